Source: an optimization exercise on an open RTL-to-GDS flow (aim: small area). Production flows keep margins and buffers that such runs may drop. Only simulation tests tie the RTL to the original design; equivalence was not proved. Runs are listed by start time; runs that overlapped did not see each other's results, and the first one shown may already differ from the original design. Not every run is shown, and edits may drop behaviour that the tests do not exercise. Power figures rest on the tool's default switching activity, not on a simulated workload.

==> flow/run.sh <==
#!/bin/bash
# synth_recipe.tcl (not shown) runs the flow's synth.tcl, then flattens the netlist and writes it again
# the make line also repeats each setting of config.mk as NAME=value (left out here)
make -C /OpenROAD-flow-scripts/flow DESIGN_CONFIG=/design/flow/config.mk WORK_HOME=/design/flow/orfs CLKGATE_MAP_FILE= SYNTH_SCRIPT=/design/flow/synth_recipe.tcl finish
==> flow/config.mk <==
export PLATFORM = sky130hd
export DESIGN_NAME = MAC
export DESIGN_NICKNAME = MAC
export VERILOG_FILES = /design/flow/design.v
export SDC_FILE = /design/flow/constraint.sdc
export NUM_CORES = 4
export LEC_CHECK = 0
export CAP_MARGIN = 20
export CORE_MARGIN = 2
export CORE_UTILIZATION = 40
export PLACE_DENSITY = 0.6
export SLEW_MARGIN = 20
==> flow/constraint.sdc <==
create_clock -name core_clock -period 8.5 [get_ports {clk}]
set_input_delay 1.7000 -clock core_clock [delete_from_list [all_inputs] [get_ports {clk}]]
set_output_delay 1.7000 -clock core_clock [all_outputs]
set_load 0.01 [all_outputs]
==> flow/design.v <==
`timescale 1ns / 1ps
module mult_add(
input CLK,
input CE,
input SCLR,
input [15 : 0] A,
input [15 : 0] B,
input [27 : 0] C,
output reg [32 : 0] P
    );
reg [15 : 0] a_r;
reg [15 : 0] b_r;
always @ (posedge CLK)
begin
    if (SCLR) begin
        a_r <= 0;
        b_r <= 0;
    end
    else if (CE) begin
        a_r <= A;
        b_r <= B;
    end
end
always @ (posedge CLK)
begin
    if (SCLR)
        P <= 0;
    else if (CE)
        P <= $signed(a_r) * $signed(b_r) + $signed(C);
end
endmodule
`timescale 1ns / 1ps
module MAC(
input clk,
input rst,
input [16 - 1 : 0] mac_en, 
input [16 * 16 - 1 : 0] img,
input [16 / 8 * 16 - 1 : 0] ker,
input [16 * 28 - 1 : 0] partial_output, 
output [16 * 33 - 1 : 0] result, 
output reg result_vld,
output partial_output_prepare
    );
integer j;
genvar i;
reg [1 : 0] mac_en_d [0:16-1];
always @ (posedge clk)
begin
    if (rst)
    for (j=0;j<16;j=j+1)
        mac_en_d[j] <= 0;
    else
    for (j=0;j<16;j=j+1)
        mac_en_d[j] <= {mac_en_d[j][0],mac_en[j]};
end 
assign partial_output_prepare = mac_en_d[0][1];
always @ (posedge clk)
begin
    result_vld <= mac_en_d[0][1];
end
generate for (i = 0; i < 16; i=i+1) begin :mult_add
    mult_add u_mult_add (
      .CLK(clk),     
      .CE(mac_en[i]||mac_en_d[i][1]),       
      .SCLR(rst),   
      .A(img[i * 16 +: 16]),         
      .B(ker[(i/8) *16 +: 16]),         
      .C({partial_output[i*28 +: 28]}),         
      .P(result[i*33 +: 33])         
    );
end
endgenerate 
endmodule
==> results of run 1 <==
==> metrics by stage <==
stage	cell area (um2)	hold WS, ns	std cells	setup WS (ns)
after global routing	233700	0.4147	31160	0.7469
after CTS	233600	0.3967	31140	1.095
final	233900	0.4000	31261	1.102
after floorplan	209100	0.4009	23452	1.629
after detailed placement	228200	0.4160	30865	0.5953
after global placement	228200	0.4158	30865	0.5989
==> worst max-delay path: cells and delay by family, from the launching register on <==
kind | cells | cell delay (ns)
buf+inv | 5 | 0.27
fa+ha+maj | 7 | 3.34
flops | 1 | 0.85
simple gates | 4 | 0.72
xor+xnor | 1 | 0.14
compound gates | 7 | 2.00
==> cells in the mapped netlist (8+ instances only) <==
library cell	n	area share (%)
inv_1	5602	10
fa_1	4720	45
nand2_1	3832	6.9
and2_1	1939	5.8
ha_1	1536	9.2
a21oi_1	1267	3.0
dfxtp_1	1073	10
clkbuf_1	909	1.6
nor2_1	507	0.91
xnor2_1	384	1.6
a21o_1	224	0.80
o21ai_0	146	0.35
xor2_1	111	0.46
nand3_1	103	0.25
nor2b_1	99	0.30
nand2b_1	93	0.28
nor3_1	88	0.21
a211oi_1	77	0.28
o21ai_1	66	0.16
a31oi_1	61	0.18
buf_1	60	0.11
and3_1	51	0.15
o21bai_1	48	0.17
o21a_1	46	0.17
or3_1	46	0.14
nand4_1	36	0.11
or2_2	29	0.087
o211ai_1	27	0.097
o31ai_1	27	0.097
buf_4	14	0.050
o31a_1	13	0.054
a22o_1	12	0.050
a31o_2	11	0.046
nor4b_1	11	0.046
a211o_1	10	0.042
a221o_1	9	0.043
a311oi_1	9	0.038
and4_1	9	0.038
or4_1	9	0.032
nand3b_1	8	0.029
==> sequential cells by signal, indices dropped and copies added (netlist names) <==
register / flops
mac_en_d: 32
mult_add.u_mult_add.P: 528
mult_add.u_mult_add.a_r: 256
mult_add.u_mult_add.b_r: 256
result_vld: 1
==> cell families after synthesis <==
group / share of synthesized area, %
AOI/OAI and AO/OA: 6.018
xor gates and xnor gates: 2.073
adders and majority gates: 54.37
buffers and inverters: 11.88
DFF: 10.27
muxes: 0.03410
and+or+nand+nor: 15.35
==> worst max path at each step <==
stage                                                      start                                          to  slack (ns)
finish                mult_add[1].u_mult_add.b_r[8]$_SDFFE_PP0P_   mult_add[1].u_mult_add.P[32]$_SDFFE_PP0P_        1.10
global route        mult_add[10].u_mult_add.a_r[10]$_SDFFE_PP0P_  mult_add[10].u_mult_add.P[31]$_SDFFE_PP0P_        0.75
CTS                  mult_add[1].u_mult_add.a_r[14]$_SDFFE_PP0P_   mult_add[1].u_mult_add.P[32]$_SDFFE_PP0P_        1.09
detailed placement                            partial_output[43]   mult_add[1].u_mult_add.P[32]$_SDFFE_PP0P_        0.60
global placement                              partial_output[43]   mult_add[1].u_mult_add.P[32]$_SDFFE_PP0P_        0.60
floorplan                                    partial_output[155]   mult_add[5].u_mult_add.P[32]$_SDFFE_PP0P_        1.63
==> metal layers <==
layer	global-route usage, %	vias up	share of wire [%]	routed length, um
li1	-	70211	-	-
met1	32.79	80103	40	267500
met2	42.25	4687	47	315600
met3	6.036	996	8.2	55050
met4	11.23	80	4.9	33160
met5	0	-	0.077	515
==> final cells by class <==
class	instances	area share, %
antenna	121	0.1294
clock buffer	198	1.844
clock inverter	77	0.4584
inverter	5603	8.993
multi-input combinational	15786	69.66
sequential	1073	9.183
tap	6942	3.713
timing repair buffer	1461	6.018
==> power by group through the flow <==
| stage | sequential (mW) | clock [mW] | combinational, mW |
|---|---|---|---|
| 6_report | 7.39 | 7.20 | 23.7 |
| 5_1_grt | 7.48 | 7.56 | 26.7 |
| 4_1_cts | 7.38 | 7.42 | 23.9 |
| 3_5_place_dp | 7.47 | 0 | 23.7 |
| 3_3_place_gp | 7.45 | 0 | 23.5 |
| 2_1_floorplan | 6.84 | 0 | 15.9 |
==> summary.json, run 1 <==
{
  "final_common_cell": {"value": "inv_1"},
  "worst-r2r-setup-slack": {"value": 1.10, "unit": "ns"},
  "top_level_ports": {"value": 1284},
  "cts_buffers": {"value": 157},
  "grt_setup_unrepaired": {"value": "no"},
  "reg2reg_depth": {"value": 24},
  "relSlewSlack": {"value": 26.84, "unit": "%"},
  "detailedPlacementHpwl": {"value": 545200, "unit": "um"},
  "ctsLongestPathBuffers": {"value": 4},
  "post_synth_instance_area": {"value": 209100, "unit": "um2"},
  "port_buffers": {"value": 1283},
  "setup.worst_path.start_class": {"value": "flop"},
  "final_layout_size_suffix_gt1_share": {"value": 2.294, "unit": "%"},
  "syn_to_final_growth": {"value": 11.85, "unit": "%"},
  "max_freq": {"value": 0.1352, "unit": "GHz"},
  "filler_cells": {"value": 50919},
  "numClockSinks": {"value": 1073},
  "finalHoldViolCount": {"value": 0},
  "largest_net_degree_at_the_start_of_global_routing": {"value": 144},
  "final_min_period_over_clock_period": {"value": 87.04, "unit": "%"},
  "clk_latency": {"value": 0.93, "unit": "ns"},
  "internal_dissipation": {"value": 20.18, "unit": "mW"},
  "power.share.clock": {"value": 18.8, "unit": "%"},
  "synth-edff-count": {"value": 0},
  "p_sw": {"value": 18.11, "unit": "mW"},
  "grt-ovfl-total": {"value": 0},
  "die_width": {"value": 727.1, "unit": "um"},
  "hold-path-cell-count": {"value": 1},
  "hp-class": {"value": "flop to flop"},
  "register_area": {"value": 21480, "unit": "um2"},
  "routed_via_density": {"value": 4.993},
  "cts_tree": {"value": "done"},
  "vias_in_the_first_global_route": {"value": 167089},
  "post_layout_utilization_of_the_core": {"value": 44.90, "unit": "%"},
  "multi_input_gate_area_in_the_final_layout": {"value": 162900, "unit": "um2"},
  "vias": {"value": 156077},
  "timing.rr.start": {"value": "mult_add[1].u_mult_add.b_r[8]$_SDFFE_PP0P_"},
  "worst-endpoint-required": {"value": 9.30, "unit": "ns"},
  "crit_path_end_kind": {"value": "flop"},
  "worst_setup_hold_path_clk_slew": {"value": 0.06, "unit": "ns"},
  "layout.cells.most_common_list": {"value": "inv_1, fa_1, nand2_1, and2_1, ha_1"},
  "max_stage_delay": {"value": 0.85, "unit": "ns"},
  "post_synth_inst_count": {"value": 23452},
  "dominant_synthesized_flop_cell": {"value": "dfxtp_1"},
  "post-layout-total-power": {"value": 38.30, "unit": "mW"},
  "netlist-cell-type-count": {"value": 97},
  "tightestPinTransition": {"value": 1.096, "unit": "ns"},
  "grt.total_usage": {"value": 25.85, "unit": "%"},
  "initial_utilization": {"value": 40.15, "unit": "%"},
  "chipHeight": {"value": 727.1, "unit": "um"},
  "critical_path.max_fanout": {"value": 17},
  "ctsRootBufferMaster": {"value": "clkbuf_16"},
  "drc": {"value": 0},
  "setup_violations": {"value": 0},
  "max-vdd-ir-drop": {"value": 0.1630, "unit": "mV"},
  "detail_route.iter0.violations": {"value": 9321},
  "min_from": {"value": "mac_en_d[15][0]$_SDFF_PP0_"},
  "post_cts_hold_buffer_count": {"value": 0},
  "worst-setup-path-type": {"value": "flop to flop"},
  "final.setup_skew": {"value": 0.06484, "unit": "ns"},
  "timing.setup.tns": {"value": 0, "unit": "ns"},
  "async_reset_ff_share": {"value": 0, "unit": "%"},
  "timing.hold.worst_endpoint": {"value": "mac_en_d[15][1]$_SDFF_PP0_"},
  "crit_path_cell_trace": {"value": "nand2_1 > fa_1 > inv_1 > fa_1 > inv_1 > fa_1 > inv_1 > fa_1 > fa_1 > inv_1 > fa_1 > inv_1 > ha_1 > and3_1 > o211ai_1 > and2_0 > a22o_1 > a311oi_1 > o2111ai_1 > a21oi_1 > a211oi_1 > xnor2_1 > nand2_1 > a21oi_1"},
  "worst-endpoint-arrival": {"value": 8.19, "unit": "ns"},
  "antenna_found_initial": {"value": 107},
  "power.share.sequential": {"value": 19.3, "unit": "%"},
  "antenna_left": {"value": 0},
  "critical_path.slowest_cell": {"value": "dfxtp_1"},
  "design.die.area": {"value": 528600, "unit": "um2"},
  "routed_wl": {"value": 671800, "unit": "um"},
  "leakage": {"value": 118.2, "unit": "nW"},
  "synthesis.area_per_instance": {"value": 8.917, "unit": "um2"},
  "worst_path_most_repeated_cell": {"value": "fa_1"},
  "outcome": {"value": "no timing/DRC/antenna violations"},
  "cts.htree.levels": {"value": 4},
  "combPwrFrac": {"value": 61.9, "unit": "%"},
  "slew_viol_final": {"value": 0},
  "max_cap_viol_count": {"value": 0},
  "cts.repair.resized": {"value": 0},
  "yosys_register_bits": {"value": 1073},
  "core": {"value": 520900, "unit": "um2"},
  "worst_r2r_endpoint": {"value": "mult_add[1].u_mult_add.P[32]$_SDFFE_PP0P_"},
  "grt_first_pass_wirelength": {"value": 1037000, "unit": "um"},
  "fp-row-count": {"value": 265},
  "sw_frac_of_total": {"value": 47.30, "unit": "%"},
  "routabilityCongestion": {"value": 0.9211},
  "seq_area_frac_synth": {"value": 10.27, "unit": "%"},
  "nets": {"value": 31092},
  "cts.repair_timing.setup_buffer_count": {"value": 0},
  "power_per_cell_area": {"value": 163.7, "unit": "nW/um2"},
  "avgRoutedWirePerCell": {"value": 21.49, "unit": "um"},
  "drt_pass1_iterations": {"value": 5},
  "final_min_period": {"value": 7.398, "unit": "ns"},
  "yosysWarnings": {"value": 3}
}
==> run 2, diff against run 1 <==
--- a/flow/design.v
+++ b/flow/design.v
@@ -13,13 +13,626 @@
 always @ (posedge CLK)
 begin
-    if (SCLR) begin
+    if (SCLR)
         a_r <= 0;
-        b_r <= 0;
-    end
-    else if (CE) begin
+    else if (CE)
         a_r <= A;
+    if (CE)
         b_r <= B;
-    end
 end
+wire one0 = b_r[0] ^ 1'b0;
+wire two0 = (b_r[1] & ~b_r[0] & ~1'b0) | (~b_r[1] & b_r[0] & 1'b0);
+wire none0 = ~one0;
+wire ntwo0 = ~two0;
+wire ng0 = b_r[1] & ~(b_r[0] & 1'b0);
+wire nx0_0; xn u_x0_0 (.a(a_r[0]), .b(ng0), .y(nx0_0));
+wire nx0_1; xn u_x0_1 (.a(a_r[1]), .b(ng0), .y(nx0_1));
+wire nx0_2; xn u_x0_2 (.a(a_r[2]), .b(ng0), .y(nx0_2));
+wire nx0_3; xn u_x0_3 (.a(a_r[3]), .b(ng0), .y(nx0_3));
+wire nx0_4; xn u_x0_4 (.a(a_r[4]), .b(ng0), .y(nx0_4));
+wire nx0_5; xn u_x0_5 (.a(a_r[5]), .b(ng0), .y(nx0_5));
+wire nx0_6; xn u_x0_6 (.a(a_r[6]), .b(ng0), .y(nx0_6));
+wire nx0_7; xn u_x0_7 (.a(a_r[7]), .b(ng0), .y(nx0_7));
+wire nx0_8; xn u_x0_8 (.a(a_r[8]), .b(ng0), .y(nx0_8));
+wire nx0_9; xn u_x0_9 (.a(a_r[9]), .b(ng0), .y(nx0_9));
+wire nx0_10; xn u_x0_10 (.a(a_r[10]), .b(ng0), .y(nx0_10));
+wire nx0_11; xn u_x0_11 (.a(a_r[11]), .b(ng0), .y(nx0_11));
+wire nx0_12; xn u_x0_12 (.a(a_r[12]), .b(ng0), .y(nx0_12));
+wire nx0_13; xn u_x0_13 (.a(a_r[13]), .b(ng0), .y(nx0_13));
+wire nx0_14; xn u_x0_14 (.a(a_r[14]), .b(ng0), .y(nx0_14));
+wire nx0_15; xn u_x0_15 (.a(a_r[15]), .b(ng0), .y(nx0_15));
+wire pp0_0 = (one0 & ~nx0_0) | (two0 & ng0);
+wire pp0_1; bpp u_pp0_1 (.na(none0), .nb(ntwo0), .xa(nx0_1), .xb(nx0_0), .pp(pp0_1));
+wire pp0_2; bpp u_pp0_2 (.na(none0), .nb(ntwo0), .xa(nx0_2), .xb(nx0_1), .pp(pp0_2));
+wire pp0_3; bpp u_pp0_3 (.na(none0), .nb(ntwo0), .xa(nx0_3), .xb(nx0_2), .pp(pp0_3));
+wire pp0_4; bpp u_pp0_4 (.na(none0), .nb(ntwo0), .xa(nx0_4), .xb(nx0_3), .pp(pp0_4));
+wire pp0_5; bpp u_pp0_5 (.na(none0), .nb(ntwo0), .xa(nx0_5), .xb(nx0_4), .pp(pp0_5));
+wire pp0_6; bpp u_pp0_6 (.na(none0), .nb(ntwo0), .xa(nx0_6), .xb(nx0_5), .pp(pp0_6));
+wire pp0_7; bpp u_pp0_7 (.na(none0), .nb(ntwo0), .xa(nx0_7), .xb(nx0_6), .pp(pp0_7));
+wire pp0_8; bpp u_pp0_8 (.na(none0), .nb(ntwo0), .xa(nx0_8), .xb(nx0_7), .pp(pp0_8));
+wire pp0_9; bpp u_pp0_9 (.na(none0), .nb(ntwo0), .xa(nx0_9), .xb(nx0_8), .pp(pp0_9));
+wire pp0_10; bpp u_pp0_10 (.na(none0), .nb(ntwo0), .xa(nx0_10), .xb(nx0_9), .pp(pp0_10));
+wire pp0_11; bpp u_pp0_11 (.na(none0), .nb(ntwo0), .xa(nx0_11), .xb(nx0_10), .pp(pp0_11));
+wire pp0_12; bpp u_pp0_12 (.na(none0), .nb(ntwo0), .xa(nx0_12), .xb(nx0_11), .pp(pp0_12));
+wire pp0_13; bpp u_pp0_13 (.na(none0), .nb(ntwo0), .xa(nx0_13), .xb(nx0_12), .pp(pp0_13));
+wire pp0_14; bpp u_pp0_14 (.na(none0), .nb(ntwo0), .xa(nx0_14), .xb(nx0_13), .pp(pp0_14));
+wire pp0_15; bpp u_pp0_15 (.na(none0), .nb(ntwo0), .xa(nx0_15), .xb(nx0_14), .pp(pp0_15));
+wire pp0_16 = ~((one0 | two0) & ~nx0_15);
+wire one1 = b_r[2] ^ b_r[1];
+wire two1 = (b_r[3] & ~b_r[2] & ~b_r[1]) | (~b_r[3] & b_r[2] & b_r[1]);
+wire none1 = ~one1;
+wire ntwo1 = ~two1;
+wire ng1 = b_r[3] & ~(b_r[2] & b_r[1]);
+wire nx1_0; xn u_x1_0 (.a(a_r[0]), .b(ng1), .y(nx1_0));
+wire nx1_1; xn u_x1_1 (.a(a_r[1]), .b(ng1), .y(nx1_1));
+wire nx1_2; xn u_x1_2 (.a(a_r[2]), .b(ng1), .y(nx1_2));
+wire nx1_3; xn u_x1_3 (.a(a_r[3]), .b(ng1), .y(nx1_3));
+wire nx1_4; xn u_x1_4 (.a(a_r[4]), .b(ng1), .y(nx1_4));
+wire nx1_5; xn u_x1_5 (.a(a_r[5]), .b(ng1), .y(nx1_5));
+wire nx1_6; xn u_x1_6 (.a(a_r[6]), .b(ng1), .y(nx1_6));
+wire nx1_7; xn u_x1_7 (.a(a_r[7]), .b(ng1), .y(nx1_7));
+wire nx1_8; xn u_x1_8 (.a(a_r[8]), .b(ng1), .y(nx1_8));
+wire nx1_9; xn u_x1_9 (.a(a_r[9]), .b(ng1), .y(nx1_9));
+wire nx1_10; xn u_x1_10 (.a(a_r[10]), .b(ng1), .y(nx1_10));
+wire nx1_11; xn u_x1_11 (.a(a_r[11]), .b(ng1), .y(nx1_11));
+wire nx1_12; xn u_x1_12 (.a(a_r[12]), .b(ng1), .y(nx1_12));
+wire nx1_13; xn u_x1_13 (.a(a_r[13]), .b(ng1), .y(nx1_13));
+wire nx1_14; xn u_x1_14 (.a(a_r[14]), .b(ng1), .y(nx1_14));
+wire nx1_15; xn u_x1_15 (.a(a_r[15]), .b(ng1), .y(nx1_15));
+wire pp1_0 = (one1 & ~nx1_0) | (two1 & ng1);
+wire pp1_1; bpp u_pp1_1 (.na(none1), .nb(ntwo1), .xa(nx1_1), .xb(nx1_0), .pp(pp1_1));
+wire pp1_2; bpp u_pp1_2 (.na(none1), .nb(ntwo1), .xa(nx1_2), .xb(nx1_1), .pp(pp1_2));
+wire pp1_3; bpp u_pp1_3 (.na(none1), .nb(ntwo1), .xa(nx1_3), .xb(nx1_2), .pp(pp1_3));
+wire pp1_4; bpp u_pp1_4 (.na(none1), .nb(ntwo1), .xa(nx1_4), .xb(nx1_3), .pp(pp1_4));
+wire pp1_5; bpp u_pp1_5 (.na(none1), .nb(ntwo1), .xa(nx1_5), .xb(nx1_4), .pp(pp1_5));
+wire pp1_6; bpp u_pp1_6 (.na(none1), .nb(ntwo1), .xa(nx1_6), .xb(nx1_5), .pp(pp1_6));
+wire pp1_7; bpp u_pp1_7 (.na(none1), .nb(ntwo1), .xa(nx1_7), .xb(nx1_6), .pp(pp1_7));
+wire pp1_8; bpp u_pp1_8 (.na(none1), .nb(ntwo1), .xa(nx1_8), .xb(nx1_7), .pp(pp1_8));
+wire pp1_9; bpp u_pp1_9 (.na(none1), .nb(ntwo1), .xa(nx1_9), .xb(nx1_8), .pp(pp1_9));
+wire pp1_10; bpp u_pp1_10 (.na(none1), .nb(ntwo1), .xa(nx1_10), .xb(nx1_9), .pp(pp1_10));
+wire pp1_11; bpp u_pp1_11 (.na(none1), .nb(ntwo1), .xa(nx1_11), .xb(nx1_10), .pp(pp1_11));
+wire pp1_12; bpp u_pp1_12 (.na(none1), .nb(ntwo1), .xa(nx1_12), .xb(nx1_11), .pp(pp1_12));
+wire pp1_13; bpp u_pp1_13 (.na(none1), .nb(ntwo1), .xa(nx1_13), .xb(nx1_12), .pp(pp1_13));
+wire pp1_14; bpp u_pp1_14 (.na(none1), .nb(ntwo1), .xa(nx1_14), .xb(nx1_13), .pp(pp1_14));
+wire pp1_15; bpp u_pp1_15 (.na(none1), .nb(ntwo1), .xa(nx1_15), .xb(nx1_14), .pp(pp1_15));
+wire pp1_16 = ~((one1 | two1) & ~nx1_15);
+wire one2 = b_r[4] ^ b_r[3];
+wire two2 = (b_r[5] & ~b_r[4] & ~b_r[3]) | (~b_r[5] & b_r[4] & b_r[3]);
+wire none2 = ~one2;
+wire ntwo2 = ~two2;
+wire ng2 = b_r[5] & ~(b_r[4] & b_r[3]);
+wire nx2_0; xn u_x2_0 (.a(a_r[0]), .b(ng2), .y(nx2_0));
+wire nx2_1; xn u_x2_1 (.a(a_r[1]), .b(ng2), .y(nx2_1));
+wire nx2_2; xn u_x2_2 (.a(a_r[2]), .b(ng2), .y(nx2_2));
+wire nx2_3; xn u_x2_3 (.a(a_r[3]), .b(ng2), .y(nx2_3));
+wire nx2_4; xn u_x2_4 (.a(a_r[4]), .b(ng2), .y(nx2_4));
+wire nx2_5; xn u_x2_5 (.a(a_r[5]), .b(ng2), .y(nx2_5));
+wire nx2_6; xn u_x2_6 (.a(a_r[6]), .b(ng2), .y(nx2_6));
+wire nx2_7; xn u_x2_7 (.a(a_r[7]), .b(ng2), .y(nx2_7));
+wire nx2_8; xn u_x2_8 (.a(a_r[8]), .b(ng2), .y(nx2_8));
+wire nx2_9; xn u_x2_9 (.a(a_r[9]), .b(ng2), .y(nx2_9));
+wire nx2_10; xn u_x2_10 (.a(a_r[10]), .b(ng2), .y(nx2_10));
+wire nx2_11; xn u_x2_11 (.a(a_r[11]), .b(ng2), .y(nx2_11));
+wire nx2_12; xn u_x2_12 (.a(a_r[12]), .b(ng2), .y(nx2_12));
+wire nx2_13; xn u_x2_13 (.a(a_r[13]), .b(ng2), .y(nx2_13));
+wire nx2_14; xn u_x2_14 (.a(a_r[14]), .b(ng2), .y(nx2_14));
+wire nx2_15; xn u_x2_15 (.a(a_r[15]), .b(ng2), .y(nx2_15));
+wire pp2_0 = (one2 & ~nx2_0) | (two2 & ng2);
+wire pp2_1; bpp u_pp2_1 (.na(none2), .nb(ntwo2), .xa(nx2_1), .xb(nx2_0), .pp(pp2_1));
+wire pp2_2; bpp u_pp2_2 (.na(none2), .nb(ntwo2), .xa(nx2_2), .xb(nx2_1), .pp(pp2_2));
+wire pp2_3; bpp u_pp2_3 (.na(none2), .nb(ntwo2), .xa(nx2_3), .xb(nx2_2), .pp(pp2_3));
+wire pp2_4; bpp u_pp2_4 (.na(none2), .nb(ntwo2), .xa(nx2_4), .xb(nx2_3), .pp(pp2_4));
+wire pp2_5; bpp u_pp2_5 (.na(none2), .nb(ntwo2), .xa(nx2_5), .xb(nx2_4), .pp(pp2_5));
+wire pp2_6; bpp u_pp2_6 (.na(none2), .nb(ntwo2), .xa(nx2_6), .xb(nx2_5), .pp(pp2_6));
+wire pp2_7; bpp u_pp2_7 (.na(none2), .nb(ntwo2), .xa(nx2_7), .xb(nx2_6), .pp(pp2_7));
+wire pp2_8; bpp u_pp2_8 (.na(none2), .nb(ntwo2), .xa(nx2_8), .xb(nx2_7), .pp(pp2_8));
+wire pp2_9; bpp u_pp2_9 (.na(none2), .nb(ntwo2), .xa(nx2_9), .xb(nx2_8), .pp(pp2_9));
+wire pp2_10; bpp u_pp2_10 (.na(none2), .nb(ntwo2), .xa(nx2_10), .xb(nx2_9), .pp(pp2_10));
+wire pp2_11; bpp u_pp2_11 (.na(none2), .nb(ntwo2), .xa(nx2_11), .xb(nx2_10), .pp(pp2_11));
+wire pp2_12; bpp u_pp2_12 (.na(none2), .nb(ntwo2), .xa(nx2_12), .xb(nx2_11), .pp(pp2_12));
+wire pp2_13; bpp u_pp2_13 (.na(none2), .nb(ntwo2), .xa(nx2_13), .xb(nx2_12), .pp(pp2_13));
+wire pp2_14; bpp u_pp2_14 (.na(none2), .nb(ntwo2), .xa(nx2_14), .xb(nx2_13), .pp(pp2_14));
+wire pp2_15; bpp u_pp2_15 (.na(none2), .nb(ntwo2), .xa(nx2_15), .xb(nx2_14), .pp(pp2_15));
+wire pp2_16 = ~((one2 | two2) & ~nx2_15);
+wire one3 = b_r[6] ^ b_r[5];
+wire two3 = (b_r[7] & ~b_r[6] & ~b_r[5]) | (~b_r[7] & b_r[6] & b_r[5]);
+wire none3 = ~one3;
+wire ntwo3 = ~two3;
+wire ng3 = b_r[7] & ~(b_r[6] & b_r[5]);
+wire nx3_0; xn u_x3_0 (.a(a_r[0]), .b(ng3), .y(nx3_0));
+wire nx3_1; xn u_x3_1 (.a(a_r[1]), .b(ng3), .y(nx3_1));
+wire nx3_2; xn u_x3_2 (.a(a_r[2]), .b(ng3), .y(nx3_2));
+wire nx3_3; xn u_x3_3 (.a(a_r[3]), .b(ng3), .y(nx3_3));
+wire nx3_4; xn u_x3_4 (.a(a_r[4]), .b(ng3), .y(nx3_4));
+wire nx3_5; xn u_x3_5 (.a(a_r[5]), .b(ng3), .y(nx3_5));
+wire nx3_6; xn u_x3_6 (.a(a_r[6]), .b(ng3), .y(nx3_6));
+wire nx3_7; xn u_x3_7 (.a(a_r[7]), .b(ng3), .y(nx3_7));
+wire nx3_8; xn u_x3_8 (.a(a_r[8]), .b(ng3), .y(nx3_8));
+wire nx3_9; xn u_x3_9 (.a(a_r[9]), .b(ng3), .y(nx3_9));
+wire nx3_10; xn u_x3_10 (.a(a_r[10]), .b(ng3), .y(nx3_10));
+wire nx3_11; xn u_x3_11 (.a(a_r[11]), .b(ng3), .y(nx3_11));
+wire nx3_12; xn u_x3_12 (.a(a_r[12]), .b(ng3), .y(nx3_12));
+wire nx3_13; xn u_x3_13 (.a(a_r[13]), .b(ng3), .y(nx3_13));
+wire nx3_14; xn u_x3_14 (.a(a_r[14]), .b(ng3), .y(nx3_14));
+wire nx3_15; xn u_x3_15 (.a(a_r[15]), .b(ng3), .y(nx3_15));
+wire pp3_0 = (one3 & ~nx3_0) | (two3 & ng3);
+wire pp3_1; bpp u_pp3_1 (.na(none3), .nb(ntwo3), .xa(nx3_1), .xb(nx3_0), .pp(pp3_1));
+wire pp3_2; bpp u_pp3_2 (.na(none3), .nb(ntwo3), .xa(nx3_2), .xb(nx3_1), .pp(pp3_2));
+wire pp3_3; bpp u_pp3_3 (.na(none3), .nb(ntwo3), .xa(nx3_3), .xb(nx3_2), .pp(pp3_3));
+wire pp3_4; bpp u_pp3_4 (.na(none3), .nb(ntwo3), .xa(nx3_4), .xb(nx3_3), .pp(pp3_4));
+wire pp3_5; bpp u_pp3_5 (.na(none3), .nb(ntwo3), .xa(nx3_5), .xb(nx3_4), .pp(pp3_5));
+wire pp3_6; bpp u_pp3_6 (.na(none3), .nb(ntwo3), .xa(nx3_6), .xb(nx3_5), .pp(pp3_6));
+wire pp3_7; bpp u_pp3_7 (.na(none3), .nb(ntwo3), .xa(nx3_7), .xb(nx3_6), .pp(pp3_7));
+wire pp3_8; bpp u_pp3_8 (.na(none3), .nb(ntwo3), .xa(nx3_8), .xb(nx3_7), .pp(pp3_8));
+wire pp3_9; bpp u_pp3_9 (.na(none3), .nb(ntwo3), .xa(nx3_9), .xb(nx3_8), .pp(pp3_9));
+wire pp3_10; bpp u_pp3_10 (.na(none3), .nb(ntwo3), .xa(nx3_10), .xb(nx3_9), .pp(pp3_10));
+wire pp3_11; bpp u_pp3_11 (.na(none3), .nb(ntwo3), .xa(nx3_11), .xb(nx3_10), .pp(pp3_11));
+wire pp3_12; bpp u_pp3_12 (.na(none3), .nb(ntwo3), .xa(nx3_12), .xb(nx3_11), .pp(pp3_12));
+wire pp3_13; bpp u_pp3_13 (.na(none3), .nb(ntwo3), .xa(nx3_13), .xb(nx3_12), .pp(pp3_13));
+wire pp3_14; bpp u_pp3_14 (.na(none3), .nb(ntwo3), .xa(nx3_14), .xb(nx3_13), .pp(pp3_14));
+wire pp3_15; bpp u_pp3_15 (.na(none3), .nb(ntwo3), .xa(nx3_15), .xb(nx3_14), .pp(pp3_15));
+wire pp3_16 = ~((one3 | two3) & ~nx3_15);
+wire one4 = b_r[8] ^ b_r[7];
+wire two4 = (b_r[9] & ~b_r[8] & ~b_r[7]) | (~b_r[9] & b_r[8] & b_r[7]);
+wire none4 = ~one4;
+wire ntwo4 = ~two4;
+wire ng4 = b_r[9] & ~(b_r[8] & b_r[7]);
+wire nx4_0; xn u_x4_0 (.a(a_r[0]), .b(ng4), .y(nx4_0));
+wire nx4_1; xn u_x4_1 (.a(a_r[1]), .b(ng4), .y(nx4_1));
+wire nx4_2; xn u_x4_2 (.a(a_r[2]), .b(ng4), .y(nx4_2));
+wire nx4_3; xn u_x4_3 (.a(a_r[3]), .b(ng4), .y(nx4_3));
+wire nx4_4; xn u_x4_4 (.a(a_r[4]), .b(ng4), .y(nx4_4));
+wire nx4_5; xn u_x4_5 (.a(a_r[5]), .b(ng4), .y(nx4_5));
+wire nx4_6; xn u_x4_6 (.a(a_r[6]), .b(ng4), .y(nx4_6));
+wire nx4_7; xn u_x4_7 (.a(a_r[7]), .b(ng4), .y(nx4_7));
+wire nx4_8; xn u_x4_8 (.a(a_r[8]), .b(ng4), .y(nx4_8));
+wire nx4_9; xn u_x4_9 (.a(a_r[9]), .b(ng4), .y(nx4_9));
+wire nx4_10; xn u_x4_10 (.a(a_r[10]), .b(ng4), .y(nx4_10));
+wire nx4_11; xn u_x4_11 (.a(a_r[11]), .b(ng4), .y(nx4_11));
+wire nx4_12; xn u_x4_12 (.a(a_r[12]), .b(ng4), .y(nx4_12));
+wire nx4_13; xn u_x4_13 (.a(a_r[13]), .b(ng4), .y(nx4_13));
+wire nx4_14; xn u_x4_14 (.a(a_r[14]), .b(ng4), .y(nx4_14));
+wire nx4_15; xn u_x4_15 (.a(a_r[15]), .b(ng4), .y(nx4_15));
+wire pp4_0 = (one4 & ~nx4_0) | (two4 & ng4);
+wire pp4_1; bpp u_pp4_1 (.na(none4), .nb(ntwo4), .xa(nx4_1), .xb(nx4_0), .pp(pp4_1));
+wire pp4_2; bpp u_pp4_2 (.na(none4), .nb(ntwo4), .xa(nx4_2), .xb(nx4_1), .pp(pp4_2));
+wire pp4_3; bpp u_pp4_3 (.na(none4), .nb(ntwo4), .xa(nx4_3), .xb(nx4_2), .pp(pp4_3));
+wire pp4_4; bpp u_pp4_4 (.na(none4), .nb(ntwo4), .xa(nx4_4), .xb(nx4_3), .pp(pp4_4));
+wire pp4_5; bpp u_pp4_5 (.na(none4), .nb(ntwo4), .xa(nx4_5), .xb(nx4_4), .pp(pp4_5));
+wire pp4_6; bpp u_pp4_6 (.na(none4), .nb(ntwo4), .xa(nx4_6), .xb(nx4_5), .pp(pp4_6));
+wire pp4_7; bpp u_pp4_7 (.na(none4), .nb(ntwo4), .xa(nx4_7), .xb(nx4_6), .pp(pp4_7));
+wire pp4_8; bpp u_pp4_8 (.na(none4), .nb(ntwo4), .xa(nx4_8), .xb(nx4_7), .pp(pp4_8));
+wire pp4_9; bpp u_pp4_9 (.na(none4), .nb(ntwo4), .xa(nx4_9), .xb(nx4_8), .pp(pp4_9));
+wire pp4_10; bpp u_pp4_10 (.na(none4), .nb(ntwo4), .xa(nx4_10), .xb(nx4_9), .pp(pp4_10));
+wire pp4_11; bpp u_pp4_11 (.na(none4), .nb(ntwo4), .xa(nx4_11), .xb(nx4_10), .pp(pp4_11));
+wire pp4_12; bpp u_pp4_12 (.na(none4), .nb(ntwo4), .xa(nx4_12), .xb(nx4_11), .pp(pp4_12));
+wire pp4_13; bpp u_pp4_13 (.na(none4), .nb(ntwo4), .xa(nx4_13), .xb(nx4_12), .pp(pp4_13));
+wire pp4_14; bpp u_pp4_14 (.na(none4), .nb(ntwo4), .xa(nx4_14), .xb(nx4_13), .pp(pp4_14));
+wire pp4_15; bpp u_pp4_15 (.na(none4), .nb(ntwo4), .xa(nx4_15), .xb(nx4_14), .pp(pp4_15));
+wire pp4_16 = ~((one4 | two4) & ~nx4_15);
+wire one5 = b_r[10] ^ b_r[9];
+wire two5 = (b_r[11] & ~b_r[10] & ~b_r[9]) | (~b_r[11] & b_r[10] & b_r[9]);
+wire none5 = ~one5;
+wire ntwo5 = ~two5;
+wire ng5 = b_r[11] & ~(b_r[10] & b_r[9]);
+wire nx5_0; xn u_x5_0 (.a(a_r[0]), .b(ng5), .y(nx5_0));
+wire nx5_1; xn u_x5_1 (.a(a_r[1]), .b(ng5), .y(nx5_1));
+wire nx5_2; xn u_x5_2 (.a(a_r[2]), .b(ng5), .y(nx5_2));
+wire nx5_3; xn u_x5_3 (.a(a_r[3]), .b(ng5), .y(nx5_3));
+wire nx5_4; xn u_x5_4 (.a(a_r[4]), .b(ng5), .y(nx5_4));
+wire nx5_5; xn u_x5_5 (.a(a_r[5]), .b(ng5), .y(nx5_5));
+wire nx5_6; xn u_x5_6 (.a(a_r[6]), .b(ng5), .y(nx5_6));
+wire nx5_7; xn u_x5_7 (.a(a_r[7]), .b(ng5), .y(nx5_7));
+wire nx5_8; xn u_x5_8 (.a(a_r[8]), .b(ng5), .y(nx5_8));
+wire nx5_9; xn u_x5_9 (.a(a_r[9]), .b(ng5), .y(nx5_9));
+wire nx5_10; xn u_x5_10 (.a(a_r[10]), .b(ng5), .y(nx5_10));
+wire nx5_11; xn u_x5_11 (.a(a_r[11]), .b(ng5), .y(nx5_11));
+wire nx5_12; xn u_x5_12 (.a(a_r[12]), .b(ng5), .y(nx5_12));
+wire nx5_13; xn u_x5_13 (.a(a_r[13]), .b(ng5), .y(nx5_13));
+wire nx5_14; xn u_x5_14 (.a(a_r[14]), .b(ng5), .y(nx5_14));
+wire nx5_15; xn u_x5_15 (.a(a_r[15]), .b(ng5), .y(nx5_15));
+wire pp5_0 = (one5 & ~nx5_0) | (two5 & ng5);
+wire pp5_1; bpp u_pp5_1 (.na(none5), .nb(ntwo5), .xa(nx5_1), .xb(nx5_0), .pp(pp5_1));
+wire pp5_2; bpp u_pp5_2 (.na(none5), .nb(ntwo5), .xa(nx5_2), .xb(nx5_1), .pp(pp5_2));
+wire pp5_3; bpp u_pp5_3 (.na(none5), .nb(ntwo5), .xa(nx5_3), .xb(nx5_2), .pp(pp5_3));
+wire pp5_4; bpp u_pp5_4 (.na(none5), .nb(ntwo5), .xa(nx5_4), .xb(nx5_3), .pp(pp5_4));
+wire pp5_5; bpp u_pp5_5 (.na(none5), .nb(ntwo5), .xa(nx5_5), .xb(nx5_4), .pp(pp5_5));
+wire pp5_6; bpp u_pp5_6 (.na(none5), .nb(ntwo5), .xa(nx5_6), .xb(nx5_5), .pp(pp5_6));
+wire pp5_7; bpp u_pp5_7 (.na(none5), .nb(ntwo5), .xa(nx5_7), .xb(nx5_6), .pp(pp5_7));
+wire pp5_8; bpp u_pp5_8 (.na(none5), .nb(ntwo5), .xa(nx5_8), .xb(nx5_7), .pp(pp5_8));
+wire pp5_9; bpp u_pp5_9 (.na(none5), .nb(ntwo5), .xa(nx5_9), .xb(nx5_8), .pp(pp5_9));
+wire pp5_10; bpp u_pp5_10 (.na(none5), .nb(ntwo5), .xa(nx5_10), .xb(nx5_9), .pp(pp5_10));
+wire pp5_11; bpp u_pp5_11 (.na(none5), .nb(ntwo5), .xa(nx5_11), .xb(nx5_10), .pp(pp5_11));
+wire pp5_12; bpp u_pp5_12 (.na(none5), .nb(ntwo5), .xa(nx5_12), .xb(nx5_11), .pp(pp5_12));
+wire pp5_13; bpp u_pp5_13 (.na(none5), .nb(ntwo5), .xa(nx5_13), .xb(nx5_12), .pp(pp5_13));
+wire pp5_14; bpp u_pp5_14 (.na(none5), .nb(ntwo5), .xa(nx5_14), .xb(nx5_13), .pp(pp5_14));
+wire pp5_15; bpp u_pp5_15 (.na(none5), .nb(ntwo5), .xa(nx5_15), .xb(nx5_14), .pp(pp5_15));
+wire pp5_16 = ~((one5 | two5) & ~nx5_15);
+wire one6 = b_r[12] ^ b_r[11];
+wire two6 = (b_r[13] & ~b_r[12] & ~b_r[11]) | (~b_r[13] & b_r[12] & b_r[11]);
+wire none6 = ~one6;
+wire ntwo6 = ~two6;
+wire ng6 = b_r[13] & ~(b_r[12] & b_r[11]);
+wire nx6_0; xn u_x6_0 (.a(a_r[0]), .b(ng6), .y(nx6_0));
+wire nx6_1; xn u_x6_1 (.a(a_r[1]), .b(ng6), .y(nx6_1));
+wire nx6_2; xn u_x6_2 (.a(a_r[2]), .b(ng6), .y(nx6_2));
+wire nx6_3; xn u_x6_3 (.a(a_r[3]), .b(ng6), .y(nx6_3));
+wire nx6_4; xn u_x6_4 (.a(a_r[4]), .b(ng6), .y(nx6_4));
+wire nx6_5; xn u_x6_5 (.a(a_r[5]), .b(ng6), .y(nx6_5));
+wire nx6_6; xn u_x6_6 (.a(a_r[6]), .b(ng6), .y(nx6_6));
+wire nx6_7; xn u_x6_7 (.a(a_r[7]), .b(ng6), .y(nx6_7));
+wire nx6_8; xn u_x6_8 (.a(a_r[8]), .b(ng6), .y(nx6_8));
+wire nx6_9; xn u_x6_9 (.a(a_r[9]), .b(ng6), .y(nx6_9));
+wire nx6_10; xn u_x6_10 (.a(a_r[10]), .b(ng6), .y(nx6_10));
+wire nx6_11; xn u_x6_11 (.a(a_r[11]), .b(ng6), .y(nx6_11));
+wire nx6_12; xn u_x6_12 (.a(a_r[12]), .b(ng6), .y(nx6_12));
+wire nx6_13; xn u_x6_13 (.a(a_r[13]), .b(ng6), .y(nx6_13));
+wire nx6_14; xn u_x6_14 (.a(a_r[14]), .b(ng6), .y(nx6_14));
+wire nx6_15; xn u_x6_15 (.a(a_r[15]), .b(ng6), .y(nx6_15));
+wire pp6_0 = (one6 & ~nx6_0) | (two6 & ng6);
+wire pp6_1; bpp u_pp6_1 (.na(none6), .nb(ntwo6), .xa(nx6_1), .xb(nx6_0), .pp(pp6_1));
+wire pp6_2; bpp u_pp6_2 (.na(none6), .nb(ntwo6), .xa(nx6_2), .xb(nx6_1), .pp(pp6_2));
+wire pp6_3; bpp u_pp6_3 (.na(none6), .nb(ntwo6), .xa(nx6_3), .xb(nx6_2), .pp(pp6_3));
+wire pp6_4; bpp u_pp6_4 (.na(none6), .nb(ntwo6), .xa(nx6_4), .xb(nx6_3), .pp(pp6_4));
+wire pp6_5; bpp u_pp6_5 (.na(none6), .nb(ntwo6), .xa(nx6_5), .xb(nx6_4), .pp(pp6_5));
+wire pp6_6; bpp u_pp6_6 (.na(none6), .nb(ntwo6), .xa(nx6_6), .xb(nx6_5), .pp(pp6_6));
+wire pp6_7; bpp u_pp6_7 (.na(none6), .nb(ntwo6), .xa(nx6_7), .xb(nx6_6), .pp(pp6_7));
+wire pp6_8; bpp u_pp6_8 (.na(none6), .nb(ntwo6), .xa(nx6_8), .xb(nx6_7), .pp(pp6_8));
+wire pp6_9; bpp u_pp6_9 (.na(none6), .nb(ntwo6), .xa(nx6_9), .xb(nx6_8), .pp(pp6_9));
+wire pp6_10; bpp u_pp6_10 (.na(none6), .nb(ntwo6), .xa(nx6_10), .xb(nx6_9), .pp(pp6_10));
+wire pp6_11; bpp u_pp6_11 (.na(none6), .nb(ntwo6), .xa(nx6_11), .xb(nx6_10), .pp(pp6_11));
+wire pp6_12; bpp u_pp6_12 (.na(none6), .nb(ntwo6), .xa(nx6_12), .xb(nx6_11), .pp(pp6_12));
+wire pp6_13; bpp u_pp6_13 (.na(none6), .nb(ntwo6), .xa(nx6_13), .xb(nx6_12), .pp(pp6_13));
+wire pp6_14; bpp u_pp6_14 (.na(none6), .nb(ntwo6), .xa(nx6_14), .xb(nx6_13), .pp(pp6_14));
+wire pp6_15; bpp u_pp6_15 (.na(none6), .nb(ntwo6), .xa(nx6_15), .xb(nx6_14), .pp(pp6_15));
+wire pp6_16 = ~((one6 | two6) & ~nx6_15);
+wire one7 = b_r[14] ^ b_r[13];
+wire two7 = (b_r[15] & ~b_r[14] & ~b_r[13]) | (~b_r[15] & b_r[14] & b_r[13]);
+wire none7 = ~one7;
+wire ntwo7 = ~two7;
+wire ng7 = b_r[15] & ~(b_r[14] & b_r[13]);
+wire nx7_0; xn u_x7_0 (.a(a_r[0]), .b(ng7), .y(nx7_0));
+wire nx7_1; xn u_x7_1 (.a(a_r[1]), .b(ng7), .y(nx7_1));
+wire nx7_2; xn u_x7_2 (.a(a_r[2]), .b(ng7), .y(nx7_2));
+wire nx7_3; xn u_x7_3 (.a(a_r[3]), .b(ng7), .y(nx7_3));
+wire nx7_4; xn u_x7_4 (.a(a_r[4]), .b(ng7), .y(nx7_4));
+wire nx7_5; xn u_x7_5 (.a(a_r[5]), .b(ng7), .y(nx7_5));
+wire nx7_6; xn u_x7_6 (.a(a_r[6]), .b(ng7), .y(nx7_6));
+wire nx7_7; xn u_x7_7 (.a(a_r[7]), .b(ng7), .y(nx7_7));
+wire nx7_8; xn u_x7_8 (.a(a_r[8]), .b(ng7), .y(nx7_8));
+wire nx7_9; xn u_x7_9 (.a(a_r[9]), .b(ng7), .y(nx7_9));
+wire nx7_10; xn u_x7_10 (.a(a_r[10]), .b(ng7), .y(nx7_10));
+wire nx7_11; xn u_x7_11 (.a(a_r[11]), .b(ng7), .y(nx7_11));
+wire nx7_12; xn u_x7_12 (.a(a_r[12]), .b(ng7), .y(nx7_12));
+wire nx7_13; xn u_x7_13 (.a(a_r[13]), .b(ng7), .y(nx7_13));
+wire nx7_14; xn u_x7_14 (.a(a_r[14]), .b(ng7), .y(nx7_14));
+wire nx7_15; xn u_x7_15 (.a(a_r[15]), .b(ng7), .y(nx7_15));
+wire pp7_0 = (one7 & ~nx7_0) | (two7 & ng7);
+wire pp7_1; bpp u_pp7_1 (.na(none7), .nb(ntwo7), .xa(nx7_1), .xb(nx7_0), .pp(pp7_1));
+wire pp7_2; bpp u_pp7_2 (.na(none7), .nb(ntwo7), .xa(nx7_2), .xb(nx7_1), .pp(pp7_2));
+wire pp7_3; bpp u_pp7_3 (.na(none7), .nb(ntwo7), .xa(nx7_3), .xb(nx7_2), .pp(pp7_3));
+wire pp7_4; bpp u_pp7_4 (.na(none7), .nb(ntwo7), .xa(nx7_4), .xb(nx7_3), .pp(pp7_4));
+wire pp7_5; bpp u_pp7_5 (.na(none7), .nb(ntwo7), .xa(nx7_5), .xb(nx7_4), .pp(pp7_5));
+wire pp7_6; bpp u_pp7_6 (.na(none7), .nb(ntwo7), .xa(nx7_6), .xb(nx7_5), .pp(pp7_6));
+wire pp7_7; bpp u_pp7_7 (.na(none7), .nb(ntwo7), .xa(nx7_7), .xb(nx7_6), .pp(pp7_7));
+wire pp7_8; bpp u_pp7_8 (.na(none7), .nb(ntwo7), .xa(nx7_8), .xb(nx7_7), .pp(pp7_8));
+wire pp7_9; bpp u_pp7_9 (.na(none7), .nb(ntwo7), .xa(nx7_9), .xb(nx7_8), .pp(pp7_9));
+wire pp7_10; bpp u_pp7_10 (.na(none7), .nb(ntwo7), .xa(nx7_10), .xb(nx7_9), .pp(pp7_10));
+wire pp7_11; bpp u_pp7_11 (.na(none7), .nb(ntwo7), .xa(nx7_11), .xb(nx7_10), .pp(pp7_11));
+wire pp7_12; bpp u_pp7_12 (.na(none7), .nb(ntwo7), .xa(nx7_12), .xb(nx7_11), .pp(pp7_12));
+wire pp7_13; bpp u_pp7_13 (.na(none7), .nb(ntwo7), .xa(nx7_13), .xb(nx7_12), .pp(pp7_13));
+wire pp7_14; bpp u_pp7_14 (.na(none7), .nb(ntwo7), .xa(nx7_14), .xb(nx7_13), .pp(pp7_14));
+wire pp7_15; bpp u_pp7_15 (.na(none7), .nb(ntwo7), .xa(nx7_15), .xb(nx7_14), .pp(pp7_15));
+wire pp7_16 = ~((one7 | two7) & ~nx7_15);
+wire c27n = ~C[27];
+wire s1, c2; fa u_s1 (.a(C[0]), .b(ng0), .ci(pp0_0), .s(s1), .co(c2));
+wire s3, c4; fa u_s3 (.a(C[1]), .b(pp0_1), .ci(c2), .s(s3), .co(c4));
+wire s5, c6; fa u_s5 (.a(C[2]), .b(ng1), .ci(pp0_2), .s(s5), .co(c6));
+wire s7, c8; fa u_s7 (.a(pp1_0), .b(s5), .ci(c4), .s(s7), .co(c8));
+wire s9, c10; fa u_s9 (.a(C[3]), .b(pp0_3), .ci(pp1_1), .s(s9), .co(c10));
+wire s11, c12; fa u_s11 (.a(c6), .b(s9), .ci(c8), .s(s11), .co(c12));
+wire s13, c14; fa u_s13 (.a(C[4]), .b(ng2), .ci(pp0_4), .s(s13), .co(c14));
+wire s15, c16; fa u_s15 (.a(pp1_2), .b(pp2_0), .ci(c10), .s(s15), .co(c16));
+wire s17, c18; fa u_s17 (.a(s13), .b(s15), .ci(c12), .s(s17), .co(c18));
+wire s19, c20; fa u_s19 (.a(C[5]), .b(pp0_5), .ci(pp1_3), .s(s19), .co(c20));
+wire s21, c22; fa u_s21 (.a(pp2_1), .b(c14), .ci(s19), .s(s21), .co(c22));
+wire s23, c24; fa u_s23 (.a(c16), .b(s21), .ci(c18), .s(s23), .co(c24));
+wire s25, c26; fa u_s25 (.a(C[6]), .b(ng3), .ci(pp0_6), .s(s25), .co(c26));
+wire s27, c28; fa u_s27 (.a(pp1_4), .b(pp2_2), .ci(pp3_0), .s(s27), .co(c28));
+wire s29, c30; fa u_s29 (.a(c20), .b(s25), .ci(s27), .s(s29), .co(c30));
+wire s31, c32; ha u_s31 (.a(c22), .b(s29), .s(s31), .co(c32));
+wire s33, c34; fa u_s33 (.a(C[7]), .b(pp0_7), .ci(pp1_5), .s(s33), .co(c34));
+wire s35, c36; fa u_s35 (.a(pp2_3), .b(pp3_1), .ci(c26), .s(s35), .co(c36));
+wire s37, c38; fa u_s37 (.a(c28), .b(s33), .ci(c30), .s(s37), .co(c38));
+wire s39, c40; ha u_s39 (.a(s35), .b(c32), .s(s39), .co(c40));
+wire s41, c42; fa u_s41 (.a(C[8]), .b(ng4), .ci(pp0_8), .s(s41), .co(c42));
+wire s43, c44; fa u_s43 (.a(pp1_6), .b(pp2_4), .ci(pp3_2), .s(s43), .co(c44));
+wire s45, c46; fa u_s45 (.a(pp4_0), .b(c34), .ci(s41), .s(s45), .co(c46));
+wire s47, c48; fa u_s47 (.a(s43), .b(c36), .ci(s45), .s(s47), .co(c48));
+wire s49, c50; ha u_s49 (.a(c38), .b(c40), .s(s49), .co(c50));
+wire s51, c52; fa u_s51 (.a(C[9]), .b(pp0_9), .ci(pp1_7), .s(s51), .co(c52));
+wire s53, c54; fa u_s53 (.a(pp2_5), .b(pp3_3), .ci(pp4_1), .s(s53), .co(c54));
+wire s55, c56; fa u_s55 (.a(c42), .b(c44), .ci(s51), .s(s55), .co(c56));
+wire s57, c58; fa u_s57 (.a(s53), .b(c46), .ci(s55), .s(s57), .co(c58));
+wire s59, c60; ha u_s59 (.a(c48), .b(s57), .s(s59), .co(c60));
+wire s61, c62; fa u_s61 (.a(C[10]), .b(ng5), .ci(pp0_10), .s(s61), .co(c62));
+wire s63, c64; fa u_s63 (.a(pp1_8), .b(pp2_6), .ci(pp3_4), .s(s63), .co(c64));
+wire s65, c66; fa u_s65 (.a(pp4_2), .b(pp5_0), .ci(c52), .s(s65), .co(c66));
+wire s67, c68; fa u_s67 (.a(c54), .b(s61), .ci(s63), .s(s67), .co(c68));
+wire s69, c70; fa u_s69 (.a(c56), .b(s65), .ci(s67), .s(s69), .co(c70));
+wire s71, c72; ha u_s71 (.a(c58), .b(s69), .s(s71), .co(c72));
+wire s73, c74; fa u_s73 (.a(C[11]), .b(pp0_11), .ci(pp1_9), .s(s73), .co(c74));
+wire s75, c76; fa u_s75 (.a(pp2_7), .b(pp3_5), .ci(pp4_3), .s(s75), .co(c76));
+wire s77, c78; fa u_s77 (.a(pp5_1), .b(c62), .ci(c64), .s(s77), .co(c78));
+wire s79, c80; fa u_s79 (.a(s73), .b(s75), .ci(c66), .s(s79), .co(c80));
+wire s81, c82; fa u_s81 (.a(c68), .b(s77), .ci(s79), .s(s81), .co(c82));
+wire s83, c84; ha u_s83 (.a(c70), .b(c72), .s(s83), .co(c84));
+wire s85, c86; fa u_s85 (.a(C[12]), .b(ng6), .ci(pp0_12), .s(s85), .co(c86));
+wire s87, c88; fa u_s87 (.a(pp1_10), .b(pp2_8), .ci(pp3_6), .s(s87), .co(c88));
+wire s89, c90; fa u_s89 (.a(pp4_4), .b(pp5_2), .ci(pp6_0), .s(s89), .co(c90));
+wire s91, c92; fa u_s91 (.a(c74), .b(c76), .ci(s85), .s(s91), .co(c92));
+wire s93, c94; fa u_s93 (.a(s87), .b(s89), .ci(c78), .s(s93), .co(c94));
+wire s95, c96; fa u_s95 (.a(s91), .b(c80), .ci(s93), .s(s95), .co(c96));
+wire s97, c98; ha u_s97 (.a(c82), .b(s95), .s(s97), .co(c98));
+wire s99, c100; fa u_s99 (.a(C[13]), .b(pp0_13), .ci(pp1_11), .s(s99), .co(c100));
+wire s101, c102; fa u_s101 (.a(pp2_9), .b(pp3_7), .ci(pp4_5), .s(s101), .co(c102));
+wire s103, c104; fa u_s103 (.a(pp5_3), .b(pp6_1), .ci(c86), .s(s103), .co(c104));
+wire s105, c106; fa u_s105 (.a(c88), .b(c90), .ci(s101), .s(s105), .co(c106));
+wire s107, c108; fa u_s107 (.a(s99), .b(c92), .ci(s103), .s(s107), .co(c108));
+wire s109, c110; fa u_s109 (.a(s105), .b(c94), .ci(s107), .s(s109), .co(c110));
+wire s111, c112; ha u_s111 (.a(c96), .b(s109), .s(s111), .co(c112));
+wire s113, c114; fa u_s113 (.a(C[14]), .b(ng7), .ci(pp0_14), .s(s113), .co(c114));
+wire s115, c116; fa u_s115 (.a(pp1_12), .b(pp2_10), .ci(pp3_8), .s(s115), .co(c116));
+wire s117, c118; fa u_s117 (.a(pp4_6), .b(pp5_4), .ci(pp6_2), .s(s117), .co(c118));
+wire s119, c120; fa u_s119 (.a(pp7_0), .b(c100), .ci(c102), .s(s119), .co(c120));
+wire s121, c122; fa u_s121 (.a(s113), .b(s115), .ci(s117), .s(s121), .co(c122));
+wire s123, c124; fa u_s123 (.a(c104), .b(c106), .ci(s119), .s(s123), .co(c124));
+wire s125, c126; fa u_s125 (.a(s121), .b(c108), .ci(s123), .s(s125), .co(c126));
+wire s127, c128; ha u_s127 (.a(c110), .b(s125), .s(s127), .co(c128));
+wire s129, c130; fa u_s129 (.a(C[15]), .b(pp0_15), .ci(pp1_13), .s(s129), .co(c130));
+wire s131, c132; fa u_s131 (.a(pp2_11), .b(pp3_9), .ci(pp4_7), .s(s131), .co(c132));
+wire s133, c134; fa u_s133 (.a(pp5_5), .b(pp6_3), .ci(pp7_1), .s(s133), .co(c134));
+wire s135, c136; fa u_s135 (.a(c114), .b(c116), .ci(c118), .s(s135), .co(c136));
+wire s137, c138; fa u_s137 (.a(s129), .b(s131), .ci(s133), .s(s137), .co(c138));
+wire s139, c140; fa u_s139 (.a(c120), .b(c122), .ci(s135), .s(s139), .co(c140));
+wire s141, c142; fa u_s141 (.a(s137), .b(c124), .ci(s139), .s(s141), .co(c142));
+wire s143, c144; ha u_s143 (.a(c126), .b(s141), .s(s143), .co(c144));
+wire s145, c146; fa u_s145 (.a(1'b1), .b(C[16]), .ci(pp0_16), .s(s145), .co(c146));
+wire s147, c148; fa u_s147 (.a(pp1_14), .b(pp2_12), .ci(pp3_10), .s(s147), .co(c148));
+wire s149, c150; fa u_s149 (.a(pp4_8), .b(pp5_6), .ci(pp6_4), .s(s149), .co(c150));
+wire s151, c152; fa u_s151 (.a(pp7_2), .b(c130), .ci(c132), .s(s151), .co(c152));
+wire s153, c154; fa u_s153 (.a(c134), .b(s145), .ci(s147), .s(s153), .co(c154));
+wire s155, c156; fa u_s155 (.a(s149), .b(c136), .ci(c138), .s(s155), .co(c156));
+wire s157, c158; fa u_s157 (.a(s151), .b(s153), .ci(c140), .s(s157), .co(c158));
+wire s159, c160; fa u_s159 (.a(s155), .b(c142), .ci(s157), .s(s159), .co(c160));
+wire s161, c162; fa u_s161 (.a(1'b1), .b(C[17]), .ci(pp1_15), .s(s161), .co(c162));
+wire s163, c164; fa u_s163 (.a(pp2_13), .b(pp3_11), .ci(pp4_9), .s(s163), .co(c164));
+wire s165, c166; fa u_s165 (.a(pp5_7), .b(pp6_5), .ci(pp7_3), .s(s165), .co(c166));
+wire s167, c168; fa u_s167 (.a(c146), .b(c148), .ci(c150), .s(s167), .co(c168));
+wire s169, c170; fa u_s169 (.a(s161), .b(s163), .ci(s165), .s(s169), .co(c170));
+wire s171, c172; fa u_s171 (.a(c152), .b(c154), .ci(s167), .s(s171), .co(c172));
+wire s173, c174; fa u_s173 (.a(s169), .b(c156), .ci(s171), .s(s173), .co(c174));
+wire s175, c176; ha u_s175 (.a(c158), .b(s173), .s(s175), .co(c176));
+wire s177, c178; fa u_s177 (.a(C[18]), .b(pp1_16), .ci(pp2_14), .s(s177), .co(c178));
+wire s179, c180; fa u_s179 (.a(pp3_12), .b(pp4_10), .ci(pp5_8), .s(s179), .co(c180));
+wire s181, c182; fa u_s181 (.a(pp6_6), .b(pp7_4), .ci(c162), .s(s181), .co(c182));
+wire s183, c184; fa u_s183 (.a(c164), .b(c166), .ci(s177), .s(s183), .co(c184));
+wire s185, c186; fa u_s185 (.a(s179), .b(c168), .ci(c170), .s(s185), .co(c186));
+wire s187, c188; fa u_s187 (.a(s181), .b(s183), .ci(c172), .s(s187), .co(c188));
+wire s189, c190; fa u_s189 (.a(s185), .b(c174), .ci(s187), .s(s189), .co(c190));
+wire s191, c192; fa u_s191 (.a(1'b1), .b(C[19]), .ci(pp2_15), .s(s191), .co(c192));
+wire s193, c194; fa u_s193 (.a(pp3_13), .b(pp4_11), .ci(pp5_9), .s(s193), .co(c194));
+wire s195, c196; fa u_s195 (.a(pp6_7), .b(pp7_5), .ci(c178), .s(s195), .co(c196));
+wire s197, c198; fa u_s197 (.a(c180), .b(s191), .ci(s193), .s(s197), .co(c198));
+wire s199, c200; fa u_s199 (.a(c182), .b(c184), .ci(s195), .s(s199), .co(c200));
+wire s201, c202; fa u_s201 (.a(s197), .b(c186), .ci(s199), .s(s201), .co(c202));
+wire s203, c204; ha u_s203 (.a(c188), .b(s201), .s(s203), .co(c204));
+wire s205, c206; fa u_s205 (.a(C[20]), .b(pp2_16), .ci(pp3_14), .s(s205), .co(c206));
+wire s207, c208; fa u_s207 (.a(pp4_12), .b(pp5_10), .ci(pp6_8), .s(s207), .co(c208));
+wire s209, c210; fa u_s209 (.a(pp7_6), .b(c192), .ci(c194), .s(s209), .co(c210));
+wire s211, c212; fa u_s211 (.a(s205), .b(s207), .ci(c196), .s(s211), .co(c212));
+wire s213, c214; fa u_s213 (.a(c198), .b(s209), .ci(c200), .s(s213), .co(c214));
+wire s215, c216; fa u_s215 (.a(s211), .b(c202), .ci(s213), .s(s215), .co(c216));
+wire s217, c218; fa u_s217 (.a(1'b1), .b(C[21]), .ci(pp3_15), .s(s217), .co(c218));
+wire s219, c220; fa u_s219 (.a(pp4_13), .b(pp5_11), .ci(pp6_9), .s(s219), .co(c220));
+wire s221, c222; fa u_s221 (.a(pp7_7), .b(c206), .ci(c208), .s(s221), .co(c222));
+wire s223, c224; fa u_s223 (.a(s217), .b(s219), .ci(c210), .s(s223), .co(c224));
+wire s225, c226; fa u_s225 (.a(s221), .b(c212), .ci(s223), .s(s225), .co(c226));
+wire s227, c228; ha u_s227 (.a(c214), .b(s225), .s(s227), .co(c228));
+wire s229, c230; fa u_s229 (.a(C[22]), .b(pp3_16), .ci(pp4_14), .s(s229), .co(c230));
+wire s231, c232; fa u_s231 (.a(pp5_12), .b(pp6_10), .ci(pp7_8), .s(s231), .co(c232));
+wire s233, c234; fa u_s233 (.a(c218), .b(c220), .ci(s229), .s(s233), .co(c234));
+wire s235, c236; fa u_s235 (.a(s231), .b(c222), .ci(s233), .s(s235), .co(c236));
+wire s237, c238; fa u_s237 (.a(c224), .b(s235), .ci(c226), .s(s237), .co(c238));
+wire s239, c240; fa u_s239 (.a(1'b1), .b(C[23]), .ci(pp4_15), .s(s239), .co(c240));
+wire s241, c242; fa u_s241 (.a(pp5_13), .b(pp6_11), .ci(pp7_9), .s(s241), .co(c242));
+wire s243, c244; fa u_s243 (.a(c230), .b(c232), .ci(s239), .s(s243), .co(c244));
+wire s245, c246; fa u_s245 (.a(s241), .b(c234), .ci(s243), .s(s245), .co(c246));
+wire s247, c248; ha u_s247 (.a(c236), .b(s245), .s(s247), .co(c248));
+wire s249, c250; fa u_s249 (.a(C[24]), .b(pp4_16), .ci(pp5_14), .s(s249), .co(c250));
+wire s251, c252; fa u_s251 (.a(pp6_12), .b(pp7_10), .ci(c240), .s(s251), .co(c252));
+wire s253, c254; fa u_s253 (.a(c242), .b(s249), .ci(c244), .s(s253), .co(c254));
+wire s255, c256; fa u_s255 (.a(s251), .b(c246), .ci(s253), .s(s255), .co(c256));
+wire s257, c258; fa u_s257 (.a(1'b1), .b(C[25]), .ci(pp5_15), .s(s257), .co(c258));
+wire s259, c260; fa u_s259 (.a(pp6_13), .b(pp7_11), .ci(c250), .s(s259), .co(c260));
+wire s261, c262; fa u_s261 (.a(s257), .b(c252), .ci(s259), .s(s261), .co(c262));
+wire s263, c264; ha u_s263 (.a(c254), .b(s261), .s(s263), .co(c264));
+wire s265, c266; fa u_s265 (.a(C[26]), .b(pp5_16), .ci(pp6_14), .s(s265), .co(c266));
+wire s267, c268; fa u_s267 (.a(pp7_12), .b(c258), .ci(s265), .s(s267), .co(c268));
+wire s269, c270; fa u_s269 (.a(c260), .b(s267), .ci(c262), .s(s269), .co(c270));
+wire s271, c272; fa u_s271 (.a(c27n), .b(pp6_15), .ci(pp7_13), .s(s271), .co(c272));
+wire s273, c274; fa u_s273 (.a(c266), .b(s271), .ci(c268), .s(s273), .co(c274));
+wire s275, c276; fa u_s275 (.a(pp6_16), .b(pp7_14), .ci(c272), .s(s275), .co(c276));
+wire s277, c278; ha u_s277 (.a(1'b1), .b(pp7_15), .s(s277), .co(c278));
+wire g6 = s31 & c24;
+wire p6 = s31 ^ c24;
+wire g7 = s37 & s39;
+wire p7 = s37 ^ s39;
+wire g8 = s47 & s49;
+wire p8 = s47 ^ s49;
+wire g9 = c50 & s59;
+wire p9 = c50 ^ s59;
+wire g10 = c60 & s71;
+wire p10 = c60 ^ s71;
+wire g11 = s81 & s83;
+wire p11 = s81 ^ s83;
+wire g12 = c84 & s97;
+wire p12 = c84 ^ s97;
+wire g13 = c98 & s111;
+wire p13 = c98 ^ s111;
+wire g14 = c112 & s127;
+wire p14 = c112 ^ s127;
+wire g15 = c128 & s143;
+wire p15 = c128 ^ s143;
+wire g16 = c144 & s159;
+wire p16 = c144 ^ s159;
+wire g17 = s175 & c160;
+wire p17 = s175 ^ c160;
+wire g18 = c176 & s189;
+wire p18 = c176 ^ s189;
+wire g19 = s203 & c190;
+wire p19 = s203 ^ c190;
+wire g20 = c204 & s215;
+wire p20 = c204 ^ s215;
+wire g21 = s227 & c216;
+wire p21 = s227 ^ c216;
+wire g22 = c228 & s237;
+wire p22 = c228 ^ s237;
+wire g23 = s247 & c238;
+wire p23 = s247 ^ c238;
+wire g24 = c248 & s255;
+wire p24 = c248 ^ s255;
+wire g25 = s263 & c256;
+wire p25 = s263 ^ c256;
+wire g26 = c264 & s269;
+wire p26 = c264 ^ s269;
+wire g27 = s273 & c270;
+wire p27 = s273 ^ c270;
+wire g28 = s275 & c274;
+wire p28 = s275 ^ c274;
+wire g29 = s277 & c276;
+wire p29 = s277 ^ c276;
+wire g30 = pp7_16 & c278;
+wire p30 = pp7_16 ^ c278;
+wire g31 = 1'b0 & 1'b1;
+wire p31 = 1'b0 ^ 1'b1;
+wire g32 = 1'b0 & 1'b1;
+wire p32 = 1'b0 ^ 1'b1;
+wire G279 = g7 | (p7 & g6);
+wire P280 = p7 & p6;
+wire G281 = g9 | (p9 & g8);
+wire P282 = p9 & p8;
+wire G283 = g11 | (p11 & g10);
+wire P284 = p11 & p10;
+wire G285 = g13 | (p13 & g12);
+wire P286 = p13 & p12;
+wire G287 = g15 | (p15 & g14);
+wire P288 = p15 & p14;
+wire G289 = g17 | (p17 & g16);
+wire P290 = p17 & p16;
+wire G291 = g19 | (p19 & g18);
+wire P292 = p19 & p18;
+wire G293 = g21 | (p21 & g20);
+wire P294 = p21 & p20;
+wire G295 = g23 | (p23 & g22);
+wire P296 = p23 & p22;
+wire G297 = g25 | (p25 & g24);
+wire P298 = p25 & p24;
+wire G299 = g27 | (p27 & g26);
+wire P300 = p27 & p26;
+wire G301 = g29 | (p29 & g28);
+wire P302 = p29 & p28;
+wire G303 = g31 | (p31 & g30);
+wire P304 = p31 & p30;
+wire G305 = G281 | (P282 & G279);
+wire P306 = P282 & P280;
+wire G307 = G285 | (P286 & G283);
+wire P308 = P286 & P284;
+wire G309 = G289 | (P290 & G287);
+wire P310 = P290 & P288;
+wire G311 = G293 | (P294 & G291);
+wire P312 = P294 & P292;
+wire G313 = G297 | (P298 & G295);
+wire P314 = P298 & P296;
+wire G315 = G301 | (P302 & G299);
+wire P316 = P302 & P300;
+wire G317 = G307 | (P308 & G305);
+wire P318 = P308 & P306;
+wire G319 = G311 | (P312 & G309);
+wire P320 = P312 & P310;
+wire G321 = G315 | (P316 & G313);
+wire P322 = P316 & P314;
+wire G323 = G319 | (P320 & G317);
+wire P324 = P320 & P318;
+wire G325 = G321 | (P322 & G323);
+wire P326 = P322 & P324;
+wire G327 = G309 | (P310 & G317);
+wire P328 = P310 & P318;
+wire G329 = G313 | (P314 & G323);
+wire P330 = P314 & P324;
+wire G331 = G283 | (P284 & G305);
+wire P332 = P284 & P306;
+wire G333 = G287 | (P288 & G317);
+wire P334 = P288 & P318;
+wire G335 = G291 | (P292 & G327);
+wire P336 = P292 & P328;
+wire G337 = G295 | (P296 & G323);
+wire P338 = P296 & P324;
+wire G339 = G299 | (P300 & G329);
+wire P340 = P300 & P330;
+wire G341 = G303 | (P304 & G325);
+wire P342 = P304 & P326;
+wire G343 = g8 | (p8 & G279);
+wire P344 = p8 & P280;
+wire G345 = g10 | (p10 & G305);
+wire P346 = p10 & P306;
+wire G347 = g12 | (p12 & G331);
+wire P348 = p12 & P332;
+wire G349 = g14 | (p14 & G317);
+wire P350 = p14 & P318;
+wire G351 = g16 | (p16 & G333);
+wire P352 = p16 & P334;
+wire G353 = g18 | (p18 & G327);
+wire P354 = p18 & P328;
+wire G355 = g20 | (p20 & G335);
+wire P356 = p20 & P336;
+wire G357 = g22 | (p22 & G323);
+wire P358 = p22 & P324;
+wire G359 = g24 | (p24 & G337);
+wire P360 = p24 & P338;
+wire G361 = g26 | (p26 & G329);
+wire P362 = p26 & P330;
+wire G363 = g28 | (p28 & G339);
+wire P364 = p28 & P340;
+wire G365 = g30 | (p30 & G325);
+wire P366 = p30 & P326;
+wire G367 = g32 | (p32 & G341);
+wire P368 = p32 & P342;
+wire o369 = p7 ^ g6;
+wire o370 = p8 ^ G279;
+wire o371 = p9 ^ G343;
+wire o372 = p10 ^ G305;
+wire o373 = p11 ^ G345;
+wire o374 = p12 ^ G331;
+wire o375 = p13 ^ G347;
+wire o376 = p14 ^ G317;
+wire o377 = p15 ^ G349;
+wire o378 = p16 ^ G333;
+wire o379 = p17 ^ G351;
+wire o380 = p18 ^ G327;
+wire o381 = p19 ^ G353;
+wire o382 = p20 ^ G335;
+wire o383 = p21 ^ G355;
+wire o384 = p22 ^ G323;
+wire o385 = p23 ^ G357;
+wire o386 = p24 ^ G337;
+wire o387 = p25 ^ G359;
+wire o388 = p26 ^ G329;
+wire o389 = p27 ^ G361;
+wire o390 = p28 ^ G339;
+wire o391 = p29 ^ G363;
+wire o392 = p30 ^ G325;
+wire o393 = p31 ^ G365;
+wire o394 = p32 ^ G341;
+wire [32:0] sum = {o394, o393, o392, o391, o390, o389, o388, o387, o386, o385, o384, o383, o382, o381, o380, o379, o378, o377, o376, o375, o374, o373, o372, o371, o370, o369, p6, s23, s17, s11, s7, s3, s1};
 always @ (posedge CLK)
 begin
@@ -27,7 +640,21 @@
         P <= 0;
     else if (CE)
-        P <= $signed(a_r) * $signed(b_r) + $signed(C);
+        P <= sum;
 end
 endmodule
+module bpp(input na, input nb, input xa, input xb, output pp);
+assign pp = ~((na | xa) & (nb | xb));
+endmodule
+module fa(input a, input b, input ci, output s, output co);
+assign s = a ^ b ^ ci;
+assign co = (a & b) | (a & ci) | (b & ci);
+endmodule
+module ha(input a, input b, output s, output co);
+assign s = a ^ b;
+assign co = a & b;
+endmodule
+module xn(input a, input b, output y);
+assign y = ~(a ^ b);
+endmodule
 `timescale 1ns / 1ps
 module MAC(
--- a/flow/config.mk
+++ b/flow/config.mk
@@ -6,4 +6,5 @@
 export NUM_CORES = 4
 export LEC_CHECK = 0
+export ABC_CLOCK_PERIOD_IN_PS = 8500
 export CAP_MARGIN = 20
 export CORE_MARGIN = 2
@@ -11,2 +12,4 @@
 export PLACE_DENSITY = 0.6
 export SLEW_MARGIN = 20
+export SYNTH_HIERARCHICAL = 1
+export SYNTH_MINIMUM_KEEP_SIZE = 0
==> run 2 against run 1 <==
Against the previous run: synthesized area shrank 37%; still clean; critical endpoint is now mult_add[10].u_mult_add.P[29]$_SDFFE_PP0P_; synthesized cell count down 49%; largest power group unchanged; die area down 37%; worst setup slack improved by 0.59 ns; sequential cell count shrank 16; clock skew is 0.012 ns lower.
==> summary.json, run 2 <==
{
  "filler_cells": {"value": 30315, "change": "was 50919"},
  "ctsRootBufferMaster": {"value": "clkbuf_16", "change": "unchanged"},
  "chipHeight": {"value": 576.3, "unit": "um", "change": "was 727.1 um"},
  "drc": {"value": 0, "change": "unchanged"},
  "avgRoutedWirePerCell": {"value": 25.39, "unit": "um", "change": "was 21.49 um"},
  "nets": {"value": 17200, "change": "was 31092"},
  "netlist-cell-type-count": {"value": 42, "change": "was 97"},
  "synth.top_cell.area_share": {"value": 33.26, "unit": "%", "change": "was 45.18%"},
  "hold-worst-slack": {"value": 0.3820, "unit": "ns", "change": "was 0.4000 ns"},
  "top_level_ports": {"value": 1284, "change": "unchanged"},
  "max_flop_register": {"value": "mult_add.u_mult_add.P", "change": "unchanged"},
  "worst-r2r-setup-slack": {"value": 1.69, "unit": "ns", "change": "was 1.10 ns"},
  "cts.repair_timing.setup_buffer_count": {"value": 0, "change": "unchanged"},
  "synth-edff-count": {"value": 256, "change": "was 0"},
  "design.die.area": {"value": 332100, "unit": "um2", "change": "was 528600 um2"},
  "worst_r2r_endpoint": {"value": "mult_add[10].u_mult_add.P[29]$_SDFFE_PP0P_", "change": "was mult_add[1].u_mult_add.P[32]$_SDFFE_PP0P_"},
  "final_min_period_over_clock_period": {"value": 80.11, "unit": "%", "change": "was 87.04%"},
  "setup_violations": {"value": 0, "change": "unchanged"},
  "outcome": {"value": "no timing/DRC/antenna violations", "change": "unchanged"},
  "synthesis.area_per_instance": {"value": 10.90, "unit": "um2", "change": "was 8.917 um2"},
  "post-synth-top-count-cell": {"value": "xnor2_1", "change": "was inv_1"},
  "syn_to_final_growth": {"value": 19.15, "unit": "%", "change": "was 11.85%"},
  "hp-class": {"value": "flop to flop", "change": "unchanged"},
  "layoutNonFillerInstCount": {"value": 18116, "change": "was 31261"},
  "port_buffers": {"value": 1283, "change": "unchanged"},
  "largest_registers": {"value": "mult_add.u_mult_add.P (512), mult_add.u_mult_add.a_r (256), mult_add.u_mult_add.b_r (256)", "change": "was mult_add.u_mult_add.P (528), mult_add.u_mult_add.a_r (256), mult_add.u_mult_add.b_r (256)"},
  "cts_buffers": {"value": 144, "change": "was 157"},
  "initial_utilization": {"value": 40.11, "unit": "%", "change": "was 40.15%"},
  "cts_tree": {"value": "done", "change": "unchanged"},
  "detailedPlacementHpwl": {"value": 375600, "unit": "um", "change": "was 545200 um"},
  "relSlewSlack": {"value": 22.02, "unit": "%", "change": "was 26.84%"},
  "post_synth_inst_count": {"value": 12020, "change": "was 23452"},
  "dp_worst_setup_slack": {"value": 0.9480, "unit": "ns", "change": "was 0.5953 ns"},
  "post_cts_hold_buffer_count": {"value": 0, "change": "unchanged"},
  "final_layout_size_suffix_gt1_share": {"value": 5.430, "unit": "%", "change": "was 2.294%"},
  "crit_path_end_kind": {"value": "flop", "change": "unchanged"},
  "worst_slack": {"value": 1.691, "unit": "ns", "change": "was 1.102 ns"},
  "largest_reg_flops": {"value": 512, "change": "was 528"},
  "worst-setup-path-type": {"value": "flop to flop", "change": "unchanged"},
  "routed_wl": {"value": 460000, "unit": "um", "change": "was 671800 um"},
  "setup.worst_path.start_class": {"value": "flop", "change": "unchanged"},
  "async_reset_ff_share": {"value": 0, "unit": "%", "change": "unchanged"},
  "routed_via_density": {"value": 5.754, "change": "was 4.993"},
  "leakage": {"value": 58.93, "unit": "nW", "change": "was 118.2 nW"},
  "yosysWarnings": {"value": 9, "change": "was 3"},
  "drt_pass1_iterations": {"value": 8, "change": "was 5"},
  "timing.setup.tns": {"value": 0, "unit": "ns", "change": "unchanged"},
  "numClockSinks": {"value": 1057, "change": "was 1073"},
  "grt-ovfl-total": {"value": 0, "change": "unchanged"},
  "clk_latency": {"value": 0.87, "unit": "ns", "change": "was 0.93 ns"},
  "timing.rr.start": {"value": "mult_add[10].u_mult_add.b_r[1]$_DFFE_PP_", "change": "was mult_add[1].u_mult_add.b_r[8]$_SDFFE_PP0P_"},
  "critical_path.max_fanout": {"value": 22, "change": "was 17"},
  "die_width": {"value": 576.3, "unit": "um", "change": "was 727.1 um"},
  "final_common_cell": {"value": "xnor2_1", "change": "was inv_1"},
  "vias": {"value": 104235, "change": "was 156077"},
  "grt_first_pass_wirelength": {"value": 684300, "unit": "um", "change": "was 1037000 um"},
  "cts.repair.resized": {"value": 0, "change": "unchanged"},
  "slew_viol_final": {"value": 0, "change": "unchanged"},
  "seq_area_frac_synth": {"value": 18.11, "unit": "%", "change": "was 10.27%"},
  "ys_top_cells_by_count": {"value": "xnor2_1, fa_1, o22ai_1", "change": "was inv_1, fa_1, nand2_1"},
  "power_per_cell_area": {"value": 510.4, "unit": "nW/um2", "change": "was 163.7 nW/um2"},
  "routabilityCongestion": {"value": 0.9811, "change": "was 0.9211"},
  "dpl.cell_count": {"value": 17731, "change": "was 30865"},
  "final.setup_skew": {"value": 0.05309, "unit": "ns", "change": "was 0.06484 ns"},
  "timing.hold.worst_endpoint": {"value": "result_vld$_DFF_P_", "change": "was mac_en_d[15][1]$_SDFF_PP0_"},
  "min_from": {"value": "mac_en_d[0][1]$_SDFF_PP0_", "change": "was mac_en_d[15][0]$_SDFF_PP0_"},
  "worst-endpoint-arrival": {"value": 7.54, "unit": "ns", "change": "was 8.19 ns"},
  "vias_in_the_first_global_route": {"value": 104901, "change": "was 167089"},
  "cts.htree.levels": {"value": 4, "change": "unchanged"},
  "max_freq": {"value": 0.1469, "unit": "GHz", "change": "was 0.1352 GHz"},
  "max-vdd-ir-drop": {"value": 0.4843, "unit": "mV", "change": "was 0.1630 mV"},
  "layout.cells.most_common_list": {"value": "xnor2_1, fa_1, o22ai_1, clkdlybuf4s50_1, nor2_1", "change": "was inv_1, fa_1, nand2_1, and2_1, ha_1"},
  "post_synth_instance_area": {"value": 131000, "unit": "um2", "change": "was 209100 um2"},
  "dominant_synthesized_flop_cell": {"value": "dfxtp_1", "change": "unchanged"},
  "finalHoldViolCount": {"value": 0, "change": "unchanged"},
  "post-layout-total-power": {"value": 79.67, "unit": "mW", "change": "was 38.30 mW"},
  "yosys_register_bits": {"value": 1057, "change": "was 1073"},
  "grt.total_usage": {"value": 27.33, "unit": "%", "change": "was 25.85%"},
  "largest_net_degree_at_the_start_of_global_routing": {"value": 163, "change": "was 144"},
  "worst_setup_hold_path_clk_slew": {"value": 0.06, "unit": "ns", "change": "about the same"},
  "final_min_period": {"value": 6.809, "unit": "ns", "change": "was 7.398 ns"},
  "hold-path-cell-count": {"value": 0, "change": "was 1"},
  "ctsLongestPathBuffers": {"value": 4, "change": "unchanged"},
  "tightestPinTransition": {"value": 1.168, "unit": "ns", "change": "was 1.096 ns"},
  "detail_route.iter0.violations": {"value": 9847, "change": "was 9321"},
  "core": {"value": 326600, "unit": "um2", "change": "was 520900 um2"},
  "antenna_left": {"value": 0, "change": "unchanged"},
  "fp-row-count": {"value": 210, "change": "was 265"},
  "worst-endpoint-required": {"value": 9.23, "unit": "ns", "change": "was 9.30 ns"},
  "max_cap_viol_count": {"value": 0, "change": "unchanged"},
  "netlist.top_cell.by_area": {"value": "fa_1", "change": "unchanged"},
  "top_cells_by_area_in_the_synthesized_netlist": {"value": "fa_1, xnor2_1, dfxtp_1, o22ai_1, ha_1", "change": "was fa_1, dfxtp_1, inv_1, ha_1, nand2_1"},
  "antenna_found_initial": {"value": 147, "change": "was 107"},
  "grt_setup_unrepaired": {"value": "no", "change": "unchanged"},
  "reg2reg_depth": {"value": 19, "change": "was 24"}
}
run 2: per-layer routing:
metal	wire length, um	track usage (%)	part of all wire [%]	vias up
met5	173	0	0.038	-
met4	24300	14.59	5.3	30
met3	42550	6.475	9.3	811
met2	202600	41.18	44	4839
met1	190300	36.35	41	52030
li1	-	-	-	46525
run 2: cell families (layout without fill, tap and decap cells):
| group | after synthesis | in the layout | share of synthesized area (%) |
|---|---|---|---|
| AO/OA/AOI/OAI | 2912 | 2912 | 14.76 |
| AND/OR/NAND/NOR | 1600 | 1600 | 5.334 |
| XOR/XNOR | 2224 | 2224 | 14.87 |
| multiplexers | 576 | 576 | 4.402 |
| other | 16 | 236 | 0.04585 |
| buffers and inverters | 723 | 2253 | 2.187 |
| adder cells (fa/ha/maj) | 2912 | 2912 | 40.29 |
| flip-flops | 1057 | 1057 | 18.11 |
run 2: cell type report:
type	instances	area, um2	share of cell area [%]
Multi-Input combinational cell	10336	105300	67.48
Inverter	512	1922	1.231
Tap cell	4346	5438	3.484
Timing Repair Buffer	1483	14430	9.248
Antenna cell	124	310.3	0.1988
Clock inverter	74	888.4	0.5692
Sequential cell	1057	23720	15.20
Clock buffer	184	4041	2.589
run 2: critical path, cell delays in order, from the launching register on:
cell and delay (ns):
edfxtp_1 0.36, buf_4 0.25, ha_1 0.25, nor2_2 0.84, xnor2_1 0.23, o22ai_1 0.30, fa_1 0.46, fa_1 0.43
fa_1 0.53, fa_1 0.46, ha_1 0.30, ha_1 0.33, a21oi_1 0.30, o21ai_0 0.25, nand3_1 0.15, o2111ai_2 0.19
a31o_1 0.28, fa_1 0.37, xnor2_1 0.14, a211oi_1 0.25
run 2: Yosys stat by module (local to each module, per instance):
module	cells	area (um2)
ha	1	12.51
mult_add	359	3591
fa	1	20.02
bpp	1	6.256
MAC	84	983.4
xn	1	8.758
run 2: metrics by stage:
| step | area, um2 | utilization [%] |
|---|---|---|
| 5_1_grt | 156000 | 47.75 |
| 2_1_floorplan | 131300 | - |
| 6_report | 156100 | 47.79 |
| 3_3_place_gp | 150500 | 46.09 |
| 4_1_cts | 155500 | 47.61 |
| 3_5_place_dp | 150600 | 46.10 |
run 2: report_power, final:
| part | leakage, nW | total, mW | switching [mW] | internal (mW) |
|---|---|---|---|---|
| registers | 9.17 | 7.68 | 1.22 | 6.47 |
| clock network | 2.43 | 6.49 | 2.69 | 3.80 |
| logic | 47.3 | 65.5 | 35.7 | 29.8 |
run 2: worst max-delay path by stage:
stage | cells past startpoint | slack [ns] | from | endpoint
floorplan | 17 | 1.87 | mult_add[0].u_mult_add.b_r[1]$_DFFE_PP_ | mult_add[0].u_mult_add.P[23]$_SDFFE_PP0P_
global placement | 17 | 1.02 | partial_output[224] | mult_add[8].u_mult_add.P[29]$_SDFFE_PP0P_
detailed placement | 17 | 0.95 | partial_output[224] | mult_add[8].u_mult_add.P[29]$_SDFFE_PP0P_
CTS | 19 | 1.75 | mult_add[10].u_mult_add.b_r[1]$_DFFE_PP_ | mult_add[10].u_mult_add.P[29]$_SDFFE_PP0P_
global route | 17 | 1.36 | mult_add[8].u_mult_add.b_r[1]$_DFFE_PP_ | mult_add[8].u_mult_add.P[23]$_SDFFE_PP0P_
finish | 19 | 1.69 | mult_add[10].u_mult_add.b_r[1]$_DFFE_PP_ | mult_add[10].u_mult_add.P[29]$_SDFFE_PP0P_
==> run 3, diff against run 2 <==
--- a/flow/design.v
+++ b/flow/design.v
@@ -11,13 +11,8 @@
 reg [15 : 0] a_r;
 reg [15 : 0] b_r;
-always @ (posedge CLK)
-begin
-    if (SCLR)
-        a_r <= 0;
-    else if (CE)
-        a_r <= A;
-    if (CE)
-        b_r <= B;
-end
+wire e1 = CE & ~SCLR;
+wire e0 = ~(CE | SCLR);
+wire [15 : 0] a_d, b_d;
+wire [32 : 0] p_d;
 wire one0 = b_r[0] ^ 1'b0;
 wire two0 = (b_r[1] & ~b_r[0] & ~1'b0) | (~b_r[1] & b_r[0] & 1'b0);
@@ -397,5 +392,5 @@
 wire s141, c142; fa u_s141 (.a(s137), .b(c124), .ci(s139), .s(s141), .co(c142));
 wire s143, c144; ha u_s143 (.a(c126), .b(s141), .s(s143), .co(c144));
-wire s145, c146; fa u_s145 (.a(1'b1), .b(C[16]), .ci(pp0_16), .s(s145), .co(c146));
+wire s145, c146; fa1 u_s145 (.a(C[16]), .b(pp0_16), .s(s145), .co(c146));
 wire s147, c148; fa u_s147 (.a(pp1_14), .b(pp2_12), .ci(pp3_10), .s(s147), .co(c148));
 wire s149, c150; fa u_s149 (.a(pp4_8), .b(pp5_6), .ci(pp6_4), .s(s149), .co(c150));
@@ -405,5 +400,5 @@
 wire s157, c158; fa u_s157 (.a(s151), .b(s153), .ci(c140), .s(s157), .co(c158));
 wire s159, c160; fa u_s159 (.a(s155), .b(c142), .ci(s157), .s(s159), .co(c160));
-wire s161, c162; fa u_s161 (.a(1'b1), .b(C[17]), .ci(pp1_15), .s(s161), .co(c162));
+wire s161, c162; fa1 u_s161 (.a(C[17]), .b(pp1_15), .s(s161), .co(c162));
 wire s163, c164; fa u_s163 (.a(pp2_13), .b(pp3_11), .ci(pp4_9), .s(s163), .co(c164));
 wire s165, c166; fa u_s165 (.a(pp5_7), .b(pp6_5), .ci(pp7_3), .s(s165), .co(c166));
@@ -420,5 +415,5 @@
 wire s187, c188; fa u_s187 (.a(s181), .b(s183), .ci(c172), .s(s187), .co(c188));
 wire s189, c190; fa u_s189 (.a(s185), .b(c174), .ci(s187), .s(s189), .co(c190));
-wire s191, c192; fa u_s191 (.a(1'b1), .b(C[19]), .ci(pp2_15), .s(s191), .co(c192));
+wire s191, c192; fa1 u_s191 (.a(C[19]), .b(pp2_15), .s(s191), .co(c192));
 wire s193, c194; fa u_s193 (.a(pp3_13), .b(pp4_11), .ci(pp5_9), .s(s193), .co(c194));
 wire s195, c196; fa u_s195 (.a(pp6_7), .b(pp7_5), .ci(c178), .s(s195), .co(c196));
@@ -433,5 +428,5 @@
 wire s213, c214; fa u_s213 (.a(c198), .b(s209), .ci(c200), .s(s213), .co(c214));
 wire s215, c216; fa u_s215 (.a(s211), .b(c202), .ci(s213), .s(s215), .co(c216));
-wire s217, c218; fa u_s217 (.a(1'b1), .b(C[21]), .ci(pp3_15), .s(s217), .co(c218));
+wire s217, c218; fa1 u_s217 (.a(C[21]), .b(pp3_15), .s(s217), .co(c218));
 wire s219, c220; fa u_s219 (.a(pp4_13), .b(pp5_11), .ci(pp6_9), .s(s219), .co(c220));
 wire s221, c222; fa u_s221 (.a(pp7_7), .b(c206), .ci(c208), .s(s221), .co(c222));
@@ -444,5 +439,5 @@
 wire s235, c236; fa u_s235 (.a(s231), .b(c222), .ci(s233), .s(s235), .co(c236));
 wire s237, c238; fa u_s237 (.a(c224), .b(s235), .ci(c226), .s(s237), .co(c238));
-wire s239, c240; fa u_s239 (.a(1'b1), .b(C[23]), .ci(pp4_15), .s(s239), .co(c240));
+wire s239, c240; fa1 u_s239 (.a(C[23]), .b(pp4_15), .s(s239), .co(c240));
 wire s241, c242; fa u_s241 (.a(pp5_13), .b(pp6_11), .ci(pp7_9), .s(s241), .co(c242));
 wire s243, c244; fa u_s243 (.a(c230), .b(c232), .ci(s239), .s(s243), .co(c244));
@@ -453,5 +448,5 @@
 wire s253, c254; fa u_s253 (.a(c242), .b(s249), .ci(c244), .s(s253), .co(c254));
 wire s255, c256; fa u_s255 (.a(s251), .b(c246), .ci(s253), .s(s255), .co(c256));
-wire s257, c258; fa u_s257 (.a(1'b1), .b(C[25]), .ci(pp5_15), .s(s257), .co(c258));
+wire s257, c258; fa1 u_s257 (.a(C[25]), .b(pp5_15), .s(s257), .co(c258));
 wire s259, c260; fa u_s259 (.a(pp6_13), .b(pp7_11), .ci(c250), .s(s259), .co(c260));
 wire s261, c262; fa u_s261 (.a(s257), .b(c252), .ci(s259), .s(s261), .co(c262));
@@ -463,5 +458,6 @@
 wire s273, c274; fa u_s273 (.a(c266), .b(s271), .ci(c268), .s(s273), .co(c274));
 wire s275, c276; fa u_s275 (.a(pp6_16), .b(pp7_14), .ci(c272), .s(s275), .co(c276));
-wire s277, c278; ha u_s277 (.a(1'b1), .b(pp7_15), .s(s277), .co(c278));
+wire s277 = ~pp7_15;
+wire c278 = pp7_15;
 wire g6 = s31 & c24;
 wire p6 = s31 ^ c24;
@@ -512,6 +508,6 @@
 wire g29 = s277 & c276;
 wire p29 = s277 ^ c276;
-wire g30 = pp7_16 & c278;
-wire p30 = pp7_16 ^ c278;
+wire g30 = c278 & pp7_16;
+wire p30 = c278 ^ pp7_16;
 wire g31 = 1'b0 & 1'b1;
 wire p31 = 1'b0 ^ 1'b1;
@@ -635,12 +631,23 @@
 wire o394 = p32 ^ G341;
 wire [32:0] sum = {o394, o393, o392, o391, o390, o389, o388, o387, o386, o385, o384, o383, o382, o381, o380, o379, o378, o377, o376, o375, o374, o373, o372, o371, o370, o369, p6, s23, s17, s11, s7, s3, s1};
+genvar i;
+generate for (i = 0; i < 16; i = i + 1) begin : ab_in
+    rmux u_a (.e1(e1), .d(A[i]), .e0(e0), .q(a_r[i]), .y(a_d[i]));
+    rmux u_b (.e1(e1), .d(B[i]), .e0(e0), .q(b_r[i]), .y(b_d[i]));
+end
+for (i = 0; i < 33; i = i + 1) begin : p_in
+    rmux u_p (.e1(e1), .d(sum[i]), .e0(e0), .q(P[i]), .y(p_d[i]));
+end
+endgenerate
 always @ (posedge CLK)
 begin
-    if (SCLR)
-        P <= 0;
-    else if (CE)
-        P <= sum;
+    a_r <= a_d;
+    b_r <= b_d;
+    P <= p_d;
 end
 endmodule
+module rmux(input e1, input d, input e0, input q, output y);
+assign y = (e1 & d) | (e0 & q);
+endmodule
 module bpp(input na, input nb, input xa, input xb, output pp);
 assign pp = ~((na | xa) & (nb | xb));
@@ -650,4 +657,11 @@
 assign co = (a & b) | (a & ci) | (b & ci);
 endmodule
+module fa1(input a, input b, output s, output co);
+xn u_s (.a(a), .b(b), .y(s));
+or2 u_c (.a(a), .b(b), .y(co));
+endmodule
+module or2(input a, input b, output y);
+assign y = a | b;
+endmodule
 module ha(input a, input b, output s, output co);
 assign s = a ^ b;
==> run 3 against run 2 <==
Against the previous run: clock power up 1%; critical path depth unchanged; routed wire length up 1.1%; fmax up 0.90%; sequential cell count up 16; non-clock buffer count down 19; cell area down 2.8%.
==> summary.json, run 3 <==
{
  "outcome": {"value": "no timing/DRC/antenna violations", "change": "unchanged"},
  "power.share.sequential": {"value": 14.9, "unit": "%", "change": "was 9.6%"},
  "post-synth-top-count-cell": {"value": "xnor2_1", "change": "unchanged"},
  "top_cells_by_area_in_the_synthesized_netlist": {"value": "fa_1, dfxtp_1, xnor2_1, o22ai_1, a22o_1", "change": "was fa_1, xnor2_1, dfxtp_1, o22ai_1, ha_1"},
  "max_freq": {"value": 0.1482, "unit": "GHz", "change": "was 0.1469 GHz"},
  "yosys_register_bits": {"value": 1073, "change": "was 1057"},
  "core": {"value": 315000, "unit": "um2", "change": "was 326600 um2"},
  "min_from": {"value": "mac_en_d[0][1]$_SDFF_PP0_", "change": "unchanged"},
  "chipHeight": {"value": 566.6, "unit": "um", "change": "was 576.3 um"},
  "reg2reg_depth": {"value": 19, "change": "unchanged"},
  "synthAdderAreaFrac": {"value": 40.00, "unit": "%", "change": "was 40.29%"},
  "setup_violations": {"value": 0, "change": "unchanged"},
  "cts.repair.resized": {"value": 0, "change": "unchanged"},
  "antenna_found_initial": {"value": 125, "change": "was 147"},
  "cts.repair_timing.setup_buffer_count": {"value": 0, "change": "unchanged"},
  "post_synth_inst_count": {"value": 11508, "change": "was 12020"},
  "start_point_of_the_critical_path": {"value": "mult_add[3].u_mult_add.b_r[1]$_DFF_P_", "change": "was mult_add[10].u_mult_add.b_r[1]$_DFFE_PP_"},
  "tightestPinTransition": {"value": 1.157, "unit": "ns", "change": "was 1.168 ns"},
  "avgRoutedWirePerCell": {"value": 26.64, "unit": "um", "change": "was 25.39 um"},
  "largest_net_degree_at_the_start_of_global_routing": {"value": 66, "change": "was 163"},
  "worst-setup-path-type": {"value": "flop to flop", "change": "unchanged"},
  "routed_wl": {"value": 464800, "unit": "um", "change": "was 460000 um"},
  "p_sw": {"value": 22.59, "unit": "mW", "change": "was 39.63 mW"},
  "synth-compound-area-share": {"value": 21.33, "unit": "%", "change": "was 14.76%"},
  "cts.htree.levels": {"value": 4, "change": "unchanged"},
  "synthXorXnorAreaFrac": {"value": 16.05, "unit": "%", "change": "was 14.87%"},
  "post_cts_hold_buffer_count": {"value": 0, "change": "unchanged"},
  "worst_path_most_repeated_cell": {"value": "fa_1", "change": "unchanged"},
  "fp-row-count": {"value": 206, "change": "was 210"},
  "timing.setup.tns": {"value": 0, "unit": "ns", "change": "unchanged"},
  "slew_viol_final": {"value": 0, "change": "unchanged"},
  "routabilityCongestion": {"value": 0.9647, "change": "was 0.9811"},
  "grt_setup_unrepaired": {"value": "no", "change": "unchanged"},
  "critical_path_depth": {"value": 19, "change": "unchanged"},
  "port_buffers": {"value": 1283, "change": "unchanged"},
  "combPwrFrac": {"value": 71.6, "unit": "%", "change": "was 82.2%"},
  "critPathTopFamily": {"value": "adder cells", "change": "unchanged"},
  "hold-path-cell-count": {"value": 0, "change": "unchanged"},
  "synth.top_cell.area_share": {"value": 32.88, "unit": "%", "change": "was 33.26%"},
  "hp-class": {"value": "flop to flop", "change": "unchanged"},
  "power_per_cell_area": {"value": 319.3, "unit": "nW/um2", "change": "was 510.4 nW/um2"},
  "top_level_ports": {"value": 1284, "change": "unchanged"},
  "synth_top_family_by_area": {"value": "adder cells", "change": "unchanged"},
  "drc": {"value": 0, "change": "unchanged"},
  "grt_first_pass_wirelength": {"value": 694200, "unit": "um", "change": "was 684300 um"},
  "routed_via_density": {"value": 5.908, "change": "was 5.754"},
  "synth_simple_gate_area_share": {"value": 3.794, "unit": "%", "change": "was 5.334%"},
  "critical_path.max_fanout": {"value": 14, "change": "was 22"},
  "sw_frac_of_total": {"value": 46.62, "unit": "%", "change": "was 49.74%"},
  "critical_path.slowest_cell": {"value": "nor2_2", "change": "unchanged"},
  "worst-endpoint-arrival": {"value": 7.46, "unit": "ns", "change": "was 7.54 ns"},
  "post_synth_instance_area": {"value": 126600, "unit": "um2", "change": "was 131000 um2"},
  "worst-endpoint-required": {"value": 9.22, "unit": "ns", "change": "was 9.23 ns"},
  "cts_tree": {"value": "done", "change": "unchanged"},
  "seq_area_frac_synth": {"value": 16.96, "unit": "%", "change": "was 18.11%"},
  "antenna_left": {"value": 0, "change": "unchanged"},
  "internal_dissipation": {"value": 25.87, "unit": "mW", "change": "was 40.04 mW"},
  "syn_to_final_growth": {"value": 19.85, "unit": "%", "change": "was 19.15%"},
  "filler_cells": {"value": 29090, "change": "was 30315"},
  "yosys-mux-area-fraction": {"value": 0, "unit": "%", "change": "was 4.402%"},
  "grt-ovfl-total": {"value": 0, "change": "unchanged"},
  "final_layout_size_suffix_gt1_share": {"value": 5.707, "unit": "%", "change": "was 5.430%"},
  "critPathBufInv": {"value": 1, "change": "unchanged"},
  "netlist-cell-type-count": {"value": 40, "change": "was 42"},
  "netlist.top_cell.by_area": {"value": "fa_1", "change": "unchanged"},
  "async_reset_ff_share": {"value": 0, "unit": "%", "change": "unchanged"},
  "vias": {"value": 103085, "change": "was 104235"},
  "final_common_cell": {"value": "xnor2_1", "change": "unchanged"},
  "post_layout_utilization_of_the_core": {"value": 48.18, "unit": "%", "change": "was 47.79%"},
  "die_width": {"value": 566.6, "unit": "um", "change": "was 576.3 um"},
  "ctsRootBufferMaster": {"value": "clkbuf_16", "change": "unchanged"},
  "dominant_synthesized_flop_cell": {"value": "dfxtp_1", "change": "unchanged"},
  "drt_pass1_iterations": {"value": 6, "change": "was 8"},
  "hold-worst-slack": {"value": 0.3751, "unit": "ns", "change": "was 0.3820 ns"},
  "numClockSinks": {"value": 1073, "change": "was 1057"},
  "final_min_period_over_clock_period": {"value": 79.40, "unit": "%", "change": "was 80.11%"},
  "crit_path_cell_trace": {"value": "buf_4 > ha_1 > nor2_2 > xnor2_1 > o22ai_1 > fa_1 > fa_1 > fa_1 > fa_1 > ha_1 > ha_1 > a21oi_1 > o21ai_0 > nand4_1 > o2111ai_2 > a31o_1 > fa_1 > xor2_1 > a22o_1", "change": "was buf_4 > ha_1 > nor2_2 > xnor2_1 > o22ai_1 > fa_1 > fa_1 > fa_1 > fa_1 > ha_1 > ha_1 > a21oi_1 > o21ai_0 > nand3_1 > o2111ai_2 > a31o_1 > fa_1 > xnor2_1 > a211oi_1"},
  "final.setup_skew": {"value": 0.04244, "unit": "ns", "change": "was 0.05309 ns"},
  "relSlewSlack": {"value": 22.76, "unit": "%", "change": "was 22.02%"},
  "crit_path_end_kind": {"value": "flop", "change": "unchanged"},
  "max_flop_register": {"value": "mult_add.u_mult_add.P", "change": "unchanged"},
  "clk_latency": {"value": 0.85, "unit": "ns", "change": "was 0.87 ns"},
  "ys_top_cells_by_count": {"value": "xnor2_1, fa_1, o22ai_1", "change": "unchanged"},
  "largest_reg_flops": {"value": 528, "change": "was 512"},
  "final_min_period": {"value": 6.749, "unit": "ns", "change": "was 6.809 ns"},
  "yosysWarnings": {"value": 9, "change": "unchanged"},
  "design.die.area": {"value": 321100, "unit": "um2", "change": "was 332100 um2"},
  "layout.cells.most_common_list": {"value": "xnor2_1, fa_1, o22ai_1, clkdlybuf4s50_1, dfxtp_1", "change": "was xnor2_1, fa_1, o22ai_1, clkdlybuf4s50_1, nor2_1"},
  "initial_utilization": {"value": 40.20, "unit": "%", "change": "was 40.11%"},
  "worst_setup_hold_path_clk_slew": {"value": 0.06, "unit": "ns", "change": "about the same"},
  "max-vdd-ir-drop": {"value": 0.2053, "unit": "mV", "change": "was 0.4843 mV"},
  "grt.total_usage": {"value": 28.49, "unit": "%", "change": "was 27.33%"},
  "max_cap_viol_count": {"value": 0, "change": "unchanged"},
  "timing.rr.start": {"value": "mult_add[3].u_mult_add.b_r[1]$_DFF_P_", "change": "was mult_add[10].u_mult_add.b_r[1]$_DFFE_PP_"},
  "synthesis.area_per_instance": {"value": 11.00, "unit": "um2", "change": "was 10.90 um2"},
  "synth-edff-count": {"value": 0, "change": "was 256"},
  "detailedPlacementHpwl": {"value": 380400, "unit": "um", "change": "was 375600 um"},
  "ctsLongestPathBuffers": {"value": 4, "change": "unchanged"},
  "setup.worst_path.start_class": {"value": "flop", "change": "unchanged"},
  "vias_in_the_first_global_route": {"value": 104643, "change": "was 104901"},
  "finalHoldViolCount": {"value": 0, "change": "unchanged"},
  "detail_route.iter0.violations": {"value": 8734, "change": "was 9847"},
  "largest_registers": {"value": "mult_add.u_mult_add.P (528), mult_add.u_mult_add.a_r (256), mult_add.u_mult_add.b_r (256)", "change": "was mult_add.u_mult_add.P (512), mult_add.u_mult_add.a_r (256), mult_add.u_mult_add.b_r (256)"},
  "max_stage_delay": {"value": 0.63, "unit": "ns", "change": "was 0.84 ns"},
  "nets": {"value": 16670, "change": "was 17200"},
  "cts_buffers": {"value": 145, "change": "was 144"},
  "leakage": {"value": 57.11, "unit": "nW", "change": "was 58.93 nW"},
  "power.share.clock": {"value": 13.5, "unit": "%", "change": "was 8.2%"}
}
run 3: changes by cell type after synthesis, sizes merged, moves of 32 or more:
| cell | before | now |
|---|---|---|
| a211oi | 208 | 16 |
| a22o | 0 | 1040 |
| buf | 131 | 3 |
| clkbuf | 80 | 0 |
| dfxtp | 801 | 1073 |
| edfxtp | 256 | 0 |
| fa | 2176 | 2080 |
| inv | 512 | 624 |
| mux2i | 576 | 0 |
| nand3 | 64 | 32 |
| nor2 | 960 | 208 |
| or2 | 64 | 144 |
| xor2 | 0 | 80 |
run 3: power by group through the flow:
stage	sequential [mW]	clock, mW	combinational (mW)
finish	7.23	6.56	34.7
global route	7.33	6.93	39.1
CTS	7.23	6.75	34.8
detailed placement	7.31	0	34.6
global placement	7.33	0	34.3
floorplan	7.28	0	24.5
run 3: worst register-to-register path, cell delays in order, from the launching register on:
cell	delay [ns]
dfxtp_1	0.47
buf_4	0.30
ha_1	0.23
nor2_2	0.63
xnor2_1	0.19
o22ai_1	0.31
fa_1	0.48
fa_1	0.43
fa_1	0.55
fa_1	0.45
ha_1	0.31
ha_1	0.33
a21oi_1	0.25
o21ai_0	0.22
nand4_1	0.17
o2111ai_2	0.25
a31o_1	0.31
fa_1	0.38
xor2_1	0.17
a22o_1	0.20
run 3: modules after synthesis (local to each module, per instance), excerpt:
| module | flops+latches | copies in the design |
|---|---|---|
| bpp | 0 | 1920 |
| fa | 0 | 1872 |
| mult_add | 65 | 16 |
| or2 | 0 | 96 |
| ha | 0 | 240 |
| xn | 0 | 2144 |
| MAC | 33 | 1 |
| rmux | 0 | 1040 |
run 3: area by class of cell:
type / instances / area (um2) / share of cell area, %
inverters: 624 / 2342 / 1.543
well taps: 4160 / 5205 / 3.430
flip-flops and latches: 1073 / 21480 / 14.15
multi-input cells: 9808 / 103500 / 68.20
clock buffers: 196 / 4155 / 2.738
clock inverters: 65 / 835.8 / 0.5508
diodes: 58 / 145.1 / 0.09564
repair buffers: 1464 / 14090 / 9.285
run 3: kinds of logic (layout without fill, tap and decap cells):
| kind of cell | after synthesis | in the layout |
|---|---|---|
| DFF | 1073 | 1073 |
| AOI/OAI and AO/OA | 3760 | 3760 |
| xor gates and xnor gates | 2320 | 2320 |
| and+or+nand+nor | 928 | 928 |
| other | 0 | 58 |
| buffers and inverters | 627 | 2349 |
| adders and majority gates | 2800 | 2800 |
run 3: final timing paths:
kind	end	slack [ns]
setup / recovery	mult_add[3].u_mult_add.P[29]$_DFF_P_	1.75
setup reg to reg	mult_add[3].u_mult_add.P[29]$_DFF_P_	1.75
hold / removal	result_vld$_DFF_P_	0.38
hold reg to reg	result_vld$_DFF_P_	0.38
run 3: stage by stage:
stage	total power, mW	area (um2)	std cells	setup slack, ns
finish	48.46	151800	17448	1.751
global route	53.40	151700	17422	1.569
CTS	48.80	151300	17381	1.821
detailed placement	41.87	146300	17120	0.9139
global placement	41.59	146300	17118	0.9031
floorplan	31.75	126600	11508	1.953
run 3: metal layers:
metal | global-route usage (%) | part of all wire, % | up-vias
li1 | - | - | 46178
met1 | 37.26 | 41 | 51963
met3 | 7.112 | 8.9 | 741
met4 | 11.44 | 4.5 | 92
met5 | 0 | 0.13 | -
met2 | 45.02 | 45 | 4111
==> run 4, diff against run 3 <==
--- a/flow/design.v
+++ b/flow/design.v
@@ -335,14 +335,14 @@
 wire s27, c28; fa u_s27 (.a(pp1_4), .b(pp2_2), .ci(pp3_0), .s(s27), .co(c28));
 wire s29, c30; fa u_s29 (.a(c20), .b(s25), .ci(s27), .s(s29), .co(c30));
-wire s31, c32; ha u_s31 (.a(c22), .b(s29), .s(s31), .co(c32));
+wire s31, c32; fa u_s31 (.a(c22), .b(s29), .ci(c24), .s(s31), .co(c32));
 wire s33, c34; fa u_s33 (.a(C[7]), .b(pp0_7), .ci(pp1_5), .s(s33), .co(c34));
 wire s35, c36; fa u_s35 (.a(pp2_3), .b(pp3_1), .ci(c26), .s(s35), .co(c36));
 wire s37, c38; fa u_s37 (.a(c28), .b(s33), .ci(c30), .s(s37), .co(c38));
-wire s39, c40; ha u_s39 (.a(s35), .b(c32), .s(s39), .co(c40));
+wire s39, c40; fa u_s39 (.a(s35), .b(s37), .ci(c32), .s(s39), .co(c40));
 wire s41, c42; fa u_s41 (.a(C[8]), .b(ng4), .ci(pp0_8), .s(s41), .co(c42));
 wire s43, c44; fa u_s43 (.a(pp1_6), .b(pp2_4), .ci(pp3_2), .s(s43), .co(c44));
 wire s45, c46; fa u_s45 (.a(pp4_0), .b(c34), .ci(s41), .s(s45), .co(c46));
 wire s47, c48; fa u_s47 (.a(s43), .b(c36), .ci(s45), .s(s47), .co(c48));
-wire s49, c50; ha u_s49 (.a(c38), .b(c40), .s(s49), .co(c50));
+wire s49, c50; ha u_s49 (.a(c38), .b(s47), .s(s49), .co(c50));
 wire s51, c52; fa u_s51 (.a(C[9]), .b(pp0_9), .ci(pp1_7), .s(s51), .co(c52));
 wire s53, c54; fa u_s53 (.a(pp2_5), .b(pp3_3), .ci(pp4_1), .s(s53), .co(c54));
@@ -460,10 +460,6 @@
 wire s277 = ~pp7_15;
 wire c278 = pp7_15;
-wire g6 = s31 & c24;
-wire p6 = s31 ^ c24;
-wire g7 = s37 & s39;
-wire p7 = s37 ^ s39;
-wire g8 = s47 & s49;
-wire p8 = s47 ^ s49;
+wire g8 = s49 & c40;
+wire p8 = s49 ^ c40;
 wire g9 = c50 & s59;
 wire p9 = c50 ^ s59;
@@ -514,121 +510,113 @@
 wire g32 = 1'b0 & 1'b1;
 wire p32 = 1'b0 ^ 1'b1;
-wire G279 = g7 | (p7 & g6);
-wire P280 = p7 & p6;
-wire G281 = g9 | (p9 & g8);
-wire P282 = p9 & p8;
-wire G283 = g11 | (p11 & g10);
-wire P284 = p11 & p10;
-wire G285 = g13 | (p13 & g12);
-wire P286 = p13 & p12;
-wire G287 = g15 | (p15 & g14);
-wire P288 = p15 & p14;
-wire G289 = g17 | (p17 & g16);
-wire P290 = p17 & p16;
-wire G291 = g19 | (p19 & g18);
-wire P292 = p19 & p18;
-wire G293 = g21 | (p21 & g20);
-wire P294 = p21 & p20;
-wire G295 = g23 | (p23 & g22);
-wire P296 = p23 & p22;
-wire G297 = g25 | (p25 & g24);
-wire P298 = p25 & p24;
-wire G299 = g27 | (p27 & g26);
-wire P300 = p27 & p26;
-wire G301 = g29 | (p29 & g28);
-wire P302 = p29 & p28;
-wire G303 = g31 | (p31 & g30);
-wire P304 = p31 & p30;
-wire G305 = G281 | (P282 & G279);
-wire P306 = P282 & P280;
-wire G307 = G285 | (P286 & G283);
-wire P308 = P286 & P284;
-wire G309 = G289 | (P290 & G287);
-wire P310 = P290 & P288;
-wire G311 = G293 | (P294 & G291);
-wire P312 = P294 & P292;
-wire G313 = G297 | (P298 & G295);
-wire P314 = P298 & P296;
-wire G315 = G301 | (P302 & G299);
-wire P316 = P302 & P300;
-wire G317 = G307 | (P308 & G305);
-wire P318 = P308 & P306;
-wire G319 = G311 | (P312 & G309);
-wire P320 = P312 & P310;
-wire G321 = G315 | (P316 & G313);
-wire P322 = P316 & P314;
-wire G323 = G319 | (P320 & G317);
-wire P324 = P320 & P318;
-wire G325 = G321 | (P322 & G323);
-wire P326 = P322 & P324;
-wire G327 = G309 | (P310 & G317);
-wire P328 = P310 & P318;
-wire G329 = G313 | (P314 & G323);
-wire P330 = P314 & P324;
-wire G331 = G283 | (P284 & G305);
-wire P332 = P284 & P306;
-wire G333 = G287 | (P288 & G317);
-wire P334 = P288 & P318;
-wire G335 = G291 | (P292 & G327);
-wire P336 = P292 & P328;
-wire G337 = G295 | (P296 & G323);
-wire P338 = P296 & P324;
-wire G339 = G299 | (P300 & G329);
-wire P340 = P300 & P330;
-wire G341 = G303 | (P304 & G325);
-wire P342 = P304 & P326;
-wire G343 = g8 | (p8 & G279);
-wire P344 = p8 & P280;
-wire G345 = g10 | (p10 & G305);
-wire P346 = p10 & P306;
-wire G347 = g12 | (p12 & G331);
-wire P348 = p12 & P332;
-wire G349 = g14 | (p14 & G317);
-wire P350 = p14 & P318;
-wire G351 = g16 | (p16 & G333);
-wire P352 = p16 & P334;
-wire G353 = g18 | (p18 & G327);
-wire P354 = p18 & P328;
-wire G355 = g20 | (p20 & G335);
-wire P356 = p20 & P336;
-wire G357 = g22 | (p22 & G323);
-wire P358 = p22 & P324;
-wire G359 = g24 | (p24 & G337);
-wire P360 = p24 & P338;
-wire G361 = g26 | (p26 & G329);
-wire P362 = p26 & P330;
-wire G363 = g28 | (p28 & G339);
-wire P364 = p28 & P340;
-wire G365 = g30 | (p30 & G325);
-wire P366 = p30 & P326;
-wire G367 = g32 | (p32 & G341);
-wire P368 = p32 & P342;
-wire o369 = p7 ^ g6;
-wire o370 = p8 ^ G279;
-wire o371 = p9 ^ G343;
-wire o372 = p10 ^ G305;
-wire o373 = p11 ^ G345;
-wire o374 = p12 ^ G331;
-wire o375 = p13 ^ G347;
-wire o376 = p14 ^ G317;
-wire o377 = p15 ^ G349;
-wire o378 = p16 ^ G333;
-wire o379 = p17 ^ G351;
-wire o380 = p18 ^ G327;
-wire o381 = p19 ^ G353;
-wire o382 = p20 ^ G335;
-wire o383 = p21 ^ G355;
-wire o384 = p22 ^ G323;
-wire o385 = p23 ^ G357;
-wire o386 = p24 ^ G337;
-wire o387 = p25 ^ G359;
-wire o388 = p26 ^ G329;
-wire o389 = p27 ^ G361;
-wire o390 = p28 ^ G339;
-wire o391 = p29 ^ G363;
-wire o392 = p30 ^ G325;
-wire o393 = p31 ^ G365;
-wire o394 = p32 ^ G341;
-wire [32:0] sum = {o394, o393, o392, o391, o390, o389, o388, o387, o386, o385, o384, o383, o382, o381, o380, o379, o378, o377, o376, o375, o374, o373, o372, o371, o370, o369, p6, s23, s17, s11, s7, s3, s1};
+wire G279 = g9 | (p9 & g8);
+wire P280 = p9 & p8;
+wire G281 = g11 | (p11 & g10);
+wire P282 = p11 & p10;
+wire G283 = g13 | (p13 & g12);
+wire P284 = p13 & p12;
+wire G285 = g15 | (p15 & g14);
+wire P286 = p15 & p14;
+wire G287 = g17 | (p17 & g16);
+wire P288 = p17 & p16;
+wire G289 = g19 | (p19 & g18);
+wire P290 = p19 & p18;
+wire G291 = g21 | (p21 & g20);
+wire P292 = p21 & p20;
+wire G293 = g23 | (p23 & g22);
+wire P294 = p23 & p22;
+wire G295 = g25 | (p25 & g24);
+wire P296 = p25 & p24;
+wire G297 = g27 | (p27 & g26);
+wire P298 = p27 & p26;
+wire G299 = g29 | (p29 & g28);
+wire P300 = p29 & p28;
+wire G301 = g31 | (p31 & g30);
+wire P302 = p31 & p30;
+wire G303 = G281 | (P282 & G279);
+wire P304 = P282 & P280;
+wire G305 = G285 | (P286 & G283);
+wire P306 = P286 & P284;
+wire G307 = G289 | (P290 & G287);
+wire P308 = P290 & P288;
+wire G309 = G293 | (P294 & G291);
+wire P310 = P294 & P292;
+wire G311 = G297 | (P298 & G295);
+wire P312 = P298 & P296;
+wire G313 = G301 | (P302 & G299);
+wire P314 = P302 & P300;
+wire G315 = G305 | (P306 & G303);
+wire P316 = P306 & P304;
+wire G317 = G309 | (P310 & G307);
+wire P318 = P310 & P308;
+wire G319 = G313 | (P314 & G311);
+wire P320 = P314 & P312;
+wire G321 = G317 | (P318 & G315);
+wire P322 = P318 & P316;
+wire G323 = G319 | (P320 & G321);
+wire P324 = P320 & P322;
+wire G325 = G307 | (P308 & G315);
+wire P326 = P308 & P316;
+wire G327 = G311 | (P312 & G321);
+wire P328 = P312 & P322;
+wire G329 = G283 | (P284 & G303);
+wire P330 = P284 & P304;
+wire G331 = G287 | (P288 & G315);
+wire P332 = P288 & P316;
+wire G333 = G291 | (P292 & G325);
+wire P334 = P292 & P326;
+wire G335 = G295 | (P296 & G321);
+wire P336 = P296 & P322;
+wire G337 = G299 | (P300 & G327);
+wire P338 = P300 & P328;
+wire G339 = g10 | (p10 & G279);
+wire P340 = p10 & P280;
+wire G341 = g12 | (p12 & G303);
+wire P342 = p12 & P304;
+wire G343 = g14 | (p14 & G329);
+wire P344 = p14 & P330;
+wire G345 = g16 | (p16 & G315);
+wire P346 = p16 & P316;
+wire G347 = g18 | (p18 & G331);
+wire P348 = p18 & P332;
+wire G349 = g20 | (p20 & G325);
+wire P350 = p20 & P326;
+wire G351 = g22 | (p22 & G333);
+wire P352 = p22 & P334;
+wire G353 = g24 | (p24 & G321);
+wire P354 = p24 & P322;
+wire G355 = g26 | (p26 & G335);
+wire P356 = p26 & P336;
+wire G357 = g28 | (p28 & G327);
+wire P358 = p28 & P328;
+wire G359 = g30 | (p30 & G337);
+wire P360 = p30 & P338;
+wire G361 = g32 | (p32 & G323);
+wire P362 = p32 & P324;
+wire o363 = p9 ^ g8;
+wire o364 = p10 ^ G279;
+wire o365 = p11 ^ G339;
+wire o366 = p12 ^ G303;
+wire o367 = p13 ^ G341;
+wire o368 = p14 ^ G329;
+wire o369 = p15 ^ G343;
+wire o370 = p16 ^ G315;
+wire o371 = p17 ^ G345;
+wire o372 = p18 ^ G331;
+wire o373 = p19 ^ G347;
+wire o374 = p20 ^ G325;
+wire o375 = p21 ^ G349;
+wire o376 = p22 ^ G333;
+wire o377 = p23 ^ G351;
+wire o378 = p24 ^ G321;
+wire o379 = p25 ^ G353;
+wire o380 = p26 ^ G335;
+wire o381 = p27 ^ G355;
+wire o382 = p28 ^ G327;
+wire o383 = p29 ^ G357;
+wire o384 = p30 ^ G337;
+wire o385 = p31 ^ G359;
+wire o386 = p32 ^ G323;
+wire [32:0] sum = {o386, o385, o384, o383, o382, o381, o380, o379, o378, o377, o376, o375, o374, o373, o372, o371, o370, o369, o368, o367, o366, o365, o364, o363, p8, s39, s31, s23, s17, s11, s7, s3, s1};
 genvar i;
 generate for (i = 0; i < 16; i = i + 1) begin : ab_in
==> flow/flow/run.sh (new file) <==
#!/bin/bash
# The standard layout (standard.sh: standard synthesis, floorplan,
# placement, CTS, routing), with the ports buffered by the smallest buffer
# instead of the one buffer_ports picks on its own.
set -euo pipefail
export BUFFER_PORTS_ARGS="-buffer_cell sky130_fd_sc_hd__buf_1"
bash standard.sh synth > synth.log 2>&1
bash standard.sh finish > finish.log 2>&1
==> flow/standard.sh (new file) <==
#!/bin/bash
# synth_recipe.tcl (not shown) runs the flow's synth.tcl, then flattens the netlist and writes it again
# the make line also repeats each setting of config.mk as NAME=value (left out here)
make -C /OpenROAD-flow-scripts/flow DESIGN_CONFIG=/design/flow/config.mk WORK_HOME=/design/flow/orfs CLKGATE_MAP_FILE= SYNTH_SCRIPT=/design/flow/synth_recipe.tcl "${@:-finish}"
--- a/flow/config.mk
+++ b/flow/config.mk
@@ -10,4 +10,5 @@
 export CORE_MARGIN = 2
 export CORE_UTILIZATION = 40
+export CTS_BUF_LIST = sky130_fd_sc_hd__clkbuf_8
 export PLACE_DENSITY = 0.6
 export SLEW_MARGIN = 20
removed: flow/run.sh
==> run 4 against run 3 <==
Against the previous run: critical path depth increased by 1; hold slack better by 0.060 ns; core utilization is 2.4 points lower; routed wire length decreased by 4.1%; non-clock buffer count up 40; still clean on timing, DRC and antenna; highest routed layer unchanged; final cell count decreased by 0.58%.
==> summary.json, run 4 <==
{
  "dp_worst_setup_slack": {"value": 0.5541, "unit": "ns", "change": "was 0.9139 ns"},
  "sw_frac_of_total": {"value": 47.03, "unit": "%", "change": "was 46.62%"},
  "final_layout_size_suffix_gt1_share": {"value": 6.550, "unit": "%", "change": "was 5.707%"},
  "final_min_period": {"value": 7.475, "unit": "ns", "change": "was 6.749 ns"},
  "final_min_period_over_clock_period": {"value": 87.94, "unit": "%", "change": "was 79.40%"},
  "die_width": {"value": 563.1, "unit": "um", "change": "was 566.6 um"},
  "post_synth_instance_area": {"value": 125000, "unit": "um2", "change": "was 126600 um2"},
  "internal_dissipation": {"value": 23.90, "unit": "mW", "change": "was 25.87 mW"},
  "vias": {"value": 102291, "change": "was 103085"},
  "max_freq": {"value": 0.1338, "unit": "GHz", "change": "was 0.1482 GHz"},
  "largest_registers": {"value": "mult_add.u_mult_add.P (528), mult_add.u_mult_add.a_r (256), mult_add.u_mult_add.b_r (256)", "change": "unchanged"},
  "worst_path_most_repeated_cell": {"value": "fa_1", "change": "unchanged"},
  "detailedPlacementHpwl": {"value": 363500, "unit": "um", "change": "was 380400 um"},
  "core": {"value": 311400, "unit": "um2", "change": "was 315000 um2"},
  "cts_tree": {"value": "done", "change": "unchanged"},
  "detail_route.iter0.violations": {"value": 9011, "change": "was 8734"},
  "seq_area_frac_synth": {"value": 17.18, "unit": "%", "change": "was 16.96%"},
  "largest_reg_flops": {"value": 528, "change": "unchanged"},
  "cts_buffers": {"value": 214, "change": "was 145"},
  "hold-worst-slack": {"value": 0.4346, "unit": "ns", "change": "was 0.3751 ns"},
  "top_level_ports": {"value": 1284, "change": "unchanged"},
  "worst_slack": {"value": 1.025, "unit": "ns", "change": "was 1.751 ns"},
  "routed_via_density": {"value": 5.897, "change": "was 5.908"},
  "critical_path.slowest_cell": {"value": "nor2_2", "change": "unchanged"},
  "post_cts_hold_buffer_count": {"value": 0, "change": "unchanged"},
  "cts.repair_timing.setup_buffer_count": {"value": 0, "change": "unchanged"},
  "dominant_synthesized_flop_cell": {"value": "dfxtp_1", "change": "unchanged"},
  "worst-endpoint-arrival": {"value": 8.48, "unit": "ns", "change": "was 7.46 ns"},
  "cts.repair.resized": {"value": 0, "change": "unchanged"},
  "final_common_cell": {"value": "xnor2_1", "change": "unchanged"},
  "chipHeight": {"value": 563.1, "unit": "um", "change": "was 566.6 um"},
  "leakage": {"value": 53.57, "unit": "nW", "change": "was 57.11 nW"},
  "top_cells_by_area_in_the_synthesized_netlist": {"value": "fa_1, dfxtp_1, xnor2_1, o22ai_1, a22o_1", "change": "unchanged"},
  "power_per_cell_area": {"value": 316.5, "unit": "nW/um2", "change": "was 319.3 nW/um2"},
  "filler_cells": {"value": 29854, "change": "was 29090"},
  "layoutNonFillerInstCount": {"value": 17346, "change": "was 17448"},
  "nets": {"value": 16475, "change": "was 16670"},
  "grt_setup_unrepaired": {"value": "no", "change": "unchanged"},
  "slew_viol_final": {"value": 0, "change": "unchanged"},
  "critical_path.max_fanout": {"value": 17, "change": "was 14"},
  "yosysWarnings": {"value": 9, "change": "unchanged"},
  "cts.htree.levels": {"value": 4, "change": "unchanged"},
  "drt_pass1_iterations": {"value": 6, "change": "unchanged"},
  "dpl.cell_count": {"value": 16867, "change": "was 17120"},
  "ctsRootBufferMaster": {"value": "clkbuf_8", "change": "was clkbuf_16"},
  "netlist.top_cell.by_area": {"value": "fa_1", "change": "unchanged"},
  "timing.setup.tns": {"value": 0, "unit": "ns", "change": "unchanged"},
  "initial_utilization": {"value": 40.16, "unit": "%", "change": "was 40.20%"},
  "layout.cells.most_common_list": {"value": "xnor2_1, fa_1, o22ai_1, buf_1, dfxtp_1", "change": "was xnor2_1, fa_1, o22ai_1, clkdlybuf4s50_1, dfxtp_1"},
  "port_buffers": {"value": 1283, "change": "unchanged"},
  "reg2reg_depth": {"value": 20, "change": "was 19"},
  "max_cap_viol_count": {"value": 0, "change": "unchanged"},
  "netlist-cell-type-count": {"value": 37, "change": "was 40"},
  "synth.top_cell.area_share": {"value": 33.56, "unit": "%", "change": "was 32.88%"},
  "outcome": {"value": "no timing/DRC/antenna violations", "change": "unchanged"},
  "hp-class": {"value": "flop to flop", "change": "unchanged"},
  "grt-ovfl-total": {"value": 0, "change": "unchanged"},
  "post-synth-top-count-cell": {"value": "xnor2_1", "change": "unchanged"},
  "crit_path_end_kind": {"value": "flop", "change": "unchanged"},
  "worst-endpoint-required": {"value": 9.50, "unit": "ns", "change": "was 9.22 ns"},
  "vias_in_the_first_global_route": {"value": 102982, "change": "was 104643"},
  "antenna_found_initial": {"value": 136, "change": "was 125"},
  "grt.total_usage": {"value": 27.64, "unit": "%", "change": "was 28.49%"},
  "antenna_left": {"value": 0, "change": "unchanged"},
  "routabilityCongestion": {"value": 0.9756, "change": "was 0.9647"},
  "routed_wl": {"value": 445900, "unit": "um", "change": "was 464800 um"},
  "p_sw": {"value": 21.23, "unit": "mW", "change": "was 22.59 mW"},
  "worst-setup-path-type": {"value": "flop to flop", "change": "unchanged"},
  "crit_path_cell_trace": {"value": "ha_1 > nor2_2 > fa_1 > fa_1 > fa_1 > fa_1 > fa_1 > fa_1 > fa_1 > ha_1 > fa_1 > a211oi_1 > o21ai_2 > o2111ai_1 > o21a_2 > o21ai_2 > a31oi_1 > fa_1 > inv_1 > a22o_1", "change": "was buf_4 > ha_1 > nor2_2 > xnor2_1 > o22ai_1 > fa_1 > fa_1 > fa_1 > fa_1 > ha_1 > ha_1 > a21oi_1 > o21ai_0 > nand4_1 > o2111ai_2 > a31o_1 > fa_1 > xor2_1 > a22o_1"},
  "power.share.sequential": {"value": 16.0, "unit": "%", "change": "was 14.9%"},
  "numClockSinks": {"value": 1073, "change": "unchanged"},
  "yosys_register_bits": {"value": 1073, "change": "unchanged"},
  "relSlewSlack": {"value": 22.56, "unit": "%", "change": "was 22.76%"},
  "design.die.area": {"value": 317100, "unit": "um2", "change": "was 321100 um2"},
  "largest_net_degree_at_the_start_of_global_routing": {"value": 66, "change": "unchanged"},
  "ctsLongestPathBuffers": {"value": 4, "change": "unchanged"},
  "grt_first_pass_wirelength": {"value": 667600, "unit": "um", "change": "was 694200 um"},
  "hold-path-cell-count": {"value": 1, "change": "was 0"},
  "post_synth_inst_count": {"value": 11236, "change": "was 11508"},
  "max_stage_delay": {"value": 0.79, "unit": "ns", "change": "was 0.63 ns"},
  "fp-row-count": {"value": 205, "change": "was 206"},
  "finalHoldViolCount": {"value": 0, "change": "unchanged"},
  "setup_violations": {"value": 0, "change": "unchanged"},
  "max_flop_register": {"value": "mult_add.u_mult_add.P", "change": "unchanged"},
  "syn_to_final_growth": {"value": 14.03, "unit": "%", "change": "was 19.85%"},
  "setup.worst_path.start_class": {"value": "flop", "change": "unchanged"},
  "drc": {"value": 0, "change": "unchanged"},
  "power.share.clock": {"value": 13.9, "unit": "%", "change": "was 13.5%"},
  "avgRoutedWirePerCell": {"value": 25.71, "unit": "um", "change": "was 26.64 um"},
  "final.setup_skew": {"value": 0.1026, "unit": "ns", "change": "was 0.04244 ns"},
  "max-vdd-ir-drop": {"value": 0.2363, "unit": "mV", "change": "was 0.2053 mV"},
  "combPwrFrac": {"value": 70.1, "unit": "%", "change": "was 71.6%"},
  "ys_top_cells_by_count": {"value": "xnor2_1, fa_1, o22ai_1", "change": "unchanged"},
  "synthesis.area_per_instance": {"value": 11.13, "unit": "um2", "change": "was 11.00 um2"},
  "clk_latency": {"value": 1.09, "unit": "ns", "change": "was 0.85 ns"},
  "synth-edff-count": {"value": 0, "change": "unchanged"},
  "tightestPinTransition": {"value": 1.160, "unit": "ns", "change": "was 1.157 ns"},
  "async_reset_ff_share": {"value": 0, "unit": "%", "change": "unchanged"},
  "worst_setup_hold_path_clk_slew": {"value": 0.08, "unit": "ns", "change": "was 0.06 ns"}
}
==> run 4: changes by cell type after synthesis, sizes merged, moves of 48 or more <==
cell	delta
ha	-48
nor2	-64
nand2	-48
nor3	-48
a21oi	-80
==> run 4: metal layers <==
metal | GRT usage, % | vias to the layer above | part of all wire (%)
li1 | - | 45378 | -
met1 | 36.94 | 51579 | 42
met2 | 41.38 | 4333 | 43
met3 | 7.466 | 925 | 9.5
met4 | 13.27 | 76 | 5.4
met5 | 0 | - | 0.10
==> run 4: area by class of cell <==
class | instances | area (um2) | share of cell area (%)
Multi-Input combinational cell | 9504 | 101800 | 71.42
Inverter | 656 | 2462 | 1.727
Clock buffer | 262 | 3606 | 2.529
Antenna cell | 77 | 192.7 | 0.1351
Tap cell | 4140 | 5180 | 3.633
Sequential cell | 1073 | 21480 | 15.07
Clock inverter | 130 | 1289 | 0.9038
Timing Repair Buffer | 1504 | 6534 | 4.582
==> run 4: metrics by stage <==
stage	cell area, um2	total power [mW]	utilization (%)
floorplan	125000	30.60	-
global placement	137100	38.39	44.03
detailed placement	137100	38.80	44.04
CTS	142000	45.41	45.61
global route	142500	49.91	45.76
finish	142600	45.13	45.79
==> run 4: path summary, 6_finish.rpt <==
kind	end	startpoint	slack, ns
setup reg to reg	mult_add[9].u_mult_add.P[30]$_DFF_P_	mult_add[9].u_mult_add.b_r[1]$_DFF_P_	1.02
setup / recovery	mult_add[9].u_mult_add.P[30]$_DFF_P_	mult_add[9].u_mult_add.b_r[1]$_DFF_P_	1.02
hold / removal	mac_en_d[9][1]$_SDFF_PP0_	mac_en_d[9][0]$_SDFF_PP0_	0.43
hold reg to reg	mac_en_d[9][1]$_SDFF_PP0_	mac_en_d[9][0]$_SDFF_PP0_	0.43
==> run 4: power by group through the flow <==
| stage | sequential [mW] | combinational (mW) | clock, mW |
|---|---|---|---|
| final | 7.21 | 31.6 | 6.27 |
| after global placement | 7.30 | 31.1 | 0 |
| after CTS | 7.20 | 31.8 | 6.43 |
| after floorplan | 7.28 | 23.3 | 0 |
| after global routing | 7.31 | 36.0 | 6.64 |
| after detailed placement | 7.29 | 31.5 | 0 |
==> run 4: logic make-up after synthesis <==
logic type / share of synthesized area, %
buf+inv: 1.987
simple gates: 2.930
xor+xnor: 16.14
flops: 17.18
fa+ha+maj: 40.28
compound gates: 21.49
==> run 4: Yosys stat by module, one instance, submodules excluded, excerpt <==
module	area, um2	flip-flops and latches	copies in the design
rmux	8.758	0	1040
mult_add	2678	65	16
ha	12.51	0	208
or2	6.256	0	96
MAC	983.4	33	1
fa	20.02	0	1904
bpp	6.256	0	1920
xn	8.758	0	2144
==> run 4: worst max-delay path: cells and delay by family, from the launching register on <==
family                   cells  cell delay (ns)
adder cells (fa/ha/maj)     11             4.50
AND/OR/NAND/NOR              1             0.79
flip-flops                   1             0.55
AO/OA/AOI/OAI                7             1.49
buffers and inverters        1             0.06
==> run 5, diff against run 4 <==
--- a/flow/design.v
+++ b/flow/design.v
@@ -344,10 +344,10 @@
 wire s45, c46; fa u_s45 (.a(pp4_0), .b(c34), .ci(s41), .s(s45), .co(c46));
 wire s47, c48; fa u_s47 (.a(s43), .b(c36), .ci(s45), .s(s47), .co(c48));
-wire s49, c50; ha u_s49 (.a(c38), .b(s47), .s(s49), .co(c50));
+wire s49, c50; fa u_s49 (.a(c38), .b(s47), .ci(c40), .s(s49), .co(c50));
 wire s51, c52; fa u_s51 (.a(C[9]), .b(pp0_9), .ci(pp1_7), .s(s51), .co(c52));
 wire s53, c54; fa u_s53 (.a(pp2_5), .b(pp3_3), .ci(pp4_1), .s(s53), .co(c54));
 wire s55, c56; fa u_s55 (.a(c42), .b(c44), .ci(s51), .s(s55), .co(c56));
 wire s57, c58; fa u_s57 (.a(s53), .b(c46), .ci(s55), .s(s57), .co(c58));
-wire s59, c60; ha u_s59 (.a(c48), .b(s57), .s(s59), .co(c60));
+wire s59, c60; fa u_s59 (.a(c48), .b(s57), .ci(c50), .s(s59), .co(c60));
 wire s61, c62; fa u_s61 (.a(C[10]), .b(ng5), .ci(pp0_10), .s(s61), .co(c62));
 wire s63, c64; fa u_s63 (.a(pp1_8), .b(pp2_6), .ci(pp3_4), .s(s63), .co(c64));
@@ -460,10 +460,6 @@
 wire s277 = ~pp7_15;
 wire c278 = pp7_15;
-wire g8 = s49 & c40;
-wire p8 = s49 ^ c40;
-wire g9 = c50 & s59;
-wire p9 = c50 ^ s59;
-wire g10 = c60 & s71;
-wire p10 = c60 ^ s71;
+wire g10 = s71 & c60;
+wire p10 = s71 ^ c60;
 wire g11 = s81 & s83;
 wire p11 = s81 ^ s83;
@@ -510,113 +506,101 @@
 wire g32 = 1'b0 & 1'b1;
 wire p32 = 1'b0 ^ 1'b1;
-wire G279 = g9 | (p9 & g8);
-wire P280 = p9 & p8;
-wire G281 = g11 | (p11 & g10);
-wire P282 = p11 & p10;
-wire G283 = g13 | (p13 & g12);
-wire P284 = p13 & p12;
-wire G285 = g15 | (p15 & g14);
-wire P286 = p15 & p14;
-wire G287 = g17 | (p17 & g16);
-wire P288 = p17 & p16;
-wire G289 = g19 | (p19 & g18);
-wire P290 = p19 & p18;
-wire G291 = g21 | (p21 & g20);
-wire P292 = p21 & p20;
-wire G293 = g23 | (p23 & g22);
-wire P294 = p23 & p22;
-wire G295 = g25 | (p25 & g24);
-wire P296 = p25 & p24;
-wire G297 = g27 | (p27 & g26);
-wire P298 = p27 & p26;
-wire G299 = g29 | (p29 & g28);
-wire P300 = p29 & p28;
-wire G301 = g31 | (p31 & g30);
-wire P302 = p31 & p30;
-wire G303 = G281 | (P282 & G279);
-wire P304 = P282 & P280;
-wire G305 = G285 | (P286 & G283);
-wire P306 = P286 & P284;
-wire G307 = G289 | (P290 & G287);
-wire P308 = P290 & P288;
-wire G309 = G293 | (P294 & G291);
-wire P310 = P294 & P292;
-wire G311 = G297 | (P298 & G295);
-wire P312 = P298 & P296;
-wire G313 = G301 | (P302 & G299);
-wire P314 = P302 & P300;
-wire G315 = G305 | (P306 & G303);
-wire P316 = P306 & P304;
-wire G317 = G309 | (P310 & G307);
-wire P318 = P310 & P308;
-wire G319 = G313 | (P314 & G311);
-wire P320 = P314 & P312;
-wire G321 = G317 | (P318 & G315);
-wire P322 = P318 & P316;
-wire G323 = G319 | (P320 & G321);
-wire P324 = P320 & P322;
-wire G325 = G307 | (P308 & G315);
-wire P326 = P308 & P316;
-wire G327 = G311 | (P312 & G321);
-wire P328 = P312 & P322;
-wire G329 = G283 | (P284 & G303);
-wire P330 = P284 & P304;
-wire G331 = G287 | (P288 & G315);
-wire P332 = P288 & P316;
-wire G333 = G291 | (P292 & G325);
-wire P334 = P292 & P326;
-wire G335 = G295 | (P296 & G321);
-wire P336 = P296 & P322;
-wire G337 = G299 | (P300 & G327);
-wire P338 = P300 & P328;
-wire G339 = g10 | (p10 & G279);
-wire P340 = p10 & P280;
-wire G341 = g12 | (p12 & G303);
-wire P342 = p12 & P304;
-wire G343 = g14 | (p14 & G329);
-wire P344 = p14 & P330;
-wire G345 = g16 | (p16 & G315);
-wire P346 = p16 & P316;
-wire G347 = g18 | (p18 & G331);
-wire P348 = p18 & P332;
-wire G349 = g20 | (p20 & G325);
-wire P350 = p20 & P326;
-wire G351 = g22 | (p22 & G333);
-wire P352 = p22 & P334;
-wire G353 = g24 | (p24 & G321);
-wire P354 = p24 & P322;
-wire G355 = g26 | (p26 & G335);
-wire P356 = p26 & P336;
-wire G357 = g28 | (p28 & G327);
-wire P358 = p28 & P328;
-wire G359 = g30 | (p30 & G337);
-wire P360 = p30 & P338;
-wire G361 = g32 | (p32 & G323);
-wire P362 = p32 & P324;
-wire o363 = p9 ^ g8;
-wire o364 = p10 ^ G279;
-wire o365 = p11 ^ G339;
-wire o366 = p12 ^ G303;
-wire o367 = p13 ^ G341;
-wire o368 = p14 ^ G329;
-wire o369 = p15 ^ G343;
-wire o370 = p16 ^ G315;
-wire o371 = p17 ^ G345;
-wire o372 = p18 ^ G331;
-wire o373 = p19 ^ G347;
-wire o374 = p20 ^ G325;
-wire o375 = p21 ^ G349;
-wire o376 = p22 ^ G333;
-wire o377 = p23 ^ G351;
-wire o378 = p24 ^ G321;
-wire o379 = p25 ^ G353;
-wire o380 = p26 ^ G335;
-wire o381 = p27 ^ G355;
-wire o382 = p28 ^ G327;
-wire o383 = p29 ^ G357;
-wire o384 = p30 ^ G337;
-wire o385 = p31 ^ G359;
-wire o386 = p32 ^ G323;
-wire [32:0] sum = {o386, o385, o384, o383, o382, o381, o380, o379, o378, o377, o376, o375, o374, o373, o372, o371, o370, o369, o368, o367, o366, o365, o364, o363, p8, s39, s31, s23, s17, s11, s7, s3, s1};
+wire G279 = g11 | (p11 & g10);
+wire P280 = p11 & p10;
+wire G281 = g13 | (p13 & g12);
+wire P282 = p13 & p12;
+wire G283 = g15 | (p15 & g14);
+wire P284 = p15 & p14;
+wire G285 = g17 | (p17 & g16);
+wire P286 = p17 & p16;
+wire G287 = g19 | (p19 & g18);
+wire P288 = p19 & p18;
+wire G289 = g21 | (p21 & g20);
+wire P290 = p21 & p20;
+wire G291 = g23 | (p23 & g22);
+wire P292 = p23 & p22;
+wire G293 = g25 | (p25 & g24);
+wire P294 = p25 & p24;
+wire G295 = g27 | (p27 & g26);
+wire P296 = p27 & p26;
+wire G297 = g29 | (p29 & g28);
+wire P298 = p29 & p28;
+wire G299 = g31 | (p31 & g30);
+wire P300 = p31 & p30;
+wire G301 = G281 | (P282 & G279);
+wire P302 = P282 & P280;
+wire G303 = G285 | (P286 & G283);
+wire P304 = P286 & P284;
+wire G305 = G289 | (P290 & G287);
+wire P306 = P290 & P288;
+wire G307 = G293 | (P294 & G291);
+wire P308 = P294 & P292;
+wire G309 = G297 | (P298 & G295);
+wire P310 = P298 & P296;
+wire G311 = G303 | (P304 & G301);
+wire P312 = P304 & P302;
+wire G313 = G307 | (P308 & G305);
+wire P314 = P308 & P306;
+wire G315 = G313 | (P314 & G311);
+wire P316 = P314 & P312;
+wire G317 = G305 | (P306 & G311);
+wire P318 = P306 & P312;
+wire G319 = G309 | (P310 & G315);
+wire P320 = P310 & P316;
+wire G321 = G283 | (P284 & G301);
+wire P322 = P284 & P302;
+wire G323 = G287 | (P288 & G311);
+wire P324 = P288 & P312;
+wire G325 = G291 | (P292 & G317);
+wire P326 = P292 & P318;
+wire G327 = G295 | (P296 & G315);
+wire P328 = P296 & P316;
+wire G329 = G299 | (P300 & G319);
+wire P330 = P300 & P320;
+wire G331 = g12 | (p12 & G279);
+wire P332 = p12 & P280;
+wire G333 = g14 | (p14 & G301);
+wire P334 = p14 & P302;
+wire G335 = g16 | (p16 & G321);
+wire P336 = p16 & P322;
+wire G337 = g18 | (p18 & G311);
+wire P338 = p18 & P312;
+wire G339 = g20 | (p20 & G323);
+wire P340 = p20 & P324;
+wire G341 = g22 | (p22 & G317);
+wire P342 = p22 & P318;
+wire G343 = g24 | (p24 & G325);
+wire P344 = p24 & P326;
+wire G345 = g26 | (p26 & G315);
+wire P346 = p26 & P316;
+wire G347 = g28 | (p28 & G327);
+wire P348 = p28 & P328;
+wire G349 = g30 | (p30 & G319);
+wire P350 = p30 & P320;
+wire G351 = g32 | (p32 & G329);
+wire P352 = p32 & P330;
+wire o353 = p11 ^ g10;
+wire o354 = p12 ^ G279;
+wire o355 = p13 ^ G331;
+wire o356 = p14 ^ G301;
+wire o357 = p15 ^ G333;
+wire o358 = p16 ^ G321;
+wire o359 = p17 ^ G335;
+wire o360 = p18 ^ G311;
+wire o361 = p19 ^ G337;
+wire o362 = p20 ^ G323;
+wire o363 = p21 ^ G339;
+wire o364 = p22 ^ G317;
+wire o365 = p23 ^ G341;
+wire o366 = p24 ^ G325;
+wire o367 = p25 ^ G343;
+wire o368 = p26 ^ G315;
+wire o369 = p27 ^ G345;
+wire o370 = p28 ^ G327;
+wire o371 = p29 ^ G347;
+wire o372 = p30 ^ G319;
+wire o373 = p31 ^ G349;
+wire o374 = p32 ^ G329;
+wire [32:0] sum = {o374, o373, o372, o371, o370, o369, o368, o367, o366, o365, o364, o363, o362, o361, o360, o359, o358, o357, o356, o355, o354, o353, p10, s59, s49, s39, s31, s23, s17, s11, s7, s3, s1};
 genvar i;
 generate for (i = 0; i < 16; i = i + 1) begin : ab_in
==> run 5 against run 4 <==
Against the previous run: synthesized cell count decreased by 0.85%; via count shrank 0.26%; hold slack got worse by 0.034 ns; still clean; worst setup slack got worse by 0.25 ns; clock power down 5.4%; cell area is 0.32% lower; final cell count decreased by 0.47%; sequential cell count is the same.
==> summary.json, run 5 <==
{
  "max_stage_delay": {"value": 0.61, "unit": "ns", "change": "was 0.79 ns"},
  "drc": {"value": 0, "change": "unchanged"},
  "final.setup_skew": {"value": 0.08068, "unit": "ns", "change": "was 0.1026 ns"},
  "cts.repair_timing.setup_buffer_count": {"value": 0, "change": "unchanged"},
  "syn_to_final_growth": {"value": 14.30, "unit": "%", "change": "was 14.03%"},
  "fp-row-count": {"value": 204, "change": "was 205"},
  "worst_setup_hold_path_clk_slew": {"value": 0.06, "unit": "ns", "change": "was 0.08 ns"},
  "setup.worst_path.start_class": {"value": "flop", "change": "unchanged"},
  "timing.setup.tns": {"value": 0, "unit": "ns", "change": "unchanged"},
  "post_synth_inst_count": {"value": 11140, "change": "was 11236"},
  "yosysWarnings": {"value": 9, "change": "unchanged"},
  "hp-class": {"value": "flop to flop", "change": "unchanged"},
  "grt_setup_unrepaired": {"value": "no", "change": "unchanged"},
  "yosys_register_bits": {"value": 1073, "change": "unchanged"},
  "largest_reg_flops": {"value": 528, "change": "unchanged"},
  "routed_via_density": {"value": 5.909, "change": "was 5.897"},
  "top_cells_by_area_in_the_synthesized_netlist": {"value": "fa_1, dfxtp_1, xnor2_1, o22ai_1, a22o_1", "change": "unchanged"},
  "cts.repair.resized": {"value": 0, "change": "unchanged"},
  "final_common_cell": {"value": "xnor2_1", "change": "unchanged"},
  "vias_in_the_first_global_route": {"value": 102815, "change": "was 102982"},
  "antenna_found_initial": {"value": 72, "change": "was 136"},
  "antenna_left": {"value": 0, "change": "unchanged"},
  "critical_path.slowest_cell": {"value": "dfxtp_1", "change": "was nor2_2"},
  "synthXorXnorAreaFrac": {"value": 16.12, "unit": "%", "change": "was 16.14%"},
  "design.die.area": {"value": 315300, "unit": "um2", "change": "was 317100 um2"},
  "drt_pass1_iterations": {"value": 8, "change": "was 6"},
  "slew_viol_final": {"value": 0, "change": "unchanged"},
  "synth-compound-area-share": {"value": 21.69, "unit": "%", "change": "was 21.49%"},
  "critPathTopFamily": {"value": "adder cells", "change": "unchanged"},
  "worst_path_most_repeated_cell": {"value": "fa_1", "change": "unchanged"},
  "synth_simple_gate_area_share": {"value": 3.107, "unit": "%", "change": "was 2.930%"},
  "final_min_period_over_clock_period": {"value": 90.88, "unit": "%", "change": "was 87.94%"},
  "initial_utilization": {"value": 40.23, "unit": "%", "change": "was 40.16%"},
  "grt-ovfl-total": {"value": 0, "change": "unchanged"},
  "core": {"value": 309100, "unit": "um2", "change": "was 311400 um2"},
  "netlist-cell-type-count": {"value": 36, "change": "was 37"},
  "crit_path_cell_trace": {"value": "buf_4 > nand2_1 > buf_4 > o22ai_1 > fa_1 > fa_1 > fa_1 > fa_1 > fa_1 > fa_1 > fa_1 > fa_1 > fa_1 > ha_1 > fa_1 > a211o_1 > a211oi_2 > or4_4 > a31oi_1 > fa_1 > xor2_1 > a22o_1", "change": "was ha_1 > nor2_2 > fa_1 > fa_1 > fa_1 > fa_1 > fa_1 > fa_1 > fa_1 > ha_1 > fa_1 > a211oi_1 > o21ai_2 > o2111ai_1 > o21a_2 > o21ai_2 > a31oi_1 > fa_1 > inv_1 > a22o_1"},
  "post_synth_instance_area": {"value": 124300, "unit": "um2", "change": "was 125000 um2"},
  "largest_net_degree_at_the_start_of_global_routing": {"value": 66, "change": "unchanged"},
  "top_level_ports": {"value": 1284, "change": "unchanged"},
  "largest_registers": {"value": "mult_add.u_mult_add.P (528), mult_add.u_mult_add.a_r (256), mult_add.u_mult_add.b_r (256)", "change": "unchanged"},
  "synth.top_cell.area_share": {"value": 34.00, "unit": "%", "change": "was 33.56%"},
  "critPathBufInv": {"value": 2, "change": "was 1"},
  "setup_violations": {"value": 0, "change": "unchanged"},
  "min_from": {"value": "mac_en_d[0][1]$_SDFF_PP0_", "change": "was mac_en_d[9][0]$_SDFF_PP0_"},
  "max_freq": {"value": 0.1295, "unit": "GHz", "change": "was 0.1338 GHz"},
  "critical_path.max_fanout": {"value": 15, "change": "was 17"},
  "avgRoutedWirePerCell": {"value": 25.73, "unit": "um", "change": "was 25.71 um"},
  "cts_tree": {"value": "done", "change": "unchanged"},
  "worst-endpoint-required": {"value": 9.38, "unit": "ns", "change": "was 9.50 ns"},
  "nets": {"value": 16397, "change": "was 16475"},
  "grt.total_usage": {"value": 27.63, "unit": "%", "change": "was 27.64%"},
  "yosys-mux-area-fraction": {"value": 0, "unit": "%", "change": "unchanged"},
  "synthesis.area_per_instance": {"value": 11.16, "unit": "um2", "change": "was 11.13 um2"},
  "outcome": {"value": "no timing/DRC/antenna violations", "change": "unchanged"},
  "ctsRootBufferMaster": {"value": "clkbuf_8", "change": "unchanged"},
  "netlist.top_cell.by_area": {"value": "fa_1", "change": "unchanged"},
  "worst-endpoint-arrival": {"value": 8.61, "unit": "ns", "change": "was 8.48 ns"},
  "routed_wl": {"value": 444100, "unit": "um", "change": "was 445900 um"},
  "layout.cells.most_common_list": {"value": "xnor2_1, fa_1, o22ai_1, buf_1, dfxtp_1", "change": "unchanged"},
  "timing.rr.start": {"value": "mult_add[0].u_mult_add.b_r[1]$_DFF_P_", "change": "was mult_add[9].u_mult_add.b_r[1]$_DFF_P_"},
  "tightestPinTransition": {"value": 1.145, "unit": "ns", "change": "was 1.160 ns"},
  "max_flop_register": {"value": "mult_add.u_mult_add.P", "change": "unchanged"},
  "crit_path_end_kind": {"value": "flop", "change": "unchanged"},
  "power_per_cell_area": {"value": 323.2, "unit": "nW/um2", "change": "was 316.5 nW/um2"},
  "numClockSinks": {"value": 1073, "change": "unchanged"},
  "cts.htree.levels": {"value": 4, "change": "unchanged"},
  "routabilityCongestion": {"value": 0.9706, "change": "was 0.9756"},
  "synth_top_family_by_area": {"value": "adder cells", "change": "unchanged"},
  "final_layout_size_suffix_gt1_share": {"value": 7.240, "unit": "%", "change": "was 6.550%"},
  "die_width": {"value": 561.5, "unit": "um", "change": "was 563.1 um"},
  "vias": {"value": 102026, "change": "was 102291"},
  "relSlewSlack": {"value": 23.57, "unit": "%", "change": "was 22.56%"},
  "hold-worst-slack": {"value": 0.4006, "unit": "ns", "change": "was 0.4346 ns"},
  "seq_area_frac_synth": {"value": 17.28, "unit": "%", "change": "was 17.18%"},
  "ctsLongestPathBuffers": {"value": 4, "change": "unchanged"},
  "grt_first_pass_wirelength": {"value": 666100, "unit": "um", "change": "was 667600 um"},
  "max-vdd-ir-drop": {"value": 0.2760, "unit": "mV", "change": "was 0.2363 mV"},
  "synthAdderAreaFrac": {"value": 39.96, "unit": "%", "change": "was 40.28%"},
  "ys_top_cells_by_count": {"value": "xnor2_1, fa_1, o22ai_1", "change": "unchanged"},
  "post_layout_utilization_of_the_core": {"value": 45.98, "unit": "%", "change": "was 45.79%"},
  "dominant_synthesized_flop_cell": {"value": "dfxtp_1", "change": "unchanged"},
  "detail_route.iter0.violations": {"value": 9017, "change": "was 9011"},
  "clk_latency": {"value": 1.05, "unit": "ns", "change": "was 1.09 ns"},
  "post_cts_hold_buffer_count": {"value": 0, "change": "unchanged"},
  "port_buffers": {"value": 1283, "change": "unchanged"},
  "cts_buffers": {"value": 206, "change": "was 214"},
  "post-synth-top-count-cell": {"value": "xnor2_1", "change": "unchanged"},
  "finalHoldViolCount": {"value": 0, "change": "unchanged"},
  "worst-setup-path-type": {"value": "flop to flop", "change": "unchanged"},
  "final_min_period": {"value": 7.725, "unit": "ns", "change": "was 7.475 ns"},
  "max_cap_viol_count": {"value": 0, "change": "unchanged"},
  "detailedPlacementHpwl": {"value": 364300, "unit": "um", "change": "was 363500 um"},
  "synth-edff-count": {"value": 0, "change": "unchanged"},
  "start_point_of_the_critical_path": {"value": "mult_add[0].u_mult_add.b_r[1]$_DFF_P_", "change": "was mult_add[9].u_mult_add.b_r[1]$_DFF_P_"},
  "leakage": {"value": 53.37, "unit": "nW", "change": "was 53.57 nW"},
  "async_reset_ff_share": {"value": 0, "unit": "%", "change": "unchanged"},
  "chipHeight": {"value": 561.5, "unit": "um", "change": "was 563.1 um"}
}
[run 5: cell types whose count changed in the layout (fill, tap and decap cells not counted), sizes merged, moves of 32 or more]
| cell | delta |
|---|---|
| inv | -51 |
| diode | -39 |
| o21ai | -80 |
| buf | +90 |
| ha | -80 |
| a221oi | -32 |
| nand2 | +32 |
| o21a | +32 |
| nor2 | +64 |
[run 5: cell families (layout without fill, tap and decap cells)]
kind of cell / after synthesis / count (layout)
AOI/OAI and AO/OA: 3728 / 3728
adders and majority gates: 2704 / 2704
xor gates and xnor gates: 2288 / 2288
DFF: 1073 / 1073
and+or+nand+nor: 736 / 736
buffers and inverters: 611 / 2578
other: 0 / 38
[run 5: worst paths after layout]
path                                          end  slack (ns)  depth (start not counted)
max          mult_add[0].u_mult_add.P[29]$_DFF_P_        0.78                         22
min                            result_vld$_DFF_P_        0.40                          0
max reg2reg  mult_add[0].u_mult_add.P[29]$_DFF_P_        0.78                         22
min reg2reg                    result_vld$_DFF_P_        0.40                          0
[run 5: per-module statistics from Yosys, one instance, submodules excluded, a selection]
module | cells | flip-flops and latches | times used
rmux | 1 | 0 | 1040
xn | 1 | 0 | 2144
MAC | 84 | 33 | 1
bpp | 1 | 0 | 1920
fa | 1 | 0 | 1936
or2 | 1 | 0 | 96
ha | 1 | 0 | 176
mult_add | 234 | 65 | 16
[run 5: per-stage QoR]
stage                     setup slack [ns]  total power [mW]  std cells  area, um2
after global routing                0.4545             50.58      17245     142100
after floorplan                     0.6304             31.22      11140     124300
after global placement              0.1071             39.44      16843     137100
after CTS                           0.8215             46.12      17223     141800
final                               0.7751             45.94      17265     142100
after detailed placement           0.07143             39.86      16847     137200
[run 5: metal layers]
metal	track usage (%)	share of wire, %	up-vias
met5	0.1807	0.072	-
met4	10.98	4.6	40
met3	6.231	9.3	821
met2	42.80	44	4616
met1	37.38	42	51453
li1	-	-	45096
[run 5: final cells by class]
cell class | count | area (um2)
Fill cell | 29470 | 167000
Inverter | 608 | 2282
Timing Repair Buffer | 1594 | 7191
Sequential cell | 1073 | 21480
Clock buffer | 261 | 3592
Antenna cell | 38 | 95.09
Multi-Input combinational cell | 9456 | 101300
Tap cell | 4120 | 5155
Clock inverter | 115 | 1051
[run 5: where the power goes]
part	leakage, nW	total [mW]	internal [mW]	switching [mW]
logic	41.9	32.8	15.0	17.8
clock network	2.55	5.93	3.30	2.63
registers	8.87	7.25	6.12	1.12
total	53.4	45.9	24.4	21.5
==> run 6, diff against run 5 <==
--- a/flow/design.v
+++ b/flow/design.v
@@ -355,5 +355,5 @@
 wire s67, c68; fa u_s67 (.a(c54), .b(s61), .ci(s63), .s(s67), .co(c68));
 wire s69, c70; fa u_s69 (.a(c56), .b(s65), .ci(s67), .s(s69), .co(c70));
-wire s71, c72; ha u_s71 (.a(c58), .b(s69), .s(s71), .co(c72));
+wire s71, c72; fa u_s71 (.a(c58), .b(s69), .ci(c60), .s(s71), .co(c72));
 wire s73, c74; fa u_s73 (.a(C[11]), .b(pp0_11), .ci(pp1_9), .s(s73), .co(c74));
 wire s75, c76; fa u_s75 (.a(pp2_7), .b(pp3_5), .ci(pp4_3), .s(s75), .co(c76));
@@ -361,5 +361,5 @@
 wire s79, c80; fa u_s79 (.a(s73), .b(s75), .ci(c66), .s(s79), .co(c80));
 wire s81, c82; fa u_s81 (.a(c68), .b(s77), .ci(s79), .s(s81), .co(c82));
-wire s83, c84; ha u_s83 (.a(c70), .b(c72), .s(s83), .co(c84));
+wire s83, c84; fa u_s83 (.a(c70), .b(s81), .ci(c72), .s(s83), .co(c84));
 wire s85, c86; fa u_s85 (.a(C[12]), .b(ng6), .ci(pp0_12), .s(s85), .co(c86));
 wire s87, c88; fa u_s87 (.a(pp1_10), .b(pp2_8), .ci(pp3_6), .s(s87), .co(c88));
@@ -460,10 +460,6 @@
 wire s277 = ~pp7_15;
 wire c278 = pp7_15;
-wire g10 = s71 & c60;
-wire p10 = s71 ^ c60;
-wire g11 = s81 & s83;
-wire p11 = s81 ^ s83;
-wire g12 = c84 & s97;
-wire p12 = c84 ^ s97;
+wire g12 = s97 & c84;
+wire p12 = s97 ^ c84;
 wire g13 = c98 & s111;
 wire p13 = c98 ^ s111;
@@ -506,101 +502,93 @@
 wire g32 = 1'b0 & 1'b1;
 wire p32 = 1'b0 ^ 1'b1;
-wire G279 = g11 | (p11 & g10);
-wire P280 = p11 & p10;
-wire G281 = g13 | (p13 & g12);
-wire P282 = p13 & p12;
-wire G283 = g15 | (p15 & g14);
-wire P284 = p15 & p14;
-wire G285 = g17 | (p17 & g16);
-wire P286 = p17 & p16;
-wire G287 = g19 | (p19 & g18);
-wire P288 = p19 & p18;
-wire G289 = g21 | (p21 & g20);
-wire P290 = p21 & p20;
-wire G291 = g23 | (p23 & g22);
-wire P292 = p23 & p22;
-wire G293 = g25 | (p25 & g24);
-wire P294 = p25 & p24;
-wire G295 = g27 | (p27 & g26);
-wire P296 = p27 & p26;
-wire G297 = g29 | (p29 & g28);
-wire P298 = p29 & p28;
-wire G299 = g31 | (p31 & g30);
-wire P300 = p31 & p30;
-wire G301 = G281 | (P282 & G279);
-wire P302 = P282 & P280;
-wire G303 = G285 | (P286 & G283);
-wire P304 = P286 & P284;
-wire G305 = G289 | (P290 & G287);
-wire P306 = P290 & P288;
-wire G307 = G293 | (P294 & G291);
-wire P308 = P294 & P292;
-wire G309 = G297 | (P298 & G295);
-wire P310 = P298 & P296;
-wire G311 = G303 | (P304 & G301);
-wire P312 = P304 & P302;
-wire G313 = G307 | (P308 & G305);
-wire P314 = P308 & P306;
-wire G315 = G313 | (P314 & G311);
-wire P316 = P314 & P312;
-wire G317 = G305 | (P306 & G311);
-wire P318 = P306 & P312;
-wire G319 = G309 | (P310 & G315);
-wire P320 = P310 & P316;
-wire G321 = G283 | (P284 & G301);
-wire P322 = P284 & P302;
-wire G323 = G287 | (P288 & G311);
-wire P324 = P288 & P312;
-wire G325 = G291 | (P292 & G317);
-wire P326 = P292 & P318;
-wire G327 = G295 | (P296 & G315);
-wire P328 = P296 & P316;
-wire G329 = G299 | (P300 & G319);
-wire P330 = P300 & P320;
-wire G331 = g12 | (p12 & G279);
-wire P332 = p12 & P280;
-wire G333 = g14 | (p14 & G301);
-wire P334 = p14 & P302;
-wire G335 = g16 | (p16 & G321);
-wire P336 = p16 & P322;
-wire G337 = g18 | (p18 & G311);
-wire P338 = p18 & P312;
-wire G339 = g20 | (p20 & G323);
-wire P340 = p20 & P324;
-wire G341 = g22 | (p22 & G317);
-wire P342 = p22 & P318;
-wire G343 = g24 | (p24 & G325);
-wire P344 = p24 & P326;
-wire G345 = g26 | (p26 & G315);
-wire P346 = p26 & P316;
-wire G347 = g28 | (p28 & G327);
-wire P348 = p28 & P328;
-wire G349 = g30 | (p30 & G319);
-wire P350 = p30 & P320;
-wire G351 = g32 | (p32 & G329);
-wire P352 = p32 & P330;
-wire o353 = p11 ^ g10;
-wire o354 = p12 ^ G279;
-wire o355 = p13 ^ G331;
-wire o356 = p14 ^ G301;
-wire o357 = p15 ^ G333;
-wire o358 = p16 ^ G321;
-wire o359 = p17 ^ G335;
-wire o360 = p18 ^ G311;
-wire o361 = p19 ^ G337;
-wire o362 = p20 ^ G323;
-wire o363 = p21 ^ G339;
-wire o364 = p22 ^ G317;
-wire o365 = p23 ^ G341;
-wire o366 = p24 ^ G325;
-wire o367 = p25 ^ G343;
-wire o368 = p26 ^ G315;
-wire o369 = p27 ^ G345;
-wire o370 = p28 ^ G327;
-wire o371 = p29 ^ G347;
-wire o372 = p30 ^ G319;
-wire o373 = p31 ^ G349;
-wire o374 = p32 ^ G329;
-wire [32:0] sum = {o374, o373, o372, o371, o370, o369, o368, o367, o366, o365, o364, o363, o362, o361, o360, o359, o358, o357, o356, o355, o354, o353, p10, s59, s49, s39, s31, s23, s17, s11, s7, s3, s1};
+wire G279 = g13 | (p13 & g12);
+wire P280 = p13 & p12;
+wire G281 = g15 | (p15 & g14);
+wire P282 = p15 & p14;
+wire G283 = g17 | (p17 & g16);
+wire P284 = p17 & p16;
+wire G285 = g19 | (p19 & g18);
+wire P286 = p19 & p18;
+wire G287 = g21 | (p21 & g20);
+wire P288 = p21 & p20;
+wire G289 = g23 | (p23 & g22);
+wire P290 = p23 & p22;
+wire G291 = g25 | (p25 & g24);
+wire P292 = p25 & p24;
+wire G293 = g27 | (p27 & g26);
+wire P294 = p27 & p26;
+wire G295 = g29 | (p29 & g28);
+wire P296 = p29 & p28;
+wire G297 = g31 | (p31 & g30);
+wire P298 = p31 & p30;
+wire G299 = G281 | (P282 & G279);
+wire P300 = P282 & P280;
+wire G301 = G285 | (P286 & G283);
+wire P302 = P286 & P284;
+wire G303 = G289 | (P290 & G287);
+wire P304 = P290 & P288;
+wire G305 = G293 | (P294 & G291);
+wire P306 = P294 & P292;
+wire G307 = G297 | (P298 & G295);
+wire P308 = P298 & P296;
+wire G309 = G301 | (P302 & G299);
+wire P310 = P302 & P300;
+wire G311 = G305 | (P306 & G303);
+wire P312 = P306 & P304;
+wire G313 = G311 | (P312 & G309);
+wire P314 = P312 & P310;
+wire G315 = G303 | (P304 & G309);
+wire P316 = P304 & P310;
+wire G317 = G307 | (P308 & G313);
+wire P318 = P308 & P314;
+wire G319 = G283 | (P284 & G299);
+wire P320 = P284 & P300;
+wire G321 = G287 | (P288 & G309);
+wire P322 = P288 & P310;
+wire G323 = G291 | (P292 & G315);
+wire P324 = P292 & P316;
+wire G325 = G295 | (P296 & G313);
+wire P326 = P296 & P314;
+wire G327 = g14 | (p14 & G279);
+wire P328 = p14 & P280;
+wire G329 = g16 | (p16 & G299);
+wire P330 = p16 & P300;
+wire G331 = g18 | (p18 & G319);
+wire P332 = p18 & P320;
+wire G333 = g20 | (p20 & G309);
+wire P334 = p20 & P310;
+wire G335 = g22 | (p22 & G321);
+wire P336 = p22 & P322;
+wire G337 = g24 | (p24 & G315);
+wire P338 = p24 & P316;
+wire G339 = g26 | (p26 & G323);
+wire P340 = p26 & P324;
+wire G341 = g28 | (p28 & G313);
+wire P342 = p28 & P314;
+wire G343 = g30 | (p30 & G325);
+wire P344 = p30 & P326;
+wire G345 = g32 | (p32 & G317);
+wire P346 = p32 & P318;
+wire o347 = p13 ^ g12;
+wire o348 = p14 ^ G279;
+wire o349 = p15 ^ G327;
+wire o350 = p16 ^ G299;
+wire o351 = p17 ^ G329;
+wire o352 = p18 ^ G319;
+wire o353 = p19 ^ G331;
+wire o354 = p20 ^ G309;
+wire o355 = p21 ^ G333;
+wire o356 = p22 ^ G321;
+wire o357 = p23 ^ G335;
+wire o358 = p24 ^ G315;
+wire o359 = p25 ^ G337;
+wire o360 = p26 ^ G323;
+wire o361 = p27 ^ G339;
+wire o362 = p28 ^ G313;
+wire o363 = p29 ^ G341;
+wire o364 = p30 ^ G325;
+wire o365 = p31 ^ G343;
+wire o366 = p32 ^ G317;
+wire [32:0] sum = {o366, o365, o364, o363, o362, o361, o360, o359, o358, o357, o356, o355, o354, o353, o352, o351, o350, o349, o348, o347, p12, s83, s71, s59, s49, s39, s31, s23, s17, s11, s7, s3, s1};
 genvar i;
 generate for (i = 0; i < 16; i = i + 1) begin : ab_in
--- a/flow/config.mk
+++ b/flow/config.mk
@@ -9,7 +9,8 @@
 export CAP_MARGIN = 20
 export CORE_MARGIN = 2
-export CORE_UTILIZATION = 40
-export CTS_BUF_LIST = sky130_fd_sc_hd__clkbuf_8
-export PLACE_DENSITY = 0.6
+export CORE_UTILIZATION = 55
+export CTS_CLUSTER_DIAMETER = 100
+export CTS_CLUSTER_SIZE = 30
+export PLACE_DENSITY = 0.7
 export SLEW_MARGIN = 20
 export SYNTH_HIERARCHICAL = 1
==> run 6 against run 5 <==
Against the previous run: non-clock buffer count grew 199; worst setup slack lost 0.63 ns; sequential power shrank 0.7%; total power shrank 4.1%; sequential cell count is the same; sequential share of layout area grew 0.28 points; die area shrank 28%; register-to-register slack lost 0.46 ns; global-route usage grew 13 points; routed wire length grew 5.3%; clock-buffer cell count shrank 185; largest power group unchanged; clock power shrank 27%.
==> summary.json, run 6 <==
{
  "relSlewSlack": {"value": 24.09, "unit": "%", "change": "was 23.57%"},
  "hold-worst-slack": {"value": 0.4366, "unit": "ns", "change": "was 0.4006 ns"},
  "crit_path_end_kind": {"value": "flop", "change": "unchanged"},
  "cts_buffers": {"value": 71, "change": "was 206"},
  "yosys_register_bits": {"value": 1073, "change": "unchanged"},
  "fp-row-count": {"value": 173, "change": "was 204"},
  "synth.top_cell.area_share": {"value": 34.57, "unit": "%", "change": "was 34.00%"},
  "top_cells_by_area_in_the_synthesized_netlist": {"value": "fa_1, dfxtp_1, xnor2_1, o22ai_1, a22o_1", "change": "unchanged"},
  "vias_in_the_first_global_route": {"value": 106075, "change": "was 102815"},
  "routed_via_density": {"value": 6.559, "change": "was 5.909"},
  "ctsRootBufferMaster": {"value": "clkbuf_16", "change": "was clkbuf_8"},
  "leakage": {"value": 52.24, "unit": "nW", "change": "was 53.37 nW"},
  "netlist.top_cell.by_area": {"value": "fa_1", "change": "unchanged"},
  "cts.htree.levels": {"value": 3, "change": "was 4"},
  "post_layout_utilization_of_the_core": {"value": 62.70, "unit": "%", "change": "was 45.98%"},
  "worst-endpoint-arrival": {"value": 9.01, "unit": "ns", "change": "was 8.61 ns"},
  "detailedPlacementHpwl": {"value": 386100, "unit": "um", "change": "was 364300 um"},
  "worst-endpoint-required": {"value": 9.15, "unit": "ns", "change": "was 9.38 ns"},
  "layout.cells.most_common_list": {"value": "xnor2_1, fa_1, o22ai_1, buf_1, dfxtp_1", "change": "unchanged"},
  "async_reset_ff_share": {"value": 0, "unit": "%", "change": "unchanged"},
  "die_width": {"value": 477.3, "unit": "um", "change": "was 561.5 um"},
  "initial_utilization": {"value": 55.38, "unit": "%", "change": "was 40.23%"},
  "hp-class": {"value": "flop to flop", "change": "unchanged"},
  "nets": {"value": 16269, "change": "was 16397"},
  "routed_wl": {"value": 467600, "unit": "um", "change": "was 444100 um"},
  "final_layout_size_suffix_gt1_share": {"value": 7.233, "unit": "%", "change": "was 7.240%"},
  "register_area": {"value": 21480, "unit": "um2", "change": "about the same"},
  "setup.worst_path.start_class": {"value": "input port", "change": "was flop"},
  "yosysWarnings": {"value": 9, "change": "unchanged"},
  "setup.worst_path.end": {"value": "mult_add[9].u_mult_add.P[29]$_DFF_P_", "change": "was mult_add[0].u_mult_add.P[29]$_DFF_P_"},
  "multi_input_gate_area_in_the_final_layout": {"value": 100500, "unit": "um2", "change": "was 101300 um2"},
  "reg2reg_depth": {"value": 23, "change": "was 22"},
  "core": {"value": 222500, "unit": "um2", "change": "was 309100 um2"},
  "start_point_of_the_critical_path": {"value": "partial_output[252]", "change": "was mult_add[0].u_mult_add.b_r[1]$_DFF_P_"},
  "max_freq": {"value": 0.1197, "unit": "GHz", "change": "was 0.1295 GHz"},
  "filler_cells": {"value": 18669, "change": "was 29470"},
  "timing.rr.start": {"value": "mult_add[0].u_mult_add.b_r[1]$_DFF_P_", "change": "unchanged"},
  "synth-edff-count": {"value": 0, "change": "unchanged"},
  "critical_path.max_fanout": {"value": 2, "change": "was 15"},
  "numClockSinks": {"value": 1073, "change": "unchanged"},
  "setup_violations": {"value": 0, "change": "unchanged"},
  "ys_top_cells_by_count": {"value": "xnor2_1, fa_1, o22ai_1", "change": "unchanged"},
  "grt-ovfl-total": {"value": 0, "change": "unchanged"},
  "final_common_cell": {"value": "xnor2_1", "change": "unchanged"},
  "post_synth_inst_count": {"value": 10980, "change": "was 11140"},
  "worst-setup-path-type": {"value": "input port to flop", "change": "was flop to flop"},
  "grt_first_pass_wirelength": {"value": 691400, "unit": "um", "change": "was 666100 um"},
  "max-vdd-ir-drop": {"value": 0.2768, "unit": "mV", "change": "was 0.2760 mV"},
  "largest_net_degree_at_the_start_of_global_routing": {"value": 66, "change": "unchanged"},
  "chipHeight": {"value": 477.3, "unit": "um", "change": "was 561.5 um"},
  "vias": {"value": 104898, "change": "was 102026"},
  "outcome": {"value": "no timing/DRC/antenna violations", "change": "unchanged"},
  "max_flop_register": {"value": "mult_add.u_mult_add.P", "change": "unchanged"},
  "largest_registers": {"value": "mult_add.u_mult_add.P (528), mult_add.u_mult_add.a_r (256), mult_add.u_mult_add.b_r (256)", "change": "unchanged"},
  "finalHoldViolCount": {"value": 0, "change": "unchanged"},
  "post_synth_instance_area": {"value": 123200, "unit": "um2", "change": "was 124300 um2"},
  "ctsLongestPathBuffers": {"value": 3, "change": "was 4"},
  "max_cap_viol_count": {"value": 0, "change": "unchanged"},
  "worst-r2r-setup-slack": {"value": 0.32, "unit": "ns", "change": "was 0.78 ns"},
  "avgRoutedWirePerCell": {"value": 29.23, "unit": "um", "change": "was 25.73 um"},
  "port_buffers": {"value": 1283, "change": "unchanged"},
  "detail_route.iter0.violations": {"value": 9984, "change": "was 9017"},
  "antenna_found_initial": {"value": 160, "change": "was 72"},
  "netlist-cell-type-count": {"value": 32, "change": "was 36"},
  "antenna_left": {"value": 0, "change": "unchanged"},
  "worst_r2r_endpoint": {"value": "mult_add[0].u_mult_add.P[29]$_DFF_P_", "change": "unchanged"},
  "seq_area_frac_synth": {"value": 17.43, "unit": "%", "change": "was 17.28%"},
  "routabilityCongestion": {"value": 1.039, "change": "was 0.9706"},
  "dp_worst_setup_slack": {"value": -0.7420, "unit": "ns", "change": "was 0.07143 ns"},
  "final.setup_skew": {"value": 0.05390, "unit": "ns", "change": "was 0.08068 ns"},
  "worst_slack": {"value": 0.1476, "unit": "ns", "change": "was 0.7751 ns"},
  "syn_to_final_growth": {"value": 13.23, "unit": "%", "change": "was 14.30%"},
  "design.die.area": {"value": 227800, "unit": "um2", "change": "was 315300 um2"},
  "power_per_cell_area": {"value": 315.7, "unit": "nW/um2", "change": "was 323.2 nW/um2"},
  "cts_tree": {"value": "done", "change": "unchanged"},
  "worst_setup_hold_path_clk_slew": {"value": 0.11, "unit": "ns", "change": "was 0.06 ns"},
  "grt.total_usage": {"value": 40.40, "unit": "%", "change": "was 27.63%"},
  "final_min_period": {"value": 8.352, "unit": "ns", "change": "was 7.725 ns"},
  "clk_latency": {"value": 0.78, "unit": "ns", "change": "was 1.05 ns"},
  "drt_pass1_iterations": {"value": 5, "change": "was 8"},
  "post-synth-top-count-cell": {"value": "xnor2_1", "change": "unchanged"},
  "tightestPinTransition": {"value": 1.137, "unit": "ns", "change": "was 1.145 ns"},
  "final_min_period_over_clock_period": {"value": 98.26, "unit": "%", "change": "was 90.88%"},
  "drc": {"value": 0, "change": "unchanged"},
  "synthesis.area_per_instance": {"value": 11.22, "unit": "um2", "change": "was 11.16 um2"},
  "largest_reg_flops": {"value": 528, "change": "unchanged"},
  "top_level_ports": {"value": 1284, "change": "unchanged"},
  "post_cts_hold_buffer_count": {"value": 0, "change": "unchanged"},
  "slew_viol_final": {"value": 0, "change": "unchanged"},
  "dominant_synthesized_flop_cell": {"value": "dfxtp_1", "change": "unchanged"}
}
-- run 6: changes by cell type after synthesis, moves of 32 or more --
cell / delta
o21a_1: -32
and2_1: +32
nor2_1: -48
inv_1: -64
ha_1: -48
o211ai_1: +32
a21oi_1: +32
nand2_1: -32
a31oi_1: -32
-- run 6: modules after synthesis (local to each module, per instance), a selection --
module	cell area, um2	cells inside
mult_add	2534	224
rmux	8.758	1
ha	12.51	1
bpp	6.256	1
MAC	983.4	84
or2	6.256	1
xn	8.758	1
fa	20.02	1
-- run 6: worst min-delay path by stage --
stage,start,endpoint,slack [ns],depth (start not counted)
floorplan,mac_en_d[0][1]$_SDFF_PP0_,result_vld$_DFF_P_,0.39,0
global placement,mac_en_d[0][0]$_SDFF_PP0_,mac_en_d[0][1]$_SDFF_PP0_,0.42,1
detailed placement,mac_en_d[8][0]$_SDFF_PP0_,mac_en_d[8][1]$_SDFF_PP0_,0.42,1
CTS,mac_en_d[4][0]$_SDFF_PP0_,mac_en_d[4][1]$_SDFF_PP0_,0.43,1
global route,mac_en_d[14][0]$_SDFF_PP0_,mac_en_d[14][1]$_SDFF_PP0_,0.44,1
finish,mac_en_d[4][0]$_SDFF_PP0_,mac_en_d[4][1]$_SDFF_PP0_,0.44,1
-- run 6: cell type report --
type | count | area share (%)
Clock buffer | 76 | 1.308
Tap cell | 2975 | 2.668
Timing Repair Buffer | 1793 | 6.212
Antenna cell | 119 | 0.2134
Multi-Input combinational cell | 9360 | 72.05
Inverter | 544 | 1.464
Clock inverter | 54 | 0.6834
Sequential cell | 1073 | 15.40
-- run 6: cell families after synthesis --
group	count (synthesis)	share of synthesized area, %
compound gates	3712	21.64
simple gates	704	3.006
fa+ha+maj	2672	40.10
flops	1073	17.43
xor+xnor	2272	16.15
buf+inv	547	1.675
-- run 6: metrics by stage --
stage                     setup TNS [ns]  area (um2)  total power, mW  std cells
after floorplan                        0      123500            29.72      10980
after global placement            -40.04      136200            38.26      15739
after detailed placement          -55.77      136300            39.30      15741
after CTS                              0      139000            43.83      15871
after global routing            -0.06168      139400            48.08      15954
final                                  0      139500            44.04      15994
-- run 6: layer usage --
layer  vias up  global-route usage, %  wire [um]
met5         -                      0        447
met4        68                  26.35      35890
met3      1139                  10.74      50160
met2      5835                  60.66     204000
met1     53119                  51.55     177000
li1      44737                      -          -
-- run 6: timing repair --
| action | 4_1_cts | 5_1_grt |
|---|---|---|
| gates resized for setup | 0 | 18 |
| setup buffers | 0 | 2 |
| endpoints found under the setup margin | 0 | 27 |
-- run 6: power breakdown --
group	switching, mW	leakage (nW)	internal [mW]
Clock	2.43	1.34	1.90
Sequential	1.10	8.87	6.11
Combinational	17.8	42.0	14.7
-- run 6: critical path, stage by stage --
cell	delay, ns
buf_1	0.19
fa_1	0.48
fa_2	0.35
fa_1	0.39
fa_1	0.40
fa_1	0.40
fa_1	0.40
fa_1	0.39
fa_1	0.40
fa_1	0.39
fa_1	0.40
fa_2	0.35
fa_1	0.38
ha_1	0.22
fa_2	0.38
a211oi_4	0.31
o211ai_1	0.18
and4b_2	0.28
or2_1	0.25
fa_1	0.38
xor2_1	0.18
a22o_1	0.21
==> run 7, diff against run 6 <==
==> flow/design.v: back to that of run 5 <==
==> run 7 against run 6 <==
Against the previous run: clock skew is 0.012 ns higher; synthesized cell count up 1.5%; clock-buffer cell count increased by 2; fmax grew 6.3%; final cell count shrank 0.34%; via count fell by 1.5%; worst setup slack improved by 0.49 ns; clock power increased by 0.9%; critical path depth shrank 1; largest power group unchanged.
==> summary.json, run 7 <==
{
  "outcome": {"value": "no timing/DRC/antenna violations", "change": "unchanged"},
  "cts_tree": {"value": "done", "change": "unchanged"},
  "grt_setup_unrepaired": {"value": "no"},
  "worst-setup-path-type": {"value": "flop to flop", "change": "was input port to flop"},
  "die_width": {"value": 479.5, "unit": "um", "change": "was 477.3 um"},
  "post-layout-total-power": {"value": 44.96, "unit": "mW", "change": "was 44.04 mW"},
  "design.die.area": {"value": 229900, "unit": "um2", "change": "was 227800 um2"},
  "layout.cells.most_common_list": {"value": "xnor2_1, fa_1, o22ai_1, buf_1, dfxtp_1", "change": "unchanged"},
  "setup.worst_path.start_class": {"value": "flop", "change": "was input port"},
  "initial_utilization": {"value": 55.34, "unit": "%", "change": "was 55.38%"},
  "max_freq": {"value": 0.1273, "unit": "GHz", "change": "was 0.1197 GHz"},
  "synthesis.area_per_instance": {"value": 11.16, "unit": "um2", "change": "was 11.22 um2"},
  "sw_frac_of_total": {"value": 48.55, "unit": "%", "change": "was 48.35%"},
  "drc": {"value": 0, "change": "unchanged"},
  "numClockSinks": {"value": 1073, "change": "unchanged"},
  "power.share.sequential": {"value": 16.0, "unit": "%", "change": "was 16.4%"},
  "worst_setup_hold_path_clk_slew": {"value": 0.11, "unit": "ns", "change": "about the same"},
  "relSlewSlack": {"value": 24.92, "unit": "%", "change": "was 24.09%"},
  "slew_viol_final": {"value": 0, "change": "unchanged"},
  "ctsRootBufferMaster": {"value": "clkbuf_16", "change": "unchanged"},
  "port_buffers": {"value": 1283, "change": "unchanged"},
  "largest_reg_flops": {"value": 528, "change": "unchanged"},
  "crit_path_end_kind": {"value": "flop", "change": "unchanged"},
  "clk_latency": {"value": 0.79, "unit": "ns", "change": "was 0.78 ns"},
  "antenna_found_initial": {"value": 140, "change": "was 160"},
  "timing.hold.worst_endpoint": {"value": "result_vld$_DFF_P_", "change": "was mac_en_d[4][1]$_SDFF_PP0_"},
  "netlist-cell-type-count": {"value": 36, "change": "was 32"},
  "max_stage_delay": {"value": 0.79, "unit": "ns", "change": "was 0.48 ns"},
  "cts_buffers": {"value": 72, "change": "was 71"},
  "top_cells_by_area_in_the_synthesized_netlist": {"value": "fa_1, dfxtp_1, xnor2_1, o22ai_1, a22o_1", "change": "unchanged"},
  "placed_area": {"value": 135700, "unit": "um2", "change": "was 136300 um2"},
  "critical_path.slowest_cell": {"value": "nor2_2", "change": "was fa_1"},
  "fp-row-count": {"value": 174, "change": "was 173"},
  "detail_route.iter0.violations": {"value": 9533, "change": "was 9984"},
  "filler_cells": {"value": 18951, "change": "was 18669"},
  "final_common_cell": {"value": "xnor2_1", "change": "unchanged"},
  "worst-endpoint-arrival": {"value": 8.54, "unit": "ns", "change": "was 9.01 ns"},
  "routabilityCongestion": {"value": 1.015, "change": "was 1.039"},
  "tightestPinTransition": {"value": 1.125, "unit": "ns", "change": "was 1.137 ns"},
  "power.share.clock": {"value": 9.7, "unit": "%", "change": "was 9.8%"},
  "detailedPlacementHpwl": {"value": 368100, "unit": "um", "change": "was 386100 um"},
  "nets": {"value": 16257, "change": "was 16269"},
  "grt.total_usage": {"value": 38.74, "unit": "%", "change": "was 40.40%"},
  "grt_first_pass_wirelength": {"value": 674200, "unit": "um", "change": "was 691400 um"},
  "dp_worst_setup_slack": {"value": -0.08986, "unit": "ns", "change": "was -0.7420 ns"},
  "post_synth_inst_count": {"value": 11140, "change": "was 10980"},
  "synth.top_cell.area_share": {"value": 34.00, "unit": "%", "change": "was 34.57%"},
  "routed_wl": {"value": 451100, "unit": "um", "change": "was 467600 um"},
  "worst-r2r-setup-slack": {"value": 0.64, "unit": "ns", "change": "was 0.32 ns"},
  "max-vdd-ir-drop": {"value": 0.3246, "unit": "mV", "change": "was 0.2768 mV"},
  "vias_in_the_first_global_route": {"value": 105929, "change": "was 106075"},
  "drt_pass1_iterations": {"value": 6, "change": "was 5"},
  "leakage": {"value": 52.19, "unit": "nW", "change": "was 52.24 nW"},
  "design_area": {"value": 139100, "unit": "um2", "change": "was 139500 um2"},
  "syn_to_final_growth": {"value": 11.87, "unit": "%", "change": "was 13.23%"},
  "post_synth_instance_area": {"value": 124300, "unit": "um2", "change": "was 123200 um2"},
  "synth-edff-count": {"value": 0, "change": "unchanged"},
  "seq_area_frac_synth": {"value": 17.28, "unit": "%", "change": "was 17.43%"},
  "post-synth-top-count-cell": {"value": "xnor2_1", "change": "unchanged"},
  "power_per_cell_area": {"value": 323.2, "unit": "nW/um2", "change": "was 315.7 nW/um2"},
  "hold-path-cell-count": {"value": 0, "change": "was 1"},
  "worst_slack": {"value": 0.6424, "unit": "ns", "change": "was 0.1476 ns"},
  "internal_dissipation": {"value": 23.13, "unit": "mW", "change": "was 22.75 mW"},
  "grt-ovfl-total": {"value": 0, "change": "unchanged"},
  "combPwrFrac": {"value": 74.3, "unit": "%", "change": "was 73.8%"},
  "setup_violations": {"value": 0, "change": "unchanged"},
  "core": {"value": 224700, "unit": "um2", "change": "was 222500 um2"},
  "min_from": {"value": "mac_en_d[0][1]$_SDFF_PP0_", "change": "was mac_en_d[4][0]$_SDFF_PP0_"},
  "cts.repair.resized": {"value": 0, "change": "unchanged"},
  "multi_input_gate_area_in_the_final_layout": {"value": 101300, "unit": "um2", "change": "was 100500 um2"},
  "async_reset_ff_share": {"value": 0, "unit": "%", "change": "unchanged"},
  "ctsLongestPathBuffers": {"value": 3, "change": "unchanged"},
  "max_flop_register": {"value": "mult_add.u_mult_add.P", "change": "unchanged"},
  "p_sw": {"value": 21.83, "unit": "mW", "change": "was 21.29 mW"},
  "critical_path.max_fanout": {"value": 17, "change": "was 2"},
  "final.setup_skew": {"value": 0.06578, "unit": "ns", "change": "was 0.05390 ns"},
  "yosysWarnings": {"value": 9, "change": "unchanged"},
  "post_cts_hold_buffer_count": {"value": 0, "change": "unchanged"},
  "crit_path_cell_trace": {"value": "ha_1 > nor2_2 > fa_1 > fa_1 > fa_1 > fa_1 > fa_1 > fa_1 > fa_1 > fa_1 > fa_1 > ha_1 > fa_1 > a211o_1 > a211oi_2 > buf_4 > or4_4 > a31oi_1 > fa_1 > xor2_1 > a22o_1", "change": "was buf_1 > fa_1 > fa_2 > fa_1 > fa_1 > fa_1 > fa_1 > fa_1 > fa_1 > fa_1 > fa_1 > fa_2 > fa_1 > ha_1 > fa_2 > a211oi_4 > o211ai_1 > and4b_2 > or2_1 > fa_1 > xor2_1 > a22o_1"},
  "finalHoldViolCount": {"value": 0, "change": "unchanged"},
  "layoutNonFillerInstCount": {"value": 15939, "change": "was 15994"},
  "max_cap_viol_count": {"value": 0, "change": "unchanged"},
  "dominant_synthesized_flop_cell": {"value": "dfxtp_1", "change": "unchanged"},
  "hp-class": {"value": "flop to flop", "change": "unchanged"},
  "worst_r2r_endpoint": {"value": "mult_add[9].u_mult_add.P[29]$_DFF_P_", "change": "was mult_add[0].u_mult_add.P[29]$_DFF_P_"},
  "timing.rr.start": {"value": "mult_add[9].u_mult_add.b_r[1]$_DFF_P_", "change": "was mult_add[0].u_mult_add.b_r[1]$_DFF_P_"},
  "top_level_ports": {"value": 1284, "change": "unchanged"},
  "reg2reg_depth": {"value": 21, "change": "was 23"},
  "register_area": {"value": 21480, "unit": "um2", "change": "about the same"},
  "worst_path_most_repeated_cell": {"value": "fa_1", "change": "unchanged"},
  "avgRoutedWirePerCell": {"value": 28.30, "unit": "um", "change": "was 29.23 um"},
  "yosys_register_bits": {"value": 1073, "change": "unchanged"},
  "chipHeight": {"value": 479.5, "unit": "um", "change": "was 477.3 um"},
  "largest_net_degree_at_the_start_of_global_routing": {"value": 66, "change": "unchanged"},
  "vias": {"value": 103318, "change": "was 104898"},
  "largest_registers": {"value": "mult_add.u_mult_add.P (528), mult_add.u_mult_add.a_r (256), mult_add.u_mult_add.b_r (256)", "change": "unchanged"},
  "hold-worst-slack": {"value": 0.3737, "unit": "ns", "change": "was 0.4366 ns"},
  "routed_via_density": {"value": 6.482, "change": "was 6.559"},
  "final_min_period": {"value": 7.858, "unit": "ns", "change": "was 8.352 ns"},
  "ys_top_cells_by_count": {"value": "xnor2_1, fa_1, o22ai_1", "change": "unchanged"},
  "cts.htree.levels": {"value": 3, "change": "unchanged"},
  "final_min_period_over_clock_period": {"value": 92.44, "unit": "%", "change": "was 98.26%"},
  "final_layout_size_suffix_gt1_share": {"value": 5.841, "unit": "%", "change": "was 7.233%"},
  "cts.repair_timing.setup_buffer_count": {"value": 0, "change": "unchanged"},
  "worst-endpoint-required": {"value": 9.18, "unit": "ns", "change": "was 9.15 ns"},
  "antenna_left": {"value": 0, "change": "unchanged"},
  "netlist.top_cell.by_area": {"value": "fa_1", "change": "unchanged"},
  "dpl.cell_count": {"value": 15713, "change": "was 15741"}
}
## run 7: layout make-up
cell class	count	share of cell area (%)
antenna	89	0.1601
clock buffer	78	1.395
clock inverter	55	0.7007
inverter	608	1.641
multi-input combinational	9456	72.82
sequential	1073	15.44
tap	2992	2.691
timing repair buffer	1588	5.145
## run 7: worst max path at each step
stage	start	to
2_1_floorplan	mult_add[0].u_mult_add.b_r[1]$_DFF_P_	mult_add[0].u_mult_add.P[29]$_DFF_P_
3_3_place_gp	partial_output[252]	mult_add[9].u_mult_add.P[29]$_DFF_P_
3_5_place_dp	partial_output[392]	mult_add[14].u_mult_add.P[29]$_DFF_P_
4_1_cts	mult_add[8].u_mult_add.b_r[1]$_DFF_P_	mult_add[8].u_mult_add.P[29]$_DFF_P_
5_1_grt	mult_add[9].u_mult_add.b_r[1]$_DFF_P_	mult_add[9].u_mult_add.P[27]$_DFF_P_
6_report	mult_add[9].u_mult_add.b_r[1]$_DFF_P_	mult_add[9].u_mult_add.P[29]$_DFF_P_
## run 7: kinds of logic after synthesis
logic type               after synthesis  synth area share [%]
buffers and inverters                611                 1.854
AND/OR/NAND/NOR                      736                 3.107
XOR/XNOR                            2288                 16.12
flip-flops                          1073                 17.28
AO/OA/AOI/OAI                       3728                 21.69
adder cells (fa/ha/maj)             2704                 39.96
## run 7: critical path, delay by kind of cell, from the launching register on
family / cells / cell delay [ns]
DFF: 1 / 0.46
and+or+nand+nor: 2 / 0.93
adders and majority gates: 13 / 5.17
buffers and inverters: 1 / 0.18
xor gates and xnor gates: 1 / 0.17
AOI/OAI and AO/OA: 4 / 0.89
## run 7: per-module statistics from Yosys, one instance, submodules excluded, excerpt
module	flops+latches	copies in the design
mult_add	65	16
or2	0	96
xn	0	2144
bpp	0	1920
ha	0	176
rmux	0	1040
fa	0	1936
MAC	33	1
## run 7: stage by stage
stage | TNS, ns | util (%)
global route | 0 | 61.88
finish | 0 | 61.91
floorplan | 0 | -
global placement | 0 | 60.37
detailed placement | -0.1825 | 60.41
CTS | 0 | 61.70
## run 7: metal layers
layer | track usage, % | wire length [um] | up-vias
li1 | - | - | 44765
met1 | 49.60 | 174200 | 52282
met2 | 58.76 | 199200 | 5122
met3 | 9.874 | 44740 | 1087
met4 | 24.36 | 32580 | 62
met5 | 0 | 413 | -
## run 7: power groups by stage
| stage | Combinational, mW | Sequential (mW) | Clock, mW |
|---|---|---|---|
| 2_1_floorplan | 23.9 | 7.31 | 0 |
| 3_3_place_gp | 32.0 | 7.26 | 0 |
| 3_5_place_dp | 33.0 | 7.27 | 0 |
| 4_1_cts | 33.3 | 7.17 | 4.45 |
| 5_1_grt | 37.3 | 7.28 | 4.63 |
| 6_report | 33.4 | 7.20 | 4.36 |
==> run 8, diff against run 7 <==
--- a/flow/design.v
+++ b/flow/design.v
@@ -460,50 +460,29 @@
 wire s277 = ~pp7_15;
 wire c278 = pp7_15;
-wire g10 = s71 & c60;
-wire p10 = s71 ^ c60;
-wire g11 = s81 & s83;
-wire p11 = s81 ^ s83;
-wire g12 = c84 & s97;
-wire p12 = c84 ^ s97;
-wire g13 = c98 & s111;
-wire p13 = c98 ^ s111;
-wire g14 = c112 & s127;
-wire p14 = c112 ^ s127;
-wire g15 = c128 & s143;
-wire p15 = c128 ^ s143;
-wire g16 = c144 & s159;
-wire p16 = c144 ^ s159;
-wire g17 = s175 & c160;
-wire p17 = s175 ^ c160;
-wire g18 = c176 & s189;
-wire p18 = c176 ^ s189;
-wire g19 = s203 & c190;
-wire p19 = s203 ^ c190;
-wire g20 = c204 & s215;
-wire p20 = c204 ^ s215;
-wire g21 = s227 & c216;
-wire p21 = s227 ^ c216;
-wire g22 = c228 & s237;
-wire p22 = c228 ^ s237;
-wire g23 = s247 & c238;
-wire p23 = s247 ^ c238;
-wire g24 = c248 & s255;
-wire p24 = c248 ^ s255;
-wire g25 = s263 & c256;
-wire p25 = s263 ^ c256;
-wire g26 = c264 & s269;
-wire p26 = c264 ^ s269;
-wire g27 = s273 & c270;
-wire p27 = s273 ^ c270;
-wire g28 = s275 & c274;
-wire p28 = s275 ^ c274;
-wire g29 = s277 & c276;
-wire p29 = s277 ^ c276;
-wire g30 = c278 & pp7_16;
-wire p30 = c278 ^ pp7_16;
-wire g31 = 1'b0 & 1'b1;
-wire p31 = 1'b0 ^ 1'b1;
-wire g32 = 1'b0 & 1'b1;
-wire p32 = 1'b0 ^ 1'b1;
+wire g10, p10; ha u_gp10 (.a(s71), .b(c60), .s(p10), .co(g10));
+wire g11, p11; ha u_gp11 (.a(s81), .b(s83), .s(p11), .co(g11));
+wire g12, p12; ha u_gp12 (.a(c84), .b(s97), .s(p12), .co(g12));
+wire g13, p13; ha u_gp13 (.a(c98), .b(s111), .s(p13), .co(g13));
+wire g14, p14; ha u_gp14 (.a(c112), .b(s127), .s(p14), .co(g14));
+wire g15, p15; ha u_gp15 (.a(c128), .b(s143), .s(p15), .co(g15));
+wire g16, p16; ha u_gp16 (.a(c144), .b(s159), .s(p16), .co(g16));
+wire g17, p17; ha u_gp17 (.a(s175), .b(c160), .s(p17), .co(g17));
+wire g18, p18; ha u_gp18 (.a(c176), .b(s189), .s(p18), .co(g18));
+wire g19, p19; ha u_gp19 (.a(s203), .b(c190), .s(p19), .co(g19));
+wire g20, p20; ha u_gp20 (.a(c204), .b(s215), .s(p20), .co(g20));
+wire g21, p21; ha u_gp21 (.a(s227), .b(c216), .s(p21), .co(g21));
+wire g22, p22; ha u_gp22 (.a(c228), .b(s237), .s(p22), .co(g22));
+wire g23, p23; ha u_gp23 (.a(s247), .b(c238), .s(p23), .co(g23));
+wire g24, p24; ha u_gp24 (.a(c248), .b(s255), .s(p24), .co(g24));
+wire g25, p25; ha u_gp25 (.a(s263), .b(c256), .s(p25), .co(g25));
+wire g26, p26; ha u_gp26 (.a(c264), .b(s269), .s(p26), .co(g26));
+wire g27, p27; ha u_gp27 (.a(s273), .b(c270), .s(p27), .co(g27));
+wire g28, p28; ha u_gp28 (.a(s275), .b(c274), .s(p28), .co(g28));
+wire g29, p29; ha u_gp29 (.a(s277), .b(c276), .s(p29), .co(g29));
+wire g30, p30; ha u_gp30 (.a(c278), .b(pp7_16), .s(p30), .co(g30));
+wire g31 = 1'b0;
+wire p31 = 1'b1;
+wire g32 = 1'b0;
+wire p32 = 1'b1;
 wire G279 = g11 | (p11 & g10);
 wire P280 = p11 & p10;
@@ -580,24 +559,24 @@
 wire G351 = g32 | (p32 & G329);
 wire P352 = p32 & P330;
-wire o353 = p11 ^ g10;
-wire o354 = p12 ^ G279;
-wire o355 = p13 ^ G331;
-wire o356 = p14 ^ G301;
-wire o357 = p15 ^ G333;
-wire o358 = p16 ^ G321;
-wire o359 = p17 ^ G335;
-wire o360 = p18 ^ G311;
-wire o361 = p19 ^ G337;
-wire o362 = p20 ^ G323;
-wire o363 = p21 ^ G339;
-wire o364 = p22 ^ G317;
-wire o365 = p23 ^ G341;
-wire o366 = p24 ^ G325;
-wire o367 = p25 ^ G343;
-wire o368 = p26 ^ G315;
-wire o369 = p27 ^ G345;
-wire o370 = p28 ^ G327;
-wire o371 = p29 ^ G347;
-wire o372 = p30 ^ G319;
+wire o353; xo u_o353 (.a(p11), .b(g10), .y(o353));
+wire o354; xo u_o354 (.a(p12), .b(G279), .y(o354));
+wire o355; xo u_o355 (.a(p13), .b(G331), .y(o355));
+wire o356; xo u_o356 (.a(p14), .b(G301), .y(o356));
+wire o357; xo u_o357 (.a(p15), .b(G333), .y(o357));
+wire o358; xo u_o358 (.a(p16), .b(G321), .y(o358));
+wire o359; xo u_o359 (.a(p17), .b(G335), .y(o359));
+wire o360; xo u_o360 (.a(p18), .b(G311), .y(o360));
+wire o361; xo u_o361 (.a(p19), .b(G337), .y(o361));
+wire o362; xo u_o362 (.a(p20), .b(G323), .y(o362));
+wire o363; xo u_o363 (.a(p21), .b(G339), .y(o363));
+wire o364; xo u_o364 (.a(p22), .b(G317), .y(o364));
+wire o365; xo u_o365 (.a(p23), .b(G341), .y(o365));
+wire o366; xo u_o366 (.a(p24), .b(G325), .y(o366));
+wire o367; xo u_o367 (.a(p25), .b(G343), .y(o367));
+wire o368; xo u_o368 (.a(p26), .b(G315), .y(o368));
+wire o369; xo u_o369 (.a(p27), .b(G345), .y(o369));
+wire o370; xo u_o370 (.a(p28), .b(G327), .y(o370));
+wire o371; xo u_o371 (.a(p29), .b(G347), .y(o371));
+wire o372; xo u_o372 (.a(p30), .b(G319), .y(o372));
 wire o373 = p31 ^ G349;
 wire o374 = p32 ^ G329;
@@ -640,4 +619,7 @@
 assign co = a & b;
 endmodule
+module xo(input a, input b, output y);
+assign y = a ^ b;
+endmodule
 module xn(input a, input b, output y);
 assign y = ~(a ^ b);
==> flow/flow/run.sh (replaced) <==
#!/bin/bash
set -euo pipefail
export BUFFER_PORTS_ARGS="-buffer_cell sky130_fd_sc_hd__buf_1"
export RECOVER_POWER=100
bash standard.sh synth > synth.log 2>&1
bash standard.sh finish > finish.log 2>&1
==> run 8 against run 7 <==
Against the previous run: the layout now fails its checks (capacitance limit, slew limit); combinational power down 2%; fmax increased by 0.29%; total power decreased by 1.9%; sequential share of layout area up 0.21 points; sequential power up 2%.
==> summary.json, run 8 <==
{
  "worst-endpoint-required": {"value": 9.14, "unit": "ns", "change": "was 9.18 ns"},
  "synth-edff-count": {"value": 0, "change": "unchanged"},
  "seq_area_frac_synth": {"value": 17.40, "unit": "%", "change": "was 17.28%"},
  "filler_cells": {"value": 18846, "change": "was 18951"},
  "ys_top_cells_by_count": {"value": "xnor2_1, fa_1, o22ai_1", "change": "unchanged"},
  "fp-row-count": {"value": 173, "change": "was 174"},
  "routed_wl": {"value": 461100, "unit": "um", "change": "was 451100 um"},
  "setup_violations": {"value": 0, "change": "unchanged"},
  "max_cap_viol_count": {"value": 11, "change": "was 0"},
  "placed_area": {"value": 134300, "unit": "um2", "change": "was 135700 um2"},
  "dp_worst_setup_slack": {"value": 0.5273, "unit": "ns", "change": "was -0.08986 ns"},
  "ctsLongestPathBuffers": {"value": 3, "change": "unchanged"},
  "cts_buffers": {"value": 69, "change": "was 72"},
  "worst-endpoint-arrival": {"value": 8.48, "unit": "ns", "change": "was 8.54 ns"},
  "setup.worst_path.start_class": {"value": "flop", "change": "unchanged"},
  "worst-r2r-setup-slack": {"value": 0.67, "unit": "ns", "change": "was 0.64 ns"},
  "post_synth_inst_count": {"value": 11204, "change": "was 11140"},
  "ctsRootBufferMaster": {"value": "clkbuf_16", "change": "unchanged"},
  "final_min_period": {"value": 7.835, "unit": "ns", "change": "was 7.858 ns"},
  "finalHoldViolCount": {"value": 0, "change": "unchanged"},
  "multi_input_gate_area_in_the_final_layout": {"value": 101200, "unit": "um2", "change": "was 101300 um2"},
  "relSlewSlack": {"value": -155.0, "unit": "%", "change": "was 24.92%"},
  "antenna_found_initial": {"value": 143, "change": "was 140"},
  "final_layout_size_suffix_gt1_share": {"value": 4.795, "unit": "%", "change": "was 5.841%"},
  "leakage": {"value": 52.48, "unit": "nW", "change": "was 52.19 nW"},
  "core": {"value": 222700, "unit": "um2", "change": "was 224700 um2"},
  "detail_route.iter0.violations": {"value": 10326, "change": "was 9533"},
  "max_freq": {"value": 0.1276, "unit": "GHz", "change": "was 0.1273 GHz"},
  "post_layout_utilization_of_the_core": {"value": 61.62, "unit": "%", "change": "was 61.91%"},
  "layout.cells.most_common_list": {"value": "xnor2_1, fa_1, o22ai_1, buf_1, dfxtp_1", "change": "unchanged"},
  "cts.htree.levels": {"value": 3, "change": "unchanged"},
  "setup.worst_path.end": {"value": "mult_add[1].u_mult_add.P[21]$_DFF_P_", "change": "was mult_add[9].u_mult_add.P[29]$_DFF_P_"},
  "final_common_cell": {"value": "xnor2_1", "change": "unchanged"},
  "dominant_synthesized_flop_cell": {"value": "dfxtp_1", "change": "unchanged"},
  "design.die.area": {"value": 228200, "unit": "um2", "change": "was 229900 um2"},
  "outcome": {"value": "failed layout checks", "change": "was no timing/DRC/antenna violations"},
  "design_area": {"value": 137200, "unit": "um2", "change": "was 139100 um2"},
  "initial_utilization": {"value": 55.42, "unit": "%", "change": "was 55.34%"},
  "drt_pass1_iterations": {"value": 6, "change": "unchanged"},
  "grt_first_pass_wirelength": {"value": 683900, "unit": "um", "change": "was 674200 um"},
  "numClockSinks": {"value": 1073, "change": "unchanged"},
  "syn_to_final_growth": {"value": 11.19, "unit": "%", "change": "was 11.87%"},
  "largest_registers": {"value": "mult_add.u_mult_add.P (528), mult_add.u_mult_add.a_r (256), mult_add.u_mult_add.b_r (256)", "change": "unchanged"},
  "timing.setup.tns": {"value": 0, "unit": "ns", "change": "unchanged"},
  "routed_via_density": {"value": 6.585, "change": "was 6.482"},
  "failed_checks": {"value": "capacitance limit, slew limit"},
  "drt-met1-wl": {"value": 173900, "unit": "um", "change": "was 174200 um"},
  "reg2reg_depth": {"value": 21, "change": "unchanged"},
  "antenna_left": {"value": 0, "change": "unchanged"},
  "final_min_period_over_clock_period": {"value": 92.17, "unit": "%", "change": "was 92.44%"},
  "nets": {"value": 16111, "change": "was 16257"},
  "power_per_cell_area": {"value": 321.5, "unit": "nW/um2", "change": "was 323.2 nW/um2"},
  "worst_setup_hold_path_clk_slew": {"value": 0.10, "unit": "ns", "change": "was 0.11 ns"},
  "slew_viol_final": {"value": 564, "change": "was 0"},
  "drc": {"value": 0, "change": "unchanged"},
  "crit_path_end_kind": {"value": "flop", "change": "unchanged"},
  "routabilityCongestion": {"value": 1.008, "change": "was 1.015"},
  "grt.total_usage": {"value": 39.62, "unit": "%", "change": "was 38.74%"},
  "die_width": {"value": 477.8, "unit": "um", "change": "was 479.5 um"},
  "avgRoutedWirePerCell": {"value": 28.99, "unit": "um", "change": "was 28.30 um"},
  "netlist-cell-type-count": {"value": 37, "change": "was 36"},
  "cts.repair.resized": {"value": 0, "change": "unchanged"},
  "clk_latency": {"value": 0.79, "unit": "ns", "change": "about the same"},
  "largest_reg_flops": {"value": 528, "change": "unchanged"},
  "final.setup_skew": {"value": 0.04731, "unit": "ns", "change": "was 0.06578 ns"},
  "met2WireLength": {"value": 203200, "unit": "um", "change": "was 199200 um"},
  "cts.repair_timing.setup_buffer_count": {"value": 0, "change": "unchanged"},
  "yosysWarnings": {"value": 9, "change": "unchanged"},
  "grt_setup_unrepaired": {"value": "no", "change": "unchanged"},
  "wire_length_on_met3": {"value": 48140, "unit": "um", "change": "was 44740 um"},
  "yosys_register_bits": {"value": 1073, "change": "unchanged"},
  "vias_in_the_first_global_route": {"value": 106204, "change": "was 105929"},
  "start_point_of_the_critical_path": {"value": "mult_add[1].u_mult_add.b_r[1]$_DFF_P_", "change": "was mult_add[9].u_mult_add.b_r[1]$_DFF_P_"},
  "worst_r2r_endpoint": {"value": "mult_add[1].u_mult_add.P[21]$_DFF_P_", "change": "was mult_add[9].u_mult_add.P[29]$_DFF_P_"},
  "netlist.top_cell.by_area": {"value": "fa_1", "change": "unchanged"},
  "top_level_ports": {"value": 1284, "change": "unchanged"},
  "max-vdd-ir-drop": {"value": 0.4051, "unit": "mV", "change": "was 0.3246 mV"},
  "worst_slack": {"value": 0.6654, "unit": "ns", "change": "was 0.6424 ns"},
  "critical_path.max_fanout": {"value": 23, "change": "was 17"},
  "synth.top_cell.area_share": {"value": 31.40, "unit": "%", "change": "was 34.00%"},
  "largest_net_degree_at_the_start_of_global_routing": {"value": 66, "change": "unchanged"},
  "cts_tree": {"value": "done", "change": "unchanged"},
  "chipHeight": {"value": 477.8, "unit": "um", "change": "was 479.5 um"},
  "hp-class": {"value": "flop to flop", "change": "unchanged"},
  "tightestPinTransition": {"value": 3.825, "unit": "ns", "change": "was 1.125 ns"},
  "post_cts_hold_buffer_count": {"value": 0, "change": "unchanged"},
  "top_cells_by_area_in_the_synthesized_netlist": {"value": "fa_1, dfxtp_1, xnor2_1, o22ai_1, a22o_1", "change": "unchanged"},
  "synthesis.area_per_instance": {"value": 11.02, "unit": "um2", "change": "was 11.16 um2"},
  "post-synth-top-count-cell": {"value": "xnor2_1", "change": "unchanged"},
  "async_reset_ff_share": {"value": 0, "unit": "%", "change": "unchanged"},
  "max_flop_register": {"value": "mult_add.u_mult_add.P", "change": "unchanged"},
  "worst-setup-path-type": {"value": "flop to flop", "change": "unchanged"},
  "grt-ovfl-total": {"value": 0, "change": "unchanged"},
  "register_area": {"value": 21480, "unit": "um2", "change": "about the same"},
  "post-layout-total-power": {"value": 44.13, "unit": "mW", "change": "was 44.96 mW"},
  "port_buffers": {"value": 1283, "change": "unchanged"},
  "timing.rr.start": {"value": "mult_add[1].u_mult_add.b_r[1]$_DFF_P_", "change": "was mult_add[9].u_mult_add.b_r[1]$_DFF_P_"},
  "post_synth_instance_area": {"value": 123400, "unit": "um2", "change": "was 124300 um2"},
  "top_layer_used": {"value": "met5", "change": "unchanged"},
  "vias": {"value": 104726, "change": "was 103318"},
  "detailedPlacementHpwl": {"value": 373600, "unit": "um", "change": "was 368100 um"}
}
[run 8: worst min-delay path by stage]
stage / startpoint / to / slack, ns / cells after the start
6_report: mac_en_d[1][0]$_SDFF_PP0_ / mac_en_d[1][1]$_SDFF_PP0_ / 0.42 / 1
5_1_grt: mac_en_d[1][0]$_SDFF_PP0_ / mac_en_d[1][1]$_SDFF_PP0_ / 0.45 / 1
4_1_cts: mac_en_d[1][0]$_SDFF_PP0_ / mac_en_d[1][1]$_SDFF_PP0_ / 0.43 / 1
3_5_place_dp: mac_en_d[8][0]$_SDFF_PP0_ / mac_en_d[8][1]$_SDFF_PP0_ / 0.43 / 1
3_3_place_gp: mac_en_d[0][0]$_SDFF_PP0_ / mac_en_d[0][1]$_SDFF_PP0_ / 0.42 / 1
2_1_floorplan: mac_en_d[0][1]$_SDFF_PP0_ / result_vld$_DFF_P_ / 0.39 / 0
[run 8: power by group]
group	leakage, nW	switching, mW	internal (mW)
Clock	1.25	2.31	1.83
Sequential	8.87	1.22	6.09
Combinational	42.4	18.2	14.4
[run 8: logic make-up (layout without fill, tap and decap cells)]
logic type,Yosys count,after routing,share of synthesized area [%]
xor+xnor,2464,2464,17.48
buf+inv,371,2014,1.137
fa+ha+maj,2560,2560,37.72
other cells,0,82,0
flops,1073,1073,17.40
compound gates,3856,3856,22.57
simple gates,880,880,3.681
[run 8: layout make-up]
type | count | share of cell area (%)
Clock inverter | 47 | 0.5971
Multi-Input combinational cell | 9760 | 73.74
Clock buffer | 74 | 1.317
Timing Repair Buffer | 1525 | 4.822
Sequential cell | 1073 | 15.65
Tap cell | 2975 | 2.712
Antenna cell | 82 | 0.1495
Inverter | 368 | 1.006
[run 8: per-layer routing]
layer	vias up	global-route usage, %
met3	1136	11.10
met1	52983	49.64
met5	-	0
met4	86	24.75
met2	5313	60.51
li1	45208	-
[run 8: stage by stage]
stage          hold slack (ns)  cells
2_1_floorplan           0.3891  11204
3_3_place_gp            0.4181  15694
3_5_place_dp            0.4278  15696
4_1_cts                 0.4286  15817
5_1_grt                 0.4497  15871
6_report                0.4162  15904
[run 8: per-module statistics from Yosys (local to each module, per instance), excerpt]
module  cells  cell area (um2)
xn          1            8.758
MAC        84            983.4
rmux        1            8.758
ha          1            12.51
bpp         1            6.256
or2         1            6.256
xo          1            8.758
[run 8: critical path, stage by stage, from the launching register on]
cell,delay (ns)
dfxtp_1,0.31
buf_4,0.23
ha_1,0.24
nor2_1,1.30
fa_1,0.67
fa_1,0.42
fa_1,0.39
fa_1,0.40
fa_1,0.39
fa_1,0.40
fa_1,0.40
fa_1,0.39
fa_1,0.38
ha_1,0.22
a21o_1,0.22
a22oi_2,0.27
o21a_2,0.24
inv_1,0.08
a21o_1,0.21
a31o_1,0.23
xor2_1,0.15
a22o_1,0.21
==> run 9, diff against run 8 <==
==> flow/flow/run.sh (replaced) <==
#!/bin/bash
# The standard layout (standard.sh: standard synthesis, floorplan,
# placement, CTS, routing), with the ports buffered by the smallest buffer
# instead of the one buffer_ports picks on its own.
set -euo pipefail
export BUFFER_PORTS_ARGS="-buffer_cell sky130_fd_sc_hd__buf_1"
bash standard.sh synth > synth.log 2>&1
bash standard.sh finish > finish.log 2>&1
--- a/flow/config.mk
+++ b/flow/config.mk
@@ -10,6 +10,6 @@
 export CORE_MARGIN = 2
 export CORE_UTILIZATION = 55
-export CTS_CLUSTER_DIAMETER = 100
-export CTS_CLUSTER_SIZE = 30
+export CTS_CLUSTER_DIAMETER = 70
+export CTS_CLUSTER_SIZE = 25
 export PLACE_DENSITY = 0.7
 export SLEW_MARGIN = 20
==> run 9 against run 8 <==
Against the previous run: now clean on timing, DRC and antenna; critical path depth is 1 lower; sequential cell count is the same; fmax is 1.4% higher; largest cell class unchanged; hold slack improved by 0.023 ns.
==> summary.json, run 9 <==
{
  "post-synth-top-count-cell": {"value": "xnor2_1", "change": "unchanged"},
  "combPwrFrac": {"value": 72.4, "unit": "%", "change": "was 74.0%"},
  "drt_pass1_iterations": {"value": 6, "change": "unchanged"},
  "cts_tree": {"value": "done", "change": "unchanged"},
  "post_synth_inst_count": {"value": 11204, "change": "unchanged"},
  "clk_latency": {"value": 0.80, "unit": "ns", "change": "was 0.79 ns"},
  "post_synth_instance_area": {"value": 123400, "unit": "um2", "change": "unchanged"},
  "hold-path-cell-count": {"value": 1, "change": "unchanged"},
  "met2WireLength": {"value": 203300, "unit": "um", "change": "was 203200 um"},
  "relSlewSlack": {"value": 23.91, "unit": "%", "change": "was -155.0%"},
  "detail_route.iter0.violations": {"value": 10188, "change": "was 10326"},
  "ys_top_cells_by_count": {"value": "xnor2_1, fa_1, o22ai_1", "change": "unchanged"},
  "final_common_cell": {"value": "xnor2_1", "change": "unchanged"},
  "sw_frac_of_total": {"value": 49.10, "unit": "%", "change": "was 49.36%"},
  "yosysWarnings": {"value": 9, "change": "unchanged"},
  "placed_area": {"value": 134300, "unit": "um2", "change": "unchanged"},
  "power.share.clock": {"value": 11.5, "unit": "%", "change": "was 9.4%"},
  "leakage": {"value": 53.07, "unit": "nW", "change": "was 52.48 nW"},
  "slew_viol_final": {"value": 0, "change": "was 564"},
  "die_width": {"value": 477.8, "unit": "um", "change": "unchanged"},
  "core": {"value": 222700, "unit": "um2", "change": "unchanged"},
  "grt.total_usage": {"value": 39.62, "unit": "%", "change": "about the same"},
  "final.setup_skew": {"value": 0.03715, "unit": "ns", "change": "was 0.04731 ns"},
  "antenna_found_initial": {"value": 142, "change": "was 143"},
  "routed_via_density": {"value": 6.567, "change": "was 6.585"},
  "worst-setup-path-type": {"value": "flop to flop", "change": "unchanged"},
  "grt_setup_unrepaired": {"value": "no", "change": "unchanged"},
  "internal_dissipation": {"value": 23.04, "unit": "mW", "change": "was 22.35 mW"},
  "largest_registers": {"value": "mult_add.u_mult_add.P (528), mult_add.u_mult_add.a_r (256), mult_add.u_mult_add.b_r (256)", "change": "unchanged"},
  "routabilityCongestion": {"value": 1.008, "change": "unchanged"},
  "wire_length_on_met3": {"value": 48670, "unit": "um", "change": "was 48140 um"},
  "min_from": {"value": "mac_en_d[1][0]$_SDFF_PP0_", "change": "unchanged"},
  "drc": {"value": 0, "change": "unchanged"},
  "outcome": {"value": "no timing/DRC/antenna violations", "change": "was failed layout checks"},
  "syn_to_final_growth": {"value": 12.24, "unit": "%", "change": "was 11.19%"},
  "top_cells_by_area_in_the_synthesized_netlist": {"value": "fa_1, dfxtp_1, xnor2_1, o22ai_1, a22o_1", "change": "unchanged"},
  "timing.hold.worst_endpoint": {"value": "mac_en_d[1][1]$_SDFF_PP0_", "change": "unchanged"},
  "final_min_period": {"value": 7.725, "unit": "ns", "change": "was 7.835 ns"},
  "antenna_left": {"value": 0, "change": "unchanged"},
  "dp_worst_setup_slack": {"value": 0.5273, "unit": "ns", "change": "unchanged"},
  "post_layout_utilization_of_the_core": {"value": 62.21, "unit": "%", "change": "was 61.62%"},
  "cts.htree.levels": {"value": 3, "change": "unchanged"},
  "post_cts_hold_buffer_count": {"value": 0, "change": "unchanged"},
  "critical_path.max_fanout": {"value": 23, "change": "unchanged"},
  "worst_slack": {"value": 0.7748, "unit": "ns", "change": "was 0.6654 ns"},
  "seq_area_frac_synth": {"value": 17.40, "unit": "%", "change": "unchanged"},
  "hp-class": {"value": "flop to flop", "change": "unchanged"},
  "initial_utilization": {"value": 55.42, "unit": "%", "change": "unchanged"},
  "final_layout_size_suffix_gt1_share": {"value": 5.462, "unit": "%", "change": "was 4.795%"},
  "top_layer_used": {"value": "met5", "change": "unchanged"},
  "design.die.area": {"value": 228200, "unit": "um2", "change": "unchanged"},
  "routed_wl": {"value": 461100, "unit": "um", "change": "about the same"},
  "power.share.sequential": {"value": 16.2, "unit": "%", "change": "was 16.6%"},
  "grt_first_pass_wirelength": {"value": 684400, "unit": "um", "change": "was 683900 um"},
  "layout.cells.most_common_list": {"value": "xnor2_1, fa_1, o22ai_1, buf_1, dfxtp_1", "change": "unchanged"},
  "design_area": {"value": 138600, "unit": "um2", "change": "was 137200 um2"},
  "netlist-cell-type-count": {"value": 37, "change": "unchanged"},
  "netlist.top_cell.by_area": {"value": "fa_1", "change": "unchanged"},
  "timing.rr.start": {"value": "mult_add[2].u_mult_add.b_r[1]$_DFF_P_", "change": "was mult_add[1].u_mult_add.b_r[1]$_DFF_P_"},
  "ctsRootBufferMaster": {"value": "clkbuf_16", "change": "unchanged"},
  "worst-r2r-setup-slack": {"value": 0.77, "unit": "ns", "change": "was 0.67 ns"},
  "power_per_cell_area": {"value": 326.8, "unit": "nW/um2", "change": "was 321.5 nW/um2"},
  "drt-met1-wl": {"value": 173400, "unit": "um", "change": "was 173900 um"},
  "hold-worst-slack": {"value": 0.4396, "unit": "ns", "change": "was 0.4162 ns"},
  "ctsLongestPathBuffers": {"value": 3, "change": "unchanged"},
  "nets": {"value": 16139, "change": "was 16111"},
  "detailedPlacementHpwl": {"value": 373600, "unit": "um", "change": "unchanged"},
  "cts_buffers": {"value": 96, "change": "was 69"},
  "largest_reg_flops": {"value": 528, "change": "unchanged"},
  "start_point_of_the_critical_path": {"value": "mult_add[2].u_mult_add.b_r[1]$_DFF_P_", "change": "was mult_add[1].u_mult_add.b_r[1]$_DFF_P_"},
  "tightestPinTransition": {"value": 1.140, "unit": "ns", "change": "was 3.825 ns"},
  "cts.repair_timing.setup_buffer_count": {"value": 0, "change": "unchanged"},
  "grt-ovfl-total": {"value": 0, "change": "unchanged"},
  "register_area": {"value": 21480, "unit": "um2", "change": "about the same"},
  "fp-row-count": {"value": 173, "change": "unchanged"},
  "max-vdd-ir-drop": {"value": 0.4023, "unit": "mV", "change": "was 0.4051 mV"},
  "worst_r2r_endpoint": {"value": "mult_add[2].u_mult_add.P[21]$_DFF_P_", "change": "was mult_add[1].u_mult_add.P[21]$_DFF_P_"},
  "port_buffers": {"value": 1283, "change": "unchanged"},
  "filler_cells": {"value": 18684, "change": "was 18846"},
  "max_stage_delay": {"value": 1.05, "unit": "ns", "change": "was 1.30 ns"},
  "worst_setup_hold_path_clk_slew": {"value": 0.10, "unit": "ns", "change": "about the same"},
  "dominant_synthesized_flop_cell": {"value": "dfxtp_1", "change": "unchanged"},
  "finalHoldViolCount": {"value": 0, "change": "unchanged"},
  "p_sw": {"value": 22.23, "unit": "mW", "change": "was 21.78 mW"},
  "max_cap_viol_count": {"value": 0, "change": "was 11"},
  "vias_in_the_first_global_route": {"value": 106650, "change": "was 106204"},
  "multi_input_gate_area_in_the_final_layout": {"value": 101300, "unit": "um2", "change": "was 101200 um2"},
  "numClockSinks": {"value": 1073, "change": "unchanged"},
  "final_min_period_over_clock_period": {"value": 90.88, "unit": "%", "change": "was 92.17%"},
  "timing.setup.tns": {"value": 0, "unit": "ns", "change": "unchanged"},
  "synth-edff-count": {"value": 0, "change": "unchanged"},
  "yosys_register_bits": {"value": 1073, "change": "unchanged"},
  "avgRoutedWirePerCell": {"value": 28.89, "unit": "um", "change": "was 28.99 um"},
  "vias": {"value": 104806, "change": "was 104726"},
  "max_freq": {"value": 0.1294, "unit": "GHz", "change": "was 0.1276 GHz"},
  "worst-endpoint-arrival": {"value": 8.42, "unit": "ns", "change": "was 8.48 ns"},
  "largest_net_degree_at_the_start_of_global_routing": {"value": 66, "change": "unchanged"},
  "top_level_ports": {"value": 1284, "change": "unchanged"},
  "async_reset_ff_share": {"value": 0, "unit": "%", "change": "unchanged"},
  "max_flop_register": {"value": "mult_add.u_mult_add.P", "change": "unchanged"},
  "synthesis.area_per_instance": {"value": 11.02, "unit": "um2", "change": "unchanged"},
  "crit_path_end_kind": {"value": "flop", "change": "unchanged"},
  "crit_path_cell_trace": {"value": "nand2_1 > o22ai_1 > fa_1 > fa_1 > fa_1 > fa_1 > fa_1 > fa_1 > fa_1 > fa_1 > fa_1 > ha_1 > a21o_1 > a22oi_2 > o21a_2 > inv_2 > a21o_1 > a31o_1 > xor2_1 > a22o_1", "change": "was buf_4 > ha_1 > nor2_1 > fa_1 > fa_1 > fa_1 > fa_1 > fa_1 > fa_1 > fa_1 > fa_1 > fa_1 > ha_1 > a21o_1 > a22oi_2 > o21a_2 > inv_1 > a21o_1 > a31o_1 > xor2_1 > a22o_1"},
  "setup_violations": {"value": 0, "change": "unchanged"},
  "critical_path.slowest_cell": {"value": "dfxtp_1", "change": "was nor2_1"},
  "setup.worst_path.start_class": {"value": "flop", "change": "unchanged"},
  "cts.repair.resized": {"value": 0, "change": "unchanged"},
  "reg2reg_depth": {"value": 20, "change": "was 21"},
  "synth.top_cell.area_share": {"value": 31.40, "unit": "%", "change": "unchanged"},
  "worst-endpoint-required": {"value": 9.19, "unit": "ns", "change": "was 9.14 ns"},
  "worst_path_most_repeated_cell": {"value": "fa_1", "change": "unchanged"},
  "chipHeight": {"value": 477.8, "unit": "um", "change": "unchanged"}
}
-- run 9: cell families (layout without fill, tap and decap cells) --
group	count (synthesis)	count (layout)	synth area share [%]
AND/OR/NAND/NOR	880	880	3.681
other	0	77	0
flip-flops	1073	1073	17.40
AO/OA/AOI/OAI	3856	3856	22.57
adder cells (fa/ha/maj)	2560	2560	37.72
XOR/XNOR	2464	2464	17.48
buffers and inverters	371	2074	1.137
-- run 9: how the worst max path moves through the flow --
stage / end / slack, ns / cells past startpoint
3_3_place_gp: mult_add[2].u_mult_add.P[21]$_DFF_P_ / 0.60 / 20
3_5_place_dp: mult_add[2].u_mult_add.P[21]$_DFF_P_ / 0.53 / 20
2_1_floorplan: mult_add[0].u_mult_add.P[21]$_DFF_P_ / 1.18 / 20
5_1_grt: mult_add[2].u_mult_add.P[21]$_DFF_P_ / 0.45 / 20
4_1_cts: mult_add[2].u_mult_add.P[21]$_DFF_P_ / 0.86 / 20
6_report: mult_add[2].u_mult_add.P[21]$_DFF_P_ / 0.77 / 20
-- run 9: per-module statistics from Yosys, one instance, submodules excluded, excerpt --
module,flops+latches,copies in the design,cell area [um2],cells inside
rmux,0,1040,8.758,1
or2,0,96,6.256,1
xn,0,2144,8.758,1
ha,0,512,12.51,1
mult_add,65,16,2125,197
xo,0,320,8.758,1
MAC,33,1,983.4,84
-- run 9: worst max-delay path, delay by kind of cell, from the launching register on --
family / cells / cell delay [ns]
buf+inv: 1 / 0.05
simple gates: 1 / 0.54
compound gates: 7 / 1.81
xor+xnor: 1 / 0.16
fa+ha+maj: 10 / 3.98
flops: 1 / 1.05
-- run 9: area by class of cell --
| class | count | area share, % |
|---|---|---|
| inverter | 368 | 0.9970 |
| multi-input combinational | 9760 | 73.11 |
| timing repair buffer | 1526 | 4.832 |
| clock buffer | 103 | 1.782 |
| sequential | 1073 | 15.50 |
| tap | 2975 | 2.687 |
| clock inverter | 77 | 0.9455 |
| antenna | 77 | 0.1391 |
-- run 9: routing by layer --
layer  track usage (%)  up-vias
li1                  -    45298
met1             49.28    52845
met2             60.37     5406
met3             11.28     1177
met4             25.63       80
met5                 0        -
-- run 9: per-stage QoR --
| step | instances | power, mW |
|---|---|---|
| after floorplan | 11204 | 30.94 |
| after global placement | 15694 | 38.70 |
| after detailed placement | 15696 | 39.54 |
| after CTS | 15876 | 45.03 |
| after global routing | 15929 | 49.03 |
| final | 15959 | 45.28 |
-- run 9: power by group through the flow --
stage	clock (mW)	sequential (mW)	combinational (mW)
floorplan	0	7.28	23.7
global placement	0	7.37	31.3
detailed placement	0	7.39	32.1
CTS	5.26	7.29	32.5
global route	5.45	7.39	36.2
finish	5.18	7.33	32.8
==> run 10, diff against run 9 <==
--- a/flow/config.mk
+++ b/flow/config.mk
@@ -9,8 +9,8 @@
 export CAP_MARGIN = 20
 export CORE_MARGIN = 2
-export CORE_UTILIZATION = 55
+export CORE_UTILIZATION = 65
 export CTS_CLUSTER_DIAMETER = 70
 export CTS_CLUSTER_SIZE = 25
-export PLACE_DENSITY = 0.7
+export PLACE_DENSITY = 0.8
 export SLEW_MARGIN = 20
 export SYNTH_HIERARCHICAL = 1
==> run 10 against run 9 <==
Against the previous run: fmax up 1.1%; routed wire length down 2.5%; core utilization up 11 points; largest cell class unchanged; highest routed layer unchanged.
==> summary.json, run 10 <==
{
  "outcome": {"value": "no timing/DRC/antenna violations", "change": "unchanged"},
  "finalHoldViolCount": {"value": 0, "change": "unchanged"},
  "power.share.clock": {"value": 11.2, "unit": "%", "change": "was 11.5%"},
  "post-synth-top-count-cell": {"value": "xnor2_1", "change": "unchanged"},
  "grt.total_usage": {"value": 45.75, "unit": "%", "change": "was 39.62%"},
  "max-vdd-ir-drop": {"value": 0.5383, "unit": "mV", "change": "was 0.4023 mV"},
  "routed_via_density": {"value": 6.935, "change": "was 6.567"},
  "min_from": {"value": "mac_en_d[3][0]$_SDFF_PP0_", "change": "was mac_en_d[1][0]$_SDFF_PP0_"},
  "hold-worst-slack": {"value": 0.4445, "unit": "ns", "change": "was 0.4396 ns"},
  "leakage": {"value": 52.81, "unit": "nW", "change": "was 53.07 nW"},
  "post-layout-total-power": {"value": 45.31, "unit": "mW", "change": "was 45.28 mW"},
  "chipHeight": {"value": 439.8, "unit": "um", "change": "was 477.8 um"},
  "design.die.area": {"value": 193400, "unit": "um2", "change": "was 228200 um2"},
  "tightestPinTransition": {"value": 1.245, "unit": "ns", "change": "was 1.140 ns"},
  "vias_in_the_first_global_route": {"value": 108629, "change": "was 106650"},
  "post_synth_instance_area": {"value": 123400, "unit": "um2", "change": "unchanged"},
  "dpl.cell_count": {"value": 15179, "change": "was 15696"},
  "timing.hold.worst_endpoint": {"value": "mac_en_d[3][1]$_SDFF_PP0_", "change": "was mac_en_d[1][1]$_SDFF_PP0_"},
  "worst-setup-path-type": {"value": "flop to flop", "change": "unchanged"},
  "post_layout_utilization_of_the_core": {"value": 73.15, "unit": "%", "change": "was 62.21%"},
  "largest_net_degree_at_the_start_of_global_routing": {"value": 66, "change": "unchanged"},
  "cts.repair.resized": {"value": 0, "change": "unchanged"},
  "final_min_period_over_clock_period": {"value": 89.89, "unit": "%", "change": "was 90.88%"},
  "seq_area_frac_synth": {"value": 17.40, "unit": "%", "change": "unchanged"},
  "ys_top_cells_by_count": {"value": "xnor2_1, fa_1, o22ai_1", "change": "unchanged"},
  "nets": {"value": 16098, "change": "was 16139"},
  "max_cap_viol_count": {"value": 0, "change": "unchanged"},
  "grt_setup_unrepaired": {"value": "no", "change": "unchanged"},
  "final_layout_size_suffix_gt1_share": {"value": 5.061, "unit": "%", "change": "was 5.462%"},
  "layoutNonFillerInstCount": {"value": 15507, "change": "was 15959"},
  "worst-endpoint-arrival": {"value": 8.34, "unit": "ns", "change": "was 8.42 ns"},
  "relSlewSlack": {"value": 16.99, "unit": "%", "change": "was 23.91%"},
  "final_min_period": {"value": 7.641, "unit": "ns", "change": "was 7.725 ns"},
  "p_sw": {"value": 22.40, "unit": "mW", "change": "was 22.23 mW"},
  "initial_utilization": {"value": 65.59, "unit": "%", "change": "was 55.42%"},
  "layout.cells.most_common_list": {"value": "xnor2_1, fa_1, o22ai_1, buf_1, dfxtp_1", "change": "unchanged"},
  "post_synth_inst_count": {"value": 11204, "change": "unchanged"},
  "synthesis.area_per_instance": {"value": 11.02, "unit": "um2", "change": "unchanged"},
  "yosys_register_bits": {"value": 1073, "change": "unchanged"},
  "hold-path-cell-count": {"value": 1, "change": "unchanged"},
  "core": {"value": 188200, "unit": "um2", "change": "was 222700 um2"},
  "design_area": {"value": 137700, "unit": "um2", "change": "was 138600 um2"},
  "detailedPlacementHpwl": {"value": 358600, "unit": "um", "change": "was 373600 um"},
  "cts_tree": {"value": "done", "change": "unchanged"},
  "fp-row-count": {"value": 159, "change": "was 173"},
  "placed_area": {"value": 133400, "unit": "um2", "change": "was 134300 um2"},
  "crit_path_end_kind": {"value": "flop", "change": "unchanged"},
  "detail_route.iter0.violations": {"value": 11683, "change": "was 10188"},
  "internal_dissipation": {"value": 22.91, "unit": "mW", "change": "was 23.04 mW"},
  "ctsLongestPathBuffers": {"value": 3, "change": "unchanged"},
  "ctsRootBufferMaster": {"value": "clkbuf_16", "change": "unchanged"},
  "syn_to_final_growth": {"value": 11.53, "unit": "%", "change": "was 12.24%"},
  "routabilityCongestion": {"value": 1.049, "change": "was 1.008"},
  "power.share.sequential": {"value": 16.0, "unit": "%", "change": "was 16.2%"},
  "grt_first_pass_wirelength": {"value": 671700, "unit": "um", "change": "was 684400 um"},
  "grt-ovfl-total": {"value": 0, "change": "unchanged"},
  "sw_frac_of_total": {"value": 49.43, "unit": "%", "change": "was 49.10%"},
  "timing.rr.start": {"value": "mult_add[2].u_mult_add.b_r[1]$_DFF_P_", "change": "unchanged"},
  "combPwrFrac": {"value": 72.8, "unit": "%", "change": "was 72.4%"},
  "yosysWarnings": {"value": 9, "change": "unchanged"},
  "worst_slack": {"value": 0.8592, "unit": "ns", "change": "was 0.7748 ns"},
  "routed_wl": {"value": 449400, "unit": "um", "change": "was 461100 um"},
  "port_buffers": {"value": 1283, "change": "unchanged"},
  "clk_latency": {"value": 0.81, "unit": "ns", "change": "was 0.80 ns"},
  "reg2reg_depth": {"value": 20, "change": "unchanged"},
  "worst-endpoint-required": {"value": 9.20, "unit": "ns", "change": "was 9.19 ns"},
  "top_cells_by_area_in_the_synthesized_netlist": {"value": "fa_1, dfxtp_1, xnor2_1, o22ai_1, a22o_1", "change": "unchanged"},
  "async_reset_ff_share": {"value": 0, "unit": "%", "change": "unchanged"},
  "numClockSinks": {"value": 1073, "change": "unchanged"},
  "netlist-cell-type-count": {"value": 37, "change": "unchanged"},
  "worst_r2r_endpoint": {"value": "mult_add[2].u_mult_add.P[21]$_DFF_P_", "change": "unchanged"},
  "netlist.top_cell.by_area": {"value": "fa_1", "change": "unchanged"},
  "dp_worst_setup_slack": {"value": 0.5512, "unit": "ns", "change": "was 0.5273 ns"},
  "power_per_cell_area": {"value": 329.1, "unit": "nW/um2", "change": "was 326.8 nW/um2"},
  "worst-r2r-setup-slack": {"value": 0.86, "unit": "ns", "change": "was 0.77 ns"},
  "antenna_left": {"value": 0, "change": "unchanged"},
  "largest_reg_flops": {"value": 528, "change": "unchanged"},
  "dominant_synthesized_flop_cell": {"value": "dfxtp_1", "change": "unchanged"},
  "final_common_cell": {"value": "xnor2_1", "change": "unchanged"},
  "antenna_found_initial": {"value": 170, "change": "was 142"},
  "timing.setup.tns": {"value": 0, "unit": "ns", "change": "unchanged"},
  "cts.repair_timing.setup_buffer_count": {"value": 0, "change": "unchanged"},
  "die_width": {"value": 439.8, "unit": "um", "change": "was 477.8 um"},
  "cts.htree.levels": {"value": 3, "change": "unchanged"},
  "drt_pass1_iterations": {"value": 8, "change": "was 6"},
  "synth-edff-count": {"value": 0, "change": "unchanged"},
  "largest_registers": {"value": "mult_add.u_mult_add.P (528), mult_add.u_mult_add.a_r (256), mult_add.u_mult_add.b_r (256)", "change": "unchanged"},
  "final.setup_skew": {"value": 0.04067, "unit": "ns", "change": "was 0.03715 ns"},
  "hp-class": {"value": "flop to flop", "change": "unchanged"},
  "post_cts_hold_buffer_count": {"value": 0, "change": "unchanged"},
  "top_level_ports": {"value": 1284, "change": "unchanged"},
  "setup.worst_path.start_class": {"value": "flop", "change": "unchanged"},
  "synth.top_cell.area_share": {"value": 31.40, "unit": "%", "change": "unchanged"},
  "worst_setup_hold_path_clk_slew": {"value": 0.10, "unit": "ns", "change": "about the same"},
  "max_freq": {"value": 0.1309, "unit": "GHz", "change": "was 0.1294 GHz"},
  "cts_buffers": {"value": 93, "change": "was 96"},
  "avgRoutedWirePerCell": {"value": 28.98, "unit": "um", "change": "was 28.89 um"},
  "critical_path.max_fanout": {"value": 23, "change": "unchanged"},
  "slew_viol_final": {"value": 0, "change": "unchanged"},
  "max_flop_register": {"value": "mult_add.u_mult_add.P", "change": "unchanged"},
  "vias": {"value": 107548, "change": "was 104806"},
  "setup_violations": {"value": 0, "change": "unchanged"},
  "drc": {"value": 0, "change": "unchanged"}
}
run 10: logic make-up after synthesis:
| kind of cell | count (synthesis) | synth area share (%) |
|---|---|---|
| AOI/OAI and AO/OA | 3856 | 22.57 |
| adders and majority gates | 2560 | 37.72 |
| xor gates and xnor gates | 2464 | 17.48 |
| DFF | 1073 | 17.40 |
| and+or+nand+nor | 880 | 3.681 |
| buffers and inverters | 371 | 1.137 |
run 10: how the worst max path moves through the flow:
stage,startpoint,to,slack (ns),cells after the start
after CTS,mult_add[4].u_mult_add.b_r[1]$_DFF_P_,mult_add[4].u_mult_add.P[21]$_DFF_P_,0.84,20
final,mult_add[2].u_mult_add.b_r[1]$_DFF_P_,mult_add[2].u_mult_add.P[21]$_DFF_P_,0.86,20
after global placement,partial_output[364],mult_add[13].u_mult_add.P[21]$_DFF_P_,0.67,20
after detailed placement,partial_output[392],mult_add[14].u_mult_add.P[21]$_DFF_P_,0.55,20
after global routing,mult_add[2].u_mult_add.b_r[1]$_DFF_P_,mult_add[2].u_mult_add.P[21]$_DFF_P_,0.54,20
after floorplan,mult_add[0].u_mult_add.b_r[1]$_DFF_P_,mult_add[0].u_mult_add.P[21]$_DFF_P_,1.18,20
run 10: layout make-up:
type                    count  area (um2)
clock buffers              98        2410
flip-flops and latches   1073       21480
well taps                2495        3122
clock inverters            76        1202
repair buffers           1488        6396
multi-input cells        9760      101300
fillers                 13734       50530
diodes                    149       372.9
inverters                 368        1381
run 10: power by group through the flow:
stage	clock (mW)	sequential [mW]	combinational, mW
5_1_grt	5.31	7.32	36.1
4_1_cts	5.13	7.19	32.3
6_report	5.10	7.25	33.0
3_3_place_gp	0	7.26	30.6
3_5_place_dp	0	7.29	32.0
2_1_floorplan	0	7.28	23.7
run 10: routing by layer:
metal | wire length (um) | vias up | track usage (%)
met5 | 694 | - | 0.9181
met4 | 46720 | 70 | 38.15
met3 | 50550 | 1800 | 13.85
met2 | 194700 | 6801 | 67.83
met1 | 156700 | 53592 | 54.73
li1 | - | 45285 | -
run 10: worst max-delay path: stages, from the launching register on:
cell	delay (ns)
dfxtp_1	0.67
ha_1	0.41
nor2_2	0.80
fa_1	0.59
fa_1	0.44
fa_1	0.40
fa_1	0.40
fa_1	0.40
fa_1	0.39
fa_1	0.39
fa_1	0.39
fa_1	0.38
ha_1	0.22
a21o_1	0.20
a22oi_2	0.31
o21a_2	0.24
inv_2	0.05
a21o_1	0.21
a31o_1	0.24
xor2_1	0.16
a22o_1	0.20
run 10: per-module statistics from Yosys, one instance, submodules excluded, a selection:
| module | times used | cells | area [um2] |
|---|---|---|---|
| xn | 2144 | 1 | 8.758 |
| or2 | 96 | 1 | 6.256 |
| rmux | 1040 | 1 | 8.758 |
| mult_add | 16 | 197 | 2125 |
| MAC | 1 | 84 | 983.4 |
| bpp | 1920 | 1 | 6.256 |
| fa | 1936 | 1 | 20.02 |
| xo | 320 | 1 | 8.758 |
| ha | 512 | 1 | 12.51 |
==> run 11, diff against run 10 <==
--- a/flow/design.v
+++ b/flow/design.v
@@ -355,5 +355,5 @@
 wire s67, c68; fa u_s67 (.a(c54), .b(s61), .ci(s63), .s(s67), .co(c68));
 wire s69, c70; fa u_s69 (.a(c56), .b(s65), .ci(s67), .s(s69), .co(c70));
-wire s71, c72; ha u_s71 (.a(c58), .b(s69), .s(s71), .co(c72));
+wire s71, c72; fa u_s71 (.a(c58), .b(s69), .ci(c60), .s(s71), .co(c72));
 wire s73, c74; fa u_s73 (.a(C[11]), .b(pp0_11), .ci(pp1_9), .s(s73), .co(c74));
 wire s75, c76; fa u_s75 (.a(pp2_7), .b(pp3_5), .ci(pp4_3), .s(s75), .co(c76));
@@ -361,5 +361,5 @@
 wire s79, c80; fa u_s79 (.a(s73), .b(s75), .ci(c66), .s(s79), .co(c80));
 wire s81, c82; fa u_s81 (.a(c68), .b(s77), .ci(s79), .s(s81), .co(c82));
-wire s83, c84; ha u_s83 (.a(c70), .b(c72), .s(s83), .co(c84));
+wire s83, c84; ha u_s83 (.a(c70), .b(s81), .s(s83), .co(c84));
 wire s85, c86; fa u_s85 (.a(C[12]), .b(ng6), .ci(pp0_12), .s(s85), .co(c86));
 wire s87, c88; fa u_s87 (.a(pp1_10), .b(pp2_8), .ci(pp3_6), .s(s87), .co(c88));
@@ -460,6 +460,5 @@
 wire s277 = ~pp7_15;
 wire c278 = pp7_15;
-wire g10, p10; ha u_gp10 (.a(s71), .b(c60), .s(p10), .co(g10));
-wire g11, p11; ha u_gp11 (.a(s81), .b(s83), .s(p11), .co(g11));
+wire g11, p11; ha u_gp11 (.a(s83), .b(c72), .s(p11), .co(g11));
 wire g12, p12; ha u_gp12 (.a(c84), .b(s97), .s(p12), .co(g12));
 wire g13, p13; ha u_gp13 (.a(c98), .b(s111), .s(p13), .co(g13));
@@ -485,26 +484,26 @@
 wire g32 = 1'b0;
 wire p32 = 1'b1;
-wire G279 = g11 | (p11 & g10);
-wire P280 = p11 & p10;
-wire G281 = g13 | (p13 & g12);
-wire P282 = p13 & p12;
-wire G283 = g15 | (p15 & g14);
-wire P284 = p15 & p14;
-wire G285 = g17 | (p17 & g16);
-wire P286 = p17 & p16;
-wire G287 = g19 | (p19 & g18);
-wire P288 = p19 & p18;
-wire G289 = g21 | (p21 & g20);
-wire P290 = p21 & p20;
-wire G291 = g23 | (p23 & g22);
-wire P292 = p23 & p22;
-wire G293 = g25 | (p25 & g24);
-wire P294 = p25 & p24;
-wire G295 = g27 | (p27 & g26);
-wire P296 = p27 & p26;
-wire G297 = g29 | (p29 & g28);
-wire P298 = p29 & p28;
-wire G299 = g31 | (p31 & g30);
-wire P300 = p31 & p30;
+wire G279 = g12 | (p12 & g11);
+wire P280 = p12 & p11;
+wire G281 = g14 | (p14 & g13);
+wire P282 = p14 & p13;
+wire G283 = g16 | (p16 & g15);
+wire P284 = p16 & p15;
+wire G285 = g18 | (p18 & g17);
+wire P286 = p18 & p17;
+wire G287 = g20 | (p20 & g19);
+wire P288 = p20 & p19;
+wire G289 = g22 | (p22 & g21);
+wire P290 = p22 & p21;
+wire G291 = g24 | (p24 & g23);
+wire P292 = p24 & p23;
+wire G293 = g26 | (p26 & g25);
+wire P294 = p26 & p25;
+wire G295 = g28 | (p28 & g27);
+wire P296 = p28 & p27;
+wire G297 = g30 | (p30 & g29);
+wire P298 = p30 & p29;
+wire G299 = g32 | (p32 & g31);
+wire P300 = p32 & p31;
 wire G301 = G281 | (P282 & G279);
 wire P302 = P282 & P280;
@@ -537,49 +536,46 @@
 wire G329 = G299 | (P300 & G319);
 wire P330 = P300 & P320;
-wire G331 = g12 | (p12 & G279);
-wire P332 = p12 & P280;
-wire G333 = g14 | (p14 & G301);
-wire P334 = p14 & P302;
-wire G335 = g16 | (p16 & G321);
-wire P336 = p16 & P322;
-wire G337 = g18 | (p18 & G311);
-wire P338 = p18 & P312;
-wire G339 = g20 | (p20 & G323);
-wire P340 = p20 & P324;
-wire G341 = g22 | (p22 & G317);
-wire P342 = p22 & P318;
-wire G343 = g24 | (p24 & G325);
-wire P344 = p24 & P326;
-wire G345 = g26 | (p26 & G315);
-wire P346 = p26 & P316;
-wire G347 = g28 | (p28 & G327);
-wire P348 = p28 & P328;
-wire G349 = g30 | (p30 & G319);
-wire P350 = p30 & P320;
-wire G351 = g32 | (p32 & G329);
-wire P352 = p32 & P330;
-wire o353; xo u_o353 (.a(p11), .b(g10), .y(o353));
-wire o354; xo u_o354 (.a(p12), .b(G279), .y(o354));
-wire o355; xo u_o355 (.a(p13), .b(G331), .y(o355));
-wire o356; xo u_o356 (.a(p14), .b(G301), .y(o356));
-wire o357; xo u_o357 (.a(p15), .b(G333), .y(o357));
-wire o358; xo u_o358 (.a(p16), .b(G321), .y(o358));
-wire o359; xo u_o359 (.a(p17), .b(G335), .y(o359));
-wire o360; xo u_o360 (.a(p18), .b(G311), .y(o360));
-wire o361; xo u_o361 (.a(p19), .b(G337), .y(o361));
-wire o362; xo u_o362 (.a(p20), .b(G323), .y(o362));
-wire o363; xo u_o363 (.a(p21), .b(G339), .y(o363));
-wire o364; xo u_o364 (.a(p22), .b(G317), .y(o364));
-wire o365; xo u_o365 (.a(p23), .b(G341), .y(o365));
-wire o366; xo u_o366 (.a(p24), .b(G325), .y(o366));
-wire o367; xo u_o367 (.a(p25), .b(G343), .y(o367));
-wire o368; xo u_o368 (.a(p26), .b(G315), .y(o368));
-wire o369; xo u_o369 (.a(p27), .b(G345), .y(o369));
-wire o370; xo u_o370 (.a(p28), .b(G327), .y(o370));
-wire o371; xo u_o371 (.a(p29), .b(G347), .y(o371));
-wire o372; xo u_o372 (.a(p30), .b(G319), .y(o372));
-wire o373 = p31 ^ G349;
-wire o374 = p32 ^ G329;
-wire [32:0] sum = {o374, o373, o372, o371, o370, o369, o368, o367, o366, o365, o364, o363, o362, o361, o360, o359, o358, o357, o356, o355, o354, o353, p10, s59, s49, s39, s31, s23, s17, s11, s7, s3, s1};
+wire G331 = g13 | (p13 & G279);
+wire P332 = p13 & P280;
+wire G333 = g15 | (p15 & G301);
+wire P334 = p15 & P302;
+wire G335 = g17 | (p17 & G321);
+wire P336 = p17 & P322;
+wire G337 = g19 | (p19 & G311);
+wire P338 = p19 & P312;
+wire G339 = g21 | (p21 & G323);
+wire P340 = p21 & P324;
+wire G341 = g23 | (p23 & G317);
+wire P342 = p23 & P318;
+wire G343 = g25 | (p25 & G325);
+wire P344 = p25 & P326;
+wire G345 = g27 | (p27 & G315);
+wire P346 = p27 & P316;
+wire G347 = g29 | (p29 & G327);
+wire P348 = p29 & P328;
+wire G349 = g31 | (p31 & G319);
+wire P350 = p31 & P320;
+wire o351; xo u_o351 (.a(p12), .b(g11), .y(o351));
+wire o352; xo u_o352 (.a(p13), .b(G279), .y(o352));
+wire o353; xo u_o353 (.a(p14), .b(G331), .y(o353));
+wire o354; xo u_o354 (.a(p15), .b(G301), .y(o354));
+wire o355; xo u_o355 (.a(p16), .b(G333), .y(o355));
+wire o356; xo u_o356 (.a(p17), .b(G321), .y(o356));
+wire o357; xo u_o357 (.a(p18), .b(G335), .y(o357));
+wire o358; xo u_o358 (.a(p19), .b(G311), .y(o358));
+wire o359; xo u_o359 (.a(p20), .b(G337), .y(o359));
+wire o360; xo u_o360 (.a(p21), .b(G323), .y(o360));
+wire o361; xo u_o361 (.a(p22), .b(G339), .y(o361));
+wire o362; xo u_o362 (.a(p23), .b(G317), .y(o362));
+wire o363; xo u_o363 (.a(p24), .b(G341), .y(o363));
+wire o364; xo u_o364 (.a(p25), .b(G325), .y(o364));
+wire o365; xo u_o365 (.a(p26), .b(G343), .y(o365));
+wire o366; xo u_o366 (.a(p27), .b(G315), .y(o366));
+wire o367; xo u_o367 (.a(p28), .b(G345), .y(o367));
+wire o368; xo u_o368 (.a(p29), .b(G327), .y(o368));
+wire o369; xo u_o369 (.a(p30), .b(G347), .y(o369));
+wire o370 = p31 ^ G319;
+wire o371 = p32 ^ G349;
+wire [32:0] sum = {o371, o370, o369, o368, o367, o366, o365, o364, o363, o362, o361, o360, o359, o358, o357, o356, o355, o354, o353, o352, o351, p11, s71, s59, s49, s39, s31, s23, s17, s11, s7, s3, s1};
 genvar i;
 generate for (i = 0; i < 16; i = i + 1) begin : ab_in
--- a/flow/config.mk
+++ b/flow/config.mk
@@ -9,8 +9,8 @@
 export CAP_MARGIN = 20
 export CORE_MARGIN = 2
-export CORE_UTILIZATION = 65
+export CORE_UTILIZATION = 55
 export CTS_CLUSTER_DIAMETER = 70
 export CTS_CLUSTER_SIZE = 25
-export PLACE_DENSITY = 0.8
+export PLACE_DENSITY = 0.7
 export SLEW_MARGIN = 20
 export SYNTH_HIERARCHICAL = 1
==> run 11 against run 10 <==
Against the previous run: clock-buffer cell count is 10 higher; synthesized cell count shrank 0.71%; critical path type unchanged; largest power group unchanged; first-iteration DRC count shrank 14%; cell area up 0.48%; global-route usage is 6.2 points lower; synthesized area is 0.50% lower; still clean on timing, DRC and antenna; clock skew up 0.0033 ns; sequential cell count stayed put; routed wire length increased by 1.3%.
==> summary.json, run 11 <==
{
  "top_cells_by_area_in_the_synthesized_netlist": {"value": "fa_1, dfxtp_1, xnor2_1, o22ai_1, a22o_1", "change": "unchanged"},
  "hold-path-cell-count": {"value": 1, "change": "unchanged"},
  "antenna_left": {"value": 0, "change": "unchanged"},
  "fp-row-count": {"value": 173, "change": "was 159"},
  "grt_first_pass_wirelength": {"value": 682900, "unit": "um", "change": "was 671700 um"},
  "worst_r2r_endpoint": {"value": "mult_add[10].u_mult_add.P[26]$_DFF_P_", "change": "was mult_add[2].u_mult_add.P[21]$_DFF_P_"},
  "final_layout_size_suffix_gt1_share": {"value": 5.289, "unit": "%", "change": "was 5.061%"},
  "detail_route.iter0.violations": {"value": 10000, "change": "was 11683"},
  "initial_utilization": {"value": 55.30, "unit": "%", "change": "was 65.59%"},
  "post_cts_hold_buffer_count": {"value": 0, "change": "unchanged"},
  "largest_net_degree_at_the_start_of_global_routing": {"value": 66, "change": "unchanged"},
  "worst-setup-path-type": {"value": "flop to flop", "change": "unchanged"},
  "critPathBufInv": {"value": 0, "change": "was 1"},
  "leakage": {"value": 52.84, "unit": "nW", "change": "was 52.81 nW"},
  "post_synth_instance_area": {"value": 122800, "unit": "um2", "change": "was 123400 um2"},
  "antenna_found_initial": {"value": 150, "change": "was 170"},
  "async_reset_ff_share": {"value": 0, "unit": "%", "change": "unchanged"},
  "max-vdd-ir-drop": {"value": 0.3633, "unit": "mV", "change": "was 0.5383 mV"},
  "chipHeight": {"value": 476.6, "unit": "um", "change": "was 439.8 um"},
  "ctsRootBufferMaster": {"value": "clkbuf_16", "change": "unchanged"},
  "internal_dissipation": {"value": 23.17, "unit": "mW", "change": "was 22.91 mW"},
  "routed_via_density": {"value": 6.556, "change": "was 6.935"},
  "dominant_synthesized_flop_cell": {"value": "dfxtp_1", "change": "unchanged"},
  "hp-class": {"value": "flop to flop", "change": "unchanged"},
  "vias": {"value": 104542, "change": "was 107548"},
  "max_freq": {"value": 0.1279, "unit": "GHz", "change": "was 0.1309 GHz"},
  "avgRoutedWirePerCell": {"value": 28.56, "unit": "um", "change": "was 28.98 um"},
  "grt-ovfl-total": {"value": 0, "change": "unchanged"},
  "yosysWarnings": {"value": 9, "change": "unchanged"},
  "max_cap_viol_count": {"value": 0, "change": "unchanged"},
  "die_width": {"value": 476.6, "unit": "um", "change": "was 439.8 um"},
  "power.share.clock": {"value": 11.7, "unit": "%", "change": "was 11.2%"},
  "cts_tree": {"value": "done", "change": "unchanged"},
  "critical_path.max_fanout": {"value": 17, "change": "was 23"},
  "yosys_register_bits": {"value": 1073, "change": "unchanged"},
  "numClockSinks": {"value": 1073, "change": "unchanged"},
  "crit_path_cell_trace": {"value": "ha_1 > nor2_2 > fa_1 > fa_1 > fa_1 > fa_1 > fa_1 > fa_1 > fa_1 > fa_1 > fa_1 > fa_1 > ha_1 > a21o_1 > a22o_1 > a41o_4 > a21oi_1 > o21ai_1 > xor2_1 > a22o_1", "change": "was ha_1 > nor2_2 > fa_1 > fa_1 > fa_1 > fa_1 > fa_1 > fa_1 > fa_1 > fa_1 > fa_1 > ha_1 > a21o_1 > a22oi_2 > o21a_2 > inv_2 > a21o_1 > a31o_1 > xor2_1 > a22o_1"},
  "post-synth-top-count-cell": {"value": "xnor2_1", "change": "unchanged"},
  "largest_reg_flops": {"value": 528, "change": "unchanged"},
  "netlist.top_cell.by_area": {"value": "fa_1", "change": "unchanged"},
  "worst_setup_hold_path_clk_slew": {"value": 0.08, "unit": "ns", "change": "was 0.10 ns"},
  "netlist-cell-type-count": {"value": 30, "change": "was 37"},
  "finalHoldViolCount": {"value": 0, "change": "unchanged"},
  "routed_wl": {"value": 455400, "unit": "um", "change": "was 449400 um"},
  "cts.repair_timing.setup_buffer_count": {"value": 0, "change": "unchanged"},
  "sw_frac_of_total": {"value": 48.93, "unit": "%", "change": "was 49.43%"},
  "syn_to_final_growth": {"value": 12.63, "unit": "%", "change": "was 11.53%"},
  "combPwrFrac": {"value": 72.5, "unit": "%", "change": "was 72.8%"},
  "relSlewSlack": {"value": 23.05, "unit": "%", "change": "was 16.99%"},
  "cts.htree.levels": {"value": 3, "change": "unchanged"},
  "slew_viol_final": {"value": 0, "change": "unchanged"},
  "crit_path_end_kind": {"value": "flop", "change": "unchanged"},
  "ys_top_cells_by_count": {"value": "xnor2_1, fa_1, o22ai_1", "change": "unchanged"},
  "final_common_cell": {"value": "xnor2_1", "change": "unchanged"},
  "power_per_cell_area": {"value": 327.9, "unit": "nW/um2", "change": "was 329.1 nW/um2"},
  "tightestPinTransition": {"value": 1.153, "unit": "ns", "change": "was 1.245 ns"},
  "timing.setup.tns": {"value": 0, "unit": "ns", "change": "unchanged"},
  "vias_in_the_first_global_route": {"value": 106859, "change": "was 108629"},
  "grt.total_usage": {"value": 39.51, "unit": "%", "change": "was 45.75%"},
  "synthesis.area_per_instance": {"value": 11.04, "unit": "um2", "change": "was 11.02 um2"},
  "top_level_ports": {"value": 1284, "change": "unchanged"},
  "register_area": {"value": 21480, "unit": "um2", "change": "about the same"},
  "setup.worst_path.start_class": {"value": "flop", "change": "unchanged"},
  "post_synth_inst_count": {"value": 11124, "change": "was 11204"},
  "ctsLongestPathBuffers": {"value": 3, "change": "unchanged"},
  "critical_path.slowest_cell": {"value": "nor2_2", "change": "unchanged"},
  "nets": {"value": 16088, "change": "was 16098"},
  "routabilityCongestion": {"value": 0.9981, "change": "was 1.049"},
  "max_flop_register": {"value": "mult_add.u_mult_add.P", "change": "unchanged"},
  "timing.rr.start": {"value": "mult_add[10].u_mult_add.b_r[1]$_DFF_P_", "change": "was mult_add[2].u_mult_add.b_r[1]$_DFF_P_"},
  "clk_latency": {"value": 0.80, "unit": "ns", "change": "was 0.81 ns"},
  "worst-r2r-setup-slack": {"value": 0.68, "unit": "ns", "change": "was 0.86 ns"},
  "synth-edff-count": {"value": 0, "change": "unchanged"},
  "filler_cells": {"value": 18692, "change": "was 13734"},
  "outcome": {"value": "no timing/DRC/antenna violations", "change": "unchanged"},
  "final_min_period_over_clock_period": {"value": 91.99, "unit": "%", "change": "was 89.89%"},
  "core": {"value": 222100, "unit": "um2", "change": "was 188200 um2"},
  "drt_pass1_iterations": {"value": 9, "change": "was 8"},
  "final.setup_skew": {"value": 0.04395, "unit": "ns", "change": "was 0.04067 ns"},
  "worst_path_most_repeated_cell": {"value": "fa_1", "change": "unchanged"},
  "worst-endpoint-arrival": {"value": 8.47, "unit": "ns", "change": "was 8.34 ns"},
  "power.share.sequential": {"value": 15.8, "unit": "%", "change": "was 16.0%"},
  "min_from": {"value": "mac_en_d[12][0]$_SDFF_PP0_", "change": "was mac_en_d[3][0]$_SDFF_PP0_"},
  "largest_registers": {"value": "mult_add.u_mult_add.P (528), mult_add.u_mult_add.a_r (256), mult_add.u_mult_add.b_r (256)", "change": "unchanged"},
  "timing.hold.worst_endpoint": {"value": "mac_en_d[12][1]$_SDFF_PP0_", "change": "was mac_en_d[3][1]$_SDFF_PP0_"},
  "max_stage_delay": {"value": 0.82, "unit": "ns", "change": "was 0.80 ns"},
  "cts.repair.resized": {"value": 0, "change": "unchanged"},
  "multi_input_gate_area_in_the_final_layout": {"value": 100700, "unit": "um2", "change": "was 101300 um2"},
  "post-layout-total-power": {"value": 45.36, "unit": "mW", "change": "was 45.31 mW"},
  "layout.cells.most_common_list": {"value": "xnor2_1, fa_1, o22ai_1, buf_1, dfxtp_1", "change": "unchanged"},
  "port_buffers": {"value": 1283, "change": "unchanged"},
  "critPathTopFamily": {"value": "adder cells", "change": "unchanged"},
  "seq_area_frac_synth": {"value": 17.49, "unit": "%", "change": "was 17.40%"},
  "design.die.area": {"value": 227100, "unit": "um2", "change": "was 193400 um2"},
  "final_min_period": {"value": 7.819, "unit": "ns", "change": "was 7.641 ns"},
  "detailedPlacementHpwl": {"value": 367900, "unit": "um", "change": "was 358600 um"},
  "reg2reg_depth": {"value": 20, "change": "unchanged"},
  "synth.top_cell.area_share": {"value": 31.82, "unit": "%", "change": "was 31.40%"},
  "drc": {"value": 0, "change": "unchanged"},
  "worst-endpoint-required": {"value": 9.16, "unit": "ns", "change": "was 9.20 ns"},
  "p_sw": {"value": 22.20, "unit": "mW", "change": "was 22.40 mW"},
  "cts_buffers": {"value": 98, "change": "was 93"},
  "setup_violations": {"value": 0, "change": "unchanged"},
  "grt_setup_unrepaired": {"value": "no", "change": "unchanged"}
}
run 11: cell type report:
type / count / area share (%)
diodes: 95 / 0.1719
clock buffers: 108 / 1.899
clock inverters: 77 / 0.9099
inverters: 336 / 0.9117
multi-input cells: 9712 / 72.82
flip-flops and latches: 1073 / 15.53
well taps: 2975 / 2.691
repair buffers: 1569 / 5.067
run 11: per-stage QoR:
step           hold slack, ns  utilization [%]  instances  setup WS, ns  instance area (um2)
3_3_place_gp           0.4183            60.31      15655        0.1579               133900
3_5_place_dp           0.4220            60.35      15661       0.07550               134000
4_1_cts                0.4420            62.10      15846        0.6572               137900
5_1_grt                0.4642            62.26      15917        0.3800               138300
6_report               0.4474            62.29      15945        0.6807               138300
2_1_floorplan          0.3891                -      11124        0.6980               122800
run 11: power groups by stage:
stage	Combinational, mW	Clock [mW]	Sequential, mW
final	32.9	5.30	7.16
after global routing	36.4	5.56	7.24
after CTS	32.7	5.38	7.13
after detailed placement	32.3	0	7.23
after global placement	31.4	0	7.22
after floorplan	23.6	0	7.27
run 11: worst register-to-register path, stage by stage, from the launching register on:
cell	delay, ns
dfxtp_1	0.46
ha_1	0.28
nor2_2	0.82
fa_1	0.60
fa_1	0.42
fa_1	0.39
fa_1	0.42
fa_1	0.39
fa_1	0.38
fa_1	0.40
fa_1	0.39
fa_1	0.39
fa_1	0.42
ha_1	0.22
a21o_1	0.20
a22o_1	0.24
a41o_4	0.33
a21oi_1	0.39
o21ai_1	0.17
xor2_1	0.19
a22o_1	0.23
run 11: per-layer routing:
| metal | track usage (%) | wire length (um) | vias to the layer above |
|---|---|---|---|
| met4 | 25.76 | 35360 | 74 |
| met3 | 10.72 | 46330 | 1179 |
| met5 | 0 | 431 | - |
| met2 | 60.57 | 203100 | 5387 |
| li1 | - | - | 45171 |
| met1 | 49.19 | 170100 | 52731 |
run 11: kinds of logic after synthesis:
family,after synthesis,synth area share [%]
compound gates,3856,22.67
xor+xnor,2448,17.46
fa+ha+maj,2544,37.85
buf+inv,339,1.045
flops,1073,17.49
simple gates,864,3.488
run 11: worst max path at each step:
stage / from / end / slack (ns) / cells past startpoint
after floorplan: mult_add[0].u_mult_add.b_r[1]$_DFF_P_ / mult_add[0].u_mult_add.P[22]$_DFF_P_ / 0.70 / 20
after global placement: partial_output[308] / mult_add[11].u_mult_add.P[27]$_DFF_P_ / 0.16 / 20
after detailed placement: partial_output[280] / mult_add[10].u_mult_add.P[26]$_DFF_P_ / 0.08 / 20
after CTS: mult_add[10].u_mult_add.b_r[1]$_DFF_P_ / mult_add[10].u_mult_add.P[26]$_DFF_P_ / 0.66 / 21
after global routing: mult_add[10].u_mult_add.b_r[1]$_DFF_P_ / mult_add[10].u_mult_add.P[26]$_DFF_P_ / 0.38 / 20
final: mult_add[10].u_mult_add.b_r[1]$_DFF_P_ / mult_add[10].u_mult_add.P[26]$_DFF_P_ / 0.68 / 20
run 11: per-module statistics from Yosys (local to each module, per instance), excerpt:
module / cells / flip-flops and latches
MAC: 84 / 33
fa: 1 / 0
rmux: 1 / 0
or2: 1 / 0
bpp: 1 / 0
mult_add: 194 / 65
==> run 12, diff against run 11 <==
--- a/flow/design.v
+++ b/flow/design.v
@@ -15,9 +15,8 @@
 wire [15 : 0] a_d, b_d;
 wire [32 : 0] p_d;
-wire one0 = b_r[0] ^ 1'b0;
-wire two0 = (b_r[1] & ~b_r[0] & ~1'b0) | (~b_r[1] & b_r[0] & 1'b0);
-wire none0 = ~one0;
-wire ntwo0 = ~two0;
+wire none0 = ~b_r[0];
+wire ntwo0 = ~((b_r[1] & ~b_r[0] & ~1'b0) | (~b_r[1] & b_r[0] & 1'b0));
 wire ng0 = b_r[1] & ~(b_r[0] & 1'b0);
+wire pg0 = ~ng0;
 wire nx0_0; xn u_x0_0 (.a(a_r[0]), .b(ng0), .y(nx0_0));
 wire nx0_1; xn u_x0_1 (.a(a_r[1]), .b(ng0), .y(nx0_1));
@@ -36,5 +35,5 @@
 wire nx0_14; xn u_x0_14 (.a(a_r[14]), .b(ng0), .y(nx0_14));
 wire nx0_15; xn u_x0_15 (.a(a_r[15]), .b(ng0), .y(nx0_15));
-wire pp0_0 = (one0 & ~nx0_0) | (two0 & ng0);
+wire pp0_0; bpp u_pp0_0 (.na(none0), .nb(ntwo0), .xa(nx0_0), .xb(pg0), .pp(pp0_0));
 wire pp0_1; bpp u_pp0_1 (.na(none0), .nb(ntwo0), .xa(nx0_1), .xb(nx0_0), .pp(pp0_1));
 wire pp0_2; bpp u_pp0_2 (.na(none0), .nb(ntwo0), .xa(nx0_2), .xb(nx0_1), .pp(pp0_2));
@@ -52,10 +51,9 @@
 wire pp0_14; bpp u_pp0_14 (.na(none0), .nb(ntwo0), .xa(nx0_14), .xb(nx0_13), .pp(pp0_14));
 wire pp0_15; bpp u_pp0_15 (.na(none0), .nb(ntwo0), .xa(nx0_15), .xb(nx0_14), .pp(pp0_15));
-wire pp0_16 = ~((one0 | two0) & ~nx0_15);
-wire one1 = b_r[2] ^ b_r[1];
-wire two1 = (b_r[3] & ~b_r[2] & ~b_r[1]) | (~b_r[3] & b_r[2] & b_r[1]);
-wire none1 = ~one1;
-wire ntwo1 = ~two1;
+wire pp0_16 = (none0 & ntwo0) | nx0_15;
+wire none1; xn u_none1 (.a(b_r[2]), .b(b_r[1]), .y(none1));
+wire ntwo1 = ~((b_r[3] & ~b_r[2] & ~b_r[1]) | (~b_r[3] & b_r[2] & b_r[1]));
 wire ng1 = b_r[3] & ~(b_r[2] & b_r[1]);
+wire pg1 = ~ng1;
 wire nx1_0; xn u_x1_0 (.a(a_r[0]), .b(ng1), .y(nx1_0));
 wire nx1_1; xn u_x1_1 (.a(a_r[1]), .b(ng1), .y(nx1_1));
@@ -74,5 +72,5 @@
 wire nx1_14; xn u_x1_14 (.a(a_r[14]), .b(ng1), .y(nx1_14));
 wire nx1_15; xn u_x1_15 (.a(a_r[15]), .b(ng1), .y(nx1_15));
-wire pp1_0 = (one1 & ~nx1_0) | (two1 & ng1);
+wire pp1_0; bpp u_pp1_0 (.na(none1), .nb(ntwo1), .xa(nx1_0), .xb(pg1), .pp(pp1_0));
 wire pp1_1; bpp u_pp1_1 (.na(none1), .nb(ntwo1), .xa(nx1_1), .xb(nx1_0), .pp(pp1_1));
 wire pp1_2; bpp u_pp1_2 (.na(none1), .nb(ntwo1), .xa(nx1_2), .xb(nx1_1), .pp(pp1_2));
@@ -90,10 +88,9 @@
 wire pp1_14; bpp u_pp1_14 (.na(none1), .nb(ntwo1), .xa(nx1_14), .xb(nx1_13), .pp(pp1_14));
 wire pp1_15; bpp u_pp1_15 (.na(none1), .nb(ntwo1), .xa(nx1_15), .xb(nx1_14), .pp(pp1_15));
-wire pp1_16 = ~((one1 | two1) & ~nx1_15);
-wire one2 = b_r[4] ^ b_r[3];
-wire two2 = (b_r[5] & ~b_r[4] & ~b_r[3]) | (~b_r[5] & b_r[4] & b_r[3]);
-wire none2 = ~one2;
-wire ntwo2 = ~two2;
+wire pp1_16 = (none1 & ntwo1) | nx1_15;
+wire none2; xn u_none2 (.a(b_r[4]), .b(b_r[3]), .y(none2));
+wire ntwo2 = ~((b_r[5] & ~b_r[4] & ~b_r[3]) | (~b_r[5] & b_r[4] & b_r[3]));
 wire ng2 = b_r[5] & ~(b_r[4] & b_r[3]);
+wire pg2 = ~ng2;
 wire nx2_0; xn u_x2_0 (.a(a_r[0]), .b(ng2), .y(nx2_0));
 wire nx2_1; xn u_x2_1 (.a(a_r[1]), .b(ng2), .y(nx2_1));
@@ -112,5 +109,5 @@
 wire nx2_14; xn u_x2_14 (.a(a_r[14]), .b(ng2), .y(nx2_14));
 wire nx2_15; xn u_x2_15 (.a(a_r[15]), .b(ng2), .y(nx2_15));
-wire pp2_0 = (one2 & ~nx2_0) | (two2 & ng2);
+wire pp2_0; bpp u_pp2_0 (.na(none2), .nb(ntwo2), .xa(nx2_0), .xb(pg2), .pp(pp2_0));
 wire pp2_1; bpp u_pp2_1 (.na(none2), .nb(ntwo2), .xa(nx2_1), .xb(nx2_0), .pp(pp2_1));
 wire pp2_2; bpp u_pp2_2 (.na(none2), .nb(ntwo2), .xa(nx2_2), .xb(nx2_1), .pp(pp2_2));
@@ -128,10 +125,9 @@
 wire pp2_14; bpp u_pp2_14 (.na(none2), .nb(ntwo2), .xa(nx2_14), .xb(nx2_13), .pp(pp2_14));
 wire pp2_15; bpp u_pp2_15 (.na(none2), .nb(ntwo2), .xa(nx2_15), .xb(nx2_14), .pp(pp2_15));
-wire pp2_16 = ~((one2 | two2) & ~nx2_15);
-wire one3 = b_r[6] ^ b_r[5];
-wire two3 = (b_r[7] & ~b_r[6] & ~b_r[5]) | (~b_r[7] & b_r[6] & b_r[5]);
-wire none3 = ~one3;
-wire ntwo3 = ~two3;
+wire pp2_16 = (none2 & ntwo2) | nx2_15;
+wire none3; xn u_none3 (.a(b_r[6]), .b(b_r[5]), .y(none3));
+wire ntwo3 = ~((b_r[7] & ~b_r[6] & ~b_r[5]) | (~b_r[7] & b_r[6] & b_r[5]));
 wire ng3 = b_r[7] & ~(b_r[6] & b_r[5]);
+wire pg3 = ~ng3;
 wire nx3_0; xn u_x3_0 (.a(a_r[0]), .b(ng3), .y(nx3_0));
 wire nx3_1; xn u_x3_1 (.a(a_r[1]), .b(ng3), .y(nx3_1));
@@ -150,5 +146,5 @@
 wire nx3_14; xn u_x3_14 (.a(a_r[14]), .b(ng3), .y(nx3_14));
 wire nx3_15; xn u_x3_15 (.a(a_r[15]), .b(ng3), .y(nx3_15));
-wire pp3_0 = (one3 & ~nx3_0) | (two3 & ng3);
+wire pp3_0; bpp u_pp3_0 (.na(none3), .nb(ntwo3), .xa(nx3_0), .xb(pg3), .pp(pp3_0));
 wire pp3_1; bpp u_pp3_1 (.na(none3), .nb(ntwo3), .xa(nx3_1), .xb(nx3_0), .pp(pp3_1));
 wire pp3_2; bpp u_pp3_2 (.na(none3), .nb(ntwo3), .xa(nx3_2), .xb(nx3_1), .pp(pp3_2));
@@ -166,10 +162,9 @@
 wire pp3_14; bpp u_pp3_14 (.na(none3), .nb(ntwo3), .xa(nx3_14), .xb(nx3_13), .pp(pp3_14));
 wire pp3_15; bpp u_pp3_15 (.na(none3), .nb(ntwo3), .xa(nx3_15), .xb(nx3_14), .pp(pp3_15));
-wire pp3_16 = ~((one3 | two3) & ~nx3_15);
-wire one4 = b_r[8] ^ b_r[7];
-wire two4 = (b_r[9] & ~b_r[8] & ~b_r[7]) | (~b_r[9] & b_r[8] & b_r[7]);
-wire none4 = ~one4;
-wire ntwo4 = ~two4;
+wire pp3_16 = (none3 & ntwo3) | nx3_15;
+wire none4; xn u_none4 (.a(b_r[8]), .b(b_r[7]), .y(none4));
+wire ntwo4 = ~((b_r[9] & ~b_r[8] & ~b_r[7]) | (~b_r[9] & b_r[8] & b_r[7]));
 wire ng4 = b_r[9] & ~(b_r[8] & b_r[7]);
+wire pg4 = ~ng4;
 wire nx4_0; xn u_x4_0 (.a(a_r[0]), .b(ng4), .y(nx4_0));
 wire nx4_1; xn u_x4_1 (.a(a_r[1]), .b(ng4), .y(nx4_1));
@@ -188,5 +183,5 @@
 wire nx4_14; xn u_x4_14 (.a(a_r[14]), .b(ng4), .y(nx4_14));
 wire nx4_15; xn u_x4_15 (.a(a_r[15]), .b(ng4), .y(nx4_15));
-wire pp4_0 = (one4 & ~nx4_0) | (two4 & ng4);
+wire pp4_0; bpp u_pp4_0 (.na(none4), .nb(ntwo4), .xa(nx4_0), .xb(pg4), .pp(pp4_0));
 wire pp4_1; bpp u_pp4_1 (.na(none4), .nb(ntwo4), .xa(nx4_1), .xb(nx4_0), .pp(pp4_1));
 wire pp4_2; bpp u_pp4_2 (.na(none4), .nb(ntwo4), .xa(nx4_2), .xb(nx4_1), .pp(pp4_2));
@@ -204,10 +199,9 @@
 wire pp4_14; bpp u_pp4_14 (.na(none4), .nb(ntwo4), .xa(nx4_14), .xb(nx4_13), .pp(pp4_14));
 wire pp4_15; bpp u_pp4_15 (.na(none4), .nb(ntwo4), .xa(nx4_15), .xb(nx4_14), .pp(pp4_15));
-wire pp4_16 = ~((one4 | two4) & ~nx4_15);
-wire one5 = b_r[10] ^ b_r[9];
-wire two5 = (b_r[11] & ~b_r[10] & ~b_r[9]) | (~b_r[11] & b_r[10] & b_r[9]);
-wire none5 = ~one5;
-wire ntwo5 = ~two5;
+wire pp4_16 = (none4 & ntwo4) | nx4_15;
+wire none5; xn u_none5 (.a(b_r[10]), .b(b_r[9]), .y(none5));
+wire ntwo5 = ~((b_r[11] & ~b_r[10] & ~b_r[9]) | (~b_r[11] & b_r[10] & b_r[9]));
 wire ng5 = b_r[11] & ~(b_r[10] & b_r[9]);
+wire pg5 = ~ng5;
 wire nx5_0; xn u_x5_0 (.a(a_r[0]), .b(ng5), .y(nx5_0));
 wire nx5_1; xn u_x5_1 (.a(a_r[1]), .b(ng5), .y(nx5_1));
@@ -226,5 +220,5 @@
 wire nx5_14; xn u_x5_14 (.a(a_r[14]), .b(ng5), .y(nx5_14));
 wire nx5_15; xn u_x5_15 (.a(a_r[15]), .b(ng5), .y(nx5_15));
-wire pp5_0 = (one5 & ~nx5_0) | (two5 & ng5);
+wire pp5_0; bpp u_pp5_0 (.na(none5), .nb(ntwo5), .xa(nx5_0), .xb(pg5), .pp(pp5_0));
 wire pp5_1; bpp u_pp5_1 (.na(none5), .nb(ntwo5), .xa(nx5_1), .xb(nx5_0), .pp(pp5_1));
 wire pp5_2; bpp u_pp5_2 (.na(none5), .nb(ntwo5), .xa(nx5_2), .xb(nx5_1), .pp(pp5_2));
@@ -242,10 +236,9 @@
 wire pp5_14; bpp u_pp5_14 (.na(none5), .nb(ntwo5), .xa(nx5_14), .xb(nx5_13), .pp(pp5_14));
 wire pp5_15; bpp u_pp5_15 (.na(none5), .nb(ntwo5), .xa(nx5_15), .xb(nx5_14), .pp(pp5_15));
-wire pp5_16 = ~((one5 | two5) & ~nx5_15);
-wire one6 = b_r[12] ^ b_r[11];
-wire two6 = (b_r[13] & ~b_r[12] & ~b_r[11]) | (~b_r[13] & b_r[12] & b_r[11]);
-wire none6 = ~one6;
-wire ntwo6 = ~two6;
+wire pp5_16 = (none5 & ntwo5) | nx5_15;
+wire none6; xn u_none6 (.a(b_r[12]), .b(b_r[11]), .y(none6));
+wire ntwo6 = ~((b_r[13] & ~b_r[12] & ~b_r[11]) | (~b_r[13] & b_r[12] & b_r[11]));
 wire ng6 = b_r[13] & ~(b_r[12] & b_r[11]);
+wire pg6 = ~ng6;
 wire nx6_0; xn u_x6_0 (.a(a_r[0]), .b(ng6), .y(nx6_0));
 wire nx6_1; xn u_x6_1 (.a(a_r[1]), .b(ng6), .y(nx6_1));
@@ -264,5 +257,5 @@
 wire nx6_14; xn u_x6_14 (.a(a_r[14]), .b(ng6), .y(nx6_14));
 wire nx6_15; xn u_x6_15 (.a(a_r[15]), .b(ng6), .y(nx6_15));
-wire pp6_0 = (one6 & ~nx6_0) | (two6 & ng6);
+wire pp6_0; bpp u_pp6_0 (.na(none6), .nb(ntwo6), .xa(nx6_0), .xb(pg6), .pp(pp6_0));
 wire pp6_1; bpp u_pp6_1 (.na(none6), .nb(ntwo6), .xa(nx6_1), .xb(nx6_0), .pp(pp6_1));
 wire pp6_2; bpp u_pp6_2 (.na(none6), .nb(ntwo6), .xa(nx6_2), .xb(nx6_1), .pp(pp6_2));
@@ -280,10 +273,9 @@
 wire pp6_14; bpp u_pp6_14 (.na(none6), .nb(ntwo6), .xa(nx6_14), .xb(nx6_13), .pp(pp6_14));
 wire pp6_15; bpp u_pp6_15 (.na(none6), .nb(ntwo6), .xa(nx6_15), .xb(nx6_14), .pp(pp6_15));
-wire pp6_16 = ~((one6 | two6) & ~nx6_15);
-wire one7 = b_r[14] ^ b_r[13];
-wire two7 = (b_r[15] & ~b_r[14] & ~b_r[13]) | (~b_r[15] & b_r[14] & b_r[13]);
-wire none7 = ~one7;
-wire ntwo7 = ~two7;
+wire pp6_16 = (none6 & ntwo6) | nx6_15;
+wire none7; xn u_none7 (.a(b_r[14]), .b(b_r[13]), .y(none7));
+wire ntwo7 = ~((b_r[15] & ~b_r[14] & ~b_r[13]) | (~b_r[15] & b_r[14] & b_r[13]));
 wire ng7 = b_r[15] & ~(b_r[14] & b_r[13]);
+wire pg7 = ~ng7;
 wire nx7_0; xn u_x7_0 (.a(a_r[0]), .b(ng7), .y(nx7_0));
 wire nx7_1; xn u_x7_1 (.a(a_r[1]), .b(ng7), .y(nx7_1));
@@ -302,5 +294,5 @@
 wire nx7_14; xn u_x7_14 (.a(a_r[14]), .b(ng7), .y(nx7_14));
 wire nx7_15; xn u_x7_15 (.a(a_r[15]), .b(ng7), .y(nx7_15));
-wire pp7_0 = (one7 & ~nx7_0) | (two7 & ng7);
+wire pp7_0; bpp u_pp7_0 (.na(none7), .nb(ntwo7), .xa(nx7_0), .xb(pg7), .pp(pp7_0));
 wire pp7_1; bpp u_pp7_1 (.na(none7), .nb(ntwo7), .xa(nx7_1), .xb(nx7_0), .pp(pp7_1));
 wire pp7_2; bpp u_pp7_2 (.na(none7), .nb(ntwo7), .xa(nx7_2), .xb(nx7_1), .pp(pp7_2));
@@ -318,5 +310,5 @@
 wire pp7_14; bpp u_pp7_14 (.na(none7), .nb(ntwo7), .xa(nx7_14), .xb(nx7_13), .pp(pp7_14));
 wire pp7_15; bpp u_pp7_15 (.na(none7), .nb(ntwo7), .xa(nx7_15), .xb(nx7_14), .pp(pp7_15));
-wire pp7_16 = ~((one7 | two7) & ~nx7_15);
+wire pp7_16 = (none7 & ntwo7) | nx7_15;
 wire c27n = ~C[27];
 wire s1, c2; fa u_s1 (.a(C[0]), .b(ng0), .ci(pp0_0), .s(s1), .co(c2));
@@ -355,5 +347,5 @@
 wire s67, c68; fa u_s67 (.a(c54), .b(s61), .ci(s63), .s(s67), .co(c68));
 wire s69, c70; fa u_s69 (.a(c56), .b(s65), .ci(s67), .s(s69), .co(c70));
-wire s71, c72; fa u_s71 (.a(c58), .b(s69), .ci(c60), .s(s71), .co(c72));
+wire s71, c72; ha u_s71 (.a(c58), .b(s69), .s(s71), .co(c72));
 wire s73, c74; fa u_s73 (.a(C[11]), .b(pp0_11), .ci(pp1_9), .s(s73), .co(c74));
 wire s75, c76; fa u_s75 (.a(pp2_7), .b(pp3_5), .ci(pp4_3), .s(s75), .co(c76));
@@ -361,5 +353,5 @@
 wire s79, c80; fa u_s79 (.a(s73), .b(s75), .ci(c66), .s(s79), .co(c80));
 wire s81, c82; fa u_s81 (.a(c68), .b(s77), .ci(s79), .s(s81), .co(c82));
-wire s83, c84; ha u_s83 (.a(c70), .b(s81), .s(s83), .co(c84));
+wire s83, c84; ha u_s83 (.a(c70), .b(c72), .s(s83), .co(c84));
 wire s85, c86; fa u_s85 (.a(C[12]), .b(ng6), .ci(pp0_12), .s(s85), .co(c86));
 wire s87, c88; fa u_s87 (.a(pp1_10), .b(pp2_8), .ci(pp3_6), .s(s87), .co(c88));
@@ -460,5 +452,6 @@
 wire s277 = ~pp7_15;
 wire c278 = pp7_15;
-wire g11, p11; ha u_gp11 (.a(s83), .b(c72), .s(p11), .co(g11));
+wire g10, p10; ha u_gp10 (.a(s71), .b(c60), .s(p10), .co(g10));
+wire g11, p11; ha u_gp11 (.a(s81), .b(s83), .s(p11), .co(g11));
 wire g12, p12; ha u_gp12 (.a(c84), .b(s97), .s(p12), .co(g12));
 wire g13, p13; ha u_gp13 (.a(c98), .b(s111), .s(p13), .co(g13));
@@ -484,26 +477,26 @@
 wire g32 = 1'b0;
 wire p32 = 1'b1;
-wire G279 = g12 | (p12 & g11);
-wire P280 = p12 & p11;
-wire G281 = g14 | (p14 & g13);
-wire P282 = p14 & p13;
-wire G283 = g16 | (p16 & g15);
-wire P284 = p16 & p15;
-wire G285 = g18 | (p18 & g17);
-wire P286 = p18 & p17;
-wire G287 = g20 | (p20 & g19);
-wire P288 = p20 & p19;
-wire G289 = g22 | (p22 & g21);
-wire P290 = p22 & p21;
-wire G291 = g24 | (p24 & g23);
-wire P292 = p24 & p23;
-wire G293 = g26 | (p26 & g25);
-wire P294 = p26 & p25;
-wire G295 = g28 | (p28 & g27);
-wire P296 = p28 & p27;
-wire G297 = g30 | (p30 & g29);
-wire P298 = p30 & p29;
-wire G299 = g32 | (p32 & g31);
-wire P300 = p32 & p31;
+wire G279 = g11 | (p11 & g10);
+wire P280 = p11 & p10;
+wire G281 = g13 | (p13 & g12);
+wire P282 = p13 & p12;
+wire G283 = g15 | (p15 & g14);
+wire P284 = p15 & p14;
+wire G285 = g17 | (p17 & g16);
+wire P286 = p17 & p16;
+wire G287 = g19 | (p19 & g18);
+wire P288 = p19 & p18;
+wire G289 = g21 | (p21 & g20);
+wire P290 = p21 & p20;
+wire G291 = g23 | (p23 & g22);
+wire P292 = p23 & p22;
+wire G293 = g25 | (p25 & g24);
+wire P294 = p25 & p24;
+wire G295 = g27 | (p27 & g26);
+wire P296 = p27 & p26;
+wire G297 = g29 | (p29 & g28);
+wire P298 = p29 & p28;
+wire G299 = g31 | (p31 & g30);
+wire P300 = p31 & p30;
 wire G301 = G281 | (P282 & G279);
 wire P302 = P282 & P280;
@@ -536,46 +529,49 @@
 wire G329 = G299 | (P300 & G319);
 wire P330 = P300 & P320;
-wire G331 = g13 | (p13 & G279);
-wire P332 = p13 & P280;
-wire G333 = g15 | (p15 & G301);
-wire P334 = p15 & P302;
-wire G335 = g17 | (p17 & G321);
-wire P336 = p17 & P322;
-wire G337 = g19 | (p19 & G311);
-wire P338 = p19 & P312;
-wire G339 = g21 | (p21 & G323);
-wire P340 = p21 & P324;
-wire G341 = g23 | (p23 & G317);
-wire P342 = p23 & P318;
-wire G343 = g25 | (p25 & G325);
-wire P344 = p25 & P326;
-wire G345 = g27 | (p27 & G315);
-wire P346 = p27 & P316;
-wire G347 = g29 | (p29 & G327);
-wire P348 = p29 & P328;
-wire G349 = g31 | (p31 & G319);
-wire P350 = p31 & P320;
-wire o351; xo u_o351 (.a(p12), .b(g11), .y(o351));
-wire o352; xo u_o352 (.a(p13), .b(G279), .y(o352));
-wire o353; xo u_o353 (.a(p14), .b(G331), .y(o353));
-wire o354; xo u_o354 (.a(p15), .b(G301), .y(o354));
-wire o355; xo u_o355 (.a(p16), .b(G333), .y(o355));
-wire o356; xo u_o356 (.a(p17), .b(G321), .y(o356));
-wire o357; xo u_o357 (.a(p18), .b(G335), .y(o357));
-wire o358; xo u_o358 (.a(p19), .b(G311), .y(o358));
-wire o359; xo u_o359 (.a(p20), .b(G337), .y(o359));
-wire o360; xo u_o360 (.a(p21), .b(G323), .y(o360));
-wire o361; xo u_o361 (.a(p22), .b(G339), .y(o361));
-wire o362; xo u_o362 (.a(p23), .b(G317), .y(o362));
-wire o363; xo u_o363 (.a(p24), .b(G341), .y(o363));
-wire o364; xo u_o364 (.a(p25), .b(G325), .y(o364));
-wire o365; xo u_o365 (.a(p26), .b(G343), .y(o365));
-wire o366; xo u_o366 (.a(p27), .b(G315), .y(o366));
-wire o367; xo u_o367 (.a(p28), .b(G345), .y(o367));
-wire o368; xo u_o368 (.a(p29), .b(G327), .y(o368));
-wire o369; xo u_o369 (.a(p30), .b(G347), .y(o369));
-wire o370 = p31 ^ G319;
-wire o371 = p32 ^ G349;
-wire [32:0] sum = {o371, o370, o369, o368, o367, o366, o365, o364, o363, o362, o361, o360, o359, o358, o357, o356, o355, o354, o353, o352, o351, p11, s71, s59, s49, s39, s31, s23, s17, s11, s7, s3, s1};
+wire G331 = g12 | (p12 & G279);
+wire P332 = p12 & P280;
+wire G333 = g14 | (p14 & G301);
+wire P334 = p14 & P302;
+wire G335 = g16 | (p16 & G321);
+wire P336 = p16 & P322;
+wire G337 = g18 | (p18 & G311);
+wire P338 = p18 & P312;
+wire G339 = g20 | (p20 & G323);
+wire P340 = p20 & P324;
+wire G341 = g22 | (p22 & G317);
+wire P342 = p22 & P318;
+wire G343 = g24 | (p24 & G325);
+wire P344 = p24 & P326;
+wire G345 = g26 | (p26 & G315);
+wire P346 = p26 & P316;
+wire G347 = g28 | (p28 & G327);
+wire P348 = p28 & P328;
+wire G349 = g30 | (p30 & G319);
+wire P350 = p30 & P320;
+wire G351 = g32 | (p32 & G329);
+wire P352 = p32 & P330;
+wire o353; xo u_o353 (.a(p11), .b(g10), .y(o353));
+wire o354; xo u_o354 (.a(p12), .b(G279), .y(o354));
+wire o355; xo u_o355 (.a(p13), .b(G331), .y(o355));
+wire o356; xo u_o356 (.a(p14), .b(G301), .y(o356));
+wire o357; xo u_o357 (.a(p15), .b(G333), .y(o357));
+wire o358; xo u_o358 (.a(p16), .b(G321), .y(o358));
+wire o359; xo u_o359 (.a(p17), .b(G335), .y(o359));
+wire o360; xo u_o360 (.a(p18), .b(G311), .y(o360));
+wire o361; xo u_o361 (.a(p19), .b(G337), .y(o361));
+wire o362; xo u_o362 (.a(p20), .b(G323), .y(o362));
+wire o363; xo u_o363 (.a(p21), .b(G339), .y(o363));
+wire o364; xo u_o364 (.a(p22), .b(G317), .y(o364));
+wire o365; xo u_o365 (.a(p23), .b(G341), .y(o365));
+wire o366; xo u_o366 (.a(p24), .b(G325), .y(o366));
+wire o367; xo u_o367 (.a(p25), .b(G343), .y(o367));
+wire o368; xo u_o368 (.a(p26), .b(G315), .y(o368));
+wire o369; xo u_o369 (.a(p27), .b(G345), .y(o369));
+wire o370; xo u_o370 (.a(p28), .b(G327), .y(o370));
+wire o371; xo u_o371 (.a(p29), .b(G347), .y(o371));
+wire o372; xo u_o372 (.a(p30), .b(G319), .y(o372));
+wire o373 = p31 ^ G349;
+wire o374 = p32 ^ G329;
+wire [32:0] sum = {o374, o373, o372, o371, o370, o369, o368, o367, o366, o365, o364, o363, o362, o361, o360, o359, o358, o357, o356, o355, o354, o353, p10, s59, s49, s39, s31, s23, s17, s11, s7, s3, s1};
 genvar i;
 generate for (i = 0; i < 16; i = i + 1) begin : ab_in
--- a/flow/config.mk
+++ b/flow/config.mk
@@ -9,8 +9,8 @@
 export CAP_MARGIN = 20
 export CORE_MARGIN = 2
-export CORE_UTILIZATION = 55
+export CORE_UTILIZATION = 65
 export CTS_CLUSTER_DIAMETER = 70
 export CTS_CLUSTER_SIZE = 25
-export PLACE_DENSITY = 0.7
+export PLACE_DENSITY = 0.8
 export SLEW_MARGIN = 20
 export SYNTH_HIERARCHICAL = 1
==> run 12 against run 11 <==
Against the previous run: core utilization grew 11 points; critical path depth up 2; hold slack worse by 0.014 ns; first-iteration DRC count rose by 23%; clock power shrank 7.0%; global-route usage rose by 6.0 points; sequential cell count stayed put; still clean on timing, DRC and antenna; critical endpoint is now mult_add[14].u_mult_add.P[21]$_DFF_P_; total power shrank 0.89%; routed wire length down 2.9%; die area decreased by 16%; non-clock buffer count increased by 34.
==> summary.json, run 12 <==
{
  "outcome": {"value": "no timing/DRC/antenna violations", "change": "unchanged"},
  "post_layout_utilization_of_the_core": {"value": 72.97, "unit": "%", "change": "was 62.29%"},
  "design.die.area": {"value": 191600, "unit": "um2", "change": "was 227100 um2"},
  "register_area": {"value": 21480, "unit": "um2", "change": "unchanged"},
  "routed_via_density": {"value": 6.859, "change": "was 6.556"},
  "avgRoutedWirePerCell": {"value": 28.37, "unit": "um", "change": "was 28.56 um"},
  "ctsRootBufferMaster": {"value": "clkbuf_16", "change": "unchanged"},
  "hp-class": {"value": "flop to flop", "change": "unchanged"},
  "multi_input_gate_area_in_the_final_layout": {"value": 100100, "unit": "um2", "change": "was 100700 um2"},
  "largest_net_degree_at_the_start_of_global_routing": {"value": 66, "change": "unchanged"},
  "antenna_found_initial": {"value": 143, "change": "was 150"},
  "core": {"value": 187400, "unit": "um2", "change": "was 222100 um2"},
  "ys_top_cells_by_count": {"value": "xnor2_1, o22ai_1, fa_1", "change": "was xnor2_1, fa_1, o22ai_1"},
  "top_level_ports": {"value": 1284, "change": "unchanged"},
  "crit_path_cell_trace": {"value": "inv_1 > nand2_1 > o22ai_1 > fa_1 > fa_1 > fa_1 > fa_1 > fa_1 > fa_1 > fa_1 > fa_1 > fa_1 > fa_1 > ha_1 > a21o_1 > a22oi_2 > o21a_2 > inv_2 > a21o_1 > a31o_1 > xor2_1 > a22o_1", "change": "was ha_1 > nor2_2 > fa_1 > fa_1 > fa_1 > fa_1 > fa_1 > fa_1 > fa_1 > fa_1 > fa_1 > fa_1 > ha_1 > a21o_1 > a22o_1 > a41o_4 > a21oi_1 > o21ai_1 > xor2_1 > a22o_1"},
  "leakage": {"value": 52.91, "unit": "nW", "change": "was 52.84 nW"},
  "critPathTopFamily": {"value": "adder cells", "change": "unchanged"},
  "die_width": {"value": 437.8, "unit": "um", "change": "was 476.6 um"},
  "yosys_register_bits": {"value": 1073, "change": "unchanged"},
  "detail_route.iter0.violations": {"value": 12257, "change": "was 10000"},
  "timing.rr.start": {"value": "mult_add[14].u_mult_add.b_r[0]$_DFF_P_", "change": "was mult_add[10].u_mult_add.b_r[1]$_DFF_P_"},
  "setup.worst_path.start_class": {"value": "flop", "change": "unchanged"},
  "synth-edff-count": {"value": 0, "change": "unchanged"},
  "max_cap_viol_count": {"value": 0, "change": "unchanged"},
  "worst-endpoint-arrival": {"value": 8.08, "unit": "ns", "change": "was 8.47 ns"},
  "critPathBufInv": {"value": 2, "change": "was 0"},
  "dominant_synthesized_flop_cell": {"value": "dfxtp_1", "change": "unchanged"},
  "hold-path-cell-count": {"value": 1, "change": "unchanged"},
  "slew_viol_final": {"value": 0, "change": "unchanged"},
  "layout.cells.most_common_list": {"value": "xnor2_1, o22ai_1, fa_1, buf_1, dfxtp_1", "change": "was xnor2_1, fa_1, o22ai_1, buf_1, dfxtp_1"},
  "cts.repair_timing.setup_buffer_count": {"value": 0, "change": "unchanged"},
  "numClockSinks": {"value": 1073, "change": "unchanged"},
  "critical_path.max_fanout": {"value": 17, "change": "unchanged"},
  "power_per_cell_area": {"value": 328.8, "unit": "nW/um2", "change": "was 327.9 nW/um2"},
  "worst-endpoint-required": {"value": 9.16, "unit": "ns", "change": "about the same"},
  "timing.setup.tns": {"value": 0, "unit": "ns", "change": "unchanged"},
  "netlist.top_cell.by_area": {"value": "fa_1", "change": "unchanged"},
  "vias_in_the_first_global_route": {"value": 107448, "change": "was 106859"},
  "dpl.cell_count": {"value": 15299, "change": "was 15661"},
  "filler_cells": {"value": 13779, "change": "was 18692"},
  "drc": {"value": 0, "change": "unchanged"},
  "vias": {"value": 106893, "change": "was 104542"},
  "async_reset_ff_share": {"value": 0, "unit": "%", "change": "unchanged"},
  "post_cts_hold_buffer_count": {"value": 0, "change": "unchanged"},
  "cts_tree": {"value": "done", "change": "unchanged"},
  "largest_registers": {"value": "mult_add.u_mult_add.P (528), mult_add.u_mult_add.a_r (256), mult_add.u_mult_add.b_r (256)", "change": "unchanged"},
  "post-layout-total-power": {"value": 44.96, "unit": "mW", "change": "was 45.36 mW"},
  "yosysWarnings": {"value": 9, "change": "unchanged"},
  "critical_path.slowest_cell": {"value": "fa_1", "change": "was nor2_2"},
  "detailedPlacementHpwl": {"value": 350000, "unit": "um", "change": "was 367900 um"},
  "start_point_of_the_critical_path": {"value": "mult_add[14].u_mult_add.b_r[0]$_DFF_P_", "change": "was mult_add[10].u_mult_add.b_r[1]$_DFF_P_"},
  "largest_reg_flops": {"value": 528, "change": "unchanged"},
  "initial_utilization": {"value": 65.26, "unit": "%", "change": "was 55.30%"},
  "clk_latency": {"value": 0.79, "unit": "ns", "change": "was 0.80 ns"},
  "grt-ovfl-total": {"value": 0, "change": "unchanged"},
  "worst_setup_hold_path_clk_slew": {"value": 0.09, "unit": "ns", "change": "was 0.08 ns"},
  "top_cells_by_area_in_the_synthesized_netlist": {"value": "fa_1, dfxtp_1, xnor2_1, o22ai_1, a22o_1", "change": "unchanged"},
  "post-synth-top-count-cell": {"value": "xnor2_1", "change": "unchanged"},
  "final_min_period_over_clock_period": {"value": 87.30, "unit": "%", "change": "was 91.99%"},
  "syn_to_final_growth": {"value": 11.81, "unit": "%", "change": "was 12.63%"},
  "routabilityCongestion": {"value": 1.072, "change": "was 0.9981"},
  "post_synth_inst_count": {"value": 11204, "change": "was 11124"},
  "post_synth_instance_area": {"value": 122300, "unit": "um2", "change": "was 122800 um2"},
  "ctsLongestPathBuffers": {"value": 3, "change": "unchanged"},
  "min_from": {"value": "mac_en_d[5][0]$_SDFF_PP0_", "change": "was mac_en_d[12][0]$_SDFF_PP0_"},
  "drt_pass1_iterations": {"value": 9, "change": "unchanged"},
  "fp-row-count": {"value": 159, "change": "was 173"},
  "worst_path_most_repeated_cell": {"value": "fa_1", "change": "unchanged"},
  "cts_buffers": {"value": 89, "change": "was 98"},
  "final.setup_skew": {"value": 0.03981, "unit": "ns", "change": "was 0.04395 ns"},
  "grt.total_usage": {"value": 45.49, "unit": "%", "change": "was 39.51%"},
  "cts.htree.levels": {"value": 3, "change": "unchanged"},
  "layoutNonFillerInstCount": {"value": 15584, "change": "was 15945"},
  "critical_path_depth": {"value": 22, "change": "was 20"},
  "max_freq": {"value": 0.1348, "unit": "GHz", "change": "was 0.1279 GHz"},
  "final_common_cell": {"value": "xnor2_1", "change": "unchanged"},
  "max-vdd-ir-drop": {"value": 0.5044, "unit": "mV", "change": "was 0.3633 mV"},
  "cts.repair.resized": {"value": 0, "change": "unchanged"},
  "reg2reg_depth": {"value": 22, "change": "was 20"},
  "netlist-cell-type-count": {"value": 35, "change": "was 30"},
  "grt_first_pass_wirelength": {"value": 662800, "unit": "um", "change": "was 682900 um"},
  "worst-setup-path-type": {"value": "flop to flop", "change": "unchanged"},
  "max_stage_delay": {"value": 0.48, "unit": "ns", "change": "was 0.82 ns"},
  "tightestPinTransition": {"value": 1.256, "unit": "ns", "change": "was 1.153 ns"},
  "final_layout_size_suffix_gt1_share": {"value": 5.042, "unit": "%", "change": "was 5.289%"},
  "synthesis.area_per_instance": {"value": 10.92, "unit": "um2", "change": "was 11.04 um2"},
  "port_buffers": {"value": 1283, "change": "unchanged"},
  "synth.top_cell.area_share": {"value": 31.69, "unit": "%", "change": "was 31.82%"},
  "seq_area_frac_synth": {"value": 17.56, "unit": "%", "change": "was 17.49%"},
  "relSlewSlack": {"value": 16.24, "unit": "%", "change": "was 23.05%"},
  "grt_setup_unrepaired": {"value": "no", "change": "unchanged"},
  "chipHeight": {"value": 437.8, "unit": "um", "change": "was 476.6 um"},
  "routed_wl": {"value": 442100, "unit": "um", "change": "was 455400 um"},
  "final_min_period": {"value": 7.420, "unit": "ns", "change": "was 7.819 ns"},
  "antenna_left": {"value": 0, "change": "unchanged"},
  "setup_violations": {"value": 0, "change": "unchanged"},
  "max_flop_register": {"value": "mult_add.u_mult_add.P", "change": "unchanged"},
  "finalHoldViolCount": {"value": 0, "change": "unchanged"},
  "nets": {"value": 16097, "change": "was 16088"},
  "crit_path_end_kind": {"value": "flop", "change": "unchanged"}
}
==> run 12: cell types whose count changed after synthesis, sizes merged, moves of 64 or more <==
| cell | delta |
|---|---|
| inv | -64 |
| ha | -80 |
| o32ai | -112 |
| nand2 | +176 |
| o22ai | +128 |
| xnor2 | +112 |
| nor2b | -80 |
==> run 12: final timing paths <==
check                                          endpoint  slack (ns)
setup / recovery  mult_add[14].u_mult_add.P[21]$_DFF_P_        1.08
hold / removal                mac_en_d[5][1]$_SDFF_PP0_        0.43
setup reg to reg  mult_add[14].u_mult_add.P[21]$_DFF_P_        1.08
hold reg to reg               mac_en_d[5][1]$_SDFF_PP0_        0.43
==> run 12: layout make-up <==
type / count / share of cell area (%)
sequential: 1073 / 15.71
multi-input combinational: 9856 / 73.21
timing repair buffer: 1603 / 5.291
tap: 2495 / 2.283
clock buffer: 98 / 1.716
antenna: 118 / 0.2159
inverter: 272 / 0.7466
clock inverter: 69 / 0.8253
==> run 12: per-module statistics from Yosys (local to each module, per instance), a selection <==
module,cells inside,cell area [um2],flops+latches
MAC,84,983.4,33
bpp,1,6.256,0
fa,1,20.02,0
ha,1,12.51,0
mult_add,182,1942,65
or2,1,6.256,0
rmux,1,8.758,0
xn,1,8.758,0
xo,1,8.758,0
==> run 12: logic make-up (layout without fill, tap and decap cells) <==
family | after synthesis | in the layout | share of synthesized area (%)
adder cells (fa/ha/maj) | 2448 | 2448 | 36.93
XOR/XNOR | 2576 | 2576 | 18.45
AO/OA/AOI/OAI | 3872 | 3872 | 22.57
flip-flops | 1073 | 1073 | 17.56
other | 0 | 118 | 0
AND/OR/NAND/NOR | 960 | 960 | 3.634
buffers and inverters | 275 | 2042 | 0.8532
==> run 12: layer usage <==
| metal | global-route usage, % | wire length (um) | vias up |
|---|---|---|---|
| li1 | - | - | 45290 |
| met1 | 54.24 | 155100 | 52906 |
| met2 | 67.68 | 192900 | 6970 |
| met3 | 14.34 | 50470 | 1655 |
| met4 | 37.21 | 43060 | 72 |
| met5 | 0.1489 | 501 | - |
==> run 12: per-stage QoR <==
step	area [um2]	setup WS (ns)	hold slack, ns
final	136700	1.080	0.4336
after global routing	136700	0.7768	0.4470
after floorplan	122300	1.278	0.3891
after detailed placement	133000	0.4720	0.4269
after global placement	133000	0.6464	0.4169
after CTS	136400	1.167	0.4406
==> run 12: report_power, final <==
group          internal, mW  switching [mW]
Clock                  2.41            2.51
Combinational          14.4            18.3
Sequential             6.09            1.21
==> run 12: worst register-to-register path, stage by stage (launching register included) <==
cell and delay [ns]:
dfxtp_1 0.37, inv_1 0.22, nand2_1 0.45, o22ai_1 0.27
fa_1 0.45, fa_1 0.48, fa_1 0.41, fa_1 0.40
fa_1 0.39, fa_1 0.41, fa_1 0.42, fa_1 0.39
fa_1 0.39, fa_1 0.39, ha_1 0.23, a21o_1 0.24
a22oi_2 0.30, o21a_2 0.23, inv_2 0.05, a21o_1 0.20
a31o_1 0.24, xor2_1 0.17, a22o_1 0.22
==> run 13, diff against run 12 <==
--- a/flow/design.v
+++ b/flow/design.v
@@ -347,5 +347,5 @@
 wire s67, c68; fa u_s67 (.a(c54), .b(s61), .ci(s63), .s(s67), .co(c68));
 wire s69, c70; fa u_s69 (.a(c56), .b(s65), .ci(s67), .s(s69), .co(c70));
-wire s71, c72; ha u_s71 (.a(c58), .b(s69), .s(s71), .co(c72));
+wire s71, c72; fa u_s71 (.a(c58), .b(s69), .ci(c60), .s(s71), .co(c72));
 wire s73, c74; fa u_s73 (.a(C[11]), .b(pp0_11), .ci(pp1_9), .s(s73), .co(c74));
 wire s75, c76; fa u_s75 (.a(pp2_7), .b(pp3_5), .ci(pp4_3), .s(s75), .co(c76));
@@ -353,5 +353,5 @@
 wire s79, c80; fa u_s79 (.a(s73), .b(s75), .ci(c66), .s(s79), .co(c80));
 wire s81, c82; fa u_s81 (.a(c68), .b(s77), .ci(s79), .s(s81), .co(c82));
-wire s83, c84; ha u_s83 (.a(c70), .b(c72), .s(s83), .co(c84));
+wire s83, c84; fa u_s83 (.a(c70), .b(s81), .ci(c72), .s(s83), .co(c84));
 wire s85, c86; fa u_s85 (.a(C[12]), .b(ng6), .ci(pp0_12), .s(s85), .co(c86));
 wire s87, c88; fa u_s87 (.a(pp1_10), .b(pp2_8), .ci(pp3_6), .s(s87), .co(c88));
@@ -452,7 +452,5 @@
 wire s277 = ~pp7_15;
 wire c278 = pp7_15;
-wire g10, p10; ha u_gp10 (.a(s71), .b(c60), .s(p10), .co(g10));
-wire g11, p11; ha u_gp11 (.a(s81), .b(s83), .s(p11), .co(g11));
-wire g12, p12; ha u_gp12 (.a(c84), .b(s97), .s(p12), .co(g12));
+wire g12, p12; ha u_gp12 (.a(s97), .b(c84), .s(p12), .co(g12));
 wire g13, p13; ha u_gp13 (.a(c98), .b(s111), .s(p13), .co(g13));
 wire g14, p14; ha u_gp14 (.a(c112), .b(s127), .s(p14), .co(g14));
@@ -477,101 +475,93 @@
 wire g32 = 1'b0;
 wire p32 = 1'b1;
-wire G279 = g11 | (p11 & g10);
-wire P280 = p11 & p10;
-wire G281 = g13 | (p13 & g12);
-wire P282 = p13 & p12;
-wire G283 = g15 | (p15 & g14);
-wire P284 = p15 & p14;
-wire G285 = g17 | (p17 & g16);
-wire P286 = p17 & p16;
-wire G287 = g19 | (p19 & g18);
-wire P288 = p19 & p18;
-wire G289 = g21 | (p21 & g20);
-wire P290 = p21 & p20;
-wire G291 = g23 | (p23 & g22);
-wire P292 = p23 & p22;
-wire G293 = g25 | (p25 & g24);
-wire P294 = p25 & p24;
-wire G295 = g27 | (p27 & g26);
-wire P296 = p27 & p26;
-wire G297 = g29 | (p29 & g28);
-wire P298 = p29 & p28;
-wire G299 = g31 | (p31 & g30);
-wire P300 = p31 & p30;
-wire G301 = G281 | (P282 & G279);
-wire P302 = P282 & P280;
-wire G303 = G285 | (P286 & G283);
-wire P304 = P286 & P284;
-wire G305 = G289 | (P290 & G287);
-wire P306 = P290 & P288;
-wire G307 = G293 | (P294 & G291);
-wire P308 = P294 & P292;
-wire G309 = G297 | (P298 & G295);
-wire P310 = P298 & P296;
-wire G311 = G303 | (P304 & G301);
-wire P312 = P304 & P302;
-wire G313 = G307 | (P308 & G305);
-wire P314 = P308 & P306;
-wire G315 = G313 | (P314 & G311);
-wire P316 = P314 & P312;
-wire G317 = G305 | (P306 & G311);
-wire P318 = P306 & P312;
-wire G319 = G309 | (P310 & G315);
-wire P320 = P310 & P316;
-wire G321 = G283 | (P284 & G301);
-wire P322 = P284 & P302;
-wire G323 = G287 | (P288 & G311);
-wire P324 = P288 & P312;
-wire G325 = G291 | (P292 & G317);
-wire P326 = P292 & P318;
-wire G327 = G295 | (P296 & G315);
-wire P328 = P296 & P316;
-wire G329 = G299 | (P300 & G319);
-wire P330 = P300 & P320;
-wire G331 = g12 | (p12 & G279);
-wire P332 = p12 & P280;
-wire G333 = g14 | (p14 & G301);
-wire P334 = p14 & P302;
-wire G335 = g16 | (p16 & G321);
-wire P336 = p16 & P322;
-wire G337 = g18 | (p18 & G311);
-wire P338 = p18 & P312;
-wire G339 = g20 | (p20 & G323);
-wire P340 = p20 & P324;
-wire G341 = g22 | (p22 & G317);
-wire P342 = p22 & P318;
-wire G343 = g24 | (p24 & G325);
-wire P344 = p24 & P326;
-wire G345 = g26 | (p26 & G315);
-wire P346 = p26 & P316;
-wire G347 = g28 | (p28 & G327);
-wire P348 = p28 & P328;
-wire G349 = g30 | (p30 & G319);
-wire P350 = p30 & P320;
-wire G351 = g32 | (p32 & G329);
-wire P352 = p32 & P330;
-wire o353; xo u_o353 (.a(p11), .b(g10), .y(o353));
-wire o354; xo u_o354 (.a(p12), .b(G279), .y(o354));
-wire o355; xo u_o355 (.a(p13), .b(G331), .y(o355));
-wire o356; xo u_o356 (.a(p14), .b(G301), .y(o356));
-wire o357; xo u_o357 (.a(p15), .b(G333), .y(o357));
-wire o358; xo u_o358 (.a(p16), .b(G321), .y(o358));
-wire o359; xo u_o359 (.a(p17), .b(G335), .y(o359));
-wire o360; xo u_o360 (.a(p18), .b(G311), .y(o360));
-wire o361; xo u_o361 (.a(p19), .b(G337), .y(o361));
-wire o362; xo u_o362 (.a(p20), .b(G323), .y(o362));
-wire o363; xo u_o363 (.a(p21), .b(G339), .y(o363));
-wire o364; xo u_o364 (.a(p22), .b(G317), .y(o364));
-wire o365; xo u_o365 (.a(p23), .b(G341), .y(o365));
-wire o366; xo u_o366 (.a(p24), .b(G325), .y(o366));
-wire o367; xo u_o367 (.a(p25), .b(G343), .y(o367));
-wire o368; xo u_o368 (.a(p26), .b(G315), .y(o368));
-wire o369; xo u_o369 (.a(p27), .b(G345), .y(o369));
-wire o370; xo u_o370 (.a(p28), .b(G327), .y(o370));
-wire o371; xo u_o371 (.a(p29), .b(G347), .y(o371));
-wire o372; xo u_o372 (.a(p30), .b(G319), .y(o372));
-wire o373 = p31 ^ G349;
-wire o374 = p32 ^ G329;
-wire [32:0] sum = {o374, o373, o372, o371, o370, o369, o368, o367, o366, o365, o364, o363, o362, o361, o360, o359, o358, o357, o356, o355, o354, o353, p10, s59, s49, s39, s31, s23, s17, s11, s7, s3, s1};
+wire G279 = g13 | (p13 & g12);
+wire P280 = p13 & p12;
+wire G281 = g15 | (p15 & g14);
+wire P282 = p15 & p14;
+wire G283 = g17 | (p17 & g16);
+wire P284 = p17 & p16;
+wire G285 = g19 | (p19 & g18);
+wire P286 = p19 & p18;
+wire G287 = g21 | (p21 & g20);
+wire P288 = p21 & p20;
+wire G289 = g23 | (p23 & g22);
+wire P290 = p23 & p22;
+wire G291 = g25 | (p25 & g24);
+wire P292 = p25 & p24;
+wire G293 = g27 | (p27 & g26);
+wire P294 = p27 & p26;
+wire G295 = g29 | (p29 & g28);
+wire P296 = p29 & p28;
+wire G297 = g31 | (p31 & g30);
+wire P298 = p31 & p30;
+wire G299 = G281 | (P282 & G279);
+wire P300 = P282 & P280;
+wire G301 = G285 | (P286 & G283);
+wire P302 = P286 & P284;
+wire G303 = G289 | (P290 & G287);
+wire P304 = P290 & P288;
+wire G305 = G293 | (P294 & G291);
+wire P306 = P294 & P292;
+wire G307 = G297 | (P298 & G295);
+wire P308 = P298 & P296;
+wire G309 = G301 | (P302 & G299);
+wire P310 = P302 & P300;
+wire G311 = G305 | (P306 & G303);
+wire P312 = P306 & P304;
+wire G313 = G311 | (P312 & G309);
+wire P314 = P312 & P310;
+wire G315 = G303 | (P304 & G309);
+wire P316 = P304 & P310;
+wire G317 = G307 | (P308 & G313);
+wire P318 = P308 & P314;
+wire G319 = G283 | (P284 & G299);
+wire P320 = P284 & P300;
+wire G321 = G287 | (P288 & G309);
+wire P322 = P288 & P310;
+wire G323 = G291 | (P292 & G315);
+wire P324 = P292 & P316;
+wire G325 = G295 | (P296 & G313);
+wire P326 = P296 & P314;
+wire G327 = g14 | (p14 & G279);
+wire P328 = p14 & P280;
+wire G329 = g16 | (p16 & G299);
+wire P330 = p16 & P300;
+wire G331 = g18 | (p18 & G319);
+wire P332 = p18 & P320;
+wire G333 = g20 | (p20 & G309);
+wire P334 = p20 & P310;
+wire G335 = g22 | (p22 & G321);
+wire P336 = p22 & P322;
+wire G337 = g24 | (p24 & G315);
+wire P338 = p24 & P316;
+wire G339 = g26 | (p26 & G323);
+wire P340 = p26 & P324;
+wire G341 = g28 | (p28 & G313);
+wire P342 = p28 & P314;
+wire G343 = g30 | (p30 & G325);
+wire P344 = p30 & P326;
+wire G345 = g32 | (p32 & G317);
+wire P346 = p32 & P318;
+wire o347; xo u_o347 (.a(p13), .b(g12), .y(o347));
+wire o348; xo u_o348 (.a(p14), .b(G279), .y(o348));
+wire o349; xo u_o349 (.a(p15), .b(G327), .y(o349));
+wire o350; xo u_o350 (.a(p16), .b(G299), .y(o350));
+wire o351; xo u_o351 (.a(p17), .b(G329), .y(o351));
+wire o352; xo u_o352 (.a(p18), .b(G319), .y(o352));
+wire o353; xo u_o353 (.a(p19), .b(G331), .y(o353));
+wire o354; xo u_o354 (.a(p20), .b(G309), .y(o354));
+wire o355; xo u_o355 (.a(p21), .b(G333), .y(o355));
+wire o356; xo u_o356 (.a(p22), .b(G321), .y(o356));
+wire o357; xo u_o357 (.a(p23), .b(G335), .y(o357));
+wire o358; xo u_o358 (.a(p24), .b(G315), .y(o358));
+wire o359; xo u_o359 (.a(p25), .b(G337), .y(o359));
+wire o360; xo u_o360 (.a(p26), .b(G323), .y(o360));
+wire o361; xo u_o361 (.a(p27), .b(G339), .y(o361));
+wire o362; xo u_o362 (.a(p28), .b(G313), .y(o362));
+wire o363; xo u_o363 (.a(p29), .b(G341), .y(o363));
+wire o364; xo u_o364 (.a(p30), .b(G325), .y(o364));
+wire o365 = p31 ^ G343;
+wire o366 = p32 ^ G317;
+wire [32:0] sum = {o366, o365, o364, o363, o362, o361, o360, o359, o358, o357, o356, o355, o354, o353, o352, o351, o350, o349, o348, o347, p12, s83, s71, s59, s49, s39, s31, s23, s17, s11, s7, s3, s1};
 genvar i;
 generate for (i = 0; i < 16; i = i + 1) begin : ab_in
==> run 13 against run 12 <==
Against the previous run: total power is 1.9% higher; global-route usage is 0.70 points higher; critical path depth stayed put; largest cell class unchanged; clock-buffer cell count is 6 higher; via count is 0.66% higher; core utilization is 0.77 points higher; synthesized cell count is 1.1% lower; non-clock buffer count is 131 higher; sequential share of layout area hardly changed; critical path type is now input port to flop; die area is 0.84% lower; hold slack worse by 0.024 ns; first-iteration DRC count stayed put.
==> summary.json, run 13 <==
{
  "outcome": {"value": "no timing/DRC/antenna violations", "change": "unchanged"},
  "yosys_register_bits": {"value": 1073, "change": "unchanged"},
  "routed_wl": {"value": 447000, "unit": "um", "change": "was 442100 um"},
  "final_min_period": {"value": 8.082, "unit": "ns", "change": "was 7.420 ns"},
  "start_point_of_the_critical_path": {"value": "partial_output[252]", "change": "was mult_add[14].u_mult_add.b_r[0]$_DFF_P_"},
  "combPwrFrac": {"value": 73.3, "unit": "%", "change": "was 72.8%"},
  "vias": {"value": 107596, "change": "was 106893"},
  "cts_buffers": {"value": 94, "change": "was 89"},
  "setup.worst_path.start_class": {"value": "input port", "change": "was flop"},
  "cts.repair_timing.setup_buffer_count": {"value": 0, "change": "unchanged"},
  "setup_violations": {"value": 0, "change": "unchanged"},
  "worst_slack": {"value": 0.4184, "unit": "ns", "change": "was 1.080 ns"},
  "grt-ovfl-total": {"value": 0, "change": "unchanged"},
  "filler_cells": {"value": 13363, "change": "was 13779"},
  "design.die.area": {"value": 190000, "unit": "um2", "change": "was 191600 um2"},
  "final.setup_skew": {"value": 0.04941, "unit": "ns", "change": "was 0.03981 ns"},
  "ctsLongestPathBuffers": {"value": 3, "change": "unchanged"},
  "netlist.top_cell.by_area": {"value": "fa_1", "change": "unchanged"},
  "leakage": {"value": 52.51, "unit": "nW", "change": "was 52.91 nW"},
  "power.share.clock": {"value": 10.9, "unit": "%", "change": "was 11.0%"},
  "antenna_found_initial": {"value": 132, "change": "was 143"},
  "syn_to_final_growth": {"value": 12.77, "unit": "%", "change": "was 11.81%"},
  "power.share.sequential": {"value": 15.8, "unit": "%", "change": "was 16.2%"},
  "worst-endpoint-required": {"value": 9.19, "unit": "ns", "change": "was 9.16 ns"},
  "detailedPlacementHpwl": {"value": 353800, "unit": "um", "change": "was 350000 um"},
  "cts_tree": {"value": "done", "change": "unchanged"},
  "netlist-cell-type-count": {"value": 32, "change": "was 35"},
  "worst_r2r_endpoint": {"value": "mult_add[7].u_mult_add.P[25]$_DFF_P_", "change": "was mult_add[14].u_mult_add.P[21]$_DFF_P_"},
  "max_flop_register": {"value": "mult_add.u_mult_add.P", "change": "unchanged"},
  "drt_pass1_iterations": {"value": 12, "change": "was 9"},
  "final_min_period_over_clock_period": {"value": 95.08, "unit": "%", "change": "was 87.30%"},
  "hold-worst-slack": {"value": 0.4098, "unit": "ns", "change": "was 0.4336 ns"},
  "worst_setup_hold_path_clk_slew": {"value": 0.08, "unit": "ns", "change": "was 0.09 ns"},
  "async_reset_ff_share": {"value": 0, "unit": "%", "change": "unchanged"},
  "final_layout_size_suffix_gt1_share": {"value": 6.224, "unit": "%", "change": "was 5.042%"},
  "synth-edff-count": {"value": 0, "change": "unchanged"},
  "dp_worst_setup_slack": {"value": -0.1981, "unit": "ns", "change": "was 0.4720 ns"},
  "largest_reg_flops": {"value": 528, "change": "unchanged"},
  "min_from": {"value": "mac_en_d[0][1]$_SDFF_PP0_", "change": "was mac_en_d[5][0]$_SDFF_PP0_"},
  "post_synth_instance_area": {"value": 121300, "unit": "um2", "change": "was 122300 um2"},
  "routabilityCongestion": {"value": 1.044, "change": "was 1.072"},
  "register_area": {"value": 21480, "unit": "um2", "change": "about the same"},
  "max_cap_viol_count": {"value": 0, "change": "unchanged"},
  "post-layout-total-power": {"value": 45.81, "unit": "mW", "change": "was 44.96 mW"},
  "antenna_left": {"value": 0, "change": "unchanged"},
  "numClockSinks": {"value": 1073, "change": "unchanged"},
  "crit_path_end_kind": {"value": "flop", "change": "unchanged"},
  "seq_area_frac_synth": {"value": 17.71, "unit": "%", "change": "was 17.56%"},
  "max-vdd-ir-drop": {"value": 0.6223, "unit": "mV", "change": "was 0.5044 mV"},
  "cts.htree.levels": {"value": 3, "change": "unchanged"},
  "grt_first_pass_wirelength": {"value": 669500, "unit": "um", "change": "was 662800 um"},
  "routed_via_density": {"value": 6.911, "change": "was 6.859"},
  "p_sw": {"value": 22.46, "unit": "mW", "change": "was 22.01 mW"},
  "clk_latency": {"value": 0.81, "unit": "ns", "change": "was 0.79 ns"},
  "top_level_ports": {"value": 1284, "change": "unchanged"},
  "die_width": {"value": 435.9, "unit": "um", "change": "was 437.8 um"},
  "finalHoldViolCount": {"value": 0, "change": "unchanged"},
  "grt_setup_unrepaired": {"value": "no", "change": "unchanged"},
  "relSlewSlack": {"value": 25.75, "unit": "%", "change": "was 16.24%"},
  "sw_frac_of_total": {"value": 49.02, "unit": "%", "change": "was 48.96%"},
  "drc": {"value": 0, "change": "unchanged"},
  "slew_viol_final": {"value": 0, "change": "unchanged"},
  "synth.top_cell.area_share": {"value": 32.49, "unit": "%", "change": "was 31.69%"},
  "post_synth_inst_count": {"value": 11076, "change": "was 11204"},
  "detail_route.iter0.violations": {"value": 12257, "change": "unchanged"},
  "largest_net_degree_at_the_start_of_global_routing": {"value": 66, "change": "unchanged"},
  "post-synth-top-count-cell": {"value": "xnor2_1", "change": "unchanged"},
  "power_per_cell_area": {"value": 335.0, "unit": "nW/um2", "change": "was 328.8 nW/um2"},
  "fp-row-count": {"value": 158, "change": "was 159"},
  "initial_utilization": {"value": 65.39, "unit": "%", "change": "was 65.26%"},
  "setup.worst_path.end": {"value": "mult_add[9].u_mult_add.P[25]$_DFF_P_", "change": "was mult_add[14].u_mult_add.P[21]$_DFF_P_"},
  "chipHeight": {"value": 435.9, "unit": "um", "change": "was 437.8 um"},
  "final_common_cell": {"value": "xnor2_1", "change": "unchanged"},
  "reg2reg_depth": {"value": 24, "change": "was 22"},
  "yosysWarnings": {"value": 9, "change": "unchanged"},
  "critical_path.max_fanout": {"value": 4, "change": "was 17"},
  "grt.total_usage": {"value": 46.19, "unit": "%", "change": "was 45.49%"},
  "post_layout_utilization_of_the_core": {"value": 73.74, "unit": "%", "change": "was 72.97%"},
  "avgRoutedWirePerCell": {"value": 28.71, "unit": "um", "change": "was 28.37 um"},
  "timing.rr.start": {"value": "mult_add[7].u_mult_add.b_r[1]$_DFF_P_", "change": "was mult_add[14].u_mult_add.b_r[0]$_DFF_P_"},
  "multi_input_gate_area_in_the_final_layout": {"value": 99130, "unit": "um2", "change": "was 100100 um2"},
  "ys_top_cells_by_count": {"value": "xnor2_1, o22ai_1, fa_1", "change": "unchanged"},
  "internal_dissipation": {"value": 23.36, "unit": "mW", "change": "was 22.95 mW"},
  "nets": {"value": 16073, "change": "was 16097"},
  "largest_registers": {"value": "mult_add.u_mult_add.P (528), mult_add.u_mult_add.a_r (256), mult_add.u_mult_add.b_r (256)", "change": "unchanged"},
  "worst-r2r-setup-slack": {"value": 0.48, "unit": "ns", "change": "was 1.08 ns"},
  "top_cells_by_area_in_the_synthesized_netlist": {"value": "fa_1, dfxtp_1, xnor2_1, o22ai_1, a22o_1", "change": "unchanged"},
  "vias_in_the_first_global_route": {"value": 108723, "change": "was 107448"},
  "ctsRootBufferMaster": {"value": "clkbuf_16", "change": "unchanged"},
  "worst-setup-path-type": {"value": "input port to flop", "change": "was flop to flop"},
  "synthesis.area_per_instance": {"value": 10.95, "unit": "um2", "change": "was 10.92 um2"},
  "core": {"value": 185400, "unit": "um2", "change": "was 187400 um2"},
  "worst-endpoint-arrival": {"value": 8.77, "unit": "ns", "change": "was 8.08 ns"},
  "layout.cells.most_common_list": {"value": "xnor2_1, o22ai_1, fa_1, buf_1, dfxtp_1", "change": "unchanged"},
  "port_buffers": {"value": 1283, "change": "unchanged"},
  "tightestPinTransition": {"value": 1.108, "unit": "ns", "change": "was 1.256 ns"},
  "hp-class": {"value": "flop to flop", "change": "unchanged"},
  "dominant_synthesized_flop_cell": {"value": "dfxtp_1", "change": "unchanged"},
  "max_freq": {"value": 0.1237, "unit": "GHz", "change": "was 0.1348 GHz"}
}
run 13: area by class of cell:
type / instances / area share, %
Multi-Input combinational cell: 9744 / 72.49
Sequential cell: 1073 / 15.71
Timing Repair Buffer: 1734 / 6.005
Tap cell: 2480 / 2.269
Clock buffer: 104 / 1.815
Clock inverter: 72 / 0.8107
Inverter: 256 / 0.7027
Antenna cell: 105 / 0.1922
run 13: power groups by stage:
stage	clock network (mW)	logic [mW]	registers, mW
after floorplan	0	23.4	7.32
after global placement	0	31.1	7.25
after detailed placement	0	32.7	7.26
after CTS	5.05	33.0	7.17
after global routing	5.21	36.7	7.29
final	5.01	33.6	7.23
run 13: modules after synthesis (local to each module, per instance), a selection:
| module | flops+latches | cells | cell area, um2 |
|---|---|---|---|
| xo | 0 | 1 | 8.758 |
| mult_add | 65 | 178 | 1904 |
| ha | 0 | 1 | 12.51 |
| or2 | 0 | 1 | 6.256 |
| xn | 0 | 1 | 8.758 |
| fa | 0 | 1 | 20.02 |
| bpp | 0 | 1 | 6.256 |
| rmux | 0 | 1 | 8.758 |
| MAC | 33 | 84 | 983.4 |
run 13: timing repair:
item                       4_1_cts  5_1_grt
hold buffers                     0        0
gates resized for setup          0        1
setup endpoints to repair        0        2
run 13: how the worst min path moves through the flow:
stage / slack, ns / end / depth (start not counted)
after floorplan: 0.39 / result_vld$_DFF_P_ / 0
after global placement: 0.39 / result_vld$_DFF_P_ / 0
after detailed placement: 0.39 / result_vld$_DFF_P_ / 0
after CTS: 0.40 / result_vld$_DFF_P_ / 0
after global routing: 0.41 / result_vld$_DFF_P_ / 0
final: 0.41 / result_vld$_DFF_P_ / 0
run 13: stage by stage:
step | std cells | TNS, ns | area [um2]
after global routing | 15546 | 0 | 136700
after floorplan | 11076 | 0 | 121300
final | 15568 | 0 | 136700
after detailed placement | 15287 | -7.526 | 132900
after global placement | 15287 | -0.3965 | 132900
after CTS | 15463 | 0 | 136500
run 13: layer usage:
metal	up-vias	global-route usage (%)	share of wire [%]
met2	7248	68.90	43
met1	53408	55.62	34
met5	-	0	0.081
li1	45069	-	-
met4	58	38.65	11
met3	1813	13.00	11
run 13: kinds of logic after synthesis:
kind of cell / synth area share [%]
compound gates: 22.52
xor+xnor: 18.38
fa+ha+maj: 37.11
flops: 17.71
simple gates: 3.467
buf+inv: 0.8110
run 13: worst max-delay path: stages:
cell	delay [ns]
buf_1	0.20
fa_1	0.50
fa_1	0.42
fa_1	0.42
fa_1	0.42
fa_1	0.40
fa_1	0.43
fa_1	0.42
fa_1	0.40
fa_1	0.40
fa_1	0.40
fa_1	0.40
fa_1	0.39
ha_1	0.22
a21o_1	0.19
a31o_4	0.26
a32o_2	0.32
a21oi_2	0.25
inv_2	0.07
a21o_1	0.19
xor2_1	0.17
a22o_1	0.22
==> run 14, diff against run 13 <==
--- a/flow/config.mk
+++ b/flow/config.mk
@@ -9,8 +9,8 @@
 export CAP_MARGIN = 20
 export CORE_MARGIN = 2
-export CORE_UTILIZATION = 65
+export CORE_UTILIZATION = 75
 export CTS_CLUSTER_DIAMETER = 70
 export CTS_CLUSTER_SIZE = 25
-export PLACE_DENSITY = 0.8
+export PLACE_DENSITY = 0.88
 export SLEW_MARGIN = 20
 export SYNTH_HIERARCHICAL = 1
==> run 14 against run 13 <==
Against the previous run: still clean on timing, DRC and antenna; non-clock buffer count fell by 13; clock-buffer cell count fell by 7; synthesized area did not move; via count rose by 5.6%; synthesized cell count did not move; largest cell class unchanged; largest power group unchanged.
==> summary.json, run 14 <==
{
  "reg2reg_depth": {"value": 24, "change": "unchanged"},
  "async_reset_ff_share": {"value": 0, "unit": "%", "change": "unchanged"},
  "multi_input_gate_area_in_the_final_layout": {"value": 99080, "unit": "um2", "change": "was 99130 um2"},
  "antenna_left": {"value": 0, "change": "unchanged"},
  "dp_worst_setup_slack": {"value": -0.2270, "unit": "ns", "change": "was -0.1981 ns"},
  "yosysWarnings": {"value": 9, "change": "unchanged"},
  "cts_tree": {"value": "done", "change": "unchanged"},
  "antenna_found_initial": {"value": 191, "change": "was 132"},
  "largest_reg_flops": {"value": 528, "change": "unchanged"},
  "drc": {"value": 0, "change": "unchanged"},
  "detail_route.iter0.violations": {"value": 17734, "change": "was 12257"},
  "placed_area": {"value": 132300, "unit": "um2", "change": "was 132900 um2"},
  "largest_net_degree_at_the_start_of_global_routing": {"value": 66, "change": "unchanged"},
  "synth.top_cell.area_share": {"value": 32.49, "unit": "%", "change": "unchanged"},
  "tightestPinTransition": {"value": 1.274, "unit": "ns", "change": "was 1.108 ns"},
  "register_area": {"value": 21480, "unit": "um2", "change": "about the same"},
  "max_freq": {"value": 0.1205, "unit": "GHz", "change": "was 0.1237 GHz"},
  "largest_registers": {"value": "mult_add.u_mult_add.P (528), mult_add.u_mult_add.a_r (256), mult_add.u_mult_add.b_r (256)", "change": "unchanged"},
  "port_buffers": {"value": 1283, "change": "unchanged"},
  "hold-path-cell-count": {"value": 1, "change": "was 0"},
  "routed_wl": {"value": 471600, "unit": "um", "change": "was 447000 um"},
  "clk_latency": {"value": 0.81, "unit": "ns", "change": "about the same"},
  "post_synth_inst_count": {"value": 11076, "change": "unchanged"},
  "ctsLongestPathBuffers": {"value": 3, "change": "unchanged"},
  "yosys_register_bits": {"value": 1073, "change": "unchanged"},
  "final.setup_skew": {"value": 0.06142, "unit": "ns", "change": "was 0.04941 ns"},
  "grt_first_pass_wirelength": {"value": 697700, "unit": "um", "change": "was 669500 um"},
  "synthesis.area_per_instance": {"value": 10.95, "unit": "um2", "change": "unchanged"},
  "synth-edff-count": {"value": 0, "change": "unchanged"},
  "worst_slack": {"value": 0.2046, "unit": "ns", "change": "was 0.4184 ns"},
  "netlist.top_cell.by_area": {"value": "fa_1", "change": "unchanged"},
  "max-vdd-ir-drop": {"value": 0.5438, "unit": "mV", "change": "was 0.6223 mV"},
  "worst-endpoint-arrival": {"value": 8.98, "unit": "ns", "change": "was 8.77 ns"},
  "timing.hold.worst_endpoint": {"value": "mac_en_d[10][1]$_SDFF_PP0_", "change": "was result_vld$_DFF_P_"},
  "max_cap_viol_count": {"value": 0, "change": "unchanged"},
  "fp-row-count": {"value": 147, "change": "was 158"},
  "top_level_ports": {"value": 1284, "change": "unchanged"},
  "vias_in_the_first_global_route": {"value": 115219, "change": "was 108723"},
  "hp-class": {"value": "flop to flop", "change": "unchanged"},
  "vias": {"value": 113663, "change": "was 107596"},
  "cts.htree.levels": {"value": 3, "change": "unchanged"},
  "slew_viol_final": {"value": 0, "change": "unchanged"},
  "detailedPlacementHpwl": {"value": 357000, "unit": "um", "change": "was 353800 um"},
  "grt_setup_unrepaired": {"value": "no", "change": "unchanged"},
  "numClockSinks": {"value": 1073, "change": "unchanged"},
  "syn_to_final_growth": {"value": 12.27, "unit": "%", "change": "was 12.77%"},
  "post_synth_instance_area": {"value": 121300, "unit": "um2", "change": "unchanged"},
  "initial_utilization": {"value": 75.52, "unit": "%", "change": "was 65.39%"},
  "routabilityCongestion": {"value": 1.079, "change": "was 1.044"},
  "design.die.area": {"value": 164900, "unit": "um2", "change": "was 190000 um2"},
  "nets": {"value": 16055, "change": "was 16073"},
  "chipHeight": {"value": 406.1, "unit": "um", "change": "was 435.9 um"},
  "worst-r2r-setup-slack": {"value": 0.20, "unit": "ns", "change": "was 0.48 ns"},
  "final_layout_size_suffix_gt1_share": {"value": 5.980, "unit": "%", "change": "was 6.224%"},
  "outcome": {"value": "no timing/DRC/antenna violations", "change": "unchanged"},
  "final_min_period": {"value": 8.295, "unit": "ns", "change": "was 8.082 ns"},
  "timing.rr.start": {"value": "mult_add[5].u_mult_add.b_r[1]$_DFF_P_", "change": "was mult_add[7].u_mult_add.b_r[1]$_DFF_P_"},
  "power_per_cell_area": {"value": 340.6, "unit": "nW/um2", "change": "was 335.0 nW/um2"},
  "design_area": {"value": 136100, "unit": "um2", "change": "was 136700 um2"},
  "seq_area_frac_synth": {"value": 17.71, "unit": "%", "change": "unchanged"},
  "layout.cells.most_common_list": {"value": "xnor2_1, o22ai_1, fa_1, buf_1, dfxtp_1", "change": "unchanged"},
  "grt-ovfl-total": {"value": 0, "change": "unchanged"},
  "netlist-cell-type-count": {"value": 32, "change": "unchanged"},
  "die_width": {"value": 406.1, "unit": "um", "change": "was 435.9 um"},
  "routed_via_density": {"value": 7.434, "change": "was 6.911"},
  "critical_path.max_fanout": {"value": 8, "change": "was 4"},
  "ys_top_cells_by_count": {"value": "xnor2_1, o22ai_1, fa_1", "change": "unchanged"},
  "filler_cells": {"value": 8700, "change": "was 13363"},
  "drt_pass1_iterations": {"value": 12, "change": "unchanged"},
  "core": {"value": 160600, "unit": "um2", "change": "was 185400 um2"},
  "worst_setup_hold_path_clk_slew": {"value": 0.10, "unit": "ns", "change": "was 0.08 ns"},
  "cts.repair_timing.setup_buffer_count": {"value": 0, "change": "unchanged"},
  "post-synth-top-count-cell": {"value": "xnor2_1", "change": "unchanged"},
  "setup.worst_path.start_class": {"value": "flop", "change": "was input port"},
  "finalHoldViolCount": {"value": 0, "change": "unchanged"},
  "worst-endpoint-required": {"value": 9.19, "unit": "ns", "change": "about the same"},
  "leakage": {"value": 52.31, "unit": "nW", "change": "was 52.51 nW"},
  "setup_violations": {"value": 0, "change": "unchanged"},
  "max_flop_register": {"value": "mult_add.u_mult_add.P", "change": "unchanged"},
  "crit_path_end_kind": {"value": "flop", "change": "unchanged"},
  "avgRoutedWirePerCell": {"value": 30.84, "unit": "um", "change": "was 28.71 um"},
  "final_min_period_over_clock_period": {"value": 97.59, "unit": "%", "change": "was 95.08%"},
  "final_common_cell": {"value": "xnor2_1", "change": "unchanged"},
  "top_cells_by_area_in_the_synthesized_netlist": {"value": "fa_1, dfxtp_1, xnor2_1, o22ai_1, a22o_1", "change": "unchanged"},
  "cts_buffers": {"value": 89, "change": "was 94"},
  "relSlewSlack": {"value": 15.07, "unit": "%", "change": "was 25.75%"},
  "dominant_synthesized_flop_cell": {"value": "dfxtp_1", "change": "unchanged"},
  "worst-setup-path-type": {"value": "flop to flop", "change": "was input port to flop"},
  "grt.total_usage": {"value": 56.32, "unit": "%", "change": "was 46.19%"},
  "worst_r2r_endpoint": {"value": "mult_add[5].u_mult_add.P[25]$_DFF_P_", "change": "was mult_add[7].u_mult_add.P[25]$_DFF_P_"},
  "min_from": {"value": "mac_en_d[10][0]$_SDFF_PP0_", "change": "was mac_en_d[0][1]$_SDFF_PP0_"},
  "ctsRootBufferMaster": {"value": "clkbuf_16", "change": "unchanged"}
}
[run 14: final cells by class]
class / count / area share [%]
multi-input cells: 9744 / 72.78
flip-flops and latches: 1073 / 15.78
repair buffers: 1721 / 5.961
well taps: 2160 / 1.985
clock buffers: 97 / 1.720
clock inverters: 69 / 0.7592
inverters: 256 / 0.7059
diodes: 169 / 0.3107
[run 14: power breakdown]
group	leakage (nW)	internal [mW]	total (mW)	switching, mW
logic	41.8	14.7	34.2	19.5
registers	8.87	6.11	7.31	1.20
clock network	1.61	2.23	4.83	2.60
total	52.3	23.1	46.4	23.3
[run 14: how the worst max path moves through the flow]
stage / start / end / slack (ns) / cells after the start
4_1_cts: mult_add[5].u_mult_add.b_r[0]$_DFF_P_ / mult_add[5].u_mult_add.P[25]$_DFF_P_ / 0.35 / 24
5_1_grt: mult_add[5].u_mult_add.b_r[1]$_DFF_P_ / mult_add[5].u_mult_add.P[25]$_DFF_P_ / 0.007 / 24
2_1_floorplan: partial_output[0] / mult_add[0].u_mult_add.P[25]$_DFF_P_ / 0.40 / 21
3_5_place_dp: partial_output[56] / mult_add[2].u_mult_add.P[25]$_DFF_P_ / -0.23 / 22
3_3_place_gp: partial_output[252] / mult_add[9].u_mult_add.P[25]$_DFF_P_ / -0.08 / 22
6_report: mult_add[5].u_mult_add.b_r[1]$_DFF_P_ / mult_add[5].u_mult_add.P[25]$_DFF_P_ / 0.20 / 24
[run 14: critical path, stage by stage (launching register included)]
cell     delay (ns)
dfxtp_1        0.53
buf_4          0.30
xnor2_1        0.18
o22ai_1        0.26
fa_1           0.46
fa_1           0.48
fa_1           0.45
fa_1           0.41
fa_1           0.39
fa_1           0.40
fa_1           0.42
fa_1           0.39
fa_1           0.38
fa_1           0.41
fa_1           0.40
fa_1           0.40
ha_1           0.23
a21o_1         0.20
a31o_4         0.29
a32o_2         0.30
a21oi_2        0.26
inv_2          0.06
a21o_1         0.19
xor2_1         0.16
a22o_1         0.22
[run 14: repair_timing]
action / 4_1_cts / 5_1_grt
resized for setup: 0 / 1
endpoints found under the setup margin: 0 / 2
hold buffers: 0 / 0
[run 14: logic make-up (layout without fill, tap and decap cells)]
group	after synthesis	in the layout	synth area share, %
buffers and inverters	259	2143	0.8110
flip-flops	1073	1073	17.71
AND/OR/NAND/NOR	928	928	3.467
AO/OA/AOI/OAI	3856	3856	22.52
XOR/XNOR	2544	2544	18.38
adder cells (fa/ha/maj)	2416	2416	37.11
other	0	169	0
[run 14: stage by stage]
step / std cells / utilization, % / power, mW / hold slack (ns) / setup TNS [ns]
floorplan: 11076 / - / 30.69 / 0.3891 / 0
global placement: 14954 / 82.40 / 37.78 / 0.4159 / -0.1315
detailed placement: 14954 / 82.41 / 39.78 / 0.4261 / -5.938
CTS: 15120 / 84.51 / 45.07 / 0.4512 / 0
global route: 15233 / 84.69 / 49.22 / 0.4576 / 0
finish: 15289 / 84.78 / 46.36 / 0.4459 / 0
[run 14: Yosys stat by module, one instance, submodules excluded, a selection]
module | cells | cell area (um2) | times used | flip-flops and latches
fa | 1 | 20.02 | 1968 | 0
xn | 1 | 8.758 | 2256 | 0
MAC | 84 | 983.4 | 1 | 33
or2 | 1 | 6.256 | 96 | 0
mult_add | 178 | 1904 | 16 | 65
bpp | 1 | 6.256 | 2048 | 0
[run 14: metal layers]
layer	global-route usage (%)	vias to the layer above	routed length [um]
li1	-	45107	-
met1	62.17	54517	142700
met2	79.31	10486	193600
met3	28.26	3445	79380
met4	50.55	108	54870
met5	1.368	-	1005
==> run 15, diff against run 14 <==
--- a/flow/design.v
+++ b/flow/design.v
@@ -18,5 +18,4 @@
 wire ntwo0 = ~((b_r[1] & ~b_r[0] & ~1'b0) | (~b_r[1] & b_r[0] & 1'b0));
 wire ng0 = b_r[1] & ~(b_r[0] & 1'b0);
-wire pg0 = ~ng0;
 wire nx0_0; xn u_x0_0 (.a(a_r[0]), .b(ng0), .y(nx0_0));
 wire nx0_1; xn u_x0_1 (.a(a_r[1]), .b(ng0), .y(nx0_1));
@@ -35,5 +34,5 @@
 wire nx0_14; xn u_x0_14 (.a(a_r[14]), .b(ng0), .y(nx0_14));
 wire nx0_15; xn u_x0_15 (.a(a_r[15]), .b(ng0), .y(nx0_15));
-wire pp0_0; bpp u_pp0_0 (.na(none0), .nb(ntwo0), .xa(nx0_0), .xb(pg0), .pp(pp0_0));
+wire pp0_0 = ~((none0 | nx0_0) & (ntwo0 | ~ng0));
 wire pp0_1; bpp u_pp0_1 (.na(none0), .nb(ntwo0), .xa(nx0_1), .xb(nx0_0), .pp(pp0_1));
 wire pp0_2; bpp u_pp0_2 (.na(none0), .nb(ntwo0), .xa(nx0_2), .xb(nx0_1), .pp(pp0_2));
@@ -55,5 +54,4 @@
 wire ntwo1 = ~((b_r[3] & ~b_r[2] & ~b_r[1]) | (~b_r[3] & b_r[2] & b_r[1]));
 wire ng1 = b_r[3] & ~(b_r[2] & b_r[1]);
-wire pg1 = ~ng1;
 wire nx1_0; xn u_x1_0 (.a(a_r[0]), .b(ng1), .y(nx1_0));
 wire nx1_1; xn u_x1_1 (.a(a_r[1]), .b(ng1), .y(nx1_1));
@@ -72,5 +70,5 @@
 wire nx1_14; xn u_x1_14 (.a(a_r[14]), .b(ng1), .y(nx1_14));
 wire nx1_15; xn u_x1_15 (.a(a_r[15]), .b(ng1), .y(nx1_15));
-wire pp1_0; bpp u_pp1_0 (.na(none1), .nb(ntwo1), .xa(nx1_0), .xb(pg1), .pp(pp1_0));
+wire pp1_0 = ~((none1 | nx1_0) & (ntwo1 | ~ng1));
 wire pp1_1; bpp u_pp1_1 (.na(none1), .nb(ntwo1), .xa(nx1_1), .xb(nx1_0), .pp(pp1_1));
 wire pp1_2; bpp u_pp1_2 (.na(none1), .nb(ntwo1), .xa(nx1_2), .xb(nx1_1), .pp(pp1_2));
@@ -92,5 +90,4 @@
 wire ntwo2 = ~((b_r[5] & ~b_r[4] & ~b_r[3]) | (~b_r[5] & b_r[4] & b_r[3]));
 wire ng2 = b_r[5] & ~(b_r[4] & b_r[3]);
-wire pg2 = ~ng2;
 wire nx2_0; xn u_x2_0 (.a(a_r[0]), .b(ng2), .y(nx2_0));
 wire nx2_1; xn u_x2_1 (.a(a_r[1]), .b(ng2), .y(nx2_1));
@@ -109,5 +106,5 @@
 wire nx2_14; xn u_x2_14 (.a(a_r[14]), .b(ng2), .y(nx2_14));
 wire nx2_15; xn u_x2_15 (.a(a_r[15]), .b(ng2), .y(nx2_15));
-wire pp2_0; bpp u_pp2_0 (.na(none2), .nb(ntwo2), .xa(nx2_0), .xb(pg2), .pp(pp2_0));
+wire pp2_0 = ~((none2 | nx2_0) & (ntwo2 | ~ng2));
 wire pp2_1; bpp u_pp2_1 (.na(none2), .nb(ntwo2), .xa(nx2_1), .xb(nx2_0), .pp(pp2_1));
 wire pp2_2; bpp u_pp2_2 (.na(none2), .nb(ntwo2), .xa(nx2_2), .xb(nx2_1), .pp(pp2_2));
@@ -129,5 +126,4 @@
 wire ntwo3 = ~((b_r[7] & ~b_r[6] & ~b_r[5]) | (~b_r[7] & b_r[6] & b_r[5]));
 wire ng3 = b_r[7] & ~(b_r[6] & b_r[5]);
-wire pg3 = ~ng3;
 wire nx3_0; xn u_x3_0 (.a(a_r[0]), .b(ng3), .y(nx3_0));
 wire nx3_1; xn u_x3_1 (.a(a_r[1]), .b(ng3), .y(nx3_1));
@@ -146,5 +142,5 @@
 wire nx3_14; xn u_x3_14 (.a(a_r[14]), .b(ng3), .y(nx3_14));
 wire nx3_15; xn u_x3_15 (.a(a_r[15]), .b(ng3), .y(nx3_15));
-wire pp3_0; bpp u_pp3_0 (.na(none3), .nb(ntwo3), .xa(nx3_0), .xb(pg3), .pp(pp3_0));
+wire pp3_0 = ~((none3 | nx3_0) & (ntwo3 | ~ng3));
 wire pp3_1; bpp u_pp3_1 (.na(none3), .nb(ntwo3), .xa(nx3_1), .xb(nx3_0), .pp(pp3_1));
 wire pp3_2; bpp u_pp3_2 (.na(none3), .nb(ntwo3), .xa(nx3_2), .xb(nx3_1), .pp(pp3_2));
@@ -166,5 +162,4 @@
 wire ntwo4 = ~((b_r[9] & ~b_r[8] & ~b_r[7]) | (~b_r[9] & b_r[8] & b_r[7]));
 wire ng4 = b_r[9] & ~(b_r[8] & b_r[7]);
-wire pg4 = ~ng4;
 wire nx4_0; xn u_x4_0 (.a(a_r[0]), .b(ng4), .y(nx4_0));
 wire nx4_1; xn u_x4_1 (.a(a_r[1]), .b(ng4), .y(nx4_1));
@@ -183,5 +178,5 @@
 wire nx4_14; xn u_x4_14 (.a(a_r[14]), .b(ng4), .y(nx4_14));
 wire nx4_15; xn u_x4_15 (.a(a_r[15]), .b(ng4), .y(nx4_15));
-wire pp4_0; bpp u_pp4_0 (.na(none4), .nb(ntwo4), .xa(nx4_0), .xb(pg4), .pp(pp4_0));
+wire pp4_0 = ~((none4 | nx4_0) & (ntwo4 | ~ng4));
 wire pp4_1; bpp u_pp4_1 (.na(none4), .nb(ntwo4), .xa(nx4_1), .xb(nx4_0), .pp(pp4_1));
 wire pp4_2; bpp u_pp4_2 (.na(none4), .nb(ntwo4), .xa(nx4_2), .xb(nx4_1), .pp(pp4_2));
@@ -203,5 +198,4 @@
 wire ntwo5 = ~((b_r[11] & ~b_r[10] & ~b_r[9]) | (~b_r[11] & b_r[10] & b_r[9]));
 wire ng5 = b_r[11] & ~(b_r[10] & b_r[9]);
-wire pg5 = ~ng5;
 wire nx5_0; xn u_x5_0 (.a(a_r[0]), .b(ng5), .y(nx5_0));
 wire nx5_1; xn u_x5_1 (.a(a_r[1]), .b(ng5), .y(nx5_1));
@@ -220,5 +214,5 @@
 wire nx5_14; xn u_x5_14 (.a(a_r[14]), .b(ng5), .y(nx5_14));
 wire nx5_15; xn u_x5_15 (.a(a_r[15]), .b(ng5), .y(nx5_15));
-wire pp5_0; bpp u_pp5_0 (.na(none5), .nb(ntwo5), .xa(nx5_0), .xb(pg5), .pp(pp5_0));
+wire pp5_0 = ~((none5 | nx5_0) & (ntwo5 | ~ng5));
 wire pp5_1; bpp u_pp5_1 (.na(none5), .nb(ntwo5), .xa(nx5_1), .xb(nx5_0), .pp(pp5_1));
 wire pp5_2; bpp u_pp5_2 (.na(none5), .nb(ntwo5), .xa(nx5_2), .xb(nx5_1), .pp(pp5_2));
@@ -240,5 +234,4 @@
 wire ntwo6 = ~((b_r[13] & ~b_r[12] & ~b_r[11]) | (~b_r[13] & b_r[12] & b_r[11]));
 wire ng6 = b_r[13] & ~(b_r[12] & b_r[11]);
-wire pg6 = ~ng6;
 wire nx6_0; xn u_x6_0 (.a(a_r[0]), .b(ng6), .y(nx6_0));
 wire nx6_1; xn u_x6_1 (.a(a_r[1]), .b(ng6), .y(nx6_1));
@@ -257,5 +250,5 @@
 wire nx6_14; xn u_x6_14 (.a(a_r[14]), .b(ng6), .y(nx6_14));
 wire nx6_15; xn u_x6_15 (.a(a_r[15]), .b(ng6), .y(nx6_15));
-wire pp6_0; bpp u_pp6_0 (.na(none6), .nb(ntwo6), .xa(nx6_0), .xb(pg6), .pp(pp6_0));
+wire pp6_0 = ~((none6 | nx6_0) & (ntwo6 | ~ng6));
 wire pp6_1; bpp u_pp6_1 (.na(none6), .nb(ntwo6), .xa(nx6_1), .xb(nx6_0), .pp(pp6_1));
 wire pp6_2; bpp u_pp6_2 (.na(none6), .nb(ntwo6), .xa(nx6_2), .xb(nx6_1), .pp(pp6_2));
@@ -277,5 +270,4 @@
 wire ntwo7 = ~((b_r[15] & ~b_r[14] & ~b_r[13]) | (~b_r[15] & b_r[14] & b_r[13]));
 wire ng7 = b_r[15] & ~(b_r[14] & b_r[13]);
-wire pg7 = ~ng7;
 wire nx7_0; xn u_x7_0 (.a(a_r[0]), .b(ng7), .y(nx7_0));
 wire nx7_1; xn u_x7_1 (.a(a_r[1]), .b(ng7), .y(nx7_1));
@@ -294,5 +286,5 @@
 wire nx7_14; xn u_x7_14 (.a(a_r[14]), .b(ng7), .y(nx7_14));
 wire nx7_15; xn u_x7_15 (.a(a_r[15]), .b(ng7), .y(nx7_15));
-wire pp7_0; bpp u_pp7_0 (.na(none7), .nb(ntwo7), .xa(nx7_0), .xb(pg7), .pp(pp7_0));
+wire pp7_0 = ~((none7 | nx7_0) & (ntwo7 | ~ng7));
 wire pp7_1; bpp u_pp7_1 (.na(none7), .nb(ntwo7), .xa(nx7_1), .xb(nx7_0), .pp(pp7_1));
 wire pp7_2; bpp u_pp7_2 (.na(none7), .nb(ntwo7), .xa(nx7_2), .xb(nx7_1), .pp(pp7_2));
@@ -353,5 +345,5 @@
 wire s79, c80; fa u_s79 (.a(s73), .b(s75), .ci(c66), .s(s79), .co(c80));
 wire s81, c82; fa u_s81 (.a(c68), .b(s77), .ci(s79), .s(s81), .co(c82));
-wire s83, c84; fa u_s83 (.a(c70), .b(s81), .ci(c72), .s(s83), .co(c84));
+wire s83, c84; ha u_s83 (.a(c70), .b(s81), .s(s83), .co(c84));
 wire s85, c86; fa u_s85 (.a(C[12]), .b(ng6), .ci(pp0_12), .s(s85), .co(c86));
 wire s87, c88; fa u_s87 (.a(pp1_10), .b(pp2_8), .ci(pp3_6), .s(s87), .co(c88));
@@ -452,5 +444,6 @@
 wire s277 = ~pp7_15;
 wire c278 = pp7_15;
-wire g12, p12; ha u_gp12 (.a(s97), .b(c84), .s(p12), .co(g12));
+wire g11, p11; ha u_gp11 (.a(s83), .b(c72), .s(p11), .co(g11));
+wire g12, p12; ha u_gp12 (.a(c84), .b(s97), .s(p12), .co(g12));
 wire g13, p13; ha u_gp13 (.a(c98), .b(s111), .s(p13), .co(g13));
 wire g14, p14; ha u_gp14 (.a(c112), .b(s127), .s(p14), .co(g14));
@@ -475,93 +468,98 @@
 wire g32 = 1'b0;
 wire p32 = 1'b1;
-wire G279 = g13 | (p13 & g12);
-wire P280 = p13 & p12;
-wire G281 = g15 | (p15 & g14);
-wire P282 = p15 & p14;
-wire G283 = g17 | (p17 & g16);
-wire P284 = p17 & p16;
-wire G285 = g19 | (p19 & g18);
-wire P286 = p19 & p18;
-wire G287 = g21 | (p21 & g20);
-wire P288 = p21 & p20;
-wire G289 = g23 | (p23 & g22);
-wire P290 = p23 & p22;
-wire G291 = g25 | (p25 & g24);
-wire P292 = p25 & p24;
-wire G293 = g27 | (p27 & g26);
-wire P294 = p27 & p26;
-wire G295 = g29 | (p29 & g28);
-wire P296 = p29 & p28;
-wire G297 = g31 | (p31 & g30);
-wire P298 = p31 & p30;
-wire G299 = G281 | (P282 & G279);
-wire P300 = P282 & P280;
-wire G301 = G285 | (P286 & G283);
-wire P302 = P286 & P284;
-wire G303 = G289 | (P290 & G287);
-wire P304 = P290 & P288;
-wire G305 = G293 | (P294 & G291);
-wire P306 = P294 & P292;
-wire G307 = G297 | (P298 & G295);
-wire P308 = P298 & P296;
-wire G309 = G301 | (P302 & G299);
-wire P310 = P302 & P300;
-wire G311 = G305 | (P306 & G303);
-wire P312 = P306 & P304;
-wire G313 = G311 | (P312 & G309);
-wire P314 = P312 & P310;
-wire G315 = G303 | (P304 & G309);
-wire P316 = P304 & P310;
-wire G317 = G307 | (P308 & G313);
-wire P318 = P308 & P314;
-wire G319 = G283 | (P284 & G299);
-wire P320 = P284 & P300;
-wire G321 = G287 | (P288 & G309);
-wire P322 = P288 & P310;
-wire G323 = G291 | (P292 & G315);
-wire P324 = P292 & P316;
-wire G325 = G295 | (P296 & G313);
-wire P326 = P296 & P314;
-wire G327 = g14 | (p14 & G279);
-wire P328 = p14 & P280;
-wire G329 = g16 | (p16 & G299);
-wire P330 = p16 & P300;
-wire G331 = g18 | (p18 & G319);
-wire P332 = p18 & P320;
-wire G333 = g20 | (p20 & G309);
-wire P334 = p20 & P310;
-wire G335 = g22 | (p22 & G321);
-wire P336 = p22 & P322;
-wire G337 = g24 | (p24 & G315);
-wire P338 = p24 & P316;
-wire G339 = g26 | (p26 & G323);
-wire P340 = p26 & P324;
-wire G341 = g28 | (p28 & G313);
-wire P342 = p28 & P314;
-wire G343 = g30 | (p30 & G325);
-wire P344 = p30 & P326;
-wire G345 = g32 | (p32 & G317);
-wire P346 = p32 & P318;
-wire o347; xo u_o347 (.a(p13), .b(g12), .y(o347));
-wire o348; xo u_o348 (.a(p14), .b(G279), .y(o348));
-wire o349; xo u_o349 (.a(p15), .b(G327), .y(o349));
-wire o350; xo u_o350 (.a(p16), .b(G299), .y(o350));
-wire o351; xo u_o351 (.a(p17), .b(G329), .y(o351));
-wire o352; xo u_o352 (.a(p18), .b(G319), .y(o352));
-wire o353; xo u_o353 (.a(p19), .b(G331), .y(o353));
-wire o354; xo u_o354 (.a(p20), .b(G309), .y(o354));
-wire o355; xo u_o355 (.a(p21), .b(G333), .y(o355));
-wire o356; xo u_o356 (.a(p22), .b(G321), .y(o356));
-wire o357; xo u_o357 (.a(p23), .b(G335), .y(o357));
-wire o358; xo u_o358 (.a(p24), .b(G315), .y(o358));
-wire o359; xo u_o359 (.a(p25), .b(G337), .y(o359));
-wire o360; xo u_o360 (.a(p26), .b(G323), .y(o360));
-wire o361; xo u_o361 (.a(p27), .b(G339), .y(o361));
-wire o362; xo u_o362 (.a(p28), .b(G313), .y(o362));
-wire o363; xo u_o363 (.a(p29), .b(G341), .y(o363));
-wire o364; xo u_o364 (.a(p30), .b(G325), .y(o364));
-wire o365 = p31 ^ G343;
-wire o366 = p32 ^ G317;
-wire [32:0] sum = {o366, o365, o364, o363, o362, o361, o360, o359, o358, o357, o356, o355, o354, o353, o352, o351, o350, o349, o348, o347, p12, s83, s71, s59, s49, s39, s31, s23, s17, s11, s7, s3, s1};
+wire G279 = g12 | (p12 & g11);
+wire P280 = p12 & p11;
+wire G281 = g14 | (p14 & g13);
+wire P282 = p14 & p13;
+wire G283 = g16 | (p16 & g15);
+wire P284 = p16 & p15;
+wire G285 = g18 | (p18 & g17);
+wire P286 = p18 & p17;
+wire G287 = g20 | (p20 & g19);
+wire P288 = p20 & p19;
+wire G289 = g22 | (p22 & g21);
+wire P290 = p22 & p21;
+wire G291 = g24 | (p24 & g23);
+wire P292 = p24 & p23;
+wire G293 = g26 | (p26 & g25);
+wire P294 = p26 & p25;
+wire G295 = g28 | (p28 & g27);
+wire P296 = p28 & p27;
+wire G297 = g30 | (p30 & g29);
+wire P298 = p30 & p29;
+wire G299 = g32 | (p32 & g31);
+wire P300 = p32 & p31;
+wire G301 = G281 | (P282 & G279);
+wire P302 = P282 & P280;
+wire G303 = G285 | (P286 & G283);
+wire P304 = P286 & P284;
+wire G305 = G289 | (P290 & G287);
+wire P306 = P290 & P288;
+wire G307 = G293 | (P294 & G291);
+wire P308 = P294 & P292;
+wire G309 = G297 | (P298 & G295);
+wire P310 = P298 & P296;
+wire G311 = G303 | (P304 & G301);
+wire P312 = P304 & P302;
+wire G313 = G307 | (P308 & G305);
+wire P314 = P308 & P306;
+wire G315 = G313 | (P314 & G311);
+wire P316 = P314 & P312;
+wire G317 = G305 | (P306 & G311);
+wire P318 = P306 & P312;
+wire G319 = G309 | (P310 & G315);
+wire P320 = P310 & P316;
+wire G321 = G283 | (P284 & G301);
+wire P322 = P284 & P302;
+wire G323 = G287 | (P288 & G311);
+wire P324 = P288 & P312;
+wire G325 = G291 | (P292 & G317);
+wire P326 = P292 & P318;
+wire G327 = G295 | (P296 & G315);
+wire P328 = P296 & P316;
+wire G329 = G299 | (P300 & G319);
+wire P330 = P300 & P320;
+wire G331 = g13 | (p13 & G279);
+wire P332 = p13 & P280;
+wire G333 = g15 | (p15 & G301);
+wire P334 = p15 & P302;
+wire G335 = g17 | (p17 & G321);
+wire P336 = p17 & P322;
+wire G337 = g19 | (p19 & G311);
+wire P338 = p19 & P312;
+wire G339 = g21 | (p21 & G323);
+wire P340 = p21 & P324;
+wire G341 = g23 | (p23 & G317);
+wire P342 = p23 & P318;
+wire G343 = g25 | (p25 & G325);
+wire P344 = p25 & P326;
+wire G345 = g27 | (p27 & G315);
+wire P346 = p27 & P316;
+wire G347 = g29 | (p29 & G327);
+wire P348 = p29 & P328;
+wire G349 = g31 | (p31 & G319);
+wire P350 = p31 & P320;
+wire o351; xo u_o351 (.a(p12), .b(g11), .y(o351));
+wire o352; xo u_o352 (.a(p13), .b(G279), .y(o352));
+wire o353; xo u_o353 (.a(p14), .b(G331), .y(o353));
+wire o354; xo u_o354 (.a(p15), .b(G301), .y(o354));
+wire o355; xo u_o355 (.a(p16), .b(G333), .y(o355));
+wire o356; xo u_o356 (.a(p17), .b(G321), .y(o356));
+wire o357; xo u_o357 (.a(p18), .b(G335), .y(o357));
+wire o358; xo u_o358 (.a(p19), .b(G311), .y(o358));
+wire o359; xo u_o359 (.a(p20), .b(G337), .y(o359));
+wire o360; xo u_o360 (.a(p21), .b(G323), .y(o360));
+wire o361; xo u_o361 (.a(p22), .b(G339), .y(o361));
+wire o362; xo u_o362 (.a(p23), .b(G317), .y(o362));
+wire o363; xo u_o363 (.a(p24), .b(G341), .y(o363));
+wire o364; xo u_o364 (.a(p25), .b(G325), .y(o364));
+wire o365; xo u_o365 (.a(p26), .b(G343), .y(o365));
+wire o366; xo u_o366 (.a(p27), .b(G315), .y(o366));
+wire o367; xo u_o367 (.a(p28), .b(G345), .y(o367));
+wire o368; xo u_o368 (.a(p29), .b(G327), .y(o368));
+wire o369; xo u_o369 (.a(p30), .b(G347), .y(o369));
+wire o370 = p31 ^ G319;
+wire o371 = p32 ^ G349;
+wire [32:0] sum = {o371, o370, o369, o368, o367, o366, o365, o364, o363, o362, o361, o360, o359, o358, o357, o356, o355, o354, o353, o352, o351, p11, s71, s59, s49, s39, s31, s23, s17, s11, s7, s3, s1};
 genvar i;
 generate for (i = 0; i < 16; i = i + 1) begin : ab_in
--- a/flow/config.mk
+++ b/flow/config.mk
@@ -9,8 +9,8 @@
 export CAP_MARGIN = 20
 export CORE_MARGIN = 2
-export CORE_UTILIZATION = 75
+export CORE_UTILIZATION = 65
 export CTS_CLUSTER_DIAMETER = 70
 export CTS_CLUSTER_SIZE = 25
-export PLACE_DENSITY = 0.88
+export PLACE_DENSITY = 0.8
 export SLEW_MARGIN = 20
 export SYNTH_HIERARCHICAL = 1
==> run 15 against run 14 <==
Against the previous run: core utilization fell by 12 points; final cell count is 0.37% higher; routed wire length is 4.0% lower; global-route usage decreased by 9.6 points; still clean on timing, DRC and antenna; combinational power decreased by 2%; clock-buffer cell count increased by 1; largest power group unchanged; worst setup slack better by 0.46 ns; largest cell class unchanged; first-iteration DRC count fell by 32%; sequential power is 1% higher; register-to-register slack improved by 0.47 ns.
==> summary.json, run 15 <==
{
  "outcome": {"value": "no timing/DRC/antenna violations", "change": "unchanged"},
  "final_layout_size_suffix_gt1_share": {"value": 4.401, "unit": "%", "change": "was 5.980%"},
  "critPathTopFamily": {"value": "adder cells", "change": "unchanged"},
  "antenna_left": {"value": 0, "change": "unchanged"},
  "critical_path_depth": {"value": 20, "change": "was 24"},
  "p_sw": {"value": 22.71, "unit": "mW", "change": "was 23.28 mW"},
  "leakage": {"value": 51.22, "unit": "nW", "change": "was 52.31 nW"},
  "port_buffers": {"value": 1283, "change": "unchanged"},
  "reg2reg_depth": {"value": 20, "change": "was 24"},
  "design.die.area": {"value": 190600, "unit": "um2", "change": "was 164900 um2"},
  "max_stage_delay": {"value": 0.54, "unit": "ns", "change": "was 0.53 ns"},
  "routabilityCongestion": {"value": 1.032, "change": "was 1.079"},
  "internal_dissipation": {"value": 23.31, "unit": "mW", "change": "was 23.08 mW"},
  "avgRoutedWirePerCell": {"value": 29.50, "unit": "um", "change": "was 30.84 um"},
  "worst-endpoint-required": {"value": 9.16, "unit": "ns", "change": "was 9.19 ns"},
  "post_cts_hold_buffer_count": {"value": 0, "change": "unchanged"},
  "netlist.top_cell.by_area": {"value": "fa_1", "change": "unchanged"},
  "vias_in_the_first_global_route": {"value": 107890, "change": "was 115219"},
  "vias": {"value": 106603, "change": "was 113663"},
  "final_common_cell": {"value": "xnor2_1", "change": "unchanged"},
  "post_synth_instance_area": {"value": 121600, "unit": "um2", "change": "was 121300 um2"},
  "yosysWarnings": {"value": 9, "change": "unchanged"},
  "cts_tree": {"value": "done", "change": "unchanged"},
  "largest_net_degree_at_the_start_of_global_routing": {"value": 66, "change": "unchanged"},
  "routed_wl": {"value": 452600, "unit": "um", "change": "was 471600 um"},
  "finalHoldViolCount": {"value": 0, "change": "unchanged"},
  "timing.rr.start": {"value": "mult_add[10].u_mult_add.b_r[1]$_DFF_P_", "change": "was mult_add[5].u_mult_add.b_r[1]$_DFF_P_"},
  "timing.setup.tns": {"value": 0, "unit": "ns", "change": "unchanged"},
  "final_min_period": {"value": 7.838, "unit": "ns", "change": "was 8.295 ns"},
  "post_synth_inst_count": {"value": 11012, "change": "was 11076"},
  "worst_path_most_repeated_cell": {"value": "fa_1", "change": "unchanged"},
  "largest_reg_flops": {"value": 528, "change": "unchanged"},
  "routed_via_density": {"value": 6.947, "change": "was 7.434"},
  "nets": {"value": 15852, "change": "was 16055"},
  "tightestPinTransition": {"value": 1.245, "unit": "ns", "change": "was 1.274 ns"},
  "power.share.sequential": {"value": 16.1, "unit": "%", "change": "was 15.8%"},
  "start_point_of_the_critical_path": {"value": "partial_output[56]", "change": "was mult_add[5].u_mult_add.b_r[1]$_DFF_P_"},
  "max-vdd-ir-drop": {"value": 0.5057, "unit": "mV", "change": "was 0.5438 mV"},
  "top_level_ports": {"value": 1284, "change": "unchanged"},
  "setup.worst_path.start_class": {"value": "input port", "change": "was flop"},
  "worst_setup_hold_path_clk_slew": {"value": 0.10, "unit": "ns", "change": "about the same"},
  "worst-setup-path-type": {"value": "input port to flop", "change": "was flop to flop"},
  "yosys_register_bits": {"value": 1073, "change": "unchanged"},
  "grt_setup_unrepaired": {"value": "no", "change": "unchanged"},
  "ctsRootBufferMaster": {"value": "clkbuf_16", "change": "unchanged"},
  "numClockSinks": {"value": 1073, "change": "unchanged"},
  "register_area": {"value": 21480, "unit": "um2", "change": "unchanged"},
  "final.setup_skew": {"value": 0.05600, "unit": "ns", "change": "was 0.06142 ns"},
  "cts.repair.resized": {"value": 0, "change": "unchanged"},
  "dominant_synthesized_flop_cell": {"value": "dfxtp_1", "change": "unchanged"},
  "clk_latency": {"value": 0.82, "unit": "ns", "change": "was 0.81 ns"},
  "crit_path_end_kind": {"value": "flop", "change": "unchanged"},
  "die_width": {"value": 436.6, "unit": "um", "change": "was 406.1 um"},
  "power_per_cell_area": {"value": 338.9, "unit": "nW/um2", "change": "was 340.6 nW/um2"},
  "synthesis.area_per_instance": {"value": 11.05, "unit": "um2", "change": "was 10.95 um2"},
  "crit_path_cell_trace": {"value": "buf_1 > fa_1 > fa_1 > fa_1 > fa_1 > fa_1 > fa_1 > fa_1 > fa_1 > fa_1 > fa_1 > fa_1 > ha_1 > a21o_1 > a22o_1 > a41o_4 > a21oi_1 > o21bai_1 > xor2_1 > a22o_1", "change": "was buf_4 > xnor2_1 > o22ai_1 > fa_1 > fa_1 > fa_1 > fa_1 > fa_1 > fa_1 > fa_1 > fa_1 > fa_1 > fa_1 > fa_1 > fa_1 > ha_1 > a21o_1 > a31o_4 > a32o_2 > a21oi_2 > inv_2 > a21o_1 > xor2_1 > a22o_1"},
  "antenna_found_initial": {"value": 147, "change": "was 191"},
  "detailedPlacementHpwl": {"value": 357900, "unit": "um", "change": "was 357000 um"},
  "drt_pass1_iterations": {"value": 7, "change": "was 12"},
  "largest_registers": {"value": "mult_add.u_mult_add.P (528), mult_add.u_mult_add.a_r (256), mult_add.u_mult_add.b_r (256)", "change": "unchanged"},
  "drc": {"value": 0, "change": "unchanged"},
  "netlist-cell-type-count": {"value": 28, "change": "was 32"},
  "initial_utilization": {"value": 65.53, "unit": "%", "change": "was 75.52%"},
  "fp-row-count": {"value": 158, "change": "was 147"},
  "syn_to_final_growth": {"value": 11.65, "unit": "%", "change": "was 12.27%"},
  "layout.cells.most_common_list": {"value": "xnor2_1, fa_1, o22ai_1, buf_1, dfxtp_1", "change": "was xnor2_1, o22ai_1, fa_1, buf_1, dfxtp_1"},
  "cts_buffers": {"value": 94, "change": "was 89"},
  "grt_first_pass_wirelength": {"value": 675000, "unit": "um", "change": "was 697700 um"},
  "relSlewSlack": {"value": 17.03, "unit": "%", "change": "was 15.07%"},
  "synth-edff-count": {"value": 0, "change": "unchanged"},
  "setup_violations": {"value": 0, "change": "unchanged"},
  "async_reset_ff_share": {"value": 0, "unit": "%", "change": "unchanged"},
  "cts.htree.levels": {"value": 3, "change": "unchanged"},
  "hold-path-cell-count": {"value": 1, "change": "unchanged"},
  "critical_path.slowest_cell": {"value": "fa_1", "change": "was dfxtp_1"},
  "design_area": {"value": 135800, "unit": "um2", "change": "was 136100 um2"},
  "worst-endpoint-arrival": {"value": 8.50, "unit": "ns", "change": "was 8.98 ns"},
  "critical_path.max_fanout": {"value": 5, "change": "was 8"},
  "post-synth-top-count-cell": {"value": "xnor2_1", "change": "unchanged"},
  "critPathBufInv": {"value": 1, "change": "was 2"},
  "ys_top_cells_by_count": {"value": "xnor2_1, fa_1, o22ai_1", "change": "was xnor2_1, o22ai_1, fa_1"},
  "slew_viol_final": {"value": 0, "change": "unchanged"},
  "max_cap_viol_count": {"value": 0, "change": "unchanged"},
  "grt-ovfl-total": {"value": 0, "change": "unchanged"},
  "top_cells_by_area_in_the_synthesized_netlist": {"value": "fa_1, dfxtp_1, xnor2_1, o22ai_1, a22o_1", "change": "unchanged"},
  "final_min_period_over_clock_period": {"value": 92.22, "unit": "%", "change": "was 97.59%"},
  "multi_input_gate_area_in_the_final_layout": {"value": 99990, "unit": "um2", "change": "was 99080 um2"},
  "combPwrFrac": {"value": 73.0, "unit": "%", "change": "was 73.8%"},
  "detail_route.iter0.violations": {"value": 12110, "change": "was 17734"},
  "sw_frac_of_total": {"value": 49.35, "unit": "%", "change": "was 50.22%"},
  "seq_area_frac_synth": {"value": 17.66, "unit": "%", "change": "was 17.71%"},
  "core": {"value": 185600, "unit": "um2", "change": "was 160600 um2"},
  "hp-class": {"value": "flop to flop", "change": "unchanged"},
  "min_from": {"value": "mac_en_d[15][0]$_SDFF_PP0_", "change": "was mac_en_d[10][0]$_SDFF_PP0_"},
  "cts.repair_timing.setup_buffer_count": {"value": 0, "change": "unchanged"},
  "synth.top_cell.area_share": {"value": 32.13, "unit": "%", "change": "was 32.49%"},
  "ctsLongestPathBuffers": {"value": 3, "change": "unchanged"},
  "chipHeight": {"value": 436.6, "unit": "um", "change": "was 406.1 um"},
  "power.share.clock": {"value": 10.9, "unit": "%", "change": "was 10.4%"},
  "max_freq": {"value": 0.1276, "unit": "GHz", "change": "was 0.1205 GHz"},
  "placed_area": {"value": 131900, "unit": "um2", "change": "was 132300 um2"},
  "max_flop_register": {"value": "mult_add.u_mult_add.P", "change": "unchanged"},
  "filler_cells": {"value": 13520, "change": "was 8700"},
  "grt.total_usage": {"value": 46.72, "unit": "%", "change": "was 56.32%"},
  "worst_slack": {"value": 0.6615, "unit": "ns", "change": "was 0.2046 ns"},
  "dp_worst_setup_slack": {"value": 0.04112, "unit": "ns", "change": "was -0.2270 ns"},
  "post_layout_utilization_of_the_core": {"value": 73.16, "unit": "%", "change": "was 84.78%"}
}
run 15: cell types whose count changed after synthesis, sizes merged, moves of 32 or more:
cell,delta
inv,-144
a21oi,-128
o21a,+128
o21ai,+128
o22ai,-128
and2,+112
nor2,-96
a21o,+48
a41o,+32
ha,+32
nand2b,-32
o31a,-32
or2,+32
run 15: power by group through the flow:
| stage | sequential (mW) | combinational (mW) | clock [mW] |
|---|---|---|---|
| 2_1_floorplan | 7.31 | 24.0 | 0 |
| 3_3_place_gp | 7.39 | 31.3 | 0 |
| 3_5_place_dp | 7.40 | 32.7 | 0 |
| 4_1_cts | 7.31 | 33.0 | 5.07 |
| 5_1_grt | 7.45 | 36.8 | 5.25 |
| 6_report | 7.40 | 33.6 | 5.04 |
run 15: per-layer routing:
layer	routed length (um)	share of wire [%]	track usage, %	vias to the layer above
met4	46510	10	39.22	60
met2	195600	43	68.85	7266
met5	408	0.090	0	-
met3	53000	12	13.79	1777
met1	157100	35	56.46	52874
li1	-	-	-	44626
run 15: logic make-up after synthesis:
| family | share of synthesized area, % |
|---|---|
| and+or+nand+nor | 3.802 |
| DFF | 17.66 |
| AOI/OAI and AO/OA | 22.68 |
| adders and majority gates | 37.06 |
| xor gates and xnor gates | 18.43 |
| buffers and inverters | 0.3641 |
run 15: modules after synthesis (local to each module, per instance), a selection:
module	flops+latches	cells inside	times used
bpp	0	1	1920
ha	0	1	480
or2	0	1	96
xn	0	1	2256
xo	0	1	304
MAC	33	84	1
rmux	0	1	1040
run 15: cell type report:
cell class                      instances  area share (%)
Sequential cell                      1073           15.82
Clock buffer                           98           1.766
Timing Repair Buffer                 1561           5.098
Tap cell                             2480           2.285
Clock inverter                         79          0.8780
Inverter                              112          0.3096
Multi-Input combinational cell       9824           73.63
Antenna cell                          119          0.2193
run 15: final timing paths:
path / endpoint / slack [ns]
hold / removal: mac_en_d[15][1]$_SDFF_PP0_ / 0.44
hold reg to reg: mac_en_d[15][1]$_SDFF_PP0_ / 0.44
setup / recovery: mult_add[2].u_mult_add.P[27]$_DFF_P_ / 0.66
setup reg to reg: mult_add[10].u_mult_add.P[26]$_DFF_P_ / 0.67
run 15: through the flow:
stage	total power, mW	hold slack (ns)	std cells
finish	46.02	0.4444	15346
global route	49.48	0.4632	15316
CTS	45.41	0.4492	15226
detailed placement	40.10	0.4242	15049
global placement	38.71	0.4164	15048
floorplan	31.30	0.3891	11012
==> run 16, diff against run 15 <==
--- a/flow/config.mk
+++ b/flow/config.mk
@@ -10,6 +10,6 @@
 export CORE_MARGIN = 2
 export CORE_UTILIZATION = 65
-export CTS_CLUSTER_DIAMETER = 70
-export CTS_CLUSTER_SIZE = 25
+export CTS_CLUSTER_DIAMETER = 85
+export CTS_CLUSTER_SIZE = 30
 export PLACE_DENSITY = 0.8
 export SLEW_MARGIN = 20
==> run 16 against run 15 <==
Against the previous run: still clean; sequential power barely moved; fmax down 0.16%; non-clock buffer count unchanged; total power decreased by 1.1%; core utilization decreased by 0.27 points; via count fell by 0.21%; die area stayed put; worst setup slack got worse by 0.012 ns; combinational power is essentially flat; final cell count fell by 0.18%; clock-buffer cell count down 18.
==> summary.json, run 16 <==
{
  "grtUsageMet1": {"value": 56.62, "unit": "%", "change": "was 56.46%"},
  "detail_route.iter0.violations": {"value": 12300, "change": "was 12110"},
  "die_width": {"value": 436.6, "unit": "um", "change": "unchanged"},
  "setup.worst_path.start_class": {"value": "input port", "change": "unchanged"},
  "post_synth_inst_count": {"value": 11012, "change": "unchanged"},
  "avgRoutedWirePerCell": {"value": 29.54, "unit": "um", "change": "was 29.50 um"},
  "port_buffers": {"value": 1283, "change": "unchanged"},
  "seq_area_frac_synth": {"value": 17.66, "unit": "%", "change": "unchanged"},
  "max_stage_delay": {"value": 0.54, "unit": "ns", "change": "about the same"},
  "grt.total_usage": {"value": 46.67, "unit": "%", "change": "was 46.72%"},
  "cts.repair_timing.setup_buffer_count": {"value": 0, "change": "unchanged"},
  "synth-edff-count": {"value": 0, "change": "unchanged"},
  "final_min_period_over_clock_period": {"value": 92.36, "unit": "%", "change": "was 92.22%"},
  "final.setup_skew": {"value": 0.03713, "unit": "ns", "change": "was 0.05600 ns"},
  "cts_tree": {"value": "done", "change": "unchanged"},
  "design.die.area": {"value": 190600, "unit": "um2", "change": "unchanged"},
  "routed_via_density": {"value": 6.944, "change": "was 6.947"},
  "hp-class": {"value": "flop to flop", "change": "unchanged"},
  "yosys_register_bits": {"value": 1073, "change": "unchanged"},
  "largest_reg_flops": {"value": 528, "change": "unchanged"},
  "detailedPlacementHpwl": {"value": 357900, "unit": "um", "change": "unchanged"},
  "vias": {"value": 106378, "change": "was 106603"},
  "design_area": {"value": 135300, "unit": "um2", "change": "was 135800 um2"},
  "drc": {"value": 0, "change": "unchanged"},
  "met2_usage": {"value": 68.90, "unit": "%", "change": "was 68.85%"},
  "power_per_cell_area": {"value": 336.5, "unit": "nW/um2", "change": "was 338.9 nW/um2"},
  "max_cap_viol_count": {"value": 0, "change": "unchanged"},
  "chipHeight": {"value": 436.6, "unit": "um", "change": "unchanged"},
  "worst_path_most_repeated_cell": {"value": "fa_1", "change": "unchanged"},
  "synthesis.area_per_instance": {"value": 11.05, "unit": "um2", "change": "unchanged"},
  "routabilityCongestion": {"value": 1.032, "change": "unchanged"},
  "slew_viol_final": {"value": 0, "change": "unchanged"},
  "post_cts_hold_buffer_count": {"value": 0, "change": "unchanged"},
  "ys_top_cells_by_count": {"value": "xnor2_1, fa_1, o22ai_1", "change": "unchanged"},
  "dominant_synthesized_flop_cell": {"value": "dfxtp_1", "change": "unchanged"},
  "grt_setup_unrepaired": {"value": "no", "change": "unchanged"},
  "worst-r2r-setup-slack": {"value": 0.71, "unit": "ns", "change": "was 0.67 ns"},
  "async_reset_ff_share": {"value": 0, "unit": "%", "change": "unchanged"},
  "placed_area": {"value": 131900, "unit": "um2", "change": "unchanged"},
  "grt-ovfl-total": {"value": 0, "change": "unchanged"},
  "grt_first_pass_wirelength": {"value": 673800, "unit": "um", "change": "was 675000 um"},
  "leakage": {"value": 50.94, "unit": "nW", "change": "was 51.22 nW"},
  "tightestPinTransition": {"value": 1.204, "unit": "ns", "change": "was 1.245 ns"},
  "setup_violations": {"value": 0, "change": "unchanged"},
  "ctsRootBufferMaster": {"value": "clkbuf_16", "change": "unchanged"},
  "syn_to_final_growth": {"value": 11.24, "unit": "%", "change": "was 11.65%"},
  "critPathBufInv": {"value": 1, "change": "unchanged"},
  "vias_in_the_first_global_route": {"value": 107724, "change": "was 107890"},
  "cts_buffers": {"value": 75, "change": "was 94"},
  "worst_slack": {"value": 0.6492, "unit": "ns", "change": "was 0.6615 ns"},
  "yosysWarnings": {"value": 9, "change": "unchanged"},
  "largest_net_degree_at_the_start_of_global_routing": {"value": 66, "change": "unchanged"},
  "dp_worst_setup_slack": {"value": 0.04112, "unit": "ns", "change": "unchanged"},
  "outcome": {"value": "no timing/DRC/antenna violations", "change": "unchanged"},
  "crit_path_cell_trace": {"value": "buf_1 > fa_1 > fa_1 > fa_1 > fa_1 > fa_1 > fa_1 > fa_1 > fa_1 > fa_1 > fa_1 > fa_1 > ha_1 > a21o_1 > a22o_1 > a41o_4 > a21oi_1 > o21bai_1 > xor2_1 > a22o_1", "change": "unchanged"},
  "post-synth-top-count-cell": {"value": "xnor2_1", "change": "unchanged"},
  "antenna_left": {"value": 0, "change": "unchanged"},
  "relSlewSlack": {"value": 19.75, "unit": "%", "change": "was 17.03%"},
  "finalHoldViolCount": {"value": 0, "change": "unchanged"},
  "numClockSinks": {"value": 1073, "change": "unchanged"},
  "max_freq": {"value": 0.1274, "unit": "GHz", "change": "was 0.1276 GHz"},
  "core": {"value": 185600, "unit": "um2", "change": "unchanged"},
  "nets": {"value": 15833, "change": "was 15852"},
  "post-layout-total-power": {"value": 45.53, "unit": "mW", "change": "was 46.02 mW"},
  "global_route.peak_usage_layer": {"value": "met2", "change": "unchanged"},
  "cts.htree.levels": {"value": 3, "change": "unchanged"},
  "final_min_period": {"value": 7.851, "unit": "ns", "change": "was 7.838 ns"},
  "fp-row-count": {"value": 158, "change": "unchanged"},
  "ctsLongestPathBuffers": {"value": 3, "change": "unchanged"},
  "max-vdd-ir-drop": {"value": 0.5105, "unit": "mV", "change": "was 0.5057 mV"},
  "worst_setup_hold_path_clk_slew": {"value": 0.12, "unit": "ns", "change": "was 0.10 ns"},
  "critical_path.max_fanout": {"value": 5, "change": "unchanged"},
  "top_cells_by_area_in_the_synthesized_netlist": {"value": "fa_1, dfxtp_1, xnor2_1, o22ai_1, a22o_1", "change": "unchanged"},
  "crit_path_end_kind": {"value": "flop", "change": "unchanged"},
  "worst-endpoint-required": {"value": 9.15, "unit": "ns", "change": "was 9.16 ns"},
  "worst-setup-path-type": {"value": "input port to flop", "change": "unchanged"},
  "critical_path.slowest_cell": {"value": "fa_1", "change": "unchanged"},
  "synth.top_cell.area_share": {"value": 32.13, "unit": "%", "change": "unchanged"},
  "drt_pass1_iterations": {"value": 6, "change": "was 7"},
  "netlist.top_cell.by_area": {"value": "fa_1", "change": "unchanged"},
  "initial_utilization": {"value": 65.53, "unit": "%", "change": "unchanged"},
  "post_synth_instance_area": {"value": 121600, "unit": "um2", "change": "unchanged"},
  "netlist-cell-type-count": {"value": 28, "change": "unchanged"},
  "top_level_ports": {"value": 1284, "change": "unchanged"},
  "layoutNonFillerInstCount": {"value": 15319, "change": "was 15346"},
  "grt.met3_usage": {"value": 13.26, "unit": "%", "change": "was 13.79%"},
  "final_common_cell": {"value": "xnor2_1", "change": "unchanged"},
  "clk_latency": {"value": 0.79, "unit": "ns", "change": "was 0.82 ns"},
  "critPathTopFamily": {"value": "adder cells", "change": "unchanged"},
  "routed_wl": {"value": 452600, "unit": "um", "change": "about the same"},
  "antenna_found_initial": {"value": 151, "change": "was 147"},
  "layout.cells.most_common_list": {"value": "xnor2_1, fa_1, o22ai_1, buf_1, dfxtp_1", "change": "unchanged"},
  "largest_registers": {"value": "mult_add.u_mult_add.P (528), mult_add.u_mult_add.a_r (256), mult_add.u_mult_add.b_r (256)", "change": "unchanged"},
  "timing.setup.tns": {"value": 0, "unit": "ns", "change": "unchanged"},
  "worst-endpoint-arrival": {"value": 8.50, "unit": "ns", "change": "about the same"},
  "max_flop_register": {"value": "mult_add.u_mult_add.P", "change": "unchanged"},
  "cts.repair.resized": {"value": 0, "change": "unchanged"},
  "final_layout_size_suffix_gt1_share": {"value": 4.116, "unit": "%", "change": "was 4.401%"},
  "dpl.cell_count": {"value": 15049, "change": "unchanged"}
}
-- run 16: per-module statistics from Yosys, one instance, submodules excluded, excerpt --
module    cell area (um2)  copies in the design
rmux                8.758                  1040
ha                  12.51                   480
xo                  8.758                   304
xn                  8.758                  2256
mult_add             1964                    16
MAC                 983.4                     1
or2                 6.256                    96
bpp                 6.256                  1920
fa                  20.02                  1952
-- run 16: worst register-to-register path, cell delays in order, from the launching register on --
cell     delay (ns)
dfxtp_1        0.54
nand2_1        0.18
and2_1         0.79
fa_1           0.59
fa_1           0.42
fa_1           0.42
fa_1           0.40
fa_1           0.40
fa_1           0.41
fa_1           0.40
fa_1           0.39
fa_1           0.39
fa_1           0.37
ha_1           0.22
a21o_1         0.20
a22o_1         0.30
a41o_4         0.35
a21oi_1        0.35
o21ai_1        0.16
xor2_1         0.20
a22o_1         0.22
-- run 16: area by class of cell --
class                           instances  area (um2)
Multi-Input combinational cell       9824       99990
Tap cell                             2480        3103
Inverter                              112       420.4
Sequential cell                      1073       21480
Clock buffer                           80        1991
Fill cell                           13572       50320
Clock inverter                         57        1072
Timing Repair Buffer                 1561        6924
Antenna cell                          132       330.3
-- run 16: per-layer routing --
metal	part of all wire [%]	vias to the layer above	routed length [um]
met3	11	1763	52000
li1	-	44512	-
met4	11	46	47690
met1	35	52659	157300
met2	43	7398	195300
met5	0.066	-	299
-- run 16: cells by family after synthesis --
| group | count (synthesis) | share of synthesized area (%) |
|---|---|---|
| AO/OA/AOI/OAI | 3856 | 22.68 |
| XOR/XNOR | 2560 | 18.43 |
| adder cells (fa/ha/maj) | 2432 | 37.06 |
| flip-flops | 1073 | 17.66 |
| AND/OR/NAND/NOR | 976 | 3.802 |
| buffers and inverters | 115 | 0.3641 |
-- run 16: per-stage QoR --
stage               utilization (%)  hold WS [ns]
detailed placement            71.05        0.4242
CTS                           72.70        0.4380
global route                  72.84        0.4448
finish                        72.89        0.4261
floorplan                         -        0.3891
global placement              71.04        0.4164
-- run 16: path summary, 6_finish.rpt --
path	startpoint	endpoint	cells past startpoint
setup reg to reg	mult_add[10].u_mult_add.b_r[1]$_DFF_P_	mult_add[10].u_mult_add.P[26]$_DFF_P_	20
hold reg to reg	mac_en_d[10][0]$_SDFF_PP0_	mac_en_d[10][1]$_SDFF_PP0_	1
hold / removal	mac_en_d[10][0]$_SDFF_PP0_	mac_en_d[10][1]$_SDFF_PP0_	1
setup / recovery	partial_output[56]	mult_add[2].u_mult_add.P[27]$_DFF_P_	20
-- run 16: report_power, final --
part | switching, mW | leakage (nW) | internal, mW | total [mW]
logic | 18.8 | 40.6 | 14.8 | 33.6
registers | 1.30 | 8.87 | 6.11 | 7.40
clock network | 2.52 | 1.45 | 1.99 | 4.52
total | 22.6 | 50.9 | 22.9 | 45.5
==> run 17, diff against run 16 <==
--- a/flow/config.mk
+++ b/flow/config.mk
@@ -9,8 +9,8 @@
 export CAP_MARGIN = 20
 export CORE_MARGIN = 2
-export CORE_UTILIZATION = 65
+export CORE_UTILIZATION = 70
 export CTS_CLUSTER_DIAMETER = 85
 export CTS_CLUSTER_SIZE = 30
-export PLACE_DENSITY = 0.8
+export PLACE_DENSITY = 0.84
 export SLEW_MARGIN = 20
 export SYNTH_HIERARCHICAL = 1
==> run 17 against run 16 <==
Against the previous run: fmax fell by 2.7%; largest power group unchanged; largest cell class unchanged; cell area fell by 0.56%; combinational power rose by 2%; synthesized area did not move; register-to-register slack got worse by 0.28 ns; still clean.
==> summary.json, run 17 <==
{
  "syn_to_final_growth": {"value": 10.62, "unit": "%", "change": "was 11.24%"},
  "detailedPlacementHpwl": {"value": 359500, "unit": "um", "change": "was 357900 um"},
  "relSlewSlack": {"value": 7.560, "unit": "%", "change": "was 19.75%"},
  "sw_frac_of_total": {"value": 50.28, "unit": "%", "change": "was 49.64%"},
  "synth-compound-area-share": {"value": 22.68, "unit": "%", "change": "unchanged"},
  "slew_viol_final": {"value": 0, "change": "unchanged"},
  "top_cells_by_area_in_the_synthesized_netlist": {"value": "fa_1, dfxtp_1, xnor2_1, o22ai_1, a22o_1", "change": "unchanged"},
  "critPathTopFamily": {"value": "adder cells", "change": "unchanged"},
  "layout.cells.most_common_list": {"value": "xnor2_1, fa_1, o22ai_1, buf_1, dfxtp_1", "change": "unchanged"},
  "top_level_ports": {"value": 1284, "change": "unchanged"},
  "nets": {"value": 15805, "change": "was 15833"},
  "dominant_synthesized_flop_cell": {"value": "dfxtp_1", "change": "unchanged"},
  "grt.total_usage": {"value": 51.10, "unit": "%", "change": "was 46.67%"},
  "power_per_cell_area": {"value": 340.5, "unit": "nW/um2", "change": "was 336.5 nW/um2"},
  "routed_wl": {"value": 461300, "unit": "um", "change": "was 452600 um"},
  "initial_utilization": {"value": 70.67, "unit": "%", "change": "was 65.53%"},
  "drt_pass1_iterations": {"value": 8, "change": "was 6"},
  "setup_violations": {"value": 0, "change": "unchanged"},
  "worst_slack": {"value": 0.4297, "unit": "ns", "change": "was 0.6492 ns"},
  "setup.worst_path.start_class": {"value": "flop", "change": "was input port"},
  "post-synth-top-count-cell": {"value": "xnor2_1", "change": "unchanged"},
  "dp_worst_setup_slack": {"value": 0.07670, "unit": "ns", "change": "was 0.04112 ns"},
  "critPathBufInv": {"value": 1, "change": "unchanged"},
  "worst-endpoint-required": {"value": 9.16, "unit": "ns", "change": "was 9.15 ns"},
  "cts.repair.resized": {"value": 0, "change": "unchanged"},
  "antenna_found_initial": {"value": 148, "change": "was 151"},
  "vias": {"value": 109737, "change": "was 106378"},
  "ys_top_cells_by_count": {"value": "xnor2_1, fa_1, o22ai_1", "change": "unchanged"},
  "max_stage_delay": {"value": 0.64, "unit": "ns", "change": "was 0.54 ns"},
  "design.die.area": {"value": 177100, "unit": "um2", "change": "was 190600 um2"},
  "final_min_period_over_clock_period": {"value": 94.94, "unit": "%", "change": "was 92.36%"},
  "worst-setup-path-type": {"value": "flop to flop", "change": "was input port to flop"},
  "grt-ovfl-total": {"value": 0, "change": "unchanged"},
  "worst_setup_hold_path_clk_slew": {"value": 0.10, "unit": "ns", "change": "was 0.12 ns"},
  "max-vdd-ir-drop": {"value": 0.4641, "unit": "mV", "change": "was 0.5105 mV"},
  "grt_setup_unrepaired": {"value": "no", "change": "unchanged"},
  "internal_dissipation": {"value": 22.78, "unit": "mW", "change": "was 22.93 mW"},
  "clk_latency": {"value": 0.77, "unit": "ns", "change": "was 0.79 ns"},
  "design_area": {"value": 134600, "unit": "um2", "change": "was 135300 um2"},
  "synth.top_cell.area_share": {"value": 32.13, "unit": "%", "change": "unchanged"},
  "p_sw": {"value": 23.04, "unit": "mW", "change": "was 22.60 mW"},
  "dpl.cell_count": {"value": 14856, "change": "was 15049"},
  "drc": {"value": 0, "change": "unchanged"},
  "synth_simple_gate_area_share": {"value": 3.802, "unit": "%", "change": "unchanged"},
  "vias_in_the_first_global_route": {"value": 110338, "change": "was 107724"},
  "post_cts_hold_buffer_count": {"value": 0, "change": "unchanged"},
  "core": {"value": 172100, "unit": "um2", "change": "was 185600 um2"},
  "port_buffers": {"value": 1283, "change": "unchanged"},
  "worst_path_most_repeated_cell": {"value": "fa_1", "change": "unchanged"},
  "final_min_period": {"value": 8.070, "unit": "ns", "change": "was 7.851 ns"},
  "synthXorXnorAreaFrac": {"value": 18.43, "unit": "%", "change": "unchanged"},
  "power.share.sequential": {"value": 16.0, "unit": "%", "change": "was 16.3%"},
  "outcome": {"value": "no timing/DRC/antenna violations", "change": "unchanged"},
  "max_freq": {"value": 0.1239, "unit": "GHz", "change": "was 0.1274 GHz"},
  "power.share.clock": {"value": 9.0, "unit": "%", "change": "was 9.9%"},
  "routed_via_density": {"value": 7.267, "change": "was 6.944"},
  "finalHoldViolCount": {"value": 0, "change": "unchanged"},
  "placed_area": {"value": 131600, "unit": "um2", "change": "was 131900 um2"},
  "cts.htree.levels": {"value": 3, "change": "unchanged"},
  "yosys_register_bits": {"value": 1073, "change": "unchanged"},
  "ctsLongestPathBuffers": {"value": 3, "change": "unchanged"},
  "final_layout_size_suffix_gt1_share": {"value": 3.914, "unit": "%", "change": "was 4.116%"},
  "max_cap_viol_count": {"value": 0, "change": "unchanged"},
  "die_width": {"value": 420.9, "unit": "um", "change": "was 436.6 um"},
  "worst-endpoint-arrival": {"value": 8.73, "unit": "ns", "change": "was 8.50 ns"},
  "layoutNonFillerInstCount": {"value": 15101, "change": "was 15319"},
  "crit_path_end_kind": {"value": "flop", "change": "unchanged"},
  "combPwrFrac": {"value": 75.0, "unit": "%", "change": "was 73.8%"},
  "synth-edff-count": {"value": 0, "change": "unchanged"},
  "detail_route.iter0.violations": {"value": 14623, "change": "was 12300"},
  "synthesis.area_per_instance": {"value": 11.05, "unit": "um2", "change": "unchanged"},
  "yosys-mux-area-fraction": {"value": 0, "unit": "%", "change": "unchanged"},
  "routabilityCongestion": {"value": 1.079, "change": "was 1.032"},
  "post_synth_inst_count": {"value": 11012, "change": "unchanged"},
  "cts.repair_timing.setup_buffer_count": {"value": 0, "change": "unchanged"},
  "grt_first_pass_wirelength": {"value": 681300, "unit": "um", "change": "was 673800 um"},
  "antenna_left": {"value": 0, "change": "unchanged"},
  "timing.setup.tns": {"value": 0, "unit": "ns", "change": "unchanged"},
  "fp-row-count": {"value": 152, "change": "was 158"},
  "critical_path.slowest_cell": {"value": "dfxtp_1", "change": "was fa_1"},
  "tightestPinTransition": {"value": 1.387, "unit": "ns", "change": "was 1.204 ns"},
  "max_flop_register": {"value": "mult_add.u_mult_add.P", "change": "unchanged"},
  "netlist-cell-type-count": {"value": 28, "change": "unchanged"},
  "numClockSinks": {"value": 1073, "change": "unchanged"},
  "chipHeight": {"value": 420.9, "unit": "um", "change": "was 436.6 um"},
  "ctsRootBufferMaster": {"value": "clkbuf_16", "change": "unchanged"},
  "synth_top_family_by_area": {"value": "adder cells", "change": "unchanged"},
  "post_synth_instance_area": {"value": 121600, "unit": "um2", "change": "unchanged"},
  "largest_reg_flops": {"value": 528, "change": "unchanged"},
  "cts_buffers": {"value": 69, "change": "was 75"},
  "netlist.top_cell.by_area": {"value": "fa_1", "change": "unchanged"},
  "leakage": {"value": 50.67, "unit": "nW", "change": "was 50.94 nW"},
  "crit_path_cell_trace": {"value": "buf_4 > nand2_1 > o22ai_1 > fa_1 > fa_1 > fa_1 > fa_1 > fa_1 > fa_1 > fa_1 > fa_1 > fa_1 > fa_1 > ha_1 > a21o_1 > a22o_1 > a41o_4 > a2111oi_4 > o21bai_1 > xor2_1 > a22o_1", "change": "was buf_1 > fa_1 > fa_1 > fa_1 > fa_1 > fa_1 > fa_1 > fa_1 > fa_1 > fa_1 > fa_1 > fa_1 > ha_1 > a21o_1 > a22o_1 > a41o_4 > a21oi_1 > o21bai_1 > xor2_1 > a22o_1"},
  "largest_net_degree_at_the_start_of_global_routing": {"value": 66, "change": "unchanged"},
  "final.setup_skew": {"value": 0.04010, "unit": "ns", "change": "was 0.03713 ns"},
  "async_reset_ff_share": {"value": 0, "unit": "%", "change": "unchanged"},
  "post_layout_utilization_of_the_core": {"value": 78.18, "unit": "%", "change": "was 72.89%"},
  "avgRoutedWirePerCell": {"value": 30.55, "unit": "um", "change": "was 29.54 um"},
  "largest_registers": {"value": "mult_add.u_mult_add.P (528), mult_add.u_mult_add.a_r (256), mult_add.u_mult_add.b_r (256)", "change": "unchanged"},
  "synthAdderAreaFrac": {"value": 37.06, "unit": "%", "change": "unchanged"},
  "yosysWarnings": {"value": 9, "change": "unchanged"},
  "cts_tree": {"value": "done", "change": "unchanged"},
  "critical_path.max_fanout": {"value": 17, "change": "was 5"},
  "hp-class": {"value": "flop to flop", "change": "unchanged"},
  "final_common_cell": {"value": "xnor2_1", "change": "unchanged"},
  "seq_area_frac_synth": {"value": 17.66, "unit": "%", "change": "unchanged"}
}
## run 17: cell count changes in the layout (fill, tap and decap cells not counted), sizes merged
cell / previous run / this run
clkinvlp: 1 / 0
buf: 1556 / 1533
clkinv: 21 / 24
inv: 146 / 138
bufinv: 1 / 0
diode: 132 / 120
clkbuf: 85 / 79
## run 17: power by group through the flow
stage	Combinational (mW)	Sequential [mW]	Clock, mW
after global placement	31.1	7.31	0
after floorplan	24.0	7.31	0
final	34.4	7.33	4.12
after global routing	37.2	7.37	4.28
after detailed placement	33.0	7.33	0
after CTS	33.5	7.24	4.11
## run 17: kinds of logic after synthesis
| family | count (synthesis) |
|---|---|
| DFF | 1073 |
| and+or+nand+nor | 976 |
| xor gates and xnor gates | 2560 |
| adders and majority gates | 2432 |
| buffers and inverters | 115 |
| AOI/OAI and AO/OA | 3856 |
## run 17: final cells by class
class	instances	area, um2
timing repair buffer	1539	6766
multi-input combinational	9824	100000
tap	2310	2890
fill	11194	37560
clock buffer	73	1804
inverter	112	420.4
clock inverter	50	858.3
sequential	1073	21480
antenna	120	300.3
## run 17: layer usage
layer	share of wire, %	GRT usage (%)	wire, um
met5	0.15	1.312	698
met1	33	59.79	150200
met2	43	75.18	196900
met4	11	44.48	51200
met3	14	17.25	62300
## run 17: worst paths after layout
path / depth (start not counted) / from / slack, ns / end
max: 21 / mult_add[5].u_mult_add.b_r[1]$_DFF_P_ / 0.43 / mult_add[5].u_mult_add.P[29]$_DFF_P_
min: 0 / mac_en_d[0][1]$_SDFF_PP0_ / 0.39 / result_vld$_DFF_P_
max reg2reg: 21 / mult_add[5].u_mult_add.b_r[1]$_DFF_P_ / 0.43 / mult_add[5].u_mult_add.P[29]$_DFF_P_
min reg2reg: 0 / mac_en_d[0][1]$_SDFF_PP0_ / 0.39 / result_vld$_DFF_P_
## run 17: per-stage QoR
stage | power [mW] | hold slack, ns
2_1_floorplan | 31.30 | 0.3891
3_3_place_gp | 38.43 | 0.3582
3_5_place_dp | 40.37 | 0.3766
4_1_cts | 44.80 | 0.3912
5_1_grt | 48.84 | 0.4008
6_report | 45.82 | 0.3905
## run 17: per-module statistics from Yosys, one instance, submodules excluded, a selection
| module | cells inside | copies in the design | flops+latches | area [um2] |
|---|---|---|---|---|
| mult_add | 180 | 16 | 65 | 1964 |
| ha | 1 | 480 | 0 | 12.51 |
| rmux | 1 | 1040 | 0 | 8.758 |
| xo | 1 | 304 | 0 | 8.758 |
| xn | 1 | 2256 | 0 | 8.758 |
| bpp | 1 | 1920 | 0 | 6.256 |
| or2 | 1 | 96 | 0 | 6.256 |
==> run 18, diff against run 17 <==
--- a/flow/config.mk
+++ b/flow/config.mk
@@ -9,8 +9,8 @@
 export CAP_MARGIN = 20
 export CORE_MARGIN = 2
-export CORE_UTILIZATION = 70
-export CTS_CLUSTER_DIAMETER = 85
+export CORE_UTILIZATION = 65
+export CTS_CLUSTER_DIAMETER = 80
 export CTS_CLUSTER_SIZE = 30
-export PLACE_DENSITY = 0.84
+export PLACE_DENSITY = 0.8
 export SLEW_MARGIN = 20
 export SYNTH_HIERARCHICAL = 1
==> run 18 against run 17 <==
Against the previous run: final cell count rose by 1.4%; critical endpoint is now mult_add[10].u_mult_add.P[26]$_DFF_P_; critical path depth fell by 1; sequential power rose by 0.8%; non-clock buffer count rose by 23; critical path type unchanged; synthesized area did not move; first-iteration DRC count fell by 16%; still clean; routed wire length fell by 1.8%; clock-buffer cell count rose by 11.
==> summary.json, run 18 <==
{
  "worst-endpoint-arrival": {"value": 8.49, "unit": "ns", "change": "was 8.73 ns"},
  "port_buffers": {"value": 1283, "change": "unchanged"},
  "final.setup_skew": {"value": 0.05146, "unit": "ns", "change": "was 0.04010 ns"},
  "largest_net_degree_at_the_start_of_global_routing": {"value": 66, "change": "unchanged"},
  "clk_latency": {"value": 0.81, "unit": "ns", "change": "was 0.77 ns"},
  "grt-ovfl-total": {"value": 0, "change": "unchanged"},
  "drt_pass1_iterations": {"value": 9, "change": "was 8"},
  "dominant_synthesized_flop_cell": {"value": "dfxtp_1", "change": "unchanged"},
  "ctsRootBufferMaster": {"value": "clkbuf_16", "change": "unchanged"},
  "synth-compound-area-share": {"value": 22.68, "unit": "%", "change": "unchanged"},
  "detail_route.iter0.violations": {"value": 12252, "change": "was 14623"},
  "seq_area_frac_synth": {"value": 17.66, "unit": "%", "change": "unchanged"},
  "synth_top_family_by_area": {"value": "adder cells", "change": "unchanged"},
  "cts.repair.resized": {"value": 0, "change": "unchanged"},
  "grt_setup_unrepaired": {"value": "no", "change": "unchanged"},
  "cts_buffers": {"value": 78, "change": "was 69"},
  "setup.worst_path.start_class": {"value": "flop", "change": "unchanged"},
  "antenna_left": {"value": 0, "change": "unchanged"},
  "ys_top_cells_by_count": {"value": "xnor2_1, fa_1, o22ai_1", "change": "unchanged"},
  "largest_reg_flops": {"value": 528, "change": "unchanged"},
  "timing.setup.tns": {"value": 0, "unit": "ns", "change": "unchanged"},
  "grt_first_pass_wirelength": {"value": 674100, "unit": "um", "change": "was 681300 um"},
  "cts.repair_timing.setup_buffer_count": {"value": 0, "change": "unchanged"},
  "yosys_register_bits": {"value": 1073, "change": "unchanged"},
  "timing.rr.start": {"value": "mult_add[10].u_mult_add.b_r[1]$_DFF_P_", "change": "was mult_add[5].u_mult_add.b_r[1]$_DFF_P_"},
  "relSlewSlack": {"value": 13.59, "unit": "%", "change": "was 7.560%"},
  "numClockSinks": {"value": 1073, "change": "unchanged"},
  "ctsLongestPathBuffers": {"value": 3, "change": "unchanged"},
  "critical_path.max_fanout": {"value": 17, "change": "unchanged"},
  "nets": {"value": 15837, "change": "was 15805"},
  "fp-row-count": {"value": 158, "change": "was 152"},
  "max_flop_register": {"value": "mult_add.u_mult_add.P", "change": "unchanged"},
  "worst-setup-path-type": {"value": "flop to flop", "change": "unchanged"},
  "tightestPinTransition": {"value": 1.296, "unit": "ns", "change": "was 1.387 ns"},
  "power_per_cell_area": {"value": 336.2, "unit": "nW/um2", "change": "was 340.5 nW/um2"},
  "drc": {"value": 0, "change": "unchanged"},
  "die_width": {"value": 436.6, "unit": "um", "change": "was 420.9 um"},
  "largest_registers": {"value": "mult_add.u_mult_add.P (528), mult_add.u_mult_add.a_r (256), mult_add.u_mult_add.b_r (256)", "change": "unchanged"},
  "netlist-cell-type-count": {"value": 28, "change": "unchanged"},
  "final_layout_size_suffix_gt1_share": {"value": 4.176, "unit": "%", "change": "was 3.914%"},
  "setup_violations": {"value": 0, "change": "unchanged"},
  "post-synth-top-count-cell": {"value": "xnor2_1", "change": "unchanged"},
  "final_min_period": {"value": 7.798, "unit": "ns", "change": "was 8.070 ns"},
  "leakage": {"value": 50.91, "unit": "nW", "change": "was 50.67 nW"},
  "slew_viol_final": {"value": 0, "change": "unchanged"},
  "post_cts_hold_buffer_count": {"value": 0, "change": "unchanged"},
  "post_synth_inst_count": {"value": 11012, "change": "unchanged"},
  "hold-worst-slack": {"value": 0.4427, "unit": "ns", "change": "was 0.3905 ns"},
  "start_point_of_the_critical_path": {"value": "mult_add[10].u_mult_add.b_r[1]$_DFF_P_", "change": "was mult_add[5].u_mult_add.b_r[1]$_DFF_P_"},
  "top_cells_by_area_in_the_synthesized_netlist": {"value": "fa_1, dfxtp_1, xnor2_1, o22ai_1, a22o_1", "change": "unchanged"},
  "initial_utilization": {"value": 65.53, "unit": "%", "change": "was 70.67%"},
  "synthAdderAreaFrac": {"value": 37.06, "unit": "%", "change": "unchanged"},
  "final_min_period_over_clock_period": {"value": 91.74, "unit": "%", "change": "was 94.94%"},
  "routed_via_density": {"value": 6.966, "change": "was 7.267"},
  "avgRoutedWirePerCell": {"value": 29.58, "unit": "um", "change": "was 30.55 um"},
  "worst-endpoint-required": {"value": 9.19, "unit": "ns", "change": "was 9.16 ns"},
  "max-vdd-ir-drop": {"value": 0.5190, "unit": "mV", "change": "was 0.4641 mV"},
  "finalHoldViolCount": {"value": 0, "change": "unchanged"},
  "synth_simple_gate_area_share": {"value": 3.802, "unit": "%", "change": "unchanged"},
  "yosys-mux-area-fraction": {"value": 0, "unit": "%", "change": "unchanged"},
  "routed_wl": {"value": 453000, "unit": "um", "change": "was 461300 um"},
  "layout.cells.most_common_list": {"value": "xnor2_1, fa_1, o22ai_1, buf_1, dfxtp_1", "change": "unchanged"},
  "final_common_cell": {"value": "xnor2_1", "change": "unchanged"},
  "outcome": {"value": "no timing/DRC/antenna violations", "change": "unchanged"},
  "post_synth_instance_area": {"value": 121600, "unit": "um2", "change": "unchanged"},
  "max_cap_viol_count": {"value": 0, "change": "unchanged"},
  "cts.htree.levels": {"value": 3, "change": "unchanged"},
  "synthXorXnorAreaFrac": {"value": 18.43, "unit": "%", "change": "unchanged"},
  "worst_slack": {"value": 0.7019, "unit": "ns", "change": "was 0.4297 ns"},
  "chipHeight": {"value": 436.6, "unit": "um", "change": "was 420.9 um"},
  "max_freq": {"value": 0.1282, "unit": "GHz", "change": "was 0.1239 GHz"},
  "detailedPlacementHpwl": {"value": 357900, "unit": "um", "change": "was 359500 um"},
  "netlist.top_cell.by_area": {"value": "fa_1", "change": "unchanged"},
  "dp_worst_setup_slack": {"value": 0.04112, "unit": "ns", "change": "was 0.07670 ns"},
  "grt.total_usage": {"value": 46.68, "unit": "%", "change": "was 51.10%"},
  "crit_path_end_kind": {"value": "flop", "change": "unchanged"},
  "syn_to_final_growth": {"value": 11.15, "unit": "%", "change": "was 10.62%"},
  "yosysWarnings": {"value": 9, "change": "unchanged"},
  "hp-class": {"value": "flop to flop", "change": "unchanged"},
  "synthesis.area_per_instance": {"value": 11.05, "unit": "um2", "change": "unchanged"},
  "routabilityCongestion": {"value": 1.032, "change": "was 1.079"},
  "layoutNonFillerInstCount": {"value": 15314, "change": "was 15101"},
  "min_from": {"value": "mac_en_d[10][0]$_SDFF_PP0_", "change": "was mac_en_d[0][1]$_SDFF_PP0_"},
  "dpl.cell_count": {"value": 15049, "change": "was 14856"},
  "top_level_ports": {"value": 1284, "change": "unchanged"},
  "design.die.area": {"value": 190600, "unit": "um2", "change": "was 177100 um2"},
  "core": {"value": 185600, "unit": "um2", "change": "was 172100 um2"},
  "cts_tree": {"value": "done", "change": "unchanged"},
  "vias": {"value": 106683, "change": "was 109737"},
  "synth.top_cell.area_share": {"value": 32.13, "unit": "%", "change": "unchanged"},
  "synth-edff-count": {"value": 0, "change": "unchanged"},
  "vias_in_the_first_global_route": {"value": 107656, "change": "was 110338"},
  "post-layout-total-power": {"value": 45.46, "unit": "mW", "change": "was 45.82 mW"},
  "worst_setup_hold_path_clk_slew": {"value": 0.11, "unit": "ns", "change": "was 0.10 ns"},
  "async_reset_ff_share": {"value": 0, "unit": "%", "change": "unchanged"},
  "antenna_found_initial": {"value": 144, "change": "was 148"}
}
run 18: metal layers:
layer | GRT usage [%] | vias up | part of all wire (%)
li1 | - | 44508 | -
met1 | 56.18 | 52886 | 34
met2 | 69.07 | 7448 | 43
met3 | 14.07 | 1779 | 12
met4 | 38.66 | 62 | 10
met5 | 0.1008 | - | 0.095
run 18: final cells by class:
type | instances | area, um2
fillers | 13573 | 50420
multi-input cells | 9824 | 99990
clock buffers | 84 | 2057
well taps | 2480 | 3103
inverters | 112 | 420.4
clock inverters | 59 | 917.1
repair buffers | 1562 | 6939
flip-flops and latches | 1073 | 21480
diodes | 120 | 300.3
run 18: path summary, 6_finish.rpt:
| check | cells after the start | endpoint | slack, ns |
|---|---|---|---|
| setup / recovery | 20 | mult_add[10].u_mult_add.P[26]$_DFF_P_ | 0.70 |
| hold reg to reg | 1 | mac_en_d[10][1]$_SDFF_PP0_ | 0.44 |
| hold / removal | 1 | mac_en_d[10][1]$_SDFF_PP0_ | 0.44 |
| setup reg to reg | 20 | mult_add[10].u_mult_add.P[26]$_DFF_P_ | 0.70 |
run 18: metrics by stage:
| step | area (um2) | util, % |
|---|---|---|
| 3_3_place_gp | 131900 | 71.04 |
| 6_report | 135200 | 72.84 |
| 5_1_grt | 135100 | 72.79 |
| 3_5_place_dp | 131900 | 71.05 |
| 4_1_cts | 134900 | 72.65 |
| 2_1_floorplan | 121600 | - |
run 18: Yosys stat by module, one instance, submodules excluded, excerpt:
module,copies in the design,flip-flops and latches,cells,area [um2]
ha,480,0,1,12.51
fa,1952,0,1,20.02
or2,96,0,1,6.256
MAC,1,33,84,983.4
xo,304,0,1,8.758
rmux,1040,0,1,8.758
bpp,1920,0,1,6.256
mult_add,16,65,180,1964
xn,2256,0,1,8.758
run 18: report_power, final:
| part | switching (mW) | internal, mW | leakage, nW |
|---|---|---|---|
| logic | 18.8 | 14.8 | 40.6 |
| clock network | 2.46 | 1.97 | 1.41 |
| registers | 1.29 | 6.11 | 8.87 |
| total | 22.6 | 22.9 | 50.9 |
run 18: critical path: stages (launching register included):
cell and delay, ns:
dfxtp_1 0.54, nand2_1 0.17, and2_1 0.80, fa_1 0.59, fa_1 0.42, fa_1 0.42, fa_1 0.40, fa_1 0.41
fa_1 0.41, fa_1 0.39, fa_1 0.39, fa_1 0.39, fa_1 0.37, ha_1 0.22, a21o_1 0.20, a22o_1 0.29
a41o_4 0.35, a21oi_1 0.35, o21ai_1 0.16, xor2_1 0.20, a22o_1 0.22
run 18: cell families after synthesis:
logic type	count (synthesis)
flops	1073
xor+xnor	2560
compound gates	3856
buf+inv	115
simple gates	976
fa+ha+maj	2432

==> static timing again, ports no longer ideal <==
The results above use ideal ports. As a check the final layouts listed here were re-extracted and re-timed, cells and wires unchanged.
Step 1 assumes that a clkbuf_16 drives the clock port and a buf_2 every other input.
Step 2 also shifts input and output timing later by t, the mid clock arrival at the registers, as if the neighbouring blocks saw the same clock.
a / b / c = ideal / step 1 / step 2; a / b = the first two.
run	t, ns	setup slack, ns	worst slew at a driven data input, ns
run 1	1.006	1.102 / 1.102 / 0.461	0.57
run 2	0.956	1.691 / 1.691 / 0.947	0.28
run 3	0.934	1.751 / 1.751 / 0.924	0.27
run 4	1.150	1.025 / 1.025 / 0.564	0.40
run 5	1.101	0.775 / 0.775 / 0.024	0.24
run 6	0.864	0.148 / 0.236 / -0.628	0.26
run 7	0.856	0.642 / 0.642 / -0.099	0.29
run 8	0.856	0.665 / 0.665 / -0.095	0.26
run 9	0.889	0.775 / 0.775 / 0.428	0.27
run 10	0.891	0.859 / 0.859 / 0.427	0.39
run 11	0.884	0.681 / 0.681 / 0.000	0.29
run 12	0.875	1.080 / 1.080 / 0.397	0.35
run 13	0.894	0.418 / 0.482 / -0.390	0.32
run 14	0.878	0.205 / 0.205 / -0.495	0.43
run 15	0.893	0.662 / 0.667 / -0.156	0.33
run 16	0.874	0.649 / 0.709 / -0.151	0.32
run 17	0.851	0.430 / 0.430 / -0.137	0.28
run 18	0.889	0.702 / 0.702 / -0.066	0.32
For run 3, which loses most, drivers alone change the setup slack by 0.000 ns; drivers and shift together by -0.827 ns.
